Background: an optimization exercise with open tools, aiming at small area, a short achievable clock period and few clock cycles per item. Do not read the settings as production practice. At most, simulation tests tie the RTL to the original design; equivalence was not proved. Order is by start time. A run may have started before the one above it ended, and the first run may already hold edits. The series may have gaps, and a smaller design here may also do less where the tests do not look. Function not checked in runs 13 to 16, 19, 20, 22, 24, 29, 30, 36, 48 and 50: the RTL went through the layout flow alone. Power and IR drop assume default switching activity.

<file path="flow/design.v">
module fpadder (output logic [31:0] sum, output logic ready,
                input logic [31:0] a, input logic clock, nreset);
    logic [31:0] m,n;       
    logic [1:0] exp;
	logic sign; 
    logic adding, stopOp, infNum, abSum, notNum, bigNum;    
	logic [7:0] exp_m, exp_n;        						  
	logic [22:0] manti_m, manti_n;						 
	logic [23:0] manti_m2, manti_n2, manti_m1, manti_n1;	 
	logic sign_m, sign_n;		 
    assign sign_m = m[31];
    assign sign_n = n[31];
    assign exp_m = {m[30:23]};
    assign exp_n = {n[30:23]};
    assign manti_m = {m[22:0]};
    assign manti_n = {n[22:0]};
	assign manti_m2 = {1'b1, manti_m};
	assign manti_n2 = {1'b1, manti_n};
	always_comb 
      begin
        notNum = (exp_m == 255 & manti_m != 0) || (exp_n == 255 & manti_n != 0);  
		bigNum = (exp_m == 255 & manti_m == 0) || (exp_n == 255 & manti_n == 0);
      end 
    always_comb 
      begin
        exp = (exp_m > exp_n)? 2'b10 : (exp_m < exp_n)? 2'b01 : 2'b00;
        sign = (sign_m == sign_n)? '1 : '0;
      end
    always_comb
      begin
          if (exp == 2'b10) begin
            manti_n1 = manti_n2 >> (exp_m - exp_n);       
			manti_m1 = manti_m2;  
			end
          else if (exp == 2'b01) begin
            manti_m1 = manti_m2 >> (exp_n - exp_m);
			manti_n1 = manti_n2;	
			end
          else begin
			manti_m1 = manti_m2; 
			manti_n1 = manti_n2;	
			end
      end                                                
    logic [24:0] manti_m3, manti_n3, sum_manti;
    logic [7:0]  sum_exp;
    logic sum_sign;
    assign manti_m3 = {1'b0, manti_m1[23:0]};
    assign manti_n3 = {1'b0, manti_n1[23:0]};
    always_ff @(posedge clock, negedge nreset)      
      if(!nreset) begin
      	sum_manti <= 0;
        sum_exp <= 0; 
        sum_sign <= 0; end
      else if (adding == '1) begin	 
        if (sign == '1) begin               
        sum_manti <= (manti_n3 + manti_m3);    
		sum_exp <= (exp ==  2'b10)? exp_m : exp_n;
        sum_sign <= sign_m; end
        else if (sign == '0 & exp == 2'b10) begin
      	sum_manti <= manti_m3 - manti_n3;
		sum_exp <= exp_m; 
        sum_sign <= sign_m; end
        else if (sign == '0 & exp == 2'b01) begin
      	sum_manti <= manti_n3 - manti_m3;
      	sum_exp <= exp_n; 
        sum_sign <= sign_n; end
        else if (sign == '0 & exp == 2'b00) begin
       	sum_manti <= (manti_m3 > manti_n3)? (manti_m3 - manti_n3) : (manti_m3 < manti_n3)? (manti_n3 - manti_m3) : 25'h1000000;
      	sum_exp <= (manti_m3 > manti_n3)? exp_m : (manti_m3 < manti_n3)? exp_n : 8'h0; 
        sum_sign <= (manti_m3 > manti_n3)? sign_m : (manti_m3 < manti_n3)? sign_n : '0; end 	end
	  else if (stopOp == 1) begin
		sum_manti[24:23] <= 2'b01;
		sum_manti[22:0] <= 23'h7fffff;
      	sum_exp <= 8'hff; 
        sum_sign <= '0; end
	  else if (infNum == 1) begin
		if (sign == 1) begin			 
			sum_manti[24:23] <= 2'b01;
			sum_manti[22:0] <= 0;
			sum_exp <= 8'hff; 
			sum_sign <= sign_m; end	
		else begin						 
			sum_manti[24:23] <= 2'b01;
			sum_manti[22:0] <= 0;
			sum_exp <= (exp == 2'b0) ? 8'h0 : 8'hff; 
			sum_sign <= (exp == 2'b10)? sign_m : (exp == 2'b01)? sign_n : 1'b0; end	end				
      always_ff @(posedge clock, negedge nreset)
		if(!nreset)
			sum <= 0;
		else if(abSum == 1) begin
        if (sum_manti[24] == 1)	begin 
			if (sum_exp == 254)						 
				sum <= {sum_sign, 8'hff, 23'b0};      
			else if (sum_exp == 0 & sum_manti[22:0] == 0)
				sum <= 0;
			else 
				sum <= {sum_sign, sum_exp + 8'b1, sum_manti[23:1]}; end			
        else begin
			if (sum_manti[23] == 1)
			sum <= {sum_sign, sum_exp, sum_manti[22:0]};  
			else if (sum_manti[22] == 1)
			sum <= {sum_sign, (sum_exp - 8'h1), sum_manti[21:0], 1'b0}; 
			else if (sum_manti[21] == 1)
			sum <= {sum_sign, (sum_exp - 8'h2), sum_manti[20:0], 2'b0};
			else if (sum_manti[20] == 1)
			sum <= {sum_sign, (sum_exp - 8'h3), sum_manti[19:0], 3'b0};
			else if (sum_manti[19] == 1)
			sum <= {sum_sign, (sum_exp - 8'h4), sum_manti[18:0], 4'b0};
			else if (sum_manti[18] == 1)
			sum <= {sum_sign, (sum_exp - 8'h5), sum_manti[17:0], 5'b0}; 
			else if (sum_manti[17] == 1)
			sum <= {sum_sign, (sum_exp - 8'h6), sum_manti[16:0], 6'b0};
			else if (sum_manti[16] == 1)
			sum <= {sum_sign, (sum_exp - 8'h7), sum_manti[15:0], 7'b0};
			else if (sum_manti[15] == 1)
			sum <= {sum_sign, (sum_exp - 8'h8), sum_manti[14:0], 8'b0};
			else if (sum_manti[14] == 1)
			sum <= {sum_sign, (sum_exp - 8'h9), sum_manti[13:0], 9'b0}; 
			else if (sum_manti[13] == 1)
			sum <= {sum_sign, (sum_exp - 8'ha), sum_manti[12:0], 10'b0};
			else if (sum_manti[12] == 1)
			sum <= {sum_sign, (sum_exp - 8'hb), sum_manti[11:0], 11'b0};
			else if (sum_manti[11] == 1)
			sum <= {sum_sign, (sum_exp - 8'hc), sum_manti[10:0], 12'b0};
			else if (sum_manti[10] == 1)
			sum <= {sum_sign, (sum_exp - 8'hd), sum_manti[9:0], 13'b0}; 
			else if (sum_manti[9] == 1)
			sum <= {sum_sign, (sum_exp - 8'he), sum_manti[8:0], 14'b0};
			else if (sum_manti[8] == 1)
			sum <= {sum_sign, (sum_exp - 8'hf), sum_manti[7:0], 15'b0};
			else if (sum_manti[7] == 1)
			sum <= {sum_sign, (sum_exp - 8'h10), sum_manti[6:0], 16'b0};
			else if (sum_manti[6] == 1)
			sum <= {sum_sign, (sum_exp - 8'h11), sum_manti[5:0], 17'b0};
			else if (sum_manti[5] == 1)
			sum <= {sum_sign, (sum_exp - 8'h12), sum_manti[4:0], 18'b0};
			else if (sum_manti[4] == 1)
			sum <= {sum_sign, (sum_exp - 8'h13), sum_manti[3:0], 19'b0};
			else if (sum_manti[3] == 1)
			sum <= {sum_sign, (sum_exp - 8'h14), sum_manti[2:0], 20'b0}; 
			else if (sum_manti[2] == 1)
			sum <= {sum_sign, (sum_exp - 8'h15), sum_manti[1:0], 21'b0};
			else if (sum_manti[1] == 1)
			sum <= {sum_sign, (sum_exp - 8'h16), sum_manti[0], 22'b0};
			else if (sum_manti[0] == 1)
			sum <= {sum_sign, (sum_exp - 8'h17), 23'b0};
			end
			end
	enum {start, loadN1, loadN2, pred, asblSum, stop} state;
    always_ff @(posedge clock, negedge nreset)
    	if(!nreset)begin
    		state <= start;
			m <= 0;
			n <= 0;
			ready <= 0;
			infNum <= 0;
			stopOp <= 0;
			adding <= 0;
			abSum <= 0;  end
    	else begin
			ready <= 0;
			infNum <= 0;
			stopOp <= 0;
			adding <= 0;
			abSum <= 0;
			case(state)
				start:begin
					state <= loadN1; end
				loadN1:begin
					n <= a;
					state <= loadN2; end
				loadN2:begin
					m <= a;
					state <= pred; end
				pred: begin
					state <= asblSum;
					if (!notNum & bigNum)
						infNum <= 1;
					else if (notNum)
						stopOp <= 1;
					else
						adding <= 1; end
				asblSum:begin
					state <= stop;
					abSum <= 1; end
				stop:begin
					ready <= 1;
					state <= start; end				
            endcase
			end		
endmodule
</file>
<file path="flow/run.sh">
#!/bin/bash
# synth_recipe.tcl (not shown) runs the flow's synth.tcl, then flattens the netlist and writes it again
# the make line also repeats each setting of config.mk as NAME=value (left out here)
make -C /OpenROAD-flow-scripts/flow DESIGN_CONFIG=/design/flow/config.mk WORK_HOME=/design/flow/orfs CLKGATE_MAP_FILE= SYNTH_SCRIPT=/design/flow/synth_recipe.tcl finish
</file>
<file path="flow/config.mk">
export PLATFORM = sky130hd
export DESIGN_NAME = fpadder
export DESIGN_NICKNAME = fpadder
export VERILOG_FILES = /design/flow/design.v
export SDC_FILE = /design/flow/constraint.sdc
export NUM_CORES = 4
export LEC_CHECK = 0
export CAP_MARGIN = 20
export CORE_MARGIN = 2
export CORE_UTILIZATION = 40
export SLEW_MARGIN = 20
</file>
<file path="flow/constraint.sdc">
create_clock -name core_clock -period 20.0 [get_ports {clock}]
set_input_delay 4.0000 -clock core_clock [delete_from_list [all_inputs] [get_ports {clock}]]
set_output_delay 4.0000 -clock core_clock [all_outputs]
set_load 0.01 [all_outputs]
</file>
==> results of run 1 <==
-- how the worst max path moves through the flow --
stage               startpoint       endpoint  depth (start not counted)
floorplan                n[23]  sum_manti[22]                         24
global placement         n[23]  sum_manti[22]                         24
detailed placement       m[25]     sum_exp[4]                         22
CTS                      m[25]     sum_exp[4]                         22
global route             m[25]     sum_exp[4]                         22
finish                   m[25]     sum_exp[4]                         22
-- sequential cells by signal, summed over array words and instances (netlist names) --
| register | flops |
|---|---|
| m | 32 |
| n | 32 |
| sum | 32 |
| sum_manti | 25 |
| sum_exp | 8 |
| state | 3 |
| abSum | 1 |
| adding | 1 |
| infNum | 1 |
| ready | 1 |
| stopOp | 1 |
| sum_sign | 1 |
-- power breakdown --
group	switching (W)	internal, W
sequential	0.0000565	0.000341
clock	0.000145	0.000164
combinational	0.00112	0.000562
total	0.00132	0.00107
-- routing by layer --
metal	track usage, %	share of wire (%)	routed length (µm)	vias up
li1	-	-	-	9158
met1	43.0	41	32000	9876
met2	52.4	46	35600	1236
met3	4.66	8.3	6470	218
met4	14.8	4.4	3430	0
met5	0	0	0	-
-- logic make-up (layout without fill, tap and decap cells) --
group / Yosys count / after routing
flops: 138 / 138
buf+inv: 352 / 289
compound gates: 1014 / 1014
xor+xnor: 81 / 81
fa+ha+maj: 111 / 111
mux: 110 / 110
simple gates: 689 / 689
-- layout make-up --
| cell class | instances | area, µm² |
|---|---|---|
| Tap cell | 600 | 751 |
| Multi-Input combinational cell | 2005 | 13600 |
| Inverter | 131 | 492 |
| Sequential cell | 138 | 3450 |
| Clock buffer | 19 | 443 |
| Timing Repair Buffer | 126 | 1110 |
| Clock inverter | 13 | 111 |
| Fill cell | 4716 | 25400 |
-- stage by stage --
step                      worst slack [ns]  util [%]  total power [W]  std cells  hold slack [ns]
after floorplan                      14.10         -          0.00148       2495            0.466
after detailed placement             12.62      42.8          0.00202       3000            0.473
after global routing                 12.08      44.0          0.00252       3032            0.506
after global placement               12.92      42.8          0.00201       3000            0.468
after CTS                            12.61      44.0          0.00233       3032            0.483
final                                12.57      44.0          0.00239       3032            0.481
-- worst register-to-register path: cells and delay by family (launching register included) --
kind	cells	cell delay, ns
flops	1	0.37
compound gates	11	3.52
fa+ha+maj	2	0.98
buf+inv	2	0.49
simple gates	7	1.92
-- cell usage in the layout (no fill, tap or decap), types with 16 or more instances in the layout --
cell type        Yosys  final
a211oi_1            65     65
a21o_1              26     26
a21oi_1            277    277
a221o_1             16     16
a221oi_1            63     63
a22oi_1             19     19
a31oi_1             34     34
buf_4                4     60
clkbuf_16            0     17
clkdlybuf4s50_1      0     65
dfrtp_1            138    138
ha_1               106    105
inv_1              120    120
mux2_2              55     55
mux2i_1             32     32
mux4_2              23     23
nand2_1            266    266
nand2b_1            22     22
nand3_1             40     40
nand4_1             18     18
nor2_1             186    185
nor2b_1             32     32
nor3_1              40     39
nor4_1              19     19
o211ai_1            38     38
o21a_1              24     24
o21ai_0            195    194
o21bai_1            19     19
o221ai_1            28     28
o22ai_1             26     26
o31ai_1             17     16
xnor2_1             65     62
==> impl_metrics.toml, run 1 <==
[yosys]
synth-edff-count = 0
synth-main-ff-cell = "dfrtp_1"
synth_mux_area_share_pct = 7.97
synth_fa_ha_area_share_pct = 7.80
ys_top_cells_by_area = "dfrtp_1 19%, a21oi_1 7.6%, ha_1 7.3%"
synthTopCellsByCount = "277 x a21oi_1, 266 x nand2_1, 195 x o21ai_0, 186 x nor2_1, 182 x clkbuf_1"
syn-cell-area_um2 = 18300
ys_ff_latch = 138
synth_compound_area_share_pct = 37.1
yosys.area_share.xor_xnor_pct = 3.88
synthArstFlopShare_pct = 100
synthSimpleGateAreaFrac_pct = 17.0
synth_largest_area_cell = "dfrtp_1"
syn_nets = 2640
synth_top_area_share_pct = 18.9
synth_top_family_by_area = "compound AO/OA/AOI/OAI gates"
avgSynthCellArea_um2 = 7.33
synth_most_common_cell = "a21oi_1"
synthDistinctLibCells = 86
seq_area_frac_synth_pct = 18.9
syn_inst = 2495
yosysWarnings = 1

[clock_network]
cts-buffers-inserted = 17
clk_pin_slew_ns = 0.07
clockBufferDepth = 2
cts_tree = "built"
clkLatencyLatePin_ns = 0.50
cts_setup_buffers = 0
clock_sinks = 138
cts.root.buffer_cell = "clkbuf_16"
cts_resized = 0
hold_buffers = 0
htree_levels = 4

[placed_design]
postPlaceCellArea_um2 = 19400
gp_congestion = 1.01
dp_hpwl_um = 57300
io_buffers = 66

[grt]
grt_usage_pct = 32.5
grt_pass1_vias = 19200
antenna_found_initial = 0
grt_max_degree = 86
grt_overflow = 0
grt_pass1_wl_um = 120000

[pwr]
powerDensity_nw_per_um2 = 120
vdd_drop_max_mv = 0.0710
p_leak_nw = 7.88

[setup_path]
crit_buf_inv = 2
reg2reg_slack_ns = 12.57
reg2regPathDepth = 22
crit_path_end_kind = "register"
cp.required_ns = 20.33
cpLargestDelayFamily = "compound AO/OA/AOI/OAI gates"
arrival_ns = 7.76
path_max_fanout = 42
cpPeakStageDelay_ns = 0.73
cp_cell_sequence = "inv_1 -> ha_1 -> a21oi_1 -> or3_1 -> a21oi_1 -> or3_1 -> buf_4 -> nor2_1 -> nand2_1 -> o31ai_1 -> a22oi_1 -> ha_1 -> nor2b_1 -> o211a_1 -> o22a_1 -> o21ai_1 -> a221o_1 -> and2_1 -> o21ai_1 -> and3_1 -> o21ai_1 -> a21oi_1"
worstReg2RegStart = "m[25]"
crit_type = "register to register"
slowest_stage = "a22oi_1"
reg2reg_to = "sum_exp[4]"
cp-start-kind = "register"

[hold_path]
hold_depth = 2
hp-start = "sum[8]"
min_path_type = "register to register"
holdPathEnd = "sum[8]"

[detailed_routing]
num_vias = 20500
routed_wl_um = 77500
drtIter0Drc = 2740
firstDrtPassIters = 7
drcViolationCount = 0
avgRoutedWirePerCell_um = 25.6
ant_nets = 0
avgViaCountPerCell = 6.76

[timing]
period_needed_ns = 7.43
period_share_pct = 37.2
slew_violations = 0
tns_ns = 0
rsz0062_at_grt = "no"
max-slew-margin-rel_pct = 13.3
hold_viol = 0
fmax_ghz = 0.135
tightest_slew_ns = 1.29
setup_violations = 0
clock_skew_ns = 0.0187

[finish]
syn_to_final_growth_pct = 9.00
layout.nets = 2564
drive_above_1_share_pct = 8.39
design_area_um2 = 19900
diodes = 0

[floorplanning]
die_area_um2 = 47400
initial_core_util_pct = 40.4
die_w_um = 218
die_h_um = 218
ios = 67
core-area_um2 = 45300
rows = 78

[outcome]
outcome = "complete, no violations"

[job]
drv_cap = 0
Testbench counts, summed over its fixed seeds: cycles 19,200, items 3,200.
==> run 2, diff against run 1 <==
==> flow/design.v (replaced) <==
module fpadder (output logic [31:0] sum, output logic ready,
                input logic [31:0] a, input logic clock, nreset);
    logic [1:0] state;
    always_ff @(posedge clock, negedge nreset)
        if (!nreset) state <= 2'b00;
        else         state <= {state[1] ^ state[0], state[1] | ~state[0]};
    assign ready = state[1] & state[0];
    logic load;
    assign load = state[1] & ~state[0];
    logic [31:0] n;
    always_ff @(posedge clock) n <= a;
    logic [7:0]  em, en;
    logic [22:0] fm, fn;
    logic        sm, sn;
    assign {sm, em, fm} = a;
    assign {sn, en, fn} = n;
    logic nan_m, nan_n, inf_m, inf_n, sg, mbig, ege;
    logic [7:0]  d;
    logic [23:0] bg, sml, shifted;
    logic [24:0] s1;
    logic        nan1, inf1, sign1;
    logic [7:0]  exp1;
    always_comb begin
        nan_m = (em == 8'hff) & (fm != 0);
        nan_n = (en == 8'hff) & (fn != 0);
        inf_m = (em == 8'hff) & (fm == 0);
        inf_n = (en == 8'hff) & (fn == 0);
        sg    = (sm == sn);
        mbig  = (a[30:0] >= n[30:0]);
        ege   = (em >= en);
        d     = ege ? (em - en) : (en - em);
        bg   = mbig ? {1'b1, fm} : {1'b1, fn};
        sml = mbig ? {1'b1, fn} : {1'b1, fm};
        shifted = sml >> d;
        s1    = sg ? ({1'b0, bg} + {1'b0, shifted}) : ({1'b0, bg} - {1'b0, shifted});
        exp1  = mbig ? em : en;
        sign1 = mbig ? sm : sn;
        nan1  = nan_m | nan_n;
        inf1  = (inf_m | inf_n) & ~(inf_m & inf_n & ~sg);
    end
    logic [24:0] s;
    logic [7:0]  e;
    logic        sgn, nan, inf;
    always_ff @(posedge clock)
        if (load) begin
            s   <= s1;
            e   <= exp1;
            sgn <= sign1;
            nan <= nan1;
            inf <= inf1;
        end
    logic [4:0]  lz;
    logic [24:0] norm;
    logic [7:0]  eo;
    logic        zero, ovf;
    always_comb begin
        lz = 5'd25;
        for (int i = 0; i <= 24; i++)
            if (s[i]) lz = 5'(24 - i);
        norm = s << lz;
        eo   = e + 8'd1 - {3'b0, lz};
        zero = (s == 0) | (s[24] & (e == 8'h00) & (s[22:0] == 0));
        ovf  = s[24] & (e == 8'hfe);
        if (nan)             sum = 32'h7fffffff;
        else if (inf | ovf)  sum = {sgn, 8'hff, 23'h0};
        else if (zero)       sum = 32'h0;
        else                 sum = {sgn, eo, norm[23:1]};
    end
endmodule
==> impl_metrics.toml, run 2 <==
[setup_path]
cp.required_ns = 20.09
crit_path_end_kind = "register"
cp-start-kind = "primary input"
slowest_stage = "and3_4"
cp_common_cell = "o21ai_0"
path_max_fanout = 88
crit_buf_inv = 3
cpPeakStageDelay_ns = 0.98
crit_type = "primary input to register"
cpLargestDelayFamily = "compound AO/OA/AOI/OAI gates"
arrival_ns = 13.28

[detailed_routing]
avgViaCountPerCell = 6.06
firstDrtPassIters = 6
routed_wl_um = 27700
ant_nets = 0
num_vias = 8901
drtIter0Drc = 752
avgRoutedWirePerCell_um = 18.9
drcViolationCount = 0

[floorplanning]
die_w_um = 156
rows = 55
initial_core_util_pct = 40.7
die_area_um2 = 24200
core-area_um2 = 22600
ios = 67
die_h_um = 156

[pwr]
power_w = 0.000800
powerDensity_nw_per_um2 = 76.8
vdd_drop_max_mv = 0.0378
p_leak_nw = 4.34

[finish]
final_cell_mix = "100 x nand2_1, 88 x nor2_1, 79 x ha_1"
fin_util_pct = 46.0
layout.nets = 1296
syn_to_final_growth_pct = 13.2
drive_above_1_share_pct = 8.53
final_common_cell = "nand2_1"
fin_cells = 1469
regMostFlops = "n"
largestRegisters = "n (32), s (25), e (8)"
diodes = 0
largest_reg_flops = 32

[outcome]
outcome = "complete, no violations"

[yosys]
synth_mux_area_share_pct = 16.4
synth_top_family_by_area = "compound AO/OA/AOI/OAI gates"
syn-cell-area_um2 = 9210
synth-edff-count = 36
synth_fa_ha_area_share_pct = 11.6
yosysWarnings = 1
synthTopCellsByCount = "100 x nand2_1, 88 x nor2_1, 79 x ha_1, 76 x inv_1, 75 x a21oi_1"
seq_area_frac_synth_pct = 19.2
syn_nets = 1259
ys_ff_latch = 70
syn_inst = 1142
avgSynthCellArea_um2 = 8.06
yosys.area_share.xor_xnor_pct = 4.57
synth-main-ff-cell = "edfxtp_1"
synth_largest_area_cell = "edfxtp_1"
synth_compound_area_share_pct = 24.4
synth_top_area_share_pct = 11.7
ys_top_cells_by_area = "edfxtp_1 12%, ha_1 11%, mux2i_1 7.8%"
synthDistinctLibCells = 80
synth_most_common_cell = "nand2_1"
synthArstFlopShare_pct = 2.86
synthSimpleGateAreaFrac_pct = 18.0

[timing]
clock_skew_ns = 0.0101
holdWs_ns = 0.560
max-slew-margin-rel_pct = 29.9
period_needed_ns = 13.20
hold_viol = 0
rsz0062_at_grt = "no"
slew_violations = 0
period_share_pct = 66.0
tightest_slew_ns = 1.05
setup_violations = 0
tns_ns = 0
fmax_ghz = 0.0758

[grt]
grt_overflow = 0
grt_usage_pct = 23.0
grt_pass1_vias = 8187
grt_max_degree = 89
grt_pass1_wl_um = 44500
antenna_found_initial = 0

[placed_design]
dp.cells = 1453
dp_hpwl_um = 21900
gp_congestion = 0.957
io_buffers = 66

[clock_network]
hold_buffers = 0
clkLatencyLatePin_ns = 0.35
clockBufferDepth = 2
cts.root.buffer_cell = "clkbuf_16"
cts_setup_buffers = 0
clock_sinks = 70
cts_resized = 0
clk_pin_slew_ns = 0.06
htree_levels = 3
cts-buffers-inserted = 9
cts_tree = "built"

[hold_path]
min_path_type = "register to register"

[job]
drv_cap = 0
-- run 2: cell types whose count changed after synthesis, sizes merged, moves of 29 or more --
cell,before,now
nand2,266,100
dfrtp,138,2
mux2i,32,74
a31oi,34,4
inv,120,76
a221oi,63,14
a211oi,65,17
xnor2,65,36
dfxtp,0,32
o21ai,204,76
edfxtp,0,36
clkbuf,182,41
nor2,186,88
a21oi,279,75
-- run 2: cell families after synthesis --
logic type,Yosys count
compound gates,337
xor+xnor,48
fa+ha+maj,83
buf+inv,131
flops,70
mux,128
simple gates,345
-- run 2: final cells by class --
| class | count | area (µm²) |
|---|---|---|
| fillers | 2245 | 12200 |
| inverters | 77 | 289 |
| repair buffers | 80 | 766 |
| well taps | 285 | 357 |
| clock buffers | 9 | 225 |
| clock inverters | 7 | 51.3 |
| flip-flops and latches | 70 | 1770 |
| multi-input cells | 941 | 6960 |
-- run 2: layer usage --
metal  part of all wire, %  vias up  global-route usage, %
met3                   5.2       43                   3.06
li1                      -     4387                      -
met5                     0        -                      0
met4                   2.5        0                   6.90
met2                    46      294                   37.1
met1                    47     4177                   32.0
-- run 2: worst min-delay path, stage by stage (launching register included) --
cell,delay [ns]
dfrtp_1,0.37
ha_1,0.13
inv_1,0.03
-- run 2: worst paths after layout --
check                          from       end  slack (ns)  depth (start not counted)
min                        state[1]  state[1]        0.56                          2
max                           a[23]     s[24]        6.80                         33
min in group asynchronous    nreset  state[1]        3.82                          1
max in group asynchronous    nreset  state[0]       16.06                          1
max reg2reg                   n[23]     s[24]       10.77                         31
min reg2reg                state[1]  state[1]        0.56                          2
-- run 2: metrics by stage --
step,worst slack [ns],cell area [µm²]
after floorplan,8.89,9210
after global placement,6.86,10100
after detailed placement,6.54,10100
after CTS,6.89,10400
after global routing,6.08,10400
final,6.80,10400
-- run 2: report_power, final --
| group | switching [W] | internal (W) |
|---|---|---|
| clock network | 0.0000672 | 0.0000839 |
| logic | 0.000271 | 0.000199 |
| registers | 0.00000478 | 0.000174 |
| total | 0.000343 | 0.000456 |
Testbench counts for the RTL of run 2, summed over its fixed seeds: cycles 9,600, items 3,200.
==> run 3, diff against run 2 <==
--- a/flow/design.v
+++ b/flow/design.v
@@ -15,8 +15,10 @@
     assign {sm, em, fm} = a;
     assign {sn, en, fn} = n;
-    logic nan_m, nan_n, inf_m, inf_n, sg, mbig, ege;
-    logic [7:0]  d;
+    logic nan_m, nan_n, inf_m, inf_n, sg, ege, flip;
+    logic [8:0]  dmn;
+    logic [7:0]  dnm, d;
     logic [23:0] bg, sml, shifted;
     logic [24:0] s1;
+    logic [25:0] sum26;
     logic        nan1, inf1, sign1;
     logic [7:0]  exp1;
@@ -27,13 +29,16 @@
         inf_n = (en == 8'hff) & (fn == 0);
         sg    = (sm == sn);
-        mbig  = (a[30:0] >= n[30:0]);
-        ege   = (em >= en);
-        d     = ege ? (em - en) : (en - em);
-        bg   = mbig ? {1'b1, fm} : {1'b1, fn};
-        sml = mbig ? {1'b1, fn} : {1'b1, fm};
-        shifted = sml >> d;
-        s1    = sg ? ({1'b0, bg} + {1'b0, shifted}) : ({1'b0, bg} - {1'b0, shifted});
-        exp1  = mbig ? em : en;
-        sign1 = mbig ? sm : sn;
+        dmn   = {1'b0, em} - {1'b0, en};
+        dnm   = en - em;
+        ege   = ~dmn[8];
+        d     = ege ? dmn[7:0] : dnm;
+        bg    = ege ? {1'b1, fm} : {1'b1, fn};
+        sml   = ege ? {1'b1, fn} : {1'b1, fm};
+        shifted = (d[7:5] != 0) ? 24'b0 : (sml >> d[4:0]);
+        flip  = ~sg & (em == en) & (fm < fn);
+        sum26 = {({1'b0, bg} ^ {25{flip}}), 1'b1} + {({1'b0, shifted} ^ {25{~sg & ~flip}}), ~sg};
+        s1    = sum26[25:1];
+        exp1  = ege ? em : en;
+        sign1 = (ege & ~flip) ? sm : sn;
         nan1  = nan_m | nan_n;
         inf1  = (inf_m | inf_n) & ~(inf_m & inf_n & ~sg);
@@ -52,11 +57,15 @@
     logic [4:0]  lz;
     logic [24:0] norm;
+    logic [31:0] x0, x1, x2, x3, x4, x5;
     logic [7:0]  eo;
     logic        zero, ovf;
     always_comb begin
-        lz = 5'd25;
-        for (int i = 0; i <= 24; i++)
-            if (s[i]) lz = 5'(24 - i);
-        norm = s << lz;
+        x0 = {s, 7'b0};
+        lz[4] = (x0[31:16] == 0); x1 = lz[4] ? {x0[15:0], 16'b0} : x0;
+        lz[3] = (x1[31:24] == 0); x2 = lz[3] ? {x1[23:0], 8'b0} : x1;
+        lz[2] = (x2[31:28] == 0); x3 = lz[2] ? {x2[27:0], 4'b0} : x2;
+        lz[1] = (x3[31:30] == 0); x4 = lz[1] ? {x3[29:0], 2'b0} : x3;
+        lz[0] = (x4[31] == 0);    x5 = lz[0] ? {x4[30:0], 1'b0} : x4;
+        norm = x5[31:7];
         eo   = e + 8'd1 - {3'b0, lz};
         zero = (s == 0) | (s[24] & (e == 8'h00) & (s[22:0] == 0));
==> impl_metrics.toml, run 3 <==
[job]
drv_cap = 0

[pwr]
switching_share_pct = 36.4
powerDensity_nw_per_um2 = 68.9
p_leak_nw = 3.95
vdd_drop_max_mv = 0.0336
power_frac_comb_pct = 46.5
p_switching_w = 0.000241
p_seq_share_pct = 25.6
pwr-share-clk_pct = 27.9
power.internal_w = 0.000420

[yosys]
synth_fa_ha_area_share_pct = 12.5
yosys.area_share.xor_xnor_pct = 8.58
synth_most_common_cell = "a21oi_1"
synthDistinctLibCells = 75
synth_top_family_by_area = "compound AO/OA/AOI/OAI gates"
synth_mux_area_share_pct = 15.5
synthArstFlopShare_pct = 2.86
avgSynthCellArea_um2 = 8.59
syn-cell-area_um2 = 8360
synth_largest_area_cell = "edfxtp_1"
syn_nets = 1088
seq_area_frac_synth_pct = 21.2
synth-main-ff-cell = "edfxtp_1"
synthSimpleGateAreaFrac_pct = 14.9
synth-edff-count = 36
syn_inst = 973
yosysWarnings = 1
synth_top_area_share_pct = 12.9
synth_compound_area_share_pct = 21.5
ys_top_cells_by_area = "edfxtp_1 13%, ha_1 12%, mux2i_1 8.7%"
synthTopCellsByCount = "85 x a21oi_1, 77 x ha_1, 75 x nand2_1, 73 x mux2i_1, 71 x nor2_1"
ys_ff_latch = 70

[finish]
drive_above_1_share_pct = 7.71
syn_to_final_growth_pct = 14.8
largest_reg_flops = 32
largestRegisters = "n (32), s (25), e (8)"
multi_input_area_um2 = 6120
diodes = 0
fin_cells = 1294
regArea_um2 = 1770
regMostFlops = "n"
fillers = 2020
final_common_cell = "a21oi_1"
final_cell_mix = "85 x a21oi_1, 77 x ha_1, 75 x nand2_1"
layout.nets = 1134

[placed_design]
gp_congestion = 0.931
dp.cells = 1276
io_buffers = 66
dp_hpwl_um = 17500

[floorplanning]
die_w_um = 149
rows = 52
initial_core_util_pct = 41.0
ios = 67
die_area_um2 = 22100
die_h_um = 149
core-area_um2 = 20400

[grt]
antenna_found_initial = 0
grt_pass1_vias = 6766
grt_max_degree = 50
grt_overflow = 0
grt_pass1_wl_um = 35800
grt_usage_pct = 20.2

[clock_network]
cts_setup_buffers = 0
cts_tree = "built"
hold_buffers = 0
clock_sinks = 70
clk_pin_slew_ns = 0.06
cts.root.buffer_cell = "clkbuf_16"
clockBufferDepth = 2
cts-buffers-inserted = 9
cts_resized = 0
htree_levels = 3
clkLatencyLatePin_ns = 0.35

[outcome]
outcome = "complete, no violations"

[setup_path]
reg2regPathDepth = 22
cp-start-kind = "primary input"
crit_path_end = "s[23]"
cp.required_ns = 20.09
arrival_ns = 10.95
crit_type = "primary input to register"
crit_path_end_kind = "register"
startpoint = "a[23]"
path_max_fanout = 49
worstReg2RegStart = "n[23]"
reg2reg_slack_ns = 13.09
reg2reg_to = "s[23]"

[timing]
tns_ns = 0
period_share_pct = 54.3
holdWs_ns = 0.556
fmax_ghz = 0.0921
clock_skew_ns = 0.0129
slew_violations = 0
hold_viol = 0
rsz0062_at_grt = "no"
period_needed_ns = 10.86
max-slew-margin-rel_pct = 37.1
tightest_slew_ns = 0.936
setup_violations = 0

[detailed_routing]
firstDrtPassIters = 6
ant_nets = 0
avgRoutedWirePerCell_um = 16.9
drtIter0Drc = 452
avgViaCountPerCell = 5.62
num_vias = 7267
drcViolationCount = 0
routed_wl_um = 21800

[hold_path]
hold_depth = 2
holdPathEnd = "state[1]"
hp-start = "state[1]"
min_path_type = "register to register"
-- run 3: changes by cell type in the layout (fill, tap and decap cells not counted), moves of 14 or more --
cell / previous run / this run
nor2_1: 88 / 70
o21ai_0: 74 / 44
mux2_2: 40 / 4
xor2_1: 12 / 31
nand3_1: 33 / 14
nand2_1: 100 / 75
xnor2_1: 35 / 49
-- run 3: metrics by stage --
stage / setup WS (ns) / total power [W] / utilization [%] / cell area (µm²)
6_report: 9.14 / 0.000661 / 47.1 / 9600
5_1_grt: 8.47 / 0.000705 / 47.1 / 9600
4_1_cts: 9.18 / 0.000660 / 47.0 / 9570
3_5_place_dp: 8.85 / 0.000475 / 45.4 / 9240
3_3_place_gp: 8.95 / 0.000476 / 45.4 / 9240
2_1_floorplan: 10.59 / 0.000409 / - / 8360
-- run 3: critical path: stages --
cell and delay (ns):
clkdlybuf4s50_1 0.56, inv_1 0.08, ha_1 0.22, fa_1 0.41, nand3b_1 0.20, a21oi_1 0.45
or2_2 0.25, buf_4 0.43, a21oi_1 0.20, xor2_1 0.64, nand2_1 0.25, o22a_1 0.26
a211oi_1 0.29, xor2_1 0.18, ha_1 0.30, a211oi_1 0.25, o21bai_1 0.12, a2111oi_0 0.56
nor2_1 0.15, a31oi_1 0.25, a21oi_1 0.16, a211o_1 0.31, a311oi_1 0.33, xnor2_1 0.10
-- run 3: power by group through the flow --
stage	Combinational, W	Sequential, W	Clock, W
CTS	0.000304	0.000169	0.000187
detailed placement	0.000302	0.000173	0
finish	0.000308	0.000170	0.000184
global placement	0.000303	0.000173	0
global route	0.000341	0.000170	0.000194
floorplan	0.000237	0.000171	0
-- run 3: cell families (layout without fill, tap and decap cells) --
| logic type | count (synthesis) | count (layout) |
|---|---|---|
| flops | 70 | 70 |
| fa+ha+maj | 81 | 81 |
| xor+xnor | 81 | 81 |
| buf+inv | 112 | 163 |
| compound gates | 273 | 273 |
| mux | 100 | 100 |
| simple gates | 256 | 256 |
-- run 3: routing by layer --
metal | wire length [µm] | vias up | track usage (%)
met5 | 0 | - | 0
met4 | 624 | 0 | 8.05
met3 | 934 | 33 | 2.48
met2 | 10200 | 192 | 32.8
met1 | 10100 | 3350 | 27.4
li1 | - | 3692 | -
-- run 3: layout make-up --
| type | count | share of cell area (%) |
|---|---|---|
| multi-input cells | 791 | 63.8 |
| clock buffers | 10 | 2.39 |
| flip-flops and latches | 70 | 18.5 |
| clock inverters | 6 | 1.13 |
| well taps | 270 | 3.52 |
| repair buffers | 80 | 8.08 |
| inverters | 67 | 2.62 |
Testbench counts for the RTL of run 3, summed over its fixed seeds: cycles 9,600, items 3,200.
==> run 4, diff against run 3 <==
==> flow/flow/run.sh (new file) <==
#!/bin/bash
# Standard ORFS flow, with repair_timing asked to leave a setup margin so
# that it shortens the critical path well below the clock period.
set -uo pipefail
bash standard.sh SETUP_SLACK_MARGIN=10 finish > standard.log 2>&1
==> flow/standard.sh (new file) <==
#!/bin/bash
# synth_recipe.tcl (not shown) runs the flow's synth.tcl, then flattens the netlist and writes it again
# the make line also repeats each setting of config.mk as NAME=value (left out here)
make -C /OpenROAD-flow-scripts/flow DESIGN_CONFIG=/design/flow/config.mk WORK_HOME=/design/flow/orfs CLKGATE_MAP_FILE= SYNTH_SCRIPT=/design/flow/synth_recipe.tcl "${@:-finish}"
removed: flow/run.sh
==> impl_metrics.toml, run 4 <==
[outcome]
outcome = "complete, no violations"

[detailed_routing]
avgViaCountPerCell = 5.73
drtIter0Drc = 543
ant_nets = 0
routed_wl_um = 22800
avgRoutedWirePerCell_um = 17.4
drcViolationCount = 0
num_vias = 7481
firstDrtPassIters = 7

[finish]
final_common_cell = "a21oi_1"
final_cell_mix = "80 x a21oi_1, 76 x ha_1, 75 x nand2_1"
drive_above_1_share_pct = 10.7
fillers = 1993
syn_to_final_growth_pct = 18.3
regMostFlops = "n"
largestRegisters = "n (32), s (25), e (8)"
design_area_um2 = 9890
layout.nets = 1146
largest_reg_flops = 32
diodes = 0

[timing]
max-slew-margin-rel_pct = 37.8
tns_ns = 0
setup_violations = 0
period_share_pct = 48.8
slew_violations = 0
fin_ws_ns = 10.24
rsz0062_at_grt = "yes"
period_needed_ns = 9.76
fmax_ghz = 0.102
clock_skew_ns = 0.0113
hold_viol = 0
tightest_slew_ns = 0.930

[yosys]
seq_area_frac_synth_pct = 21.2
synth_largest_area_cell = "edfxtp_1"
synth_top_area_share_pct = 12.9
syn-cell-area_um2 = 8360
synth-edff-count = 36
synthDistinctLibCells = 75
avgSynthCellArea_um2 = 8.59
syn_nets = 1088
synthTopCellsByCount = "85 x a21oi_1, 77 x ha_1, 75 x nand2_1, 73 x mux2i_1, 71 x nor2_1"
ys_ff_latch = 70
ys_top_cells_by_area = "edfxtp_1 13%, ha_1 12%, mux2i_1 8.7%"
synth-main-ff-cell = "edfxtp_1"
synthArstFlopShare_pct = 2.86
synth_most_common_cell = "a21oi_1"
yosysWarnings = 1
syn_inst = 973

[setup_path]
cp.required_ns = 16.00
arrival_ns = 5.76
reg2regPathDepth = 24
reg2reg_slack_ns = 14.05
cp-start-kind = "register"
worstReg2RegStart = "n[23]"
crit_buf_inv = 3
reg2reg_to = "s[23]"
crit_path_end_kind = "output pin"
cpLargestDelayFamily = "compound AO/OA/AOI/OAI gates"
cp_cell_sequence = "or4_1 -> or4_4 -> o21ai_4 -> nor2_2 -> buf_4 -> a21o_1 -> a221o_1 -> buf_4 -> ha_1 -> ha_1 -> fa_1 -> a21o_1 -> a21o_1 -> a21o_1 -> a21oi_1 -> xnor2_1 -> o21ai_0 -> clkdlybuf4s50_1"
path_max_fanout = 29
cpPeakStageDelay_ns = 0.71
cp_common_cell = "a21o_1"
crit_type = "register to output pin"
slowest_stage = "or4_1"

[placed_design]
gp_congestion = 0.931
io_buffers = 66
postPlaceCellArea_um2 = 9240
dp_hpwl_um = 17500
dp_slack_ns = 8.85

[floorplanning]
initial_core_util_pct = 41.0
die_area_um2 = 22100
rows = 52
die_w_um = 149
die_h_um = 149
ios = 67
core-area_um2 = 20400

[clock_network]
clk_pin_slew_ns = 0.06
clockBufferDepth = 2
cts-buffers-inserted = 9
cts.root.buffer_cell = "clkbuf_16"
clock_sinks = 70
clkLatencyLatePin_ns = 0.35
hold_buffers = 0
cts_tree = "built"
htree_levels = 3

[pwr]
switching_share_pct = 36.9
p_seq_share_pct = 24.9
p_leak_nw = 4.07
power_frac_comb_pct = 48.2
p_switching_w = 0.000252
powerDensity_nw_per_um2 = 69.0
pwr-share-clk_pct = 26.9
power.internal_w = 0.000431
vdd_drop_max_mv = 0.0347

[grt]
grt_pass1_wl_um = 36400
grt_overflow = 0
grt_usage_pct = 20.7
grt_max_degree = 50
grt_pass1_vias = 6880
antenna_found_initial = 0

[hold_path]
holdPathEnd = "state[1]"
hold_depth = 2
hp-start = "state[1]"
min_path_type = "register to register"

[job]
drv_cap = 0
## run 4: cell count changes in the layout (fill, tap and decap cells not counted), sizes merged
cell,before,now
buf,14,23
nor2,73,75
clkbuf,10,11
dlymetal6s2s,0,1
clkdlybuf4s50,66,65
## run 4: stage by stage
step	power [W]	instances	hold slack [ns]	util, %
after global routing	0.000725	1306	0.590	48.6
final	0.000682	1306	0.556	48.6
after detailed placement	0.000475	1276	0.552	45.4
after floorplan	0.000409	973	0.529	-
after CTS	0.000666	1298	0.561	47.5
after global placement	0.000476	1276	0.554	45.4
## run 4: cells by family after synthesis
logic type / after synthesis / synth area share, %
AND/OR/NAND/NOR: 256 / 14.9
adder cells (fa/ha/maj): 81 / 12.5
buffers and inverters: 112 / 5.90
AO/OA/AOI/OAI: 273 / 21.5
multiplexers: 100 / 15.5
flip-flops: 70 / 21.2
XOR/XNOR: 81 / 8.58
## run 4: per-layer routing
layer  share of wire [%]  track usage (%)  vias to the layer above
met4                 3.5             8.90                        0
li1                    -                -                     3718
met1                  45             27.4                     3490
met5                   0                0                        -
met3                 4.3             2.61                       50
met2                  47             34.0                      223
## run 4: how the worst max path moves through the flow
stage | start | to | slack [ns] | cells after the start
6_report | s[13] | sum[30] | 10.24 | 18
2_1_floorplan | a[26] | s[23] | 10.59 | 22
3_3_place_gp | a[26] | s[23] | 8.95 | 22
3_5_place_dp | a[26] | s[23] | 8.85 | 22
5_1_grt | a[29] | s[23] | 9.94 | 23
4_1_cts | a[23] | s[23] | 9.95 | 25
## run 4: power groups by stage
stage	logic [W]	registers, W	clock network, W
global placement	0.000303	0.000173	0
finish	0.000329	0.000170	0.000184
floorplan	0.000237	0.000171	0
global route	0.000360	0.000170	0.000194
detailed placement	0.000302	0.000173	0
CTS	0.000309	0.000169	0.000187
## run 4: area by class of cell
type | count | area [µm²] | share of cell area (%)
inverters | 67 | 251 | 2.54
clock inverters | 6 | 109 | 1.10
flip-flops and latches | 70 | 1770 | 17.9
repair buffers | 90 | 892 | 9.02
multi-input cells | 793 | 6300 | 63.7
clock buffers | 10 | 229 | 2.31
well taps | 270 | 338 | 3.42
## run 4: repair_timing
action | in CTS | in global routing
gates resized for setup | 11 | 30
buffers inserted | 4 | 5
setup endpoints to repair | 15 | 11
pin swaps | 2 | 5
cloned | 2 | 2
==> run 5, diff against run 4 <==
==> flow/flow/run.sh (replaced) <==
#!/bin/bash
# Standard ORFS flow, with repair_timing asked to leave a setup margin so
# that it shortens the critical path well below the clock period.
set -uo pipefail
bash standard.sh SETUP_SLACK_MARGIN=14 finish > standard.log 2>&1
==> impl_metrics.toml, run 5 <==
[placed_design]
gp_congestion = 0.921
io_buffers = 66
dp_hpwl_um = 18100

[grt]
grt_overflow = 0
grt_max_degree = 37
antenna_found_initial = 0
grt_pass1_wl_um = 42700
grt_pass1_vias = 8108
grt_usage_pct = 24.3

[timing]
hold_viol = 0
max-slew-margin-rel_pct = 50.7
tns_ns = 0
clock_skew_ns = 0.0114
holdWs_ns = 0.558
setup_violations = 0
tightest_slew_ns = 0.739
rsz0062_at_grt = "yes"
period_share_pct = 44.6
period_needed_ns = 8.92
slew_violations = 0
fmax_ghz = 0.112

[setup_path]
cpLargestDelayFamily = "compound AO/OA/AOI/OAI gates"
cp-start-kind = "primary input"
crit_path_end_kind = "register"
path_max_fanout = 6
slowest_stage = "fa_2"
crit_type = "primary input to register"
cp.required_ns = 20.09
cpPeakStageDelay_ns = 0.43
arrival_ns = 9.01
cp_common_cell = "buf_12"
crit_buf_inv = 5

[pwr]
powerDensity_nw_per_um2 = 71.2
power_w = 0.000864
vdd_drop_max_mv = 0.0394
p_leak_nw = 4.99

[finish]
regMostFlops = "n"
final_cell_mix = "86 x buf_4, 74 x nand2_1, 65 x nor2_1"
largestRegisters = "n (32), s (25), e (8)"
syn_to_final_growth_pct = 45.3
final_common_cell = "buf_4"
layout.nets = 1278
drive_above_1_share_pct = 35.6
largest_reg_flops = 32
diodes = 0

[yosys]
syn-cell-area_um2 = 8360
synth_largest_area_cell = "edfxtp_1"
synthTopCellsByCount = "85 x a21oi_1, 77 x ha_1, 75 x nand2_1, 73 x mux2i_1, 71 x nor2_1"
synth_most_common_cell = "a21oi_1"
synth-main-ff-cell = "edfxtp_1"
syn_inst = 973
syn_nets = 1088
ys_top_cells_by_area = "edfxtp_1 13%, ha_1 12%, mux2i_1 8.7%"
synthDistinctLibCells = 75
synth-edff-count = 36
ys_ff_latch = 70
synth_top_area_share_pct = 12.9
synthArstFlopShare_pct = 2.86
yosysWarnings = 1
avgSynthCellArea_um2 = 8.59
seq_area_frac_synth_pct = 21.2

[detailed_routing]
drcViolationCount = 0
drtIter0Drc = 733
avgRoutedWirePerCell_um = 19.5
avgViaCountPerCell = 5.85
firstDrtPassIters = 6
num_vias = 8411
ant_nets = 0
routed_wl_um = 28100

[clock_network]
cts_tree = "built"
clock_sinks = 70
cts.root.buffer_cell = "clkbuf_16"
cts-buffers-inserted = 9
htree_levels = 3
clkLatencyLatePin_ns = 0.35
hold_buffers = 0
clk_pin_slew_ns = 0.05
clockBufferDepth = 2

[floorplanning]
rows = 52
die_area_um2 = 22100
initial_core_util_pct = 41.0
core-area_um2 = 20400
die_h_um = 149
ios = 67
die_w_um = 149

[job]
drv_cap = 0

[hold_path]
min_path_type = "register to register"

[outcome]
outcome = "complete, no violations"
## run 5: cell counts after synthesis
Identical to the previous run, type by type.
## run 5: per-stage QoR
step | cells | setup WS [ns] | utilization, % | area (µm²)
floorplan | 973 | 11.04 | - | 8760
global route | 1438 | 10.95 | 59.6 | 12100
detailed placement | 1276 | 9.37 | 46.9 | 9540
global placement | 1276 | 9.48 | 46.9 | 9540
CTS | 1397 | 11.00 | 55.8 | 11400
finish | 1438 | 11.08 | 59.6 | 12100
## run 5: per-layer routing
metal  GRT usage, %  wire (µm)  vias to the layer above  share of wire (%)
met5              0          0                        -                  0
met4           10.3       1270                        0                4.5
met3           2.76       1280                      102                4.5
met2           42.5      13900                      342                 50
met1           30.4      11600                     3996                 41
li1               -          -                     3971                  -
## run 5: timing repair
item	CTS	global route
setup buffers	92	39
endpoints found under the setup margin	64	59
gates resized for setup	327	116
cloned	13	2
pin swaps	88	79
## run 5: cell type report
cell class              count  area, µm²
clock buffers              10        229
well taps                 270        338
clock inverters             6        111
flip-flops and latches     70       1770
multi-input cells         792       7160
inverters                  67        279
fillers                  1683       8220
repair buffers            223       2260
## run 5: kinds of logic (layout without fill, tap and decap cells)
kind of cell               Yosys count  in the layout  synth area share, %
AOI/OAI and AO/OA                  273            273                 21.5
and+or+nand+nor                    256            257                 14.9
buffers and inverters              112            306                 5.90
muxes                              100            100                 15.5
adders and majority gates           81             81                 12.5
xor gates and xnor gates            81             81                 8.58
DFF                                 70             70                 21.2
## run 5: final timing paths
path / to / startpoint / cells after the start / slack [ns]
min in group asynchronous: state[1] / nreset / 1 / 3.81
setup reg to reg: s[23] / n[23] / 24 / 14.47
setup / recovery: s[23] / a[23] / 26 / 11.08
max in group asynchronous: state[0] / nreset / 1 / 16.07
hold reg to reg: state[1] / state[1] / 2 / 0.56
hold / removal: state[1] / state[1] / 2 / 0.56
## run 5: report_power, final
group          leakage (nW)  switching (W)  internal (W)
Sequential            0.613     0.00000409      0.000166
Combinational          4.21       0.000256      0.000253
Clock                 0.163      0.0000643      0.000122
Total                  4.99       0.000324      0.000540
## run 5: tightest hold or removal path, delay by kind of cell (launching register included)
| family | cells | cell delay, ns |
|---|---|---|
| buffers and inverters | 1 | 0.03 |
| adder cells (fa/ha/maj) | 1 | 0.13 |
| flip-flops | 1 | 0.36 |
==> run 6, diff against run 5 <==
==> flow/flow/run.sh (replaced) <==
#!/bin/bash
# Standard ORFS flow, with repair_timing asked to leave a setup margin so
# that it shortens the critical path well below the clock period.
set -uo pipefail
bash standard.sh SETUP_SLACK_MARGIN=12 finish > standard.log 2>&1
==> impl_metrics.toml, run 6 <==
[finish]
largest_reg_flops = 32
largestRegisters = "n (32), s (25), e (8)"
layout.nets = 1256
regMostFlops = "n"
regArea_um2 = 1770
fillers = 1750
syn_to_final_growth_pct = 40.7
design_area_um2 = 11800
fin_util_pct = 57.8
multi_input_area_um2 = 7080
final_cell_mix = "93 x buf_4, 72 x nand2_1, 66 x ha_1"
diodes = 0
drive_above_1_share_pct = 32.3
final_common_cell = "buf_4"

[yosys]
synthArstFlopShare_pct = 2.86
seq_area_frac_synth_pct = 21.2
syn-cell-area_um2 = 8360
synth_fa_ha_area_share_pct = 12.5
ys_top_cells_by_area = "edfxtp_1 13%, ha_1 12%, mux2i_1 8.7%"
synth_top_family_by_area = "compound AO/OA/AOI/OAI gates"
syn_inst = 973
synth_top_area_share_pct = 12.9
avgSynthCellArea_um2 = 8.59
synth_most_common_cell = "a21oi_1"
synthTopCellsByCount = "85 x a21oi_1, 77 x ha_1, 75 x nand2_1, 73 x mux2i_1, 71 x nor2_1"
synth-main-ff-cell = "edfxtp_1"
ys_ff_latch = 70
synth-edff-count = 36
synthSimpleGateAreaFrac_pct = 14.9
yosys.area_share.xor_xnor_pct = 8.58
synthDistinctLibCells = 75
synth_mux_area_share_pct = 15.5
synth_largest_area_cell = "edfxtp_1"
syn_nets = 1088
synth_compound_area_share_pct = 21.5
yosysWarnings = 1

[floorplanning]
die_h_um = 149
die_area_um2 = 22100
die_w_um = 149
rows = 52
initial_core_util_pct = 41.0
ios = 67
core-area_um2 = 20400

[grt]
grt_usage_pct = 24.1
grt_pass1_wl_um = 42200
antenna_found_initial = 0
grt_max_degree = 37
grt_pass1_vias = 7955
grt_overflow = 0

[setup_path]
cp.required_ns = 20.09
worstReg2RegStart = "n[23]"
cp-start-kind = "primary input"
arrival_ns = 9.21
reg2regPathDepth = 25
crit_type = "primary input to register"
cpPeakStageDelay_ns = 0.37
slowest_stage = "a2111oi_4"
path_max_fanout = 7
crit_path_end = "s[23]"
reg2reg_slack_ns = 14.26
crit_path_end_kind = "register"
reg2reg_to = "s[23]"
cp_common_cell = "buf_4"
startpoint = "a[23]"

[clock_network]
clkLatencyLatePin_ns = 0.36
htree_levels = 3
cts-buffers-inserted = 9
cts.root.buffer_cell = "clkbuf_16"
cts_tree = "built"
clockBufferDepth = 2
clk_pin_slew_ns = 0.05
clock_sinks = 70

[pwr]
powerDensity_nw_per_um2 = 68.6
vdd_drop_max_mv = 0.0363
power_w = 0.000807
p_leak_nw = 4.84

[detailed_routing]
routed_wl_um = 26900
drcViolationCount = 0
firstDrtPassIters = 5
avgRoutedWirePerCell_um = 19.0
avgViaCountPerCell = 5.79
ant_nets = 0
drtIter0Drc = 578
num_vias = 8201

[timing]
period_needed_ns = 9.12
clock_skew_ns = 0.0118
tightest_slew_ns = 0.827
fmax_ghz = 0.110
tns_ns = 0
hold_viol = 0
period_share_pct = 45.6
holdWs_ns = 0.558
slew_violations = 0
setup_violations = 0
max-slew-margin-rel_pct = 44.5
rsz0062_at_grt = "yes"

[placed_design]
postPlaceCellArea_um2 = 9400
io_buffers = 66
dp_hpwl_um = 18100
gp_congestion = 0.945

[job]
drv_cap = 0

[hold_path]
min_path_type = "register to register"

[outcome]
outcome = "complete, no violations"
-- run 6: cell counts after synthesis --
No cell type changed its count.
-- run 6: timing repair --
action / in CTS / in global routing
buffers inserted: 78 / 34
resized for setup: 245 / 121
pin swaps: 70 / 60
setup endpoints to repair: 56 / 52
gates cloned: 12 / 0
hold buffers: 0 / 0
-- run 6: kinds of logic (layout without fill, tap and decap cells) --
group	count (synthesis)	count (layout)
fa+ha+maj	81	81
compound gates	273	273
buf+inv	112	284
xor+xnor	81	81
flops	70	70
mux	100	100
simple gates	256	257
-- run 6: critical path, delay by kind of cell --
kind,cells,cell delay (ns)
AO/OA/AOI/OAI,11,2.65
XOR/XNOR,2,0.23
adder cells (fa/ha/maj),3,0.85
buffers and inverters,6,0.75
AND/OR/NAND/NOR,5,0.71
-- run 6: how the worst min path moves through the flow --
stage              from        to  slack (ns)  depth (start not counted)
3_5_place_dp   state[1]  state[1]        0.56                          2
2_1_floorplan  state[1]  state[1]        0.53                          2
5_1_grt        state[1]  state[1]        0.59                          2
3_3_place_gp   state[1]  state[1]        0.55                          2
6_report       state[1]  state[1]        0.56                          2
4_1_cts        state[1]  state[1]        0.56                          2
-- run 6: layout make-up --
cell class                 instances  share of cell area [%]
multi-input combinational        792                    60.2
timing repair buffer             201                    16.8
sequential                        70                    15.1
tap                              270                    2.87
inverter                          67                    2.27
clock buffer                       9                    1.91
clock inverter                     7                   0.957
-- run 6: power by group --
part           internal (W)  switching (W)  leakage [nW]
Combinational      0.000220       0.000233          4.06
Clock              0.000121      0.0000634         0.167
Sequential         0.000166     0.00000409         0.613
Total              0.000506       0.000301          4.84
-- run 6: stage by stage --
step	setup slack (ns)	std cells
floorplan	11.04	973
global placement	9.49	1276
detailed placement	9.36	1276
CTS	10.93	1382
global route	10.71	1416
finish	10.88	1416
-- run 6: per-layer routing --
layer	GRT usage (%)	vias up	wire length [µm]
li1	-	3938	-
met1	29.0	3869	11000
met2	41.5	300	13300
met3	3.53	94	1270
met4	13.0	0	1340
met5	0	-	0
==> run 7, diff against run 6 <==
==> flow/flow/run.sh (replaced) <==
#!/bin/bash
# Standard ORFS flow, with repair_timing asked to leave a setup margin so
# that it shortens the critical path well below the clock period.
set -uo pipefail
bash standard.sh SETUP_SLACK_MARGIN=11 finish > standard.log 2>&1
--- a/flow/config.mk
+++ b/flow/config.mk
@@ -6,4 +6,5 @@
 export NUM_CORES = 4
 export LEC_CHECK = 0
+export ABC_AREA = 1
 export CAP_MARGIN = 20
 export CORE_MARGIN = 2
==> impl_metrics.toml, run 7 <==
[finish]
diodes = 0
final_cell_mix = "389 x nand2_1, 197 x nand3_1, 129 x inv_1"
drive_above_1_share_pct = 9.22
fillers = 2279
syn_to_final_growth_pct = 18.7
regMostFlops = "n"
largest_reg_flops = 32
final_common_cell = "nand2_1"
layout.nets = 1541
largestRegisters = "n (32), s (25), e (8)"

[detailed_routing]
avgViaCountPerCell = 5.37
ant_nets = 0
avgRoutedWirePerCell_um = 15.2
firstDrtPassIters = 5
routed_wl_um = 26000
drcViolationCount = 0
drtIter0Drc = 585
num_vias = 9188

[setup_path]
cp-start-kind = "primary input"
startpoint = "a[23]"
cpPeakStageDelay_ns = 0.56
crit_path_end_kind = "register"
worstReg2RegStart = "n[23]"
reg2reg_slack_ns = 15.24
path_max_fanout = 29
crit_type = "primary input to register"
cp_common_cell = "nand2_1"
slowest_stage = "clkdlybuf4s50_1"
crit_path_end = "s[22]"
cp.required_ns = 20.08
arrival_ns = 8.82
reg2reg_to = "s[22]"
reg2regPathDepth = 26

[clock_network]
cts_tree = "built"
clock_sinks = 70
clk_pin_slew_ns = 0.06
clockBufferDepth = 2
htree_levels = 3
hold_buffers = 0
cts-buffers-inserted = 9
cts.root.buffer_cell = "clkbuf_16"
clkLatencyLatePin_ns = 0.35

[floorplanning]
die_h_um = 152
core-area_um2 = 21800
initial_core_util_pct = 40.5
ios = 67
die_w_um = 152
rows = 54
die_area_um2 = 23200

[outcome]
outcome = "complete, no violations"

[timing]
tns_ns = 0
tightest_slew_ns = 0.676
max-slew-margin-rel_pct = 54.9
period_needed_ns = 8.73
slew_violations = 0
setup_violations = 0
period_share_pct = 43.7
clock_skew_ns = 0.0161
fmax_ghz = 0.114
rsz0062_at_grt = "no"
holdWs_ns = 0.563
hold_viol = 0

[yosys]
syn-cell-area_um2 = 8810
synthTopCellsByCount = "394 x nand2_1, 197 x nand3_1, 130 x inv_1, 100 x o21ai_0, 77 x ha_1"
synth-main-ff-cell = "edfxtp_1"
yosysWarnings = 1
synth_top_area_share_pct = 16.8
avgSynthCellArea_um2 = 6.45
synthArstFlopShare_pct = 2.86
ys_top_cells_by_area = "nand2_1 17%, edfxtp_1 12%, nand3_1 11%"
ys_ff_latch = 70
synth_most_common_cell = "nand2_1"
synth_largest_area_cell = "nand2_1"
synthDistinctLibCells = 53
syn_nets = 1481
syn_inst = 1366
seq_area_frac_synth_pct = 20.1
synth-edff-count = 36

[pwr]
power_w = 0.000648
vdd_drop_max_mv = 0.0530
powerDensity_nw_per_um2 = 62.0
p_leak_nw = 4.75

[placed_design]
dp_hpwl_um = 19600
gp_congestion = 0.942
io_buffers = 66

[grt]
grt_pass1_vias = 8673
grt_pass1_wl_um = 42500
grt_usage_pct = 21.9
grt_overflow = 0
antenna_found_initial = 0
grt_max_degree = 58

[job]
drv_cap = 0

[hold_path]
hp-start = "state[1]"
min_path_type = "register to register"
-- run 7: cell types whose count changed after synthesis, moves of 11 or more --
cell,previous run,this run
o21ai_0,45,100
a21oi_1,85,58
a21o_1,21,3
nand3_1,14,197
nand2_1,75,394
xor2_1,31,61
nand2_2,0,11
mux2i_1,73,4
xnor2_1,49,12
mux4_2,23,0
o21bai_1,20,5
nor2_1,71,49
inv_1,66,130
-- run 7: kinds of logic after synthesis --
group	Yosys count	share of synthesized area [%]
fa+ha+maj	81	11.8
mux	4	0.454
xor+xnor	74	7.44
buf+inv	201	9.83
compound gates	217	13.8
simple gates	719	36.5
flops	70	20.1
-- run 7: report_power, final --
group,leakage (nW),switching [W],internal [W]
Combinational,4.00,0.000202,0.000122
Sequential,0.613,0.00000277,0.000164
Clock,0.143,0.0000713,0.0000858
Total,4.75,0.000276,0.000372
-- run 7: metal layers --
metal	wire length [µm]	global-route usage, %
met1	11600	28.0
met2	12700	38.2
met3	1100	2.87
met4	630	6.88
met5	0	0
-- run 7: critical path, delay by kind of cell --
family	cells	cell delay (ns)
AOI/OAI and AO/OA	11	1.70
adders and majority gates	3	0.94
buffers and inverters	5	1.11
xor gates and xnor gates	1	0.16
and+or+nand+nor	8	0.88
-- run 7: cell type report --
| cell class | count | area [µm²] | area share, % |
|---|---|---|---|
| multi-input cells | 1101 | 6450 | 61.7 |
| flip-flops and latches | 70 | 1770 | 16.9 |
| repair buffers | 105 | 1050 | 10.1 |
| inverters | 138 | 546 | 5.22 |
| well taps | 280 | 350 | 3.35 |
| clock buffers | 9 | 225 | 2.15 |
| clock inverters | 7 | 53.8 | 0.515 |
| repair inverters | 1 | 7.51 | 0.0718 |
-- run 7: per-stage QoR --
stage                     instances  instance area (µm²)  utilization [%]  setup WS (ns)
after floorplan                1366                 8810                -          11.65
after global placement         1655                 9520             43.8           9.48
after detailed placement       1655                 9520             43.8           9.41
after CTS                      1695                10200             46.7          10.98
after global routing           1711                10500             48.1          10.98
final                          1711                10500             48.1          11.27
-- run 7: repair_timing --
action | in CTS | in global routing
gates cloned | 6 | 3
endpoints found under the hold margin | 0 | 0
resized for setup | 39 | 40
endpoints found under the setup margin | 27 | 14
pin swaps | 9 | 11
buffers inserted | 18 | 13
-- run 7: worst min-delay path by stage --
stage	endpoint	slack, ns	cells after the start
after floorplan	state[1]	0.53	2
after global placement	state[1]	0.55	2
after detailed placement	state[1]	0.56	2
after CTS	state[1]	0.57	2
after global routing	state[1]	0.61	2
final	state[1]	0.56	2
==> run 8, diff against run 7 <==
==> flow/flow/run.sh (replaced) <==
#!/bin/bash
# Standard ORFS flow, with repair_timing asked to leave a setup margin so
# that it shortens the critical path well below the clock period.
set -uo pipefail
bash standard.sh SETUP_SLACK_MARGIN=10 finish > standard.log 2>&1
==> impl_metrics.toml, run 8 <==
[finish]
diodes = 0
largestRegisters = "n (32), s (25), e (8)"
regMostFlops = "n"
final_common_cell = "nand2_1"
fillers = 2335
final_cell_mix = "390 x nand2_1, 197 x nand3_1, 129 x inv_1"
drive_above_1_share_pct = 5.23
largest_reg_flops = 32
layout.nets = 1505
syn_to_final_growth_pct = 12.5

[clock_network]
clock_sinks = 70
cts_tree = "built"
clockBufferDepth = 2
cts-buffers-inserted = 9
hold_buffers = 0
htree_levels = 3
clkLatencyLatePin_ns = 0.36
cts.root.buffer_cell = "clkbuf_16"
clk_pin_slew_ns = 0.06

[detailed_routing]
firstDrtPassIters = 6
ant_nets = 0
drcViolationCount = 0
avgViaCountPerCell = 5.30
num_vias = 8883
drtIter0Drc = 578
avgRoutedWirePerCell_um = 14.8
routed_wl_um = 24800

[floorplanning]
core-area_um2 = 21800
die_w_um = 152
die_area_um2 = 23200
initial_core_util_pct = 40.5
die_h_um = 152
ios = 67
rows = 54

[timing]
fin_ws_ns = 10.54
rsz0062_at_grt = "no"
clock_skew_ns = 0.0155
hold_viol = 0
slew_violations = 0
tightest_slew_ns = 0.673
fmax_ghz = 0.106
tns_ns = 0
period_needed_ns = 9.46
period_share_pct = 47.3
setup_violations = 0
holdWs_ns = 0.563
max-slew-margin-rel_pct = 55.1

[setup_path]
crit_path_end_kind = "register"
cpPeakStageDelay_ns = 0.54
path_max_fanout = 28
cp_common_cell = "nand2_1"
cp.required_ns = 20.09
slowest_stage = "clkdlybuf4s50_1"
crit_type = "primary input to register"
arrival_ns = 9.55
cp-start-kind = "primary input"
cpLargestDelayFamily = "compound AO/OA/AOI/OAI gates"
crit_buf_inv = 4

[yosys]
syn_inst = 1366
synthArstFlopShare_pct = 2.86
syn_nets = 1481
syn-cell-area_um2 = 8810
avgSynthCellArea_um2 = 6.45
ys_top_cells_by_area = "nand2_1 17%, edfxtp_1 12%, nand3_1 11%"
synth-main-ff-cell = "edfxtp_1"
synth_largest_area_cell = "nand2_1"
yosysWarnings = 1
synth_most_common_cell = "nand2_1"
synth_top_area_share_pct = 16.8
seq_area_frac_synth_pct = 20.1
ys_ff_latch = 70
synthDistinctLibCells = 53
synthTopCellsByCount = "394 x nand2_1, 197 x nand3_1, 130 x inv_1, 100 x o21ai_0, 77 x ha_1"
synth-edff-count = 36

[grt]
met2_usage_pct = 36.8
grt_max_degree = 115
met1_usage_pct = 28.0
grt_overflow = 0
grt_pass1_wl_um = 41000
grt_pass1_vias = 8303
use_met3_pct = 2.22
antenna_found_initial = 0
grt_usage_pct = 21.0
busiest_layer = "met2"

[hold_path]
min_path_type = "register to register"

[placed_design]
gp_congestion = 0.942
dp_slack_ns = 9.41
dp_hpwl_um = 19600
io_buffers = 66

[pwr]
powerDensity_nw_per_um2 = 62.3
vdd_drop_max_mv = 0.0530
p_leak_nw = 4.56

[outcome]
outcome = "complete, no violations"

[job]
drv_cap = 0
==> run 8: cell counts after synthesis <==
No cell type changed its count.
==> run 8: area by class of cell <==
cell class / count / area (µm²) / area share (%)
clock buffer: 9 / 225 / 2.27
clock inverter: 7 / 53.8 / 0.543
inverter: 138 / 526 / 5.30
multi-input combinational: 1097 / 6230 / 62.8
sequential: 70 / 1770 / 17.9
tap: 280 / 350 / 3.54
timing repair buffer: 73 / 751 / 7.58
timing repair inverter: 1 / 5.00 / 0.0505
==> run 8: where the power goes <==
group	switching, W	internal, W
clock network	0.0000723	0.0000859
logic	0.000189	0.000103
registers	0.00000277	0.000164
total	0.000264	0.000353
==> run 8: cell families after synthesis <==
group / Yosys count / synth area share, %
DFF: 70 / 20.1
adders and majority gates: 81 / 11.8
buffers and inverters: 201 / 9.83
AOI/OAI and AO/OA: 217 / 13.8
muxes: 4 / 0.454
and+or+nand+nor: 719 / 36.5
xor gates and xnor gates: 74 / 7.44
==> run 8: repair_timing <==
item	4_1_cts	5_1_grt
resized for setup	3	16
pin swaps	0	2
endpoints found under the setup margin	5	15
gates cloned	0	4
buffers inserted	0	0
==> run 8: worst paths after layout <==
path                       startpoint  endpoint  slack, ns  cells past startpoint
max                             a[28]     s[23]      10.54                     27
min                          state[1]  state[1]       0.56                      2
max reg2reg                     n[28]     s[23]      14.49                     25
min reg2reg                  state[1]  state[1]       0.56                      2
max in group asynchronous      nreset  state[1]      16.07                      1
min in group asynchronous      nreset  state[0]       3.81                      1
==> run 8: worst register-to-register path, delay by kind of cell (launching register included) <==
family / cells / cell delay [ns]
compound gates: 11 / 2.23
xor+xnor: 1 / 0.15
fa+ha+maj: 2 / 0.78
buf+inv: 2 / 0.56
flops: 1 / 0.32
simple gates: 9 / 1.19
==> run 8: per-layer routing <==
metal / share of wire [%] / wire (µm) / up-vias
li1: - / - / 4642
met1: 46 / 11500 / 4038
met2: 49 / 12200 / 185
met3: 3.5 / 874 / 18
met4: 1.2 / 297 / 0
met5: 0 / 0 / -
==> run 8: stage by stage <==
| stage | cells | power (W) | cell area [µm²] | utilization [%] |
|---|---|---|---|---|
| floorplan | 1366 | 0.000386 | 8810 | - |
| global placement | 1655 | 0.000452 | 9520 | 43.8 |
| detailed placement | 1655 | 0.000451 | 9520 | 43.8 |
| CTS | 1671 | 0.000611 | 9820 | 45.1 |
| global route | 1675 | 0.000666 | 9910 | 45.5 |
| finish | 1675 | 0.000617 | 9910 | 45.5 |
==> run 9, diff against run 8 <==
==> flow/flow/run.sh (replaced) <==
#!/bin/bash
# Standard ORFS flow (standard.sh) with two changes to how the layout
# is made: repair_timing is asked to leave a setup margin, so that it shortens
# the critical path well below the clock period, and the port buffers use a
# plain buffer cell instead of the delay cell buffer_ports picks by default.
set -uo pipefail
bash standard.sh SETUP_SLACK_MARGIN=10 "BUFFER_PORTS_ARGS=-buffer_cell sky130_fd_sc_hd__buf_2" finish > standard.log 2>&1
==> impl_metrics.toml, run 9 <==
[timing]
tns_ns = 0
slew_violations = 0
tightest_slew_ns = 0.833
period_share_pct = 47.1
clock_skew_ns = 0.0168
fmax_ghz = 0.106
setup_violations = 0
hold_viol = 0
holdWs_ns = 0.563
period_needed_ns = 9.42
max-slew-margin-rel_pct = 44.3
rsz0062_at_grt = "yes"

[clock_network]
clock_sinks = 70
clkLatencyLatePin_ns = 0.36
hold_buffers = 0
cts_tree = "built"
clockBufferDepth = 2
htree_levels = 3
clk_pin_slew_ns = 0.07
cts.root.buffer_cell = "clkbuf_16"
cts-buffers-inserted = 9

[setup_path]
cpPeakStageDelay_ns = 0.46
cp.required_ns = 20.09
path_max_fanout = 116
crit_buf_inv = 5
path_depth = 27
worstReg2RegStart = "n[23]"
arrival_ns = 9.51
cpLargestDelayFamily = "compound AO/OA/AOI/OAI gates"
crit_type = "primary input to register"
cp_common_cell = "nand2_1"
reg2reg_to = "s[23]"
slowest_stage = "fa_1"
crit_path_end_kind = "register"
cp-start-kind = "primary input"
reg2regPathDepth = 25
reg2reg_slack_ns = 14.09

[finish]
drive_above_1_share_pct = 9.48
largestRegisters = "n (32), s (25), e (8)"
final_cell_mix = "393 x nand2_1, 197 x nand3_1, 129 x inv_1"
regArea_um2 = 1770
diodes = 0
multi_input_area_um2 = 6190
regMostFlops = "n"
final_common_cell = "nand2_1"
layout.nets = 1503
syn_to_final_growth_pct = 8.22
fillers = 2355
largest_reg_flops = 32

[floorplanning]
initial_core_util_pct = 40.5
die_h_um = 152
die_area_um2 = 23200
ios = 67
die_w_um = 152
core-area_um2 = 21800
rows = 54

[yosys]
synthDistinctLibCells = 53
synth_most_common_cell = "nand2_1"
yosysWarnings = 1
seq_area_frac_synth_pct = 20.1
synthTopCellsByCount = "394 x nand2_1, 197 x nand3_1, 130 x inv_1, 100 x o21ai_0, 77 x ha_1"
synth_largest_area_cell = "nand2_1"
synth-main-ff-cell = "edfxtp_1"
synth_top_area_share_pct = 16.8
syn_inst = 1366
syn_nets = 1481
avgSynthCellArea_um2 = 6.45
synthArstFlopShare_pct = 2.86
syn-cell-area_um2 = 8810
synth-edff-count = 36
ys_top_cells_by_area = "nand2_1 17%, edfxtp_1 12%, nand3_1 11%"
ys_ff_latch = 70

[grt]
busiest_layer = "met2"
use_met3_pct = 1.82
antenna_found_initial = 0
met2_usage_pct = 36.3
met1_usage_pct = 28.5
grt_overflow = 0
grt_pass1_wl_um = 41300
grt_pass1_vias = 8403
grt_max_degree = 117
grt_usage_pct = 21.3

[pwr]
p_switching_w = 0.000268
powerDensity_nw_per_um2 = 64.9
pwr-share-clk_pct = 26.7
switching_share_pct = 43.4
p_leak_nw = 4.48
power.internal_w = 0.000350
vdd_drop_max_mv = 0.0463
p_seq_share_pct = 27.0
power_frac_comb_pct = 46.3

[detailed_routing]
avgRoutedWirePerCell_um = 14.7
drtIter0Drc = 624
firstDrtPassIters = 7
avgViaCountPerCell = 5.30
num_vias = 8865
drcViolationCount = 0
routed_wl_um = 24500
ant_nets = 0

[hold_path]
hold_depth = 2
hp-start = "state[1]"
holdPathEnd = "state[1]"
min_path_type = "register to register"

[placed_design]
io_buffers = 66
dp_hpwl_um = 19700
gp_congestion = 0.933

[job]
drv_cap = 0

[outcome]
outcome = "complete, no violations"
-- run 9: power groups by stage --
| stage | sequential, W | clock, W | combinational (W) |
|---|---|---|---|
| floorplan | 0.000169 | 0 | 0.000217 |
| global placement | 0.000170 | 0 | 0.000278 |
| detailed placement | 0.000170 | 0 | 0.000280 |
| CTS | 0.000167 | 0.000167 | 0.000282 |
| global route | 0.000168 | 0.000173 | 0.000326 |
| finish | 0.000167 | 0.000165 | 0.000286 |
-- run 9: logic make-up after synthesis --
logic type	Yosys count	synth area share (%)
xor+xnor	74	7.44
mux	4	0.454
compound gates	217	13.8
fa+ha+maj	81	11.8
simple gates	719	36.5
flops	70	20.1
buf+inv	201	9.83
-- run 9: metrics by stage --
| stage | power, W | cell area [µm²] | worst slack [ns] | std cells | util [%] |
|---|---|---|---|---|---|
| after CTS | 0.000616 | 9500 | 10.14 | 1672 | 43.7 |
| after detailed placement | 0.000450 | 9200 | 9.58 | 1656 | 42.3 |
| after global routing | 0.000666 | 9540 | 9.97 | 1673 | 43.8 |
| final | 0.000619 | 9540 | 10.58 | 1673 | 43.8 |
| after floorplan | 0.000386 | 8810 | 11.65 | 1366 | - |
| after global placement | 0.000448 | 9200 | 9.79 | 1656 | 42.3 |
-- run 9: area by class of cell --
class                   count  area share [%]
flip-flops and latches     70            18.6
clock buffers               9            2.36
multi-input cells        1095            64.9
clock inverters             7           0.761
inverters                 138            5.51
repair buffers             73            4.15
well taps                 280            3.67
repair inverters            1          0.0525
-- run 9: timing repair --
item | CTS | global route
cloned | 0 | 1
setup endpoints to repair | 2 | 11
gates resized for setup | 1 | 8
setup buffers | 0 | 0
-- run 9: per-layer routing --
metal | share of wire (%) | wire length, µm
met1 | 48 | 11700
met2 | 46 | 11400
met3 | 3.6 | 880
met4 | 2.5 | 616
met5 | 0 | 0
-- run 9: worst max path at each step --
stage               startpoint    end
finish                   a[23]  s[23]
global placement         a[23]  s[23]
floorplan                a[23]  s[23]
global route             a[23]  s[23]
CTS                      a[23]  s[23]
detailed placement       a[23]  s[23]
-- run 9: tightest hold or removal path, stage by stage (launching register included) --
cell	delay, ns
dfrtp_1	0.37
ha_1	0.13
inv_1	0.03
==> run 10, diff against run 9 <==
--- a/flow/flow/run.sh
+++ b/flow/flow/run.sh
@@ -5,3 +5,3 @@
 # plain buffer cell instead of the delay cell buffer_ports picks by default.
 set -uo pipefail
-bash standard.sh SETUP_SLACK_MARGIN=10 "BUFFER_PORTS_ARGS=-buffer_cell sky130_fd_sc_hd__buf_2" finish > standard.log 2>&1
+bash standard.sh SETUP_SLACK_MARGIN=10 "BUFFER_PORTS_ARGS=-buffer_cell sky130_fd_sc_hd__buf_1" finish > standard.log 2>&1
==> impl_metrics.toml, run 10 <==
[outcome]
outcome = "complete, no violations"

[yosys]
seq_area_frac_synth_pct = 20.1
syn_nets = 1481
synth-main-ff-cell = "edfxtp_1"
ys_top_cells_by_area = "nand2_1 17%, edfxtp_1 12%, nand3_1 11%"
ys_ff_latch = 70
synthArstFlopShare_pct = 2.86
synth_largest_area_cell = "nand2_1"
syn-cell-area_um2 = 8810
yosys.area_share.xor_xnor_pct = 7.44
synth_top_family_by_area = "simple AND/OR/NAND/NOR gates"
yosysWarnings = 1
synth_mux_area_share_pct = 0.454
synthTopCellsByCount = "394 x nand2_1, 197 x nand3_1, 130 x inv_1, 100 x o21ai_0, 77 x ha_1"
synth_fa_ha_area_share_pct = 11.8
synth_top_area_share_pct = 16.8
synth_most_common_cell = "nand2_1"
avgSynthCellArea_um2 = 6.45
synthSimpleGateAreaFrac_pct = 36.5
syn_inst = 1366
synthDistinctLibCells = 53
synth-edff-count = 36
synth_compound_area_share_pct = 13.8

[finish]
fin_util_pct = 43.7
diodes = 0
fin_cells = 1677
layout.nets = 1507
largest_reg_flops = 32
fillers = 2379
drive_above_1_share_pct = 5.08
largestRegisters = "n (32), s (25), e (8)"
design_area_um2 = 9510
final_common_cell = "nand2_1"
regArea_um2 = 1770
multi_input_area_um2 = 6200
final_cell_mix = "392 x nand2_1, 197 x nand3_1, 129 x inv_1"
regMostFlops = "n"
syn_to_final_growth_pct = 7.87

[detailed_routing]
ant_nets = 0
drcViolationCount = 0
routed_wl_um = 25000
num_vias = 8890
drtIter0Drc = 678
avgViaCountPerCell = 5.30
firstDrtPassIters = 7
avgRoutedWirePerCell_um = 14.9

[placed_design]
dp.cells = 1656
io_buffers = 66
dp_slack_ns = 9.22
dp_hpwl_um = 20000
gp_congestion = 0.942
postPlaceCellArea_um2 = 9110

[pwr]
power_w = 0.000625
vdd_drop_max_mv = 0.0374
pwr-share-clk_pct = 26.4
powerDensity_nw_per_um2 = 65.8
p_leak_nw = 4.37
power.internal_w = 0.000354
p_seq_share_pct = 26.7
p_switching_w = 0.000271
switching_share_pct = 43.3
power_frac_comb_pct = 46.8

[grt]
antenna_found_initial = 0
grt_usage_pct = 21.6
grt_pass1_vias = 8322
grt_pass1_wl_um = 41500
grt_overflow = 0
grt_max_degree = 117

[clock_network]
htree_levels = 3
cts_tree = "built"
cts.root.buffer_cell = "clkbuf_16"
clockBufferDepth = 2
clock_sinks = 70
cts-buffers-inserted = 9
hold_buffers = 0
clkLatencyLatePin_ns = 0.35
clk_pin_slew_ns = 0.07

[timing]
period_needed_ns = 9.46
max-slew-margin-rel_pct = 42.7
rsz0062_at_grt = "no"
clock_skew_ns = 0.0138
hold_viol = 0
period_share_pct = 47.3
tightest_slew_ns = 0.857
setup_violations = 0
slew_violations = 0
tns_ns = 0
fin_ws_ns = 10.54
fmax_ghz = 0.106
holdWs_ns = 0.584

[setup_path]
cp.required_ns = 20.09
cp-start-kind = "primary input"
reg2regPathDepth = 22
arrival_ns = 9.55
crit_path_end_kind = "register"
crit_type = "primary input to register"
path_max_fanout = 116

[job]
drv_cap = 0

[floorplanning]
die_h_um = 152
core-area_um2 = 21800
die_area_um2 = 23200
rows = 54
die_w_um = 152
ios = 67
initial_core_util_pct = 40.5

[hold_path]
min_path_type = "register to register"
hold_depth = 2
run 10: cell counts after synthesis:
Identical to the previous run, type by type.
run 10: per-layer routing:
| layer | part of all wire [%] | up-vias | GRT usage [%] |
|---|---|---|---|
| met1 | 47 | 4029 | 28.1 |
| li1 | - | 4640 | - |
| met2 | 48 | 192 | 38.1 |
| met5 | 0 | - | 0 |
| met4 | 2.0 | 0 | 6.44 |
| met3 | 3.4 | 29 | 1.85 |
run 10: final cells by class:
type | instances | share of cell area, %
Clock buffer | 9 | 2.37
Timing Repair Buffer | 77 | 3.74
Sequential cell | 70 | 18.6
Timing Repair inverter | 1 | 0.0527
Clock inverter | 7 | 0.777
Tap cell | 280 | 3.69
Multi-Input combinational cell | 1095 | 65.2
Inverter | 138 | 5.53
run 10: kinds of logic after synthesis:
family	count (synthesis)
AO/OA/AOI/OAI	217
multiplexers	4
flip-flops	70
AND/OR/NAND/NOR	719
adder cells (fa/ha/maj)	81
XOR/XNOR	74
buffers and inverters	201
run 10: power by group through the flow:
stage               sequential (W)  clock, W  combinational [W]
floorplan                 0.000169         0           0.000217
CTS                       0.000167  0.000169           0.000282
detailed placement        0.000170         0           0.000279
global placement          0.000170         0           0.000277
global route              0.000168  0.000173           0.000330
finish                    0.000167  0.000165           0.000293
run 10: what timing repair did:
| action | in CTS | in global routing |
|---|---|---|
| buffers inserted | 0 | 4 |
| cloned | 0 | 1 |
| resized for setup | 4 | 8 |
| endpoints found under the setup margin | 6 | 8 |
run 10: path summary, 6_finish.rpt:
| kind | from | end | slack [ns] |
|---|---|---|---|
| max in group asynchronous | nreset | state[1] | 16.46 |
| max | a[23] | s[21] | 10.54 |
| min in group asynchronous | nreset | state[0] | 3.42 |
| min reg2reg | state[1] | state[1] | 0.58 |
| max reg2reg | n[23] | s[21] | 14.14 |
| min | state[1] | state[1] | 0.58 |
run 10: critical path, cell delays in order:
cell and delay [ns]:
buf_1 0.18, inv_1 0.07, ha_1 0.24, fa_1 0.44
o21ai_1 0.21, nand2_1 0.09, nand2_2 0.10, buf_12 0.33
nand2_1 0.10, o21ai_1 0.11, xor2_1 0.19, nand4_1 0.50
nor2_2 0.58, nand3_1 0.18, xor2_1 0.18, ha_1 0.39
a21oi_1 0.20, o21ai_0 0.13, a21oi_1 0.14, a21boi_1 0.30
o21ai_0 0.17, a21boi_0 0.40, o21bai_1 0.13, xor2_1 0.16
==> run 11, diff against run 10 <==
--- a/flow/flow/run.sh
+++ b/flow/flow/run.sh
@@ -5,3 +5,3 @@
 # plain buffer cell instead of the delay cell buffer_ports picks by default.
 set -uo pipefail
-bash standard.sh SETUP_SLACK_MARGIN=10 "BUFFER_PORTS_ARGS=-buffer_cell sky130_fd_sc_hd__buf_1" finish > standard.log 2>&1
+bash standard.sh SETUP_SLACK_MARGIN=11 "BUFFER_PORTS_ARGS=-buffer_cell sky130_fd_sc_hd__buf_2" finish > standard.log 2>&1
==> impl_metrics.toml, run 11 <==
[outcome]
outcome = "complete, no violations"

[setup_path]
cpPeakStageDelay_ns = 0.43
cpLargestDelayFamily = "simple AND/OR/NAND/NOR gates"
path_max_fanout = 25
cp-start-kind = "register"
slowest_stage = "edfxtp_1"
arrival_ns = 4.59
cp_common_cell = "nand2_1"
crit_path_end_kind = "output pin"
reg2reg_slack_ns = 14.84
startpoint = "s[13]"
crit_type = "register to output pin"
cp.required_ns = 16.00
worstReg2RegStart = "n[2]"
crit_buf_inv = 7

[pwr]
power_frac_comb_pct = 48.0
vdd_drop_max_mv = 0.0465
power.internal_w = 0.000364
pwr-share-clk_pct = 25.9
p_leak_nw = 4.61
p_seq_share_pct = 26.1
switching_share_pct = 43.2
p_switching_w = 0.000277
power_w = 0.000641
powerDensity_nw_per_um2 = 64.5

[finish]
largestRegisters = "n (32), s (25), e (8)"
fin_cells = 1695
design_area_um2 = 9930
final_common_cell = "nand2_1"
diodes = 0
largest_reg_flops = 32
final_cell_mix = "390 x nand2_1, 197 x nand3_1, 129 x inv_1"
layout.nets = 1525
syn_to_final_growth_pct = 12.7
fin_util_pct = 45.7
drive_above_1_share_pct = 12.0
regMostFlops = "n"

[floorplanning]
initial_core_util_pct = 40.5
rows = 54
die_w_um = 152
die_h_um = 152
ios = 67
core-area_um2 = 21800
die_area_um2 = 23200

[clock_network]
clkLatencyLatePin_ns = 0.36
clock_sinks = 70
cts-buffers-inserted = 9
cts.root.buffer_cell = "clkbuf_16"
clk_pin_slew_ns = 0.07
hold_buffers = 0
clockBufferDepth = 2
cts_tree = "built"
htree_levels = 3

[detailed_routing]
firstDrtPassIters = 5
avgRoutedWirePerCell_um = 15.2
ant_nets = 0
avgViaCountPerCell = 5.36
drcViolationCount = 0
drtIter0Drc = 683
num_vias = 9079
routed_wl_um = 25800

[timing]
fin_ws_ns = 11.41
clock_skew_ns = 0.0189
hold_viol = 0
slew_violations = 0
holdWs_ns = 0.563
rsz0062_at_grt = "no"
tns_ns = 0
fmax_ghz = 0.116
period_needed_ns = 8.59
max-slew-margin-rel_pct = 54.7
period_share_pct = 43.0
tightest_slew_ns = 0.678
setup_violations = 0

[grt]
grt_max_degree = 59
grt_pass1_wl_um = 42200
grt_usage_pct = 21.9
grt_overflow = 0
grt_pass1_vias = 8537
antenna_found_initial = 0

[placed_design]
io_buffers = 66
dp.cells = 1656
postPlaceCellArea_um2 = 9200
dp_hpwl_um = 19700
gp_congestion = 0.933
dp_slack_ns = 9.58

[yosys]
syn_inst = 1366
synth_most_common_cell = "nand2_1"
synthDistinctLibCells = 53
ys_ff_latch = 70
synth-edff-count = 36
ys_top_cells_by_area = "nand2_1 17%, edfxtp_1 12%, nand3_1 11%"
avgSynthCellArea_um2 = 6.45
synth-main-ff-cell = "edfxtp_1"
synthTopCellsByCount = "394 x nand2_1, 197 x nand3_1, 130 x inv_1, 100 x o21ai_0, 77 x ha_1"
syn_nets = 1481
seq_area_frac_synth_pct = 20.1
synthArstFlopShare_pct = 2.86
syn-cell-area_um2 = 8810
synth_largest_area_cell = "nand2_1"
yosysWarnings = 1
synth_top_area_share_pct = 16.8

[hold_path]
min_path_type = "register to register"
hp-start = "state[1]"

[job]
drv_cap = 0
## run 11: final cells by class
cell class	instances	area [µm²]
flip-flops and latches	70	1770
well taps	280	350
inverters	138	544
clock inverters	7	72.6
repair buffers	90	603
clock buffers	9	225
repair inverters	2	15.0
multi-input cells	1099	6350
fillers	2327	11800
## run 11: cells by family (layout without fill, tap and decap cells)
kind of cell | Yosys count | in the layout | share of synthesized area [%]
AOI/OAI and AO/OA | 217 | 217 | 13.8
DFF | 70 | 70 | 20.1
muxes | 4 | 4 | 0.454
buffers and inverters | 201 | 246 | 9.83
and+or+nand+nor | 719 | 723 | 36.5
xor gates and xnor gates | 74 | 74 | 7.44
adders and majority gates | 81 | 81 | 11.8
## run 11: timing repair
item / 4_1_cts / 5_1_grt
pin swaps: 2 / 10
endpoints found under the setup margin: 23 / 15
setup buffers: 3 / 12
gates cloned: 4 / 4
gates resized for setup: 14 / 48
## run 11: power by group through the flow
stage	combinational, W	sequential (W)	clock, W
after floorplan	0.000217	0.000169	0
after global placement	0.000278	0.000170	0
after detailed placement	0.000280	0.000170	0
after CTS	0.000289	0.000167	0.000167
after global routing	0.000347	0.000168	0.000173
final	0.000308	0.000167	0.000166
## run 11: worst paths after layout
check / end / cells after the start
min reg2reg: state[1] / 2
min in group asynchronous: state[1] / 1
max in group asynchronous: state[0] / 1
min: state[1] / 2
max: sum[30] / 29
max reg2reg: s[23] / 23
## run 11: worst reg2reg max path: stages (launching register included)
cell and delay (ns):
dfxtp_1 0.36, inv_1 0.08, ha_1 0.29, nand2_1 0.06, a21oi_1 0.12, a211oi_1 0.06
o221ai_1 0.40, nand3_1 0.14, nand3_1 0.10, buf_4 0.40, nand2_2 0.43, inv_1 0.48
nand2_1 0.10, nand2_1 0.07, ha_1 0.26, a21oi_1 0.14, nand2_1 0.11, a31oi_2 0.19
o21ai_1 0.16, a21boi_2 0.21, o21ai_0 0.14, a21boi_1 0.30, o211ai_1 0.14, xor2_1 0.15
## run 11: routing by layer
metal,global-route usage (%),share of wire [%],vias to the layer above
li1,-,-,4680
met1,28.8,46,4130
met2,37.3,47,224
met3,1.82,3.9,45
met4,8.29,3.2,0
met5,0,0,-
==> run 12, diff against run 11 <==
--- a/flow/flow/run.sh
+++ b/flow/flow/run.sh
@@ -5,3 +5,3 @@
 # plain buffer cell instead of the delay cell buffer_ports picks by default.
 set -uo pipefail
-bash standard.sh SETUP_SLACK_MARGIN=11 "BUFFER_PORTS_ARGS=-buffer_cell sky130_fd_sc_hd__buf_2" finish > standard.log 2>&1
+bash standard.sh SETUP_SLACK_MARGIN=12 "BUFFER_PORTS_ARGS=-buffer_cell sky130_fd_sc_hd__buf_2" finish > standard.log 2>&1
==> impl_metrics.toml, run 12 <==
[grt]
busiest_layer = "met2"
grt_usage_pct = 24.7
grt_overflow = 0
grt_pass1_vias = 9460
met1_usage_pct = 30.0
met2_usage_pct = 43.7
use_met3_pct = 3.16
antenna_found_initial = 0
grt_pass1_wl_um = 47400
grt_max_degree = 59

[timing]
fmax_ghz = 0.121
hold_viol = 0
clock_skew_ns = 0.0174
rsz0062_at_grt = "yes"
slew_violations = 0
period_needed_ns = 8.27
max-slew-margin-rel_pct = 53.9
setup_violations = 0
tns_ns = 0
period_share_pct = 41.3
tightest_slew_ns = 0.691

[detailed_routing]
avgViaCountPerCell = 5.55
firstDrtPassIters = 6
ant_nets = 0
num_vias = 10000
drcViolationCount = 0
avgRoutedWirePerCell_um = 16.8
routed_wl_um = 30400
drtIter0Drc = 875

[setup_path]
cp_common_cell = "nand2_2"
crit_path_end_kind = "output pin"
cp.required_ns = 16.00
crit_type = "register to output pin"
cp-start-kind = "register"
path_depth = 29
startpoint = "s[11]"
slowest_stage = "edfxtp_1"
reg2reg_slack_ns = 15.40
cpPeakStageDelay_ns = 0.42
crit_buf_inv = 7
reg2reg_to = "s[23]"
cpLargestDelayFamily = "simple AND/OR/NAND/NOR gates"
arrival_ns = 4.27
reg2regPathDepth = 24
crit_path_end = "sum[30]"
worstReg2RegStart = "n[28]"
path_max_fanout = 6

[floorplanning]
rows = 54
core-area_um2 = 21800
die_h_um = 152
ios = 67
initial_core_util_pct = 40.5
die_w_um = 152
die_area_um2 = 23200

[yosys]
avgSynthCellArea_um2 = 6.45
synthDistinctLibCells = 53
synth-main-ff-cell = "edfxtp_1"
syn_nets = 1481
synthArstFlopShare_pct = 2.86
syn-cell-area_um2 = 8810
synth-edff-count = 36
ys_ff_latch = 70
ys_top_cells_by_area = "nand2_1 17%, edfxtp_1 12%, nand3_1 11%"
yosysWarnings = 1
seq_area_frac_synth_pct = 20.1
syn_inst = 1366
synth_largest_area_cell = "nand2_1"
synth_top_area_share_pct = 16.8
synthTopCellsByCount = "394 x nand2_1, 197 x nand3_1, 130 x inv_1, 100 x o21ai_0, 77 x ha_1"
synth_most_common_cell = "nand2_1"

[finish]
largest_reg_flops = 32
diodes = 0
layout.nets = 1640
largestRegisters = "n (32), s (25), e (8)"
final_cell_mix = "364 x nand2_1, 179 x nand3_1, 119 x inv_1"
syn_to_final_growth_pct = 35.3
fin_util_pct = 54.8
design_area_um2 = 11900
final_common_cell = "nand2_1"
drive_above_1_share_pct = 27.1
fillers = 2077
regMostFlops = "n"

[pwr]
switching_share_pct = 43.7
vdd_drop_max_mv = 0.0504
p_seq_share_pct = 21.8
powerDensity_nw_per_um2 = 64.3
power_frac_comb_pct = 56.3
p_leak_nw = 5.39
p_switching_w = 0.000335
pwr-share-clk_pct = 21.9
power.internal_w = 0.000431

[clock_network]
clockBufferDepth = 2
cts_tree = "built"
cts.root.buffer_cell = "clkbuf_16"
htree_levels = 3
clock_sinks = 70
clkLatencyLatePin_ns = 0.36
clk_pin_slew_ns = 0.07
cts-buffers-inserted = 9

[hold_path]
min_path_type = "register to register"

[placed_design]
gp_congestion = 0.940
postPlaceCellArea_um2 = 9220
dp_hpwl_um = 20000
io_buffers = 66

[job]
drv_cap = 0

[outcome]
outcome = "complete, no violations"
## run 12: cell types whose count changed in the layout (fill, tap and decap cells not counted), sizes merged
cell      delta
nor2         +2
nand2       +10
buf        +101
clkinvlp     -1
clkinv       +5
inv          -2
## run 12: layout make-up
class                   instances  area, µm²  share of cell area (%)
repair inverters                4       22.5                   0.189
well taps                     280        350                    2.94
repair buffers                191       1540                    12.9
multi-input cells            1111       7370                    61.8
flip-flops and latches         70       1770                    14.9
inverters                     138        576                    4.83
clock buffers                   9        225                    1.89
clock inverters                 7       73.8                   0.619
## run 12: worst min-delay path by stage
stage	start	end	slack [ns]	cells after the start
after floorplan	state[1]	state[1]	0.53	2
after global placement	state[1]	state[1]	0.55	2
after detailed placement	state[1]	state[1]	0.56	2
after CTS	state[1]	state[1]	0.57	2
after global routing	state[1]	state[1]	0.60	2
final	state[1]	state[1]	0.56	2
## run 12: logic make-up after synthesis
group | synth area share [%]
AO/OA/AOI/OAI | 13.8
XOR/XNOR | 7.44
adder cells (fa/ha/maj) | 11.8
buffers and inverters | 9.83
flip-flops | 20.1
multiplexers | 0.454
AND/OR/NAND/NOR | 36.5
## run 12: through the flow
step	instances	hold slack, ns	setup WS (ns)	power, W
finish	1810	0.561	11.73	0.000766
global placement	1654	0.552	9.99	0.000453
global route	1810	0.604	11.47	0.000809
floorplan	1366	0.529	12.00	0.000390
CTS	1754	0.565	11.78	0.000677
detailed placement	1654	0.556	9.80	0.000454
## run 12: power by group through the flow
| stage | combinational (W) | clock (W) | sequential, W |
|---|---|---|---|
| after global routing | 0.000467 | 0.000174 | 0.000168 |
| after floorplan | 0.000221 | 0 | 0.000169 |
| after global placement | 0.000283 | 0 | 0.000170 |
| after CTS | 0.000341 | 0.000168 | 0.000167 |
| final | 0.000431 | 0.000168 | 0.000167 |
| after detailed placement | 0.000284 | 0 | 0.000170 |
## run 12: what timing repair did
| action | CTS | global route |
|---|---|---|
| pin swaps | 56 | 85 |
| endpoints found under the setup margin | 56 | 22 |
| hold buffers | 0 | 0 |
| setup buffers | 66 | 51 |
| gates resized for setup | 128 | 143 |
| cloned | 18 | 5 |
## run 12: routing by layer
metal,share of wire [%],wire (µm)
met4,4.7,1430
met3,5.0,1530
met2,49,15000
met1,41,12500
met5,0,0
## run 12: tightest hold or removal path: cells and delay by family (launching register included)
family	cells	cell delay [ns]
flip-flops	1	0.37
buffers and inverters	1	0.03
adder cells (fa/ha/maj)	1	0.13
==> run 13, diff against run 12 <==
--- a/flow/design.v
+++ b/flow/design.v
@@ -61,11 +61,8 @@
     logic        zero, ovf;
     always_comb begin
-        x0 = {s, 7'b0};
-        lz[4] = (x0[31:16] == 0); x1 = lz[4] ? {x0[15:0], 16'b0} : x0;
-        lz[3] = (x1[31:24] == 0); x2 = lz[3] ? {x1[23:0], 8'b0} : x1;
-        lz[2] = (x2[31:28] == 0); x3 = lz[2] ? {x2[27:0], 4'b0} : x2;
-        lz[1] = (x3[31:30] == 0); x4 = lz[1] ? {x3[29:0], 2'b0} : x3;
-        lz[0] = (x4[31] == 0);    x5 = lz[0] ? {x4[30:0], 1'b0} : x4;
-        norm = x5[31:7];
+        lz = 5'd25;
+        for (int i = 0; i <= 24; i++)
+            if (s[i]) lz = 5'(24 - i);
+        norm = s << lz;
         eo   = e + 8'd1 - {3'b0, lz};
         zero = (s == 0) | (s[24] & (e == 8'h00) & (s[22:0] == 0));
--- a/flow/flow/run.sh
+++ b/flow/flow/run.sh
@@ -5,3 +5,3 @@
 # plain buffer cell instead of the delay cell buffer_ports picks by default.
 set -uo pipefail
-bash standard.sh SETUP_SLACK_MARGIN=12 "BUFFER_PORTS_ARGS=-buffer_cell sky130_fd_sc_hd__buf_2" finish > standard.log 2>&1
+bash standard.sh SETUP_SLACK_MARGIN=11 "BUFFER_PORTS_ARGS=-buffer_cell sky130_fd_sc_hd__buf_2" finish > standard.log 2>&1
==> impl_metrics.toml, run 13 <==
[grt]
grt_overflow = 0
grt_pass1_wl_um = 39400
grt_pass1_vias = 7998
grt_max_degree = 44
grt_usage_pct = 22.0
antenna_found_initial = 0

[finish]
drive_above_1_share_pct = 16.8
multi_input_area_um2 = 6240
largestRegisters = "n (32), s (25), e (8)"
final_common_cell = "nand2_1"
final_cell_mix = "351 x nand2_1, 153 x inv_1, 135 x nand3_1"
diodes = 0
fillers = 2149
layout.nets = 1506
regArea_um2 = 1770
regMostFlops = "n"
syn_to_final_growth_pct = 20.7
largest_reg_flops = 32

[pwr]
p_leak_nw = 4.68
powerDensity_nw_per_um2 = 67.1
switching_share_pct = 40.9
vdd_drop_max_mv = 0.0387
p_seq_share_pct = 24.6
pwr-share-clk_pct = 22.7
p_switching_w = 0.000281
power.internal_w = 0.000405
power_frac_comb_pct = 52.7

[timing]
slew_violations = 0
clock_skew_ns = 0.00908
hold_viol = 0
period_share_pct = 43.8
setup_violations = 0
period_needed_ns = 8.76
tns_ns = 0
rsz0062_at_grt = "yes"
max-slew-margin-rel_pct = 33.1
fin_ws_ns = 11.24
tightest_slew_ns = 1.00
fmax_ghz = 0.114

[detailed_routing]
avgViaCountPerCell = 5.21
drtIter0Drc = 521
ant_nets = 0
num_vias = 8713
firstDrtPassIters = 5
routed_wl_um = 24600
drcViolationCount = 0
avgRoutedWirePerCell_um = 14.7

[yosys]
ys_top_cells_by_area = "nand2_1 16%, edfxtp_1 13%, ha_1 11%"
synth_top_area_share_pct = 16.0
avgSynthCellArea_um2 = 6.47
syn-cell-area_um2 = 8470
synthTopCellsByCount = "361 x nand2_1, 159 x inv_1, 138 x nand3_1, 105 x o21ai_0, 77 x ha_1"
synthArstFlopShare_pct = 2.86
synth_largest_area_cell = "nand2_1"
synth-edff-count = 36
syn_inst = 1310
synth-main-ff-cell = "edfxtp_1"
yosysWarnings = 1
synthDistinctLibCells = 54
ys_ff_latch = 70
syn_nets = 1425
synth_most_common_cell = "nand2_1"
seq_area_frac_synth_pct = 20.9

[setup_path]
crit_buf_inv = 6
arrival_ns = 8.85
crit_type = "primary input to register"
crit_path_end_kind = "register"
cp-start-kind = "primary input"
path_max_fanout = 7
cpPeakStageDelay_ns = 0.43
slowest_stage = "fa_2"
path_depth = 33
reg2regPathDepth = 31
cp_common_cell = "o21ai_2"
cpLargestDelayFamily = "compound AO/OA/AOI/OAI gates"
cp.required_ns = 20.10

[job]
drv_cap = 0

[outcome]
outcome = "complete, no violations"

[placed_design]
dp_hpwl_um = 18900
gp_congestion = 0.942
io_buffers = 66
dp_slack_ns = 9.17

[clock_network]
clk_pin_slew_ns = 0.06
clock_sinks = 70
cts_tree = "built"
cts.root.buffer_cell = "clkbuf_16"
htree_levels = 3
clockBufferDepth = 2
hold_buffers = 0
clkLatencyLatePin_ns = 0.35
cts-buffers-inserted = 9

[hold_path]
min_path_type = "register to register"
hold_depth = 2

[floorplanning]
die_area_um2 = 22400
die_h_um = 150
rows = 53
core-area_um2 = 20900
initial_core_util_pct = 40.6
die_w_um = 150
ios = 67
==> run 13: changes by cell type in the layout (fill, tap and decap cells not counted), sizes merged, moves of 5 or more <==
cell	before	now
buf	188	119
clkinv	6	1
inv	140	166
nand2	422	364
nand3	198	138
o21ai	114	135
xnor2	12	24
==> run 13: cell families after synthesis <==
group,synth area share [%]
buffers and inverters,10.4
multiplexers,0.945
flip-flops,20.9
AND/OR/NAND/NOR,30.6
adder cells (fa/ha/maj),12.3
XOR/XNOR,8.65
AO/OA/AOI/OAI,16.2
==> run 13: path summary, 6_finish.rpt <==
check                           startpoint  slack [ns]       end
worst max register to register       n[27]       14.60     s[24]
min in group asynchronous           nreset        3.42  state[0]
worst max-delay path                 a[23]       11.24     s[24]
worst min-delay path              state[1]        0.56  state[1]
worst min register to register    state[1]        0.56  state[1]
max in group asynchronous           nreset       16.49  state[1]
==> run 13: metal layers <==
metal  global-route usage [%]  up-vias  wire, µm
met3                     2.44       45       948
met5                        0        -         0
met4                     8.62        0       803
met2                     38.2      223     11800
li1                         -     4525         -
met1                     27.8     3920     11000
==> run 13: final cells by class <==
class	count	area share, %
clock buffer	9	2.20
multi-input combinational	1023	61.0
inverter	164	6.22
clock inverter	7	0.624
tap	275	3.37
timing repair buffer	123	9.22
sequential	70	17.3
==> run 13: repair_timing <==
item	in CTS	in global routing
gates cloned	5	0
pin swaps	10	42
setup endpoints to repair	21	11
gates resized for setup	32	110
setup buffers	17	28
==> run 13: worst reg2reg max path: cells and delay by family (launching register included) <==
family                     cells  cell delay (ns)
AOI/OAI and AO/OA             14             2.23
adders and majority gates      2             0.60
muxes                          1             0.29
xor gates and xnor gates       2             0.30
DFF                            1             0.38
and+or+nand+nor                7             0.63
buffers and inverters          5             0.73
==> run 13: through the flow <==
stage               hold WS, ns  cell area [µm²]  cells  utilization (%)  total power [W]
CTS                       0.572             9620   1643             46.0         0.000636
global placement          0.548             8940   1605             42.8         0.000443
detailed placement        0.563             8940   1605             42.8         0.000444
floorplan                 0.529             8470   1310                -         0.000387
global route              0.605            10200   1671             48.9         0.000733
finish                    0.562            10200   1671             48.9         0.000686
==> run 13: power by group through the flow <==
stage / sequential (W) / clock, W / combinational [W]
after CTS: 0.000168 / 0.000161 / 0.000307
after detailed placement: 0.000171 / 0 / 0.000273
after global placement: 0.000171 / 0 / 0.000272
after floorplan: 0.000171 / 0 / 0.000217
final: 0.000168 / 0.000156 / 0.000362
after global routing: 0.000169 / 0.000166 / 0.000398
==> run 14, diff against run 13 <==
==> flow/flow/run.sh (replaced) <==
#!/bin/bash
# Standard ORFS flow (standard.sh) with three changes to how the
# layout is made:
#  - ABC maps the logic with flow/abc.script (a copy of ORFS's scripts folder
#    is used, identical except for that ABC recipe);
#  - repair_timing is asked to leave a setup margin, so that it shortens the
#    critical path well below the clock period;
#  - the port buffers use a plain buffer cell instead of the delay cell that
#    buffer_ports picks by default.
set -uo pipefail
rm -rf scripts_mod
cp -r "$FLOW_HOME/scripts" scripts_mod
cp flow/abc.script scripts_mod/abc_area.script
bash standard.sh SCRIPTS_DIR=$PWD/scripts_mod ABC_AREA=1 SETUP_SLACK_MARGIN=11 "BUFFER_PORTS_ARGS=-buffer_cell sky130_fd_sc_hd__buf_2" finish > standard.log 2>&1
==> flow/flow/abc.script (new file) <==
strash
dch
map -a
topo
buffer -c
topo
stime -c
upsize -c
dnsize -c
==> impl_metrics.toml, run 14 <==
[clock_network]
clockBufferDepth = 2
clock_sinks = 70
cts.root.buffer_cell = "clkbuf_16"
cts_tree = "built"
hold_buffers = 0
clkLatencyLatePin_ns = 0.35
clk_pin_slew_ns = 0.06
cts-buffers-inserted = 9
htree_levels = 3

[floorplanning]
ios = 67
die_h_um = 147
rows = 52
initial_core_util_pct = 40.6
die_w_um = 147
core-area_um2 = 20100
die_area_um2 = 21500

[grt]
antenna_found_initial = 0
grt_pass1_vias = 7624
grt_max_degree = 61
grt_pass1_wl_um = 37100
grt_overflow = 0
grt_usage_pct = 20.9

[yosys]
synth_top_area_share_pct = 13.3
synth_most_common_cell = "nand2_1"
synthDistinctLibCells = 60
synthArstFlopShare_pct = 2.86
synth_largest_area_cell = "edfxtp_1"
syn-cell-area_um2 = 8160
syn_inst = 1226
synth-edff-count = 36
ys_top_cells_by_area = "edfxtp_1 13%, nand2_1 12%, ha_1 12%"
seq_area_frac_synth_pct = 21.7
syn_nets = 1341
ys_ff_latch = 70
avgSynthCellArea_um2 = 6.65
synth-main-ff-cell = "edfxtp_1"
synthTopCellsByCount = "266 x nand2_1, 154 x o21ai_0, 147 x inv_1, 107 x nor2_1, 80 x a21oi_1"
yosysWarnings = 1

[timing]
tightest_slew_ns = 1.05
period_share_pct = 45.2
clock_skew_ns = 0.0131
setup_violations = 0
fin_ws_ns = 10.96
slew_violations = 0
period_needed_ns = 9.04
holdWs_ns = 0.569
rsz0062_at_grt = "yes"
max-slew-margin-rel_pct = 29.8
fmax_ghz = 0.111
tns_ns = 0
hold_viol = 0

[detailed_routing]
avgRoutedWirePerCell_um = 14.6
drcViolationCount = 0
num_vias = 8272
drtIter0Drc = 549
avgViaCountPerCell = 5.16
firstDrtPassIters = 5
routed_wl_um = 23400
ant_nets = 0

[setup_path]
path_max_fanout = 8
crit_path_end_kind = "register"
cpPeakStageDelay_ns = 0.42
cp.required_ns = 20.08
slowest_stage = "fa_2"
crit_type = "primary input to register"
cp-start-kind = "primary input"
cp_common_cell = "nand3_2"
arrival_ns = 9.11

[finish]
final_common_cell = "nand2_1"
largest_reg_flops = 32
diodes = 0
fin_util_pct = 50.0
layout.nets = 1442
drive_above_1_share_pct = 20.1
syn_to_final_growth_pct = 23.2
fin_cells = 1602
final_cell_mix = "253 x nand2_1, 129 x inv_1, 126 x o21ai_0"
largestRegisters = "n (32), s (25), e (8)"
regMostFlops = "n"

[pwr]
p_leak_nw = 4.43
vdd_drop_max_mv = 0.0389
powerDensity_nw_per_um2 = 70.2

[hold_path]
min_path_type = "register to register"

[job]
drv_cap = 0

[placed_design]
dp_hpwl_um = 16900
io_buffers = 66
dp.cells = 1518
dp_slack_ns = 9.10
gp_congestion = 0.963

[outcome]
outcome = "complete, no violations"
-- run 14: cell count changes in the layout (fill, tap and decap cells not counted), sizes merged, moves of 16 or more --
cell	before	now
nand3	138	44
o21ai	135	177
a21oi	63	81
nor2	59	110
nand2	364	272
buf	119	135
-- run 14: metal layers --
layer,vias up,track usage (%),wire [µm]
met5,-,0,0
met4,0,6.02,543
met3,40,2.30,800
met2,182,36.9,11400
met1,3736,27.1,10600
li1,4314,-,-
-- run 14: worst paths after layout --
kind                            endpoint  startpoint  slack, ns  cells past startpoint
worst max-delay path               s[24]       a[23]      10.96                     40
worst min-delay path            state[1]    state[1]       0.57                      2
worst max register to register     s[24]       n[27]      14.30                     39
worst min register to register  state[1]    state[1]       0.57                      2
max in group asynchronous       state[1]      nreset      16.47                      1
min in group asynchronous       state[0]      nreset       3.43                      1
-- run 14: final cells by class --
cell class / count / area, µm²
repair inverters: 2 / 15.0
well taps: 270 / 338
inverters: 152 / 593
repair buffers: 135 / 923
multi-input cells: 957 / 6080
flip-flops and latches: 70 / 1770
clock buffers: 9 / 225
clock inverters: 7 / 103
fillers: 2022 / 10100
-- run 14: worst max-delay path, delay by kind of cell --
kind                       cells  cell delay [ns]
and+or+nand+nor               22             2.18
buffers and inverters          4             0.35
adders and majority gates      3             0.93
xor gates and xnor gates       3             0.42
AOI/OAI and AO/OA              8             1.20
-- run 14: timing repair --
| action | CTS | global route |
|---|---|---|
| endpoints found under the setup margin | 19 | 11 |
| gates resized for setup | 81 | 75 |
| buffers inserted | 40 | 20 |
| pin swaps | 23 | 47 |
| cloned | 7 | 1 |
-- run 14: logic make-up after synthesis --
family	Yosys count	synth area share (%)
AOI/OAI and AO/OA	318	22.2
xor gates and xnor gates	81	8.79
adders and majority gates	81	12.8
buffers and inverters	204	10.1
DFF	70	21.7
muxes	7	0.859
and+or+nand+nor	465	23.6
-- run 14: power breakdown --
part / internal, W / switching, W / total [W]
combinational: 0.000148 / 0.000210 / 0.000358
clock: 0.000111 / 0.0000688 / 0.000180
sequential: 0.000165 / 0.00000322 / 0.000168
-- run 14: per-stage QoR --
step / area, µm² / power, W
floorplan: 8160 / 0.000374
global placement: 8650 / 0.000426
detailed placement: 8650 / 0.000426
CTS: 9660 / 0.000665
global route: 10000 / 0.000751
finish: 10000 / 0.000705
==> run 15, diff against run 14 <==
--- a/flow/design.v
+++ b/flow/design.v
@@ -10,4 +10,15 @@
     logic [31:0] n;
     always_ff @(posedge clock) n <= a;
+    function automatic logic less(input logic [31:0] x, input logic [31:0] y);
+        logic [31:0] g, p;
+        g = ~x & y;
+        p = ~x | y;
+        for (int w = 1; w < 32; w = w * 2)
+            for (int j = 0; j + w < 32; j += 2 * w) begin
+                g[j + 2*w - 1] = g[j + 2*w - 1] | (p[j + 2*w - 1] & g[j + w - 1]);
+                p[j + 2*w - 1] = p[j + 2*w - 1] & p[j + w - 1];
+            end
+        less = g[31];
+    endfunction
     logic [7:0]  em, en;
     logic [22:0] fm, fn;
@@ -31,10 +42,10 @@
         dmn   = {1'b0, em} - {1'b0, en};
         dnm   = en - em;
-        ege   = ~dmn[8];
+        ege   = ~less({24'b0, em}, {24'b0, en});
         d     = ege ? dmn[7:0] : dnm;
         bg    = ege ? {1'b1, fm} : {1'b1, fn};
         sml   = ege ? {1'b1, fn} : {1'b1, fm};
         shifted = (d[7:5] != 0) ? 24'b0 : (sml >> d[4:0]);
-        flip  = ~sg & (em == en) & (fm < fn);
+        flip  = ~sg & (em == en) & less({9'b0, fm}, {9'b0, fn});
         sum26 = {({1'b0, bg} ^ {25{flip}}), 1'b1} + {({1'b0, shifted} ^ {25{~sg & ~flip}}), ~sg};
         s1    = sum26[25:1];
==> flow/flow/run.sh (replaced) <==
#!/bin/bash
# Standard ORFS flow (standard.sh) with two changes to how the layout
# is made: repair_timing is asked to leave a setup margin, so that it shortens
# the critical path well below the clock period, and the port buffers use a
# plain buffer cell instead of the delay cell buffer_ports picks by default.
set -uo pipefail
bash standard.sh SETUP_SLACK_MARGIN=11 "BUFFER_PORTS_ARGS=-buffer_cell sky130_fd_sc_hd__buf_2" finish > standard.log 2>&1
removed: flow/flow/abc.script
==> impl_metrics.toml, run 15 <==
[outcome]
outcome = "complete, no violations"

[hold_path]
hp-start = "state[1]"
holdPathEnd = "state[1]"
min_path_type = "register to register"
hold_depth = 2

[timing]
hold_viol = 0
fmax_ghz = 0.114
tns_ns = 0
period_share_pct = 43.7
rsz0062_at_grt = "yes"
setup_violations = 0
slew_violations = 0
period_needed_ns = 8.74
clock_skew_ns = 0.0118
max-slew-margin-rel_pct = 41.5
tightest_slew_ns = 0.878

[detailed_routing]
ant_nets = 0
top_layer = "met4"
drcViolationCount = 0
firstDrtPassIters = 5
met3WireLength_um = 927
avgViaCountPerCell = 5.31
num_vias = 8590
drtIter0Drc = 589
wl_met2_um = 11400
avgRoutedWirePerCell_um = 15.0
routed_wl_um = 24300
met1_length_um = 11100

[yosys]
synth_compound_area_share_pct = 18.2
synth_top_area_share_pct = 14.8
synth-edff-count = 36
yosys.area_share.xor_xnor_pct = 8.57
ys_top_cells_by_area = "nand2_1 15%, edfxtp_1 13%, ha_1 8.3%"
syn_inst = 1268
synthTopCellsByCount = "333 x nand2_1, 133 x inv_1, 124 x nand3_1, 82 x o21ai_0"
synthSimpleGateAreaFrac_pct = 32.4
syn_nets = 1362
synthArstFlopShare_pct = 2.86
synth_fa_ha_area_share_pct = 9.25
seq_area_frac_synth_pct = 21.0
ys_ff_latch = 70
synth_mux_area_share_pct = 0.519
synth_largest_area_cell = "nand2_1"
synth_most_common_cell = "nand2_1"
avgSynthCellArea_um2 = 6.65
synthDistinctLibCells = 61
synth_top_family_by_area = "simple AND/OR/NAND/NOR gates"
yosysWarnings = 1
synth-main-ff-cell = "edfxtp_1"
syn-cell-area_um2 = 8440

[setup_path]
cp-start-kind = "primary input"
slowest_stage = "ha_1"
cpPeakStageDelay_ns = 0.37
cp_common_cell = "buf_4"
reg2regPathDepth = 34
crit_buf_inv = 10
worstReg2RegStart = "n[23]"
arrival_ns = 8.83
startpoint = "a[23]"
reg2reg_to = "s[24]"
reg2reg_slack_ns = 14.70
cp.required_ns = 20.09
path_max_fanout = 12
crit_type = "primary input to register"
cpLargestDelayFamily = "compound AO/OA/AOI/OAI gates"
crit_path_end_kind = "register"

[finish]
largest_reg_flops = 32
regMostFlops = "n"
final_cell_mix = "326 x nand2_1, 129 x inv_1, 119 x nand3_1"
multi_input_area_um2 = 6110
regArea_um2 = 1770
syn_to_final_growth_pct = 18.0
design_area_um2 = 9960
layout.nets = 1433
largestRegisters = "n (32), s (25), e (8)"
final_common_cell = "nand2_1"
drive_above_1_share_pct = 19.3
fin_util_pct = 47.7
diodes = 0
fillers = 2179

[pwr]
power_frac_comb_pct = 52.6
power.internal_w = 0.000412
p_leak_nw = 4.44
p_switching_w = 0.000280
p_seq_share_pct = 24.3
switching_share_pct = 40.4
powerDensity_nw_per_um2 = 69.5
pwr-share-clk_pct = 23.1
power_w = 0.000692
vdd_drop_max_mv = 0.0496

[grt]
grt_max_degree = 48
grt_overflow = 0
antenna_found_initial = 0
grt_usage_pct = 21.4
grt_pass1_vias = 7787
grt_pass1_wl_um = 38400

[placed_design]
postPlaceCellArea_um2 = 8880
dp_hpwl_um = 17800
gp_congestion = 0.947
io_buffers = 66

[floorplanning]
rows = 53
ios = 67
initial_core_util_pct = 40.4
die_w_um = 149
die_h_um = 149
die_area_um2 = 22300
core-area_um2 = 20900

[clock_network]
clockBufferDepth = 2
clock_sinks = 70
clk_pin_slew_ns = 0.06
htree_levels = 3
cts_tree = "built"
hold_buffers = 0
cts-buffers-inserted = 9
cts.root.buffer_cell = "clkbuf_16"
clkLatencyLatePin_ns = 0.35

[job]
drv_cap = 0
## run 15: cell count changes after synthesis, sizes merged, moves of 13 or more
cell   change
nand3    +105
nand2     +79
nor2      -53
o21ai     -31
a21oi     -25
ha        -21
buf       +13
## run 15: final cells by class
| type | count | share of cell area, % |
|---|---|---|
| well taps | 275 | 3.46 |
| repair buffers | 113 | 8.70 |
| multi-input cells | 1000 | 61.3 |
| repair inverters | 1 | 0.0503 |
| flip-flops and latches | 70 | 17.8 |
| clock inverters | 7 | 0.729 |
| inverters | 144 | 5.68 |
| clock buffers | 9 | 2.26 |
## run 15: how the worst max path moves through the flow
stage             to  slack (ns)  cells past startpoint
5_1_grt        s[23]       10.91                     46
3_3_place_gp   s[24]        9.56                     33
2_1_floorplan  s[23]       11.26                     42
3_5_place_dp   s[24]        9.49                     33
4_1_cts        s[23]       11.00                     45
6_report       s[24]       11.26                     36
## run 15: worst register-to-register path, delay by kind of cell (launching register included)
| kind | cells | cell delay, ns |
|---|---|---|
| and+or+nand+nor | 8 | 0.80 |
| xor gates and xnor gates | 3 | 0.50 |
| adders and majority gates | 3 | 0.91 |
| DFF | 1 | 0.37 |
| buffers and inverters | 8 | 0.89 |
| AOI/OAI and AO/OA | 12 | 1.60 |
## run 15: metrics by stage
step                      worst slack, ns  cells  hold slack [ns]
after floorplan                     11.26   1268            0.529
after global placement               9.56   1564            0.557
after detailed placement             9.49   1564            0.553
after CTS                           11.00   1600            0.561
after global routing                10.91   1619            0.584
final                               11.26   1619            0.553
## run 15: layer usage
layer / up-vias / GRT usage, %
li1: 4424 / -
met1: 3885 / 28.5
met2: 235 / 35.1
met3: 46 / 2.35
met4: 0 / 9.19
met5: - / 0
## run 15: cells by family (layout without fill, tap and decap cells)
| family | count (synthesis) | after routing |
|---|---|---|
| fa+ha+maj | 60 | 60 |
| flops | 70 | 70 |
| buf+inv | 198 | 274 |
| compound gates | 259 | 259 |
| xor+xnor | 80 | 80 |
| simple gates | 597 | 597 |
| mux | 4 | 4 |
## run 15: timing repair
action | CTS | global route
setup endpoints to repair | 18 | 10
pin swaps | 6 | 28
setup buffers | 14 | 18
resized for setup | 29 | 63
cloned | 6 | 1
## run 15: power groups by stage
stage	clock network, W	registers [W]	logic (W)
after floorplan	0	0.000170	0.000227
after global placement	0	0.000171	0.000281
after detailed placement	0	0.000171	0.000281
after CTS	0.000164	0.000168	0.000318
after global routing	0.000169	0.000168	0.000399
final	0.000160	0.000168	0.000364
==> run 16, diff against run 15 <==
--- a/flow/design.v
+++ b/flow/design.v
@@ -47,5 +47,5 @@
         sml   = ege ? {1'b1, fn} : {1'b1, fm};
         shifted = (d[7:5] != 0) ? 24'b0 : (sml >> d[4:0]);
-        flip  = ~sg & (em == en) & less({9'b0, fm}, {9'b0, fn});
+        flip  = ~sg & (em == en) & (fm < fn);
         sum26 = {({1'b0, bg} ^ {25{flip}}), 1'b1} + {({1'b0, shifted} ^ {25{~sg & ~flip}}), ~sg};
         s1    = sum26[25:1];
==> impl_metrics.toml, run 16 <==
[hold_path]
hp-start = "state[1]"
hold_depth = 2
min_path_type = "register to register"
holdPathEnd = "state[1]"

[placed_design]
io_buffers = 66
gp_congestion = 0.943
postPlaceCellArea_um2 = 8880
dp_hpwl_um = 18400

[setup_path]
cp-start-kind = "primary input"
reg2regPathDepth = 39
arrival_ns = 8.80
reg2reg_to = "s[24]"
cpPeakStageDelay_ns = 0.29
cpLargestDelayFamily = "compound AO/OA/AOI/OAI gates"
reg2reg_slack_ns = 14.58
crit_type = "primary input to register"
cp_common_cell = "inv_1"
crit_path_end_kind = "register"
startpoint = "a[28]"
cp.required_ns = 20.09
crit_buf_inv = 9
slowest_stage = "a221oi_4"
path_depth = 36
path_max_fanout = 7
worstReg2RegStart = "n[24]"

[clock_network]
clockBufferDepth = 2
cts-buffers-inserted = 9
htree_levels = 3
clk_pin_slew_ns = 0.06
clock_sinks = 70
cts.root.buffer_cell = "clkbuf_16"
cts_tree = "built"
hold_buffers = 0
clkLatencyLatePin_ns = 0.35

[finish]
largestRegisters = "n (32), s (25), e (8)"
diodes = 0
drive_above_1_share_pct = 14.9
design_area_um2 = 9900
final_cell_mix = "344 x nand2_1, 135 x inv_1, 131 x nand3_1"
layout.nets = 1474
regMostFlops = "n"
final_common_cell = "nand2_1"
largest_reg_flops = 32
syn_to_final_growth_pct = 17.7

[floorplanning]
rows = 53
die_w_um = 149
ios = 67
core-area_um2 = 20800
die_h_um = 149
die_area_um2 = 22200
initial_core_util_pct = 40.4

[yosys]
ys_ff_latch = 70
synthArstFlopShare_pct = 2.86
syn_inst = 1283
synth-main-ff-cell = "edfxtp_1"
synthTopCellsByCount = "351 x nand2_1, 136 x inv_1, 131 x nand3_1, 106 x o21ai_0, 79 x ha_1"
synth-edff-count = 36
synth_largest_area_cell = "nand2_1"
yosysWarnings = 1
synthDistinctLibCells = 58
synth_top_area_share_pct = 15.7
syn_nets = 1400
avgSynthCellArea_um2 = 6.56
synth_most_common_cell = "nand2_1"
syn-cell-area_um2 = 8410
seq_area_frac_synth_pct = 21.1
ys_top_cells_by_area = "nand2_1 16%, edfxtp_1 13%, ha_1 12%"

[detailed_routing]
routed_wl_um = 24400
drtIter0Drc = 510
firstDrtPassIters = 5
avgRoutedWirePerCell_um = 14.9
ant_nets = 0
drcViolationCount = 0
avgViaCountPerCell = 5.21
num_vias = 8524

[pwr]
powerDensity_nw_per_um2 = 68.7
vdd_drop_max_mv = 0.0556
p_leak_nw = 4.60
power_w = 0.000680

[grt]
grt_overflow = 0
grt_pass1_wl_um = 37300
grt_usage_pct = 20.7
antenna_found_initial = 0
grt_pass1_vias = 7618
grt_max_degree = 84

[timing]
hold_viol = 0
slew_violations = 0
tightest_slew_ns = 0.822
clock_skew_ns = 0.00826
rsz0062_at_grt = "yes"
period_share_pct = 43.6
setup_violations = 0
period_needed_ns = 8.72
max-slew-margin-rel_pct = 45.1
fmax_ghz = 0.115
tns_ns = 0

[outcome]
outcome = "complete, no violations"

[job]
drv_cap = 0
-- run 16: worst max-delay path by stage --
stage	slack (ns)	to
4_1_cts	10.94	s[21]
6_report	11.28	s[24]
3_5_place_dp	9.59	s[23]
3_3_place_gp	9.77	s[23]
5_1_grt	10.87	s[24]
2_1_floorplan	11.56	s[23]
-- run 16: routing by layer --
metal | up-vias | GRT usage, % | share of wire, %
li1 | 4455 | - | -
met1 | 3776 | 27.5 | 45
met2 | 236 | 34.7 | 47
met3 | 57 | 2.35 | 4.3
met4 | 0 | 7.57 | 3.6
met5 | - | 0 | 0
-- run 16: cell families (layout without fill, tap and decap cells) --
kind of cell / Yosys count / in the layout / synth area share, %
flip-flops: 70 / 70 / 21.1
AO/OA/AOI/OAI: 255 / 256 / 17.4
buffers and inverters: 197 / 272 / 9.51
AND/OR/NAND/NOR: 593 / 596 / 30.2
adder cells (fa/ha/maj): 83 / 83 / 12.7
multiplexers: 3 / 3 / 0.357
XOR/XNOR: 82 / 82 / 8.76
-- run 16: layout make-up --
| cell class | count | area, µm² |
|---|---|---|
| inverters | 143 | 558 |
| repair buffers | 111 | 774 |
| clock inverters | 7 | 97.6 |
| multi-input cells | 1020 | 6120 |
| flip-flops and latches | 70 | 1770 |
| clock buffers | 9 | 225 |
| well taps | 275 | 344 |
| repair inverters | 2 | 10.0 |
| fillers | 2213 | 10900 |
-- run 16: per-stage QoR --
stage | worst slack [ns] | hold slack [ns] | std cells | util (%)
2_1_floorplan | 11.56 | 0.529 | 1283 | -
3_3_place_gp | 9.77 | 0.550 | 1578 | 42.7
3_5_place_dp | 9.59 | 0.562 | 1578 | 42.7
4_1_cts | 10.94 | 0.563 | 1599 | 44.6
5_1_grt | 10.87 | 0.576 | 1637 | 47.5
6_report | 11.28 | 0.558 | 1637 | 47.5
-- run 16: power by group --
| group | internal, W | switching (W) | total [W] |
|---|---|---|---|
| clock network | 0.000109 | 0.0000626 | 0.000172 |
| logic | 0.000134 | 0.000206 | 0.000341 |
| registers | 0.000166 | 0.00000185 | 0.000168 |
| total | 0.000409 | 0.000271 | 0.000680 |
-- run 16: worst min-delay path, cell delays in order, from the launching register on --
cell	delay, ns
dfrtp_1	0.36
ha_1	0.12
inv_1	0.04
-- run 16: what timing repair did --
action | in CTS | in global routing
cloned | 1 | 9
hold endpoints to repair | 0 | 0
pin swaps | 1 | 22
setup endpoints to repair | 15 | 15
buffers inserted | 4 | 29
gates resized for setup | 9 | 84
==> run 17, diff against run 16 <==
--- a/flow/design.v
+++ b/flow/design.v
@@ -10,15 +10,4 @@
     logic [31:0] n;
     always_ff @(posedge clock) n <= a;
-    function automatic logic less(input logic [31:0] x, input logic [31:0] y);
-        logic [31:0] g, p;
-        g = ~x & y;
-        p = ~x | y;
-        for (int w = 1; w < 32; w = w * 2)
-            for (int j = 0; j + w < 32; j += 2 * w) begin
-                g[j + 2*w - 1] = g[j + 2*w - 1] | (p[j + 2*w - 1] & g[j + w - 1]);
-                p[j + 2*w - 1] = p[j + 2*w - 1] & p[j + w - 1];
-            end
-        less = g[31];
-    endfunction
     logic [7:0]  em, en;
     logic [22:0] fm, fn;
@@ -42,5 +31,5 @@
         dmn   = {1'b0, em} - {1'b0, en};
         dnm   = en - em;
-        ege   = ~less({24'b0, em}, {24'b0, en});
+        ege   = ~dmn[8];
         d     = ege ? dmn[7:0] : dnm;
         bg    = ege ? {1'b1, fm} : {1'b1, fn};
@@ -72,8 +61,11 @@
     logic        zero, ovf;
     always_comb begin
-        lz = 5'd25;
-        for (int i = 0; i <= 24; i++)
-            if (s[i]) lz = 5'(24 - i);
-        norm = s << lz;
+        x0 = {s, 7'b0};
+        lz[4] = (x0[31:16] == 0); x1 = lz[4] ? {x0[15:0], 16'b0} : x0;
+        lz[3] = (x1[31:24] == 0); x2 = lz[3] ? {x1[23:0], 8'b0} : x1;
+        lz[2] = (x2[31:28] == 0); x3 = lz[2] ? {x2[27:0], 4'b0} : x2;
+        lz[1] = (x3[31:30] == 0); x4 = lz[1] ? {x3[29:0], 2'b0} : x3;
+        lz[0] = (x4[31] == 0);    x5 = lz[0] ? {x4[30:0], 1'b0} : x4;
+        norm = x5[31:7];
         eo   = e + 8'd1 - {3'b0, lz};
         zero = (s == 0) | (s[24] & (e == 8'h00) & (s[22:0] == 0));
--- a/flow/config.mk
+++ b/flow/config.mk
@@ -9,4 +9,4 @@
 export CAP_MARGIN = 20
 export CORE_MARGIN = 2
-export CORE_UTILIZATION = 40
+export CORE_UTILIZATION = 50
 export SLEW_MARGIN = 20
==> impl_metrics.toml, run 17 <==
[detailed_routing]
top_layer = "met4"
firstDrtPassIters = 5
drtIter0Drc = 652
avgViaCountPerCell = 5.57
num_vias = 9094
wl_met2_um = 12700
ant_nets = 0
met1_length_um = 11300
met3WireLength_um = 940
routed_wl_um = 25700
drcViolationCount = 0
avgRoutedWirePerCell_um = 15.7

[timing]
period_share_pct = 43.3
fmax_ghz = 0.116
rsz0062_at_grt = "yes"
hold_viol = 0
setup_violations = 0
period_needed_ns = 8.65
max-slew-margin-rel_pct = 53.7
tightest_slew_ns = 0.688
slew_violations = 0
tns_ns = 0
clock_skew_ns = 0.0163

[yosys]
synth_most_common_cell = "nand2_1"
synth_top_area_share_pct = 16.8
synthArstFlopShare_pct = 2.86
ys_top_cells_by_area = "nand2_1 17%, edfxtp_1 12%, nand3_1 11%"
seq_area_frac_synth_pct = 20.1
syn-cell-area_um2 = 8810
synthDistinctLibCells = 53
synth-edff-count = 36
syn_nets = 1481
avgSynthCellArea_um2 = 6.45
synthTopCellsByCount = "394 x nand2_1, 197 x nand3_1, 130 x inv_1, 100 x o21ai_0, 77 x ha_1"
ys_ff_latch = 70
yosysWarnings = 1
syn_inst = 1366
synth_largest_area_cell = "nand2_1"
synth-main-ff-cell = "edfxtp_1"

[clock_network]
clock_sinks = 70
hold_buffers = 0
clkLatencyLatePin_ns = 0.36
cts_tree = "built"
cts.root.buffer_cell = "clkbuf_16"
clk_pin_slew_ns = 0.07
cts-buffers-inserted = 9
clockBufferDepth = 2
htree_levels = 3

[floorplanning]
ios = 67
core-area_um2 = 17200
die_h_um = 137
die_area_um2 = 18700
initial_core_util_pct = 51.1
die_w_um = 137
rows = 48

[hold_path]
hold_depth = 2
holdPathEnd = "state[1]"
min_path_type = "register to register"
hp-start = "state[1]"

[grt]
grt_usage_pct = 27.6
grt_overflow = 0
grt_pass1_vias = 8295
antenna_found_initial = 0
grt_max_degree = 59
grt_pass1_wl_um = 40800

[setup_path]
path_max_fanout = 21
reg2reg_slack_ns = 14.93
slowest_stage = "edfxtp_1"
cpPeakStageDelay_ns = 0.43
cp-start-kind = "register"
crit_path_end_kind = "output pin"
reg2regPathDepth = 26
cp.required_ns = 16.00
worstReg2RegStart = "n[23]"
crit_type = "register to output pin"
arrival_ns = 4.65
reg2reg_to = "s[23]"

[pwr]
vdd_drop_max_mv = 0.0420
powerDensity_nw_per_um2 = 64.1
p_leak_nw = 4.59
power_w = 0.000625

[finish]
diodes = 0
layout.nets = 1519
largest_reg_flops = 32
largestRegisters = "n (32), s (25), e (8)"
final_cell_mix = "389 x nand2_1, 197 x nand3_1, 129 x inv_1"
fin_util_pct = 56.5
syn_to_final_growth_pct = 10.5
fin_cells = 1634
regMostFlops = "n"
drive_above_1_share_pct = 11.6
final_common_cell = "nand2_1"

[job]
drv_cap = 0

[outcome]
outcome = "complete, no violations"

[placed_design]
dp_hpwl_um = 19800
gp_congestion = 0.950
io_buffers = 66
dp.cells = 1601
run 17: layout make-up:
class / count / area (µm²)
multi-input cells: 1100 / 6340
clock inverters: 7 / 61.3
inverters: 138 / 541
well taps: 225 / 282
fillers: 1812 / 7490
repair inverters: 1 / 7.51
clock buffers: 9 / 225
flip-flops and latches: 70 / 1770
repair buffers: 84 / 514
run 17: through the flow:
stage / hold slack (ns) / cell area [µm²] / setup slack [ns]
floorplan: 0.529 / 8810 / 11.65
global placement: 0.559 / 9130 / 9.58
detailed placement: 0.567 / 9130 / 9.38
CTS: 0.577 / 9550 / 11.01
global route: 0.609 / 9740 / 11.00
finish: 0.565 / 9740 / 11.35
run 17: how the worst max path moves through the flow:
stage,to,startpoint,slack [ns]
after floorplan,s[23],a[23],11.65
after global placement,s[23],a[23],9.58
after detailed placement,s[23],a[23],9.38
after CTS,s[22],a[23],11.01
after global routing,s[22],a[23],11.00
final,sum[30],s[9],11.35
run 17: power by group:
part	internal, W	total (W)	switching, W
sequential	0.000164	0.000167	0.00000293
combinational	0.000107	0.000299	0.000193
clock	0.0000867	0.000158	0.0000717
total	0.000357	0.000625	0.000267
run 17: what timing repair did:
item / in CTS / in global routing
hold endpoints to repair: 0 / 0
cloned: 4 / 3
buffers inserted: 4 / 6
pin swaps: 2 / 5
setup endpoints to repair: 26 / 14
resized for setup: 16 / 33
run 17: kinds of logic (layout without fill, tap and decap cells):
| group | count (synthesis) | in the layout | synth area share, % |
|---|---|---|---|
| and+or+nand+nor | 719 | 724 | 36.5 |
| DFF | 70 | 70 | 20.1 |
| xor gates and xnor gates | 74 | 74 | 7.44 |
| muxes | 4 | 4 | 0.454 |
| AOI/OAI and AO/OA | 217 | 217 | 13.8 |
| adders and majority gates | 81 | 81 | 11.8 |
| buffers and inverters | 201 | 239 | 9.83 |
run 17: layer usage:
| metal | GRT usage [%] | up-vias |
|---|---|---|
| met3 | 2.67 | 49 |
| met1 | 34.4 | 4103 |
| met4 | 9.26 | 0 |
| met2 | 49.5 | 272 |
| li1 | - | 4670 |
| met5 | 0 | - |
run 17: critical path: cells and delay by family (launching register included):
kind	cells	cell delay (ns)
AND/OR/NAND/NOR	17	2.13
adder cells (fa/ha/maj)	3	0.88
flip-flops	1	0.43
buffers and inverters	4	0.38
AO/OA/AOI/OAI	3	0.32
XOR/XNOR	1	0.13
Testbench counts for the RTL of run 17, summed over its fixed seeds: cycles 9,600, items 3,200.
==> run 18, diff against run 17 <==
--- a/flow/config.mk
+++ b/flow/config.mk
@@ -9,4 +9,4 @@
 export CAP_MARGIN = 20
 export CORE_MARGIN = 2
-export CORE_UTILIZATION = 50
+export CORE_UTILIZATION = 65
 export SLEW_MARGIN = 20
==> impl_metrics.toml, run 18 <==
[job]
drv_cap = 0

[setup_path]
cp_common_cell = "nand2_1"
cp-start-kind = "primary input"
cp.required_ns = 20.11
cpLargestDelayFamily = "compound AO/OA/AOI/OAI gates"
arrival_ns = 8.80
crit_buf_inv = 5
slowest_stage = "fa_1"
path_max_fanout = 58
cpPeakStageDelay_ns = 0.45
crit_type = "primary input to register"
crit_path_end_kind = "register"

[timing]
fmax_ghz = 0.115
clock_skew_ns = 0.0128
holdWs_ns = 0.563
tightest_slew_ns = 0.958
max-slew-margin-rel_pct = 36.2
tns_ns = 0
fin_ws_ns = 11.31
rsz0062_at_grt = "no"
slew_violations = 0
setup_violations = 0
hold_viol = 0
period_needed_ns = 8.69
period_share_pct = 43.5

[clock_network]
clockBufferDepth = 2
cts-buffers-inserted = 9
clk_pin_slew_ns = 0.07
cts_tree = "built"
clock_sinks = 70
cts.root.buffer_cell = "clkbuf_16"
clkLatencyLatePin_ns = 0.36
hold_buffers = 0
htree_levels = 3

[grt]
busiest_layer = "met2"
met1_usage_pct = 42.6
antenna_found_initial = 0
grt_usage_pct = 33.9
use_met3_pct = 3.82
met2_usage_pct = 58.9
grt_pass1_vias = 8449
grt_overflow = 0
grt_max_degree = 117
grt_pass1_wl_um = 39800

[yosys]
ys_top_cells_by_area = "nand2_1 17%, edfxtp_1 12%, nand3_1 11%"
synthTopCellsByCount = "394 x nand2_1, 197 x nand3_1, 130 x inv_1, 100 x o21ai_0, 77 x ha_1"
synthSimpleGateAreaFrac_pct = 36.5
syn_inst = 1366
avgSynthCellArea_um2 = 6.45
synth_largest_area_cell = "nand2_1"
synth_mux_area_share_pct = 0.454
synthArstFlopShare_pct = 2.86
yosys.area_share.xor_xnor_pct = 7.44
synth_top_family_by_area = "simple AND/OR/NAND/NOR gates"
synth_compound_area_share_pct = 13.8
synth-main-ff-cell = "edfxtp_1"
synth_most_common_cell = "nand2_1"
synthDistinctLibCells = 53
synth_top_area_share_pct = 16.8
synth-edff-count = 36
yosysWarnings = 1
synth_fa_ha_area_share_pct = 11.8
syn-cell-area_um2 = 8810
ys_ff_latch = 70
syn_nets = 1481
seq_area_frac_synth_pct = 20.1

[finish]
fillers = 1190
layout.nets = 1520
diodes = 0
largestRegisters = "n (32), s (25), e (8)"
regMostFlops = "n"
syn_to_final_growth_pct = 10.0
final_common_cell = "nand2_1"
final_cell_mix = "390 x nand2_1, 197 x nand3_1, 129 x inv_1"
largest_reg_flops = 32
drive_above_1_share_pct = 11.7

[detailed_routing]
firstDrtPassIters = 6
routed_wl_um = 24500
drtIter0Drc = 940
avgViaCountPerCell = 5.87
num_vias = 9306
ant_nets = 0
drcViolationCount = 0
avgRoutedWirePerCell_um = 15.4

[pwr]
powerDensity_nw_per_um2 = 65.9
p_leak_nw = 4.58
vdd_drop_max_mv = 0.0536

[floorplanning]
core-area_um2 = 13200
initial_core_util_pct = 66.5
die_h_um = 120
die_area_um2 = 14500
die_w_um = 120
ios = 67
rows = 42

[hold_path]
min_path_type = "register to register"

[placed_design]
gp_congestion = 0.986
dp_slack_ns = 9.74
io_buffers = 66
dp_hpwl_um = 18700

[outcome]
outcome = "complete, no violations"
## run 18: what timing repair did
| action | 4_1_cts | 5_1_grt |
|---|---|---|
| endpoints found under the hold margin | 0 | 0 |
| gates resized for setup | 12 | 34 |
| buffers inserted | 6 | 7 |
| setup endpoints to repair | 22 | 17 |
| cloned | 3 | 3 |
| pin swaps | 2 | 5 |
## run 18: worst paths after layout
path	cells after the start	start	slack, ns	end
min in group asynchronous	1	nreset	3.42	state[0]
worst min-delay path	2	state[1]	0.56	state[1]
worst max-delay path	27	a[23]	11.31	s[23]
worst max register to register	19	n[23]	14.82	s[23]
worst min register to register	2	state[1]	0.56	state[1]
max in group asynchronous	1	nreset	16.49	state[1]
## run 18: cell type report
class	instances	area, µm²	area share [%]
Tap cell	176	220	2.27
Inverter	138	534	5.51
Multi-Input combinational cell	1099	6320	65.2
Sequential cell	70	1770	18.3
Clock inverter	7	87.6	0.903
Timing Repair Buffer	86	526	5.42
Timing Repair inverter	1	7.51	0.0774
Clock buffer	9	225	2.32
## run 18: worst reg2reg max path, delay by kind of cell (launching register included)
kind | cells | cell delay (ns)
adders and majority gates | 2 | 1.33
buffers and inverters | 2 | 0.63
and+or+nand+nor | 8 | 1.48
AOI/OAI and AO/OA | 6 | 1.03
xor gates and xnor gates | 1 | 0.15
DFF | 1 | 0.32
## run 18: metal layers
layer | vias up | routed length (µm)
met5 | - | 0
met4 | 0 | 882
met3 | 68 | 1190
met2 | 322 | 11900
met1 | 4247 | 10500
li1 | 4669 | -
## run 18: metrics by stage
| stage | std cells | util, % | power [W] | instance area (µm²) |
|---|---|---|---|---|
| finish | 1586 | 73.2 | 0.000639 | 9700 |
| global route | 1586 | 73.2 | 0.000684 | 9700 |
| CTS | 1576 | 71.6 | 0.000619 | 9480 |
| detailed placement | 1551 | 68.4 | 0.000443 | 9060 |
| global placement | 1551 | 68.4 | 0.000439 | 9060 |
| floorplan | 1366 | - | 0.000386 | 8810 |
## run 18: report_power, final
part / internal, W / total, W / switching, W
sequential: 0.000164 / 0.000167 / 0.00000270
clock: 0.0000999 / 0.000173 / 0.0000727
combinational: 0.000108 / 0.000300 / 0.000192
## run 18: kinds of logic (layout without fill, tap and decap cells)
group	Yosys count	in the layout
AO/OA/AOI/OAI	217	217
AND/OR/NAND/NOR	719	723
multiplexers	4	4
XOR/XNOR	74	74
buffers and inverters	201	241
adder cells (fa/ha/maj)	81	81
flip-flops	70	70
==> run 19, diff against run 18 <==
--- a/flow/design.v
+++ b/flow/design.v
@@ -10,4 +10,41 @@
     logic [31:0] n;
     always_ff @(posedge clock) n <= a;
+    function automatic logic less(input logic [31:0] x, input logic [31:0] y);
+        logic [31:0] g, p;
+        g = ~x & y;
+        p = ~x | y;
+        for (int w = 1; w < 32; w = w * 2)
+            for (int j = 0; j + w < 32; j += 2 * w) begin
+                g[j + 2*w - 1] = g[j + 2*w - 1] | (p[j + 2*w - 1] & g[j + w - 1]);
+                p[j + 2*w - 1] = p[j + 2*w - 1] & p[j + w - 1];
+            end
+        less = g[31];
+    endfunction
+    function automatic logic [4:0] lzc32(input logic [31:0] x);
+        logic [15:0] z1, c1;
+        logic [7:0]  z2;
+        logic [7:0][1:0] c2;
+        logic [3:0]  z3;
+        logic [3:0][2:0] c3;
+        logic [1:0]  z4;
+        logic [1:0][3:0] c4;
+        for (int i = 0; i < 16; i++) begin
+            z1[i] = ~x[2*i+1] & ~x[2*i];
+            c1[i] = ~x[2*i+1];
+        end
+        for (int i = 0; i < 8; i++) begin
+            z2[i] = z1[2*i+1] & z1[2*i];
+            c2[i] = z1[2*i+1] ? {1'b1, c1[2*i]} : {1'b0, c1[2*i+1]};
+        end
+        for (int i = 0; i < 4; i++) begin
+            z3[i] = z2[2*i+1] & z2[2*i];
+            c3[i] = z2[2*i+1] ? {1'b1, c2[2*i]} : {1'b0, c2[2*i+1]};
+        end
+        for (int i = 0; i < 2; i++) begin
+            z4[i] = z3[2*i+1] & z3[2*i];
+            c4[i] = z3[2*i+1] ? {1'b1, c3[2*i]} : {1'b0, c3[2*i+1]};
+        end
+        lzc32 = z4[1] ? {1'b1, c4[0]} : {1'b0, c4[1]};
+    endfunction
     logic [7:0]  em, en;
     logic [22:0] fm, fn;
@@ -31,5 +68,5 @@
         dmn   = {1'b0, em} - {1'b0, en};
         dnm   = en - em;
-        ege   = ~dmn[8];
+        ege   = ~less({24'b0, em}, {24'b0, en});
         d     = ege ? dmn[7:0] : dnm;
         bg    = ege ? {1'b1, fm} : {1'b1, fn};
@@ -39,5 +76,5 @@
         sum26 = {({1'b0, bg} ^ {25{flip}}), 1'b1} + {({1'b0, shifted} ^ {25{~sg & ~flip}}), ~sg};
         s1    = sum26[25:1];
-        exp1  = ege ? em : en;
+        exp1  = ege ? em + 8'd1 : en + 8'd1;    
         sign1 = (ege & ~flip) ? sm : sn;
         nan1  = nan_m | nan_n;
@@ -45,5 +82,5 @@
     end
     logic [24:0] s;
-    logic [7:0]  e;
+    logic [7:0]  e;      
     logic        sgn, nan, inf;
     always_ff @(posedge clock)
@@ -61,14 +98,9 @@
     logic        zero, ovf;
     always_comb begin
-        x0 = {s, 7'b0};
-        lz[4] = (x0[31:16] == 0); x1 = lz[4] ? {x0[15:0], 16'b0} : x0;
-        lz[3] = (x1[31:24] == 0); x2 = lz[3] ? {x1[23:0], 8'b0} : x1;
-        lz[2] = (x2[31:28] == 0); x3 = lz[2] ? {x2[27:0], 4'b0} : x2;
-        lz[1] = (x3[31:30] == 0); x4 = lz[1] ? {x3[29:0], 2'b0} : x3;
-        lz[0] = (x4[31] == 0);    x5 = lz[0] ? {x4[30:0], 1'b0} : x4;
-        norm = x5[31:7];
-        eo   = e + 8'd1 - {3'b0, lz};
-        zero = (s == 0) | (s[24] & (e == 8'h00) & (s[22:0] == 0));
-        ovf  = s[24] & (e == 8'hfe);
+        lz   = lzc32({s, 7'b1000000});
+        norm = s << lz;
+        eo   = e - {3'b0, lz};
+        zero = (s == 0) | (s[24] & (e == 8'h01) & (s[22:0] == 0));
+        ovf  = s[24] & (e == 8'hff);
         if (nan)             sum = 32'h7fffffff;
         else if (inf | ovf)  sum = {sgn, 8'hff, 23'h0};
--- a/flow/flow/run.sh
+++ b/flow/flow/run.sh
@@ -5,3 +5,3 @@
 # plain buffer cell instead of the delay cell buffer_ports picks by default.
 set -uo pipefail
-bash standard.sh SETUP_SLACK_MARGIN=11 "BUFFER_PORTS_ARGS=-buffer_cell sky130_fd_sc_hd__buf_2" finish > standard.log 2>&1
+bash standard.sh SETUP_SLACK_MARGIN=12 "BUFFER_PORTS_ARGS=-buffer_cell sky130_fd_sc_hd__buf_2" finish > standard.log 2>&1
--- a/flow/config.mk
+++ b/flow/config.mk
@@ -9,4 +9,4 @@
 export CAP_MARGIN = 20
 export CORE_MARGIN = 2
-export CORE_UTILIZATION = 65
+export CORE_UTILIZATION = 50
 export SLEW_MARGIN = 20
==> impl_metrics.toml, run 19 <==
[grt]
grt_pass1_wl_um = 49100
grt_usage_pct = 30.9
antenna_found_initial = 0
grt_max_degree = 44
grt_pass1_vias = 9347
grt_overflow = 0

[yosys]
synth_fa_ha_area_share_pct = 10.5
synthTopCellsByCount = "382 x nand2_1, 332 x nand3_1, 144 x inv_1, 80 x a21oi_1, 74 x o21ai_0"
syn-cell-area_um2 = 9430
synth-edff-count = 36
syn_nets = 1606
synth-main-ff-cell = "edfxtp_1"
syn_inst = 1495
ys_ff_latch = 70
synth_largest_area_cell = "nand3_1"
seq_area_frac_synth_pct = 18.8
yosys.area_share.xor_xnor_pct = 7.34
synthDistinctLibCells = 50
synthSimpleGateAreaFrac_pct = 40.9
synth_compound_area_share_pct = 11.9
synth_top_family_by_area = "simple AND/OR/NAND/NOR gates"
synthArstFlopShare_pct = 2.86
ys_top_cells_by_area = "nand3_1 18%, nand2_1 15%, edfxtp_1 11%"
synth_most_common_cell = "nand2_1"
synth_top_area_share_pct = 17.6
yosysWarnings = 1
avgSynthCellArea_um2 = 6.31
synth_mux_area_share_pct = 0

[detailed_routing]
num_vias = 10300
avgRoutedWirePerCell_um = 17.5
drtIter0Drc = 719
routed_wl_um = 31300
ant_nets = 0
drcViolationCount = 0
avgViaCountPerCell = 5.74
firstDrtPassIters = 5

[timing]
hold_viol = 0
rsz0062_at_grt = "yes"
period_share_pct = 38.8
max-slew-margin-rel_pct = 34.6
setup_violations = 0
tns_ns = 0
fmax_ghz = 0.129
period_needed_ns = 7.75
tightest_slew_ns = 0.980
clock_skew_ns = 0.0143
slew_violations = 0

[clock_network]
hold_buffers = 0
clock_sinks = 70
clockBufferDepth = 2
cts.root.buffer_cell = "clkbuf_16"
cts_setup_buffers = 16
clk_pin_slew_ns = 0.06
cts_resized = 52
htree_levels = 3
cts_tree = "built"
clkLatencyLatePin_ns = 0.35
cts-buffers-inserted = 9

[floorplanning]
core-area_um2 = 18600
die_w_um = 141
rows = 50
die_h_um = 141
die_area_um2 = 20000
ios = 67
initial_core_util_pct = 50.7

[finish]
fillers = 1866
multi_input_area_um2 = 7010
layout.nets = 1666
regArea_um2 = 1770
fin_cells = 1794
regMostFlops = "n"
final_common_cell = "nand2_1"
diodes = 0
fin_util_pct = 58.4
final_cell_mix = "378 x nand2_1, 329 x nand3_1, 141 x inv_1"
syn_to_final_growth_pct = 15.1
largestRegisters = "n (32), s (25), e (8)"
largest_reg_flops = 32
drive_above_1_share_pct = 15.2

[pwr]
p_leak_nw = 5.13
power.internal_w = 0.000427
power_frac_comb_pct = 54.4
vdd_drop_max_mv = 0.0464
p_seq_share_pct = 22.3
p_switching_w = 0.000324
powerDensity_nw_per_um2 = 69.2
switching_share_pct = 43.1
pwr-share-clk_pct = 23.3

[placed_design]
gp_congestion = 0.946
dp.cells = 1737
dp_hpwl_um = 23200
io_buffers = 66

[setup_path]
arrival_ns = 7.86
cp_common_cell = "nand2_1"
path_max_fanout = 5
cpPeakStageDelay_ns = 0.42
crit_path_end_kind = "register"
slowest_stage = "fa_1"
cp.required_ns = 20.11
crit_type = "primary input to register"
cp-start-kind = "primary input"

[job]
drv_cap = 0

[hold_path]
min_path_type = "register to register"

[outcome]
outcome = "complete, no violations"
run 19: cell count changes after synthesis, moves of 7 or more:
cell      change
o21ai_0      -26
o211ai_1      -8
buf_2         +8
nand2_1      -12
xor2_1        +9
clkbuf_1      -9
nand3_1     +135
a21oi_1      +22
nor2_2        +7
inv_1        +14
run 19: cell type report:
class	instances	share of cell area (%)
Tap cell	234	2.70
Inverter	155	5.56
Clock buffer	10	2.11
Sequential cell	70	16.3
Timing Repair Buffer	113	7.92
Clock inverter	6	0.795
Multi-Input combinational cell	1206	64.6
run 19: power groups by stage:
stage	Combinational, W	Clock (W)	Sequential, W
6_report	0.000408	0.000175	0.000168
5_1_grt	0.000449	0.000181	0.000168
4_1_cts	0.000374	0.000176	0.000167
3_5_place_dp	0.000331	0	0.000170
3_3_place_gp	0.000330	0	0.000171
2_1_floorplan	0.000260	0	0.000170
run 19: path summary, 6_finish.rpt:
| path | startpoint | end | slack [ns] | cells past startpoint |
|---|---|---|---|---|
| setup reg to reg | n[24] | s[18] | 15.59 | 34 |
| hold reg to reg | state[1] | state[1] | 0.57 | 2 |
| max in group asynchronous | nreset | state[1] | 16.48 | 1 |
| setup / recovery | a[23] | s[18] | 12.25 | 30 |
| hold / removal | state[1] | state[1] | 0.57 | 2 |
| min in group asynchronous | nreset | state[0] | 3.43 | 1 |
run 19: stage by stage:
| step | hold slack, ns | total power [W] | setup slack [ns] | cell area, µm² |
|---|---|---|---|---|
| after floorplan | 0.529 | 0.000430 | 12.21 | 9430 |
| after global placement | 0.557 | 0.000501 | 9.70 | 9710 |
| after detailed placement | 0.570 | 0.000501 | 9.57 | 9710 |
| after CTS | 0.579 | 0.000717 | 11.99 | 10500 |
| after global routing | 0.605 | 0.000798 | 11.99 | 10900 |
| final | 0.573 | 0.000751 | 12.25 | 10900 |
run 19: worst max-delay path, delay by kind of cell:
kind / cells / cell delay [ns]
compound gates: 6 / 0.89
simple gates: 14 / 1.34
buf+inv: 7 / 0.81
fa+ha+maj: 3 / 0.82
run 19: per-layer routing:
layer | GRT usage, % | wire [µm] | vias to the layer above
met3 | 4.45 | 1890 | 57
met4 | 10.4 | 1080 | 0
li1 | - | - | 5182
met1 | 40.9 | 13500 | 4696
met2 | 52.0 | 14900 | 361
met5 | 0 | 0 | -
run 19: kinds of logic (layout without fill, tap and decap cells):
group / count (synthesis) / count (layout)
xor+xnor: 79 / 79
compound gates: 203 / 204
fa+ha+maj: 77 / 77
simple gates: 844 / 846
flops: 70 / 70
buf+inv: 222 / 284
==> run 20, diff against run 19 <==
--- a/flow/flow/run.sh
+++ b/flow/flow/run.sh
@@ -5,3 +5,3 @@
 # plain buffer cell instead of the delay cell buffer_ports picks by default.
 set -uo pipefail
-bash standard.sh SETUP_SLACK_MARGIN=12 "BUFFER_PORTS_ARGS=-buffer_cell sky130_fd_sc_hd__buf_2" finish > standard.log 2>&1
+bash standard.sh SETUP_SLACK_MARGIN=11 "BUFFER_PORTS_ARGS=-buffer_cell sky130_fd_sc_hd__buf_2" finish > standard.log 2>&1
==> impl_metrics.toml, run 20 <==
[clock_network]
clk_pin_slew_ns = 0.06
hold_buffers = 0
cts.root.buffer_cell = "clkbuf_16"
clockBufferDepth = 2
clkLatencyLatePin_ns = 0.35
clock_sinks = 70
cts_tree = "built"
htree_levels = 3
cts-buffers-inserted = 9

[job]
drv_cap = 0

[yosys]
syn_inst = 1495
yosysWarnings = 1
syn_nets = 1606
synthDistinctLibCells = 50
ys_ff_latch = 70
synth_largest_area_cell = "nand3_1"
syn-cell-area_um2 = 9430
avgSynthCellArea_um2 = 6.31
seq_area_frac_synth_pct = 18.8
synth-main-ff-cell = "edfxtp_1"
ys_top_cells_by_area = "nand3_1 18%, nand2_1 15%, edfxtp_1 11%"
synth_most_common_cell = "nand2_1"
synth-edff-count = 36
synthArstFlopShare_pct = 2.86
synth_top_area_share_pct = 17.6
synthTopCellsByCount = "382 x nand2_1, 332 x nand3_1, 144 x inv_1, 80 x a21oi_1, 74 x o21ai_0"

[finish]
final_common_cell = "nand2_1"
fillers = 1960
diodes = 0
final_cell_mix = "380 x nand2_1, 332 x nand3_1, 144 x inv_1"
drive_above_1_share_pct = 9.73
largest_reg_flops = 32
regMostFlops = "n"
largestRegisters = "n (32), s (25), e (8)"
layout.nets = 1627
syn_to_final_growth_pct = 7.33

[pwr]
power_frac_comb_pct = 50.2
power.internal_w = 0.000389
p_leak_nw = 4.84
powerDensity_nw_per_um2 = 67.8
p_seq_share_pct = 24.4
switching_share_pct = 43.3
pwr-share-clk_pct = 25.4
vdd_drop_max_mv = 0.0437
p_switching_w = 0.000297
power_w = 0.000686

[outcome]
outcome = "complete, no violations"

[timing]
fin_ws_ns = 11.49
slew_violations = 0
clock_skew_ns = 0.0126
rsz0062_at_grt = "yes"
hold_viol = 0
fmax_ghz = 0.118
tightest_slew_ns = 0.951
holdWs_ns = 0.570
tns_ns = 0
max-slew-margin-rel_pct = 36.5
period_needed_ns = 8.51
period_share_pct = 42.5
setup_violations = 0

[floorplanning]
core-area_um2 = 18600
die_w_um = 141
die_area_um2 = 20000
ios = 67
rows = 50
initial_core_util_pct = 50.7
die_h_um = 141

[detailed_routing]
ant_nets = 0
met1_length_um = 13300
met3WireLength_um = 1350
drtIter0Drc = 695
num_vias = 9892
firstDrtPassIters = 7
top_layer = "met4"
avgRoutedWirePerCell_um = 16.7
avgViaCountPerCell = 5.64
wl_met2_um = 13900
drcViolationCount = 0
routed_wl_um = 29300

[grt]
grt_usage_pct = 29.3
grt_max_degree = 86
grt_pass1_vias = 9038
antenna_found_initial = 0
grt_pass1_wl_um = 46900
grt_overflow = 0

[placed_design]
dp_hpwl_um = 23200
io_buffers = 66
dp_slack_ns = 9.57
gp_congestion = 0.946

[setup_path]
arrival_ns = 8.60
path_max_fanout = 86
crit_type = "primary input to register"
cp.required_ns = 20.09
cp-start-kind = "primary input"
crit_path_end_kind = "register"

[hold_path]
min_path_type = "register to register"
run 20: layout make-up:
cell class	instances	area [µm²]	share of cell area (%)
multi-input combinational	1204	6720	66.4
sequential	70	1770	17.5
inverter	155	584	5.77
timing repair buffer	76	438	4.33
tap	234	293	2.89
clock buffer	10	229	2.26
clock inverter	6	86.3	0.853
run 20: worst max-delay path: stages:
cell and delay [ns]:
buf_2 0.12, ha_1 0.21, nor2_1 0.18, and2_1 0.26, nand2_8 0.17, nand2_4 0.22
buf_12 0.31, o21ai_1 0.13, nand2_1 0.10, buf_6 0.25, inv_4 0.16, nand3_1 0.14
nand3_1 0.13, a21oi_2 0.23, nand2_1 0.10, nand2_1 0.07, nand2_1 0.06, fa_1 0.41
o21ai_1 0.23, a21oi_1 0.13, o21ai_1 0.25, a21oi_1 0.17, o21bai_1 0.25, a21oi_1 0.13
xnor2_1 0.14
run 20: path summary, 6_finish.rpt:
check	startpoint	endpoint	slack, ns	cells past startpoint
min in group asynchronous	nreset	state[0]	3.43	1
worst min-delay path	state[1]	state[1]	0.57	2
worst max register to register	n[30]	s[17]	14.84	25
max in group asynchronous	nreset	state[1]	16.47	1
worst min register to register	state[1]	state[1]	0.57	2
worst max-delay path	a[30]	s[17]	11.49	25
run 20: cells by family (layout without fill, tap and decap cells):
family | Yosys count | in the layout | share of synthesized area (%)
AO/OA/AOI/OAI | 203 | 204 | 11.9
XOR/XNOR | 79 | 79 | 7.34
adder cells (fa/ha/maj) | 77 | 77 | 10.5
buffers and inverters | 222 | 247 | 10.5
flip-flops | 70 | 70 | 18.8
AND/OR/NAND/NOR | 844 | 844 | 40.9
run 20: power by group through the flow:
stage	Combinational [W]	Clock [W]	Sequential, W
6_report	0.000345	0.000174	0.000168
5_1_grt	0.000387	0.000181	0.000168
4_1_cts	0.000335	0.000176	0.000167
3_5_place_dp	0.000331	0	0.000170
3_3_place_gp	0.000330	0	0.000171
2_1_floorplan	0.000260	0	0.000170
run 20: through the flow:
stage          std cells  util, %  cell area [µm²]
6_report            1755     54.5            10100
5_1_grt             1755     54.5            10100
4_1_cts             1753     54.1            10100
3_5_place_dp        1737     52.3             9710
3_3_place_gp        1737     52.3             9710
2_1_floorplan       1495        -             9430
run 20: per-layer routing:
layer,vias up,global-route usage [%]
met1,4507,40.7
met3,42,2.77
met2,254,48.4
met4,0,8.95
met5,-,0
li1,5089,-
run 20: what timing repair did:
item | CTS | global route
resized for setup | 9 | 11
endpoints found under the setup margin | 20 | 17
pin swaps | 0 | 2
gates cloned | 0 | 1
setup buffers | 0 | 1
hold endpoints to repair | 0 | 0
==> run 21, diff against run 20 <==
==> flow/design.v: back to that of run 3 <==
--- a/flow/config.mk
+++ b/flow/config.mk
@@ -6,5 +6,4 @@
 export NUM_CORES = 4
 export LEC_CHECK = 0
-export ABC_AREA = 1
 export CAP_MARGIN = 20
 export CORE_MARGIN = 2
==> impl_metrics.toml, run 21 <==
[yosys]
synthTopCellsByCount = "85 x a21oi_1, 77 x ha_1, 75 x nand2_1, 73 x mux2i_1, 71 x nor2_1"
syn-cell-area_um2 = 8360
synth_top_area_share_pct = 12.9
syn_nets = 1088
synthArstFlopShare_pct = 2.86
synth_most_common_cell = "a21oi_1"
synth-main-ff-cell = "edfxtp_1"
seq_area_frac_synth_pct = 21.2
synth-edff-count = 36
ys_top_cells_by_area = "edfxtp_1 13%, ha_1 12%, mux2i_1 8.7%"
avgSynthCellArea_um2 = 8.59
syn_inst = 973
synth_largest_area_cell = "edfxtp_1"
synthDistinctLibCells = 75
yosysWarnings = 1
ys_ff_latch = 70

[placed_design]
io_buffers = 66
postPlaceCellArea_um2 = 8880
gp_congestion = 0.925
dp_hpwl_um = 17600
dp.cells = 1227

[timing]
setup_violations = 0
period_share_pct = 45.6
period_needed_ns = 9.12
tightest_slew_ns = 0.974
hold_viol = 0
slew_violations = 0
rsz0062_at_grt = "yes"
max-slew-margin-rel_pct = 34.8
clock_skew_ns = 0.0126
holdWs_ns = 0.564
tns_ns = 0
fmax_ghz = 0.110

[setup_path]
crit_path_end_kind = "register"
crit_type = "primary input to register"
arrival_ns = 9.22
path_max_fanout = 5
crit_buf_inv = 4
cpLargestDelayFamily = "compound AO/OA/AOI/OAI gates"
worstReg2RegStart = "n[23]"
slowest_stage = "or4b_4"
cp.required_ns = 20.09
startpoint = "a[23]"
cp-start-kind = "primary input"
cpPeakStageDelay_ns = 0.53

[clock_network]
htree_levels = 3
clkLatencyLatePin_ns = 0.35
clock_sinks = 70
hold_buffers = 0
clk_pin_slew_ns = 0.05
clockBufferDepth = 2
cts_tree = "built"
cts-buffers-inserted = 9
cts.root.buffer_cell = "clkbuf_16"

[finish]
largest_reg_flops = 32
largestRegisters = "n (32), s (25), e (8)"
syn_to_final_growth_pct = 24.1
regMostFlops = "n"
diodes = 0
layout.nets = 1211
final_cell_mix = "75 x nand2_1, 71 x mux2i_1, 70 x a21oi_1, 70 x ha_1, 65 x nor2_1"
fillers = 1446
design_area_um2 = 10400
fin_cells = 1321
fin_util_pct = 63.0
final_common_cell = "nand2_1"
drive_above_1_share_pct = 25.5

[grt]
grt_overflow = 0
grt_max_degree = 37
antenna_found_initial = 0
grt_pass1_vias = 7311
grt_usage_pct = 26.9
grt_pass1_wl_um = 38200

[hold_path]
hp-start = "state[1]"
min_path_type = "register to register"

[detailed_routing]
firstDrtPassIters = 7
drcViolationCount = 0
routed_wl_um = 24700
ant_nets = 0
num_vias = 7956
avgRoutedWirePerCell_um = 18.7
drtIter0Drc = 568
avgViaCountPerCell = 6.02

[outcome]
outcome = "complete, no violations"

[floorplanning]
initial_core_util_pct = 50.8
die_area_um2 = 17800
die_h_um = 133
die_w_um = 133
ios = 67
core-area_um2 = 16500
rows = 47

[pwr]
powerDensity_nw_per_um2 = 69.9
p_leak_nw = 4.37
vdd_drop_max_mv = 0.0419

[job]
drv_cap = 0
==> run 21: worst paths after layout <==
path	cells after the start	endpoint	slack, ns
setup / recovery	25	s[23]	10.88
hold / removal	2	state[1]	0.56
setup reg to reg	23	s[23]	14.25
hold reg to reg	2	state[1]	0.56
max in group asynchronous	1	state[0]	16.48
min in group asynchronous	1	state[1]	3.43
==> run 21: cells by family after synthesis <==
family / after synthesis / share of synthesized area, %
compound gates: 273 / 21.5
simple gates: 256 / 14.9
buf+inv: 112 / 5.90
mux: 100 / 15.5
xor+xnor: 81 / 8.58
fa+ha+maj: 81 / 12.5
flops: 70 / 21.2
==> run 21: layout make-up <==
| class | count | area, µm² | share of cell area (%) |
|---|---|---|---|
| clock buffer | 11 | 243 | 2.34 |
| clock inverter | 5 | 25.0 | 0.241 |
| inverter | 67 | 256 | 2.47 |
| multi-input combinational | 793 | 6540 | 63.1 |
| sequential | 70 | 1770 | 17.1 |
| tap | 220 | 275 | 2.65 |
| timing repair buffer | 155 | 1260 | 12.1 |
==> run 21: metal layers <==
metal	vias up	track usage, %	wire length (µm)
li1	3848	-	-
met1	3763	34.0	10500
met2	269	47.3	12200
met3	76	2.59	1090
met4	0	11.0	957
met5	-	0	0
==> run 21: metrics by stage <==
step	power, W	setup WS [ns]
after floorplan	0.000413	10.91
after global placement	0.000477	9.85
after detailed placement	0.000476	9.77
after CTS	0.000670	10.77
after global routing	0.000765	10.67
final	0.000725	10.88
==> run 21: worst reg2reg max path: cells and delay by family (launching register included) <==
kind,cells,cell delay [ns]
buffers and inverters,2,0.32
DFF,1,0.35
xor gates and xnor gates,2,0.23
muxes,1,0.33
adders and majority gates,3,0.91
and+or+nand+nor,4,0.92
AOI/OAI and AO/OA,11,2.42
==> run 21: where the power goes <==
part	total (W)	internal, W	leakage (nW)	switching [W]
Clock	0.000145	0.0000858	0.130	0.0000596
Combinational	0.000410	0.000191	3.62	0.000219
Sequential	0.000170	0.000166	0.613	0.00000375
==> run 21: repair_timing <==
action,4_1_cts,5_1_grt
gates resized for setup,62,57
pin swaps,31,54
buffers inserted,39,32
setup endpoints to repair,21,17
cloned,3,4
Testbench counts for the RTL of run 21, summed over its fixed seeds: cycles 9,600, items 3,200.
==> run 22, diff against run 21 <==
==> flow/design.v: back to that of run 19 <==
==> impl_metrics.toml, run 22 <==
[timing]
hold_viol = 0
clock_skew_ns = 0.0131
slew_violations = 0
setup_violations = 0
holdWs_ns = 0.566
max-slew-margin-rel_pct = 45.9
tns_ns = 0
fmax_ghz = 0.111
period_share_pct = 44.9
period_needed_ns = 8.99
rsz0062_at_grt = "yes"
tightest_slew_ns = 0.801

[detailed_routing]
drcViolationCount = 0
avgViaCountPerCell = 6.48
avgRoutedWirePerCell_um = 22.4
drtIter0Drc = 1125
firstDrtPassIters = 10
num_vias = 10400
ant_nets = 0
routed_wl_um = 35900

[floorplanning]
initial_core_util_pct = 51.3
ios = 67
die_w_um = 143
die_h_um = 143
rows = 50
core-area_um2 = 18800
die_area_um2 = 20500

[finish]
design_area_um2 = 12300
final_common_cell = "nor2_1"
layout.nets = 1442
fillers = 1627
largestRegisters = "n (32), s (25), e (8)"
syn_to_final_growth_pct = 27.0
drive_above_1_share_pct = 26.4
fin_cells = 1597
largest_reg_flops = 32
regMostFlops = "n"
final_cell_mix = "101 x nor2_1, 100 x buf_4, 87 x mux2i_1"
fin_util_pct = 65.1

[yosys]
yosysWarnings = 1
ys_top_cells_by_area = "edfxtp_1 11%, ha_1 9.5%, mux2i_1 9.4%"
syn_inst = 1186
synth_most_common_cell = "nor2_1"
synthArstFlopShare_pct = 2.86
syn-cell-area_um2 = 9660
synth_top_area_share_pct = 11.2
synth-edff-count = 36
synthDistinctLibCells = 104
seq_area_frac_synth_pct = 18.3
synthTopCellsByCount = "104 x nor2_1, 91 x mux2i_1, 75 x nand2_1, 73 x ha_1, 71 x inv_1"
ys_ff_latch = 70
avgSynthCellArea_um2 = 8.15
synth_largest_area_cell = "edfxtp_1"
synth-main-ff-cell = "edfxtp_1"
syn_nets = 1297

[clock_network]
htree_levels = 3
cts_tree = "built"
cts.root.buffer_cell = "clkbuf_16"
cts-buffers-inserted = 9
clk_pin_slew_ns = 0.07
clock_sinks = 70
clkLatencyLatePin_ns = 0.36
clockBufferDepth = 2

[hold_path]
min_path_type = "register to register"
hp-start = "state[1]"

[setup_path]
cpLargestDelayFamily = "compound AO/OA/AOI/OAI gates"
cp_common_cell = "a21o_1"
startpoint = "a[26]"
arrival_ns = 9.09
crit_type = "primary input to register"
crit_path_end_kind = "register"
path_max_fanout = 7
slowest_stage = "a311o_1"
cp-start-kind = "primary input"
worstReg2RegStart = "n[27]"
cp.required_ns = 20.10
crit_buf_inv = 5
cpPeakStageDelay_ns = 0.40

[pwr]
powerDensity_nw_per_um2 = 71.9
p_leak_nw = 4.94
vdd_drop_max_mv = 0.0722

[job]
drv_cap = 0

[grt]
grt_pass1_vias = 9458
grt_overflow = 0
grt_pass1_wl_um = 53200
antenna_found_initial = 1
grt_usage_pct = 33.6
grt_max_degree = 37

[placed_design]
gp_congestion = 0.949
io_buffers = 66
dp.cells = 1473
dp_hpwl_um = 24200
postPlaceCellArea_um2 = 10200

[outcome]
outcome = "complete, no violations"
## run 22: cells by family after synthesis
logic type	after synthesis	share of synthesized area, %
flip-flops	70	18.3
multiplexers	119	13.0
AO/OA/AOI/OAI	315	23.4
adder cells (fa/ha/maj)	77	10.3
AND/OR/NAND/NOR	381	20.3
XOR/XNOR	89	8.42
buffers and inverters	135	6.28
## run 22: tightest hold or removal path, stage by stage (launching register included)
cell	delay (ns)
dfrtp_1	0.38
ha_1	0.13
inv_1	0.03
## run 22: path summary, 6_finish.rpt
check | end | slack [ns] | cells past startpoint
setup / recovery | s[22] | 11.01 | 26
hold / removal | state[1] | 0.57 | 2
setup reg to reg | s[22] | 14.15 | 27
hold reg to reg | state[1] | 0.57 | 2
max in group asynchronous | state[1] | 16.49 | 1
min in group asynchronous | state[0] | 3.41 | 1
## run 22: cell type report
class	instances	area, µm²	share of cell area [%]
Multi-Input combinational cell	983	7920	64.6
Sequential cell	70	1770	14.4
Inverter	74	294	2.40
Tap cell	260	325	2.65
Antenna cell	1	2.50	0.0204
Timing Repair inverter	1	5.00	0.0408
Clock buffer	9	225	1.84
Timing Repair Buffer	192	1650	13.4
Clock inverter	7	75.1	0.612
## run 22: routing by layer
metal,global-route usage (%),part of all wire [%],up-vias
li1,-,-,4756
met1,44.6,41,4846
met2,54.0,44,590
met3,5.73,9.2,164
met4,14.3,5.3,0
met5,0,0,-
## run 22: power breakdown
| group | total (W) | leakage [nW] | internal (W) | switching, W |
|---|---|---|---|---|
| Combinational | 0.000541 | 4.18 | 0.000241 | 0.000300 |
| Sequential | 0.000174 | 0.613 | 0.000167 | 0.00000636 |
| Clock | 0.000168 | 0.145 | 0.0000887 | 0.0000792 |
| Total | 0.000883 | 4.94 | 0.000497 | 0.000385 |
## run 22: stage by stage
step	power (W)	worst slack, ns
global route	0.000926	10.86
floorplan	0.000477	11.01
detailed placement	0.000582	9.22
CTS	0.000827	11.00
finish	0.000883	11.01
global placement	0.000580	9.11
## run 22: what timing repair did
action	in CTS	in global routing
endpoints found under the hold margin	0	0
buffers inserted	46	49
gates cloned	7	5
setup endpoints to repair	22	8
resized for setup	94	76
pin swaps	28	39
hold buffers	0	0
==> run 23, diff against run 22 <==
==> flow/design.v: back to that of run 3 <==
--- a/flow/flow/run.sh
+++ b/flow/flow/run.sh
@@ -5,3 +5,3 @@
 # plain buffer cell instead of the delay cell buffer_ports picks by default.
 set -uo pipefail
-bash standard.sh SETUP_SLACK_MARGIN=11 "BUFFER_PORTS_ARGS=-buffer_cell sky130_fd_sc_hd__buf_2" finish > standard.log 2>&1
+bash standard.sh SETUP_SLACK_MARGIN=11.5 "BUFFER_PORTS_ARGS=-buffer_cell sky130_fd_sc_hd__buf_2" finish > standard.log 2>&1
--- a/flow/config.mk
+++ b/flow/config.mk
@@ -6,4 +6,5 @@
 export NUM_CORES = 4
 export LEC_CHECK = 0
+export ABC_AREA = 1
 export CAP_MARGIN = 20
 export CORE_MARGIN = 2
==> impl_metrics.toml, run 23 <==
[setup_path]
cp_cell_sequence = "buf_2 -> inv_1 -> ha_1 -> fa_2 -> o21ai_2 -> nand2_1 -> nand2_4 -> bufbuf_16 -> o21ai_1 -> xor2_1 -> nand4_1 -> buf_4 -> nor2_4 -> nand3_1 -> xor2_1 -> ha_1 -> nand2_1 -> nor4_1 -> a21boi_2 -> o21ai_1 -> a21boi_2 -> o211ai_1 -> xor2_1"
cpPeakStageDelay_ns = 0.44
worstReg2RegStart = "n[23]"
cp_common_cell = "xor2_1"
cp.required_ns = 20.09
arrival_ns = 8.38
slowest_stage = "fa_2"
crit_buf_inv = 4
cp-start-kind = "primary input"
startpoint = "a[23]"
cpLargestDelayFamily = "simple AND/OR/NAND/NOR gates"
path_max_fanout = 29
reg2regPathDepth = 21
path_depth = 23
crit_type = "primary input to register"
reg2reg_slack_ns = 15.23
crit_path_end_kind = "register"
reg2reg_to = "s[23]"
crit_path_end = "s[23]"

[yosys]
synthDistinctLibCells = 53
seq_area_frac_synth_pct = 20.1
syn_inst = 1366
syn_nets = 1481
synthTopCellsByCount = "394 x nand2_1, 197 x nand3_1, 130 x inv_1, 100 x o21ai_0, 77 x ha_1"
avgSynthCellArea_um2 = 6.45
syn-cell-area_um2 = 8810
synthArstFlopShare_pct = 2.86
synth_largest_area_cell = "nand2_1"
yosysWarnings = 1
synth-main-ff-cell = "edfxtp_1"
ys_ff_latch = 70
synth_most_common_cell = "nand2_1"
ys_top_cells_by_area = "nand2_1 17%, edfxtp_1 12%, nand3_1 11%"
synth-edff-count = 36
synth_top_area_share_pct = 16.8

[timing]
fin_ws_ns = 11.71
rsz0062_at_grt = "yes"
hold_viol = 0
tightest_slew_ns = 0.812
clock_skew_ns = 0.0162
period_needed_ns = 8.29
max-slew-margin-rel_pct = 45.4
tns_ns = 0
setup_violations = 0
period_share_pct = 41.5
slew_violations = 0
fmax_ghz = 0.121

[pwr]
powerDensity_nw_per_um2 = 62.4
vdd_drop_max_mv = 0.0421
p_leak_nw = 4.84

[clock_network]
clockBufferDepth = 2
cts_resized = 53
hold_buffers = 0
clk_pin_slew_ns = 0.07
cts-buffers-inserted = 9
clock_sinks = 70
cts.root.buffer_cell = "clkbuf_16"
clkLatencyLatePin_ns = 0.35
cts_tree = "built"
cts_setup_buffers = 26
htree_levels = 3

[detailed_routing]
ant_nets = 0
avgViaCountPerCell = 5.59
drcViolationCount = 0
firstDrtPassIters = 6
routed_wl_um = 27500
avgRoutedWirePerCell_um = 16.3
num_vias = 9424
drtIter0Drc = 626

[finish]
layout.nets = 1570
regMostFlops = "n"
final_cell_mix = "381 x nand2_1, 190 x nand3_1, 127 x inv_1"
drive_above_1_share_pct = 17.6
largest_reg_flops = 32
diodes = 0
final_common_cell = "nand2_1"
largestRegisters = "n (32), s (25), e (8)"
syn_to_final_growth_pct = 18.7

[floorplanning]
rows = 48
initial_core_util_pct = 51.1
die_area_um2 = 18700
die_h_um = 137
ios = 67
die_w_um = 137
core-area_um2 = 17200

[placed_design]
gp_congestion = 0.950
io_buffers = 66
dp_slack_ns = 9.38
dp_hpwl_um = 19800

[grt]
grt_pass1_vias = 8595
grt_pass1_wl_um = 42600
grt_usage_pct = 28.8
grt_max_degree = 59
grt_overflow = 0
antenna_found_initial = 0

[hold_path]
min_path_type = "register to register"

[job]
drv_cap = 0

[outcome]
outcome = "complete, no violations"
[run 23: cell count changes after synthesis, sizes merged, moves of 37 or more]
| cell | previous run | this run |
|---|---|---|
| nand3 | 30 | 198 |
| xor2 | 25 | 62 |
| nand2 | 77 | 410 |
| nor2 | 106 | 56 |
| o21ai | 58 | 114 |
| xnor2 | 64 | 12 |
| mux2i | 92 | 4 |
| inv | 73 | 137 |
[run 23: final cells by class]
class / instances / area [µm²]
repair inverters: 3 / 21.3
repair buffers: 130 / 917
inverters: 138 / 567
fillers: 1716 / 6770
clock buffers: 9 / 225
well taps: 225 / 282
clock inverters: 7 / 61.3
flip-flops and latches: 70 / 1770
multi-input cells: 1103 / 6620
[run 23: worst min-delay path by stage]
stage                   from       end  slack [ns]  cells after the start
floorplan           state[1]  state[1]        0.53                      2
global placement    state[1]  state[1]        0.56                      2
detailed placement  state[1]  state[1]        0.57                      2
CTS                 state[1]  state[1]        0.58                      2
global route        state[1]  state[1]        0.61                      2
finish              state[1]  state[1]        0.57                      2
[run 23: routing by layer]
layer	global-route usage [%]	up-vias	routed length (µm)	share of wire [%]
met5	0	-	0	0
met4	13.5	0	1010	3.7
met3	2.59	71	1040	3.8
met2	51.1	283	13700	50
met1	35.0	4303	11800	43
li1	-	4767	-	-
[run 23: logic make-up (layout without fill, tap and decap cells)]
logic type	after synthesis	after routing	share of synthesized area [%]
adder cells (fa/ha/maj)	81	81	11.8
AND/OR/NAND/NOR	719	727	36.5
multiplexers	4	4	0.454
flip-flops	70	70	20.1
AO/OA/AOI/OAI	217	217	13.8
buffers and inverters	201	287	9.83
XOR/XNOR	74	74	7.44
[run 23: per-stage QoR]
| stage | hold slack [ns] | util, % | power [W] | cell area (µm²) | instances |
|---|---|---|---|---|---|
| 2_1_floorplan | 0.529 | - | 0.000386 | 8810 | 1366 |
| 3_3_place_gp | 0.559 | 53.0 | 0.000446 | 9130 | 1601 |
| 3_5_place_dp | 0.567 | 53.0 | 0.000447 | 9130 | 1601 |
| 4_1_cts | 0.577 | 57.6 | 0.000628 | 9930 | 1653 |
| 5_1_grt | 0.609 | 60.7 | 0.000700 | 10500 | 1685 |
| 6_report | 0.566 | 60.7 | 0.000653 | 10500 | 1685 |
[run 23: tightest hold or removal path, stage by stage (launching register included)]
cell and delay (ns):
dfrtp_1 0.37, ha_1 0.13, inv_1 0.03
[run 23: report_power, final]
group,leakage [nW],internal (W),switching [W],total [W]
clock network,0.143,0.0000867,0.0000723,0.000159
registers,0.613,0.000164,0.00000298,0.000167
logic,4.09,0.000123,0.000204,0.000326
total,4.84,0.000374,0.000279,0.000653
Testbench counts for the RTL of run 23, summed over its fixed seeds: cycles 9,600, items 3,200.
==> run 24, diff against run 23 <==
==> flow/design.v: back to that of run 19 <==
==> flow/flow/run.sh (replaced) <==
#!/bin/bash
# Standard ORFS flow (standard.sh, run unchanged) with these changes
# to how the layout is made, passed as make variables:
#  - ADDER_MAP_FILE= : synthesis leaves adders as plain gates for ABC to map
#    (no extraction into ripple chains of full/half adder cells);
#  - SETUP_SLACK_MARGIN : repair_timing is asked to leave a setup margin, so
#    it shortens the critical path well below the clock period;
#  - BUFFER_PORTS_ARGS : the port buffers use a plain buffer cell instead of
#    the delay cell that buffer_ports picks by default.
# All tool output goes to standard.log and ORFS's own logs under orfs/logs.
set -uo pipefail
bash standard.sh SETUP_SLACK_MARGIN=13 "BUFFER_PORTS_ARGS=-buffer_cell sky130_fd_sc_hd__buf_2" ADDER_MAP_FILE= finish > standard.log 2>&1
==> impl_metrics.toml, run 24 <==
[setup_path]
crit_path_end_kind = "output pin"
cp.required_ns = 16.00
crit_type = "register to output pin"
cpPeakStageDelay_ns = 0.43
cp-start-kind = "register"
crit_buf_inv = 5
path_max_fanout = 6
arrival_ns = 3.40
cp_cell_sequence = "nor2_2 -> inv_1 -> nor3_4 -> inv_1 -> o211ai_1 -> nand2_4 -> nand2_4 -> buf_12 -> or2_4 -> nand2_2 -> o21ai_2 -> inv_1 -> nor2_2 -> a21oi_2 -> or2_1 -> nand2_2 -> nand3_4 -> nand2_4 -> nor3_2 -> nand2_1 -> nand2_1 -> o21ai_1 -> buf_2"
cpLargestDelayFamily = "simple AND/OR/NAND/NOR gates"
slowest_stage = "edfxtp_1"

[placed_design]
dp_slack_ns = 10.64
gp_congestion = 0.963
postPlaceCellArea_um2 = 10300
dp.cells = 2080
dp_hpwl_um = 25900
io_buffers = 66

[finish]
largest_reg_flops = 32
final_cell_mix = "468 x nand2_1, 234 x nand3_1, 177 x inv_1"
final_common_cell = "nand2_1"
largestRegisters = "n (32), s (25), e (8)"
layout.nets = 2062
syn_to_final_growth_pct = 48.9
regMostFlops = "n"
drive_above_1_share_pct = 37.0
fin_cells = 2298
design_area_um2 = 14800
diodes = 0

[yosys]
avgSynthCellArea_um2 = 5.50
synth-edff-count = 36
synth_largest_area_cell = "nand2_1"
syn-cell-area_um2 = 9950
synthTopCellsByCount = "601 x nand2_1, 308 x nand3_1, 200 x inv_1, 129 x o21ai_0, 127 x nor2_1"
synth_most_common_cell = "nand2_1"
ys_top_cells_by_area = "nand2_1 23%, nand3_1 15%, edfxtp_1 11%"
synthDistinctLibCells = 49
synth_top_area_share_pct = 22.7
synthArstFlopShare_pct = 2.86
syn_nets = 1841
seq_area_frac_synth_pct = 17.8
syn_inst = 1807
yosysWarnings = 1
synth-main-ff-cell = "edfxtp_1"
ys_ff_latch = 70

[pwr]
p_switching_w = 0.000465
p_leak_nw = 6.99
pg_seq_w = 0.000167
power_frac_comb_pct = 64.5
top_power_group = "combinational cells"
powerDensity_nw_per_um2 = 61.9
power.internal_w = 0.000451
vdd_drop_max_mv = 0.0529
switching_share_pct = 50.7
clock_power_w = 0.000159
p_seq_share_pct = 18.2
pwr-share-clk_pct = 17.3
pg_comb_w = 0.000591

[timing]
fmax_ghz = 0.135
clock_skew_ns = 0.0167
slew_violations = 5
tightest_slew_ns = 1.61
fin_ws_ns = 12.60
tns_ns = 0
max-slew-margin-rel_pct = -8.74
period_needed_ns = 7.40
hold_viol = 0
holdWs_ns = 0.494
period_share_pct = 37.0
rsz0062_at_grt = "yes"
setup_violations = 0

[grt]
grt_pass1_vias = 11600
grt_pass1_wl_um = 59500
antenna_found_initial = 0
grt_overflow = 0
grt_max_degree = 53
grt_usage_pct = 34.8

[floorplanning]
die_area_um2 = 21000
die_h_um = 145
ios = 67
die_w_um = 145
initial_core_util_pct = 51.1
core-area_um2 = 19500
rows = 51

[detailed_routing]
drcViolationCount = 0
routed_wl_um = 44600
num_vias = 14000
drtIter0Drc = 1547
ant_nets = 0
firstDrtPassIters = 6
avgRoutedWirePerCell_um = 19.4
avgViaCountPerCell = 6.09

[outcome]
outcome = "failed layout checks"
so_faults = "capacitance limit, slew limit"

[clock_network]
clock_sinks = 70
clkLatencyLatePin_ns = 0.37
clockBufferDepth = 2
cts.root.buffer_cell = "clkbuf_16"
cts_tree = "built"
clk_pin_slew_ns = 0.07
htree_levels = 3
hold_buffers = 0
cts-buffers-inserted = 9

[hold_path]
min_path_type = "register to register"

[job]
drv_cap = 1
==> run 24: cell types whose count changed in the layout (fill, tap and decap cells not counted), sizes merged, moves of 18 or more <==
cell | before | now
nand2 | 415 | 635
nand3 | 198 | 335
buf | 128 | 243
inv | 139 | 227
nor2 | 59 | 145
ha | 77 | 0
o21ai | 114 | 142
xor2 | 62 | 36
nand4 | 16 | 34
==> run 24: layout make-up <==
type,instances,area [µm²]
clock buffer,9,225
tap,265,332
inverter,227,922
timing repair buffer,249,2150
sequential,70,1770
fill,1518,4650
timing repair inverter,5,37.5
multi-input combinational,1466,9320
clock inverter,7,52.6
==> run 24: stage by stage <==
step,util (%),total power [W]
final,76.1,0.000916
after global routing,76.1,0.000957
after CTS,60.8,0.000737
after detailed placement,52.9,0.000536
after global placement,52.9,0.000535
after floorplan,-,0.000456
==> run 24: cells by family (layout without fill, tap and decap cells) <==
| kind of cell | Yosys count | in the layout | synth area share, % |
|---|---|---|---|
| and+or+nand+nor | 1174 | 1191 | 53.2 |
| buffers and inverters | 291 | 497 | 12.2 |
| AOI/OAI and AO/OA | 215 | 218 | 11.8 |
| DFF | 70 | 70 | 17.8 |
| xor gates and xnor gates | 54 | 54 | 4.75 |
| muxes | 3 | 3 | 0.302 |
==> run 24: repair_timing <==
action                     in CTS  in global routing
buffers inserted               54                115
setup endpoints to repair      59                 55
gates resized for setup       150                515
gates cloned                   20                 13
pin swaps                      38                166
==> run 24: worst register-to-register path, delay by kind of cell, from the launching register on <==
| kind | cells | cell delay, ns |
|---|---|---|
| flip-flops | 1 | 0.43 |
| buffers and inverters | 4 | 0.55 |
| AND/OR/NAND/NOR | 18 | 2.32 |
| AO/OA/AOI/OAI | 1 | 0.26 |
==> run 24: per-layer routing <==
layer | track usage (%) | vias up | wire length, µm
li1 | - | 6381 | -
met1 | 46.5 | 6424 | 16900
met2 | 56.5 | 906 | 20200
met3 | 5.72 | 274 | 4870
met4 | 12.8 | 0 | 2630
met5 | 0 | - | 0
==> run 24: final timing paths <==
path                               start  endpoint  slack (ns)  cells after the start
worst max-delay path                s[7]   sum[30]       12.60                     23
worst min-delay path            state[1]  state[1]        0.49                      1
worst max register to register     n[28]     s[18]       16.18                     23
worst min register to register  state[1]  state[1]        0.49                      1
max in group asynchronous         nreset  state[1]       16.50                      1
min in group asynchronous         nreset  state[0]        3.41                      1
==> run 25, diff against run 24 <==
--- a/flow/design.v
+++ b/flow/design.v
@@ -47,4 +47,17 @@
         lzc32 = z4[1] ? {1'b1, c4[0]} : {1'b0, c4[1]};
     endfunction
+    function automatic logic [24:0] add25(input logic [24:0] x, input logic [24:0] y, input logic ci);
+        logic [25:0] g, p, h;
+        g = {x & y, ci};
+        p = {x | y, 1'b0};
+        h = {x ^ y, 1'b0};
+        for (int k = 0; k < 5; k++)
+            for (int i = 0; i < 26; i++)
+                if ((i >> k) & 1) begin
+                    g[i] = g[i] | (p[i] & g[((i >> k) << k) - 1]);
+                    p[i] = p[i] & p[((i >> k) << k) - 1];
+                end
+        add25 = h[25:1] ^ g[24:0];
+    endfunction
     logic [7:0]  em, en;
     logic [22:0] fm, fn;
@@ -57,5 +70,4 @@
     logic [23:0] bg, sml, shifted;
     logic [24:0] s1;
-    logic [25:0] sum26;
     logic        nan1, inf1, sign1;
     logic [7:0]  exp1;
@@ -74,6 +86,5 @@
         shifted = (d[7:5] != 0) ? 24'b0 : (sml >> d[4:0]);
         flip  = ~sg & (em == en) & (fm < fn);
-        sum26 = {({1'b0, bg} ^ {25{flip}}), 1'b1} + {({1'b0, shifted} ^ {25{~sg & ~flip}}), ~sg};
-        s1    = sum26[25:1];
+        s1    = add25({1'b0, bg} ^ {25{flip}}, {1'b0, shifted} ^ {25{~sg & ~flip}}, ~sg);
         exp1  = ege ? em + 8'd1 : en + 8'd1;    
         sign1 = (ege & ~flip) ? sm : sn;
@@ -99,5 +110,11 @@
     always_comb begin
         lz   = lzc32({s, 7'b1000000});
-        norm = s << lz;
+        x0 = {s, 7'b0};
+        x1 = lz[4] ? {x0[15:0], 16'b0} : x0;
+        x2 = lz[3] ? {x1[23:0], 8'b0} : x1;
+        x3 = lz[2] ? {x2[27:0], 4'b0} : x2;
+        x4 = lz[1] ? {x3[29:0], 2'b0} : x3;
+        x5 = lz[0] ? {x4[30:0], 1'b0} : x4;
+        norm = x5[31:7];
         eo   = e - {3'b0, lz};
         zero = (s == 0) | (s[24] & (e == 8'h01) & (s[22:0] == 0));
==> impl_metrics.toml, run 25 <==
[clock_network]
cts-buffers-inserted = 9
clkLatencyLatePin_ns = 0.36
clk_pin_slew_ns = 0.08
cts_tree = "built"
clockBufferDepth = 2
htree_levels = 3
cts.root.buffer_cell = "clkbuf_16"
hold_buffers = 0
clock_sinks = 70

[grt]
antenna_found_initial = 0
grt_pass1_wl_um = 47300
grt_usage_pct = 32.2
grt_overflow = 0
grt_max_degree = 46
grt_pass1_vias = 9543

[timing]
period_needed_ns = 7.36
max-slew-margin-rel_pct = 38.2
clock_skew_ns = 0.0189
setup_violations = 0
hold_viol = 0
slew_violations = 0
tightest_slew_ns = 0.925
fin_ws_ns = 12.64
fmax_ghz = 0.136
period_share_pct = 36.8
tns_ns = 0
rsz0062_at_grt = "yes"

[finish]
largestRegisters = "n (32), s (25), e (8)"
diodes = 0
syn_to_final_growth_pct = 37.1
final_common_cell = "nand2_1"
fin_cells = 1902
regMostFlops = "n"
drive_above_1_share_pct = 29.9
layout.nets = 1706
fin_util_pct = 69.7
final_cell_mix = "404 x nand2_1, 182 x nand3_1, 129 x inv_1"
largest_reg_flops = 32

[yosys]
yosysWarnings = 1
syn_nets = 1558
seq_area_frac_synth_pct = 20.2
synth_most_common_cell = "nand2_1"
synth-edff-count = 36
avgSynthCellArea_um2 = 5.75
synth_top_area_share_pct = 20.1
syn_inst = 1524
synthDistinctLibCells = 55
synthTopCellsByCount = "469 x nand2_1, 241 x nand3_1, 144 x inv_1, 137 x o21ai_0, 109 x nor2_1"
syn-cell-area_um2 = 8760
synthArstFlopShare_pct = 2.86
ys_ff_latch = 70
synth-main-ff-cell = "edfxtp_1"
ys_top_cells_by_area = "nand2_1 20%, nand3_1 14%, edfxtp_1 12%"
synth_largest_area_cell = "nand2_1"

[setup_path]
path_max_fanout = 4
crit_buf_inv = 6
crit_path_end_kind = "output pin"
cp-start-kind = "register"
arrival_ns = 3.36
cp_common_cell = "nand2_2"
slowest_stage = "edfxtp_1"
cpPeakStageDelay_ns = 0.41
startpoint = "s[21]"
crit_type = "register to output pin"
cp.required_ns = 16.00
worstReg2RegStart = "n[23]"
cpLargestDelayFamily = "simple AND/OR/NAND/NOR gates"

[detailed_routing]
num_vias = 11100
drcViolationCount = 0
firstDrtPassIters = 6
avgRoutedWirePerCell_um = 17.2
avgViaCountPerCell = 5.82
routed_wl_um = 32800
drtIter0Drc = 863
ant_nets = 0

[pwr]
vdd_drop_max_mv = 0.0474
switching_share_pct = 46.9
pwr-share-clk_pct = 21.1
p_switching_w = 0.000363
power_frac_comb_pct = 57.2
power_w = 0.000775
powerDensity_nw_per_um2 = 64.5
p_leak_nw = 5.51
p_seq_share_pct = 21.7
power.internal_w = 0.000412

[floorplanning]
die_h_um = 136
rows = 48
die_area_um2 = 18600
ios = 67
die_w_um = 136
core-area_um2 = 17200
initial_core_util_pct = 50.8

[placed_design]
dp_hpwl_um = 20600
io_buffers = 66
gp_congestion = 0.903
dp.cells = 1760
dp_slack_ns = 11.11

[hold_path]
min_path_type = "register to register"
hp-start = "state[1]"

[job]
drv_cap = 0

[outcome]
outcome = "complete, no violations"
## run 25: layout make-up
cell class | instances | area, µm²
fillers | 1491 | 5230
repair buffers | 172 | 1410
inverters | 168 | 728
clock buffers | 9 | 225
well taps | 225 | 282
multi-input cells | 1244 | 7470
flip-flops and latches | 70 | 1770
repair inverters | 7 | 57.6
clock inverters | 7 | 66.3
## run 25: per-stage QoR
stage	area (µm²)	hold slack (ns)
after floorplan	8760	0.460
after global placement	9080	0.477
after detailed placement	9080	0.495
after CTS	10400	0.508
after global routing	12000	0.522
final	12000	0.500
## run 25: routing by layer
metal	track usage (%)	share of wire [%]
met1	38.4	39
met2	55.2	47
met3	5.74	7.1
met4	16.9	7.2
met5	0	0
## run 25: worst paths after layout
check	slack [ns]	cells after the start	endpoint
min in group asynchronous	3.40	1	state[0]
worst max register to register	16.31	22	s[8]
max in group asynchronous	16.50	1	state[1]
worst min register to register	0.50	1	state[1]
worst min-delay path	0.50	1	state[1]
worst max-delay path	12.64	25	sum[30]
## run 25: power by group through the flow
| stage | clock network [W] | logic [W] | registers [W] |
|---|---|---|---|
| final | 0.000164 | 0.000443 | 0.000168 |
| after detailed placement | 0 | 0.000311 | 0.000171 |
| after floorplan | 0 | 0.000256 | 0.000170 |
| after CTS | 0.000165 | 0.000350 | 0.000167 |
| after global placement | 0 | 0.000308 | 0.000171 |
| after global routing | 0.000172 | 0.000482 | 0.000168 |
## run 25: worst register-to-register path, stage by stage, from the launching register on
cell and delay [ns]:
dfxtp_1 0.38, inv_1 0.12, nand2_2 0.12, inv_1 0.11
nor2_4 0.17, buf_12 0.18, clkinvlp_4 0.14, buf_4 0.22
nand3_2 0.14, nand2_1 0.07, nand2_1 0.11, nand4_1 0.19
a21oi_2 0.27, nand3_1 0.12, nand2_2 0.11, nand2_1 0.09
nand2_2 0.10, nor2_2 0.04, nor2_2 0.14, nand2_4 0.10
buf_4 0.16, o21ai_1 0.23, xor2_1 0.10
## run 25: timing repair
item / 4_1_cts / 5_1_grt
gates cloned: 17 / 6
setup buffers: 51 / 52
gates resized for setup: 124 / 304
setup endpoints to repair: 56 / 50
pin swaps: 38 / 103
## run 25: logic make-up after synthesis
| logic type | synth area share [%] |
|---|---|
| DFF | 20.2 |
| AOI/OAI and AO/OA | 14.6 |
| muxes | 0.457 |
| buffers and inverters | 10.8 |
| adders and majority gates | 0.229 |
| xor gates and xnor gates | 6.60 |
| and+or+nand+nor | 47.1 |
Testbench counts for the RTL of run 25, summed over its fixed seeds: cycles 9,600, items 3,200.
==> run 26, diff against run 25 <==
--- a/flow/flow/run.sh
+++ b/flow/flow/run.sh
@@ -10,3 +10,3 @@
 # All tool output goes to standard.log and ORFS's own logs under orfs/logs.
 set -uo pipefail
-bash standard.sh SETUP_SLACK_MARGIN=13 "BUFFER_PORTS_ARGS=-buffer_cell sky130_fd_sc_hd__buf_2" ADDER_MAP_FILE= finish > standard.log 2>&1
+bash standard.sh SETUP_SLACK_MARGIN=11.5 "BUFFER_PORTS_ARGS=-buffer_cell sky130_fd_sc_hd__buf_2" ADDER_MAP_FILE= finish > standard.log 2>&1
==> impl_metrics.toml, run 26 <==
[yosys]
syn-cell-area_um2 = 8760
ys_top_cells_by_area = "nand2_1 20%, nand3_1 14%, edfxtp_1 12%"
synth_largest_area_cell = "nand2_1"
synthTopCellsByCount = "469 x nand2_1, 241 x nand3_1, 144 x inv_1, 137 x o21ai_0, 109 x nor2_1"
synthDistinctLibCells = 55
yosysWarnings = 1
synth-main-ff-cell = "edfxtp_1"
syn_inst = 1524
ys_ff_latch = 70
synth-edff-count = 36
syn_nets = 1558
avgSynthCellArea_um2 = 5.75
synth_most_common_cell = "nand2_1"
seq_area_frac_synth_pct = 20.2
synth_top_area_share_pct = 20.1
synthArstFlopShare_pct = 2.86

[setup_path]
crit_path_end = "sum[30]"
reg2reg_slack_ns = 15.49
cp.required_ns = 16.00
cp-start-kind = "register"
worstReg2RegStart = "n[23]"
reg2regPathDepth = 22
path_max_fanout = 23
crit_type = "register to output pin"
reg2reg_to = "s[21]"
startpoint = "s[22]"
arrival_ns = 4.04
crit_path_end_kind = "output pin"

[floorplanning]
ios = 67
die_h_um = 136
die_area_um2 = 18600
initial_core_util_pct = 50.8
core-area_um2 = 17200
die_w_um = 136
rows = 48

[finish]
regArea_um2 = 1770
largestRegisters = "n (32), s (25), e (8)"
largest_reg_flops = 32
final_common_cell = "nand2_1"
syn_to_final_growth_pct = 8.09
layout.nets = 1585
regMostFlops = "n"
fillers = 1871
multi_input_area_um2 = 6110
diodes = 0
fin_cells = 1781
drive_above_1_share_pct = 10.8
final_cell_mix = "466 x nand2_1, 241 x nand3_1, 142 x inv_1"

[pwr]
pwr-share-clk_pct = 25.1
p_seq_share_pct = 25.9
p_leak_nw = 4.54
clock_power_w = 0.000162
top_power_group = "combinational cells"
pg_seq_w = 0.000168
p_switching_w = 0.000293
switching_share_pct = 45.3
pg_comb_w = 0.000317
powerDensity_nw_per_um2 = 68.3
power.internal_w = 0.000354
power_frac_comb_pct = 49.0
vdd_drop_max_mv = 0.0429

[detailed_routing]
avgRoutedWirePerCell_um = 14.6
drtIter0Drc = 690
drcViolationCount = 0
routed_wl_um = 25900
ant_nets = 0
num_vias = 9813
avgViaCountPerCell = 5.51
firstDrtPassIters = 6

[timing]
fmax_ghz = 0.124
setup_violations = 0
max-slew-margin-rel_pct = 31.2
rsz0062_at_grt = "yes"
holdWs_ns = 0.500
period_share_pct = 40.2
clock_skew_ns = 0.0196
hold_viol = 0
tightest_slew_ns = 1.03
period_needed_ns = 8.04
tns_ns = 0
slew_violations = 0
fin_ws_ns = 11.96

[placed_design]
io_buffers = 66
dp_slack_ns = 11.11
dp.cells = 1760
dp_hpwl_um = 20600
gp_congestion = 0.903

[clock_network]
clockBufferDepth = 2
clk_pin_slew_ns = 0.08
htree_levels = 3
clock_sinks = 70
cts-buffers-inserted = 9
clkLatencyLatePin_ns = 0.36
cts.root.buffer_cell = "clkbuf_16"
cts_tree = "built"

[grt]
busiest_layer = "met2"
met1_usage_pct = 36.5
grt_overflow = 0
grt_pass1_vias = 8545
met2_usage_pct = 48.2
use_met3_pct = 3.88
grt_pass1_wl_um = 41800
grt_max_degree = 92
grt_usage_pct = 28.1
antenna_found_initial = 0

[job]
drv_cap = 0

[outcome]
outcome = "complete, no violations"

[hold_path]
min_path_type = "register to register"
[run 26: cell count changes in the layout (fill, tap and decap cells not counted), sizes merged]
| cell | before | now |
|---|---|---|
| clkbuf | 10 | 9 |
| nor2 | 121 | 120 |
| nand3 | 247 | 246 |
| clkinv | 5 | 2 |
| clkinvlp | 9 | 3 |
| inv | 168 | 171 |
| buf | 171 | 69 |
| nand2 | 503 | 493 |
[run 26: area by class of cell]
cell class	instances	share of cell area [%]
clock inverters	7	0.701
flip-flops and latches	70	18.7
clock buffers	9	2.38
repair buffers	69	3.73
multi-input cells	1232	64.6
well taps	225	2.97
inverters	168	6.85
repair inverters	1	0.0529
[run 26: worst min path at each step]
stage             start  endpoint  slack, ns  cells past startpoint
4_1_cts        state[1]  state[1]       0.51                      1
6_report       state[1]  state[1]       0.50                      1
5_1_grt        state[1]  state[1]       0.52                      1
3_3_place_gp   state[1]  state[1]       0.48                      1
2_1_floorplan  state[1]  state[1]       0.46                      1
3_5_place_dp   state[1]  state[1]       0.50                      1
[run 26: cell families (layout without fill, tap and decap cells)]
group           after synthesis  after routing  share of synthesized area (%)
compound gates              236            236                           14.6
xor+xnor                     66             66                           6.60
fa+ha+maj                     2              2                          0.229
buf+inv                     224            254                           10.8
flops                        70             70                           20.2
mux                           4              4                          0.457
simple gates                922            924                           47.1
[run 26: per-stage QoR]
step / cell area [µm²] / utilization (%) / total power, W
6_report: 9470 / 54.9 / 0.000647
5_1_grt: 9470 / 54.9 / 0.000699
4_1_cts: 9390 / 54.5 / 0.000645
3_5_place_dp: 9080 / 52.7 / 0.000482
3_3_place_gp: 9080 / 52.7 / 0.000479
2_1_floorplan: 8760 / - / 0.000425
[run 26: metal layers]
layer  part of all wire (%)  wire, µm
met1                     45     11800
met2                     47     12100
met3                    5.0      1290
met5                      0         0
met4                    2.8       725
[run 26: what timing repair did]
action | 4_1_cts | 5_1_grt
pin swaps | 0 | 2
gates cloned | 0 | 3
setup buffers | 0 | 2
hold buffers | 0 | 0
resized for setup | 6 | 7
setup endpoints to repair | 30 | 18
[run 26: critical path, stage by stage (launching register included)]
cell and delay [ns]:
edfxtp_1 0.41, nor2_1 0.16, inv_1 0.07, nor3_1 0.13, inv_1 0.11, nor2_4 0.34, clkinvlp_4 0.25, nor2_4 0.24
nand2_1 0.14, nand2_4 0.21, or2_2 0.15, nand2_1 0.07, o21ai_0 0.23, inv_1 0.08, o21ai_1 0.16, nand3_1 0.11
nand2_1 0.09, nand3_1 0.09, nand2_1 0.09, nor2_1 0.06, nand2_1 0.06, inv_1 0.05, nand2_1 0.06, nand2_1 0.06
o21ai_1 0.12, buf_2 0.14
==> run 27, diff against run 26 <==
--- a/flow/flow/run.sh
+++ b/flow/flow/run.sh
@@ -10,3 +10,3 @@
 # All tool output goes to standard.log and ORFS's own logs under orfs/logs.
 set -uo pipefail
-bash standard.sh SETUP_SLACK_MARGIN=11.5 "BUFFER_PORTS_ARGS=-buffer_cell sky130_fd_sc_hd__buf_2" ADDER_MAP_FILE= finish > standard.log 2>&1
+bash standard.sh SETUP_SLACK_MARGIN=12 "BUFFER_PORTS_ARGS=-buffer_cell sky130_fd_sc_hd__buf_2" ADDER_MAP_FILE= finish > standard.log 2>&1
==> impl_metrics.toml, run 27 <==
[outcome]
outcome = "complete, no violations"

[finish]
drive_above_1_share_pct = 12.3
largestRegisters = "n (32), s (25), e (8)"
diodes = 0
final_cell_mix = "466 x nand2_1, 241 x nand3_1, 142 x inv_1"
layout.nets = 1609
regMostFlops = "n"
largest_reg_flops = 32
design_area_um2 = 9700
syn_to_final_growth_pct = 10.8
final_common_cell = "nand2_1"

[floorplanning]
rows = 48
die_area_um2 = 18600
ios = 67
die_w_um = 136
initial_core_util_pct = 50.8
die_h_um = 136
core-area_um2 = 17200

[grt]
grt_pass1_wl_um = 42000
antenna_found_initial = 0
grt_max_degree = 92
grt_usage_pct = 28.2
grt_overflow = 0
grt_pass1_vias = 8603

[detailed_routing]
ant_nets = 0
drcViolationCount = 0
num_vias = 9921
drtIter0Drc = 803
routed_wl_um = 27300
avgViaCountPerCell = 5.50
avgRoutedWirePerCell_um = 15.1
firstDrtPassIters = 6

[timing]
period_share_pct = 38.5
tns_ns = 0
hold_viol = 0
rsz0062_at_grt = "no"
fmax_ghz = 0.130
max-slew-margin-rel_pct = 29.5
setup_violations = 0
slew_violations = 0
clock_skew_ns = 0.0191
period_needed_ns = 7.69
fin_ws_ns = 12.31
tightest_slew_ns = 1.05
holdWs_ns = 0.500

[yosys]
seq_area_frac_synth_pct = 20.2
syn_nets = 1558
syn_inst = 1524
synthDistinctLibCells = 55
synth-main-ff-cell = "edfxtp_1"
yosysWarnings = 1
synth_most_common_cell = "nand2_1"
ys_top_cells_by_area = "nand2_1 20%, nand3_1 14%, edfxtp_1 12%"
synth_top_area_share_pct = 20.1
synth_largest_area_cell = "nand2_1"
synthArstFlopShare_pct = 2.86
syn-cell-area_um2 = 8760
synth-edff-count = 36
ys_ff_latch = 70
avgSynthCellArea_um2 = 5.75
synthTopCellsByCount = "469 x nand2_1, 241 x nand3_1, 144 x inv_1, 137 x o21ai_0, 109 x nor2_1"

[setup_path]
arrival_ns = 3.69
cp-start-kind = "register"
path_max_fanout = 8
cp.required_ns = 16.00
reg2reg_slack_ns = 15.78
crit_type = "register to output pin"
crit_path_end_kind = "output pin"

[placed_design]
io_buffers = 66
gp_congestion = 0.903
dp_hpwl_um = 20600
postPlaceCellArea_um2 = 9080
dp_slack_ns = 11.11

[clock_network]
cts_tree = "built"
clk_pin_slew_ns = 0.07
cts.root.buffer_cell = "clkbuf_16"
clockBufferDepth = 2
cts-buffers-inserted = 9
htree_levels = 3
clock_sinks = 70
clkLatencyLatePin_ns = 0.36

[job]
drv_cap = 0

[pwr]
powerDensity_nw_per_um2 = 67.6
vdd_drop_max_mv = 0.0429
p_leak_nw = 4.66

[hold_path]
min_path_type = "register to register"
## run 27: final cells by class
class,instances,area [µm²]
clock buffers,9,225
clock inverters,7,66.3
fillers,1849,7540
inverters,168,658
multi-input cells,1238,6200
flip-flops and latches,70,1770
well taps,225,282
repair buffers,87,488
repair inverters,1,5.00
## run 27: worst max-delay path, stage by stage (launching register included)
cell and delay [ns]:
edfxtp_1 0.41, nor2_1 0.16, inv_1 0.07, nor3_1 0.13
inv_1 0.12, nor2_4 0.23, clkinvlp_4 0.16, buf_4 0.19
a21oi_1 0.31, inv_1 0.23, or2_2 0.33, nand3_1 0.10
nand2_1 0.07, nand3_1 0.08, nand2_1 0.07, nor2_1 0.15
nand2_1 0.07, inv_1 0.09, nand2_1 0.06, nand2_1 0.07
o21ai_1 0.06, buf_2 0.16
## run 27: cells by family after synthesis
group / after synthesis / synth area share, %
AOI/OAI and AO/OA: 236 / 14.6
xor gates and xnor gates: 66 / 6.60
adders and majority gates: 2 / 0.229
buffers and inverters: 224 / 10.8
DFF: 70 / 20.2
muxes: 4 / 0.457
and+or+nand+nor: 922 / 47.1
## run 27: per-stage QoR
step	power, W	std cells	utilization, %
4_1_cts	0.000646	1778	54.8
3_3_place_gp	0.000479	1760	52.7
2_1_floorplan	0.000425	1524	-
6_report	0.000656	1805	56.3
3_5_place_dp	0.000482	1760	52.7
5_1_grt	0.000707	1805	56.3
## run 27: metal layers
layer / global-route usage, % / share of wire, % / vias up
li1: - / - / 5139
met1: 36.5 / 44 / 4445
met2: 48.2 / 48 / 289
met3: 3.99 / 5.3 / 48
met4: 9.49 / 2.9 / 0
met5: 0 / 0 / -
## run 27: power breakdown
group | switching (W) | internal [W]
sequential | 0.00000403 | 0.000164
clock | 0.0000750 | 0.0000880
combinational | 0.000220 | 0.000106
total | 0.000299 | 0.000357
## run 27: path summary, 6_finish.rpt
path,startpoint,to,depth (start not counted)
worst min-delay path,state[1],state[1],1
worst min register to register,state[1],state[1],1
max in group asynchronous,nreset,state[1],1
worst max register to register,n[27],s[21],25
worst max-delay path,s[22],sum[30],21
min in group asynchronous,nreset,state[0],1
## run 27: repair_timing
action | CTS | global route
pin swaps | 1 | 9
gates resized for setup | 12 | 16
gates cloned | 1 | 8
endpoints found under the setup margin | 45 | 33
hold buffers | 0 | 0
buffers inserted | 1 | 19
==> run 28, diff against run 27 <==
--- a/flow/flow/run.sh
+++ b/flow/flow/run.sh
@@ -10,3 +10,3 @@
 # All tool output goes to standard.log and ORFS's own logs under orfs/logs.
 set -uo pipefail
-bash standard.sh SETUP_SLACK_MARGIN=12 "BUFFER_PORTS_ARGS=-buffer_cell sky130_fd_sc_hd__buf_2" ADDER_MAP_FILE= finish > standard.log 2>&1
+bash standard.sh SETUP_SLACK_MARGIN=12.5 "BUFFER_PORTS_ARGS=-buffer_cell sky130_fd_sc_hd__buf_2" ADDER_MAP_FILE= finish > standard.log 2>&1
==> impl_metrics.toml, run 28 <==
[floorplanning]
initial_core_util_pct = 50.8
core-area_um2 = 17200
die_w_um = 136
die_area_um2 = 18600
rows = 48
ios = 67
die_h_um = 136

[pwr]
powerDensity_nw_per_um2 = 66.6
power.internal_w = 0.000361
pwr-share-clk_pct = 24.4
pg_comb_w = 0.000336
top_power_group = "combinational cells"
power_frac_comb_pct = 50.5
vdd_drop_max_mv = 0.0437
p_seq_share_pct = 25.2
pg_seq_w = 0.000168
p_switching_w = 0.000306
switching_share_pct = 45.9
p_leak_nw = 4.74
clock_power_w = 0.000162
power_w = 0.000666

[clock_network]
cts_tree = "built"
cts.root.buffer_cell = "clkbuf_16"
htree_levels = 3
cts-buffers-inserted = 9
clkLatencyLatePin_ns = 0.36
clock_sinks = 70
clk_pin_slew_ns = 0.07
clockBufferDepth = 2

[detailed_routing]
routed_wl_um = 28800
firstDrtPassIters = 6
avgRoutedWirePerCell_um = 15.8
drtIter0Drc = 757
avgViaCountPerCell = 5.62
ant_nets = 0
drcViolationCount = 0
num_vias = 10200

[yosys]
synth-edff-count = 36
synthArstFlopShare_pct = 2.86
synthDistinctLibCells = 55
synth_largest_area_cell = "nand2_1"
syn-cell-area_um2 = 8760
synth-main-ff-cell = "edfxtp_1"
syn_nets = 1558
seq_area_frac_synth_pct = 20.2
avgSynthCellArea_um2 = 5.75
synth_top_area_share_pct = 20.1
synthTopCellsByCount = "469 x nand2_1, 241 x nand3_1, 144 x inv_1, 137 x o21ai_0, 109 x nor2_1"
syn_inst = 1524
ys_top_cells_by_area = "nand2_1 20%, nand3_1 14%, edfxtp_1 12%"
ys_ff_latch = 70
yosysWarnings = 1
synth_most_common_cell = "nand2_1"

[timing]
tightest_slew_ns = 1.06
rsz0062_at_grt = "no"
hold_viol = 0
period_share_pct = 37.0
setup_violations = 0
tns_ns = 0
fmax_ghz = 0.135
slew_violations = 0
holdWs_ns = 0.500
period_needed_ns = 7.41
clock_skew_ns = 0.0187
max-slew-margin-rel_pct = 29.1

[setup_path]
path_depth = 25
reg2regPathDepth = 25
slowest_stage = "edfxtp_1"
crit_type = "register to output pin"
cpLargestDelayFamily = "simple AND/OR/NAND/NOR gates"
cpPeakStageDelay_ns = 0.43
cp-start-kind = "register"
path_max_fanout = 4
crit_buf_inv = 6
crit_path_end_kind = "output pin"
cp.required_ns = 16.00
arrival_ns = 3.41

[finish]
largestRegisters = "n (32), s (25), e (8)"
regMostFlops = "n"
diodes = 0
drive_above_1_share_pct = 15.3
fillers = 1819
layout.nets = 1621
final_common_cell = "nand2_1"
syn_to_final_growth_pct = 14.3
largest_reg_flops = 32
final_cell_mix = "455 x nand2_1, 237 x nand3_1, 136 x inv_1"

[outcome]
outcome = "complete, no violations"

[hold_path]
min_path_type = "register to register"
hold_depth = 1

[placed_design]
dp_hpwl_um = 20600
gp_congestion = 0.903
io_buffers = 66

[grt]
grt_overflow = 0
grt_max_degree = 46
grt_pass1_vias = 8968
grt_usage_pct = 30.2
grt_pass1_wl_um = 44600
antenna_found_initial = 0

[job]
drv_cap = 0
[run 28: cell types whose count changed in the layout (fill, tap and decap cells not counted), moves of 4 or more]
cell / change
nand3_1: -4
nand2_4: +5
buf_4: +5
o21ai_1: -4
nand2_1: -11
nand3_2: +4
a21oi_1: -5
a21oi_2: +5
nand2_2: +8
inv_2: +4
o21ai_2: +4
inv_1: -6
[run 28: what timing repair did]
item / CTS / global route
gates resized for setup: 32 / 54
endpoints found under the hold margin: 0 / 0
cloned: 10 / 4
pin swaps: 10 / 16
hold buffers: 0 / 0
buffers inserted: 11 / 16
endpoints found under the setup margin: 54 / 42
[run 28: worst paths after layout]
path                               start       end  slack, ns
worst max-delay path               s[22]   sum[30]      12.59
worst min-delay path            state[1]  state[1]       0.50
worst max register to register     n[29]     s[21]      16.18
worst min register to register  state[1]  state[1]       0.50
max in group asynchronous         nreset  state[1]      16.50
min in group asynchronous         nreset  state[0]       3.41
[run 28: metal layers]
layer | share of wire [%] | global-route usage, % | routed length (µm) | vias to the layer above
met4 | 4.6 | 10.6 | 1340 | 0
li1 | - | - | - | 5178
met2 | 47 | 52.6 | 13500 | 354
met3 | 5.9 | 4.33 | 1710 | 84
met1 | 42 | 38.0 | 12200 | 4590
met5 | 0 | 0 | 0 | -
[run 28: final cells by class]
class	count	area (µm²)	area share, %
Tap cell	225	282	2.81
Sequential cell	70	1770	17.7
Clock inverter	7	66.3	0.663
Timing Repair inverter	2	15.0	0.150
Timing Repair Buffer	94	548	5.48
Multi-Input combinational cell	1242	6420	64.2
Clock buffer	9	225	2.25
Inverter	168	679	6.79
[run 28: stage by stage]
stage	std cells	utilization [%]	cell area, µm²	setup slack (ns)
2_1_floorplan	1524	-	8760	13.15
3_3_place_gp	1760	52.7	9080	11.31
3_5_place_dp	1760	52.7	9080	11.11
4_1_cts	1797	56.1	9670	12.52
5_1_grt	1817	58.1	10000	12.38
6_report	1817	58.1	10000	12.59
[run 28: cells by family (layout without fill, tap and decap cells)]
family | Yosys count | in the layout | share of synthesized area (%)
flip-flops | 70 | 70 | 20.2
buffers and inverters | 224 | 280 | 10.8
AO/OA/AOI/OAI | 236 | 236 | 14.6
multiplexers | 4 | 4 | 0.457
XOR/XNOR | 66 | 66 | 6.60
adder cells (fa/ha/maj) | 2 | 2 | 0.229
AND/OR/NAND/NOR | 922 | 934 | 47.1
==> run 29, diff against run 28 <==
--- a/flow/design.v
+++ b/flow/design.v
@@ -65,5 +65,5 @@
     assign {sm, em, fm} = a;
     assign {sn, en, fn} = n;
-    logic nan_m, nan_n, inf_m, inf_n, sg, ege, flip;
+    logic nan_m, nan_n, inf_m, inf_n, sg, ege, mbig;
     logic [8:0]  dmn;
     logic [7:0]  dnm, d;
@@ -82,11 +82,11 @@
         ege   = ~less({24'b0, em}, {24'b0, en});
         d     = ege ? dmn[7:0] : dnm;
-        bg    = ege ? {1'b1, fm} : {1'b1, fn};
-        sml   = ege ? {1'b1, fn} : {1'b1, fm};
+        mbig  = ~less({1'b0, a[30:0]}, {1'b0, n[30:0]});
+        bg    = mbig ? {1'b1, fm} : {1'b1, fn};
+        sml   = mbig ? {1'b1, fn} : {1'b1, fm};
         shifted = (d[7:5] != 0) ? 24'b0 : (sml >> d[4:0]);
-        flip  = ~sg & (em == en) & (fm < fn);
-        s1    = add25({1'b0, bg} ^ {25{flip}}, {1'b0, shifted} ^ {25{~sg & ~flip}}, ~sg);
+        s1    = add25({1'b0, bg}, {1'b0, shifted} ^ {25{~sg}}, ~sg);
         exp1  = ege ? em + 8'd1 : en + 8'd1;    
-        sign1 = (ege & ~flip) ? sm : sn;
+        sign1 = mbig ? sm : sn;
         nan1  = nan_m | nan_n;
         inf1  = (inf_m | inf_n) & ~(inf_m & inf_n & ~sg);
--- a/flow/config.mk
+++ b/flow/config.mk
@@ -11,2 +11,3 @@
 export CORE_UTILIZATION = 50
 export SLEW_MARGIN = 20
+export TNS_END_PERCENT = 0
==> impl_metrics.toml, run 29 <==
[floorplanning]
die_h_um = 134
initial_core_util_pct = 51.3
core-area_um2 = 16600
ios = 67
rows = 47
die_w_um = 134
die_area_um2 = 18100

[setup_path]
path_max_fanout = 6
arrival_ns = 3.51
cp.required_ns = 16.00
crit_type = "register to output pin"
reg2regPathDepth = 28
crit_path_end_kind = "output pin"
cp-start-kind = "register"

[yosys]
synth_most_common_cell = "nand2_1"
syn_inst = 1508
syn-cell-area_um2 = 8500
avgSynthCellArea_um2 = 5.64
synth_largest_area_cell = "nand2_1"
synth-main-ff-cell = "edfxtp_1"
seq_area_frac_synth_pct = 20.8
ys_top_cells_by_area = "nand2_1 21%, edfxtp_1 13%, nand3_1 12%"
yosysWarnings = 1
ys_ff_latch = 70
synthDistinctLibCells = 54
syn_nets = 1542
synth_top_area_share_pct = 21.4
synth-edff-count = 36
synthArstFlopShare_pct = 2.86
synthTopCellsByCount = "485 x nand2_1, 212 x nand3_1, 163 x inv_1, 131 x o21ai_0, 116 x nor2_1"

[timing]
max-slew-margin-rel_pct = 36.5
hold_viol = 0
tightest_slew_ns = 0.949
slew_violations = 0
rsz0062_at_grt = "yes"
setup_violations = 0
period_share_pct = 37.5
tns_ns = 0
holdWs_ns = 0.500
period_needed_ns = 7.51
clock_skew_ns = 0.0180
fin_ws_ns = 12.49
fmax_ghz = 0.133

[placed_design]
dp_hpwl_um = 19700
postPlaceCellArea_um2 = 8880
gp_congestion = 0.921
dp_slack_ns = 10.93
io_buffers = 66
dp.cells = 1745

[clock_network]
clk_pin_slew_ns = 0.07
cts-buffers-inserted = 9
cts_tree = "built"
clock_sinks = 70
clockBufferDepth = 2
clkLatencyLatePin_ns = 0.36
htree_levels = 3
cts.root.buffer_cell = "clkbuf_16"

[pwr]
vdd_drop_max_mv = 0.0419
powerDensity_nw_per_um2 = 67.2
p_leak_nw = 4.90
power_w = 0.000665

[finish]
final_common_cell = "nand2_1"
fillers = 1779
design_area_um2 = 9900
largestRegisters = "n (32), s (25), e (8)"
largest_reg_flops = 32
layout.nets = 1618
syn_to_final_growth_pct = 16.5
regMostFlops = "n"
fin_util_pct = 59.7
fin_cells = 1809
final_cell_mix = "475 x nand2_1, 210 x nand3_1, 159 x inv_1"
drive_above_1_share_pct = 15.9
diodes = 0

[detailed_routing]
firstDrtPassIters = 7
num_vias = 9917
routed_wl_um = 26400
avgViaCountPerCell = 5.48
avgRoutedWirePerCell_um = 14.6
ant_nets = 0
drtIter0Drc = 750
drcViolationCount = 0

[grt]
grt_overflow = 0
antenna_found_initial = 0
grt_pass1_vias = 8715
grt_usage_pct = 29.2
grt_max_degree = 39
grt_pass1_wl_um = 42800

[hold_path]
min_path_type = "register to register"
hold_depth = 1

[job]
drv_cap = 0

[outcome]
outcome = "complete, no violations"
run 29: worst max-delay path, cell delays in order, from the launching register on:
cell and delay [ns]:
edfxtp_1 0.42, nor2_1 0.09, nand2_1 0.12, nor2_4 0.04
buf_6 0.13, a21oi_1 0.36, nand2_4 0.11, buf_12 0.16
buf_12 0.12, nand2_1 0.11, nand2_2 0.10, o21ai_2 0.11
inv_1 0.07, nor2_2 0.13, a21oi_2 0.05, or2_4 0.24
a21oi_2 0.15, a21oi_1 0.05, inv_1 0.11, nor2_4 0.06
nand2_2 0.08, inv_2 0.04, o21ai_1 0.11, nand2_1 0.05
buf_2 0.14
run 29: cells by family (layout without fill, tap and decap cells):
logic type | Yosys count | count (layout) | share of synthesized area, %
AOI/OAI and AO/OA | 245 | 246 | 16.1
DFF | 70 | 70 | 20.8
buffers and inverters | 241 | 317 | 11.6
xor gates and xnor gates | 42 | 42 | 4.33
and+or+nand+nor | 904 | 908 | 46.3
muxes | 6 | 6 | 0.721
run 29: final timing paths:
path                            startpoint  endpoint  slack (ns)
worst min-delay path              state[1]  state[1]        0.50
max in group asynchronous           nreset  state[0]       16.49
min in group asynchronous           nreset  state[1]        3.42
worst max register to register       n[25]     s[19]       16.07
worst min register to register    state[1]  state[1]        0.50
worst max-delay path                 s[20]   sum[29]       12.49
run 29: final cells by class:
class	instances	area [µm²]	area share (%)
clock buffer	10	250	2.53
clock inverter	6	46.3	0.468
inverter	186	746	7.53
multi-input combinational	1202	6030	60.9
sequential	70	1770	17.9
tap	220	275	2.78
timing repair buffer	115	777	7.85
run 29: metal layers:
| metal | vias to the layer above | track usage, % | part of all wire [%] |
|---|---|---|---|
| met4 | 0 | 13.2 | 4.0 |
| met3 | 58 | 3.25 | 4.9 |
| met5 | - | 0 | 0 |
| met1 | 4450 | 38.7 | 45 |
| li1 | 5093 | - | - |
| met2 | 316 | 47.9 | 46 |
run 29: power by group:
part | switching [W] | internal (W)
logic | 0.000227 | 0.000108
clock network | 0.0000690 | 0.0000931
registers | 0.00000336 | 0.000164
run 29: timing repair:
| action | 4_1_cts | 5_1_grt |
|---|---|---|
| pin swaps | 7 | 17 |
| cloned | 4 | 3 |
| setup endpoints to repair | 56 | 47 |
| endpoints found under the hold margin | 0 | 0 |
| setup buffers | 11 | 30 |
| hold buffers | 0 | 0 |
| gates resized for setup | 31 | 52 |
==> run 30, diff against run 29 <==
--- a/flow/design.v
+++ b/flow/design.v
@@ -65,5 +65,5 @@
     assign {sm, em, fm} = a;
     assign {sn, en, fn} = n;
-    logic nan_m, nan_n, inf_m, inf_n, sg, ege, mbig;
+    logic nan_m, nan_n, inf_m, inf_n, sg, ege, flip;
     logic [8:0]  dmn;
     logic [7:0]  dnm, d;
@@ -82,11 +82,11 @@
         ege   = ~less({24'b0, em}, {24'b0, en});
         d     = ege ? dmn[7:0] : dnm;
-        mbig  = ~less({1'b0, a[30:0]}, {1'b0, n[30:0]});
-        bg    = mbig ? {1'b1, fm} : {1'b1, fn};
-        sml   = mbig ? {1'b1, fn} : {1'b1, fm};
+        bg    = ege ? {1'b1, fm} : {1'b1, fn};
+        sml   = ege ? {1'b1, fn} : {1'b1, fm};
         shifted = (d[7:5] != 0) ? 24'b0 : (sml >> d[4:0]);
-        s1    = add25({1'b0, bg}, {1'b0, shifted} ^ {25{~sg}}, ~sg);
+        flip  = ~sg & (em == en) & less({9'b0, fm}, {9'b0, fn});
+        s1    = add25({1'b0, bg} ^ {25{flip}}, {1'b0, shifted} ^ {25{~sg & ~flip}}, ~sg);
         exp1  = ege ? em + 8'd1 : en + 8'd1;    
-        sign1 = mbig ? sm : sn;
+        sign1 = (ege & ~flip) ? sm : sn;
         nan1  = nan_m | nan_n;
         inf1  = (inf_m | inf_n) & ~(inf_m & inf_n & ~sg);
==> impl_metrics.toml, run 30 <==
[grt]
grt_usage_pct = 30.3
grt_pass1_vias = 8775
grt_pass1_wl_um = 44000
grt_overflow = 0
grt_max_degree = 39
antenna_found_initial = 0

[timing]
max-slew-margin-rel_pct = 33.5
period_share_pct = 37.1
clock_skew_ns = 0.0200
slew_violations = 0
setup_violations = 0
rsz0062_at_grt = "yes"
tightest_slew_ns = 0.994
hold_viol = 0
period_needed_ns = 7.42
fin_ws_ns = 12.58
fmax_ghz = 0.135
tns_ns = 0

[finish]
largestRegisters = "n (32), s (25), e (8)"
fin_cells = 1810
syn_to_final_growth_pct = 15.8
multi_input_area_um2 = 6280
layout.nets = 1614
final_common_cell = "nand2_1"
final_cell_mix = "452 x nand2_1, 243 x nand3_1, 144 x inv_1"
regMostFlops = "n"
fillers = 1775
largest_reg_flops = 32
drive_above_1_share_pct = 15.3
diodes = 0
regArea_um2 = 1770

[floorplanning]
rows = 48
initial_core_util_pct = 50.6
die_area_um2 = 18300
die_h_um = 135
core-area_um2 = 17100
ios = 67
die_w_um = 135

[setup_path]
reg2regPathDepth = 24
reg2reg_to = "s[24]"
cp-start-kind = "register"
worstReg2RegStart = "n[23]"
startpoint = "s[22]"
crit_path_end_kind = "output pin"
path_max_fanout = 25
crit_type = "register to output pin"
arrival_ns = 3.42
crit_path_end = "sum[22]"
reg2reg_slack_ns = 16.05
cp.required_ns = 16.00

[yosys]
avgSynthCellArea_um2 = 5.73
synth_top_area_share_pct = 20.3
synth_most_common_cell = "nand2_1"
synth_largest_area_cell = "nand2_1"
seq_area_frac_synth_pct = 20.5
syn_nets = 1539
synth-edff-count = 36
synth-main-ff-cell = "edfxtp_1"
syn_inst = 1505
syn-cell-area_um2 = 8620
synthArstFlopShare_pct = 2.86
yosysWarnings = 1
ys_top_cells_by_area = "nand2_1 20%, nand3_1 14%, edfxtp_1 13%"
synthTopCellsByCount = "467 x nand2_1, 247 x nand3_1, 150 x inv_1, 138 x o21ai_0, 102 x nor2_1"
synthDistinctLibCells = 57
ys_ff_latch = 70

[detailed_routing]
ant_nets = 0
avgRoutedWirePerCell_um = 15.9
firstDrtPassIters = 6
drcViolationCount = 0
avgViaCountPerCell = 5.60
num_vias = 10100
drtIter0Drc = 845
routed_wl_um = 28700

[hold_path]
hp-start = "state[1]"
holdPathEnd = "state[1]"
min_path_type = "register to register"
hold_depth = 1

[placed_design]
dp_slack_ns = 10.62
gp_congestion = 0.952
dp_hpwl_um = 20100
dp.cells = 1741
io_buffers = 66

[pwr]
powerDensity_nw_per_um2 = 68.4
p_leak_nw = 4.79
vdd_drop_max_mv = 0.0422

[clock_network]
clk_pin_slew_ns = 0.08
cts-buffers-inserted = 9
cts.root.buffer_cell = "clkbuf_16"
htree_levels = 3
clockBufferDepth = 2
clock_sinks = 70
hold_buffers = 0
clkLatencyLatePin_ns = 0.35
cts_tree = "built"

[job]
drv_cap = 0

[outcome]
outcome = "complete, no violations"
## run 30: changes by cell type after synthesis, moves of 7 or more
cell	delta
nand3_1	+35
nor2_1	-14
o21ai_0	+7
nand2_1	-18
xor2_1	+10
buf_2	+11
xnor2_1	+9
inv_1	-13
## run 30: what timing repair did
action                     4_1_cts  5_1_grt
gates resized for setup         39       50
cloned                          10        7
setup endpoints to repair       56       47
buffers inserted                12       24
pin swaps                        7       19
## run 30: area by class of cell
| type | count | area share [%] |
|---|---|---|
| clock inverter | 7 | 0.702 |
| inverter | 168 | 6.96 |
| clock buffer | 9 | 2.26 |
| timing repair inverter | 4 | 0.276 |
| sequential | 70 | 17.7 |
| tap | 225 | 2.82 |
| timing repair buffer | 105 | 6.28 |
| multi-input combinational | 1222 | 63.0 |
## run 30: cell families (layout without fill, tap and decap cells)
logic type / count (synthesis) / after routing / share of synthesized area (%)
compound gates: 246 / 246 / 15.6
xor+xnor: 62 / 62 / 6.39
fa+ha+maj: 1 / 1 / 0.116
buf+inv: 226 / 293 / 10.9
flops: 70 / 70 / 20.5
mux: 4 / 4 / 0.464
simple gates: 896 / 909 / 45.9
## run 30: metal layers
| metal | vias up | GRT usage (%) | part of all wire (%) |
|---|---|---|---|
| met4 | 0 | 12.9 | 5.2 |
| met2 | 381 | 51.6 | 47 |
| met1 | 4516 | 38.2 | 42 |
| met5 | - | 0 | 0 |
| li1 | 5153 | - | - |
| met3 | 86 | 4.56 | 5.9 |
## run 30: critical path, cell delays in order (launching register included)
cell and delay, ns:
edfxtp_1 0.45, nor2_2 0.16, inv_1 0.07, nor2_1 0.10, inv_1 0.08, nor2_2 0.11
buf_6 0.14, inv_4 0.06, nor2_4 0.22, nand2_1 0.21, nand2_4 0.13, buf_4 0.18
inv_1 0.30, a211oi_1 0.48, o21ai_0 0.18, buf_2 0.19
## run 30: power breakdown
group	leakage [nW]	switching (W)	total (W)	internal (W)
clock network	0.144	0.0000761	0.000165	0.0000885
logic	4.03	0.000237	0.000351	0.000113
registers	0.613	0.00000332	0.000167	0.000164
## run 30: stage by stage
step / util (%) / power, W / area (µm²) / hold WS, ns
detailed placement: 52.5 / 0.000486 / 8950 / 0.504
finish: 58.5 / 0.000683 / 9980 / 0.502
global route: 58.5 / 0.000734 / 9980 / 0.531
floorplan: - / 0.000430 / 8620 / 0.460
global placement: 52.5 / 0.000485 / 8950 / 0.479
CTS: 56.1 / 0.000665 / 9570 / 0.514
==> run 31, diff against run 30 <==
--- a/flow/design.v
+++ b/flow/design.v
@@ -85,5 +85,5 @@
         sml   = ege ? {1'b1, fn} : {1'b1, fm};
         shifted = (d[7:5] != 0) ? 24'b0 : (sml >> d[4:0]);
-        flip  = ~sg & (em == en) & less({9'b0, fm}, {9'b0, fn});
+        flip  = ~sg & (em == en) & (fm < fn);
         s1    = add25({1'b0, bg} ^ {25{flip}}, {1'b0, shifted} ^ {25{~sg & ~flip}}, ~sg);
         exp1  = ege ? em + 8'd1 : en + 8'd1;    
==> impl_metrics.toml, run 31 <==
[outcome]
outcome = "complete, no violations"

[timing]
tightest_slew_ns = 1.04
rsz0062_at_grt = "yes"
setup_violations = 0
fmax_ghz = 0.135
tns_ns = 0
clock_skew_ns = 0.0158
slew_violations = 0
max-slew-margin-rel_pct = 30.4
period_needed_ns = 7.40
hold_viol = 0
period_share_pct = 37.0
fin_ws_ns = 12.60

[yosys]
synthTopCellsByCount = "469 x nand2_1, 241 x nand3_1, 144 x inv_1, 137 x o21ai_0, 109 x nor2_1"
ys_ff_latch = 70
syn_nets = 1558
yosysWarnings = 1
synth_top_family_by_area = "simple AND/OR/NAND/NOR gates"
yosys.area_share.xor_xnor_pct = 6.60
synthSimpleGateAreaFrac_pct = 47.1
syn_inst = 1524
synth-main-ff-cell = "edfxtp_1"
avgSynthCellArea_um2 = 5.75
synth_compound_area_share_pct = 14.6
synthDistinctLibCells = 55
seq_area_frac_synth_pct = 20.2
ys_top_cells_by_area = "nand2_1 20%, nand3_1 14%, edfxtp_1 12%"
synth_largest_area_cell = "nand2_1"
synth_fa_ha_area_share_pct = 0.229
synthArstFlopShare_pct = 2.86
synth-edff-count = 36
synth_top_area_share_pct = 20.1
syn-cell-area_um2 = 8760
synth_mux_area_share_pct = 0.457
synth_most_common_cell = "nand2_1"

[pwr]
powerDensity_nw_per_um2 = 67.1
vdd_drop_max_mv = 0.0429
p_seq_share_pct = 25.3
power_frac_comb_pct = 50.1
power.internal_w = 0.000360
pwr-share-clk_pct = 24.6
p_switching_w = 0.000302
switching_share_pct = 45.6
p_leak_nw = 4.68

[detailed_routing]
routed_wl_um = 28000
firstDrtPassIters = 6
avgRoutedWirePerCell_um = 15.5
ant_nets = 0
drtIter0Drc = 839
avgViaCountPerCell = 5.56
drcViolationCount = 0
num_vias = 10000

[clock_network]
htree_levels = 3
clk_pin_slew_ns = 0.07
clock_sinks = 70
clkLatencyLatePin_ns = 0.36
cts_tree = "built"
cts.root.buffer_cell = "clkbuf_16"
cts-buffers-inserted = 9
clockBufferDepth = 2

[floorplanning]
ios = 67
die_h_um = 136
initial_core_util_pct = 50.8
rows = 48
die_w_um = 136
core-area_um2 = 17200
die_area_um2 = 18600

[setup_path]
cp_common_cell = "nand2_1"
startpoint = "s[22]"
cp_cell_sequence = "nor2_2 -> inv_1 -> nor3_2 -> inv_2 -> nor2_4 -> clkinvlp_4 -> buf_4 -> a21oi_2 -> inv_1 -> or2_2 -> nand3_1 -> nand2_1 -> nand3_1 -> nand2_1 -> nor2_2 -> nand2_1 -> inv_1 -> nand2_1 -> nand2_1 -> o21ai_1 -> buf_2"
reg2regPathDepth = 25
reg2reg_slack_ns = 16.13
slowest_stage = "edfxtp_1"
crit_path_end_kind = "output pin"
cp-start-kind = "register"
arrival_ns = 3.40
cp.required_ns = 16.00
worstReg2RegStart = "n[29]"
crit_type = "register to output pin"
path_max_fanout = 8
reg2reg_to = "s[21]"
cpPeakStageDelay_ns = 0.44

[job]
drv_cap = 0

[hold_path]
min_path_type = "register to register"
holdPathEnd = "state[1]"
hp-start = "state[1]"
hold_depth = 1

[finish]
diodes = 0
largest_reg_flops = 32
drive_above_1_share_pct = 13.7
syn_to_final_growth_pct = 12.6
regMostFlops = "n"
final_cell_mix = "464 x nand2_1, 239 x nand3_1, 139 x inv_1"
final_common_cell = "nand2_1"
layout.nets = 1612
regArea_um2 = 1770
largestRegisters = "n (32), s (25), e (8)"
fillers = 1833
multi_input_area_um2 = 6330

[placed_design]
dp_slack_ns = 11.11
gp_congestion = 0.903
io_buffers = 66
dp_hpwl_um = 20600

[grt]
grt_usage_pct = 30.1
grt_overflow = 0
antenna_found_initial = 0
grt_pass1_wl_um = 44400
grt_pass1_vias = 8941
grt_max_degree = 46
==> run 31: cell count changes in the layout (fill, tap and decap cells not counted), sizes merged, moves of 3 or more <==
cell      change
nor3          +5
a31oi         +3
nand3b        +8
nand3         -4
o21ai         -8
or2           +5
clkinvlp      -3
nor2          +8
buf          -18
==> run 31: layout make-up <==
| type | count | share of cell area [%] |
|---|---|---|
| multi-input combinational | 1240 | 64.2 |
| tap | 225 | 2.86 |
| sequential | 70 | 18.0 |
| inverter | 168 | 6.87 |
| clock buffer | 9 | 2.28 |
| clock inverter | 7 | 0.673 |
| timing repair inverter | 2 | 0.127 |
| timing repair buffer | 87 | 5.03 |
==> run 31: critical path: cells and delay by family (launching register included) <==
family / cells / cell delay (ns)
compound gates: 2 / 0.26
flops: 1 / 0.44
simple gates: 12 / 1.42
buf+inv: 7 / 0.92
==> run 31: metrics by stage <==
step           instance area [µm²]  instances  util, %  hold slack, ns  total power (W)
2_1_floorplan                 8760       1524        -           0.460         0.000425
3_3_place_gp                  9080       1760     52.7           0.477         0.000479
3_5_place_dp                  9080       1760     52.7           0.495         0.000482
4_1_cts                       9650       1796     56.0           0.508         0.000654
5_1_grt                       9860       1808     57.2           0.522         0.000714
6_report                      9860       1808     57.2           0.500         0.000662
==> run 31: how the worst max path moves through the flow <==
stage / slack (ns) / end / cells after the start
final: 12.60 / sum[30] / 21
after detailed placement: 11.11 / sum[30] / 25
after floorplan: 13.15 / sum[30] / 25
after CTS: 12.49 / s[21] / 29
after global routing: 12.36 / sum[30] / 25
after global placement: 11.31 / sum[30] / 25
==> run 31: per-layer routing <==
metal  routed length (µm)  global-route usage [%]
met1                12100                    37.6
met5                    0                       0
met2                13200                    51.9
met3                 1600                    4.92
met4                 1060                    11.5
==> run 31: cells by family (layout without fill, tap and decap cells) <==
logic type	count (synthesis)	in the layout
xor+xnor	66	66
buf+inv	224	273
compound gates	236	236
flops	70	70
fa+ha+maj	2	2
simple gates	922	932
mux	4	4
==> run 31: repair_timing <==
item                                    CTS  global route
endpoints found under the setup margin   54            42
endpoints found under the hold margin     0             0
pin swaps                                10             8
hold buffers                              0             0
setup buffers                            11             9
resized for setup                        31            31
gates cloned                              9             3
==> run 31: power groups by stage <==
stage          clock [W]  sequential [W]  combinational, W
4_1_cts         0.000165        0.000167          0.000321
6_report        0.000163        0.000168          0.000331
2_1_floorplan          0        0.000170          0.000256
3_5_place_dp           0        0.000171          0.000311
5_1_grt         0.000172        0.000168          0.000374
3_3_place_gp           0        0.000171          0.000308
Testbench counts for the RTL of run 31, summed over its fixed seeds: cycles 9,600, items 3,200.
==> run 32, diff against run 31 <==
--- a/flow/config.mk
+++ b/flow/config.mk
@@ -10,4 +10,5 @@
 export CORE_MARGIN = 2
 export CORE_UTILIZATION = 50
+export CTS_BUF_LIST = sky130_fd_sc_hd__clkbuf_8
 export SLEW_MARGIN = 20
 export TNS_END_PERCENT = 0
==> impl_metrics.toml, run 32 <==
[floorplanning]
die_area_um2 = 18600
rows = 48
ios = 67
initial_core_util_pct = 50.8
die_h_um = 136
die_w_um = 136
core-area_um2 = 17200

[detailed_routing]
routed_wl_um = 28200
firstDrtPassIters = 8
ant_nets = 0
drcViolationCount = 0
num_vias = 10100
avgViaCountPerCell = 5.57
avgRoutedWirePerCell_um = 15.5
drtIter0Drc = 874

[hold_path]
min_path_type = "register to register"
hp-start = "state[1]"
hold_depth = 1
holdPathEnd = "state[1]"

[setup_path]
slowest_stage = "edfxtp_1"
cp.required_ns = 16.00
reg2reg_slack_ns = 16.04
crit_path_end_kind = "output pin"
worstReg2RegStart = "n[6]"
crit_type = "register to output pin"
cp-start-kind = "register"
path_max_fanout = 4
cpPeakStageDelay_ns = 0.44
arrival_ns = 3.43
reg2regPathDepth = 22
reg2reg_to = "s[21]"

[finish]
largest_reg_flops = 32
fillers = 1850
design_area_um2 = 9820
layout.nets = 1619
drive_above_1_share_pct = 14.4
regMostFlops = "n"
diodes = 0
final_common_cell = "nand2_1"
fin_cells = 1815
final_cell_mix = "460 x nand2_1, 238 x nand3_1, 137 x inv_1"
fin_util_pct = 57.0
largestRegisters = "n (32), s (25), e (8)"
syn_to_final_growth_pct = 12.1

[yosys]
ys_ff_latch = 70
synthArstFlopShare_pct = 2.86
synth_top_area_share_pct = 20.1
synth-edff-count = 36
seq_area_frac_synth_pct = 20.2
synthDistinctLibCells = 55
syn_nets = 1558
synth_most_common_cell = "nand2_1"
avgSynthCellArea_um2 = 5.75
syn_inst = 1524
synth_largest_area_cell = "nand2_1"
yosysWarnings = 1
synth-main-ff-cell = "edfxtp_1"
synthTopCellsByCount = "469 x nand2_1, 241 x nand3_1, 144 x inv_1, 137 x o21ai_0, 109 x nor2_1"
syn-cell-area_um2 = 8760
ys_top_cells_by_area = "nand2_1 20%, nand3_1 14%, edfxtp_1 12%"

[grt]
antenna_found_initial = 0
grt_overflow = 0
grt_usage_pct = 30.1
grt_pass1_wl_um = 44300
grt_max_degree = 46
grt_pass1_vias = 8981

[timing]
setup_violations = 0
clock_skew_ns = 0.0267
rsz0062_at_grt = "yes"
max-slew-margin-rel_pct = 29.4
hold_viol = 0
period_share_pct = 37.2
slew_violations = 0
tightest_slew_ns = 1.06
tns_ns = 0
fmax_ghz = 0.135
period_needed_ns = 7.43

[clock_network]
clk_pin_slew_ns = 0.11
clkLatencyLatePin_ns = 0.39
cts.root.buffer_cell = "clkbuf_8"
clock_sinks = 70
htree_levels = 3
hold_buffers = 0
clockBufferDepth = 2
cts_tree = "built"
cts-buffers-inserted = 9

[pwr]
power_w = 0.000616
vdd_drop_max_mv = 0.0418
p_leak_nw = 4.67
powerDensity_nw_per_um2 = 62.7

[outcome]
outcome = "complete, no violations"

[placed_design]
gp_congestion = 0.903
postPlaceCellArea_um2 = 9080
dp_hpwl_um = 20600
dp.cells = 1760
io_buffers = 66

[job]
drv_cap = 0
==> run 32: per-layer routing <==
layer / GRT usage [%] / part of all wire, %
met5: 0 / 0
met4: 13.2 / 4.7
met3: 3.80 / 5.2
met2: 51.6 / 47
met1: 37.8 / 43
==> run 32: power by group <==
part / switching (W) / leakage (nW) / total, W / internal, W
combinational: 0.000223 / 3.96 / 0.000331 / 0.000108
clock: 0.0000685 / 0.0995 / 0.000117 / 0.0000490
sequential: 0.00000406 / 0.613 / 0.000167 / 0.000163
==> run 32: cell families after synthesis <==
family                   count (synthesis)  synth area share, %
flip-flops                              70                 20.2
AO/OA/AOI/OAI                          236                 14.6
XOR/XNOR                                66                 6.60
multiplexers                             4                0.457
AND/OR/NAND/NOR                        922                 47.1
buffers and inverters                  224                 10.8
adder cells (fa/ha/maj)                  2                0.229
==> run 32: how the worst max path moves through the flow <==
stage,slack [ns],end,cells past startpoint,startpoint
final,12.57,sum[30],25,s[22]
after global routing,12.32,sum[30],25,s[22]
after CTS,12.49,s[21],29,a[24]
after detailed placement,11.11,sum[30],25,s[22]
after global placement,11.31,sum[30],25,s[22]
after floorplan,13.15,sum[30],25,s[22]
==> run 32: area by class of cell <==
type,count,area (µm²),area share (%)
Clock inverter,7,66.3,0.676
Timing Repair Buffer,94,544,5.54
Inverter,168,677,6.90
Multi-Input combinational cell,1240,6340,64.6
Timing Repair inverter,2,15.0,0.153
Sequential cell,70,1770,18.0
Clock buffer,9,124,1.26
Tap cell,225,282,2.87
==> run 32: repair_timing <==
item,CTS,global route
gates cloned,9,3
pin swaps,10,14
endpoints found under the setup margin,54,45
resized for setup,31,36
buffers inserted,13,14
==> run 32: critical path, delay by kind of cell, from the launching register on <==
kind	cells	cell delay, ns
simple gates	16	1.63
compound gates	3	0.45
flops	1	0.44
buf+inv	6	0.51
==> run 32: stage by stage <==
step	worst slack, ns	hold WS [ns]
after floorplan	13.15	0.460
after global placement	11.31	0.477
after detailed placement	11.11	0.495
after CTS	12.49	0.513
after global routing	12.32	0.527
final	12.57	0.505
==> run 33, diff against run 32 <==
--- a/flow/flow/run.sh
+++ b/flow/flow/run.sh
@@ -10,3 +10,3 @@
 # All tool output goes to standard.log and ORFS's own logs under orfs/logs.
 set -uo pipefail
-bash standard.sh SETUP_SLACK_MARGIN=12.5 "BUFFER_PORTS_ARGS=-buffer_cell sky130_fd_sc_hd__buf_2" ADDER_MAP_FILE= finish > standard.log 2>&1
+bash standard.sh SETUP_SLACK_MARGIN=12.75 "BUFFER_PORTS_ARGS=-buffer_cell sky130_fd_sc_hd__buf_1" ADDER_MAP_FILE= finish > standard.log 2>&1
==> impl_metrics.toml, run 33 <==
[grt]
grt_overflow = 0
grt_usage_pct = 30.2
grt_max_degree = 46
grt_pass1_wl_um = 44300
antenna_found_initial = 0
grt_pass1_vias = 8877

[yosys]
ys_top_cells_by_area = "nand2_1 20%, nand3_1 14%, edfxtp_1 12%"
synth-edff-count = 36
synth_top_area_share_pct = 20.1
syn_nets = 1558
synth_fa_ha_area_share_pct = 0.229
synth_compound_area_share_pct = 14.6
synthDistinctLibCells = 55
synth_most_common_cell = "nand2_1"
synth_mux_area_share_pct = 0.457
ys_ff_latch = 70
synth-main-ff-cell = "edfxtp_1"
synthArstFlopShare_pct = 2.86
syn_inst = 1524
yosysWarnings = 1
yosys.area_share.xor_xnor_pct = 6.60
synthTopCellsByCount = "469 x nand2_1, 241 x nand3_1, 144 x inv_1, 137 x o21ai_0, 109 x nor2_1"
synth_largest_area_cell = "nand2_1"
synthSimpleGateAreaFrac_pct = 47.1
syn-cell-area_um2 = 8760
seq_area_frac_synth_pct = 20.2
synth_top_family_by_area = "simple AND/OR/NAND/NOR gates"
avgSynthCellArea_um2 = 5.75

[timing]
hold_viol = 0
max-slew-margin-rel_pct = 32.2
clock_skew_ns = 0.0293
period_needed_ns = 7.28
period_share_pct = 36.4
rsz0062_at_grt = "yes"
slew_violations = 0
fmax_ghz = 0.137
setup_violations = 0
tightest_slew_ns = 1.01
tns_ns = 0

[detailed_routing]
firstDrtPassIters = 5
ant_nets = 0
wl_met2_um = 13100
met1_length_um = 12500
drtIter0Drc = 763
num_vias = 10200
met3WireLength_um = 1490
drcViolationCount = 0
avgRoutedWirePerCell_um = 15.5
avgViaCountPerCell = 5.53
top_layer = "met4"
routed_wl_um = 28600

[finish]
syn_to_final_growth_pct = 15.2
fillers = 1853
fin_cells = 1842
final_cell_mix = "456 x nand2_1, 237 x nand3_1, 138 x inv_1"
largestRegisters = "n (32), s (25), e (8)"
largest_reg_flops = 32
drive_above_1_share_pct = 12.6
regMostFlops = "n"
regArea_um2 = 1770
layout.nets = 1646
fin_util_pct = 58.5
final_common_cell = "nand2_1"
multi_input_area_um2 = 6420
diodes = 0

[clock_network]
clockBufferDepth = 2
clk_pin_slew_ns = 0.09
hold_buffers = 0
cts-buffers-inserted = 9
cts_tree = "built"
clkLatencyLatePin_ns = 0.39
htree_levels = 3
cts.root.buffer_cell = "clkbuf_8"
clock_sinks = 70

[floorplanning]
ios = 67
rows = 48
initial_core_util_pct = 50.8
die_area_um2 = 18600
core-area_um2 = 17200
die_h_um = 136
die_w_um = 136

[setup_path]
startpoint = "s[21]"
arrival_ns = 3.28
path_max_fanout = 4
crit_type = "register to output pin"
crit_path_end_kind = "output pin"
worstReg2RegStart = "n[29]"
cp-start-kind = "register"
cp.required_ns = 16.00

[pwr]
powerDensity_nw_per_um2 = 62.7
p_leak_nw = 4.72
vdd_drop_max_mv = 0.0352

[placed_design]
io_buffers = 66
dp_hpwl_um = 20400
gp_congestion = 0.905
dp.cells = 1761

[job]
drv_cap = 0

[hold_path]
hp-start = "state[1]"
min_path_type = "register to register"

[outcome]
outcome = "complete, no violations"
## run 33: cell counts after synthesis
No cell type changed its count.
## run 33: power breakdown
part / switching, W / leakage, nW / internal [W]
Sequential: 0.00000409 / 0.613 / 0.000163
Clock: 0.0000655 / 0.101 / 0.0000589
Combinational: 0.000229 / 4.01 / 0.000112
Total: 0.000298 / 4.72 / 0.000334
## run 33: stage by stage
step	setup WS (ns)	hold WS, ns	power [W]	cell area (µm²)
floorplan	13.15	0.460	0.000425	8760
global placement	11.62	0.478	0.000478	9010
detailed placement	11.48	0.488	0.000480	9010
CTS	12.69	0.501	0.000617	9650
global route	12.46	0.519	0.000686	10100
finish	12.72	0.504	0.000633	10100
## run 33: cells by family (layout without fill, tap and decap cells)
group	count (synthesis)	after routing
flops	70	70
mux	4	4
simple gates	922	934
buf+inv	224	305
xor+xnor	66	66
compound gates	236	236
fa+ha+maj	2	2
## run 33: final cells by class
type | instances | area share (%)
clock buffer | 9 | 1.23
inverter | 168 | 6.86
clock inverter | 7 | 0.769
timing repair inverter | 1 | 0.0744
sequential | 70 | 17.6
tap | 225 | 2.79
timing repair buffer | 120 | 7.08
multi-input combinational | 1242 | 63.6
## run 33: final timing paths
| kind | endpoint | slack, ns | cells after the start |
|---|---|---|---|
| max reg2reg | s[21] | 16.13 | 25 |
| min reg2reg | state[1] | 0.50 | 1 |
| max in group asynchronous | state[0] | 16.50 | 1 |
| min | state[1] | 0.50 | 1 |
| max | sum[30] | 12.72 | 26 |
| min in group asynchronous | state[1] | 3.38 | 1 |
## run 33: repair_timing
action / in CTS / in global routing
cloned: 9 / 5
buffers inserted: 23 / 28
endpoints found under the setup margin: 56 / 48
gates resized for setup: 53 / 36
pin swaps: 15 / 25
## run 33: critical path: stages (launching register included)
cell and delay (ns):
edfxtp_1 0.41, nor2_2 0.15, inv_2 0.05, nor3_2 0.16
inv_2 0.07, nor2_4 0.14, inv_4 0.06, nor2_4 0.12
buf_6 0.13, buf_6 0.11, nand2_4 0.05, nand2_4 0.09
nor2_4 0.04, o21ai_2 0.15, inv_1 0.07, o21ai_2 0.17
nand3_2 0.10, nand2_2 0.09, nand3_2 0.09, nand2_2 0.10
nor2_2 0.05, nand2_1 0.08, inv_2 0.04, nand2_1 0.05
nand2_1 0.05, o21ai_1 0.12, buf_2 0.14
## run 33: per-layer routing
| metal | GRT usage, % | up-vias |
|---|---|---|
| met5 | 0 | - |
| met4 | 13.5 | 0 |
| met3 | 3.91 | 81 |
| met2 | 49.9 | 348 |
| met1 | 39.2 | 4542 |
| li1 | - | 5222 |
==> run 34, diff against run 33 <==
--- a/flow/design.v
+++ b/flow/design.v
@@ -65,10 +65,10 @@
     assign {sm, em, fm} = a;
     assign {sn, en, fn} = n;
-    logic nan_m, nan_n, inf_m, inf_n, sg, ege, flip;
+    logic nan_m, nan_n, inf_m, inf_n, sg, ege, mbig, nan1, inf1, spec, sub;
     logic [8:0]  dmn;
     logic [7:0]  dnm, d;
     logic [23:0] bg, sml, shifted;
     logic [24:0] s1;
-    logic        nan1, inf1, sign1;
+    logic        sign1;
     logic [7:0]  exp1;
     always_comb begin
@@ -78,21 +78,23 @@
         inf_n = (en == 8'hff) & (fn == 0);
         sg    = (sm == sn);
+        nan1  = nan_m | nan_n;
+        inf1  = ~nan1 & (inf_m | inf_n) & ~(inf_m & inf_n & ~sg);
+        spec  = nan1 | inf1;
+        sub   = ~sg & ~spec;
         dmn   = {1'b0, em} - {1'b0, en};
         dnm   = en - em;
         ege   = ~less({24'b0, em}, {24'b0, en});
         d     = ege ? dmn[7:0] : dnm;
-        bg    = ege ? {1'b1, fm} : {1'b1, fn};
-        sml   = ege ? {1'b1, fn} : {1'b1, fm};
-        shifted = (d[7:5] != 0) ? 24'b0 : (sml >> d[4:0]);
-        flip  = ~sg & (em == en) & (fm < fn);
-        s1    = add25({1'b0, bg} ^ {25{flip}}, {1'b0, shifted} ^ {25{~sg & ~flip}}, ~sg);
-        exp1  = ege ? em + 8'd1 : en + 8'd1;    
-        sign1 = (ege & ~flip) ? sm : sn;
-        nan1  = nan_m | nan_n;
-        inf1  = (inf_m | inf_n) & ~(inf_m & inf_n & ~sg);
+        mbig  = ~less({1'b0, a[30:0]}, {1'b0, n[30:0]});
+        bg    = spec ? 24'hffffff : mbig ? {1'b1, fm} : {1'b1, fn};
+        sml   = mbig ? {1'b1, fn} : {1'b1, fm};
+        shifted = ((d[7:5] != 0) | spec) ? 24'b0 : (sml >> d[4:0]);
+        s1    = add25({1'b0, bg}, {1'b0, shifted} ^ {25{sub}}, sub | inf1);
+        exp1  = nan1 ? 8'h00 : inf1 ? 8'hff : (ege ? em : en) + 8'd1;    
+        sign1 = ~nan1 & (mbig ? sm : sn);
     end
     logic [24:0] s;
     logic [7:0]  e;      
-    logic        sgn, nan, inf;
+    logic        sgn;
     always_ff @(posedge clock)
         if (load) begin
@@ -100,6 +102,4 @@
             e   <= exp1;
             sgn <= sign1;
-            nan <= nan1;
-            inf <= inf1;
         end
     logic [4:0]  lz;
@@ -120,6 +120,5 @@
         zero = (s == 0) | (s[24] & (e == 8'h01) & (s[22:0] == 0));
         ovf  = s[24] & (e == 8'hff);
-        if (nan)             sum = 32'h7fffffff;
-        else if (inf | ovf)  sum = {sgn, 8'hff, 23'h0};
+        if (ovf)             sum = {sgn, 8'hff, 23'h0};
         else if (zero)       sum = 32'h0;
         else                 sum = {sgn, eo, norm[23:1]};
--- a/flow/flow/run.sh
+++ b/flow/flow/run.sh
@@ -10,3 +10,3 @@
 # All tool output goes to standard.log and ORFS's own logs under orfs/logs.
 set -uo pipefail
-bash standard.sh SETUP_SLACK_MARGIN=12.75 "BUFFER_PORTS_ARGS=-buffer_cell sky130_fd_sc_hd__buf_1" ADDER_MAP_FILE= finish > standard.log 2>&1
+bash standard.sh SETUP_SLACK_MARGIN=12.5 "BUFFER_PORTS_ARGS=-buffer_cell sky130_fd_sc_hd__buf_1" ADDER_MAP_FILE= finish > standard.log 2>&1
==> impl_metrics.toml, run 34 <==
[outcome]
outcome = "complete, no violations"

[detailed_routing]
ant_nets = 0
num_vias = 10100
avgViaCountPerCell = 5.55
avgRoutedWirePerCell_um = 15.9
firstDrtPassIters = 6
routed_wl_um = 29100
drtIter0Drc = 911
drcViolationCount = 0

[finish]
drive_above_1_share_pct = 17.0
final_common_cell = "nand2_1"
regMostFlops = "n"
largestRegisters = "n (32), s (25), e (8)"
largest_reg_flops = 32
syn_to_final_growth_pct = 18.1
layout.nets = 1639
diodes = 0
fillers = 1713
final_cell_mix = "431 x nand2_1, 216 x nand3_1, 144 x inv_1"

[grt]
grt_usage_pct = 30.6
grt_max_degree = 67
grt_overflow = 0
grt_pass1_vias = 8948
antenna_found_initial = 0
grt_pass1_wl_um = 44600

[timing]
fmax_ghz = 0.136
setup_violations = 0
rsz0062_at_grt = "yes"
max-slew-margin-rel_pct = 54.6
fin_ws_ns = 12.64
period_share_pct = 36.8
slew_violations = 0
clock_skew_ns = 0.0228
period_needed_ns = 7.37
hold_viol = 0
tightest_slew_ns = 0.678
tns_ns = 0

[setup_path]
crit_path_end_kind = "output pin"
cp-start-kind = "register"
cpPeakStageDelay_ns = 0.46
worstReg2RegStart = "n[15]"
crit_type = "register to output pin"
cp_cell_sequence = "nor2_4 -> nand3_4 -> nor4_4 -> inv_2 -> nor2_4 -> buf_6 -> nand2_2 -> nand2_2 -> nor2_2 -> o21ai_2 -> nand3_2 -> nand2_2 -> nand3_2 -> nand2_2 -> a21oi_2 -> inv_1 -> nor2_1 -> inv_1 -> or2_1 -> xor2_1 -> nor2_1 -> buf_2"
cp.required_ns = 16.00
slowest_stage = "edfxtp_1"
arrival_ns = 3.36
path_max_fanout = 5
cp_common_cell = "nand2_2"
startpoint = "s[16]"

[pwr]
powerDensity_nw_per_um2 = 66.9
p_leak_nw = 4.91
vdd_drop_max_mv = 0.0398

[yosys]
synth-main-ff-cell = "edfxtp_1"
synth_largest_area_cell = "nand2_1"
synthTopCellsByCount = "446 x nand2_1, 225 x nand3_1, 159 x inv_1, 142 x nor2_1, 106 x o21ai_0"
seq_area_frac_synth_pct = 20.1
syn-cell-area_um2 = 8510
synth_most_common_cell = "nand2_1"
avgSynthCellArea_um2 = 5.65
yosysWarnings = 1
synthDistinctLibCells = 57
ys_ff_latch = 68
synth_top_area_share_pct = 19.7
syn_inst = 1505
synth-edff-count = 34
synthArstFlopShare_pct = 2.94
syn_nets = 1539
ys_top_cells_by_area = "nand2_1 20%, nand3_1 13%, edfxtp_1 12%"

[floorplanning]
initial_core_util_pct = 51.3
die_area_um2 = 18100
ios = 67
die_h_um = 134
core-area_um2 = 16600
die_w_um = 134
rows = 47

[job]
drv_cap = 0

[clock_network]
hold_buffers = 0
clockBufferDepth = 2
cts_tree = "built"
htree_levels = 3
clock_sinks = 68
cts-buffers-inserted = 9
cts.root.buffer_cell = "clkbuf_8"
clkLatencyLatePin_ns = 0.37
clk_pin_slew_ns = 0.08

[hold_path]
min_path_type = "register to register"
hp-start = "state[1]"

[placed_design]
gp_congestion = 1.00
dp_slack_ns = 11.41
dp_hpwl_um = 20800
io_buffers = 66
[run 34: cell types whose count changed after synthesis, sizes merged, moves of 4 or more]
cell and change:
a21oi +12, buf -5, inv +22, nand2 -8, nand3 -17, nor2 +32, nor3 +4, nor3b +4
nor4 -12, o21ai -25, xnor2 -4, xor2 -27
[run 34: layout make-up]
cell class | count | area (µm²) | share of cell area, %
tap | 220 | 275 | 2.74
timing repair buffer | 130 | 806 | 8.02
clock inverter | 4 | 53.8 | 0.535
multi-input combinational | 1205 | 6250 | 62.2
inverter | 189 | 772 | 7.68
timing repair inverter | 2 | 12.5 | 0.125
clock buffer | 12 | 165 | 1.64
sequential | 68 | 1710 | 17.0
[run 34: cells by family (layout without fill, tap and decap cells)]
logic type	Yosys count	in the layout	share of synthesized area, %
xor+xnor	35	35	3.69
flops	68	68	20.1
buf+inv	243	337	11.9
mux	5	5	0.588
simple gates	927	938	48.5
compound gates	227	227	15.3
[run 34: worst paths after layout]
| check | end | slack [ns] | depth (start not counted) |
|---|---|---|---|
| min in group asynchronous | state[0] | 3.40 | 1 |
| max | sum[30] | 12.64 | 22 |
| min | state[1] | 0.50 | 1 |
| max reg2reg | s[20] | 15.90 | 25 |
| min reg2reg | state[1] | 0.50 | 1 |
| max in group asynchronous | state[1] | 16.49 | 1 |
[run 34: report_power, final]
| group | switching, W | leakage, nW | internal [W] | total [W] |
|---|---|---|---|---|
| sequential | 0.00000367 | 0.598 | 0.000160 | 0.000163 |
| clock | 0.0000595 | 0.114 | 0.0000686 | 0.000128 |
| combinational | 0.000253 | 4.20 | 0.000128 | 0.000381 |
[run 34: metal layers]
metal	vias up	track usage (%)	share of wire, %
met1	4542	39.8	43
met5	-	0	0
li1	5141	-	-
met4	0	13.3	4.7
met2	385	50.9	45
met3	80	4.20	7.1
[run 34: worst max-delay path: cells and delay by family, from the launching register on]
kind,cells,cell delay [ns]
and+or+nand+nor,14,1.63
AOI/OAI and AO/OA,2,0.23
xor gates and xnor gates,1,0.14
buffers and inverters,5,0.55
DFF,1,0.46
[run 34: timing repair]
item / 4_1_cts / 5_1_grt
resized for setup: 35 / 99
endpoints found under the setup margin: 52 / 32
cloned: 6 / 8
pin swaps: 6 / 33
buffers inserted: 13 / 44
[run 34: metrics by stage]
stage	cells	utilization (%)	instance area (µm²)	power [W]	hold slack, ns
6_report	1830	60.6	10000	0.000672	0.496
3_3_place_gp	1743	53.0	8780	0.000502	0.487
2_1_floorplan	1505	-	8510	0.000441	0.460
5_1_grt	1830	60.6	10000	0.000726	0.526
4_1_cts	1778	55.9	9270	0.000640	0.502
3_5_place_dp	1743	53.0	8780	0.000505	0.488
Testbench counts for the RTL of run 34, summed over its fixed seeds: cycles 9,600, items 3,200.
==> run 35, diff against run 34 <==
==> flow/design.v: back to that of run 25 <==
==> impl_metrics.toml, run 35 <==
[outcome]
outcome = "complete, no violations"

[pwr]
p_leak_nw = 4.57
vdd_drop_max_mv = 0.0350
powerDensity_nw_per_um2 = 63.7
power_w = 0.000622

[detailed_routing]
num_vias = 10000
met3WireLength_um = 1460
drcViolationCount = 0
met1_length_um = 12400
avgViaCountPerCell = 5.52
ant_nets = 0
drtIter0Drc = 752
firstDrtPassIters = 8
top_layer = "met4"
wl_met2_um = 12900
routed_wl_um = 27900
avgRoutedWirePerCell_um = 15.4

[grt]
grt_pass1_vias = 8761
grt_max_degree = 46
grt_overflow = 0
antenna_found_initial = 0
grt_pass1_wl_um = 44100
grt_usage_pct = 30.0

[finish]
multi_input_area_um2 = 6350
layout.nets = 1619
fin_util_pct = 56.6
largestRegisters = "n (32), s (25), e (8)"
fillers = 1865
final_common_cell = "nand2_1"
largest_reg_flops = 32
regArea_um2 = 1770
final_cell_mix = "459 x nand2_1, 238 x nand3_1, 141 x inv_1"
diodes = 0
regMostFlops = "n"
syn_to_final_growth_pct = 11.4
drive_above_1_share_pct = 10.5

[yosys]
synth_largest_area_cell = "nand2_1"
synth-main-ff-cell = "edfxtp_1"
ys_top_cells_by_area = "nand2_1 20%, nand3_1 14%, edfxtp_1 12%"
syn_inst = 1524
synthTopCellsByCount = "469 x nand2_1, 241 x nand3_1, 144 x inv_1, 137 x o21ai_0, 109 x nor2_1"
synth-edff-count = 36
synth_most_common_cell = "nand2_1"
synth_top_area_share_pct = 20.1
syn-cell-area_um2 = 8760
avgSynthCellArea_um2 = 5.75
synthDistinctLibCells = 55
syn_nets = 1558
ys_ff_latch = 70
seq_area_frac_synth_pct = 20.2
yosysWarnings = 1
synthArstFlopShare_pct = 2.86

[clock_network]
hold_buffers = 0
clock_sinks = 70
cts-buffers-inserted = 9
clockBufferDepth = 2
cts.root.buffer_cell = "clkbuf_8"
clkLatencyLatePin_ns = 0.39
htree_levels = 3
clk_pin_slew_ns = 0.09
cts_tree = "built"

[floorplanning]
core-area_um2 = 17200
initial_core_util_pct = 50.8
ios = 67
die_h_um = 136
rows = 48
die_w_um = 136
die_area_um2 = 18600

[setup_path]
arrival_ns = 3.45
cp-start-kind = "register"
reg2reg_to = "s[21]"
reg2reg_slack_ns = 16.06
reg2regPathDepth = 27
crit_path_end_kind = "output pin"
worstReg2RegStart = "n[29]"
cp.required_ns = 16.00
path_max_fanout = 5
crit_type = "register to output pin"

[hold_path]
min_path_type = "register to register"
holdPathEnd = "state[1]"
hold_depth = 1
hp-start = "state[1]"

[timing]
setup_violations = 0
clock_skew_ns = 0.0284
slew_violations = 0
tightest_slew_ns = 1.02
rsz0062_at_grt = "yes"
period_share_pct = 37.3
period_needed_ns = 7.45
fmax_ghz = 0.134
tns_ns = 0
hold_viol = 0
holdWs_ns = 0.506
max-slew-margin-rel_pct = 32.0
fin_ws_ns = 12.55

[placed_design]
dp_hpwl_um = 20400
io_buffers = 66
gp_congestion = 0.905
dp_slack_ns = 11.48

[job]
drv_cap = 0
run 35: changes by cell type after synthesis, sizes merged, moves of 5 or more:
cell | previous run | this run
inv | 188 | 166
nand2 | 484 | 492
a21oi | 62 | 50
buf | 32 | 37
nor4 | 3 | 15
xor2 | 15 | 42
nor2 | 151 | 119
o21ai | 121 | 146
nand3 | 229 | 246
run 35: cell families (layout without fill, tap and decap cells):
family          Yosys count  after routing  synth area share (%)
compound gates          236            236                  14.6
xor+xnor                 66             66                  6.60
fa+ha+maj                 2              2                 0.229
buf+inv                 224            281                  10.8
flops                    70             70                  20.2
mux                       4              4                 0.457
simple gates            922            931                  47.1
run 35: worst max path at each step:
stage                     startpoint  endpoint  slack, ns
final                          s[16]   sum[28]      12.55
after global routing           s[16]   sum[30]      12.31
after CTS                      s[16]   sum[30]      12.42
after detailed placement       a[23]     s[20]      11.48
after global placement         s[21]   sum[30]      11.62
after floorplan                s[22]   sum[30]      13.15
run 35: per-layer routing:
| layer | global-route usage (%) | up-vias |
|---|---|---|
| li1 | - | 5168 |
| met4 | 11.9 | 0 |
| met3 | 3.84 | 73 |
| met5 | 0 | - |
| met1 | 39.6 | 4458 |
| met2 | 49.5 | 323 |
run 35: critical path: stages (launching register included):
cell      delay (ns)
edfxtp_1        0.42
nor2_2          0.16
nand3_2         0.13
nor4_4          0.33
inv_1           0.13
nor2_4          0.14
buf_6           0.15
nand2_4         0.06
nand2_4         0.07
or2_2           0.11
nand2_2         0.06
o21ai_2         0.14
inv_1           0.07
o21ai_2         0.17
nand3_2         0.10
nand2_2         0.09
nand3_2         0.09
nand2_2         0.10
nor2_2          0.05
buf_4           0.13
o21ai_0         0.15
nand2_1         0.06
buf_1           0.14
run 35: final cells by class:
type                            instances  share of cell area, %
Tap cell                              225                   2.89
Clock buffer                            9                   1.27
Timing Repair Buffer                   95                   4.80
Inverter                              168                   6.86
Multi-Input combinational cell       1239                   65.1
Sequential cell                        70                   18.2
Clock inverter                          7                  0.795
Timing Repair inverter                  2                  0.167
run 35: power by group:
group	total, W	switching, W	internal, W
logic	0.000330	0.000224	0.000106
clock network	0.000124	0.0000650	0.0000589
registers	0.000168	0.00000408	0.000163
run 35: metrics by stage:
stage / area (µm²) / instances
after floorplan: 8760 / 1524
after global placement: 9010 / 1761
after detailed placement: 9010 / 1761
after CTS: 9450 / 1797
after global routing: 9760 / 1815
final: 9760 / 1815
run 35: timing repair:
action,4_1_cts,5_1_grt
setup buffers,11,14
pin swaps,8,17
cloned,9,4
hold endpoints to repair,0,0
setup endpoints to repair,54,46
gates resized for setup,23,48
Testbench counts for the RTL of run 35, summed over its fixed seeds: cycles 9,600, items 3,200.
==> run 36, diff against run 35 <==
--- a/flow/design.v
+++ b/flow/design.v
@@ -52,10 +52,14 @@
         p = {x | y, 1'b0};
         h = {x ^ y, 1'b0};
-        for (int k = 0; k < 5; k++)
-            for (int i = 0; i < 26; i++)
-                if ((i >> k) & 1) begin
-                    g[i] = g[i] | (p[i] & g[((i >> k) << k) - 1]);
-                    p[i] = p[i] & p[((i >> k) << k) - 1];
-                end
+        for (int k = 1; k <= 16; k = k * 2)
+            for (int i = 2 * k - 1; i < 26; i += 2 * k) begin
+                g[i] = g[i] | (p[i] & g[i - k]);
+                p[i] = p[i] & p[i - k];
+            end
+        for (int k = 16; k >= 1; k = k / 2)
+            for (int i = 3 * k - 1; i < 26; i += 2 * k) begin
+                g[i] = g[i] | (p[i] & g[i - k]);
+                p[i] = p[i] & p[i - k];
+            end
         add25 = h[25:1] ^ g[24:0];
     endfunction
==> impl_metrics.toml, run 36 <==
[outcome]
outcome = "complete, no violations"

[grt]
grt_pass1_wl_um = 44000
grt_usage_pct = 30.1
antenna_found_initial = 0
grt_overflow = 0
grt_max_degree = 45
grt_pass1_vias = 8795

[floorplanning]
rows = 47
die_h_um = 135
ios = 67
die_w_um = 135
core-area_um2 = 16700
die_area_um2 = 18200
initial_core_util_pct = 51.4

[yosys]
synth_most_common_cell = "nand2_1"
ys_top_cells_by_area = "nand2_1 19%, nand3_1 14%, edfxtp_1 13%"
synth_largest_area_cell = "nand2_1"
syn-cell-area_um2 = 8580
synthTopCellsByCount = "428 x nand2_1, 242 x nand3_1, 136 x inv_1, 133 x o21ai_0, 113 x nor2_1"
ys_ff_latch = 70
syn_inst = 1477
synthDistinctLibCells = 50
synth-main-ff-cell = "edfxtp_1"
synth-edff-count = 36
avgSynthCellArea_um2 = 5.81
synth_top_area_share_pct = 18.7
syn_nets = 1511
yosysWarnings = 1
seq_area_frac_synth_pct = 20.6
synthArstFlopShare_pct = 2.86

[setup_path]
path_depth = 21
slowest_stage = "edfxtp_1"
reg2reg_to = "s[22]"
cp.required_ns = 16.00
cpPeakStageDelay_ns = 0.44
worstReg2RegStart = "n[26]"
crit_type = "register to output pin"
cp-start-kind = "register"
reg2reg_slack_ns = 15.97
crit_buf_inv = 11
crit_path_end_kind = "output pin"
cp_common_cell = "buf_4"
startpoint = "s[21]"
arrival_ns = 3.49
cpLargestDelayFamily = "buffers and inverters"
path_max_fanout = 14
cp_cell_sequence = "nor2_2 -> inv_2 -> nor3_2 -> inv_1 -> nor2_2 -> buf_6 -> inv_6 -> nor2_4 -> buf_6 -> o21ai_1 -> nand2_1 -> buf_4 -> buf_4 -> buf_4 -> buf_4 -> bufbuf_16 -> o21ai_0 -> o21ai_0 -> o21ai_0 -> o21ai_1 -> buf_1"
reg2regPathDepth = 29
crit_path_end = "sum[13]"

[finish]
largest_reg_flops = 32
syn_to_final_growth_pct = 14.6
largestRegisters = "n (32), s (25), e (8)"
drive_above_1_share_pct = 12.3
fillers = 1775
regMostFlops = "n"
layout.nets = 1585
final_common_cell = "nand2_1"
diodes = 0
design_area_um2 = 9840
final_cell_mix = "421 x nand2_1, 239 x nand3_1, 133 x inv_1"

[detailed_routing]
drtIter0Drc = 750
avgRoutedWirePerCell_um = 15.6
avgViaCountPerCell = 5.63
drcViolationCount = 0
ant_nets = 0
firstDrtPassIters = 6
routed_wl_um = 27600
num_vias = 9994

[clock_network]
clk_pin_slew_ns = 0.10
hold_buffers = 0
cts-buffers-inserted = 9
clock_sinks = 70
cts_tree = "built"
clockBufferDepth = 2
clkLatencyLatePin_ns = 0.39
cts.root.buffer_cell = "clkbuf_8"
htree_levels = 3

[placed_design]
dp_hpwl_um = 19800
postPlaceCellArea_um2 = 8870
io_buffers = 66
dp_slack_ns = 10.95
gp_congestion = 0.956

[timing]
hold_viol = 0
setup_violations = 0
clock_skew_ns = 0.0314
fin_ws_ns = 12.51
fmax_ghz = 0.133
tns_ns = 0
max-slew-margin-rel_pct = 38.3
period_share_pct = 37.5
period_needed_ns = 7.49
tightest_slew_ns = 0.922
rsz0062_at_grt = "yes"
slew_violations = 0

[hold_path]
hp-start = "state[1]"
min_path_type = "register to register"

[job]
drv_cap = 0

[pwr]
power_w = 0.000616
powerDensity_nw_per_um2 = 62.6
vdd_drop_max_mv = 0.0393
p_leak_nw = 4.56
## run 36: worst min path at each step
| stage | to | depth (start not counted) | slack (ns) |
|---|---|---|---|
| finish | state[1] | 1 | 0.50 |
| global route | state[1] | 1 | 0.51 |
| CTS | state[1] | 1 | 0.50 |
| detailed placement | state[1] | 1 | 0.49 |
| global placement | state[1] | 1 | 0.48 |
| floorplan | state[1] | 1 | 0.46 |
## run 36: routing by layer
layer / wire length (µm) / part of all wire, % / up-vias / GRT usage, %
li1: - / - / 5065 / -
met1: 12000 / 43 / 4505 / 38.6
met2: 12900 / 47 / 347 / 51.4
met3: 1560 / 5.6 / 77 / 3.94
met4: 1230 / 4.4 / 0 / 11.5
met5: 0 / 0 / - / 0
## run 36: cell families (layout without fill, tap and decap cells)
group | after synthesis | after routing | synth area share (%)
adders and majority gates | 1 | 1 | 0.117
xor gates and xnor gates | 77 | 77 | 8.08
muxes | 5 | 5 | 0.583
buffers and inverters | 218 | 286 | 10.5
and+or+nand+nor | 877 | 887 | 45.3
AOI/OAI and AO/OA | 229 | 230 | 14.8
DFF | 70 | 70 | 20.6
## run 36: per-stage QoR
| stage | std cells | util (%) | hold slack [ns] |
|---|---|---|---|
| 6_report | 1776 | 58.9 | 0.499 |
| 3_5_place_dp | 1712 | 53.1 | 0.489 |
| 2_1_floorplan | 1477 | - | 0.460 |
| 4_1_cts | 1761 | 57.0 | 0.503 |
| 3_3_place_gp | 1712 | 53.1 | 0.482 |
| 5_1_grt | 1776 | 58.9 | 0.515 |
## run 36: area by class of cell
type / count / area, µm² / area share, %
inverters: 161 / 649 / 6.60
clock inverters: 7 / 67.6 / 0.687
well taps: 220 / 275 / 2.80
flip-flops and latches: 70 / 1770 / 18.0
multi-input cells: 1200 / 6310 / 64.2
repair buffers: 109 / 639 / 6.50
clock buffers: 9 / 124 / 1.26
## run 36: power by group
group          internal [W]  switching, W
Sequential         0.000165    0.00000368
Clock             0.0000489     0.0000678
Combinational      0.000110      0.000221
## run 36: repair_timing
| action | CTS | global route |
|---|---|---|
| cloned | 10 | 3 |
| pin swaps | 12 | 18 |
| setup endpoints to repair | 56 | 46 |
| gates resized for setup | 42 | 73 |
| buffers inserted | 23 | 12 |
==> run 37, diff against run 36 <==
--- a/flow/design.v
+++ b/flow/design.v
@@ -52,14 +52,10 @@
         p = {x | y, 1'b0};
         h = {x ^ y, 1'b0};
-        for (int k = 1; k <= 16; k = k * 2)
-            for (int i = 2 * k - 1; i < 26; i += 2 * k) begin
-                g[i] = g[i] | (p[i] & g[i - k]);
-                p[i] = p[i] & p[i - k];
-            end
-        for (int k = 16; k >= 1; k = k / 2)
-            for (int i = 3 * k - 1; i < 26; i += 2 * k) begin
-                g[i] = g[i] | (p[i] & g[i - k]);
-                p[i] = p[i] & p[i - k];
-            end
+        for (int k = 0; k < 5; k++)
+            for (int i = 0; i < 26; i++)
+                if ((i >> k) & 1) begin
+                    g[i] = g[i] | (p[i] & g[((i >> k) << k) - 1]);
+                    p[i] = p[i] & p[((i >> k) << k) - 1];
+                end
         add25 = h[25:1] ^ g[24:0];
     endfunction
--- a/flow/flow/run.sh
+++ b/flow/flow/run.sh
@@ -10,3 +10,3 @@
 # All tool output goes to standard.log and ORFS's own logs under orfs/logs.
 set -uo pipefail
-bash standard.sh SETUP_SLACK_MARGIN=12.5 "BUFFER_PORTS_ARGS=-buffer_cell sky130_fd_sc_hd__buf_1" ADDER_MAP_FILE= finish > standard.log 2>&1
+bash standard.sh SETUP_SLACK_MARGIN=12.25 "BUFFER_PORTS_ARGS=-buffer_cell sky130_fd_sc_hd__buf_1" ADDER_MAP_FILE= finish > standard.log 2>&1
==> impl_metrics.toml, run 37 <==
[outcome]
outcome = "complete, no violations"

[finish]
regMostFlops = "n"
design_area_um2 = 9590
final_cell_mix = "463 x nand2_1, 240 x nand3_1, 142 x inv_1"
drive_above_1_share_pct = 8.92
syn_to_final_growth_pct = 9.54
diodes = 0
layout.nets = 1609
largest_reg_flops = 32
fin_util_pct = 55.7
largestRegisters = "n (32), s (25), e (8)"
final_common_cell = "nand2_1"

[setup_path]
reg2regPathDepth = 25
reg2reg_slack_ns = 15.94
path_max_fanout = 8
worstReg2RegStart = "n[29]"
startpoint = "s[22]"
cp-start-kind = "register"
crit_type = "register to output pin"
cp.required_ns = 16.00
crit_path_end_kind = "output pin"
arrival_ns = 3.50
reg2reg_to = "s[21]"

[placed_design]
gp_congestion = 0.905
dp_hpwl_um = 20400
io_buffers = 66
dp_slack_ns = 11.48
postPlaceCellArea_um2 = 9010

[grt]
grt_pass1_vias = 8625
grt_max_degree = 47
grt_usage_pct = 29.0
grt_overflow = 0
antenna_found_initial = 0
grt_pass1_wl_um = 42800

[detailed_routing]
drtIter0Drc = 703
met3WireLength_um = 1380
top_layer = "met4"
avgRoutedWirePerCell_um = 15.1
ant_nets = 0
num_vias = 9912
met1_length_um = 12300
wl_met2_um = 12400
avgViaCountPerCell = 5.49
drcViolationCount = 0
routed_wl_um = 27200
firstDrtPassIters = 6

[pwr]
powerDensity_nw_per_um2 = 64.4
power_w = 0.000618
p_leak_nw = 4.50
vdd_drop_max_mv = 0.0344

[job]
drv_cap = 0

[floorplanning]
die_w_um = 136
die_h_um = 136
rows = 48
core-area_um2 = 17200
initial_core_util_pct = 50.8
die_area_um2 = 18600
ios = 67

[timing]
tightest_slew_ns = 1.02
hold_viol = 0
tns_ns = 0
fin_ws_ns = 12.50
period_share_pct = 37.5
slew_violations = 0
period_needed_ns = 7.50
fmax_ghz = 0.133
rsz0062_at_grt = "yes"
setup_violations = 0
clock_skew_ns = 0.0301
max-slew-margin-rel_pct = 31.6

[clock_network]
htree_levels = 3
cts-buffers-inserted = 9
clk_pin_slew_ns = 0.09
clkLatencyLatePin_ns = 0.39
hold_buffers = 0
cts.root.buffer_cell = "clkbuf_8"
clockBufferDepth = 2
clock_sinks = 70
cts_tree = "built"

[yosys]
synth_top_area_share_pct = 20.1
synth-edff-count = 36
syn-cell-area_um2 = 8760
synth_most_common_cell = "nand2_1"
synthArstFlopShare_pct = 2.86
avgSynthCellArea_um2 = 5.75
synthDistinctLibCells = 55
ys_top_cells_by_area = "nand2_1 20%, nand3_1 14%, edfxtp_1 12%"
syn_inst = 1524
ys_ff_latch = 70
seq_area_frac_synth_pct = 20.2
syn_nets = 1558
synth-main-ff-cell = "edfxtp_1"
yosysWarnings = 1
synthTopCellsByCount = "469 x nand2_1, 241 x nand3_1, 144 x inv_1, 137 x o21ai_0, 109 x nor2_1"
synth_largest_area_cell = "nand2_1"

[hold_path]
hp-start = "state[1]"
holdPathEnd = "state[1]"
min_path_type = "register to register"
hold_depth = 1
[run 37: worst max-delay path by stage]
stage	endpoint	cells past startpoint
final	sum[30]	26
after global routing	sum[30]	27
after CTS	sum[30]	26
after detailed placement	s[20]	23
after global placement	sum[30]	25
after floorplan	sum[30]	25
[run 37: kinds of logic after synthesis]
| family | count (synthesis) | synth area share (%) |
|---|---|---|
| AO/OA/AOI/OAI | 236 | 14.6 |
| XOR/XNOR | 66 | 6.60 |
| adder cells (fa/ha/maj) | 2 | 0.229 |
| buffers and inverters | 224 | 10.8 |
| flip-flops | 70 | 20.2 |
| multiplexers | 4 | 0.457 |
| AND/OR/NAND/NOR | 922 | 47.1 |
[run 37: per-layer routing]
layer  vias to the layer above  GRT usage [%]
li1                       5139              -
met1                      4383           38.5
met2                       323           47.2
met3                        67           3.77
met4                         0           12.7
met5                         -              0
[run 37: critical path: stages, from the launching register on]
cell,delay (ns)
edfxtp_1,0.43
nor2_2,0.13
inv_1,0.06
nor3_1,0.12
inv_1,0.11
nor2_4,0.15
clkinvlp_4,0.14
nor2_4,0.15
buf_6,0.16
nand2_2,0.11
nand2_4,0.10
buf_4,0.13
nand2_1,0.09
nand2_2,0.11
o21ai_2,0.07
inv_1,0.08
o21ai_2,0.06
nand3_1,0.09
nand2_1,0.07
nand3_1,0.09
nand2_1,0.08
nor2_2,0.12
nand2_1,0.06
inv_1,0.08
nor2_1,0.04
o21ai_1,0.12
clkbuf_2,0.14
[run 37: cell type report]
type / count / area (µm²)
inverter: 168 / 666
sequential: 70 / 1770
clock inverter: 7 / 77.6
timing repair buffer: 88 / 415
multi-input combinational: 1237 / 6250
timing repair inverter: 1 / 5.00
clock buffer: 9 / 124
fill: 1884 / 7640
tap: 225 / 282
[run 37: power by group]
| group | switching (W) | leakage (nW) | internal, W |
|---|---|---|---|
| sequential | 0.00000408 | 0.613 | 0.000163 |
| clock | 0.0000654 | 0.101 | 0.0000589 |
| combinational | 0.000221 | 3.78 | 0.000105 |
| total | 0.000290 | 4.50 | 0.000327 |
[run 37: metrics by stage]
step,hold WS [ns],cells
final,0.504,1805
after global routing,0.519,1805
after CTS,0.501,1788
after detailed placement,0.488,1761
after global placement,0.478,1761
after floorplan,0.460,1524
[run 37: repair_timing]
item                       4_1_cts  5_1_grt
gates resized for setup         13       31
setup endpoints to repair       51       30
pin swaps                        6        5
buffers inserted                 6       13
gates cloned                     5        4
Testbench counts for the RTL of run 37, summed over its fixed seeds: cycles 9,600, items 3,200.
==> run 38, diff against run 37 <==
==> flow/design.v: back to that of run 34 <==
--- a/flow/flow/run.sh
+++ b/flow/flow/run.sh
@@ -10,3 +10,3 @@
 # All tool output goes to standard.log and ORFS's own logs under orfs/logs.
 set -uo pipefail
-bash standard.sh SETUP_SLACK_MARGIN=12.25 "BUFFER_PORTS_ARGS=-buffer_cell sky130_fd_sc_hd__buf_1" ADDER_MAP_FILE= finish > standard.log 2>&1
+bash standard.sh SETUP_SLACK_MARGIN=12.75 "BUFFER_PORTS_ARGS=-buffer_cell sky130_fd_sc_hd__buf_1" ADDER_MAP_FILE= finish > standard.log 2>&1
==> impl_metrics.toml, run 38 <==
[pwr]
power_w = 0.000680
p_seq_share_pct = 24.0
pwr-share-clk_pct = 18.8
power_frac_comb_pct = 57.1
powerDensity_nw_per_um2 = 66.4
power.internal_w = 0.000361
switching_share_pct = 46.9
p_leak_nw = 5.01
p_switching_w = 0.000319
vdd_drop_max_mv = 0.0416

[clock_network]
clock_sinks = 68
clockBufferDepth = 2
hold_buffers = 0
clkLatencyLatePin_ns = 0.38
cts_tree = "built"
htree_levels = 3
cts.root.buffer_cell = "clkbuf_8"
cts-buffers-inserted = 9
clk_pin_slew_ns = 0.08

[finish]
fin_util_pct = 61.8
drive_above_1_share_pct = 18.5
final_cell_mix = "427 x nand2_1, 216 x nand3_1, 144 x inv_1"
diodes = 0
largestRegisters = "n (32), s (25), e (8)"
regMostFlops = "n"
syn_to_final_growth_pct = 20.4
layout.nets = 1653
largest_reg_flops = 32
final_common_cell = "nand2_1"
fin_cells = 1844
design_area_um2 = 10200

[timing]
period_share_pct = 36.8
period_needed_ns = 7.36
fin_ws_ns = 12.64
setup_violations = 0
slew_violations = 0
holdWs_ns = 0.496
tns_ns = 0
tightest_slew_ns = 0.682
rsz0062_at_grt = "yes"
clock_skew_ns = 0.0257
fmax_ghz = 0.136
max-slew-margin-rel_pct = 54.3
hold_viol = 0

[placed_design]
dp_hpwl_um = 20800
dp_slack_ns = 11.41
postPlaceCellArea_um2 = 8780
dp.cells = 1743
io_buffers = 66
gp_congestion = 1.00

[setup_path]
startpoint = "s[16]"
cp-start-kind = "register"
cp_cell_sequence = "nor2_4 -> nand3_4 -> nor4_4 -> inv_2 -> nor2_4 -> buf_6 -> nand2_2 -> nand2_4 -> nor2_4 -> o21ai_2 -> nand3_2 -> nand2_2 -> nand3_2 -> nand2_2 -> a21oi_2 -> inv_1 -> nor2_1 -> inv_1 -> or2_1 -> xor2_1 -> nor2_1 -> buf_2"
cpPeakStageDelay_ns = 0.46
slowest_stage = "edfxtp_1"
crit_path_end_kind = "output pin"
cp.required_ns = 16.00
path_max_fanout = 5
arrival_ns = 3.36
crit_type = "register to output pin"
worstReg2RegStart = "n[15]"

[floorplanning]
die_area_um2 = 18100
die_h_um = 134
ios = 67
initial_core_util_pct = 51.3
rows = 47
core-area_um2 = 16600
die_w_um = 134

[grt]
grt_pass1_vias = 8948
antenna_found_initial = 0
grt_usage_pct = 30.6
grt_overflow = 0
grt_max_degree = 67
grt_pass1_wl_um = 44600

[yosys]
synth-edff-count = 34
synth-main-ff-cell = "edfxtp_1"
ys_ff_latch = 68
syn-cell-area_um2 = 8510
synthTopCellsByCount = "446 x nand2_1, 225 x nand3_1, 159 x inv_1, 142 x nor2_1, 106 x o21ai_0"
syn_nets = 1539
seq_area_frac_synth_pct = 20.1
avgSynthCellArea_um2 = 5.65
yosysWarnings = 1
synth_top_area_share_pct = 19.7
synth_largest_area_cell = "nand2_1"
ys_top_cells_by_area = "nand2_1 20%, nand3_1 13%, edfxtp_1 12%"
syn_inst = 1505
synthArstFlopShare_pct = 2.94
synth_most_common_cell = "nand2_1"
synthDistinctLibCells = 57

[hold_path]
min_path_type = "register to register"
hp-start = "state[1]"

[detailed_routing]
avgRoutedWirePerCell_um = 16.0
num_vias = 10300
ant_nets = 0
routed_wl_um = 29400
drcViolationCount = 0
avgViaCountPerCell = 5.57
drtIter0Drc = 1035
firstDrtPassIters = 6

[outcome]
outcome = "complete, no violations"

[job]
drv_cap = 0
==> run 38: cell count changes after synthesis, moves of 6 or more <==
cell     previous run  this run
buf_2              22        15
nand2_2            16        31
a21oi_1            46        52
nor2_1            109       142
inv_2              19        28
nand2_1           469       446
xor2_1             42        14
inv_1             144       159
o21ai_0           137       106
nor4_1             14         3
nand3_1           241       225
==> run 38: critical path: cells and delay by family, from the launching register on <==
family	cells	cell delay (ns)
AND/OR/NAND/NOR	14	1.61
buffers and inverters	5	0.54
flip-flops	1	0.46
AO/OA/AOI/OAI	2	0.23
XOR/XNOR	1	0.14
==> run 38: what timing repair did <==
item	in CTS	in global routing
gates cloned	6	9
gates resized for setup	35	122
setup buffers	13	57
endpoints found under the setup margin	56	51
pin swaps	6	41
==> run 38: layer usage <==
layer | GRT usage (%) | up-vias | wire length (µm)
met5 | 0 | - | 0
met4 | 13.3 | 0 | 1350
met3 | 4.20 | 77 | 2110
met2 | 50.9 | 443 | 13400
met1 | 39.8 | 4586 | 12600
li1 | - | 5164 | -
==> run 38: worst paths after layout <==
check / cells after the start / slack, ns / endpoint
max: 22 / 12.64 / sum[30]
min: 1 / 0.50 / state[1]
max reg2reg: 27 / 15.90 / s[20]
min reg2reg: 1 / 0.50 / state[1]
max in group asynchronous: 1 / 16.49 / state[1]
min in group asynchronous: 1 / 3.40 / state[0]
==> run 38: layout make-up <==
| cell class | count | area, µm² |
|---|---|---|
| Timing Repair inverter | 2 | 12.5 |
| Clock buffer | 12 | 165 |
| Sequential cell | 68 | 1710 |
| Tap cell | 220 | 275 |
| Clock inverter | 4 | 53.8 |
| Fill cell | 1696 | 6340 |
| Multi-Input combinational cell | 1206 | 6350 |
| Inverter | 189 | 776 |
| Timing Repair Buffer | 143 | 903 |
==> run 38: power groups by stage <==
stage,logic (W),registers (W),clock network (W)
4_1_cts,0.000346,0.000163,0.000131
5_1_grt,0.000434,0.000164,0.000136
2_1_floorplan,0.000276,0.000165,0
3_5_place_dp,0.000338,0.000166,0
3_3_place_gp,0.000336,0.000166,0
6_report,0.000389,0.000163,0.000128
==> run 38: logic make-up after synthesis <==
kind of cell | share of synthesized area (%)
and+or+nand+nor | 48.5
buffers and inverters | 11.9
AOI/OAI and AO/OA | 15.3
DFF | 20.1
xor gates and xnor gates | 3.69
muxes | 0.588
Testbench counts for the RTL of run 38, summed over its fixed seeds: cycles 9,600, items 3,200.
==> run 39, diff against run 38 <==
==> flow/design.v: back to that of run 25 <==
--- a/flow/flow/run.sh
+++ b/flow/flow/run.sh
@@ -10,3 +10,3 @@
 # All tool output goes to standard.log and ORFS's own logs under orfs/logs.
 set -uo pipefail
-bash standard.sh SETUP_SLACK_MARGIN=12.75 "BUFFER_PORTS_ARGS=-buffer_cell sky130_fd_sc_hd__buf_1" ADDER_MAP_FILE= finish > standard.log 2>&1
+bash standard.sh SETUP_SLACK_MARGIN=12.0 "BUFFER_PORTS_ARGS=-buffer_cell sky130_fd_sc_hd__buf_1" ADDER_MAP_FILE= finish > standard.log 2>&1
==> impl_metrics.toml, run 39 <==
[outcome]
outcome = "complete, no violations"

[finish]
largestRegisters = "n (32), s (25), e (8)"
regArea_um2 = 1770
multi_input_area_um2 = 6190
syn_to_final_growth_pct = 7.83
final_cell_mix = "464 x nand2_1, 241 x nand3_1, 142 x inv_1"
drive_above_1_share_pct = 7.59
layout.nets = 1597
regMostFlops = "n"
diodes = 0
final_common_cell = "nand2_1"
fin_util_pct = 54.8
largest_reg_flops = 32
fillers = 1889

[clock_network]
cts.root.buffer_cell = "clkbuf_8"
clk_pin_slew_ns = 0.09
cts_tree = "built"
hold_buffers = 0
clock_sinks = 70
cts-buffers-inserted = 9
htree_levels = 3
clockBufferDepth = 2
clkLatencyLatePin_ns = 0.40

[floorplanning]
die_area_um2 = 18600
die_h_um = 136
core-area_um2 = 17200
rows = 48
ios = 67
die_w_um = 136
initial_core_util_pct = 50.8

[detailed_routing]
met1_length_um = 12300
avgRoutedWirePerCell_um = 14.9
top_layer = "met4"
ant_nets = 0
firstDrtPassIters = 5
routed_wl_um = 26800
met3WireLength_um = 1260
num_vias = 9840
drcViolationCount = 0
wl_met2_um = 12100
drtIter0Drc = 805
avgViaCountPerCell = 5.49

[pwr]
vdd_drop_max_mv = 0.0329
p_leak_nw = 4.43
powerDensity_nw_per_um2 = 65.0
power_w = 0.000614

[placed_design]
gp_congestion = 0.905
io_buffers = 66
dp_hpwl_um = 20400

[yosys]
synth_largest_area_cell = "nand2_1"
synthTopCellsByCount = "469 x nand2_1, 241 x nand3_1, 144 x inv_1, 137 x o21ai_0, 109 x nor2_1"
synth_most_common_cell = "nand2_1"
avgSynthCellArea_um2 = 5.75
yosysWarnings = 1
synthArstFlopShare_pct = 2.86
ys_ff_latch = 70
synth_top_area_share_pct = 20.1
syn_nets = 1558
syn_inst = 1524
synth-main-ff-cell = "edfxtp_1"
ys_top_cells_by_area = "nand2_1 20%, nand3_1 14%, edfxtp_1 12%"
synthDistinctLibCells = 55
seq_area_frac_synth_pct = 20.2
syn-cell-area_um2 = 8760
synth-edff-count = 36

[setup_path]
path_max_fanout = 10
cp.required_ns = 16.00
reg2regPathDepth = 25
crit_type = "register to output pin"
worstReg2RegStart = "n[29]"
reg2reg_to = "s[21]"
arrival_ns = 3.66
cp-start-kind = "register"
crit_path_end_kind = "output pin"
reg2reg_slack_ns = 15.80

[grt]
antenna_found_initial = 0
grt_usage_pct = 27.8
grt_max_degree = 92
grt_pass1_wl_um = 41300
grt_overflow = 0
grt_pass1_vias = 8434

[timing]
period_needed_ns = 7.66
tightest_slew_ns = 1.02
rsz0062_at_grt = "yes"
hold_viol = 0
setup_violations = 0
slew_violations = 0
fmax_ghz = 0.131
period_share_pct = 38.3
holdWs_ns = 0.505
max-slew-margin-rel_pct = 31.6
clock_skew_ns = 0.0314
tns_ns = 0

[hold_path]
min_path_type = "register to register"
holdPathEnd = "state[1]"
hold_depth = 1
hp-start = "state[1]"

[job]
drv_cap = 0
## run 39: cell type report
type | instances | share of cell area, %
sequential | 70 | 18.8
multi-input combinational | 1236 | 65.6
clock buffer | 9 | 1.31
clock inverter | 7 | 0.822
timing repair buffer | 77 | 3.52
inverter | 168 | 6.97
tap | 225 | 2.98
timing repair inverter | 1 | 0.0530
## run 39: stage by stage
step / setup slack [ns] / area, µm² / instances
floorplan: 13.15 / 8760 / 1524
global placement: 11.62 / 9010 / 1761
detailed placement: 11.48 / 9010 / 1761
CTS: 11.91 / 9250 / 1778
global route: 11.96 / 9440 / 1793
finish: 12.34 / 9440 / 1793
## run 39: report_power, final
| group | switching, W | internal [W] | total [W] |
|---|---|---|---|
| clock network | 0.0000661 | 0.0000589 | 0.000125 |
| logic | 0.000218 | 0.000103 | 0.000321 |
| registers | 0.00000409 | 0.000163 | 0.000168 |
| total | 0.000288 | 0.000326 | 0.000614 |
## run 39: cells by family (layout without fill, tap and decap cells)
logic type	after synthesis	after routing	synth area share, %
DFF	70	70	20.2
xor gates and xnor gates	66	66	6.60
adders and majority gates	2	2	0.229
and+or+nand+nor	922	928	47.1
AOI/OAI and AO/OA	236	236	14.6
muxes	4	4	0.457
buffers and inverters	224	262	10.8
## run 39: layer usage
layer  track usage, %  up-vias
met5                0        -
met4             11.1        0
met3             3.36       61
met2             45.2      275
met1             37.5     4390
li1                 -     5114
## run 39: worst max path at each step
stage / start / end / slack, ns / depth (start not counted)
3_3_place_gp: s[21] / sum[30] / 11.62 / 25
5_1_grt: s[21] / sum[30] / 11.96 / 26
4_1_cts: s[16] / sum[30] / 11.91 / 24
2_1_floorplan: s[22] / sum[30] / 13.15 / 25
3_5_place_dp: a[23] / s[20] / 11.48 / 23
6_report: s[21] / sum[30] / 12.34 / 26
## run 39: critical path, stage by stage, from the launching register on
cell and delay [ns]:
edfxtp_1 0.43, nor2_1 0.17, inv_1 0.07, nor3_1 0.12
inv_1 0.12, nor2_4 0.17, clkinvlp_4 0.14, nor2_4 0.16
buf_6 0.17, nand2_2 0.11, nand2_4 0.11, or2_2 0.10
nand2_1 0.07, o21ai_1 0.18, inv_1 0.07, o21ai_1 0.17
nand3_1 0.12, nand2_1 0.09, nand3_1 0.09, nand2_1 0.09
nor2_1 0.06, nand2_1 0.06, inv_1 0.05, nand2_1 0.05
nand2_1 0.05, o21ai_1 0.11, clkbuf_2 0.14
## run 39: what timing repair did
action                     CTS  global route
pin swaps                    1             5
setup buffers                1             7
setup endpoints to repair   41            32
cloned                       0             8
gates resized for setup      8            23
Testbench counts for the RTL of run 39, summed over its fixed seeds: cycles 9,600, items 3,200.
==> run 40, diff against run 39 <==
==> flow/design.v: back to that of run 34 <==
==> impl_metrics.toml, run 40 <==
[setup_path]
crit_type = "primary input to register"
crit_path_end_kind = "register"
cp_common_cell = "nand2_1"
cpPeakStageDelay_ns = 0.27
arrival_ns = 7.78
crit_buf_inv = 7
path_max_fanout = 22
cp-start-kind = "primary input"
slowest_stage = "nor2_2"
cpLargestDelayFamily = "simple AND/OR/NAND/NOR gates"
cp.required_ns = 20.12

[yosys]
avgSynthCellArea_um2 = 5.65
synthDistinctLibCells = 57
ys_top_cells_by_area = "nand2_1 20%, nand3_1 13%, edfxtp_1 12%"
synth_fa_ha_area_share_pct = 0
syn-cell-area_um2 = 8510
synth_most_common_cell = "nand2_1"
synthArstFlopShare_pct = 2.94
synthTopCellsByCount = "446 x nand2_1, 225 x nand3_1, 159 x inv_1, 142 x nor2_1, 106 x o21ai_0"
syn_inst = 1505
yosys.area_share.xor_xnor_pct = 3.69
synthSimpleGateAreaFrac_pct = 48.5
synth_top_family_by_area = "simple AND/OR/NAND/NOR gates"
yosysWarnings = 1
syn_nets = 1539
synth-edff-count = 34
synth-main-ff-cell = "edfxtp_1"
synth_compound_area_share_pct = 15.3
synth_largest_area_cell = "nand2_1"
seq_area_frac_synth_pct = 20.1
synth_top_area_share_pct = 19.7
ys_ff_latch = 68
synth_mux_area_share_pct = 0.588

[floorplanning]
rows = 47
core-area_um2 = 16600
ios = 67
initial_core_util_pct = 51.3
die_h_um = 134
die_w_um = 134
die_area_um2 = 18100

[job]
drv_cap = 0

[pwr]
vdd_drop_max_mv = 0.0399
powerDensity_nw_per_um2 = 68.7
p_leak_nw = 4.57

[timing]
period_needed_ns = 7.66
fin_ws_ns = 12.34
tightest_slew_ns = 0.688
hold_viol = 0
rsz0062_at_grt = "yes"
holdWs_ns = 0.497
max-slew-margin-rel_pct = 53.9
slew_violations = 0
fmax_ghz = 0.131
clock_skew_ns = 0.0268
period_share_pct = 38.3
setup_violations = 0
tns_ns = 0

[finish]
syn_to_final_growth_pct = 9.37
diodes = 0
regMostFlops = "n"
final_common_cell = "nand2_1"
drive_above_1_share_pct = 10.5
layout.nets = 1587
largestRegisters = "n (32), s (25), e (8)"
largest_reg_flops = 32
final_cell_mix = "442 x nand2_1, 224 x nand3_1, 155 x inv_1"

[placed_design]
dp_slack_ns = 11.41
dp_hpwl_um = 20800
io_buffers = 66
gp_congestion = 1.00

[grt]
grt_pass1_vias = 8752
grt_overflow = 0
grt_max_degree = 67
grt_pass1_wl_um = 43300
antenna_found_initial = 0
grt_usage_pct = 29.6

[clock_network]
clockBufferDepth = 2
cts_tree = "built"
clkLatencyLatePin_ns = 0.38
clock_sinks = 68
clk_pin_slew_ns = 0.08
cts-buffers-inserted = 9
cts.root.buffer_cell = "clkbuf_8"
htree_levels = 3
hold_buffers = 0

[detailed_routing]
num_vias = 9737
ant_nets = 0
firstDrtPassIters = 6
avgRoutedWirePerCell_um = 15.3
drcViolationCount = 0
routed_wl_um = 27100
drtIter0Drc = 832
avgViaCountPerCell = 5.48

[outcome]
outcome = "complete, no violations"

[hold_path]
min_path_type = "register to register"
## run 40: area by class of cell
type,instances,area (µm²)
well taps,220,275
fillers,1790,7280
repair buffers,84,387
clock inverters,4,53.8
flip-flops and latches,68,1710
multi-input cells,1198,5960
clock buffers,12,165
repair inverters,3,20.0
inverters,189,734
## run 40: kinds of logic after synthesis
logic type,Yosys count
buf+inv,243
compound gates,227
simple gates,927
mux,5
flops,68
xor+xnor,35
## run 40: repair_timing
action,4_1_cts,5_1_grt
gates resized for setup,7,32
gates cloned,1,6
buffers inserted,2,10
endpoints found under the setup margin,42,28
pin swaps,1,5
## run 40: per-stage QoR
stage          total power (W)  instances  util, %  area (µm²)
2_1_floorplan         0.000441       1505        -        8510
3_5_place_dp          0.000505       1743     53.0        8780
6_report              0.000639       1778     56.1        9310
5_1_grt               0.000695       1778     56.1        9310
4_1_cts               0.000634       1762     54.6        9050
3_3_place_gp          0.000502       1743     53.0        8780
## run 40: report_power, final
| part | internal (W) | total [W] | switching [W] |
|---|---|---|---|
| Combinational | 0.000112 | 0.000348 | 0.000236 |
| Sequential | 0.000160 | 0.000163 | 0.00000350 |
| Clock | 0.0000686 | 0.000128 | 0.0000591 |
| Total | 0.000341 | 0.000639 | 0.000298 |
## run 40: routing by layer
layer,up-vias,track usage [%],wire [µm]
li1,5013,-,-
met1,4331,38.5,12000
met2,336,49.3,12300
met3,57,4.04,1730
met4,0,12.6,1100
met5,-,0,0
## run 40: worst paths after layout
kind	from	endpoint	slack [ns]	depth (start not counted)
setup / recovery	a[24]	s[20]	12.34	30
hold / removal	state[1]	state[1]	0.50	1
setup reg to reg	n[15]	s[22]	15.63	23
hold reg to reg	state[1]	state[1]	0.50	1
max in group asynchronous	nreset	state[0]	16.48	1
min in group asynchronous	nreset	state[1]	3.40	1
Testbench counts for the RTL of run 40, summed over its fixed seeds: cycles 9,600, items 3,200.
==> run 41, diff against run 40 <==
--- a/flow/flow/run.sh
+++ b/flow/flow/run.sh
@@ -10,3 +10,3 @@
 # All tool output goes to standard.log and ORFS's own logs under orfs/logs.
 set -uo pipefail
-bash standard.sh SETUP_SLACK_MARGIN=12.0 "BUFFER_PORTS_ARGS=-buffer_cell sky130_fd_sc_hd__buf_1" ADDER_MAP_FILE= finish > standard.log 2>&1
+bash standard.sh SETUP_SLACK_MARGIN=12.25 "BUFFER_PORTS_ARGS=-buffer_cell sky130_fd_sc_hd__buf_1" ADDER_MAP_FILE= finish > standard.log 2>&1
==> impl_metrics.toml, run 41 <==
[outcome]
outcome = "complete, no violations"

[yosys]
synth_largest_area_cell = "nand2_1"
seq_area_frac_synth_pct = 20.1
avgSynthCellArea_um2 = 5.65
ys_ff_latch = 68
synth-edff-count = 34
yosysWarnings = 1
synthArstFlopShare_pct = 2.94
synthTopCellsByCount = "446 x nand2_1, 225 x nand3_1, 159 x inv_1, 142 x nor2_1, 106 x o21ai_0"
syn-cell-area_um2 = 8510
syn_nets = 1539
synth-main-ff-cell = "edfxtp_1"
synthDistinctLibCells = 57
synth_most_common_cell = "nand2_1"
syn_inst = 1505
synth_top_area_share_pct = 19.7
ys_top_cells_by_area = "nand2_1 20%, nand3_1 13%, edfxtp_1 12%"

[grt]
grt_pass1_wl_um = 44100
grt_overflow = 0
antenna_found_initial = 0
grt_max_degree = 67
grt_usage_pct = 30.2
grt_pass1_vias = 8889

[timing]
tightest_slew_ns = 0.702
tns_ns = 0
hold_viol = 0
rsz0062_at_grt = "yes"
max-slew-margin-rel_pct = 52.9
period_share_pct = 37.5
clock_skew_ns = 0.0235
slew_violations = 0
setup_violations = 0
fin_ws_ns = 12.50
period_needed_ns = 7.50
fmax_ghz = 0.133

[finish]
drive_above_1_share_pct = 12.3
regMostFlops = "n"
final_cell_mix = "442 x nand2_1, 223 x nand3_1, 153 x inv_1"
final_common_cell = "nand2_1"
largest_reg_flops = 32
diodes = 0
layout.nets = 1606
syn_to_final_growth_pct = 12.2
largestRegisters = "n (32), s (25), e (8)"

[floorplanning]
die_w_um = 134
core-area_um2 = 16600
rows = 47
ios = 67
initial_core_util_pct = 51.3
die_h_um = 134
die_area_um2 = 18100

[setup_path]
crit_buf_inv = 4
crit_type = "register to output pin"
cp_common_cell = "nand2_1"
cpLargestDelayFamily = "simple AND/OR/NAND/NOR gates"
arrival_ns = 3.50
crit_path_end_kind = "output pin"
slowest_stage = "edfxtp_1"
cp_cell_sequence = "nor2_1 -> inv_1 -> nor3_1 -> nand2_1 -> o221ai_1 -> nand2_1 -> nand2_4 -> nor2_2 -> o21ai_1 -> nand3_1 -> nand2_1 -> nand3_1 -> nand2_1 -> a21oi_1 -> inv_1 -> nor2_1 -> inv_1 -> or2_1 -> xor2_1 -> nor2_1 -> buf_1"
cpPeakStageDelay_ns = 0.47
path_max_fanout = 5
cp.required_ns = 16.00
cp-start-kind = "register"

[detailed_routing]
avgRoutedWirePerCell_um = 15.5
drtIter0Drc = 850
drcViolationCount = 0
ant_nets = 0
firstDrtPassIters = 6
routed_wl_um = 27800
avgViaCountPerCell = 5.53
num_vias = 9931

[clock_network]
cts_tree = "built"
clkLatencyLatePin_ns = 0.37
hold_buffers = 0
clk_pin_slew_ns = 0.08
cts-buffers-inserted = 9
clockBufferDepth = 2
clock_sinks = 68
cts.root.buffer_cell = "clkbuf_8"
htree_levels = 3

[job]
drv_cap = 0

[pwr]
switching_share_pct = 46.8
power.internal_w = 0.000345
p_seq_share_pct = 25.2
power_frac_comb_pct = 55.1
powerDensity_nw_per_um2 = 67.8
vdd_drop_max_mv = 0.0398
pwr-share-clk_pct = 19.7
p_switching_w = 0.000303
p_leak_nw = 4.69

[placed_design]
io_buffers = 66
dp_hpwl_um = 20800
dp_slack_ns = 11.41
gp_congestion = 1.00

[hold_path]
min_path_type = "register to register"
## run 41: timing repair
action | 4_1_cts | 5_1_grt
setup buffers | 5 | 23
endpoints found under the setup margin | 51 | 26
cloned | 5 | 5
resized for setup | 20 | 44
pin swaps | 4 | 8
## run 41: cells by family after synthesis
| family | share of synthesized area [%] |
|---|---|
| XOR/XNOR | 3.69 |
| AND/OR/NAND/NOR | 48.5 |
| flip-flops | 20.1 |
| multiplexers | 0.588 |
| buffers and inverters | 11.9 |
| AO/OA/AOI/OAI | 15.3 |
## run 41: through the flow
stage / util (%) / cells / total power, W / cell area, µm² / hold slack, ns
after floorplan: - / 1505 / 0.000441 / 8510 / 0.460
after global placement: 53.0 / 1743 / 0.000502 / 8780 / 0.487
after detailed placement: 53.0 / 1743 / 0.000505 / 8780 / 0.488
after CTS: 55.2 / 1769 / 0.000635 / 9160 / 0.502
after global routing: 57.6 / 1797 / 0.000704 / 9550 / 0.526
final: 57.6 / 1797 / 0.000648 / 9550 / 0.497
## run 41: worst paths after layout
check / from / to / slack, ns / depth (start not counted)
max: s[3] / sum[30] / 12.50 / 21
min: state[1] / state[1] / 0.50 / 1
max reg2reg: n[15] / s[20] / 15.78 / 25
min reg2reg: state[1] / state[1] / 0.50 / 1
max in group asynchronous: nreset / state[0] / 16.48 / 1
min in group asynchronous: nreset / state[1] / 3.40 / 1
## run 41: cell type report
class	count	area [µm²]
Fill cell	1774	7040
Multi-Input combinational cell	1200	6040
Sequential cell	68	1710
Inverter	189	751
Timing Repair Buffer	101	528
Tap cell	220	275
Clock buffer	12	165
Clock inverter	4	53.8
Timing Repair inverter	3	20.0
## run 41: layer usage
layer / up-vias / global-route usage (%) / wire length (µm)
met4: 0 / 13.5 / 1260
li1: 5059 / - / -
met2: 384 / 50.2 / 12500
met1: 4421 / 39.2 / 12000
met3: 67 / 4.08 / 2000
met5: - / 0 / 0
## run 41: power groups by stage
stage	clock network, W	logic, W	registers, W
2_1_floorplan	0	0.000276	0.000165
3_3_place_gp	0	0.000336	0.000166
5_1_grt	0.000136	0.000404	0.000164
3_5_place_dp	0	0.000338	0.000166
4_1_cts	0.000131	0.000341	0.000163
6_report	0.000127	0.000357	0.000163
==> run 42, diff against run 41 <==
--- a/flow/config.mk
+++ b/flow/config.mk
@@ -11,4 +11,5 @@
 export CORE_UTILIZATION = 50
 export CTS_BUF_LIST = sky130_fd_sc_hd__clkbuf_8
+export PLACE_DENSITY = 0.8
 export SLEW_MARGIN = 20
 export TNS_END_PERCENT = 0
==> impl_metrics.toml, run 42 <==
[detailed_routing]
drtIter0Drc = 681
firstDrtPassIters = 7
routed_wl_um = 25800
num_vias = 9960
drcViolationCount = 0
avgRoutedWirePerCell_um = 14.4
ant_nets = 0
avgViaCountPerCell = 5.55

[setup_path]
cp.required_ns = 16.00
startpoint = "s[14]"
crit_type = "register to output pin"
path_max_fanout = 7
reg2reg_slack_ns = 15.72
crit_buf_inv = 6
cp_cell_sequence = "inv_1 -> nand3_2 -> nor4_4 -> inv_2 -> nor2_4 -> nand2_4 -> nand2_8 -> clkinvlp_4 -> nand2_1 -> nand2_1 -> o21ai_2 -> nand3_1 -> nand2_1 -> nand3_1 -> nand2_2 -> a21oi_1 -> inv_1 -> nor2_1 -> inv_1 -> or2_1 -> xor2_1 -> nor2_1 -> buf_2"
reg2regPathDepth = 23
worstReg2RegStart = "n[13]"
cpPeakStageDelay_ns = 0.42
reg2reg_to = "s[19]"
crit_path_end = "sum[30]"
crit_path_end_kind = "output pin"
path_depth = 23
slowest_stage = "edfxtp_1"
cpLargestDelayFamily = "simple AND/OR/NAND/NOR gates"
cp-start-kind = "register"
arrival_ns = 3.53

[finish]
regArea_um2 = 1710
final_common_cell = "nand2_1"
syn_to_final_growth_pct = 11.2
regMostFlops = "n"
layout.nets = 1605
diodes = 0
fin_cells = 1796
largestRegisters = "n (32), s (25), e (8)"
multi_input_area_um2 = 6010
fillers = 1687
drive_above_1_share_pct = 12.0
largest_reg_flops = 32
final_cell_mix = "440 x nand2_1, 224 x nand3_1, 155 x inv_1"

[job]
drv_cap = 0

[grt]
grt_usage_pct = 28.0
antenna_found_initial = 0
grt_overflow = 0
grt_pass1_vias = 8745
grt_pass1_wl_um = 41500
grt_max_degree = 67

[yosys]
synthArstFlopShare_pct = 2.94
synth_most_common_cell = "nand2_1"
synth_top_area_share_pct = 19.7
synth_largest_area_cell = "nand2_1"
synth-edff-count = 34
ys_ff_latch = 68
seq_area_frac_synth_pct = 20.1
synth-main-ff-cell = "edfxtp_1"
syn_nets = 1539
yosysWarnings = 1
avgSynthCellArea_um2 = 5.65
syn_inst = 1505
syn-cell-area_um2 = 8510
synthDistinctLibCells = 57
synthTopCellsByCount = "446 x nand2_1, 225 x nand3_1, 159 x inv_1, 142 x nor2_1, 106 x o21ai_0"
ys_top_cells_by_area = "nand2_1 20%, nand3_1 13%, edfxtp_1 12%"

[clock_network]
htree_levels = 3
clk_pin_slew_ns = 0.08
cts-buffers-inserted = 9
hold_buffers = 0
cts_tree = "built"
cts.root.buffer_cell = "clkbuf_8"
clkLatencyLatePin_ns = 0.39
clock_sinks = 68
clockBufferDepth = 2

[timing]
tightest_slew_ns = 0.993
slew_violations = 0
tns_ns = 0
holdWs_ns = 0.491
period_needed_ns = 7.53
clock_skew_ns = 0.0151
hold_viol = 0
period_share_pct = 37.6
rsz0062_at_grt = "yes"
fin_ws_ns = 12.47
setup_violations = 0
fmax_ghz = 0.133
max-slew-margin-rel_pct = 33.3

[floorplanning]
die_w_um = 134
die_h_um = 134
die_area_um2 = 18100
core-area_um2 = 16600
ios = 67
initial_core_util_pct = 51.3
rows = 47

[placed_design]
dp_slack_ns = 11.44
gp_congestion = 1.02
dp.cells = 1742
dp_hpwl_um = 19500
io_buffers = 66

[pwr]
p_switching_w = 0.000297
vdd_drop_max_mv = 0.0418
power.internal_w = 0.000330
pwr-share-clk_pct = 18.5
power_frac_comb_pct = 55.5
powerDensity_nw_per_um2 = 66.3
power_w = 0.000627
p_seq_share_pct = 26.0
switching_share_pct = 47.4
p_leak_nw = 4.66

[hold_path]
hold_depth = 1
min_path_type = "register to register"

[outcome]
outcome = "complete, no violations"
==> run 42: cell counts after synthesis <==
Identical to the previous run, type by type.
==> run 42: routing by layer <==
layer	up-vias	share of wire (%)	wire (µm)	GRT usage [%]
met4	0	5.1	1310	14.3
met3	101	5.6	1450	3.21
li1	5061	-	-	-
met5	-	0	0	0
met2	388	47	12100	47.8
met1	4410	42	10900	35.0
==> run 42: layout make-up <==
cell class	count	share of cell area, %
multi-input cells	1201	63.6
flip-flops and latches	68	18.1
inverters	189	7.86
repair buffers	100	5.42
well taps	220	2.91
clock buffers	9	1.31
clock inverters	7	0.714
repair inverters	2	0.132
==> run 42: worst min-delay path by stage <==
stage / endpoint / slack, ns / start
after floorplan: state[1] / 0.46 / state[1]
after global placement: state[1] / 0.48 / state[1]
after detailed placement: state[1] / 0.48 / state[1]
after CTS: state[1] / 0.49 / state[1]
after global routing: state[1] / 0.55 / state[1]
final: state[1] / 0.49 / state[1]
==> run 42: per-stage QoR <==
stage	utilization, %	area (µm²)
floorplan	-	8510
global placement	52.9	8770
detailed placement	52.9	8770
CTS	54.9	9110
global route	57.0	9460
finish	57.0	9460
==> run 42: repair_timing <==
action	4_1_cts	5_1_grt
resized for setup	16	40
gates cloned	3	6
pin swaps	4	8
setup endpoints to repair	51	40
endpoints found under the hold margin	0	0
setup buffers	6	23
==> run 42: worst register-to-register path, stage by stage (launching register included) <==
cell and delay [ns]:
dfxtp_1 0.35, inv_1 0.10, nand4_1 0.10, nor3_1 0.45, nand4_1 0.28, nor2_1 0.15
nand3b_1 0.10, a21oi_1 0.14, buf_4 0.26, inv_1 0.19, nor2_1 0.16, buf_6 0.26
clkinvlp_4 0.32, nand2_1 0.15, nand2_1 0.07, or2_1 0.24, nand2_1 0.07, nand2_1 0.05
nand2_1 0.14, a21oi_4 0.10, nand2_8 0.12, nand2_2 0.07, nand3_1 0.10, nand2_1 0.07
==> run 42: logic make-up (layout without fill, tap and decap cells) <==
family / count (synthesis) / in the layout / synth area share (%)
DFF: 68 / 68 / 20.1
and+or+nand+nor: 927 / 934 / 48.5
buffers and inverters: 243 / 307 / 11.9
xor gates and xnor gates: 35 / 35 / 3.69
muxes: 5 / 5 / 0.588
AOI/OAI and AO/OA: 227 / 227 / 15.3
==> run 42: power by group through the flow <==
stage	clock network [W]	registers (W)	logic, W
after floorplan	0	0.000165	0.000276
after global placement	0	0.000166	0.000326
after detailed placement	0	0.000166	0.000333
after CTS	0.000117	0.000163	0.000335
after global routing	0.000122	0.000164	0.000390
final	0.000116	0.000163	0.000348
==> run 43, diff against run 42 <==
--- a/flow/config.mk
+++ b/flow/config.mk
@@ -11,5 +11,5 @@
 export CORE_UTILIZATION = 50
 export CTS_BUF_LIST = sky130_fd_sc_hd__clkbuf_8
-export PLACE_DENSITY = 0.8
+export GPL_ROUTABILITY_DRIVEN = 0
 export SLEW_MARGIN = 20
 export TNS_END_PERCENT = 0
==> impl_metrics.toml, run 43 <==
[grt]
grt_pass1_wl_um = 43500
grt_pass1_vias = 8777
grt_usage_pct = 30.0
met2_usage_pct = 49.5
grt_overflow = 0
busiest_layer = "met2"
met1_usage_pct = 39.0
antenna_found_initial = 0
use_met3_pct = 4.01
grt_max_degree = 67

[timing]
tightest_slew_ns = 0.664
slew_violations = 0
holdWs_ns = 0.501
setup_violations = 0
tns_ns = 0
fmax_ghz = 0.133
period_share_pct = 37.5
rsz0062_at_grt = "yes"
max-slew-margin-rel_pct = 55.5
clock_skew_ns = 0.0268
period_needed_ns = 7.49
fin_ws_ns = 12.51
hold_viol = 0

[clock_network]
clockBufferDepth = 2
htree_levels = 3
cts-buffers-inserted = 9
cts.root.buffer_cell = "clkbuf_8"
cts_tree = "built"
hold_buffers = 0
clkLatencyLatePin_ns = 0.39
clk_pin_slew_ns = 0.09
clock_sinks = 68

[finish]
diodes = 0
regMostFlops = "n"
final_cell_mix = "441 x nand2_1, 223 x nand3_1, 152 x inv_1"
largestRegisters = "n (32), s (25), e (8)"
largest_reg_flops = 32
syn_to_final_growth_pct = 12.0
layout.nets = 1601
fin_util_pct = 57.4
design_area_um2 = 9530
drive_above_1_share_pct = 12.3
final_common_cell = "nand2_1"
fin_cells = 1792

[setup_path]
arrival_ns = 3.49
cp.required_ns = 16.00
crit_type = "register to output pin"
cp-start-kind = "register"
crit_path_end_kind = "output pin"
path_max_fanout = 15

[yosys]
ys_ff_latch = 68
synth_most_common_cell = "nand2_1"
synth-edff-count = 34
synth_top_area_share_pct = 19.7
syn-cell-area_um2 = 8510
syn_inst = 1505
yosysWarnings = 1
synthDistinctLibCells = 57
syn_nets = 1539
avgSynthCellArea_um2 = 5.65
synth_largest_area_cell = "nand2_1"
ys_top_cells_by_area = "nand2_1 20%, nand3_1 13%, edfxtp_1 12%"
synthTopCellsByCount = "446 x nand2_1, 225 x nand3_1, 159 x inv_1, 142 x nor2_1, 106 x o21ai_0"
synthArstFlopShare_pct = 2.94
synth-main-ff-cell = "edfxtp_1"
seq_area_frac_synth_pct = 20.1

[detailed_routing]
drtIter0Drc = 879
drcViolationCount = 0
firstDrtPassIters = 8
avgViaCountPerCell = 5.58
num_vias = 9995
avgRoutedWirePerCell_um = 15.5
routed_wl_um = 27800
ant_nets = 0

[pwr]
vdd_drop_max_mv = 0.0435
powerDensity_nw_per_um2 = 67.9
power_w = 0.000647
p_leak_nw = 4.65

[placed_design]
dp.cells = 1741
io_buffers = 66
dp_slack_ns = 11.09
dp_hpwl_um = 20700
postPlaceCellArea_um2 = 8770

[floorplanning]
die_w_um = 134
die_area_um2 = 18100
die_h_um = 134
core-area_um2 = 16600
initial_core_util_pct = 51.3
ios = 67
rows = 47

[hold_path]
min_path_type = "register to register"

[outcome]
outcome = "complete, no violations"

[job]
drv_cap = 0
run 43: cell types whose count changed in the layout (fill, tap and decap cells not counted), moves of 2 or more:
cell,delta
buf_12,+2
buf_4,-6
clkbuf_2,+2
clkinv_2,-2
inv_1,-3
inv_2,+3
inv_4,-2
inv_6,+3
nand2_2,-2
nor2_1,-3
nor2_4,+3
nor3_1,-3
nor3_2,+3
run 43: final timing paths:
kind                       startpoint       end  slack, ns  cells past startpoint
max reg2reg                     n[13]     s[22]      15.75                     26
min reg2reg                  state[1]  state[1]       0.50                      1
max                             s[24]   sum[30]      12.51                     22
min                          state[1]  state[1]       0.50                      1
min in group asynchronous      nreset  state[0]       3.38                      1
max in group asynchronous      nreset  state[1]      16.50                      1
run 43: cell type report:
cell class	count	area, µm²
inverters	189	749
multi-input cells	1200	6060
fillers	1752	7060
clock buffers	9	124
repair buffers	97	514
well taps	220	275
repair inverters	2	12.5
flip-flops and latches	68	1710
clock inverters	7	81.3
run 43: critical path, stage by stage (launching register included):
cell	delay, ns
edfxtp_1	0.44
nor2_4	0.08
nand2_1	0.16
nor2_4	0.07
buf_4	0.19
a21oi_1	0.41
nand2_4	0.14
clkinvlp_4	0.13
nand2_1	0.06
nand2_1	0.09
o21ai_1	0.09
nand3_1	0.09
nand2_1	0.07
nand3_1	0.08
nand2_1	0.08
a21oi_1	0.13
inv_1	0.07
nor2_1	0.09
inv_1	0.06
or2_1	0.23
xor2_1	0.14
nor2_1	0.09
clkbuf_2	0.13
run 43: logic make-up after synthesis:
logic type,count (synthesis),share of synthesized area (%)
multiplexers,5,0.588
AND/OR/NAND/NOR,927,48.5
XOR/XNOR,35,3.69
buffers and inverters,243,11.9
AO/OA/AOI/OAI,227,15.3
flip-flops,68,20.1
run 43: metal layers:
metal | wire, µm | part of all wire, % | vias to the layer above
li1 | - | - | 5057
met1 | 12300 | 44 | 4491
met2 | 12500 | 45 | 373
met3 | 1760 | 6.3 | 74
met4 | 1240 | 4.5 | 0
met5 | 0 | 0 | -
run 43: timing repair:
action | in CTS | in global routing
setup buffers | 6 | 20
gates resized for setup | 20 | 48
setup endpoints to repair | 50 | 35
pin swaps | 5 | 8
cloned | 5 | 4
run 43: power by group:
group          internal [W]  switching (W)
Clock             0.0000593      0.0000668
Sequential         0.000160     0.00000339
Combinational      0.000116       0.000242
Total              0.000335       0.000312
==> run 44, diff against run 43 <==
==> flow/design.v: back to that of run 25 <==
--- a/flow/config.mk
+++ b/flow/config.mk
@@ -11,5 +11,5 @@
 export CORE_UTILIZATION = 50
 export CTS_BUF_LIST = sky130_fd_sc_hd__clkbuf_8
-export GPL_ROUTABILITY_DRIVEN = 0
+export PLACE_DENSITY = 0.8
 export SLEW_MARGIN = 20
 export TNS_END_PERCENT = 0
==> impl_metrics.toml, run 44 <==
[outcome]
outcome = "complete, no violations"

[setup_path]
cp.required_ns = 16.00
worstReg2RegStart = "n[29]"
crit_path_end = "sum[30]"
path_max_fanout = 7
reg2regPathDepth = 25
reg2reg_to = "s[19]"
crit_path_end_kind = "output pin"
cp-start-kind = "register"
arrival_ns = 3.47
crit_type = "register to output pin"
reg2reg_slack_ns = 16.03
startpoint = "s[22]"

[finish]
diodes = 0
layout.nets = 1618
final_cell_mix = "463 x nand2_1, 240 x nand3_1, 142 x inv_1"
regMostFlops = "n"
final_common_cell = "nand2_1"
drive_above_1_share_pct = 9.57
largestRegisters = "n (32), s (25), e (8)"
largest_reg_flops = 32
syn_to_final_growth_pct = 10.3

[timing]
clock_skew_ns = 0.0297
fin_ws_ns = 12.53
rsz0062_at_grt = "yes"
period_share_pct = 37.4
slew_violations = 0
period_needed_ns = 7.47
tns_ns = 0
tightest_slew_ns = 0.883
max-slew-margin-rel_pct = 40.9
hold_viol = 0
fmax_ghz = 0.134
setup_violations = 0

[yosys]
avgSynthCellArea_um2 = 5.75
ys_top_cells_by_area = "nand2_1 20%, nand3_1 14%, edfxtp_1 12%"
seq_area_frac_synth_pct = 20.2
synth_most_common_cell = "nand2_1"
syn_inst = 1524
synth_top_area_share_pct = 20.1
synth-main-ff-cell = "edfxtp_1"
syn-cell-area_um2 = 8760
ys_ff_latch = 70
synthTopCellsByCount = "469 x nand2_1, 241 x nand3_1, 144 x inv_1, 137 x o21ai_0, 109 x nor2_1"
synthDistinctLibCells = 55
synthArstFlopShare_pct = 2.86
synth_largest_area_cell = "nand2_1"
synth-edff-count = 36
yosysWarnings = 1
syn_nets = 1558

[hold_path]
hp-start = "state[1]"
min_path_type = "register to register"
hold_depth = 1
holdPathEnd = "state[1]"

[pwr]
p_seq_share_pct = 27.2
powerDensity_nw_per_um2 = 63.6
power.internal_w = 0.000328
power_frac_comb_pct = 52.6
p_leak_nw = 4.53
switching_share_pct = 46.6
pwr-share-clk_pct = 20.1
vdd_drop_max_mv = 0.0522
p_switching_w = 0.000286

[placed_design]
gp_congestion = 0.962
dp_slack_ns = 11.18
io_buffers = 66
dp_hpwl_um = 18800

[grt]
grt_overflow = 0
grt_usage_pct = 26.2
grt_pass1_vias = 8541
grt_max_degree = 92
antenna_found_initial = 1
grt_pass1_wl_um = 39700

[detailed_routing]
drtIter0Drc = 837
avgRoutedWirePerCell_um = 14.1
num_vias = 10100
routed_wl_um = 25600
drcViolationCount = 0
avgViaCountPerCell = 5.56
firstDrtPassIters = 6
ant_nets = 0

[clock_network]
htree_levels = 3
clock_sinks = 70
clkLatencyLatePin_ns = 0.39
clockBufferDepth = 2
cts_setup_buffers = 4
cts_tree = "built"
cts_resized = 13
cts-buffers-inserted = 9
clk_pin_slew_ns = 0.09
cts.root.buffer_cell = "clkbuf_8"
hold_buffers = 0

[floorplanning]
initial_core_util_pct = 50.8
die_h_um = 136
die_w_um = 136
core-area_um2 = 17200
ios = 67
rows = 48
die_area_um2 = 18600

[job]
drv_cap = 0
[run 44: changes by cell type in the layout (fill, tap and decap cells not counted), sizes merged, moves of 9 or more]
cell,change
inv,-21
nor4,+12
nand3,+18
a21oi,-12
nor2,-31
nand2,+9
xor2,+27
o21ai,+25
[run 44: kinds of logic (layout without fill, tap and decap cells)]
family          Yosys count  count (layout)  synth area share (%)
mux                       4               4                 0.457
simple gates            922             931                  47.1
fa+ha+maj                 2               2                 0.229
compound gates          236             236                  14.6
flops                    70              70                  20.2
buf+inv                 224             280                  10.8
xor+xnor                 66              66                  6.60
[run 44: metrics by stage]
| step | cells | area (µm²) | power [W] | util [%] | hold WS [ns] |
|---|---|---|---|---|---|
| after CTS | 1782 | 9300 | 0.000600 | 54.0 | 0.498 |
| final | 1814 | 9660 | 0.000615 | 56.0 | 0.505 |
| after floorplan | 1524 | 8760 | 0.000425 | - | 0.460 |
| after global placement | 1761 | 9000 | 0.000470 | 52.2 | 0.476 |
| after detailed placement | 1761 | 9000 | 0.000475 | 52.2 | 0.485 |
| after global routing | 1814 | 9660 | 0.000664 | 56.0 | 0.526 |
[run 44: power groups by stage]
stage	Clock (W)	Combinational [W]	Sequential (W)
3_5_place_dp	0	0.000305	0.000171
6_report	0.000124	0.000324	0.000167
2_1_floorplan	0	0.000256	0.000170
4_1_cts	0.000126	0.000306	0.000167
5_1_grt	0.000130	0.000366	0.000168
3_3_place_gp	0	0.000300	0.000170
[run 44: final cells by class]
type | instances | area (µm²)
fill | 1756 | 7580
multi-input combinational | 1239 | 6270
sequential | 70 | 1770
inverter | 168 | 663
timing repair buffer | 95 | 465
tap | 225 | 282
clock buffer | 9 | 124
clock inverter | 7 | 81.3
timing repair inverter | 1 | 7.51
[run 44: worst max-delay path, cell delays in order (launching register included)]
cell        delay, ns
edfxtp_1         0.43
nor2_2           0.12
inv_1            0.06
nor3_1           0.14
inv_1            0.12
nor2_4           0.18
clkinvlp_4       0.17
nor2_4           0.18
nand2_2          0.11
nand2_4          0.13
or2_2            0.11
nand2_1          0.08
o21ai_2          0.17
inv_1            0.08
o21ai_2          0.13
nand3_1          0.10
nand2_1          0.09
nand3_1          0.09
nand2_1          0.10
nor2_2           0.05
nand2_1          0.06
inv_1            0.05
nand2_1          0.05
nand2_1          0.05
o21ai_1          0.11
buf_1            0.15
[run 44: metal layers]
metal	vias up	track usage, %	part of all wire, %
met5	-	0	0.051
met1	4452	34.1	44
met4	2	13.3	5.0
met3	75	3.32	6.1
li1	5170	-	-
met2	392	42.7	45
Testbench counts for the RTL of run 44, summed over its fixed seeds: cycles 9,600, items 3,200.
==> run 45, diff against run 44 <==
==> flow/design.v: back to that of run 34 <==
--- a/flow/config.mk
+++ b/flow/config.mk
@@ -11,4 +11,5 @@
 export CORE_UTILIZATION = 50
 export CTS_BUF_LIST = sky130_fd_sc_hd__clkbuf_8
+export GPL_ROUTABILITY_DRIVEN = 0
 export PLACE_DENSITY = 0.8
 export SLEW_MARGIN = 20
==> impl_metrics.toml, run 45 <==
[yosys]
seq_area_frac_synth_pct = 20.1
ys_ff_latch = 68
synth_top_family_by_area = "simple AND/OR/NAND/NOR gates"
synthArstFlopShare_pct = 2.94
yosys.area_share.xor_xnor_pct = 3.69
synthSimpleGateAreaFrac_pct = 48.5
synth_compound_area_share_pct = 15.3
synth_top_area_share_pct = 19.7
synthDistinctLibCells = 57
synth-main-ff-cell = "edfxtp_1"
ys_top_cells_by_area = "nand2_1 20%, nand3_1 13%, edfxtp_1 12%"
avgSynthCellArea_um2 = 5.65
syn-cell-area_um2 = 8510
synthTopCellsByCount = "446 x nand2_1, 225 x nand3_1, 159 x inv_1, 142 x nor2_1, 106 x o21ai_0"
syn_inst = 1505
synth_most_common_cell = "nand2_1"
synth_largest_area_cell = "nand2_1"
syn_nets = 1539
synth_fa_ha_area_share_pct = 0
synth_mux_area_share_pct = 0.588
yosysWarnings = 1
synth-edff-count = 34

[pwr]
top_power_group = "combinational cells"
power_frac_comb_pct = 56.8
p_seq_share_pct = 26.3
pwr-share-clk_pct = 16.9
p_leak_nw = 4.58
power.internal_w = 0.000318
vdd_drop_max_mv = 0.0387
pg_comb_w = 0.000352
p_switching_w = 0.000301
switching_share_pct = 48.6
pg_seq_w = 0.000163
powerDensity_nw_per_um2 = 66.1
clock_power_w = 0.000104

[floorplanning]
initial_core_util_pct = 51.3
die_h_um = 134
rows = 47
ios = 67
die_area_um2 = 18100
die_w_um = 134
core-area_um2 = 16600

[finish]
largestRegisters = "n (32), s (25), e (8)"
final_common_cell = "nand2_1"
fillers = 1650
layout.nets = 1598
final_cell_mix = "442 x nand2_1, 223 x nand3_1, 155 x inv_1"
diodes = 0
syn_to_final_growth_pct = 10.1
design_area_um2 = 9370
largest_reg_flops = 32
fin_util_pct = 56.5
drive_above_1_share_pct = 11.3
regMostFlops = "n"

[timing]
holdWs_ns = 0.499
tightest_slew_ns = 0.699
period_share_pct = 37.9
slew_violations = 0
rsz0062_at_grt = "yes"
setup_violations = 0
hold_viol = 0
period_needed_ns = 7.58
tns_ns = 0
max-slew-margin-rel_pct = 53.0
fmax_ghz = 0.132
fin_ws_ns = 12.42
clock_skew_ns = 0.0157

[clock_network]
clockBufferDepth = 2
clk_pin_slew_ns = 0.08
htree_levels = 3
cts-buffers-inserted = 9
clock_sinks = 68
cts.root.buffer_cell = "clkbuf_8"
clkLatencyLatePin_ns = 0.39
cts_tree = "built"

[grt]
grt_usage_pct = 26.5
antenna_found_initial = 0
grt_pass1_wl_um = 39600
grt_max_degree = 67
grt_pass1_vias = 8681
grt_overflow = 0

[job]
drv_cap = 0

[setup_path]
path_max_fanout = 15
crit_buf_inv = 5
cp-start-kind = "register"
crit_type = "register to output pin"
slowest_stage = "edfxtp_1"
cpLargestDelayFamily = "simple AND/OR/NAND/NOR gates"
cp_common_cell = "nand2_1"
cp_cell_sequence = "nor2_2 -> nand3_2 -> nor4_4 -> inv_2 -> nor2_4 -> buf_4 -> o21ai_2 -> nand2_4 -> nand2_1 -> nand3_1 -> nand2_1 -> nand3_1 -> nand2_1 -> a21oi_1 -> inv_1 -> nor2_1 -> inv_1 -> or2_1 -> xor2_1 -> nor2_1 -> buf_1"
cp.required_ns = 16.00
arrival_ns = 3.58
crit_path_end_kind = "output pin"
cpPeakStageDelay_ns = 0.44

[detailed_routing]
drcViolationCount = 0
ant_nets = 0
avgViaCountPerCell = 5.66
avgRoutedWirePerCell_um = 14.2
routed_wl_um = 25500
drtIter0Drc = 1176
firstDrtPassIters = 10
num_vias = 10100

[hold_path]
min_path_type = "register to register"

[placed_design]
dp_slack_ns = 11.32
dp_hpwl_um = 18400
postPlaceCellArea_um2 = 8770
io_buffers = 66

[outcome]
outcome = "complete, no violations"
[run 45: cell types whose count changed after synthesis, sizes merged, moves of 5 or more]
cell / delta
nor4: -12
nand2: -8
nand3: -17
inv: +22
xor2: -27
buf: -5
a21oi: +12
o21ai: -25
nor2: +32
[run 45: worst register-to-register path: stages, from the launching register on]
cell        delay, ns
dfxtp_1          0.36
inv_1            0.06
nand3_1          0.09
nor3_1           0.42
nand4_1          0.27
nor2_1           0.17
nand3b_1         0.11
a21oi_1          0.14
buf_4            0.26
inv_1            0.18
nor2_1           0.15
buf_6            0.26
clkinvlp_4       0.26
buf_4            0.19
nand2_2          0.07
nand2_1          0.05
nand2_1          0.07
nand2_1          0.09
nand3_1          0.08
nand2_1          0.11
a21oi_4          0.24
nand2_8          0.12
nand2_2          0.08
nand2_1          0.06
nand2_1          0.06
nand2_1          0.05
[run 45: what timing repair did]
| item | in CTS | in global routing |
|---|---|---|
| buffers inserted | 3 | 18 |
| cloned | 2 | 9 |
| pin swaps | 4 | 7 |
| hold endpoints to repair | 0 | 0 |
| hold buffers | 0 | 0 |
| setup endpoints to repair | 49 | 25 |
| resized for setup | 13 | 38 |
[run 45: final timing paths]
kind                       startpoint  endpoint  slack (ns)  cells past startpoint
max                             s[16]   sum[30]       12.42                     21
min                          state[1]  state[1]        0.50                      1
max reg2reg                     n[10]     s[17]       15.76                     25
min reg2reg                  state[1]  state[1]        0.50                      1
max in group asynchronous      nreset  state[0]       16.49                      1
min in group asynchronous      nreset  state[1]        3.38                      1
[run 45: metrics by stage]
stage               cells  total power [W]
floorplan            1505         0.000441
global placement     1741         0.000489
detailed placement   1741         0.000499
CTS                  1762         0.000603
global route         1789         0.000669
finish               1789         0.000620
[run 45: kinds of logic after synthesis]
| family | after synthesis |
|---|---|
| flip-flops | 68 |
| AO/OA/AOI/OAI | 227 |
| multiplexers | 5 |
| buffers and inverters | 243 |
| AND/OR/NAND/NOR | 927 |
| XOR/XNOR | 35 |
[run 45: per-layer routing]
layer,part of all wire [%],vias up,global-route usage (%)
li1,-,5041,-
met2,46,446,43.9
met4,5.0,0,13.2
met3,7.0,104,4.27
met5,0,-,0
met1,42,4532,33.5
[run 45: cell type report]
class                           count  area (µm²)  share of cell area (%)
Clock buffer                        9         124                    1.32
Timing Repair Buffer               91         439                    4.69
Inverter                          189         739                    7.89
Sequential cell                    68        1710                    18.3
Multi-Input combinational cell   1201        6010                    64.2
Clock inverter                      7        43.8                   0.467
Timing Repair inverter              4        25.0                   0.267
Tap cell                          220         275                    2.94
Testbench counts for the RTL of run 45, summed over its fixed seeds: cycles 9,600, items 3,200.
==> run 46, diff against run 45 <==
--- a/flow/config.mk
+++ b/flow/config.mk
@@ -9,8 +9,8 @@
 export CAP_MARGIN = 20
 export CORE_MARGIN = 2
-export CORE_UTILIZATION = 50
+export CORE_UTILIZATION = 60
 export CTS_BUF_LIST = sky130_fd_sc_hd__clkbuf_8
 export GPL_ROUTABILITY_DRIVEN = 0
-export PLACE_DENSITY = 0.8
+export PLACE_DENSITY = 0.9
 export SLEW_MARGIN = 20
 export TNS_END_PERCENT = 0
==> impl_metrics.toml, run 46 <==
[clock_network]
cts_tree = "built"
clockBufferDepth = 2
clock_sinks = 68
cts-buffers-inserted = 9
clk_pin_slew_ns = 0.09
htree_levels = 3
hold_buffers = 0
clkLatencyLatePin_ns = 0.39
cts.root.buffer_cell = "clkbuf_8"

[detailed_routing]
avgRoutedWirePerCell_um = 14.7
routed_wl_um = 25800
avgViaCountPerCell = 5.99
ant_nets = 0
num_vias = 10500
drtIter0Drc = 1553
drcViolationCount = 0
firstDrtPassIters = 10

[yosys]
ys_ff_latch = 68
synthDistinctLibCells = 57
ys_top_cells_by_area = "nand2_1 20%, nand3_1 13%, edfxtp_1 12%"
synthTopCellsByCount = "446 x nand2_1, 225 x nand3_1, 159 x inv_1, 142 x nor2_1, 106 x o21ai_0"
synth-edff-count = 34
synth_most_common_cell = "nand2_1"
syn_inst = 1505
seq_area_frac_synth_pct = 20.1
synthArstFlopShare_pct = 2.94
synth_largest_area_cell = "nand2_1"
syn_nets = 1539
yosysWarnings = 1
synth_top_area_share_pct = 19.7
avgSynthCellArea_um2 = 5.65
synth-main-ff-cell = "edfxtp_1"
syn-cell-area_um2 = 8510

[floorplanning]
die_area_um2 = 15100
die_h_um = 123
ios = 67
die_w_um = 123
rows = 43
initial_core_util_pct = 61.3
core-area_um2 = 13900

[timing]
clock_skew_ns = 0.0123
tightest_slew_ns = 1.13
setup_violations = 0
period_share_pct = 37.8
tns_ns = 0
slew_violations = 0
fmax_ghz = 0.132
hold_viol = 0
period_needed_ns = 7.57
fin_ws_ns = 12.43
rsz0062_at_grt = "yes"
max-slew-margin-rel_pct = 24.0

[pwr]
pwr-share-clk_pct = 17.8
p_switching_w = 0.000302
power_frac_comb_pct = 56.0
powerDensity_nw_per_um2 = 66.6
p_seq_share_pct = 26.1
vdd_drop_max_mv = 0.0460
switching_share_pct = 48.3
power.internal_w = 0.000323
p_leak_nw = 4.62

[finish]
regMostFlops = "n"
syn_to_final_growth_pct = 10.3
largest_reg_flops = 32
drive_above_1_share_pct = 12.0
layout.nets = 1601
regArea_um2 = 1710
largestRegisters = "n (32), s (25), e (8)"
fillers = 1226
multi_input_area_um2 = 6020
diodes = 0
design_area_um2 = 9380
final_cell_mix = "442 x nand2_1, 224 x nand3_1, 153 x inv_1"
final_common_cell = "nand2_1"

[outcome]
outcome = "complete, no violations"

[grt]
grt_max_degree = 67
antenna_found_initial = 0
grt_pass1_wl_um = 39800
grt_overflow = 0
grt_usage_pct = 32.4
grt_pass1_vias = 8787

[setup_path]
path_max_fanout = 15
crit_type = "register to output pin"
cp_cell_sequence = "inv_1 -> nand3_2 -> nor4_4 -> inv_2 -> nor2_4 -> o21ai_2 -> nand2_4 -> clkinvlp_4 -> nand2_1 -> nand3_1 -> nand2_1 -> nand3_1 -> nand2_1 -> a21oi_1 -> inv_1 -> nor2_1 -> inv_1 -> or2_1 -> xor2_1 -> nor2_1 -> buf_1"
cpPeakStageDelay_ns = 0.42
cp.required_ns = 16.00
cp-start-kind = "register"
arrival_ns = 3.57
crit_path_end_kind = "output pin"
slowest_stage = "edfxtp_1"

[job]
drv_cap = 0

[hold_path]
min_path_type = "register to register"

[placed_design]
postPlaceCellArea_um2 = 8720
dp_slack_ns = 11.26
io_buffers = 66
dp_hpwl_um = 18100
==> run 46: cell counts after synthesis <==
Identical to the previous run, type by type.
==> run 46: per-stage QoR <==
step | power (W) | hold slack (ns) | std cells | util [%]
2_1_floorplan | 0.000441 | 0.460 | 1505 | -
3_3_place_gp | 0.000486 | 0.474 | 1701 | 62.8
3_5_place_dp | 0.000496 | 0.491 | 1701 | 62.8
4_1_cts | 0.000608 | 0.506 | 1727 | 65.0
5_1_grt | 0.000672 | 0.526 | 1752 | 67.6
6_report | 0.000625 | 0.506 | 1752 | 67.6
==> run 46: worst paths after layout <==
kind,from,endpoint,slack (ns),cells past startpoint
setup reg to reg,n[8],s[21],15.62,23
hold / removal,state[1],state[1],0.51,1
max in group asynchronous,nreset,state[0],16.51,1
min in group asynchronous,nreset,state[0],3.37,1
setup / recovery,s[14],sum[30],12.43,21
hold reg to reg,state[1],state[1],0.51,1
==> run 46: cell type report <==
cell class	instances	area share [%]
sequential	68	18.2
tap	180	2.40
inverter	189	7.83
timing repair inverter	3	0.213
timing repair buffer	96	5.17
clock buffer	10	1.47
multi-input combinational	1200	64.2
clock inverter	6	0.507
==> run 46: cell families (layout without fill, tap and decap cells) <==
logic type | Yosys count | count (layout) | synth area share [%]
compound gates | 227 | 227 | 15.3
simple gates | 927 | 933 | 48.5
xor+xnor | 35 | 35 | 3.69
flops | 68 | 68 | 20.1
mux | 5 | 5 | 0.588
buf+inv | 243 | 304 | 11.9
==> run 46: routing by layer <==
metal / part of all wire [%] / track usage [%] / vias up
met1: 38 / 38.3 / 4561
met2: 46 / 54.6 / 695
met4: 6.0 / 16.6 / 0
met5: 0 / 0 / -
li1: - / - / 5068
met3: 10 / 7.56 / 167
==> run 46: worst max-delay path, delay by kind of cell, from the launching register on <==
| kind | cells | cell delay, ns |
|---|---|---|
| xor+xnor | 1 | 0.15 |
| buf+inv | 6 | 0.87 |
| flops | 1 | 0.42 |
| simple gates | 12 | 1.53 |
| compound gates | 2 | 0.21 |
==> run 46: power groups by stage <==
| stage | registers, W | clock network, W | logic [W] |
|---|---|---|---|
| after floorplan | 0.000165 | 0 | 0.000276 |
| after global placement | 0.000166 | 0 | 0.000319 |
| after detailed placement | 0.000166 | 0 | 0.000330 |
| after CTS | 0.000163 | 0.000113 | 0.000332 |
| after global routing | 0.000164 | 0.000118 | 0.000390 |
| final | 0.000163 | 0.000112 | 0.000350 |
==> run 46: repair_timing <==
action,in CTS,in global routing
resized for setup,13,43
pin swaps,5,9
endpoints found under the setup margin,51,41
cloned,3,6
setup buffers,7,19
==> run 47, diff against run 46 <==
==> flow/design.v: back to that of run 25 <==
--- a/flow/config.mk
+++ b/flow/config.mk
@@ -9,8 +9,8 @@
 export CAP_MARGIN = 20
 export CORE_MARGIN = 2
-export CORE_UTILIZATION = 60
+export CORE_UTILIZATION = 50
 export CTS_BUF_LIST = sky130_fd_sc_hd__clkbuf_8
 export GPL_ROUTABILITY_DRIVEN = 0
-export PLACE_DENSITY = 0.9
+export PLACE_DENSITY = 0.8
 export SLEW_MARGIN = 20
 export TNS_END_PERCENT = 0
==> impl_metrics.toml, run 47 <==
[detailed_routing]
avgViaCountPerCell = 5.69
drcViolationCount = 0
drtIter0Drc = 911
avgRoutedWirePerCell_um = 14.0
num_vias = 10300
firstDrtPassIters = 8
ant_nets = 0
routed_wl_um = 25200

[finish]
largest_reg_flops = 32
final_cell_mix = "466 x nand2_1, 240 x nand3_1, 142 x inv_1"
regMostFlops = "n"
diodes = 0
layout.nets = 1608
final_common_cell = "nand2_1"
fin_cells = 1804
largestRegisters = "n (32), s (25), e (8)"
fillers = 1688
drive_above_1_share_pct = 8.23
design_area_um2 = 9540
syn_to_final_growth_pct = 8.97

[pwr]
powerDensity_nw_per_um2 = 64.1
vdd_drop_max_mv = 0.0435
p_leak_nw = 4.47

[yosys]
synth_fa_ha_area_share_pct = 0.229
synthDistinctLibCells = 55
synth_top_family_by_area = "simple AND/OR/NAND/NOR gates"
yosysWarnings = 1
synthSimpleGateAreaFrac_pct = 47.1
syn_nets = 1558
ys_ff_latch = 70
ys_top_cells_by_area = "nand2_1 20%, nand3_1 14%, edfxtp_1 12%"
synthArstFlopShare_pct = 2.86
syn-cell-area_um2 = 8760
avgSynthCellArea_um2 = 5.75
synth_mux_area_share_pct = 0.457
syn_inst = 1524
synth_largest_area_cell = "nand2_1"
synth_most_common_cell = "nand2_1"
yosys.area_share.xor_xnor_pct = 6.60
synth-edff-count = 36
synth_top_area_share_pct = 20.1
synth_compound_area_share_pct = 14.6
synth-main-ff-cell = "edfxtp_1"
seq_area_frac_synth_pct = 20.2
synthTopCellsByCount = "469 x nand2_1, 241 x nand3_1, 144 x inv_1, 137 x o21ai_0, 109 x nor2_1"

[timing]
tns_ns = 0
period_share_pct = 37.6
period_needed_ns = 7.52
max-slew-margin-rel_pct = 41.1
hold_viol = 0
fmax_ghz = 0.133
rsz0062_at_grt = "yes"
tightest_slew_ns = 0.880
setup_violations = 0
clock_skew_ns = 0.0171
slew_violations = 0

[placed_design]
dp_hpwl_um = 18400
postPlaceCellArea_um2 = 9000
io_buffers = 66
dp.cells = 1761

[floorplanning]
die_h_um = 136
initial_core_util_pct = 50.8
die_w_um = 136
ios = 67
core-area_um2 = 17200
die_area_um2 = 18600
rows = 48

[grt]
grt_overflow = 0
grt_pass1_wl_um = 40100
grt_usage_pct = 26.3
antenna_found_initial = 0
grt_max_degree = 47
grt_pass1_vias = 8726

[clock_network]
hold_buffers = 0
clkLatencyLatePin_ns = 0.38
clk_pin_slew_ns = 0.08
clockBufferDepth = 2
htree_levels = 3
cts.root.buffer_cell = "clkbuf_8"
clock_sinks = 70
cts-buffers-inserted = 9
cts_tree = "built"

[setup_path]
crit_path_end_kind = "output pin"
cp-start-kind = "register"
crit_type = "register to output pin"
arrival_ns = 3.52
cp.required_ns = 16.00
path_max_fanout = 5

[job]
drv_cap = 0

[hold_path]
min_path_type = "register to register"

[outcome]
outcome = "complete, no violations"
[run 47: timing repair]
action | CTS | global route
setup buffers | 2 | 15
pin swaps | 3 | 9
gates resized for setup | 14 | 19
endpoints found under the setup margin | 51 | 31
gates cloned | 2 | 8
[run 47: routing by layer]
layer | routed length [µm] | vias to the layer above | GRT usage, %
met5 | 0 | - | 0
met4 | 1190 | 0 | 10.2
met3 | 2180 | 105 | 4.21
met2 | 11200 | 545 | 44.0
met1 | 10600 | 4463 | 33.9
li1 | - | 5152 | -
[run 47: metrics by stage]
stage / utilization [%] / hold slack (ns) / power [W] / setup slack [ns]
2_1_floorplan: - / 0.460 / 0.000425 / 13.15
3_3_place_gp: 52.2 / 0.474 / 0.000469 / 11.54
6_report: 55.4 / 0.500 / 0.000612 / 12.48
4_1_cts: 54.0 / 0.508 / 0.000599 / 12.21
5_1_grt: 55.4 / 0.521 / 0.000661 / 12.20
3_5_place_dp: 52.2 / 0.494 / 0.000476 / 11.37
[run 47: where the power goes]
| group | total (W) | switching [W] | internal [W] |
|---|---|---|---|
| Sequential | 0.000167 | 0.00000403 | 0.000163 |
| Combinational | 0.000324 | 0.000219 | 0.000105 |
| Clock | 0.000121 | 0.0000616 | 0.0000590 |
[run 47: path summary, 6_finish.rpt]
| kind | from | end | slack (ns) | cells past startpoint |
|---|---|---|---|---|
| worst max-delay path | s[22] | sum[30] | 12.48 | 25 |
| worst min-delay path | state[1] | state[1] | 0.50 | 1 |
| worst max register to register | n[29] | s[20] | 15.97 | 25 |
| worst min register to register | state[1] | state[1] | 0.50 | 1 |
| max in group asynchronous | nreset | state[0] | 16.47 | 1 |
| min in group asynchronous | nreset | state[1] | 3.39 | 1 |
[run 47: critical path, cell delays in order (launching register included)]
cell and delay (ns):
edfxtp_1 0.41, nor2_1 0.14, inv_1 0.07, nor3_1 0.13, inv_1 0.12, nor2_4 0.17, clkinvlp_4 0.14, nor2_4 0.18
nand2_1 0.16, nand2_4 0.13, or2_2 0.10, nand2_1 0.07, o21ai_1 0.18, inv_1 0.09, o21ai_2 0.15, nand3_1 0.11
nand2_1 0.09, nand3_1 0.09, nand2_1 0.09, nor2_1 0.06, nand2_1 0.06, inv_1 0.05, nand2_1 0.05, nand2_1 0.05
o21ai_1 0.11, buf_1 0.15
[run 47: layout make-up]
type,count,area [µm²],share of cell area [%]
clock buffer,9,124,1.30
sequential,70,1770,18.6
timing repair inverter,2,13.8,0.144
tap,225,282,2.95
clock inverter,7,80.1,0.839
inverter,168,666,6.98
timing repair buffer,85,390,4.09
multi-input combinational,1238,6220,65.1
Testbench counts for the RTL of run 47, summed over its fixed seeds: cycles 9,600, items 3,200.
==> run 48, diff against run 47 <==
--- a/flow/design.v
+++ b/flow/design.v
@@ -52,10 +52,14 @@
         p = {x | y, 1'b0};
         h = {x ^ y, 1'b0};
-        for (int k = 0; k < 5; k++)
-            for (int i = 0; i < 26; i++)
-                if ((i >> k) & 1) begin
-                    g[i] = g[i] | (p[i] & g[((i >> k) << k) - 1]);
-                    p[i] = p[i] & p[((i >> k) << k) - 1];
-                end
+        for (int k = 1; k <= 16; k = k * 2)
+            for (int i = 2 * k - 1; i < 26; i += 2 * k) begin
+                g[i] = g[i] | (p[i] & g[i - k]);
+                p[i] = p[i] & p[i - k];
+            end
+        for (int k = 16; k >= 1; k = k / 2)
+            for (int i = 3 * k - 1; i < 26; i += 2 * k) begin
+                g[i] = g[i] | (p[i] & g[i - k]);
+                p[i] = p[i] & p[i - k];
+            end
         add25 = h[25:1] ^ g[24:0];
     endfunction
==> impl_metrics.toml, run 48 <==
[setup_path]
reg2regPathDepth = 28
cp_common_cell = "nor2_1"
path_max_fanout = 8
crit_type = "register to output pin"
reg2reg_slack_ns = 15.92
arrival_ns = 3.52
crit_buf_inv = 4
cp_cell_sequence = "nor2_1 -> nand3_2 -> nor4_4 -> inv_2 -> nor2_4 -> o21ai_0 -> nand2_4 -> xor2_1 -> nor2_2 -> a21oi_1 -> or2_1 -> a21oi_2 -> nor2_1 -> inv_1 -> nor2_2 -> nand2_1 -> inv_1 -> nor2_1 -> o21ai_1 -> clkbuf_2"
cpPeakStageDelay_ns = 0.42
cpLargestDelayFamily = "simple AND/OR/NAND/NOR gates"
worstReg2RegStart = "n[30]"
crit_path_end_kind = "output pin"
cp-start-kind = "register"
cp.required_ns = 16.00
slowest_stage = "edfxtp_1"
reg2reg_to = "s[24]"

[finish]
final_cell_mix = "423 x nand2_1, 240 x nand3_1, 135 x inv_1"
fin_util_pct = 57.0
drive_above_1_share_pct = 10.2
design_area_um2 = 9520
layout.nets = 1567
regMostFlops = "n"
diodes = 0
multi_input_area_um2 = 6200
largestRegisters = "n (32), s (25), e (8)"
final_common_cell = "nand2_1"
regArea_um2 = 1770
syn_to_final_growth_pct = 10.9
fillers = 1627
largest_reg_flops = 32

[timing]
fmax_ghz = 0.133
period_needed_ns = 7.52
fin_ws_ns = 12.48
hold_viol = 0
period_share_pct = 37.6
setup_violations = 0
tightest_slew_ns = 0.915
max-slew-margin-rel_pct = 38.6
holdWs_ns = 0.492
slew_violations = 0
clock_skew_ns = 0.0165
rsz0062_at_grt = "yes"
tns_ns = 0

[placed_design]
io_buffers = 66
dp_hpwl_um = 17900
postPlaceCellArea_um2 = 8830
dp_slack_ns = 11.02

[yosys]
synth-edff-count = 36
synthTopCellsByCount = "428 x nand2_1, 242 x nand3_1, 136 x inv_1, 133 x o21ai_0, 113 x nor2_1"
syn_inst = 1477
synthArstFlopShare_pct = 2.86
syn_nets = 1511
ys_ff_latch = 70
synth_largest_area_cell = "nand2_1"
synth_most_common_cell = "nand2_1"
seq_area_frac_synth_pct = 20.6
synthDistinctLibCells = 50
avgSynthCellArea_um2 = 5.81
synth-main-ff-cell = "edfxtp_1"
synth_top_area_share_pct = 18.7
syn-cell-area_um2 = 8580
ys_top_cells_by_area = "nand2_1 19%, nand3_1 14%, edfxtp_1 13%"
yosysWarnings = 1

[grt]
grt_overflow = 0
grt_max_degree = 45
grt_usage_pct = 26.6
grt_pass1_wl_um = 40200
grt_pass1_vias = 8525
antenna_found_initial = 0

[clock_network]
hold_buffers = 0
clk_pin_slew_ns = 0.08
cts-buffers-inserted = 9
clkLatencyLatePin_ns = 0.38
cts.root.buffer_cell = "clkbuf_8"
htree_levels = 3
clock_sinks = 70
cts_tree = "built"
clockBufferDepth = 2

[floorplanning]
ios = 67
die_h_um = 135
die_area_um2 = 18200
core-area_um2 = 16700
die_w_um = 135
initial_core_util_pct = 51.4
rows = 47

[hold_path]
hp-start = "state[1]"
holdPathEnd = "state[1]"
hold_depth = 1
min_path_type = "register to register"

[detailed_routing]
ant_nets = 0
firstDrtPassIters = 7
drtIter0Drc = 1035
avgViaCountPerCell = 5.71
num_vias = 10000
avgRoutedWirePerCell_um = 14.4
routed_wl_um = 25300
drcViolationCount = 0

[job]
drv_cap = 0

[pwr]
power.internal_w = 0.000318
p_seq_share_pct = 28.0
powerDensity_nw_per_um2 = 63.0
pwr-share-clk_pct = 18.0
switching_share_pct = 47.0
vdd_drop_max_mv = 0.0402
power_frac_comb_pct = 54.0
p_leak_nw = 4.40
p_switching_w = 0.000282

[outcome]
outcome = "complete, no violations"
==> run 48: changes by cell type after synthesis, moves of 4 or more <==
cell,change
nand4_1,+4
o21ai_2,+4
nor2_1,+4
nand3b_1,-6
a21oi_1,-8
o21ai_0,-4
nand2_1,-41
inv_2,+5
xnor2_1,+10
inv_1,-8
==> run 48: metal layers <==
layer | vias up | wire length [µm] | GRT usage [%]
met5 | - | 0 | 0
met4 | 0 | 1350 | 11.7
met3 | 130 | 2060 | 3.60
met2 | 537 | 11200 | 42.9
met1 | 4356 | 10700 | 35.7
li1 | 5015 | - | -
==> run 48: repair_timing <==
item | 4_1_cts | 5_1_grt
cloned | 6 | 6
pin swaps | 6 | 10
buffers inserted | 5 | 17
resized for setup | 20 | 41
endpoints found under the setup margin | 55 | 30
==> run 48: kinds of logic after synthesis <==
| group | after synthesis | share of synthesized area (%) |
|---|---|---|
| simple gates | 877 | 45.3 |
| compound gates | 229 | 14.8 |
| buf+inv | 218 | 10.5 |
| xor+xnor | 77 | 8.08 |
| flops | 70 | 20.6 |
| mux | 5 | 0.583 |
| fa+ha+maj | 1 | 0.117 |
==> run 48: worst max path at each step <==
stage / cells past startpoint / start / slack, ns / end
2_1_floorplan: 16 / s[16] / 13.05 / sum[8]
3_3_place_gp: 27 / a[23] / 11.23 / s[24]
3_5_place_dp: 30 / a[28] / 11.02 / s[24]
4_1_cts: 28 / a[28] / 12.24 / s[24]
5_1_grt: 21 / s[16] / 12.15 / sum[30]
6_report: 20 / s[16] / 12.48 / sum[30]
==> run 48: power groups by stage <==
stage                     combinational, W  clock, W  sequential [W]
final                             0.000324  0.000108        0.000168
after global routing              0.000362  0.000115        0.000169
after CTS                         0.000307  0.000109        0.000168
after detailed placement          0.000299         0        0.000171
after global placement            0.000293         0        0.000171
after floorplan                   0.000250         0        0.000171
==> run 48: final cells by class <==
type	count	share of cell area, %
Multi-Input combinational cell	1201	65.2
Clock buffer	9	1.30
Tap cell	220	2.89
Sequential cell	70	18.6
Timing Repair Buffer	90	4.80
Inverter	161	6.64
Clock inverter	7	0.604
==> run 48: worst reg2reg max path, delay by kind of cell, from the launching register on <==
| family | cells | cell delay, ns |
|---|---|---|
| AO/OA/AOI/OAI | 3 | 0.69 |
| XOR/XNOR | 1 | 0.22 |
| buffers and inverters | 6 | 0.76 |
| flip-flops | 1 | 0.35 |
| AND/OR/NAND/NOR | 18 | 1.84 |
==> run 48: metrics by stage <==
stage                     cells  power (W)
after detailed placement   1708   0.000470
final                      1758   0.000600
after floorplan            1477   0.000420
after CTS                  1735   0.000584
after global placement     1708   0.000464
after global routing       1758   0.000645
==> run 49, diff against run 48 <==
==> flow/design.v: back to that of run 34 <==
--- a/flow/flow/run.sh
+++ b/flow/flow/run.sh
@@ -10,3 +10,3 @@
 # All tool output goes to standard.log and ORFS's own logs under orfs/logs.
 set -uo pipefail
-bash standard.sh SETUP_SLACK_MARGIN=12.25 "BUFFER_PORTS_ARGS=-buffer_cell sky130_fd_sc_hd__buf_1" ADDER_MAP_FILE= finish > standard.log 2>&1
+bash standard.sh SETUP_SLACK_MARGIN=12.0 "BUFFER_PORTS_ARGS=-buffer_cell sky130_fd_sc_hd__buf_1" ADDER_MAP_FILE= finish > standard.log 2>&1
==> impl_metrics.toml, run 49 <==
[yosys]
synthArstFlopShare_pct = 2.94
seq_area_frac_synth_pct = 20.1
synth-main-ff-cell = "edfxtp_1"
synthTopCellsByCount = "446 x nand2_1, 225 x nand3_1, 159 x inv_1, 142 x nor2_1, 106 x o21ai_0"
synth_top_area_share_pct = 19.7
ys_ff_latch = 68
syn-cell-area_um2 = 8510
syn_nets = 1539
synth-edff-count = 34
yosysWarnings = 1
synth_largest_area_cell = "nand2_1"
synth_most_common_cell = "nand2_1"
synthDistinctLibCells = 57
ys_top_cells_by_area = "nand2_1 20%, nand3_1 13%, edfxtp_1 12%"
syn_inst = 1505
avgSynthCellArea_um2 = 5.65

[detailed_routing]
firstDrtPassIters = 6
avgViaCountPerCell = 5.55
ant_nets = 0
drtIter0Drc = 1119
avgRoutedWirePerCell_um = 13.8
routed_wl_um = 24600
drcViolationCount = 0
num_vias = 9866

[floorplanning]
die_area_um2 = 18100
rows = 47
die_w_um = 134
ios = 67
initial_core_util_pct = 51.3
core-area_um2 = 16600
die_h_um = 134

[finish]
final_common_cell = "nand2_1"
fillers = 1689
syn_to_final_growth_pct = 7.99
final_cell_mix = "443 x nand2_1, 224 x nand3_1, 158 x inv_1"
design_area_um2 = 9190
drive_above_1_share_pct = 9.88
largestRegisters = "n (32), s (25), e (8)"
layout.nets = 1587
fin_cells = 1778
regMostFlops = "n"
largest_reg_flops = 32
diodes = 0

[clock_network]
clockBufferDepth = 2
clkLatencyLatePin_ns = 0.38
hold_buffers = 0
cts_tree = "built"
clk_pin_slew_ns = 0.08
cts.root.buffer_cell = "clkbuf_8"
clock_sinks = 68
htree_levels = 3
cts-buffers-inserted = 9

[pwr]
power_w = 0.000612
powerDensity_nw_per_um2 = 66.6
p_leak_nw = 4.54
vdd_drop_max_mv = 0.0389

[setup_path]
path_max_fanout = 8
crit_type = "register to output pin"
crit_path_end_kind = "output pin"
reg2reg_to = "s[17]"
cp-start-kind = "register"
startpoint = "s[24]"
reg2regPathDepth = 26
reg2reg_slack_ns = 15.60
worstReg2RegStart = "n[10]"
cp.required_ns = 16.00
crit_path_end = "sum[30]"
arrival_ns = 3.70

[timing]
hold_viol = 0
slew_violations = 0
period_needed_ns = 7.70
tightest_slew_ns = 0.772
holdWs_ns = 0.500
max-slew-margin-rel_pct = 48.5
rsz0062_at_grt = "yes"
tns_ns = 0
period_share_pct = 38.5
fmax_ghz = 0.130
clock_skew_ns = 0.0172
setup_violations = 0

[grt]
grt_usage_pct = 26.3
grt_pass1_vias = 8579
grt_pass1_wl_um = 39300
grt_overflow = 0
antenna_found_initial = 0
grt_max_degree = 67

[outcome]
outcome = "complete, no violations"

[job]
drv_cap = 0

[placed_design]
dp.cells = 1741
io_buffers = 66
dp_hpwl_um = 18400
postPlaceCellArea_um2 = 8770

[hold_path]
min_path_type = "register to register"
## run 49: worst max-delay path, cell delays in order (launching register included)
cell      delay [ns]
edfxtp_1        0.44
nor2_2          0.23
nand2_2         0.15
nor2_4          0.21
inv_1           0.15
a21oi_1         0.63
inv_1           0.32
nand2_1         0.18
nand2_1         0.09
a21oi_1         0.12
inv_1           0.06
nor2_1          0.08
inv_1           0.06
or2_1           0.23
xor2_1          0.14
nor2_1          0.08
buf_1           0.15
## run 49: per-layer routing
layer  routed length [µm]  GRT usage (%)  up-vias
met5                    0              0        -
met4                 1090           12.9        0
met3                 1690           4.31       80
met2                11200           43.5      385
met1                10600           33.3     4390
li1                     -              -     5011
## run 49: worst min-delay path by stage
stage,from,endpoint,slack (ns),cells after the start
CTS,state[1],state[1],0.50,1
finish,state[1],state[1],0.50,1
global route,state[1],state[1],0.52,1
global placement,state[1],state[1],0.48,1
detailed placement,state[1],state[1],0.48,1
floorplan,state[1],state[1],0.46,1
## run 49: layout make-up
| type | count | area (µm²) | share of cell area [%] |
|---|---|---|---|
| flip-flops and latches | 68 | 1710 | 18.6 |
| clock inverters | 7 | 43.8 | 0.477 |
| multi-input cells | 1198 | 5910 | 64.3 |
| repair inverters | 3 | 17.5 | 0.191 |
| well taps | 220 | 275 | 3.00 |
| clock buffers | 9 | 124 | 1.35 |
| inverters | 189 | 722 | 7.86 |
| repair buffers | 84 | 383 | 4.17 |
## run 49: cells by family (layout without fill, tap and decap cells)
| kind of cell | count (synthesis) | after routing | synth area share (%) |
|---|---|---|---|
| xor gates and xnor gates | 35 | 35 | 3.69 |
| DFF | 68 | 68 | 20.1 |
| and+or+nand+nor | 927 | 931 | 48.5 |
| AOI/OAI and AO/OA | 227 | 227 | 15.3 |
| muxes | 5 | 5 | 0.588 |
| buffers and inverters | 243 | 292 | 11.9 |
## run 49: repair_timing
action,in CTS,in global routing
buffers inserted,0,14
resized for setup,9,16
pin swaps,0,5
gates cloned,1,6
setup endpoints to repair,42,44
endpoints found under the hold margin,0,0
## run 49: stage by stage
stage	setup WS, ns	util (%)
finish	12.30	55.4
global route	11.94	55.4
CTS	11.88	54.1
detailed placement	11.32	52.9
global placement	11.54	52.9
floorplan	13.07	-
## run 49: report_power, final
part | internal (W) | switching, W
Combinational | 0.000112 | 0.000232
Sequential | 0.000160 | 0.00000338
Clock | 0.0000442 | 0.0000602
Total | 0.000316 | 0.000296
Testbench counts for the RTL of run 49, summed over its fixed seeds: cycles 9,600, items 3,200.
==> run 50, diff against run 49 <==
--- a/flow/design.v
+++ b/flow/design.v
@@ -52,10 +52,14 @@
         p = {x | y, 1'b0};
         h = {x ^ y, 1'b0};
-        for (int k = 0; k < 5; k++)
-            for (int i = 0; i < 26; i++)
-                if ((i >> k) & 1) begin
-                    g[i] = g[i] | (p[i] & g[((i >> k) << k) - 1]);
-                    p[i] = p[i] & p[((i >> k) << k) - 1];
-                end
+        for (int k = 1; k <= 16; k = k * 2)
+            for (int i = 2 * k - 1; i < 26; i += 2 * k) begin
+                g[i] = g[i] | (p[i] & g[i - k]);
+                p[i] = p[i] & p[i - k];
+            end
+        for (int k = 16; k >= 1; k = k / 2)
+            for (int i = 3 * k - 1; i < 26; i += 2 * k) begin
+                g[i] = g[i] | (p[i] & g[i - k]);
+                p[i] = p[i] & p[i - k];
+            end
         add25 = h[25:1] ^ g[24:0];
     endfunction
--- a/flow/flow/run.sh
+++ b/flow/flow/run.sh
@@ -10,3 +10,3 @@
 # All tool output goes to standard.log and ORFS's own logs under orfs/logs.
 set -uo pipefail
-bash standard.sh SETUP_SLACK_MARGIN=12.0 "BUFFER_PORTS_ARGS=-buffer_cell sky130_fd_sc_hd__buf_1" ADDER_MAP_FILE= finish > standard.log 2>&1
+bash standard.sh SETUP_SLACK_MARGIN=12.25 "BUFFER_PORTS_ARGS=-buffer_cell sky130_fd_sc_hd__buf_1" ADDER_MAP_FILE= finish > standard.log 2>&1
==> impl_metrics.toml, run 50 <==
[timing]
clock_skew_ns = 0.0194
setup_violations = 0
slew_violations = 0
max-slew-margin-rel_pct = 56.2
period_needed_ns = 7.72
period_share_pct = 38.6
fmax_ghz = 0.130
hold_viol = 0
rsz0062_at_grt = "yes"
tns_ns = 0
fin_ws_ns = 12.28
tightest_slew_ns = 0.653

[yosys]
seq_area_frac_synth_pct = 20.7
synthArstFlopShare_pct = 2.94
syn_inst = 1433
synth_compound_area_share_pct = 14.9
synthDistinctLibCells = 54
synth_most_common_cell = "nand2_1"
synthSimpleGateAreaFrac_pct = 47.2
synth_largest_area_cell = "nand2_1"
ys_ff_latch = 68
synth-main-ff-cell = "edfxtp_1"
synthTopCellsByCount = "431 x nand2_1, 197 x nand3_1, 159 x inv_1, 140 x nor2_1, 106 x o21ai_0"
synth-edff-count = 34
synth_mux_area_share_pct = 0.485
synth_top_family_by_area = "simple AND/OR/NAND/NOR gates"
ys_top_cells_by_area = "nand2_1 20%, edfxtp_1 12%, nand3_1 12%"
yosys.area_share.xor_xnor_pct = 5.53
synth_top_area_share_pct = 19.6
synth_fa_ha_area_share_pct = 0
yosysWarnings = 1
syn_nets = 1467
syn-cell-area_um2 = 8260
avgSynthCellArea_um2 = 5.76

[finish]
fillers = 1552
multi_input_area_um2 = 5860
final_cell_mix = "424 x nand2_1, 196 x nand3_1, 157 x inv_1"
largestRegisters = "n (32), s (25), e (8)"
layout.nets = 1538
final_common_cell = "nand2_1"
design_area_um2 = 9350
drive_above_1_share_pct = 11.6
syn_to_final_growth_pct = 13.2
regArea_um2 = 1710
fin_cells = 1725
diodes = 0
regMostFlops = "n"
largest_reg_flops = 32

[setup_path]
cpPeakStageDelay_ns = 0.47
slowest_stage = "edfxtp_1"
worstReg2RegStart = "n[23]"
reg2reg_to = "s[22]"
crit_path_end_kind = "output pin"
cp-start-kind = "register"
arrival_ns = 3.72
reg2regPathDepth = 24
path_max_fanout = 26
reg2reg_slack_ns = 15.82
crit_type = "register to output pin"
cp.required_ns = 16.00
startpoint = "s[22]"
crit_path_end = "sum[30]"

[grt]
antenna_found_initial = 0
grt_pass1_wl_um = 38900
grt_usage_pct = 26.7
grt_overflow = 0
grt_max_degree = 63
grt_pass1_vias = 8120

[floorplanning]
core-area_um2 = 16000
die_h_um = 133
die_area_um2 = 17600
initial_core_util_pct = 51.6
ios = 67
rows = 46
die_w_um = 133

[pwr]
vdd_drop_max_mv = 0.0568
powerDensity_nw_per_um2 = 66.0
p_leak_nw = 4.52

[clock_network]
clockBufferDepth = 2
htree_levels = 3
cts.root.buffer_cell = "clkbuf_8"
cts_tree = "built"
cts-buffers-inserted = 9
clk_pin_slew_ns = 0.08
clkLatencyLatePin_ns = 0.38
clock_sinks = 68

[placed_design]
dp_hpwl_um = 18000
dp.cells = 1669
postPlaceCellArea_um2 = 8550
io_buffers = 66
dp_slack_ns = 11.40

[detailed_routing]
avgViaCountPerCell = 5.68
num_vias = 9791
avgRoutedWirePerCell_um = 14.7
drcViolationCount = 0
ant_nets = 0
drtIter0Drc = 1167
firstDrtPassIters = 8
routed_wl_um = 25400

[job]
drv_cap = 0

[outcome]
outcome = "complete, no violations"

[hold_path]
min_path_type = "register to register"
==> run 50: cell count changes after synthesis, moves of 5 or more <==
cell	before	now
inv_2	28	15
xor2_1	14	26
nand2_2	31	16
nand3_2	4	9
nand3_1	225	197
clkbuf_1	22	27
nand2_1	446	431
==> run 50: cell type report <==
| cell class | instances | share of cell area, % |
|---|---|---|
| clock inverter | 7 | 0.803 |
| inverter | 174 | 7.15 |
| timing repair inverter | 1 | 0.0535 |
| multi-input combinational | 1145 | 62.7 |
| timing repair buffer | 105 | 6.77 |
| clock buffer | 9 | 1.32 |
| tap | 216 | 2.89 |
| sequential | 68 | 18.3 |
==> run 50: metrics by stage <==
stage / utilization, % / hold slack, ns / power, W
2_1_floorplan: - / 0.460 / 0.000424
3_3_place_gp: 53.5 / 0.474 / 0.000472
3_5_place_dp: 53.5 / 0.489 / 0.000479
4_1_cts: 55.1 / 0.501 / 0.000598
5_1_grt: 58.4 / 0.540 / 0.000662
6_report: 58.4 / 0.507 / 0.000617
==> run 50: layer usage <==
layer / part of all wire, % / wire length (µm) / GRT usage [%] / vias up
met1: 41 / 10400 / 35.7 / 4224
met2: 44 / 11300 / 42.5 / 596
met3: 9.4 / 2380 / 4.67 / 136
li1: - / - / - / 4835
met4: 5.6 / 1430 / 10.9 / 0
met5: 0 / 0 / 0 / -
==> run 50: worst max-delay path, delay by kind of cell, from the launching register on <==
kind	cells	cell delay, ns
AND/OR/NAND/NOR	14	1.42
buffers and inverters	8	1.04
flip-flops	1	0.47
AO/OA/AOI/OAI	5	0.40
==> run 50: worst min path at each step <==
stage | start | end | slack [ns] | cells past startpoint
global route | state[1] | state[1] | 0.54 | 1
global placement | state[1] | state[1] | 0.47 | 1
detailed placement | state[1] | state[1] | 0.49 | 1
finish | state[1] | state[1] | 0.51 | 1
CTS | state[1] | state[1] | 0.50 | 1
floorplan | state[1] | state[1] | 0.46 | 1
==> run 50: where the power goes <==
group | switching, W | total [W] | internal [W]
logic | 0.000221 | 0.000334 | 0.000113
registers | 0.00000333 | 0.000164 | 0.000161
clock network | 0.0000609 | 0.000119 | 0.0000579
==> run 50: cell families after synthesis <==
| family | Yosys count |
|---|---|
| mux | 4 |
| flops | 68 |
| buf+inv | 226 |
| xor+xnor | 50 |
| compound gates | 215 |
| simple gates | 870 |
==> run 50: timing repair <==
| item | in CTS | in global routing |
|---|---|---|
| pin swaps | 3 | 17 |
| setup endpoints to repair | 48 | 22 |
| hold buffers | 0 | 0 |
| resized for setup | 11 | 53 |
| endpoints found under the hold margin | 0 | 0 |
| gates cloned | 2 | 7 |
| buffers inserted | 1 | 30 |

afterwards: timing with drivers on the ports:
Ports are ideal in the flow. The routed layouts listed here were re-timed in OpenROAD.
Step 1 assumes that a clkbuf_16 drives the clock port and a buf_2 every other input.
Step 2, shift: input delay + t, output delay - t, t = (earliest + latest rising clock arrival at the registers) / 2. This alone moves slack from input paths to output paths.
a / b / c = ideal / step 1 / step 2; a / b = the first two.
run | t (ns) | setup WS [ns] | worst hold slack (ns) | clock arrival spread, ns | pins driven straight from the clock port
run 1 | 0.548 | 12.568 / 12.568 / 12.568 | 0.481 / 0.481 / 0.481 | 0.019 / 0.019 | 1
run 2 | 0.386 | 6.803 / 6.822 / 6.436 | 0.560 / 0.560 / 0.560 | 0.010 / 0.010 | 1
run 3 | 0.394 | 9.142 / 9.160 / 8.767 | 0.556 / 0.556 / 0.556 | 0.013 / 0.013 | 1
run 4 | 0.391 | 10.239 / 10.194 / 9.872 | 0.556 / 0.556 / 0.556 | 0.012 / 0.011 | 1
run 5 | 0.393 | 11.079 / 11.061 / 10.668 | 0.558 / 0.558 / 0.558 | 0.012 / 0.012 | 1
run 6 | 0.397 | 10.885 / 10.869 / 10.472 | 0.558 / 0.558 / 0.558 | 0.012 / 0.012 | 1
run 7 | 0.390 | 11.266 / 11.286 / 10.898 | 0.563 / 0.563 / 0.563 | 0.016 / 0.016 | 1
run 8 | 0.392 | 10.542 / 10.517 / 10.162 | 0.563 / 0.563 / 0.563 | 0.016 / 0.015 | 1
run 9 | 0.396 | 10.582 / 10.595 / 10.208 | 0.563 / 0.563 / 0.563 | 0.017 / 0.017 | 1
run 10 | 0.393 | 10.540 / 10.559 / 10.166 | 0.584 / 0.584 / 0.584 | 0.014 / 0.014 | 1
run 11 | 0.395 | 11.405 / 11.361 / 11.090 | 0.563 / 0.563 / 0.563 | 0.018 / 0.019 | 1
run 12 | 0.402 | 11.733 / 11.687 / 11.636 | 0.561 / 0.561 / 0.561 | 0.017 / 0.018 | 1
run 13 | 0.392 | 11.244 / 11.242 / 10.850 | 0.562 / 0.562 / 0.562 | 0.009 / 0.009 | 1
run 14 | 0.379 | 10.964 / 10.954 / 10.575 | 0.569 / 0.569 / 0.569 | 0.013 / 0.013 | 1
run 15 | 0.383 | 11.259 / 11.278 / 10.895 | 0.553 / 0.553 / 0.553 | 0.012 / 0.012 | 1
run 16 | 0.383 | 11.283 / 11.305 / 10.922 | 0.558 / 0.558 / 0.558 | 0.008 / 0.008 | 1
run 17 | 0.394 | 11.348 / 11.302 / 11.029 | 0.565 / 0.565 / 0.565 | 0.016 / 0.016 | 1
run 18 | 0.396 | 11.305 / 11.327 / 10.931 | 0.563 / 0.563 / 0.563 | 0.013 / 0.012 | 1
run 19 | 0.396 | 12.247 / 12.246 / 11.882 | 0.573 / 0.573 / 0.573 | 0.014 / 0.014 | 1
run 20 | 0.392 | 11.495 / 11.524 / 11.132 | 0.570 / 0.570 / 0.570 | 0.013 / 0.012 | 1
run 21 | 0.389 | 10.877 / 10.859 / 10.470 | 0.564 / 0.564 / 0.564 | 0.013 / 0.012 | 1
run 22 | 0.398 | 11.013 / 11.015 / 10.617 | 0.566 / 0.566 / 0.566 | 0.014 / 0.013 | 1
run 23 | 0.389 | 11.707 / 11.670 / 11.339 | 0.566 / 0.566 / 0.566 | 0.016 / 0.016 | 1
run 24 | 0.414 | 12.601 / 12.549 / 12.450 | 0.494 / 0.494 / 0.494 | 0.016 / 0.017 | 1
run 25 | 0.397 | 12.638 / 12.594 / 12.618 | 0.500 / 0.500 / 0.500 | 0.019 / 0.018 | 1
run 26 | 0.397 | 11.959 / 11.914 / 11.726 | 0.500 / 0.500 / 0.500 | 0.020 / 0.020 | 1
run 27 | 0.396 | 12.306 / 12.262 / 12.018 | 0.500 / 0.500 / 0.500 | 0.019 / 0.019 | 1
run 28 | 0.396 | 12.592 / 12.547 / 12.415 | 0.500 / 0.500 / 0.500 | 0.018 / 0.018 | 1
run 29 | 0.397 | 12.490 / 12.442 / 12.334 | 0.500 / 0.500 / 0.500 | 0.018 / 0.018 | 1
run 30 | 0.394 | 12.579 / 12.529 / 12.350 | 0.502 / 0.502 / 0.502 | 0.020 / 0.020 | 1
run 31 | 0.394 | 12.603 / 12.559 / 12.358 | 0.500 / 0.500 / 0.500 | 0.016 / 0.015 | 1
run 32 | 0.413 | 12.567 / 12.527 / 12.271 | 0.505 / 0.505 / 0.505 | 0.027 / 0.026 | 1
run 33 | 0.420 | 12.724 / 12.683 / 12.412 | 0.504 / 0.504 / 0.504 | 0.029 / 0.029 | 1
run 34 | 0.401 | 12.635 / 12.594 / 12.373 | 0.496 / 0.496 / 0.496 | 0.023 / 0.022 | 1
run 35 | 0.420 | 12.547 / 12.505 / 12.225 | 0.506 / 0.506 / 0.506 | 0.029 / 0.029 | 1
run 36 | 0.411 | 12.507 / 12.465 / 12.264 | 0.499 / 0.499 / 0.499 | 0.031 / 0.031 | 1
run 37 | 0.420 | 12.499 / 12.459 / 12.164 | 0.504 / 0.504 / 0.504 | 0.030 / 0.030 | 1
run 38 | 0.404 | 12.636 / 12.595 / 12.373 | 0.496 / 0.496 / 0.496 | 0.026 / 0.026 | 1
run 39 | 0.427 | 12.342 / 12.298 / 11.967 | 0.505 / 0.505 / 0.505 | 0.031 / 0.032 | 1
run 40 | 0.404 | 12.339 / 12.308 / 11.939 | 0.497 / 0.497 / 0.497 | 0.027 / 0.027 | 1
run 41 | 0.402 | 12.498 / 12.456 / 12.126 | 0.497 / 0.497 / 0.497 | 0.024 / 0.023 | 1
run 42 | 0.420 | 12.472 / 12.430 / 12.106 | 0.491 / 0.491 / 0.491 | 0.015 / 0.015 | 1
run 43 | 0.420 | 12.505 / 12.464 / 12.147 | 0.501 / 0.501 / 0.501 | 0.027 / 0.027 | 1
run 44 | 0.415 | 12.525 / 12.489 / 12.253 | 0.505 / 0.505 / 0.505 | 0.030 / 0.030 | 1
run 45 | 0.414 | 12.422 / 12.386 / 12.191 | 0.499 / 0.499 / 0.499 | 0.016 / 0.017 | 1
run 46 | 0.419 | 12.431 / 12.395 / 12.092 | 0.506 / 0.506 / 0.506 | 0.012 / 0.013 | 1
run 47 | 0.413 | 12.479 / 12.441 / 12.136 | 0.500 / 0.500 / 0.500 | 0.017 / 0.017 | 1
run 48 | 0.403 | 12.476 / 12.439 / 12.148 | 0.492 / 0.492 / 0.492 | 0.016 / 0.017 | 1
run 49 | 0.412 | 12.298 / 12.262 / 11.960 | 0.500 / 0.500 / 0.500 | 0.018 / 0.018 | 1
run 50 | 0.410 | 12.283 / 12.247 / 11.975 | 0.507 / 0.507 / 0.507 | 0.019 / 0.019 | 1
The setup slack of run 6, which loses most, moves by -0.016 ns with the drivers and by -0.413 ns with both steps.
